Source: an optimization exercise on an open RTL-to-GDS flow (aim: small area). Production flows keep margins and buffers that such runs may drop.
At most, simulation tests tie the RTL to the original design; equivalence was not proved.
Order is by start time. A run may have started before the one above it ended, and the first run may already hold edits.
Some runs may be left out. An edit can pass the tests and still lose a function that they never use.
Only the layout flow was run in run 3; the RTL was not checked for function there.

## flow/config.mk

```make
export PLATFORM = sky130hd
export DESIGN_NAME = mag_dig_top
export DESIGN_NICKNAME = mag_dig_top
export VERILOG_FILES = /design/flow/design.v
export SDC_FILE = /design/flow/constraint.sdc
export NUM_CORES = 8
export LEC_CHECK = 0
export CAP_MARGIN = 20
export CORE_MARGIN = 2
export CORE_UTILIZATION = 45
export PLACE_DENSITY = 0.6
export SLEW_MARGIN = 20
```

## flow/run.sh

```bash
#!/bin/bash
# synth_recipe.tcl (not shown) runs the flow's synth.tcl, then flattens the netlist and writes it again
# the make line also repeats each setting of config.mk as NAME=value (left out here)
make -C /OpenROAD-flow-scripts/flow DESIGN_CONFIG=/design/flow/config.mk WORK_HOME=/design/flow/orfs CLKGATE_MAP_FILE= SYNTH_SCRIPT=/design/flow/synth_recipe.tcl finish
```

## flow/design.v

```verilog
module sat_add #(parameter W=24) (
  input  signed [W-1:0] a,
  input  signed [W-1:0] b,
  output signed [W-1:0] y
);
  wire signed [W:0] s = a + b;
  assign y = (s[W] ^ s[W-1]) ? (s[W] ? {1'b1,{(W-1){1'b0}}} : {1'b0,{(W-1){1'b1}}}) : s[W-1:0];
endmodule
module sat_clip #(parameter WIN=48, parameter WOUT=24) (
  input  signed [WIN-1:0] din,
  output signed [WOUT-1:0] dout
);
  localparam signed [WIN-1:0] MAXP = {{(WIN-WOUT){1'b0}}, 1'b0, {(WOUT-1){1'b1}}};
  localparam signed [WIN-1:0] MAXN = {{(WIN-WOUT){1'b1}}, 1'b1, {(WOUT-1){1'b0}}};
  assign dout = (din > MAXP) ? MAXP[WOUT-1:0] :
                (din < MAXN) ? MAXN[WOUT-1:0] :
                din[WOUT-1:0];
endmodule
module crc8_poly07 (
  input        clk,
  input        rst_n,
  input        clr,        
  input        en,         
  input        din,        
  output [7:0] crc
);
  reg [7:0] r;
  wire fb = din ^ r[7];
  assign crc = r;
  always @(posedge clk or negedge rst_n) begin
    if(!rst_n) r <= 8'h00;
    else if (clr) r <= 8'h00;
    else if (en) begin
      r[7] <= r[6];
      r[6] <= r[5];
      r[5] <= r[4];
      r[4] <= r[3];
      r[3] <= r[2];
      r[2] <= r[1] ^ fb;  
      r[1] <= r[0] ^ fb;  
      r[0] <= fb;         
    end
  end
endmodule
module adc_axis_router #(
  parameter ADC_BITS = 10,
  parameter W = 24,
  parameter FRAC = 12
)(
  input                       clk,
  input                       rst_n,
  input      [ADC_BITS-1:0]   adc_code,    
  input                       adc_valid,
  input      [1:0]            mux_sel,     
  output reg signed [W-1:0]   x_sample, y_sample, z_sample,
  output reg                  x_valid,  y_valid,  z_valid
);
  wire [ADC_BITS:0] u = {1'b0, adc_code};
  wire signed [ADC_BITS:0] s = $signed(u) - (1 << (ADC_BITS-1));
  wire signed [W-1:0] q = {{(W-(ADC_BITS+1+FRAC)){s[ADC_BITS]}}, s, {FRAC{1'b0}}};
  always @(posedge clk or negedge rst_n) begin
    if(!rst_n) begin
      x_sample <= 0; y_sample <= 0; z_sample <= 0;
      x_valid <= 1'b0; y_valid <= 1'b0; z_valid <= 1'b0;
    end else begin
      x_valid <= 1'b0; y_valid <= 1'b0; z_valid <= 1'b0;
      if (adc_valid) begin
        case (mux_sel)
          2'd0: begin x_sample <= q; x_valid <= 1'b1; end
          2'd1: begin y_sample <= q; y_valid <= 1'b1; end
          2'd2: begin z_sample <= q; z_valid <= 1'b1; end
          default: ;
        endcase
      end
    end
  end
endmodule
module osr_mavg_dyn #(
  parameter W = 24,
  parameter LOG2_OSR_MAX = 8   
)(
  input                        clk,
  input                        rst_n,
  input  signed [W-1:0]        din,
  input                        din_valid,
  input        [7:0]           log2_osr,    
  output reg signed [W-1:0]    dout,
  output reg                   dout_valid
);
  reg [LOG2_OSR_MAX-1:0] cnt;
  reg signed [W+LOG2_OSR_MAX:0] acc;
  wire [LOG2_OSR_MAX-1:0] osr_mask = (1'b1 << log2_osr[LOG2_OSR_MAX-1:0]) - 1'b1;
  wire [LOG2_OSR_MAX-1:0] osr_val  = (1'b1 << log2_osr[LOG2_OSR_MAX-1:0]);
  always @(posedge clk or negedge rst_n) begin
    if(!rst_n) begin
      cnt <= 0; acc <= 0; dout <= 0; dout_valid <= 1'b0;
    end else begin
      dout_valid <= 1'b0;
      if (din_valid) begin
        acc <= acc + din;
        cnt <= cnt + 1'b1;
        if (cnt == osr_val - 1) begin
          dout <= acc >>> log2_osr[LOG2_OSR_MAX-1:0];
          dout_valid <= 1'b1;
          cnt <= 0;
          acc <= 0;
        end
      end
    end
  end
endmodule
module gain_offset_apply #(
  parameter W=24,
  parameter FRAC=12
)(
  input  signed [W-1:0] din,
  input  signed [W-1:0] offset,
  input  signed [W-1:0] gain,
  output signed [W-1:0] dout
);
  wire signed [W-1:0] din_z = din - offset;
  wire signed [2*W-1:0] p = din_z * gain;
  wire signed [2*W-1:0] pr = p + (1<<(FRAC-1));
  wire signed [W-1:0] s = pr >>> FRAC;
  wire signed [W:0] ext = {s[W-1], s};
  assign dout = (ext[W]^ext[W-1]) ? (ext[W] ? {1'b1,{(W-1){1'b0}}} : {1'b0,{(W-1){1'b1}}}) : s;
endmodule
module ema_drift #(
  parameter W=24
)(
  input                      clk,
  input                      rst_n,
  input  signed [W-1:0]      din,
  input                      din_valid,
  input  [7:0]               alpha_shift,
  input  signed [W-1:0]      freeze_th,
  output reg signed [W-1:0]  drift_out
);
  wire signed [W-1:0] err = din - drift_out;
  wire [W-1:0] abs_err = err[W-1] ? (~err + 1'b1) : err;
  always @(posedge clk or negedge rst_n) begin
    if(!rst_n) begin
      drift_out <= 0;
    end else if(din_valid) begin
      if(abs_err <= freeze_th) begin
        drift_out <= drift_out + (err >>> alpha_shift);
      end
    end
  end
endmodule
module iir_notch2 #(
  parameter W=24,
  parameter FRAC=12
)(
  input                       clk,
  input                       rst_n,
  input  signed [W-1:0]       din,
  input                       din_valid,
  input  signed [W-1:0]       b1,    
  input  signed [W-1:0]       a1,    
  input  signed [W-1:0]       a2,    
  output reg signed [W-1:0]   dout,
  output reg                  dout_valid
);
  reg signed [W-1:0] x1, x2, y1, y2;
  function [W-1:0] mult_q;
    input signed [W-1:0] a, b;
    reg signed [2*W-1:0] p;
    begin p = a*b + (1<<(FRAC-1)); mult_q = p >>> FRAC; end
  endfunction
  wire signed [W-1:0] t1 = mult_q(b1, x1);
  wire signed [W-1:0] t2 = mult_q(a1, y1);
  wire signed [W-1:0] t3 = mult_q(a2, y2);
  wire signed [W:0] ypre = $signed(din) + $signed(t1) + $signed(x2) - $signed(t2) - $signed(t3);
  wire signed [W-1:0] ys = (ypre[W]^ypre[W-1]) ? (ypre[W] ? {1'b1,{(W-1){1'b0}}} : {1'b0,{(W-1){1'b1}}}) : ypre[W-1:0];
  always @(posedge clk or negedge rst_n) begin
    if(!rst_n) begin x1<=0; x2<=0; y1<=0; y2<=0; dout<=0; dout_valid<=1'b0; end
    else begin
      dout_valid <= 1'b0;
      if(din_valid) begin
        dout <= ys; dout_valid <= 1'b1;
        x2 <= x1; x1 <= din;
        y2 <= y1; y1 <= ys;
      end
    end
  end
endmodule
module mat3x3_q12 #(
  parameter W=24,
  parameter FRAC=12
)(
  input  signed [W-1:0] x_in, y_in, z_in,
  input  signed [W-1:0] m00,m01,m02,m10,m11,m12,m20,m21,m22,
  output signed [W-1:0] x_out, y_out, z_out
);
  function [W-1:0] mult_q;
    input signed [W-1:0] a,b;
    reg signed [2*W-1:0] p;
    begin p = a*b + (1<<(FRAC-1)); mult_q = p >>> FRAC; end
  endfunction
  wire signed [W-1:0] x0 = mult_q(m00, x_in);
  wire signed [W-1:0] x1 = mult_q(m01, y_in);
  wire signed [W-1:0] x2 = mult_q(m02, z_in);
  wire signed [W-1:0] y0 = mult_q(m10, x_in);
  wire signed [W-1:0] y1 = mult_q(m11, y_in);
  wire signed [W-1:0] y2 = mult_q(m12, z_in);
  wire signed [W-1:0] z0 = mult_q(m20, x_in);
  wire signed [W-1:0] z1 = mult_q(m21, y_in);
  wire signed [W-1:0] z2 = mult_q(m22, z_in);
  wire signed [W-1:0] t01, sx, t23, sy, t45, sz;
  sat_add #(W) ax0 (.a(x0), .b(x1), .y(t01));
  sat_add #(W) ax1 (.a(t01), .b(x2), .y(sx));
  sat_add #(W) ay0 (.a(y0), .b(y1), .y(t23));
  sat_add #(W) ay1 (.a(t23), .b(y2), .y(sy));
  sat_add #(W) az0 (.a(z0), .b(z1), .y(t45));
  sat_add #(W) az1 (.a(t45), .b(z2), .y(sz));
  assign x_out = sx; assign y_out = sy; assign z_out = sz;
endmodule
module spi_regfile_crc #(
  parameter W=24,
  parameter FRAC=12
)(
  input  clk,
  input  rst_n,
  input  sclk,
  input  cs_n,
  input  mosi,
  output miso,
  output reg        notch50_en,
  output reg        notch60_en,
  output reg        selftest_en,
  output reg [7:0]  osr_log2,
  output reg [7:0]  drift_alpha_shift,
  output reg signed [W-1:0] drift_freeze_th,
  output reg signed [W-1:0] offset_x, offset_y, offset_z,
  output reg signed [W-1:0] gain_x, gain_y, gain_z,
  output reg signed [W-1:0] b1_50, a1_50, a2_50,
  output reg signed [W-1:0] b1_60, a1_60, a2_60,
  output reg signed [W-1:0] m00, m01, m02, m10, m11, m12, m20, m21, m22,
  output reg        cal_start,
  input             cal_busy,
  input             cal_done,
  input  signed [W-1:0] out_x, out_y, out_z,
  input  [31:0]     out_mag2,
  input  [31:0]     version_id,
  input  [31:0]     drift_slope_x, drift_slope_y, drift_slope_z,
  output reg        crc_error   
);
  reg miso_r; assign miso = miso_r;
  reg sclk_d, sclk_dd, cs_d;
  always @(posedge clk or negedge rst_n) begin
    if(!rst_n) begin sclk_d<=0; sclk_dd<=0; cs_d<=1; end
    else begin sclk_d<=sclk; sclk_dd<=sclk_d; cs_d<=cs_n; end
  end
  wire sclk_rise = (sclk_d & ~sclk_dd) & ~cs_d;
  wire sclk_fall = (~sclk_d & sclk_dd) & ~cs_d;
  reg [39:0] sh_in;    
  reg [31:0] sh_out;
  reg [5:0]  bitcnt;
  reg        in_crc_phase;
  wire       rw   = sh_in[39];
  wire [6:0] addr = sh_in[38:32];
  wire [7:0] crc_rx, crc_tx;
  wire       crc_clr = cs_n;
  wire       crc_en  = sclk_rise & ~in_crc_phase;
  wire       crc_tx_bit = (bitcnt < 6'd8) ? mosi : miso_r;
  crc8_poly07 UCRCRX (.clk(clk), .rst_n(rst_n), .clr(crc_clr), .en(crc_en), .din(mosi), .crc(crc_rx));
  crc8_poly07 UCRCTX (.clk(clk), .rst_n(rst_n), .clr(crc_clr), .en(crc_en), .din(crc_tx_bit), .crc(crc_tx));
  reg [7:0] crc_recvd;
  always @(posedge clk or negedge rst_n) begin
    if(!rst_n) begin
      notch50_en<=1'b0; notch60_en<=1'b0; selftest_en<=1'b0;
      osr_log2<=8'd3; drift_alpha_shift<=8'd18; drift_freeze_th<=0;
      offset_x<=0; offset_y<=0; offset_z<=0;
      gain_x<=(1<<FRAC); gain_y<=(1<<FRAC); gain_z<=(1<<FRAC);
      {b1_50,a1_50,a2_50,b1_60,a1_60,a2_60} <= 0;
      {m00,m01,m02,m10,m11,m12,m20,m21,m22} <= 0;
      cal_start<=1'b0; crc_error<=1'b0;
      bitcnt<=0; sh_in<=0; sh_out<=32'h0; miso_r<=1'b0;
      in_crc_phase<=1'b0; crc_recvd<=8'h00;
    end else begin
      cal_start <= 1'b0;
      if(cs_n) begin
        bitcnt <= 0; in_crc_phase<=1'b0;
      end else begin
        if(sclk_rise) begin
          if(!in_crc_phase) begin
            sh_in <= {sh_in[38:0], mosi};
            bitcnt <= bitcnt + 1'b1;
            if(bitcnt==7) begin
              case ({sh_in[5:0], mosi})
                7'h00: sh_out <= 32'h4D41474D;   
                7'h01: sh_out <= version_id;
                7'h02: sh_out <= {28'h0, selftest_en, notch60_en, notch50_en, 1'b0};
                7'h03: sh_out <= {30'h0, cal_done, cal_busy};
                7'h04: sh_out <= {crc_error, 31'h0};
                7'h10: sh_out <= {{(32-W){offset_x[W-1]}}, offset_x};
                7'h11: sh_out <= {{(32-W){offset_y[W-1]}}, offset_y};
                7'h12: sh_out <= {{(32-W){offset_z[W-1]}}, offset_z};
                7'h14: sh_out <= {{(32-W){gain_x[W-1]}}, gain_x};
                7'h15: sh_out <= {{(32-W){gain_y[W-1]}}, gain_y};
                7'h16: sh_out <= {{(32-W){gain_z[W-1]}}, gain_z};
                7'h18: sh_out <= {{(32-W){drift_freeze_th[W-1]}}, drift_freeze_th};
                7'h19: sh_out <= {24'h0, drift_alpha_shift};
                7'h1A: sh_out <= {24'h0, osr_log2};
                7'h1B: sh_out <= {{(32-W){b1_50[W-1]}}, b1_50};
                7'h1C: sh_out <= {{(32-W){a1_50[W-1]}}, a1_50};
                7'h1D: sh_out <= {{(32-W){a2_50[W-1]}}, a2_50};
                7'h1E: sh_out <= {{(32-W){b1_60[W-1]}}, b1_60};
                7'h1F: sh_out <= {{(32-W){a1_60[W-1]}}, a1_60};
                7'h20: sh_out <= {{(32-W){a2_60[W-1]}}, a2_60};
                7'h30: sh_out <= {{(32-W){m00[W-1]}}, m00};
                7'h31: sh_out <= {{(32-W){m01[W-1]}}, m01};
                7'h32: sh_out <= {{(32-W){m02[W-1]}}, m02};
                7'h33: sh_out <= {{(32-W){m10[W-1]}}, m10};
                7'h34: sh_out <= {{(32-W){m11[W-1]}}, m11};
                7'h35: sh_out <= {{(32-W){m12[W-1]}}, m12};
                7'h36: sh_out <= {{(32-W){m20[W-1]}}, m20};
                7'h37: sh_out <= {{(32-W){m21[W-1]}}, m21};
                7'h38: sh_out <= {{(32-W){m22[W-1]}}, m22};
                7'h40: sh_out <= drift_slope_x;
                7'h41: sh_out <= drift_slope_y;
                7'h42: sh_out <= drift_slope_z;
                7'h50: sh_out <= {{(32-W){out_x[W-1]}}, out_x};
                7'h51: sh_out <= {{(32-W){out_y[W-1]}}, out_y};
                7'h52: sh_out <= {{(32-W){out_z[W-1]}}, out_z};
                7'h53: sh_out <= out_mag2;
                default: sh_out <= 32'h0;
              endcase
            end
            if(bitcnt==39) begin
              in_crc_phase <= 1'b1;
              bitcnt <= 0;
            end
          end else begin
            crc_recvd <= {crc_recvd[6:0], mosi};
            bitcnt <= bitcnt + 1'b1;
            if(bitcnt==7) begin
              if(!rw) begin
                crc_error <= ({crc_recvd[6:0], mosi} != crc_rx);
                if({crc_recvd[6:0], mosi} == crc_rx) begin
                  case (addr)
                    7'h02: begin notch50_en<=sh_in[2]; notch60_en<=sh_in[3]; selftest_en<=sh_in[4]; cal_start<=sh_in[0]; end
                    7'h10: offset_x <= sh_in[23:0];
                    7'h11: offset_y <= sh_in[23:0];
                    7'h12: offset_z <= sh_in[23:0];
                    7'h14: gain_x   <= sh_in[23:0];
                    7'h15: gain_y   <= sh_in[23:0];
                    7'h16: gain_z   <= sh_in[23:0];
                    7'h18: drift_freeze_th <= sh_in[23:0];
                    7'h19: drift_alpha_shift <= sh_in[7:0];
                    7'h1A: osr_log2 <= sh_in[7:0];
                    7'h1B: b1_50 <= sh_in[23:0];
                    7'h1C: a1_50 <= sh_in[23:0];
                    7'h1D: a2_50 <= sh_in[23:0];
                    7'h1E: b1_60 <= sh_in[23:0];
                    7'h1F: a1_60 <= sh_in[23:0];
                    7'h20: a2_60 <= sh_in[23:0];
                    7'h30: m00 <= sh_in[23:0];
                    7'h31: m01 <= sh_in[23:0];
                    7'h32: m02 <= sh_in[23:0];
                    7'h33: m10 <= sh_in[23:0];
                    7'h34: m11 <= sh_in[23:0];
                    7'h35: m12 <= sh_in[23:0];
                    7'h36: m20 <= sh_in[23:0];
                    7'h37: m21 <= sh_in[23:0];
                    7'h38: m22 <= sh_in[23:0];
                    default: ;
                  endcase
                end
              end
            end
          end
        end
        if(sclk_fall) begin
          if(!in_crc_phase) begin
            miso_r   <= sh_out[31];
            sh_out   <= {sh_out[30:0], 1'b0};
          end else begin
            miso_r <= crc_tx[7 - bitcnt];
          end
        end
      end
    end
  end
endmodule
module mag_dig_top #(
  parameter ADC_BITS=10,
  parameter W=24,
  parameter FRAC=12,
  parameter LOG2_OSR_MAX=8
)(
  input                 clk,
  input                 rst_n,
  input  [ADC_BITS-1:0] adc_code,
  input                 adc_valid,
  input  [1:0]          mux_sel,
  input  sclk,
  input  cs_n,
  input  mosi,
  output miso,
  input  [31:0]         version_id
);
  wire signed [W-1:0] xs, ys, zs; wire xv, yv, zv;
  adc_axis_router #(.ADC_BITS(ADC_BITS),.W(W),.FRAC(FRAC)) UROUT (
    .clk(clk), .rst_n(rst_n),
    .adc_code(adc_code), .adc_valid(adc_valid), .mux_sel(mux_sel),
    .x_sample(xs), .y_sample(ys), .z_sample(zs),
    .x_valid(xv), .y_valid(yv), .z_valid(zv)
  );
  wire notch50_en, notch60_en, selftest_en;
  wire [7:0] osr_log2, drift_alpha_shift;
  wire signed [W-1:0] drift_freeze_th;
  wire signed [W-1:0] offset_x,offset_y,offset_z;
  wire signed [W-1:0] gain_x,gain_y,gain_z;
  wire signed [W-1:0] b1_50,a1_50,a2_50,b1_60,a1_60,a2_60;
  wire signed [W-1:0] m00,m01,m02,m10,m11,m12,m20,m21,m22;
  wire cal_start;
  wire crc_error;
  wire signed [W-1:0] out_x, out_y, out_z;
  wire [31:0] out_mag2;
  wire [31:0] drift_slope_x, drift_slope_y, drift_slope_z;
  wire cal_busy, cal_done;
  assign cal_busy = 1'b0;  
  assign cal_done = 1'b0;
  spi_regfile_crc #(.W(W),.FRAC(FRAC)) USPI (
    .clk(clk), .rst_n(rst_n),
    .sclk(sclk), .cs_n(cs_n), .mosi(mosi), .miso(miso),
    .notch50_en(notch50_en), .notch60_en(notch60_en), .selftest_en(selftest_en),
    .osr_log2(osr_log2), .drift_alpha_shift(drift_alpha_shift), .drift_freeze_th(drift_freeze_th),
    .offset_x(offset_x), .offset_y(offset_y), .offset_z(offset_z),
    .gain_x(gain_x), .gain_y(gain_y), .gain_z(gain_z),
    .b1_50(b1_50), .a1_50(a1_50), .a2_50(a2_50),
    .b1_60(b1_60), .a1_60(a1_60), .a2_60(a2_60),
    .m00(m00), .m01(m01), .m02(m02), .m10(m10), .m11(m11), .m12(m12), .m20(m20), .m21(m21), .m22(m22),
    .cal_start(cal_start),
    .cal_busy(cal_busy), .cal_done(cal_done),
    .out_x(out_x), .out_y(out_y), .out_z(out_z), .out_mag2(out_mag2),
    .version_id(version_id),
    .drift_slope_x(drift_slope_x), .drift_slope_y(drift_slope_y), .drift_slope_z(drift_slope_z),
    .crc_error(crc_error)
  );
  wire signed [W-1:0] x_dec, y_dec, z_dec; wire xv_dec, yv_dec, zv_dec;
  osr_mavg_dyn #(.W(W), .LOG2_OSR_MAX(LOG2_OSR_MAX)) UDX (.clk(clk), .rst_n(rst_n), .din(xs), .din_valid(xv), .log2_osr(osr_log2), .dout(x_dec), .dout_valid(xv_dec));
  osr_mavg_dyn #(.W(W), .LOG2_OSR_MAX(LOG2_OSR_MAX)) UDY (.clk(clk), .rst_n(rst_n), .din(ys), .din_valid(yv), .log2_osr(osr_log2), .dout(y_dec), .dout_valid(yv_dec));
  osr_mavg_dyn #(.W(W), .LOG2_OSR_MAX(LOG2_OSR_MAX)) UDZ (.clk(clk), .rst_n(rst_n), .din(zs), .din_valid(zv), .log2_osr(osr_log2), .dout(z_dec), .dout_valid(zv_dec));
  wire signed [W-1:0] x_cg,y_cg,z_cg;
  gain_offset_apply #(.W(W),.FRAC(FRAC)) CGX (.din(x_dec), .offset(offset_x), .gain(gain_x), .dout(x_cg));
  gain_offset_apply #(.W(W),.FRAC(FRAC)) CGY (.din(y_dec), .offset(offset_y), .gain(gain_y), .dout(y_cg));
  gain_offset_apply #(.W(W),.FRAC(FRAC)) CGZ (.din(z_dec), .offset(offset_z), .gain(gain_z), .dout(z_cg));
  wire signed [W-1:0] x_drift, y_drift, z_drift;
  ema_drift #(.W(W)) DFX (.clk(clk), .rst_n(rst_n), .din(x_cg), .din_valid(xv_dec), .alpha_shift(drift_alpha_shift), .freeze_th(drift_freeze_th), .drift_out(x_drift));
  ema_drift #(.W(W)) DFY (.clk(clk), .rst_n(rst_n), .din(y_cg), .din_valid(yv_dec), .alpha_shift(drift_alpha_shift), .freeze_th(drift_freeze_th), .drift_out(y_drift));
  ema_drift #(.W(W)) DFZ (.clk(clk), .rst_n(rst_n), .din(z_cg), .din_valid(zv_dec), .alpha_shift(drift_alpha_shift), .freeze_th(drift_freeze_th), .drift_out(z_drift));
  wire signed [W-1:0] x_hp = x_cg - x_drift;
  wire signed [W-1:0] y_hp = y_cg - y_drift;
  wire signed [W-1:0] z_hp = z_cg - z_drift;
  wire signed [W-1:0] x_n50,y_n50,z_n50, x_n60,y_n60,z_n60;
  iir_notch2 #(.W(W),.FRAC(FRAC)) N50X (.clk(clk), .rst_n(rst_n), .din(x_hp), .din_valid(xv_dec), .b1(b1_50), .a1(a1_50), .a2(a2_50), .dout(x_n50), .dout_valid());
  iir_notch2 #(.W(W),.FRAC(FRAC)) N50Y (.clk(clk), .rst_n(rst_n), .din(y_hp), .din_valid(yv_dec), .b1(b1_50), .a1(a1_50), .a2(a2_50), .dout(y_n50), .dout_valid());
  iir_notch2 #(.W(W),.FRAC(FRAC)) N50Z (.clk(clk), .rst_n(rst_n), .din(z_hp), .din_valid(zv_dec), .b1(b1_50), .a1(a1_50), .a2(a2_50), .dout(z_n50), .dout_valid());
  wire signed [W-1:0] x_after50 = notch50_en ? x_n50 : x_hp;
  wire signed [W-1:0] y_after50 = notch50_en ? y_n50 : y_hp;
  wire signed [W-1:0] z_after50 = notch50_en ? z_n50 : z_hp;
  iir_notch2 #(.W(W),.FRAC(FRAC)) N60X (.clk(clk), .rst_n(rst_n), .din(x_after50), .din_valid(xv_dec), .b1(b1_60), .a1(a1_60), .a2(a2_60), .dout(x_n60), .dout_valid());
  iir_notch2 #(.W(W),.FRAC(FRAC)) N60Y (.clk(clk), .rst_n(rst_n), .din(y_after50), .din_valid(yv_dec), .b1(b1_60), .a1(a1_60), .a2(a2_60), .dout(y_n60), .dout_valid());
  iir_notch2 #(.W(W),.FRAC(FRAC)) N60Z (.clk(clk), .rst_n(rst_n), .din(z_after50), .din_valid(zv_dec), .b1(b1_60), .a1(a1_60), .a2(a2_60), .dout(z_n60), .dout_valid());
  wire signed [W-1:0] x_lin_in = notch60_en ? x_n60 : x_after50;
  wire signed [W-1:0] y_lin_in = notch60_en ? y_n60 : y_after50;
  wire signed [W-1:0] z_lin_in = notch60_en ? z_n60 : z_after50;
  wire signed [W-1:0] x_pre = selftest_en ? 0 : x_lin_in;
  wire signed [W-1:0] y_pre = selftest_en ? 0 : y_lin_in;
  wire signed [W-1:0] z_pre = selftest_en ? 0 : z_lin_in;
  mat3x3_q12 #(.W(W),.FRAC(FRAC)) MAT (
    .x_in(x_pre), .y_in(y_pre), .z_in(z_pre),
    .m00(m00), .m01(m01), .m02(m02),
    .m10(m10), .m11(m11), .m12(m12),
    .m20(m20), .m21(m21), .m22(m22),
    .x_out(out_x), .y_out(out_y), .z_out(out_z)
  );
  wire signed [2*W-1:0] xx = out_x * out_x;
  wire signed [2*W-1:0] yy = out_y * out_y;
  wire signed [2*W-1:0] zz = out_z * out_z;
  wire signed [2*W:0] sum = xx + yy + zz;
  assign out_mag2 = sum[31:0];
  reg [9:0] cntx, cnty, cntz;
  reg signed [W-1:0] x_drift_prev, y_drift_prev, z_drift_prev;
  reg [31:0] slope_x, slope_y, slope_z;
  always @(posedge clk or negedge rst_n) begin
    if(!rst_n) begin
      cntx<=0; x_drift_prev<=0; slope_x<=0;
      cnty<=0; y_drift_prev<=0; slope_y<=0;
      cntz<=0; z_drift_prev<=0; slope_z<=0;
    end else begin
      if(xv_dec) begin
        cntx <= cntx + 1'b1;
        if(cntx==10'd1023) begin slope_x <= x_drift - x_drift_prev; x_drift_prev <= x_drift; cntx<=0; end
      end
      if(yv_dec) begin
        cnty <= cnty + 1'b1;
        if(cnty==10'd1023) begin slope_y <= y_drift - y_drift_prev; y_drift_prev <= y_drift; cnty<=0; end
      end
      if(zv_dec) begin
        cntz <= cntz + 1'b1;
        if(cntz==10'd1023) begin slope_z <= z_drift - z_drift_prev; z_drift_prev <= z_drift; cntz<=0; end
      end
    end
  end
  assign drift_slope_x = slope_x;
  assign drift_slope_y = slope_y;
  assign drift_slope_z = slope_z;
endmodule
```

## flow/constraint.sdc

```tcl
create_clock -name core_clock -period 55.0 [get_ports {clk}]
set_input_delay 11.0000 -clock core_clock [delete_from_list [all_inputs] [get_ports {clk}]]
set_output_delay 11.0000 -clock core_clock [all_outputs]
set_load 0.01 [all_outputs]
```

==> summary.md, run 1 <==
Endpoint with the worst hold slack: cntx[8]. By area the synthesized netlist is led by sky130_fd_sc_hd__fa_1 (48%), sky130_fd_sc_hd__inv_1 (9.9%), sky130_fd_sc_hd__ha_1 (8.8%). Timing would allow up to 25.7 MHz. The mean routed wirelength per cell was 27.1 µm; the number of cells produced by synthesis was 70288. The commonest cells after synthesis are sky130_fd_sc_hd__inv_1 (16798), sky130_fd_sc_hd__fa_1 (15207), sky130_fd_sc_hd__nand2_1 (11096). The endpoint identified for the worst register-to-register timing path is USPI.sh_out[31]. The max-slew violation count was 0; the floorplan die width was 1190 µm. In this run the worst hold path is classified as reg -> reg. The die covers 1430000 µm². By instance count, the cell type seen most on the critical path is sky130_fd_sc_hd__fa_1.

Across all layers, the routed design uses 479606 vias. The average vias per placed instance works out to 5.46. After filler insertion, the fill cell instance count of the layout stands at 136595. For the violation count after the first detailed-routing iteration, the log shows 41022. Number of design rule violations left after detail routing: 0.

Detailed placement finished with a half-perimeter wire length of 1910000 µm. The most common cell in the synthesized netlist was sky130_fd_sc_hd__inv_1. The logs give 245 for the TritonCTS buffer count and 51 for the I/O pin total. The worst stage delay on the critical path was 0.87 ns; the fraction of synthesized cell area taken by the top area cell type was 47.8%. The clock period minus final worst setup slack works out to 38.87 ns.

The total instance count after detailed placement came out at 87022. The tool flagged a number of max-cap violations equal to 0. The number of different library cells used by synthesis comes to 99.

The iteration count of the initial detailed-routing pass was 9. The run gives 0 as the setup-violating endpoint count in the final report. The root cell of the clock tree was sky130_fd_sc_hd__clkbuf_16. The number of antenna violations at the first check in global routing was 288; the clock slew at the register clock pins of the worst setup and hold paths was 0.06 ns.

The run gives 56.04 ns as the required time at the endpoint of the critical path. Of all cell types, the one taking the most synthesized area is sky130_fd_sc_hd__fa_1. The sort of element at the end of the critical path is a flop. The transition time of the tightest slew-check pin is 1.37 ns.

The logs give 0 for the post-cts sizing count and 0 for the setup fix buffers added after clock tree synthesis. Summed over all layers, the routed wires come to 2380000 µm. After the flow finishes, the layout carries non-filler instances totaling 87797. After synthesis the cells add up to 637000 µm². The origin of the worst min-delay path was cntx[8]. Buffer depth of the longest clock path: 5. The core region is 1410000 µm². Routability-driven placement finished with a final weighted congestion of 1.05. In the synthesized netlist the async set-or-reset flop fraction comes to 100%. The first global-routing pass estimated 3510000 µm of wire.

In this run, synthesis produced a sequential element count of 1674. Adding up every negative setup slack in the final design gives 0 ns. The relative area change from synthesis to final layout was 5.41%; the depth of the worst register-to-register path was 142. The remaining global-route overflow is 0, and the flop-to-flop setup slack is 16.13 ns. For this design, the sink count on the clock tree is 1674.

The predominant post-synthesis flop cell was sky130_fd_sc_hd__dfrtp_1. Broken down by cell family, the worst path's largest delay share belongs to adder cells. The logic depth of the worst path, buffers included was 142.

Of the synthesized area, sequential elements account for 6.58%. The via count of the first global-routing pass was 505640; the effective utilization at floorplan was 45.1%. STA classifies the critical path startpoint as a flop. In the finished design, the share of the clock period the worst path needs comes to 70.7%.

The later-pin clock latency in the skew report is 1.25 ns. For this run, the number of Yosys warnings is 8. STA puts the critical path data arrival time at 39.91 ns. The initialized floorplan defines 437 standard-cell rows.

In this run the tightest slew margin relative to its limit is 8.42%. In this run the remaining antenna-violating nets after routing total 0. The run finished with no timing, DRC or antenna violations. For this run, the post-layout net count is 88161. The run gives 4 as the number of levels in the clock H-tree. Together, buffers and inverters on the worst path number 25.

The synthesized design contains 0 enable-type register cells. Entering global routing, the biggest net connects 157 pins. The startpoint identified for the worst register-to-register timing path is USPI.offset_x[0]. The share of final-layout standard cells stronger than drive strength 1 works out to 5.58%. Across every metal layer, demand over resource in global routing totals 33.8%. The slowest cell on the critical path is sky130_fd_sc_hd__a2111oi_0.

Clock skew on the completed layout was measured at 0.201 ns. Setup repair after global routing left no endpoint under its margin. TritonCTS built the clock tree. The mean instance size in the synthesized netlist is 9.06 µm², and the vertical extent of the die is 1190 µm. In this run the worst path has a maximum fanout of 25. The count of cells along the worst hold path works out to 1.

Launch point of the worst path: USPI.offset_x[0]. For the hold buffer count at cts, the log shows 0. The setup path with the least slack is of type reg -> reg. The count of input and output buffers is 50, and the final-report hold violation count is 0.
## logic make-up (layout without fill, tap and decap cells)
group / Yosys count / count (layout) / share of synthesized area (%)
AO/OA/AOI/OAI: 4378 / 4378 / 4.35
AND/OR/NAND/NOR: 20319 / 20319 / 14.8
adder cells (fa/ha/maj): 19792 / 19792 / 56.8
flip-flops: 1674 / 1674 / 6.58
XOR/XNOR: 2327 / 2327 / 3.26
buffers and inverters: 20603 / 18919 / 12.1
multiplexers: 1195 / 1195 / 2.11
other: 0 / 316 / 0
## how the worst max path moves through the flow
stage	slack, ns	endpoint
after floorplan	23.05	USPI.sh_out[31]
after global placement	16.21	USPI.sh_out[31]
after detailed placement	16.60	USPI.sh_out[31]
after CTS	16.39	USPI.sh_out[31]
after global routing	14.15	USPI.sh_out[31]
final	16.13	USPI.sh_out[31]
## cell usage in the layout, fill, tap and decap left out, drive strengths merged, types with 162 or more instances in the layout
cell type,netlist,layout
a21o,339,339
a21oi,1178,1178
and2,5132,5132
and3,281,281
buf,163,1596
clkbuf,3618,315
dfrtp,1666,1666
diode,0,316
fa,15207,15207
ha,4504,4504
inv,16804,16831
mux2,986,986
mux2i,193,193
nand2,11096,11096
nand2b,467,467
nand3,279,279
nor2,1751,1751
nor2b,326,326
nor3,403,403
o21a,201,201
o21ai,1186,1186
o21bai,162,162
xnor2,1714,1714
xor2,586,586
## routing by layer
metal / vias up / track usage [%] / routed length, µm
li1: 201582 / - / -
met1: 250305 / 42.1 / 895000
met2: 22232 / 51.3 / 1040000
met3: 5407 / 8.86 / 237000
met4: 80 / 23.8 / 209000
met5: - / 0.152 / 705
## area by class of cell
type / instances / area, µm² / share of cell area [%]
Multi-Input combinational cell: 48011 / 520000 / 77.5
Clock inverter: 139 / 1770 / 0.263
Timing Repair Buffer: 1646 / 12800 / 1.90
Clock buffer: 312 / 6780 / 1.01
Sequential cell: 1674 / 42500 / 6.33
Antenna cell: 316 / 791 / 0.118
Inverter: 16822 / 63200 / 9.40
Tap cell: 18877 / 23600 / 3.52
## state kept, by name (all words and copies together) (netlist names), 25 cells and up
| signal | cells |
|---|---|
| slope_x | 25 |
| slope_z | 25 |
| USPI.sh_out | 32 |
| USPI.sh_in | 40 |
| slope_y | 25 |
## stage by stage
step | instance area (µm²) | setup slack, ns | hold slack [ns] | util [%]
2_1_floorplan | 637000 | 23.05 | 0.380 | -
3_3_place_gp | 662000 | 16.21 | 0.456 | 46.8
3_5_place_dp | 662000 | 16.60 | 0.458 | 46.8
4_1_cts | 671000 | 16.39 | 0.471 | 47.4
5_1_grt | 671000 | 14.15 | 0.489 | 47.5
6_report | 672000 | 16.13 | 0.469 | 47.5
Power of run 1 is not shown: the default activity estimate is doubtful for this run.
==> inputs of run 2 (changes only) <==
==> flow/design.v (replaced) <==
module mag_dig_top #(
  parameter ADC_BITS=10,
  parameter W=24,
  parameter FRAC=12,
  parameter LOG2_OSR_MAX=8
)(
  input                 clk,
  input                 rst_n,
  input  [ADC_BITS-1:0] adc_code,
  input                 adc_valid,
  input  [1:0]          mux_sel,
  input  sclk,
  input  cs_n,
  input  mosi,
  output miso,
  input  [31:0]         version_id
);
  reg  [3:0] ph;
  reg        sweep;
  wire [15:0] P = 16'd1 << ph;
  reg        rtC, rtR;         
  reg  [1:0] wax;              
  wire       rtCR = rtC | rtR;
  wire       adc_ok = adc_valid & (mux_sel != 2'd3);
  reg        bv;
  reg  [1:0] bax;
  reg  [9:0] bs;                
  reg        rp;
  reg  [1:0] rpax;
  always @(posedge clk or negedge rst_n) begin
    if (!rst_n) begin
      ph <= 4'd0; sweep <= 1'b1;
      rtC <= 1'b0; rtR <= 1'b0; wax <= 2'd0;
      bv <= 1'b0;
    end else begin
      ph <= ph + 4'd1;
      if (P[15]) begin
        sweep <= 1'b0;
        if (bv | adc_ok) begin
          rtC <= 1'b1; rtR <= 1'b0; wax <= adc_ok ? mux_sel : bax;
        end else if (rp) begin
          rtC <= 1'b0; rtR <= 1'b1; wax <= rpax;
        end else begin
          rtC <= 1'b0; rtR <= 1'b0;
        end
      end
      if (adc_ok) bv <= 1'b1;
      else if (P[0] & rtC) bv <= 1'b0;
    end
  end
  always @(posedge clk) begin
    if (adc_ok) begin bax <= mux_sel; bs <= {~adc_code[9], adc_code[8:0]}; end
  end
  reg        n50, n60, st;
  reg  [7:0] alpha, osr;
  reg        crc_error;
  reg  [2:0] slope24;           
  reg  [2:0] offs, gains;       
  reg  [383:0] LX, LY, LZ, G;
  reg  [1:0] cap_ax;
  wire [1:0] lsel = rtCR ? wax : cap_ax;
  wire [23:0] HEAD  = (lsel == 2'd0) ? LX[360 +: 24] : (lsel == 2'd1) ? LY[360 +: 24] : LZ[360 +: 24];
  wire [23:0] NEXT  = (lsel == 2'd0) ? LX[336 +: 24] : (lsel == 2'd1) ? LY[336 +: 24] : LZ[336 +: 24];
  wire [23:0] NEXT2 = (lsel == 2'd0) ? LX[312 +: 24] : (lsel == 2'd1) ? LY[312 +: 24] : LZ[312 +: 24];
  wire [23:0] GH  = G[360 +: 24];
  wire [23:0] GN2 = G[312 +: 24];
  reg  [23:0] T;
  reg  [31:0] S;
  reg  [24:0] S2;
  reg         ev_r, sl_r, cond_r, flo;
  reg  [23:0] PX, PY, PZ;       
  reg  [23:0] OUT0, OUT1, OUT2;
  reg  [31:0] MAG;
  reg  [23:0] MA, MB;
  reg         rnd;
  wire signed [35:0] PR = $signed(MA) * $signed(MB) + $signed({24'd0, rnd, 11'd0});
  wire [23:0] rq = PR[35:12];
  wire [31:0] sq = PR[31:0];
  wire        alo = (alpha <= 8'd12);
  wire [4:0]  ash = alo ? (5'd12 - alpha[4:0]) : ((alpha >= 8'd23) ? 5'd1 : (5'd24 - alpha[4:0]));
  wire [23:0] Tsh = alo ? T : {{12{T[23]}}, T[23:12]};
  wire [4:0]  dsh = 5'd21 - {2'b0, osr[2:0]};
  wire [23:0] X1Bo = flo ? NEXT2 : NEXT;
  wire [23:0] PSEL = st ? 24'd0 : (P[1] | P[4] | P[7]) ? PX : (P[2] | P[5] | P[8]) ? PY : PZ;
  wire [23:0] OSEL = P[9] ? OUT0 : P[11] ? OUT1 : OUT2;
  always @* begin
    MA = GN2; MB = HEAD; rnd = 1'b1;
    if (rtCR) begin
      if (P[0])              begin MA = HEAD; MB = 24'd1 << dsh; end
      else if (P[4])         begin MA = T;    MB = HEAD; end
      else if (P[7] | P[15]) begin MA = Tsh;  MB = 24'd1 << ash; rnd = 1'b0; end
      else if (P[9])         begin MA = GN2;  MB = X1Bo; end
      else                   begin MA = GN2;  MB = HEAD; end
    end else begin
      if (P[9] | P[11] | P[12]) begin MA = OSEL; MB = OSEL; rnd = 1'b0; end
      else                      begin MA = GH;   MB = PSEL; end
    end
  end
  reg  [31:0] A1, B1; reg sub1;
  wire [31:0] R1 = A1 + (sub1 ? ~B1 : B1) + {31'd0, sub1};
  reg  [24:0] A2, B2; reg sub2;
  wire [24:0] R2 = A2 + (sub2 ? ~B2 : B2) + {24'd0, sub2};
  wire [31:0] rq32 = {{8{rq[23]}}, rq};
  wire [24:0] rq25 = {rq[23], rq};
  function [24:0] sx25; input [23:0] v; sx25 = {v[23], v}; endfunction
  function [31:0] sx32; input [23:0] v; sx32 = {{8{v[23]}}, v}; endfunction
  function [23:0] sat25; input [24:0] v;
    sat25 = (v[24] ^ v[23]) ? (v[24] ? 24'h800000 : 24'h7FFFFF) : v[23:0];
  endfunction
  wire [24:0] cmpv = {1'b0, GN2} + {1'b0, T[23] ? T : ~T} + {24'd0, ~T[23]};
  wire        cond = cmpv[24];
  wire [23:0] dm = (P[7] ? cond : cond_r) ? rq : 24'd0;    
  wire [20:0] s21 = {{11{bs[9]}}, bs};
  always @* begin
    A1 = S; B1 = rq32; sub1 = 1'b0;
    A2 = S2; B2 = rq25; sub2 = 1'b0;
    if (rtCR) begin
      if (P[8])  begin A1 = sx32(T); B1 = sx32(HEAD); end
      if (P[11] | P[12]) sub1 = 1'b1;
      if (P[15]) begin A1 = sx32(T); B1 = sx32(dm); sub1 = 1'b1; end
      if (P[0])  begin A2 = sx25(HEAD); B2 = sx25({s21, 3'b0}); end
      if (P[3])  begin A2 = sx25(T); B2 = sx25(HEAD); sub2 = 1'b1; end
      if (P[5])  begin A2 = sx25(NEXT2); B2 = sx25(NEXT); sub2 = 1'b1; end
      if (P[6])  begin A2 = sx25(T); B2 = sx25(NEXT); sub2 = 1'b1; end
      if (P[7])  begin A2 = sx25(HEAD); B2 = sx25(dm); end
      if (P[9])  begin A2 = sx25(HEAD); end
      if (P[12]) begin B2 = sx25(n50 ? HEAD : T); end
      if (P[13] | P[14]) sub2 = 1'b1;
    end else begin
      B1 = sq;
      if (P[9])  A1 = 32'd0;
      if (P[1] | P[4] | P[7]) A2 = 25'd0;
    end
  end
  wire [7:0]  omask = (8'd1 << osr[2:0]) - 8'd1;
  wire        ev = rtC & (osr[7:3] == 5'd0) & (NEXT[7:0] == omask);
  wire        sl = ev & (NEXT[17:8] == 10'h3FF);
  reg  [23:0] cwd;    
  reg         cwe;    
  always @* begin
    cwd = 24'd0; cwe = 1'b0;
    case (ph)
      4'd0:  begin cwe = rtC;  cwd = ev ? 24'd0 : R2[23:0]; end
      4'd1:  begin cwe = rtC;  cwd = {5'd0, ev_r ? n50 : HEAD[18],
                                           ev_r ? HEAD[17:8] + 10'd1 : HEAD[17:8],
                                           ev_r ? 8'd0 : HEAD[7:0] + 8'd1}; end
      4'd2:  begin cwe = ev_r; cwd = {5'd0, T[23:5]}; end
      4'd5:  begin cwe = sl_r; cwd = R2[23:0]; end
      4'd6:  begin cwe = sl_r; cwd = NEXT; end
      4'd7:  begin cwe = ev_r; cwd = R2[23:0]; end
      4'd8:  begin cwe = ev_r; cwd = NEXT2; end
      4'd9:  begin cwe = ev_r; cwd = X1Bo; end
      4'd10: begin cwe = ev_r; cwd = T; end
      4'd11: begin cwe = ev_r; cwd = NEXT; end
      4'd12: begin cwe = ev_r; cwd = sat25(R1[24:0]); end
      4'd13: begin cwe = ev_r; cwd = NEXT; end
      4'd14: begin cwe = ev_r; cwd = sat25(R2); end
      4'd15: begin cwe = 1'b1; cwd = R1[23:0]; end
      default: ;
    endcase
    cwe = cwe & rtCR;
  end
  always @(posedge clk) begin
    if (rtCR) begin
      if (P[0]) begin T <= rq; ev_r <= ev; sl_r <= sl; end
      if (P[1]) flo <= HEAD[18];
      if (P[2] & ~ev_r) T <= {HEAD[18:0], 5'd0};
      if (P[3] | P[6]) T <= R2[23:0];
      if (P[4]) T <= rq;
      if (P[7]) cond_r <= cond & ev_r;
      if (P[8] | P[10] | P[11]) S <= R1;
      if (P[9] | P[12] | P[13]) S2 <= R2;
    end else begin
      ev_r <= 1'b0; sl_r <= 1'b0;
      if (P[1] | P[2] | P[4] | P[5] | P[7] | P[8]) S2 <= sx25(sat25(R2));
      if (P[3])  OUT0 <= sat25(R2);
      if (P[6])  OUT1 <= sat25(R2);
      if (P[10]) OUT2 <= sat25(R2);
      if (P[9] | P[11]) S <= R1;
      if (P[12]) MAG <= R1;
    end
    if (n60 ? P[15] : n50 ? P[13] : P[0]) begin
      PX <= LX[23:0]; PY <= LY[23:0]; PZ <= LZ[23:0];
    end
  end
  reg sclk_d, sclk_dd, cs_d;
  wire srise = sclk_d & ~sclk_dd & ~cs_d;
  wire sfall = ~sclk_d & sclk_dd & ~cs_d;
  reg  [5:0]  fc;
  reg  [7:0]  cmd;
  reg  [7:0]  lf;
  reg  [7:0]  HI;
  reg  [23:0] SH;
  reg         miso_r;
  assign miso = miso_r;
  wire        rw = cmd[7];
  reg         wp, wp_g;
  reg  [1:0]  wp_ax;
  reg  [3:0]  wp_slot;
  reg         cap, cap_g;
  reg  [3:0]  cap_slot;
  wire        land  = wp & (ph == wp_slot);
  wire        lland = land & ~wp_g;
  wire        gland = land & wp_g;
  function [7:0] crc_step; input [7:0] r; input b;
    reg fb; begin fb = b ^ r[7]; crc_step = {r[6:2], r[1] ^ fb, r[0] ^ fb, fb}; end
  endfunction
  wire        crc_in = (fc < 6'd8 || !rw) ? mosi : miso_r;
  wire [7:0]  lf_next = crc_step(lf, crc_in);
  wire [6:0]  ra = {cmd[5:0], mosi};
  reg  [31:0] rv;          
  reg         rring;       
  reg         rg;          
  reg  [1:0]  rax;
  reg  [3:0]  rslot;
  reg         rsgn_l;      
  always @* begin
    rv = 32'd0; rring = 1'b0; rg = 1'b0; rax = ra[1:0]; rslot = 4'd0; rsgn_l = 1'b0;
    case (ra)
      7'h00: rv = 32'h4D41474D;
      7'h01: rv = version_id;
      7'h02: rv = {28'd0, st, n60, n50, 1'b0};
      7'h04: rv = {crc_error, 31'd0};
      7'h10, 7'h11, 7'h12: begin rring = 1'b1; rslot = 4'd3; rsgn_l = offs[ra[1:0]]; end
      7'h14, 7'h15, 7'h16: begin rring = 1'b1; rslot = 4'd4; rsgn_l = gains[ra[1:0]]; end
      7'h40, 7'h41, 7'h42: begin rring = 1'b1; rslot = 4'd5; rsgn_l = slope24[ra[1:0]]; end
      7'h18: begin rring = 1'b1; rg = 1'b1; rslot = 4'd9;  end
      7'h19: rv = {24'd0, alpha};
      7'h1A: rv = {24'd0, osr};
      7'h1B: begin rring = 1'b1; rg = 1'b1; rslot = 4'd12; end
      7'h1C: begin rring = 1'b1; rg = 1'b1; rslot = 4'd14; end
      7'h1D: begin rring = 1'b1; rg = 1'b1; rslot = 4'd13; end
      7'h1E: begin rring = 1'b1; rg = 1'b1; rslot = 4'd11; end
      7'h1F: begin rring = 1'b1; rg = 1'b1; rslot = 4'd0;  end
      7'h20: begin rring = 1'b1; rg = 1'b1; rslot = 4'd15; end
      7'h30: begin rring = 1'b1; rg = 1'b1; rslot = 4'd1;  end
      7'h31: begin rring = 1'b1; rg = 1'b1; rslot = 4'd2;  end
      7'h32: begin rring = 1'b1; rg = 1'b1; rslot = 4'd3;  end
      7'h33: begin rring = 1'b1; rg = 1'b1; rslot = 4'd4;  end
      7'h34: begin rring = 1'b1; rg = 1'b1; rslot = 4'd5;  end
      7'h35: begin rring = 1'b1; rg = 1'b1; rslot = 4'd6;  end
      7'h36: begin rring = 1'b1; rg = 1'b1; rslot = 4'd7;  end
      7'h37: begin rring = 1'b1; rg = 1'b1; rslot = 4'd8;  end
      7'h38: begin rring = 1'b1; rg = 1'b1; rslot = 4'd10; end
      7'h50: rv = sx32(OUT0);
      7'h51: rv = sx32(OUT1);
      7'h52: rv = sx32(OUT2);
      7'h53: rv = MAG;
      default: ;
    endcase
  end
  wire [3:0]  gpos = ph + 4'd15 - rslot;
  wire        gsgn = G[{gpos, 4'd0} + {gpos, 3'd0} + 9'd23];
  wire        rsgn = rg ? gsgn : rsgn_l;
  wire [6:0]  wa = cmd[6:0];
  reg         wring, wg;
  reg  [3:0]  wslot;
  always @* begin
    wring = 1'b1; wg = 1'b1; wslot = 4'd0;
    case (wa)
      7'h10, 7'h11, 7'h12: begin wg = 1'b0; wslot = 4'd3; end
      7'h14, 7'h15, 7'h16: begin wg = 1'b0; wslot = 4'd4; end
      7'h18: wslot = 4'd9;
      7'h1B: wslot = 4'd12;
      7'h1C: wslot = 4'd14;
      7'h1D: wslot = 4'd13;
      7'h1E: wslot = 4'd11;
      7'h1F: wslot = 4'd0;
      7'h20: wslot = 4'd15;
      7'h30: wslot = 4'd1;
      7'h31: wslot = 4'd2;
      7'h32: wslot = 4'd3;
      7'h33: wslot = 4'd4;
      7'h34: wslot = 4'd5;
      7'h35: wslot = 4'd6;
      7'h36: wslot = 4'd7;
      7'h37: wslot = 4'd8;
      7'h38: wslot = 4'd10;
      default: wring = 1'b0;
    endcase
  end
  wire commit_cyc = srise & (fc == 6'd47) & ~rw;
  wire crc_ok = (lf_next == 8'd0);
  always @(posedge clk or negedge rst_n) begin
    if (!rst_n) begin
      sclk_d <= 1'b0; sclk_dd <= 1'b0; cs_d <= 1'b1;
      n50 <= 1'b0; n60 <= 1'b0; st <= 1'b0;
      alpha <= 8'd18; osr <= 8'd3; crc_error <= 1'b0;
      wp <= 1'b0; cap <= 1'b0; rp <= 1'b0;
      offs <= 3'd0; gains <= 3'd0; slope24 <= 3'd0;
    end else begin
      sclk_d <= sclk; sclk_dd <= sclk_d; cs_d <= cs_n;
      if (commit_cyc) begin
        crc_error <= ~crc_ok;
        if (crc_ok) begin
          if (wa == 7'h02) begin n50 <= SH[2]; n60 <= SH[3]; st <= SH[4]; end
          if (wa == 7'h19) alpha <= SH[7:0];
          if (wa == 7'h1A) osr <= SH[7:0];
          if (wring) begin wp <= 1'b1; wp_g <= wg; wp_ax <= wa[1:0]; wp_slot <= wslot; end
        end
      end
      if (land) wp <= 1'b0;
      if (lland) begin
        rp <= 1'b1; rpax <= wp_ax;
        if (wp_slot == 4'd3) offs[wp_ax] <= SH[23];
        else gains[wp_ax] <= SH[23];
      end else if (P[15] & ~(bv | adc_ok)) rp <= 1'b0;
      if (srise & (fc == 6'd7) & cmd[6] & rring) begin
        cap <= 1'b1; cap_g <= rg; cap_ax <= ra[1:0]; cap_slot <= rslot;
      end else if (cap & (ph == cap_slot)) cap <= 1'b0;
      if (rtCR & P[5] & sl_r) slope24[wax] <= R2[24];
    end
  end
  always @(posedge clk) begin
    if (cs_n) begin
      fc <= 6'd0; lf <= 8'd0;
    end else begin
      if (srise) begin
        fc <= fc + 6'd1;
        if (fc < 6'd8) cmd <= {cmd[6:0], mosi};
        if (fc < 6'd40 || !rw) lf <= lf_next;
        if (fc >= 6'd8 && fc < 6'd40 && !rw) SH <= {SH[22:0], mosi};
        if (fc == 6'd7 && cmd[6]) begin
          if (rring) HI <= {8{rsgn}};
          else begin HI <= rv[31:24]; SH <= rv[23:0]; end
        end
      end
      if (sfall && rw) begin
        if (fc >= 6'd8 && fc < 6'd16) begin miso_r <= HI[7]; HI <= {HI[6:0], 1'b0}; end
        else if (fc >= 6'd16 && fc < 6'd40) begin miso_r <= SH[23]; SH <= {SH[22:0], 1'b0}; end
        else if (fc >= 6'd40 && fc < 6'd48) begin miso_r <= lf[7]; lf <= {lf[6:0], 1'b0}; end
      end
    end
    if (cap & (ph == cap_slot)) SH <= cap_g ? GH : HEAD;
  end
  wire [23:0] BUS = sweep ? (P[4] ? 24'h001000 : 24'd0) : lland ? SH : cwd;
  wire weX = sweep | (cwe & (wax == 2'd0)) | (lland & (wp_ax == 2'd0));
  wire weY = sweep | (cwe & (wax == 2'd1)) | (lland & (wp_ax == 2'd1));
  wire weZ = sweep | (cwe & (wax == 2'd2)) | (lland & (wp_ax == 2'd2));
  wire [23:0] Gin = sweep ? 24'd0 : gland ? SH : GH;
  always @(posedge clk) begin
    LX <= {LX[359:0], weX ? BUS : LX[360 +: 24]};
    LY <= {LY[359:0], weY ? BUS : LY[360 +: 24]};
    LZ <= {LZ[359:0], weZ ? BUS : LZ[360 +: 24]};
    G  <= {G[359:0], Gin};
  end
endmodule
==> run 2 against run 1 <==
  * Worst hold slack got worse by 0.22 ns
  * Clock skew is 0.063 ns lower
  * Area after synthesis down 87%
  * First-iteration DRC count down 77%
  * Global-route usage increased by 2.1 points
==> summary.md, run 2 <==
The number of antenna-violating nets in the routed design is 0 (unchanged), and the post-synthesis sequential area ratio is 51.5% (+45 points). The later-pin clock latency in the skew report was 0.89 ns (-0.36 ns); the required time at the endpoint of the critical path was 55.69 ns (-0.35 ns). TritonCTS built the clock tree. The most common cell in the synthesized netlist is sky130_fd_sc_hd__dfxtp_1. The run gives 60062 (-88%) as the via count of the first global-routing pass. The cell row count was 156 (-64%); the total routed wirelength was 334000 µm (-86%).

The weighted congestion reported at the end of routability-driven placement is 1.13 (+7.6%). The worst hold path class was reg -> reg. The max-cap violation count was 0 (unchanged). For this run, the leading register cell type out of synthesis is sky130_fd_sc_hd__dfxtp_1. The global routing met3 resource utilization came out at 13.1% (+4.2 points). The data arrival time of the worst path was 18.04 ns (-21.87 ns). For this design, the slowest cell found on the critical path is sky130_fd_sc_hd__xor2_1. The transition time of the tightest slew-check pin was 1.35 ns (-0.0256 ns); the async set-or-reset flop fraction in the synthesized netlist was 2.33% (-98 points). The run gives 0 (unchanged) as the setup fix buffers added after clock tree synthesis.

Among the stages of the critical path, the cell type that occurs most often is sky130_fd_sc_hd__inv_1. The I/O pin total came out at 51 (unchanged). The setup-violating endpoint count in the final report came out at 0 (unchanged).

The violation count after the first detailed-routing iteration is 9308 (-77%), and the worst hold slack is 0.251 ns (-0.218 ns). The worst max-slew margin expressed relative to the limit came out at 10.0% (+1.6 points). The half-perimeter wire length after detailed placement is 245000 µm (-87%), and the layout net count is 8433 (-90%). The run gives 50.9% (-0.47 points) as the met2 demand-to-capacity share in global routing.

The count of input and output buffers was 50 (unchanged); the hold buffer count at cts was 0 (unchanged). The logs give 0 (unchanged) for the post-cts sizing count and 45.7% (+3.6 points) for the met1 routing resource usage after global routing. Total vias in the final route: 62769 (-87%). The clock slew at the register clock pins of the worst setup and hold paths was 0.06 ns (about the same). Worst stage delay on the critical path: 1.01 ns (+0.14 ns). The number of cells produced by synthesis is 7567 (-89%). The count of cell types in the netlist is 111 (+12%), and the iteration count of the initial detailed-routing pass is 10 (+1). The fraction of synthesized cell area taken by the top area cell type came out at 38.1% (-9.6 points). The final-layout setup total negative slack is 0 ns (unchanged), and the post-route fraction of the period consumed by the critical path is 31.5% (-39 points). The remaining global-route overflow came out at 0 (unchanged). The post-layout utilization of the core was 51.6% (+4.1 points). The max-slew violation count was 0 (unchanged); the mean instance size in the synthesized netlist was 10.8 µm² (+19%). The run gives 124 (-21%) as the largest net degree at the start of global routing.

The root buffer cell chosen for the clock tree is sky130_fd_sc_hd__clkbuf_16. Setup repair after global routing left no endpoint under its margin. Global-route usage over all layers: 35.8% (+2.1 points). The tools report the final-report hold violation count as 0 (unchanged). The mean routed wirelength per cell is 32.6 µm (+20%). The yosys synthesis warning count is 1 (-7), and the effective utilization at floorplan is 45.3% (+0.24 points).

Number of synthesized flops with an enable pin: 326 (+326). The floorplan die area is 185000 µm² (-87%), and the final cell count without fillers is 10243 (-88%). The tools report the total standard cell area after synthesis as 81900 µm² (-87%). The sort of element at the end of the critical path is a flop. Startpoint-to-endpoint class of the critical path: reg -> reg. TritonCTS buffer count: 182 (-26%). The area growth from synthesis to layout is 13.8%. The tools report the sink count of the clock tree as 1931 (+15%). The leading cell type in the layout, fill and taps excluded was sky130_fd_sc_hd__dfxtp_1. The run finished with no timing, DRC or antenna violations. The highest clock rate is 57.6 MHz (+120%).

The number of synthesized register bits works out to 1931 (+15%). The largest total area in the synthesized netlist belongs to sky130_fd_sc_hd__dfxtp_1. In this run the most used layer during global routing was met2. The buffer depth of the longest clock path is 3 (-2), and the number of antenna violations at the first check in global routing is 50 (-83%).

The clock period minus final worst setup slack was 17.35 ns (-21.52 ns). The number of design rule violations left after detail routing was 0 (unchanged). The total instance count after detailed placement was 9874 (-89%). The share of final-layout standard cells stronger than drive strength 1 is 10.8% (+5.2 points), and the vertical extent of the die is 431 µm (-64%). The average vias per placed instance came out at 6.13 (+12%).

STA classifies the critical path startpoint as a flop. By count the netlist is led by sky130_fd_sc_hd__dfxtp_1 (1560), sky130_fd_sc_hd__nand2_1 (822), sky130_fd_sc_hd__inv_1 (650). The logs give 4 (unchanged) for the number of levels in the clock H-tree and 465000 µm (-87%) for the global-route wire length before repair. Sorting the synthesized cells by area gives the leading types as sky130_fd_sc_hd__dfxtp_1 (38%), sky130_fd_sc_hd__edfxtp_1 (12%), sky130_fd_sc_hd__fa_1 (11%). Leaving out fill and tap cells, the most frequent cells in the layout are sky130_fd_sc_hd__dfxtp_1 (1560), sky130_fd_sc_hd__nand2_1 (821), sky130_fd_sc_hd__inv_1 (650).

Largest driver fanout on the critical path: 36 (+44%). The placeable core region was 181000 µm² (-87%). The final worst clock skew was 0.138 ns (-0.0633 ns); the floorplan die width was 431 µm (-64%).
[run 2: cell count changes after synthesis, moves of 1555 or more]
cell / change
sky130_fd_sc_hd__and2_1: -5061
sky130_fd_sc_hd__clkbuf_1: -3281
sky130_fd_sc_hd__dfrtp_1: -1627
sky130_fd_sc_hd__dfxtp_1: +1560
sky130_fd_sc_hd__fa_1: -14748
sky130_fd_sc_hd__ha_1: -4269
sky130_fd_sc_hd__inv_1: -16148
sky130_fd_sc_hd__nand2_1: -10274
sky130_fd_sc_hd__xnor2_1: -1555
[run 2: path summary, 6_finish.rpt]
path	from	to	slack, ns	cells after the start
max reg2reg	ph[1]	LZ[23]	37.65	49
min in group asynchronous	rst_n	crc_error	10.08	1
max in group asynchronous	rst_n	ph[3]	43.89	2
max	ph[1]	LZ[23]	37.65	49
min	G[130]	G[154]	0.25	0
min reg2reg	G[130]	G[154]	0.25	0
[run 2: per-stage QoR]
step	area, µm²	setup WS, ns
floorplan	81900	38.76
global placement	86300	38.06
detailed placement	86400	38.16
CTS	93000	38.13
global route	93100	37.38
finish	93200	37.65
[run 2: layer usage]
layer  routed length (µm)  vias to the layer above
met1               127000                    31111
li1                     -                    26250
met5                  184                        -
met2               136000                     4207
met3                43300                     1171
met4                27900                       30
[run 2: cell families (layout without fill, tap and decap cells)]
family                   after synthesis  after routing  share of synthesized area [%]
other                                  0             32                              0
adder cells (fa/ha/maj)              713            713                           15.1
buffers and inverters               1077           1351                           5.05
AND/OR/NAND/NOR                     1777           1777                           9.56
multiplexers                         143            143                           2.37
AO/OA/AOI/OAI                       1710           1710                           14.1
flip-flops                          1931           1931                           51.5
XOR/XNOR                             216            216                           2.38
[run 2: worst max-delay path, delay by kind of cell, from the launching register on]
kind / cells / cell delay, ns
adder cells (fa/ha/maj): 10 / 4.99
AND/OR/NAND/NOR: 9 / 2.11
AO/OA/AOI/OAI: 17 / 6.01
XOR/XNOR: 1 / 1.01
buffers and inverters: 10 / 1.99
flip-flops: 1 / 0.48
multiplexers: 2 / 0.58
[run 2: area by class of cell]
type,instances,area [µm²]
Clock buffer,259,5510
Timing Repair Buffer,362,2850
Sequential cell,1931,42200
Multi-Input combinational cell,4559,36000
Tap cell,2370,2970
Clock inverter,77,1150
Inverter,653,2450
Antenna cell,32,80.1
Fill cell,16023,87500
Power of run 2 is not shown: the default activity estimate is doubtful for this run.
==> inputs of run 3 (changes only) <==
--- a/flow/design.v
+++ b/flow/design.v
@@ -73,7 +73,8 @@
   reg  [31:0] MAG;
   reg  [23:0] MA, MB;
   reg         rnd;
-  wire signed [35:0] PR = $signed(MA) * $signed(MB) + $signed({24'd0, rnd, 11'd0});
+  wire [35:0] PR;
+  mul24b UMUL (.a(MA), .b(MB), .rnd(rnd), .p(PR));
   wire [23:0] rq = PR[35:12];
   wire [31:0] sq = PR[31:0];
   wire        alo = (alpha <= 8'd12);
@@ -82,24 +83,42 @@
   wire [4:0]  dsh = 5'd21 - {2'b0, osr[2:0]};
   wire [23:0] X1Bo = flo ? NEXT2 : NEXT;
   wire [23:0] PSEL = st ? 24'd0 : (P[1] | P[4] | P[7]) ? PX : (P[2] | P[5] | P[8]) ? PY : PZ;
-  wire [23:0] OSEL = P[9] ? OUT0 : P[11] ? OUT1 : OUT2;
+  wire [23:0] OSEL = ({24{P[9]}} & OUT0) | ({24{P[11]}} & OUT1) | ({24{P[12]}} & OUT2);
+  wire [4:0]  osh = P[0] ? dsh : ash;
+  wire [23:0] OH  = 24'd1 << osh;
+  wire mHEAD = rtCR & (P[0] | P[4]);
+  wire mTSH  = rtCR & (P[7] | P[15]);
+  wire mGN2  = rtCR & ~(P[0] | P[4] | P[7] | P[15]);
+  wire mOSL  = ~rtCR & (P[9] | P[11] | P[12]);
+  wire mGH   = ~rtCR & ~(P[9] | P[11] | P[12]);
+  wire nOH   = rtCR & (P[0] | P[7] | P[15]);
+  wire nT    = rtCR & P[4];
+  wire nN1   = rtCR & P[9] & ~flo;
+  wire nN2   = rtCR & P[9] & flo;
+  wire nHEAD = rtCR & (P[10] | P[11] | P[12] | P[13] | P[14]);
+  wire nPX   = ~rtCR & ~st & (P[1] | P[4] | P[7]);
+  wire nPY   = ~rtCR & ~st & (P[2] | P[5] | P[8]);
+  wire nPZ   = ~rtCR & ~st & (P[3] | P[6] | P[10]);
   always @* begin
-    MA = GN2; MB = HEAD; rnd = 1'b1;
-    if (rtCR) begin
-      if (P[0])              begin MA = HEAD; MB = 24'd1 << dsh; end
-      else if (P[4])         begin MA = T;    MB = HEAD; end
-      else if (P[7] | P[15]) begin MA = Tsh;  MB = 24'd1 << ash; rnd = 1'b0; end
-      else if (P[9])         begin MA = GN2;  MB = X1Bo; end
-      else                   begin MA = GN2;  MB = HEAD; end
-    end else begin
-      if (P[9] | P[11] | P[12]) begin MA = OSEL; MB = OSEL; rnd = 1'b0; end
-      else                      begin MA = GH;   MB = PSEL; end
-    end
+    rnd = ~(mTSH | mOSL);
+    MA = ({24{mHEAD}} & HEAD) | ({24{mTSH}} & Tsh) | ({24{mGN2}} & GN2) |
+         ({24{mOSL}} & OSEL) | ({24{mGH}} & GH);
+    MB = ({24{nOH}} & OH) | ({24{nT}} & T) | ({24{nN1}} & NEXT) | ({24{nN2}} & NEXT2) |
+         ({24{nHEAD}} & HEAD) | ({24{nPX}} & PX) | ({24{nPY}} & PY) | ({24{nPZ}} & PZ) |
+         ({24{mOSL}} & OSEL);
   end
   reg  [31:0] A1, B1; reg sub1;
-  wire [31:0] R1 = A1 + (sub1 ? ~B1 : B1) + {31'd0, sub1};
+  function [31:0] radd32; input [31:0] a; input [31:0] b; input ci;
+    integer i; reg c;
+    begin c = ci; for (i = 0; i < 32; i = i + 1) begin radd32[i] = a[i] ^ b[i] ^ c; c = (a[i] & b[i]) | (c & (a[i] ^ b[i])); end end
+  endfunction
+  function [24:0] radd25; input [24:0] a; input [24:0] b; input ci;
+    integer i; reg c;
+    begin c = ci; for (i = 0; i < 25; i = i + 1) begin radd25[i] = a[i] ^ b[i] ^ c; c = (a[i] & b[i]) | (c & (a[i] ^ b[i])); end end
+  endfunction
+  wire [31:0] R1 = radd32(A1, sub1 ? ~B1 : B1, sub1);
   reg  [24:0] A2, B2; reg sub2;
-  wire [24:0] R2 = A2 + (sub2 ? ~B2 : B2) + {24'd0, sub2};
+  wire [24:0] R2 = radd25(A2, sub2 ? ~B2 : B2, sub2);
   wire [31:0] rq32 = {{8{rq[23]}}, rq};
   wire [24:0] rq25 = {rq[23], rq};
   function [24:0] sx25; input [23:0] v; sx25 = {v[23], v}; endfunction
@@ -107,59 +126,56 @@
   function [23:0] sat25; input [24:0] v;
     sat25 = (v[24] ^ v[23]) ? (v[24] ? 24'h800000 : 24'h7FFFFF) : v[23:0];
   endfunction
-  wire [24:0] cmpv = {1'b0, GN2} + {1'b0, T[23] ? T : ~T} + {24'd0, ~T[23]};
-  wire        cond = cmpv[24];
-  wire [23:0] dm = (P[7] ? cond : cond_r) ? rq : 24'd0;    
+  function carry24; input [23:0] a; input [23:0] b; input ci;
+    integer i; reg c;
+    begin c = ci; for (i = 0; i < 24; i = i + 1) c = (a[i] & b[i]) | (c & (a[i] ^ b[i])); carry24 = c; end
+  endfunction
+  wire        cond = carry24(GN2, T[23] ? T : ~T, ~T[23]);
   wire [20:0] s21 = {{11{bs[9]}}, bs};
+  wire mprod = ~rtCR & (P[1] | P[2] | P[3] | P[4] | P[5] | P[6] | P[7] | P[8] | P[10]);
+  wire a1S  = (rtCR & (P[10] | P[11] | P[12])) | (~rtCR & (P[11] | P[12]));
+  wire a1T  = rtCR & (P[8] | P[15]);
+  wire b1rq = rtCR & (P[10] | P[11] | P[12] | (P[15] & cond_r));
+  wire b1H  = rtCR & P[8];
+  wire b1sq = ~rtCR & (P[9] | P[11] | P[12]);
+  wire a2H  = rtCR & (P[0] | P[7] | P[9]);
+  wire a2T  = rtCR & (P[3] | P[6]);
+  wire a2N2 = rtCR & P[5];
+  wire a2S2 = (rtCR & (P[12] | P[13] | P[14])) | (~rtCR & (P[2] | P[3] | P[5] | P[6] | P[8] | P[10]));
+  wire b2s  = rtCR & P[0];
+  wire b2H  = rtCR & (P[3] | (P[12] & n50));
+  wire b2N  = rtCR & (P[5] | P[6]);
+  wire b2T  = rtCR & P[12] & ~n50;
+  wire b2rq = (rtCR & (P[9] | P[13] | P[14] | (P[7] & cond))) | mprod;
   always @* begin
-    A1 = S; B1 = rq32; sub1 = 1'b0;
-    A2 = S2; B2 = rq25; sub2 = 1'b0;
-    if (rtCR) begin
-      if (P[8])  begin A1 = sx32(T); B1 = sx32(HEAD); end
-      if (P[11] | P[12]) sub1 = 1'b1;
-      if (P[15]) begin A1 = sx32(T); B1 = sx32(dm); sub1 = 1'b1; end
-      if (P[0])  begin A2 = sx25(HEAD); B2 = sx25({s21, 3'b0}); end
-      if (P[3])  begin A2 = sx25(T); B2 = sx25(HEAD); sub2 = 1'b1; end
-      if (P[5])  begin A2 = sx25(NEXT2); B2 = sx25(NEXT); sub2 = 1'b1; end
-      if (P[6])  begin A2 = sx25(T); B2 = sx25(NEXT); sub2 = 1'b1; end
-      if (P[7])  begin A2 = sx25(HEAD); B2 = sx25(dm); end
-      if (P[9])  begin A2 = sx25(HEAD); end
-      if (P[12]) begin B2 = sx25(n50 ? HEAD : T); end
-      if (P[13] | P[14]) sub2 = 1'b1;
-    end else begin
-      B1 = sq;
-      if (P[9])  A1 = 32'd0;
-      if (P[1] | P[4] | P[7]) A2 = 25'd0;
-    end
+    sub1 = rtCR & (P[11] | P[12] | P[15]);
+    sub2 = rtCR & (P[3] | P[5] | P[6] | P[13] | P[14]);
+    A1 = ({32{a1S}} & S) | ({32{a1T}} & sx32(T));
+    B1 = ({32{b1rq}} & rq32) | ({32{b1H}} & sx32(HEAD)) | ({32{b1sq}} & sq);
+    A2 = ({25{a2H}} & sx25(HEAD)) | ({25{a2T}} & sx25(T)) | ({25{a2N2}} & sx25(NEXT2)) | ({25{a2S2}} & S2);
+    B2 = ({25{b2s}} & sx25({s21, 3'b0})) | ({25{b2H}} & sx25(HEAD)) | ({25{b2N}} & sx25(NEXT)) |
+         ({25{b2T}} & sx25(T)) | ({25{b2rq}} & rq25);
   end
   wire [7:0]  omask = (8'd1 << osr[2:0]) - 8'd1;
   wire        ev = rtC & (osr[7:3] == 5'd0) & (NEXT[7:0] == omask);
   wire        sl = ev & (NEXT[17:8] == 10'h3FF);
-  reg  [23:0] cwd;    
-  reg         cwe;    
-  always @* begin
-    cwd = 24'd0; cwe = 1'b0;
-    case (ph)
-      4'd0:  begin cwe = rtC;  cwd = ev ? 24'd0 : R2[23:0]; end
-      4'd1:  begin cwe = rtC;  cwd = {5'd0, ev_r ? n50 : HEAD[18],
-                                           ev_r ? HEAD[17:8] + 10'd1 : HEAD[17:8],
-                                           ev_r ? 8'd0 : HEAD[7:0] + 8'd1}; end
-      4'd2:  begin cwe = ev_r; cwd = {5'd0, T[23:5]}; end
-      4'd5:  begin cwe = sl_r; cwd = R2[23:0]; end
-      4'd6:  begin cwe = sl_r; cwd = NEXT; end
-      4'd7:  begin cwe = ev_r; cwd = R2[23:0]; end
-      4'd8:  begin cwe = ev_r; cwd = NEXT2; end
-      4'd9:  begin cwe = ev_r; cwd = X1Bo; end
-      4'd10: begin cwe = ev_r; cwd = T; end
-      4'd11: begin cwe = ev_r; cwd = NEXT; end
-      4'd12: begin cwe = ev_r; cwd = sat25(R1[24:0]); end
-      4'd13: begin cwe = ev_r; cwd = NEXT; end
-      4'd14: begin cwe = ev_r; cwd = sat25(R2); end
-      4'd15: begin cwe = 1'b1; cwd = R1[23:0]; end
-      default: ;
-    endcase
-    cwe = cwe & rtCR;
-  end
+  wire [23:0] cnt_new = {5'd0, ev_r ? n50 : HEAD[18],
+                         ev_r ? HEAD[17:8] + 10'd1 : HEAD[17:8],
+                         ev_r ? 8'd0 : HEAD[7:0] + 8'd1};
+  wire w_R2  = (P[0] & ~ev) | P[5] | P[7];
+  wire w_CNT = P[1];
+  wire w_DEC = P[2];
+  wire w_N   = P[6] | P[11] | P[13] | (P[9] & ~flo);
+  wire w_N2  = P[8] | (P[9] & flo);
+  wire w_T   = P[10];
+  wire w_S1  = P[12];
+  wire w_S2  = P[14];
+  wire w_R1  = P[15];
+  wire [23:0] cwd = ({24{w_R2}} & R2[23:0]) | ({24{w_CNT}} & cnt_new) | ({24{w_DEC}} & {5'd0, T[23:5]}) |
+                    ({24{w_N}} & NEXT) | ({24{w_N2}} & NEXT2) | ({24{w_T}} & T) |
+                    ({24{w_S1}} & sat25(R1[24:0])) | ({24{w_S2}} & sat25(R2)) | ({24{w_R1}} & R1[23:0]);
+  wire cwe = rtCR & ((rtC & (P[0] | P[1])) | (ev_r & (P[2] | P[7] | P[8] | P[9] | P[10] | P[11] | P[12] | P[13] | P[14])) |
+                     (sl_r & (P[5] | P[6])) | P[15]);
   always @(posedge clk) begin
     if (rtCR) begin
       if (P[0]) begin T <= rq; ev_r <= ev; sl_r <= sl; end
@@ -189,14 +205,15 @@
   reg  [5:0]  fc;
   reg  [7:0]  cmd;
   reg  [7:0]  lf;
-  reg  [7:0]  HI;
+  reg         rwr;           
   reg  [23:0] SH;
   reg         miso_r;
   assign miso = miso_r;
-  wire        rw = cmd[7];
-  reg         wp, wp_g;
-  reg  [1:0]  wp_ax;
-  reg  [3:0]  wp_slot;
+  wire        rw = rwr;
+  reg         wp;
+  wire        wp_g;
+  wire [1:0]  wp_ax;
+  wire [3:0]  wp_slot;
   reg         cap, cap_g;
   reg  [3:0]  cap_slot;
   wire        land  = wp & (ph == wp_slot);
@@ -250,7 +267,9 @@
     endcase
   end
   wire [3:0]  gpos = ph + 4'd15 - rslot;
-  wire        gsgn = G[{gpos, 4'd0} + {gpos, 3'd0} + 9'd23];
+  wire [15:0] gmsb = {G[383], G[359], G[335], G[311], G[287], G[263], G[239], G[215],
+                      G[191], G[167], G[143], G[119], G[95],  G[71],  G[47],  G[23]};
+  wire        gsgn = gmsb[gpos];
   wire        rsgn = rg ? gsgn : rsgn_l;
   wire [6:0]  wa = cmd[6:0];
   reg         wring, wg;
@@ -280,6 +299,9 @@
     endcase
   end
   wire commit_cyc = srise & (fc == 6'd47) & ~rw;
+  assign wp_g = wg;
+  assign wp_ax = wa[1:0];
+  assign wp_slot = wslot;
   wire crc_ok = (lf_next == 8'd0);
   always @(posedge clk or negedge rst_n) begin
     if (!rst_n) begin
@@ -296,7 +318,7 @@
           if (wa == 7'h02) begin n50 <= SH[2]; n60 <= SH[3]; st <= SH[4]; end
           if (wa == 7'h19) alpha <= SH[7:0];
           if (wa == 7'h1A) osr <= SH[7:0];
-          if (wring) begin wp <= 1'b1; wp_g <= wg; wp_ax <= wa[1:0]; wp_slot <= wslot; end
+          if (wring) wp <= 1'b1;
         end
       end
       if (land) wp <= 1'b0;
@@ -318,15 +340,16 @@
       if (srise) begin
         fc <= fc + 6'd1;
         if (fc < 6'd8) cmd <= {cmd[6:0], mosi};
+        if (fc == 6'd7) rwr <= cmd[6];
         if (fc < 6'd40 || !rw) lf <= lf_next;
         if (fc >= 6'd8 && fc < 6'd40 && !rw) SH <= {SH[22:0], mosi};
         if (fc == 6'd7 && cmd[6]) begin
-          if (rring) HI <= {8{rsgn}};
-          else begin HI <= rv[31:24]; SH <= rv[23:0]; end
+          if (rring) cmd <= {8{rsgn}};
+          else begin cmd <= rv[31:24]; SH <= rv[23:0]; end
         end
       end
       if (sfall && rw) begin
-        if (fc >= 6'd8 && fc < 6'd16) begin miso_r <= HI[7]; HI <= {HI[6:0], 1'b0}; end
+        if (fc >= 6'd8 && fc < 6'd16) begin miso_r <= cmd[7]; cmd <= {cmd[6:0], 1'b0}; end
         else if (fc >= 6'd16 && fc < 6'd40) begin miso_r <= SH[23]; SH <= {SH[22:0], 1'b0}; end
         else if (fc >= 6'd40 && fc < 6'd48) begin miso_r <= lf[7]; lf <= {lf[6:0], 1'b0}; end
       end
@@ -345,3 +368,776 @@
     G  <= {G[359:0], Gin};
   end
 endmodule
+module mul24b(input [23:0] a, input [23:0] b, input rnd, output [35:0] p);
+  wire neg0 = b[1];
+  wire one0 = b[0] ^ 1'b0;
+  wire two0 = (b[1] & ~b[0] & ~1'b0) | (~b[1] & b[0] & 1'b0);
+  wire pp0_0 = (((one0 & a[0]) | (two0 & 1'b0)) ^ neg0);
+  wire pp0_1 = (((one0 & a[1]) | (two0 & a[0])) ^ neg0);
+  wire pp0_2 = (((one0 & a[2]) | (two0 & a[1])) ^ neg0);
+  wire pp0_3 = (((one0 & a[3]) | (two0 & a[2])) ^ neg0);
+  wire pp0_4 = (((one0 & a[4]) | (two0 & a[3])) ^ neg0);
+  wire pp0_5 = (((one0 & a[5]) | (two0 & a[4])) ^ neg0);
+  wire pp0_6 = (((one0 & a[6]) | (two0 & a[5])) ^ neg0);
+  wire pp0_7 = (((one0 & a[7]) | (two0 & a[6])) ^ neg0);
+  wire pp0_8 = (((one0 & a[8]) | (two0 & a[7])) ^ neg0);
+  wire pp0_9 = (((one0 & a[9]) | (two0 & a[8])) ^ neg0);
+  wire pp0_10 = (((one0 & a[10]) | (two0 & a[9])) ^ neg0);
+  wire pp0_11 = (((one0 & a[11]) | (two0 & a[10])) ^ neg0);
+  wire pp0_12 = (((one0 & a[12]) | (two0 & a[11])) ^ neg0);
+  wire pp0_13 = (((one0 & a[13]) | (two0 & a[12])) ^ neg0);
+  wire pp0_14 = (((one0 & a[14]) | (two0 & a[13])) ^ neg0);
+  wire pp0_15 = (((one0 & a[15]) | (two0 & a[14])) ^ neg0);
+  wire pp0_16 = (((one0 & a[16]) | (two0 & a[15])) ^ neg0);
+  wire pp0_17 = (((one0 & a[17]) | (two0 & a[16])) ^ neg0);
+  wire pp0_18 = (((one0 & a[18]) | (two0 & a[17])) ^ neg0);
+  wire pp0_19 = (((one0 & a[19]) | (two0 & a[18])) ^ neg0);
+  wire pp0_20 = (((one0 & a[20]) | (two0 & a[19])) ^ neg0);
+  wire pp0_21 = (((one0 & a[21]) | (two0 & a[20])) ^ neg0);
+  wire pp0_22 = (((one0 & a[22]) | (two0 & a[21])) ^ neg0);
+  wire pp0_23 = (((one0 & a[23]) | (two0 & a[22])) ^ neg0);
+  wire pp0_24 = ~(((one0 & a[23]) | (two0 & a[23])) ^ neg0);
+  wire neg1 = b[3];
+  wire one1 = b[2] ^ b[1];
+  wire two1 = (b[3] & ~b[2] & ~b[1]) | (~b[3] & b[2] & b[1]);
+  wire pp1_0 = (((one1 & a[0]) | (two1 & 1'b0)) ^ neg1);
+  wire pp1_1 = (((one1 & a[1]) | (two1 & a[0])) ^ neg1);
+  wire pp1_2 = (((one1 & a[2]) | (two1 & a[1])) ^ neg1);
+  wire pp1_3 = (((one1 & a[3]) | (two1 & a[2])) ^ neg1);
+  wire pp1_4 = (((one1 & a[4]) | (two1 & a[3])) ^ neg1);
+  wire pp1_5 = (((one1 & a[5]) | (two1 & a[4])) ^ neg1);
+  wire pp1_6 = (((one1 & a[6]) | (two1 & a[5])) ^ neg1);
+  wire pp1_7 = (((one1 & a[7]) | (two1 & a[6])) ^ neg1);
+  wire pp1_8 = (((one1 & a[8]) | (two1 & a[7])) ^ neg1);
+  wire pp1_9 = (((one1 & a[9]) | (two1 & a[8])) ^ neg1);
+  wire pp1_10 = (((one1 & a[10]) | (two1 & a[9])) ^ neg1);
+  wire pp1_11 = (((one1 & a[11]) | (two1 & a[10])) ^ neg1);
+  wire pp1_12 = (((one1 & a[12]) | (two1 & a[11])) ^ neg1);
+  wire pp1_13 = (((one1 & a[13]) | (two1 & a[12])) ^ neg1);
+  wire pp1_14 = (((one1 & a[14]) | (two1 & a[13])) ^ neg1);
+  wire pp1_15 = (((one1 & a[15]) | (two1 & a[14])) ^ neg1);
+  wire pp1_16 = (((one1 & a[16]) | (two1 & a[15])) ^ neg1);
+  wire pp1_17 = (((one1 & a[17]) | (two1 & a[16])) ^ neg1);
+  wire pp1_18 = (((one1 & a[18]) | (two1 & a[17])) ^ neg1);
+  wire pp1_19 = (((one1 & a[19]) | (two1 & a[18])) ^ neg1);
+  wire pp1_20 = (((one1 & a[20]) | (two1 & a[19])) ^ neg1);
+  wire pp1_21 = (((one1 & a[21]) | (two1 & a[20])) ^ neg1);
+  wire pp1_22 = (((one1 & a[22]) | (two1 & a[21])) ^ neg1);
+  wire pp1_23 = (((one1 & a[23]) | (two1 & a[22])) ^ neg1);
+  wire pp1_24 = ~(((one1 & a[23]) | (two1 & a[23])) ^ neg1);
+  wire neg2 = b[5];
+  wire one2 = b[4] ^ b[3];
+  wire two2 = (b[5] & ~b[4] & ~b[3]) | (~b[5] & b[4] & b[3]);
+  wire pp2_0 = (((one2 & a[0]) | (two2 & 1'b0)) ^ neg2);
+  wire pp2_1 = (((one2 & a[1]) | (two2 & a[0])) ^ neg2);
+  wire pp2_2 = (((one2 & a[2]) | (two2 & a[1])) ^ neg2);
+  wire pp2_3 = (((one2 & a[3]) | (two2 & a[2])) ^ neg2);
+  wire pp2_4 = (((one2 & a[4]) | (two2 & a[3])) ^ neg2);
+  wire pp2_5 = (((one2 & a[5]) | (two2 & a[4])) ^ neg2);
+  wire pp2_6 = (((one2 & a[6]) | (two2 & a[5])) ^ neg2);
+  wire pp2_7 = (((one2 & a[7]) | (two2 & a[6])) ^ neg2);
+  wire pp2_8 = (((one2 & a[8]) | (two2 & a[7])) ^ neg2);
+  wire pp2_9 = (((one2 & a[9]) | (two2 & a[8])) ^ neg2);
+  wire pp2_10 = (((one2 & a[10]) | (two2 & a[9])) ^ neg2);
+  wire pp2_11 = (((one2 & a[11]) | (two2 & a[10])) ^ neg2);
+  wire pp2_12 = (((one2 & a[12]) | (two2 & a[11])) ^ neg2);
+  wire pp2_13 = (((one2 & a[13]) | (two2 & a[12])) ^ neg2);
+  wire pp2_14 = (((one2 & a[14]) | (two2 & a[13])) ^ neg2);
+  wire pp2_15 = (((one2 & a[15]) | (two2 & a[14])) ^ neg2);
+  wire pp2_16 = (((one2 & a[16]) | (two2 & a[15])) ^ neg2);
+  wire pp2_17 = (((one2 & a[17]) | (two2 & a[16])) ^ neg2);
+  wire pp2_18 = (((one2 & a[18]) | (two2 & a[17])) ^ neg2);
+  wire pp2_19 = (((one2 & a[19]) | (two2 & a[18])) ^ neg2);
+  wire pp2_20 = (((one2 & a[20]) | (two2 & a[19])) ^ neg2);
+  wire pp2_21 = (((one2 & a[21]) | (two2 & a[20])) ^ neg2);
+  wire pp2_22 = (((one2 & a[22]) | (two2 & a[21])) ^ neg2);
+  wire pp2_23 = (((one2 & a[23]) | (two2 & a[22])) ^ neg2);
+  wire pp2_24 = ~(((one2 & a[23]) | (two2 & a[23])) ^ neg2);
+  wire neg3 = b[7];
+  wire one3 = b[6] ^ b[5];
+  wire two3 = (b[7] & ~b[6] & ~b[5]) | (~b[7] & b[6] & b[5]);
+  wire pp3_0 = (((one3 & a[0]) | (two3 & 1'b0)) ^ neg3);
+  wire pp3_1 = (((one3 & a[1]) | (two3 & a[0])) ^ neg3);
+  wire pp3_2 = (((one3 & a[2]) | (two3 & a[1])) ^ neg3);
+  wire pp3_3 = (((one3 & a[3]) | (two3 & a[2])) ^ neg3);
+  wire pp3_4 = (((one3 & a[4]) | (two3 & a[3])) ^ neg3);
+  wire pp3_5 = (((one3 & a[5]) | (two3 & a[4])) ^ neg3);
+  wire pp3_6 = (((one3 & a[6]) | (two3 & a[5])) ^ neg3);
+  wire pp3_7 = (((one3 & a[7]) | (two3 & a[6])) ^ neg3);
+  wire pp3_8 = (((one3 & a[8]) | (two3 & a[7])) ^ neg3);
+  wire pp3_9 = (((one3 & a[9]) | (two3 & a[8])) ^ neg3);
+  wire pp3_10 = (((one3 & a[10]) | (two3 & a[9])) ^ neg3);
+  wire pp3_11 = (((one3 & a[11]) | (two3 & a[10])) ^ neg3);
+  wire pp3_12 = (((one3 & a[12]) | (two3 & a[11])) ^ neg3);
+  wire pp3_13 = (((one3 & a[13]) | (two3 & a[12])) ^ neg3);
+  wire pp3_14 = (((one3 & a[14]) | (two3 & a[13])) ^ neg3);
+  wire pp3_15 = (((one3 & a[15]) | (two3 & a[14])) ^ neg3);
+  wire pp3_16 = (((one3 & a[16]) | (two3 & a[15])) ^ neg3);
+  wire pp3_17 = (((one3 & a[17]) | (two3 & a[16])) ^ neg3);
+  wire pp3_18 = (((one3 & a[18]) | (two3 & a[17])) ^ neg3);
+  wire pp3_19 = (((one3 & a[19]) | (two3 & a[18])) ^ neg3);
+  wire pp3_20 = (((one3 & a[20]) | (two3 & a[19])) ^ neg3);
+  wire pp3_21 = (((one3 & a[21]) | (two3 & a[20])) ^ neg3);
+  wire pp3_22 = (((one3 & a[22]) | (two3 & a[21])) ^ neg3);
+  wire pp3_23 = (((one3 & a[23]) | (two3 & a[22])) ^ neg3);
+  wire pp3_24 = ~(((one3 & a[23]) | (two3 & a[23])) ^ neg3);
+  wire neg4 = b[9];
+  wire one4 = b[8] ^ b[7];
+  wire two4 = (b[9] & ~b[8] & ~b[7]) | (~b[9] & b[8] & b[7]);
+  wire pp4_0 = (((one4 & a[0]) | (two4 & 1'b0)) ^ neg4);
+  wire pp4_1 = (((one4 & a[1]) | (two4 & a[0])) ^ neg4);
+  wire pp4_2 = (((one4 & a[2]) | (two4 & a[1])) ^ neg4);
+  wire pp4_3 = (((one4 & a[3]) | (two4 & a[2])) ^ neg4);
+  wire pp4_4 = (((one4 & a[4]) | (two4 & a[3])) ^ neg4);
+  wire pp4_5 = (((one4 & a[5]) | (two4 & a[4])) ^ neg4);
+  wire pp4_6 = (((one4 & a[6]) | (two4 & a[5])) ^ neg4);
+  wire pp4_7 = (((one4 & a[7]) | (two4 & a[6])) ^ neg4);
+  wire pp4_8 = (((one4 & a[8]) | (two4 & a[7])) ^ neg4);
+  wire pp4_9 = (((one4 & a[9]) | (two4 & a[8])) ^ neg4);
+  wire pp4_10 = (((one4 & a[10]) | (two4 & a[9])) ^ neg4);
+  wire pp4_11 = (((one4 & a[11]) | (two4 & a[10])) ^ neg4);
+  wire pp4_12 = (((one4 & a[12]) | (two4 & a[11])) ^ neg4);
+  wire pp4_13 = (((one4 & a[13]) | (two4 & a[12])) ^ neg4);
+  wire pp4_14 = (((one4 & a[14]) | (two4 & a[13])) ^ neg4);
+  wire pp4_15 = (((one4 & a[15]) | (two4 & a[14])) ^ neg4);
+  wire pp4_16 = (((one4 & a[16]) | (two4 & a[15])) ^ neg4);
+  wire pp4_17 = (((one4 & a[17]) | (two4 & a[16])) ^ neg4);
+  wire pp4_18 = (((one4 & a[18]) | (two4 & a[17])) ^ neg4);
+  wire pp4_19 = (((one4 & a[19]) | (two4 & a[18])) ^ neg4);
+  wire pp4_20 = (((one4 & a[20]) | (two4 & a[19])) ^ neg4);
+  wire pp4_21 = (((one4 & a[21]) | (two4 & a[20])) ^ neg4);
+  wire pp4_22 = (((one4 & a[22]) | (two4 & a[21])) ^ neg4);
+  wire pp4_23 = (((one4 & a[23]) | (two4 & a[22])) ^ neg4);
+  wire pp4_24 = ~(((one4 & a[23]) | (two4 & a[23])) ^ neg4);
+  wire neg5 = b[11];
+  wire one5 = b[10] ^ b[9];
+  wire two5 = (b[11] & ~b[10] & ~b[9]) | (~b[11] & b[10] & b[9]);
+  wire pp5_0 = (((one5 & a[0]) | (two5 & 1'b0)) ^ neg5);
+  wire pp5_1 = (((one5 & a[1]) | (two5 & a[0])) ^ neg5);
+  wire pp5_2 = (((one5 & a[2]) | (two5 & a[1])) ^ neg5);
+  wire pp5_3 = (((one5 & a[3]) | (two5 & a[2])) ^ neg5);
+  wire pp5_4 = (((one5 & a[4]) | (two5 & a[3])) ^ neg5);
+  wire pp5_5 = (((one5 & a[5]) | (two5 & a[4])) ^ neg5);
+  wire pp5_6 = (((one5 & a[6]) | (two5 & a[5])) ^ neg5);
+  wire pp5_7 = (((one5 & a[7]) | (two5 & a[6])) ^ neg5);
+  wire pp5_8 = (((one5 & a[8]) | (two5 & a[7])) ^ neg5);
+  wire pp5_9 = (((one5 & a[9]) | (two5 & a[8])) ^ neg5);
+  wire pp5_10 = (((one5 & a[10]) | (two5 & a[9])) ^ neg5);
+  wire pp5_11 = (((one5 & a[11]) | (two5 & a[10])) ^ neg5);
+  wire pp5_12 = (((one5 & a[12]) | (two5 & a[11])) ^ neg5);
+  wire pp5_13 = (((one5 & a[13]) | (two5 & a[12])) ^ neg5);
+  wire pp5_14 = (((one5 & a[14]) | (two5 & a[13])) ^ neg5);
+  wire pp5_15 = (((one5 & a[15]) | (two5 & a[14])) ^ neg5);
+  wire pp5_16 = (((one5 & a[16]) | (two5 & a[15])) ^ neg5);
+  wire pp5_17 = (((one5 & a[17]) | (two5 & a[16])) ^ neg5);
+  wire pp5_18 = (((one5 & a[18]) | (two5 & a[17])) ^ neg5);
+  wire pp5_19 = (((one5 & a[19]) | (two5 & a[18])) ^ neg5);
+  wire pp5_20 = (((one5 & a[20]) | (two5 & a[19])) ^ neg5);
+  wire pp5_21 = (((one5 & a[21]) | (two5 & a[20])) ^ neg5);
+  wire pp5_22 = (((one5 & a[22]) | (two5 & a[21])) ^ neg5);
+  wire pp5_23 = (((one5 & a[23]) | (two5 & a[22])) ^ neg5);
+  wire pp5_24 = ~(((one5 & a[23]) | (two5 & a[23])) ^ neg5);
+  wire neg6 = b[13];
+  wire one6 = b[12] ^ b[11];
+  wire two6 = (b[13] & ~b[12] & ~b[11]) | (~b[13] & b[12] & b[11]);
+  wire pp6_0 = (((one6 & a[0]) | (two6 & 1'b0)) ^ neg6);
+  wire pp6_1 = (((one6 & a[1]) | (two6 & a[0])) ^ neg6);
+  wire pp6_2 = (((one6 & a[2]) | (two6 & a[1])) ^ neg6);
+  wire pp6_3 = (((one6 & a[3]) | (two6 & a[2])) ^ neg6);
+  wire pp6_4 = (((one6 & a[4]) | (two6 & a[3])) ^ neg6);
+  wire pp6_5 = (((one6 & a[5]) | (two6 & a[4])) ^ neg6);
+  wire pp6_6 = (((one6 & a[6]) | (two6 & a[5])) ^ neg6);
+  wire pp6_7 = (((one6 & a[7]) | (two6 & a[6])) ^ neg6);
+  wire pp6_8 = (((one6 & a[8]) | (two6 & a[7])) ^ neg6);
+  wire pp6_9 = (((one6 & a[9]) | (two6 & a[8])) ^ neg6);
+  wire pp6_10 = (((one6 & a[10]) | (two6 & a[9])) ^ neg6);
+  wire pp6_11 = (((one6 & a[11]) | (two6 & a[10])) ^ neg6);
+  wire pp6_12 = (((one6 & a[12]) | (two6 & a[11])) ^ neg6);
+  wire pp6_13 = (((one6 & a[13]) | (two6 & a[12])) ^ neg6);
+  wire pp6_14 = (((one6 & a[14]) | (two6 & a[13])) ^ neg6);
+  wire pp6_15 = (((one6 & a[15]) | (two6 & a[14])) ^ neg6);
+  wire pp6_16 = (((one6 & a[16]) | (two6 & a[15])) ^ neg6);
+  wire pp6_17 = (((one6 & a[17]) | (two6 & a[16])) ^ neg6);
+  wire pp6_18 = (((one6 & a[18]) | (two6 & a[17])) ^ neg6);
+  wire pp6_19 = (((one6 & a[19]) | (two6 & a[18])) ^ neg6);
+  wire pp6_20 = (((one6 & a[20]) | (two6 & a[19])) ^ neg6);
+  wire pp6_21 = (((one6 & a[21]) | (two6 & a[20])) ^ neg6);
+  wire pp6_22 = (((one6 & a[22]) | (two6 & a[21])) ^ neg6);
+  wire pp6_23 = (((one6 & a[23]) | (two6 & a[22])) ^ neg6);
+  wire neg7 = b[15];
+  wire one7 = b[14] ^ b[13];
+  wire two7 = (b[15] & ~b[14] & ~b[13]) | (~b[15] & b[14] & b[13]);
+  wire pp7_0 = (((one7 & a[0]) | (two7 & 1'b0)) ^ neg7);
+  wire pp7_1 = (((one7 & a[1]) | (two7 & a[0])) ^ neg7);
+  wire pp7_2 = (((one7 & a[2]) | (two7 & a[1])) ^ neg7);
+  wire pp7_3 = (((one7 & a[3]) | (two7 & a[2])) ^ neg7);
+  wire pp7_4 = (((one7 & a[4]) | (two7 & a[3])) ^ neg7);
+  wire pp7_5 = (((one7 & a[5]) | (two7 & a[4])) ^ neg7);
+  wire pp7_6 = (((one7 & a[6]) | (two7 & a[5])) ^ neg7);
+  wire pp7_7 = (((one7 & a[7]) | (two7 & a[6])) ^ neg7);
+  wire pp7_8 = (((one7 & a[8]) | (two7 & a[7])) ^ neg7);
+  wire pp7_9 = (((one7 & a[9]) | (two7 & a[8])) ^ neg7);
+  wire pp7_10 = (((one7 & a[10]) | (two7 & a[9])) ^ neg7);
+  wire pp7_11 = (((one7 & a[11]) | (two7 & a[10])) ^ neg7);
+  wire pp7_12 = (((one7 & a[12]) | (two7 & a[11])) ^ neg7);
+  wire pp7_13 = (((one7 & a[13]) | (two7 & a[12])) ^ neg7);
+  wire pp7_14 = (((one7 & a[14]) | (two7 & a[13])) ^ neg7);
+  wire pp7_15 = (((one7 & a[15]) | (two7 & a[14])) ^ neg7);
+  wire pp7_16 = (((one7 & a[16]) | (two7 & a[15])) ^ neg7);
+  wire pp7_17 = (((one7 & a[17]) | (two7 & a[16])) ^ neg7);
+  wire pp7_18 = (((one7 & a[18]) | (two7 & a[17])) ^ neg7);
+  wire pp7_19 = (((one7 & a[19]) | (two7 & a[18])) ^ neg7);
+  wire pp7_20 = (((one7 & a[20]) | (two7 & a[19])) ^ neg7);
+  wire pp7_21 = (((one7 & a[21]) | (two7 & a[20])) ^ neg7);
+  wire neg8 = b[17];
+  wire one8 = b[16] ^ b[15];
+  wire two8 = (b[17] & ~b[16] & ~b[15]) | (~b[17] & b[16] & b[15]);
+  wire pp8_0 = (((one8 & a[0]) | (two8 & 1'b0)) ^ neg8);
+  wire pp8_1 = (((one8 & a[1]) | (two8 & a[0])) ^ neg8);
+  wire pp8_2 = (((one8 & a[2]) | (two8 & a[1])) ^ neg8);
+  wire pp8_3 = (((one8 & a[3]) | (two8 & a[2])) ^ neg8);
+  wire pp8_4 = (((one8 & a[4]) | (two8 & a[3])) ^ neg8);
+  wire pp8_5 = (((one8 & a[5]) | (two8 & a[4])) ^ neg8);
+  wire pp8_6 = (((one8 & a[6]) | (two8 & a[5])) ^ neg8);
+  wire pp8_7 = (((one8 & a[7]) | (two8 & a[6])) ^ neg8);
+  wire pp8_8 = (((one8 & a[8]) | (two8 & a[7])) ^ neg8);
+  wire pp8_9 = (((one8 & a[9]) | (two8 & a[8])) ^ neg8);
+  wire pp8_10 = (((one8 & a[10]) | (two8 & a[9])) ^ neg8);
+  wire pp8_11 = (((one8 & a[11]) | (two8 & a[10])) ^ neg8);
+  wire pp8_12 = (((one8 & a[12]) | (two8 & a[11])) ^ neg8);
+  wire pp8_13 = (((one8 & a[13]) | (two8 & a[12])) ^ neg8);
+  wire pp8_14 = (((one8 & a[14]) | (two8 & a[13])) ^ neg8);
+  wire pp8_15 = (((one8 & a[15]) | (two8 & a[14])) ^ neg8);
+  wire pp8_16 = (((one8 & a[16]) | (two8 & a[15])) ^ neg8);
+  wire pp8_17 = (((one8 & a[17]) | (two8 & a[16])) ^ neg8);
+  wire pp8_18 = (((one8 & a[18]) | (two8 & a[17])) ^ neg8);
+  wire pp8_19 = (((one8 & a[19]) | (two8 & a[18])) ^ neg8);
+  wire neg9 = b[19];
+  wire one9 = b[18] ^ b[17];
+  wire two9 = (b[19] & ~b[18] & ~b[17]) | (~b[19] & b[18] & b[17]);
+  wire pp9_0 = (((one9 & a[0]) | (two9 & 1'b0)) ^ neg9);
+  wire pp9_1 = (((one9 & a[1]) | (two9 & a[0])) ^ neg9);
+  wire pp9_2 = (((one9 & a[2]) | (two9 & a[1])) ^ neg9);
+  wire pp9_3 = (((one9 & a[3]) | (two9 & a[2])) ^ neg9);
+  wire pp9_4 = (((one9 & a[4]) | (two9 & a[3])) ^ neg9);
+  wire pp9_5 = (((one9 & a[5]) | (two9 & a[4])) ^ neg9);
+  wire pp9_6 = (((one9 & a[6]) | (two9 & a[5])) ^ neg9);
+  wire pp9_7 = (((one9 & a[7]) | (two9 & a[6])) ^ neg9);
+  wire pp9_8 = (((one9 & a[8]) | (two9 & a[7])) ^ neg9);
+  wire pp9_9 = (((one9 & a[9]) | (two9 & a[8])) ^ neg9);
+  wire pp9_10 = (((one9 & a[10]) | (two9 & a[9])) ^ neg9);
+  wire pp9_11 = (((one9 & a[11]) | (two9 & a[10])) ^ neg9);
+  wire pp9_12 = (((one9 & a[12]) | (two9 & a[11])) ^ neg9);
+  wire pp9_13 = (((one9 & a[13]) | (two9 & a[12])) ^ neg9);
+  wire pp9_14 = (((one9 & a[14]) | (two9 & a[13])) ^ neg9);
+  wire pp9_15 = (((one9 & a[15]) | (two9 & a[14])) ^ neg9);
+  wire pp9_16 = (((one9 & a[16]) | (two9 & a[15])) ^ neg9);
+  wire pp9_17 = (((one9 & a[17]) | (two9 & a[16])) ^ neg9);
+  wire neg10 = b[21];
+  wire one10 = b[20] ^ b[19];
+  wire two10 = (b[21] & ~b[20] & ~b[19]) | (~b[21] & b[20] & b[19]);
+  wire pp10_0 = (((one10 & a[0]) | (two10 & 1'b0)) ^ neg10);
+  wire pp10_1 = (((one10 & a[1]) | (two10 & a[0])) ^ neg10);
+  wire pp10_2 = (((one10 & a[2]) | (two10 & a[1])) ^ neg10);
+  wire pp10_3 = (((one10 & a[3]) | (two10 & a[2])) ^ neg10);
+  wire pp10_4 = (((one10 & a[4]) | (two10 & a[3])) ^ neg10);
+  wire pp10_5 = (((one10 & a[5]) | (two10 & a[4])) ^ neg10);
+  wire pp10_6 = (((one10 & a[6]) | (two10 & a[5])) ^ neg10);
+  wire pp10_7 = (((one10 & a[7]) | (two10 & a[6])) ^ neg10);
+  wire pp10_8 = (((one10 & a[8]) | (two10 & a[7])) ^ neg10);
+  wire pp10_9 = (((one10 & a[9]) | (two10 & a[8])) ^ neg10);
+  wire pp10_10 = (((one10 & a[10]) | (two10 & a[9])) ^ neg10);
+  wire pp10_11 = (((one10 & a[11]) | (two10 & a[10])) ^ neg10);
+  wire pp10_12 = (((one10 & a[12]) | (two10 & a[11])) ^ neg10);
+  wire pp10_13 = (((one10 & a[13]) | (two10 & a[12])) ^ neg10);
+  wire pp10_14 = (((one10 & a[14]) | (two10 & a[13])) ^ neg10);
+  wire pp10_15 = (((one10 & a[15]) | (two10 & a[14])) ^ neg10);
+  wire neg11 = b[23];
+  wire one11 = b[22] ^ b[21];
+  wire two11 = (b[23] & ~b[22] & ~b[21]) | (~b[23] & b[22] & b[21]);
+  wire pp11_0 = (((one11 & a[0]) | (two11 & 1'b0)) ^ neg11);
+  wire pp11_1 = (((one11 & a[1]) | (two11 & a[0])) ^ neg11);
+  wire pp11_2 = (((one11 & a[2]) | (two11 & a[1])) ^ neg11);
+  wire pp11_3 = (((one11 & a[3]) | (two11 & a[2])) ^ neg11);
+  wire pp11_4 = (((one11 & a[4]) | (two11 & a[3])) ^ neg11);
+  wire pp11_5 = (((one11 & a[5]) | (two11 & a[4])) ^ neg11);
+  wire pp11_6 = (((one11 & a[6]) | (two11 & a[5])) ^ neg11);
+  wire pp11_7 = (((one11 & a[7]) | (two11 & a[6])) ^ neg11);
+  wire pp11_8 = (((one11 & a[8]) | (two11 & a[7])) ^ neg11);
+  wire pp11_9 = (((one11 & a[9]) | (two11 & a[8])) ^ neg11);
+  wire pp11_10 = (((one11 & a[10]) | (two11 & a[9])) ^ neg11);
+  wire pp11_11 = (((one11 & a[11]) | (two11 & a[10])) ^ neg11);
+  wire pp11_12 = (((one11 & a[12]) | (two11 & a[11])) ^ neg11);
+  wire pp11_13 = (((one11 & a[13]) | (two11 & a[12])) ^ neg11);
+  wire s1 = pp0_16 ^ pp1_14;
+  wire c2 = pp0_16 & pp1_14;
+  wire s3 = pp0_17 ^ pp1_15;
+  wire c4 = pp0_17 & pp1_15;
+  wire s5 = pp0_18 ^ pp1_16 ^ pp2_14;
+  wire c6 = (pp0_18 & pp1_16) | (pp0_18 & pp2_14) | (pp1_16 & pp2_14);
+  wire s7 = pp3_12 ^ pp4_10;
+  wire c8 = pp3_12 & pp4_10;
+  wire s9 = pp0_19 ^ pp1_17 ^ pp2_15;
+  wire c10 = (pp0_19 & pp1_17) | (pp0_19 & pp2_15) | (pp1_17 & pp2_15);
+  wire s11 = pp3_13 ^ pp4_11;
+  wire c12 = pp3_13 & pp4_11;
+  wire s13 = pp0_20 ^ pp1_18 ^ pp2_16;
+  wire c14 = (pp0_20 & pp1_18) | (pp0_20 & pp2_16) | (pp1_18 & pp2_16);
+  wire s15 = pp3_14 ^ pp4_12 ^ pp5_10;
+  wire c16 = (pp3_14 & pp4_12) | (pp3_14 & pp5_10) | (pp4_12 & pp5_10);
+  wire s17 = pp6_8 ^ pp7_6;
+  wire c18 = pp6_8 & pp7_6;
+  wire s19 = pp0_21 ^ pp1_19 ^ pp2_17;
+  wire c20 = (pp0_21 & pp1_19) | (pp0_21 & pp2_17) | (pp1_19 & pp2_17);
+  wire s21 = pp3_15 ^ pp4_13 ^ pp5_11;
+  wire c22 = (pp3_15 & pp4_13) | (pp3_15 & pp5_11) | (pp4_13 & pp5_11);
+  wire s23 = pp6_9 ^ pp7_7;
+  wire c24 = pp6_9 & pp7_7;
+  wire s25 = pp0_22 ^ pp1_20 ^ pp2_18;
+  wire c26 = (pp0_22 & pp1_20) | (pp0_22 & pp2_18) | (pp1_20 & pp2_18);
+  wire s27 = pp3_16 ^ pp4_14 ^ pp5_12;
+  wire c28 = (pp3_16 & pp4_14) | (pp3_16 & pp5_12) | (pp4_14 & pp5_12);
+  wire s29 = pp6_10 ^ pp7_8 ^ pp8_6;
+  wire c30 = (pp6_10 & pp7_8) | (pp6_10 & pp8_6) | (pp7_8 & pp8_6);
+  wire s31 = pp9_4 ^ pp10_2;
+  wire c32 = pp9_4 & pp10_2;
+  wire s33 = pp0_23 ^ pp1_21 ^ pp2_19;
+  wire c34 = (pp0_23 & pp1_21) | (pp0_23 & pp2_19) | (pp1_21 & pp2_19);
+  wire s35 = pp3_17 ^ pp4_15 ^ pp5_13;
+  wire c36 = (pp3_17 & pp4_15) | (pp3_17 & pp5_13) | (pp4_15 & pp5_13);
+  wire s37 = pp6_11 ^ pp7_9 ^ pp8_7;
+  wire c38 = (pp6_11 & pp7_9) | (pp6_11 & pp8_7) | (pp7_9 & pp8_7);
+  wire s39 = pp9_5 ^ pp10_3;
+  wire c40 = pp9_5 & pp10_3;
+  wire s41 = pp0_24 ^ pp1_22 ^ pp2_20;
+  wire c42 = (pp0_24 & pp1_22) | (pp0_24 & pp2_20) | (pp1_22 & pp2_20);
+  wire s43 = pp3_18 ^ pp4_16 ^ pp5_14;
+  wire c44 = (pp3_18 & pp4_16) | (pp3_18 & pp5_14) | (pp4_16 & pp5_14);
+  wire s45 = pp6_12 ^ pp7_10 ^ pp8_8;
+  wire c46 = (pp6_12 & pp7_10) | (pp6_12 & pp8_8) | (pp7_10 & pp8_8);
+  wire s47 = pp9_6 ^ pp10_4 ^ pp11_2;
+  wire c48 = (pp9_6 & pp10_4) | (pp9_6 & pp11_2) | (pp10_4 & pp11_2);
+  wire s49 = pp1_23 ^ pp2_21 ^ pp3_19;
+  wire c50 = (pp1_23 & pp2_21) | (pp1_23 & pp3_19) | (pp2_21 & pp3_19);
+  wire s51 = pp4_17 ^ pp5_15 ^ pp6_13;
+  wire c52 = (pp4_17 & pp5_15) | (pp4_17 & pp6_13) | (pp5_15 & pp6_13);
+  wire s53 = pp7_11 ^ pp8_9 ^ pp9_7;
+  wire c54 = (pp7_11 & pp8_9) | (pp7_11 & pp9_7) | (pp8_9 & pp9_7);
+  wire s55 = pp10_5 ^ pp11_3;
+  wire c56 = pp10_5 & pp11_3;
+  wire s57 = pp1_24 ^ pp2_22 ^ pp3_20;
+  wire c58 = (pp1_24 & pp2_22) | (pp1_24 & pp3_20) | (pp2_22 & pp3_20);
+  wire s59 = pp4_18 ^ pp5_16 ^ pp6_14;
+  wire c60 = (pp4_18 & pp5_16) | (pp4_18 & pp6_14) | (pp5_16 & pp6_14);
+  wire s61 = pp7_12 ^ pp8_10 ^ pp9_8;
+  wire c62 = (pp7_12 & pp8_10) | (pp7_12 & pp9_8) | (pp8_10 & pp9_8);
+  wire s63 = pp2_23 ^ pp3_21 ^ pp4_19;
+  wire c64 = (pp2_23 & pp3_21) | (pp2_23 & pp4_19) | (pp3_21 & pp4_19);
+  wire s65 = pp5_17 ^ pp6_15 ^ pp7_13;
+  wire c66 = (pp5_17 & pp6_15) | (pp5_17 & pp7_13) | (pp6_15 & pp7_13);
+  wire s67 = pp8_11 ^ pp9_9;
+  wire c68 = pp8_11 & pp9_9;
+  wire s69 = pp2_24 ^ pp3_22 ^ pp4_20;
+  wire c70 = (pp2_24 & pp3_22) | (pp2_24 & pp4_20) | (pp3_22 & pp4_20);
+  wire s71 = pp5_18 ^ pp6_16 ^ pp7_14;
+  wire c72 = (pp5_18 & pp6_16) | (pp5_18 & pp7_14) | (pp6_16 & pp7_14);
+  wire s73 = pp3_23 ^ pp4_21 ^ pp5_19;
+  wire c74 = (pp3_23 & pp4_21) | (pp3_23 & pp5_19) | (pp4_21 & pp5_19);
+  wire s75 = pp6_17 ^ pp7_15;
+  wire c76 = pp6_17 & pp7_15;
+  wire s77 = pp3_24 ^ pp4_22 ^ pp5_20;
+  wire c78 = (pp3_24 & pp4_22) | (pp3_24 & pp5_20) | (pp4_22 & pp5_20);
+  wire s79 = pp4_23 ^ pp5_21;
+  wire c80 = pp4_23 & pp5_21;
+  wire s81 = pp0_10 ^ pp1_8;
+  wire c82 = pp0_10 & pp1_8;
+  wire s83 = pp0_11 ^ pp1_9 ^ pp2_7;
+  wire c84 = (pp0_11 & pp1_9) | (pp0_11 & pp2_7) | (pp1_9 & pp2_7);
+  wire s85 = pp0_12 ^ pp1_10 ^ pp2_8;
+  wire c86 = (pp0_12 & pp1_10) | (pp0_12 & pp2_8) | (pp1_10 & pp2_8);
+  wire s87 = pp3_6 ^ pp4_4;
+  wire c88 = pp3_6 & pp4_4;
+  wire s89 = pp0_13 ^ pp1_11 ^ pp2_9;
+  wire c90 = (pp0_13 & pp1_11) | (pp0_13 & pp2_9) | (pp1_11 & pp2_9);
+  wire s91 = pp3_7 ^ pp4_5;
+  wire c92 = pp3_7 & pp4_5;
+  wire s93 = pp0_14 ^ pp1_12 ^ pp2_10;
+  wire c94 = (pp0_14 & pp1_12) | (pp0_14 & pp2_10) | (pp1_12 & pp2_10);
+  wire s95 = pp3_8 ^ pp4_6 ^ pp5_4;
+  wire c96 = (pp3_8 & pp4_6) | (pp3_8 & pp5_4) | (pp4_6 & pp5_4);
+  wire s97 = pp6_2 ^ pp7_0;
+  wire c98 = pp6_2 & pp7_0;
+  wire s99 = pp0_15 ^ pp1_13 ^ pp2_11;
+  wire c100 = (pp0_15 & pp1_13) | (pp0_15 & pp2_11) | (pp1_13 & pp2_11);
+  wire s101 = pp3_9 ^ pp4_7 ^ pp5_5;
+  wire c102 = (pp3_9 & pp4_7) | (pp3_9 & pp5_5) | (pp4_7 & pp5_5);
+  wire s103 = pp6_3 ^ pp7_1;
+  wire c104 = pp6_3 & pp7_1;
+  wire s105 = s1 ^ pp2_12 ^ pp3_10;
+  wire c106 = (s1 & pp2_12) | (s1 & pp3_10) | (pp2_12 & pp3_10);
+  wire s107 = pp4_8 ^ pp5_6 ^ pp6_4;
+  wire c108 = (pp4_8 & pp5_6) | (pp4_8 & pp6_4) | (pp5_6 & pp6_4);
+  wire s109 = pp7_2 ^ pp8_0 ^ neg8;
+  wire c110 = (pp7_2 & pp8_0) | (pp7_2 & neg8) | (pp8_0 & neg8);
+  wire s111 = c2 ^ s3 ^ pp2_13;
+  wire c112 = (c2 & s3) | (c2 & pp2_13) | (s3 & pp2_13);
+  wire s113 = pp3_11 ^ pp4_9 ^ pp5_7;
+  wire c114 = (pp3_11 & pp4_9) | (pp3_11 & pp5_7) | (pp4_9 & pp5_7);
+  wire s115 = pp6_5 ^ pp7_3 ^ pp8_1;
+  wire c116 = (pp6_5 & pp7_3) | (pp6_5 & pp8_1) | (pp7_3 & pp8_1);
+  wire s117 = c4 ^ s5 ^ s7;
+  wire c118 = (c4 & s5) | (c4 & s7) | (s5 & s7);
+  wire s119 = pp5_8 ^ pp6_6 ^ pp7_4;
+  wire c120 = (pp5_8 & pp6_6) | (pp5_8 & pp7_4) | (pp6_6 & pp7_4);
+  wire s121 = pp8_2 ^ pp9_0 ^ neg9;
+  wire c122 = (pp8_2 & pp9_0) | (pp8_2 & neg9) | (pp9_0 & neg9);
+  wire s123 = c6 ^ c8 ^ s9;
+  wire c124 = (c6 & c8) | (c6 & s9) | (c8 & s9);
+  wire s125 = s11 ^ pp5_9 ^ pp6_7;
+  wire c126 = (s11 & pp5_9) | (s11 & pp6_7) | (pp5_9 & pp6_7);
+  wire s127 = pp7_5 ^ pp8_3 ^ pp9_1;
+  wire c128 = (pp7_5 & pp8_3) | (pp7_5 & pp9_1) | (pp8_3 & pp9_1);
+  wire s129 = c10 ^ c12 ^ s13;
+  wire c130 = (c10 & c12) | (c10 & s13) | (c12 & s13);
+  wire s131 = s15 ^ s17 ^ pp8_4;
+  wire c132 = (s15 & s17) | (s15 & pp8_4) | (s17 & pp8_4);
+  wire s133 = pp9_2 ^ pp10_0 ^ neg10;
+  wire c134 = (pp9_2 & pp10_0) | (pp9_2 & neg10) | (pp10_0 & neg10);
+  wire s135 = c14 ^ c16 ^ c18;
+  wire c136 = (c14 & c16) | (c14 & c18) | (c16 & c18);
+  wire s137 = s19 ^ s21 ^ s23;
+  wire c138 = (s19 & s21) | (s19 & s23) | (s21 & s23);
+  wire s139 = pp8_5 ^ pp9_3 ^ pp10_1;
+  wire c140 = (pp8_5 & pp9_3) | (pp8_5 & pp10_1) | (pp9_3 & pp10_1);
+  wire s141 = c20 ^ c22 ^ c24;
+  wire c142 = (c20 & c22) | (c20 & c24) | (c22 & c24);
+  wire s143 = s25 ^ s27 ^ s29;
+  wire c144 = (s25 & s27) | (s25 & s29) | (s27 & s29);
+  wire s145 = s31 ^ pp11_0 ^ neg11;
+  wire c146 = (s31 & pp11_0) | (s31 & neg11) | (pp11_0 & neg11);
+  wire s147 = c26 ^ c28 ^ c30;
+  wire c148 = (c26 & c28) | (c26 & c30) | (c28 & c30);
+  wire s149 = c32 ^ s33 ^ s35;
+  wire c150 = (c32 & s33) | (c32 & s35) | (s33 & s35);
+  wire s151 = s37 ^ s39 ^ pp11_1;
+  wire c152 = (s37 & s39) | (s37 & pp11_1) | (s39 & pp11_1);
+  wire s153 = c34 ^ c36 ^ c38;
+  wire c154 = (c34 & c36) | (c34 & c38) | (c36 & c38);
+  wire s155 = c40 ^ s41 ^ s43;
+  wire c156 = (c40 & s41) | (c40 & s43) | (s41 & s43);
+  wire s157 = s45 ^ s47 ^ 1'b1;
+  wire c158 = (s45 & s47) | (s45 & 1'b1) | (s47 & 1'b1);
+  wire s159 = c42 ^ c44 ^ c46;
+  wire c160 = (c42 & c44) | (c42 & c46) | (c44 & c46);
+  wire s161 = c48 ^ s49 ^ s51;
+  wire c162 = (c48 & s49) | (c48 & s51) | (s49 & s51);
+  wire s163 = s53 ^ s55 ^ 1'b1;
+  wire c164 = (s53 & s55) | (s53 & 1'b1) | (s55 & 1'b1);
+  wire s165 = c50 ^ c52 ^ c54;
+  wire c166 = (c50 & c52) | (c50 & c54) | (c52 & c54);
+  wire s167 = c56 ^ s57 ^ s59;
+  wire c168 = (c56 & s57) | (c56 & s59) | (s57 & s59);
+  wire s169 = s61 ^ pp10_6 ^ pp11_4;
+  wire c170 = (s61 & pp10_6) | (s61 & pp11_4) | (pp10_6 & pp11_4);
+  wire s171 = c58 ^ c60 ^ c62;
+  wire c172 = (c58 & c60) | (c58 & c62) | (c60 & c62);
+  wire s173 = s63 ^ s65 ^ s67;
+  wire c174 = (s63 & s65) | (s63 & s67) | (s65 & s67);
+  wire s175 = pp10_7 ^ pp11_5 ^ 1'b1;
+  wire c176 = (pp10_7 & pp11_5) | (pp10_7 & 1'b1) | (pp11_5 & 1'b1);
+  wire s177 = c64 ^ c66 ^ c68;
+  wire c178 = (c64 & c66) | (c64 & c68) | (c66 & c68);
+  wire s179 = s69 ^ s71 ^ pp8_12;
+  wire c180 = (s69 & s71) | (s69 & pp8_12) | (s71 & pp8_12);
+  wire s181 = pp9_10 ^ pp10_8 ^ pp11_6;
+  wire c182 = (pp9_10 & pp10_8) | (pp9_10 & pp11_6) | (pp10_8 & pp11_6);
+  wire s183 = c70 ^ c72 ^ s73;
+  wire c184 = (c70 & c72) | (c70 & s73) | (c72 & s73);
+  wire s185 = s75 ^ pp8_13 ^ pp9_11;
+  wire c186 = (s75 & pp8_13) | (s75 & pp9_11) | (pp8_13 & pp9_11);
+  wire s187 = pp10_9 ^ pp11_7 ^ 1'b1;
+  wire c188 = (pp10_9 & pp11_7) | (pp10_9 & 1'b1) | (pp11_7 & 1'b1);
+  wire s189 = c74 ^ c76 ^ s77;
+  wire c190 = (c74 & c76) | (c74 & s77) | (c76 & s77);
+  wire s191 = pp6_18 ^ pp7_16 ^ pp8_14;
+  wire c192 = (pp6_18 & pp7_16) | (pp6_18 & pp8_14) | (pp7_16 & pp8_14);
+  wire s193 = pp9_12 ^ pp10_10 ^ pp11_8;
+  wire c194 = (pp9_12 & pp10_10) | (pp9_12 & pp11_8) | (pp10_10 & pp11_8);
+  wire s195 = c78 ^ s79 ^ pp6_19;
+  wire c196 = (c78 & s79) | (c78 & pp6_19) | (s79 & pp6_19);
+  wire s197 = pp7_17 ^ pp8_15 ^ pp9_13;
+  wire c198 = (pp7_17 & pp8_15) | (pp7_17 & pp9_13) | (pp8_15 & pp9_13);
+  wire s199 = pp10_11 ^ pp11_9 ^ 1'b1;
+  wire c200 = (pp10_11 & pp11_9) | (pp10_11 & 1'b1) | (pp11_9 & 1'b1);
+  wire s201 = c80 ^ pp4_24 ^ pp5_22;
+  wire c202 = (c80 & pp4_24) | (c80 & pp5_22) | (pp4_24 & pp5_22);
+  wire s203 = pp6_20 ^ pp7_18 ^ pp8_16;
+  wire c204 = (pp6_20 & pp7_18) | (pp6_20 & pp8_16) | (pp7_18 & pp8_16);
+  wire s205 = pp9_14 ^ pp10_12 ^ pp11_10;
+  wire c206 = (pp9_14 & pp10_12) | (pp9_14 & pp11_10) | (pp10_12 & pp11_10);
+  wire s207 = pp5_23 ^ pp6_21 ^ pp7_19;
+  wire c208 = (pp5_23 & pp6_21) | (pp5_23 & pp7_19) | (pp6_21 & pp7_19);
+  wire s209 = pp8_17 ^ pp9_15 ^ pp10_13;
+  wire c210 = (pp8_17 & pp9_15) | (pp8_17 & pp10_13) | (pp9_15 & pp10_13);
+  wire s211 = pp11_11 ^ 1'b1;
+  wire c212 = pp11_11 & 1'b1;
+  wire s213 = pp5_24 ^ pp6_22 ^ pp7_20;
+  wire c214 = (pp5_24 & pp6_22) | (pp5_24 & pp7_20) | (pp6_22 & pp7_20);
+  wire s215 = pp8_18 ^ pp9_16 ^ pp10_14;
+  wire c216 = (pp8_18 & pp9_16) | (pp8_18 & pp10_14) | (pp9_16 & pp10_14);
+  wire s217 = pp6_23 ^ pp7_21 ^ pp8_19;
+  wire c218 = (pp6_23 & pp7_21) | (pp6_23 & pp8_19) | (pp7_21 & pp8_19);
+  wire s219 = pp9_17 ^ pp10_15;
+  wire c220 = pp9_17 & pp10_15;
+  wire s221 = pp0_6 ^ pp1_4;
+  wire c222 = pp0_6 & pp1_4;
+  wire s223 = pp0_7 ^ pp1_5;
+  wire c224 = pp0_7 & pp1_5;
+  wire s225 = pp0_8 ^ pp1_6 ^ pp2_4;
+  wire c226 = (pp0_8 & pp1_6) | (pp0_8 & pp2_4) | (pp1_6 & pp2_4);
+  wire s227 = pp3_2 ^ pp4_0;
+  wire c228 = pp3_2 & pp4_0;
+  wire s229 = pp0_9 ^ pp1_7 ^ pp2_5;
+  wire c230 = (pp0_9 & pp1_7) | (pp0_9 & pp2_5) | (pp1_7 & pp2_5);
+  wire s231 = pp3_3 ^ pp4_1;
+  wire c232 = pp3_3 & pp4_1;
+  wire s233 = s81 ^ pp2_6 ^ pp3_4;
+  wire c234 = (s81 & pp2_6) | (s81 & pp3_4) | (pp2_6 & pp3_4);
+  wire s235 = pp4_2 ^ pp5_0 ^ neg5;
+  wire c236 = (pp4_2 & pp5_0) | (pp4_2 & neg5) | (pp5_0 & neg5);
+  wire s237 = c82 ^ s83 ^ pp3_5;
+  wire c238 = (c82 & s83) | (c82 & pp3_5) | (s83 & pp3_5);
+  wire s239 = pp4_3 ^ pp5_1 ^ rnd;
+  wire c240 = (pp4_3 & pp5_1) | (pp4_3 & rnd) | (pp5_1 & rnd);
+  wire s241 = c84 ^ s85 ^ s87;
+  wire c242 = (c84 & s85) | (c84 & s87) | (s85 & s87);
+  wire s243 = pp5_2 ^ pp6_0 ^ neg6;
+  wire c244 = (pp5_2 & pp6_0) | (pp5_2 & neg6) | (pp6_0 & neg6);
+  wire s245 = c86 ^ c88 ^ s89;
+  wire c246 = (c86 & c88) | (c86 & s89) | (c88 & s89);
+  wire s247 = s91 ^ pp5_3 ^ pp6_1;
+  wire c248 = (s91 & pp5_3) | (s91 & pp6_1) | (pp5_3 & pp6_1);
+  wire s249 = c90 ^ c92 ^ s93;
+  wire c250 = (c90 & c92) | (c90 & s93) | (c92 & s93);
+  wire s251 = s95 ^ s97 ^ neg7;
+  wire c252 = (s95 & s97) | (s95 & neg7) | (s97 & neg7);
+  wire s253 = c94 ^ c96 ^ c98;
+  wire c254 = (c94 & c96) | (c94 & c98) | (c96 & c98);
+  wire s255 = s99 ^ s101 ^ s103;
+  wire c256 = (s99 & s101) | (s99 & s103) | (s101 & s103);
+  wire s257 = c100 ^ c102 ^ c104;
+  wire c258 = (c100 & c102) | (c100 & c104) | (c102 & c104);
+  wire s259 = s105 ^ s107 ^ s109;
+  wire c260 = (s105 & s107) | (s105 & s109) | (s107 & s109);
+  wire s261 = c106 ^ c108 ^ c110;
+  wire c262 = (c106 & c108) | (c106 & c110) | (c108 & c110);
+  wire s263 = s111 ^ s113 ^ s115;
+  wire c264 = (s111 & s113) | (s111 & s115) | (s113 & s115);
+  wire s265 = c112 ^ c114 ^ c116;
+  wire c266 = (c112 & c114) | (c112 & c116) | (c114 & c116);
+  wire s267 = s117 ^ s119 ^ s121;
+  wire c268 = (s117 & s119) | (s117 & s121) | (s119 & s121);
+  wire s269 = c118 ^ c120 ^ c122;
+  wire c270 = (c118 & c120) | (c118 & c122) | (c120 & c122);
+  wire s271 = s123 ^ s125 ^ s127;
+  wire c272 = (s123 & s125) | (s123 & s127) | (s125 & s127);
+  wire s273 = c124 ^ c126 ^ c128;
+  wire c274 = (c124 & c126) | (c124 & c128) | (c126 & c128);
+  wire s275 = s129 ^ s131 ^ s133;
+  wire c276 = (s129 & s131) | (s129 & s133) | (s131 & s133);
+  wire s277 = c130 ^ c132 ^ c134;
+  wire c278 = (c130 & c132) | (c130 & c134) | (c132 & c134);
+  wire s279 = s135 ^ s137 ^ s139;
+  wire c280 = (s135 & s137) | (s135 & s139) | (s137 & s139);
+  wire s281 = c136 ^ c138 ^ c140;
+  wire c282 = (c136 & c138) | (c136 & c140) | (c138 & c140);
+  wire s283 = s141 ^ s143 ^ s145;
+  wire c284 = (s141 & s143) | (s141 & s145) | (s143 & s145);
+  wire s285 = c142 ^ c144 ^ c146;
+  wire c286 = (c142 & c144) | (c142 & c146) | (c144 & c146);
+  wire s287 = s147 ^ s149 ^ s151;
+  wire c288 = (s147 & s149) | (s147 & s151) | (s149 & s151);
+  wire s289 = c148 ^ c150 ^ c152;
+  wire c290 = (c148 & c150) | (c148 & c152) | (c150 & c152);
+  wire s291 = s153 ^ s155 ^ s157;
+  wire c292 = (s153 & s155) | (s153 & s157) | (s155 & s157);
+  wire s293 = c154 ^ c156 ^ c158;
+  wire c294 = (c154 & c156) | (c154 & c158) | (c156 & c158);
+  wire s295 = s159 ^ s161 ^ s163;
+  wire c296 = (s159 & s161) | (s159 & s163) | (s161 & s163);
+  wire s297 = c160 ^ c162 ^ c164;
+  wire c298 = (c160 & c162) | (c160 & c164) | (c162 & c164);
+  wire s299 = s165 ^ s167 ^ s169;
+  wire c300 = (s165 & s167) | (s165 & s169) | (s167 & s169);
+  wire s301 = c166 ^ c168 ^ c170;
+  wire c302 = (c166 & c168) | (c166 & c170) | (c168 & c170);
+  wire s303 = s171 ^ s173 ^ s175;
+  wire c304 = (s171 & s173) | (s171 & s175) | (s173 & s175);
+  wire s305 = c172 ^ c174 ^ c176;
+  wire c306 = (c172 & c174) | (c172 & c176) | (c174 & c176);
+  wire s307 = s177 ^ s179 ^ s181;
+  wire c308 = (s177 & s179) | (s177 & s181) | (s179 & s181);
+  wire s309 = c178 ^ c180 ^ c182;
+  wire c310 = (c178 & c180) | (c178 & c182) | (c180 & c182);
+  wire s311 = s183 ^ s185 ^ s187;
+  wire c312 = (s183 & s185) | (s183 & s187) | (s185 & s187);
+  wire s313 = c184 ^ c186 ^ c188;
+  wire c314 = (c184 & c186) | (c184 & c188) | (c186 & c188);
+  wire s315 = s189 ^ s191 ^ s193;
+  wire c316 = (s189 & s191) | (s189 & s193) | (s191 & s193);
+  wire s317 = c190 ^ c192 ^ c194;
+  wire c318 = (c190 & c192) | (c190 & c194) | (c192 & c194);
+  wire s319 = s195 ^ s197 ^ s199;
+  wire c320 = (s195 & s197) | (s195 & s199) | (s197 & s199);
+  wire s321 = c196 ^ c198 ^ c200;
+  wire c322 = (c196 & c198) | (c196 & c200) | (c198 & c200);
+  wire s323 = s201 ^ s203 ^ s205;
+  wire c324 = (s201 & s203) | (s201 & s205) | (s203 & s205);
+  wire s325 = c202 ^ c204 ^ c206;
+  wire c326 = (c202 & c204) | (c202 & c206) | (c204 & c206);
+  wire s327 = s207 ^ s209 ^ s211;
+  wire c328 = (s207 & s209) | (s207 & s211) | (s209 & s211);
+  wire s329 = c208 ^ c210 ^ c212;
+  wire c330 = (c208 & c210) | (c208 & c212) | (c210 & c212);
+  wire s331 = s213 ^ s215 ^ pp11_12;
+  wire c332 = (s213 & s215) | (s213 & pp11_12) | (s215 & pp11_12);
+  wire s333 = c214 ^ c216 ^ s217;
+  wire c334 = (c214 & c216) | (c214 & s217) | (c216 & s217);
+  wire s335 = s219 ^ pp11_13 ^ 1'b1;
+  wire c336 = (s219 & pp11_13) | (s219 & 1'b1) | (pp11_13 & 1'b1);
+  wire s337 = pp0_4 ^ pp1_2;
+  wire c338 = pp0_4 & pp1_2;
+  wire s339 = pp0_5 ^ pp1_3;
+  wire c340 = pp0_5 & pp1_3;
+  wire s341 = s221 ^ pp2_2 ^ pp3_0;
+  wire c342 = (s221 & pp2_2) | (s221 & pp3_0) | (pp2_2 & pp3_0);
+  wire s343 = c222 ^ s223 ^ pp2_3;
+  wire c344 = (c222 & s223) | (c222 & pp2_3) | (s223 & pp2_3);
+  wire s345 = c224 ^ s225 ^ s227;
+  wire c346 = (c224 & s225) | (c224 & s227) | (s225 & s227);
+  wire s347 = c226 ^ c228 ^ s229;
+  wire c348 = (c226 & c228) | (c226 & s229) | (c228 & s229);
+  wire s349 = c230 ^ c232 ^ s233;
+  wire c350 = (c230 & c232) | (c230 & s233) | (c232 & s233);
+  wire s351 = c234 ^ c236 ^ s237;
+  wire c352 = (c234 & c236) | (c234 & s237) | (c236 & s237);
+  wire s353 = c238 ^ c240 ^ s241;
+  wire c354 = (c238 & c240) | (c238 & s241) | (c240 & s241);
+  wire s355 = c242 ^ c244 ^ s245;
+  wire c356 = (c242 & c244) | (c242 & s245) | (c244 & s245);
+  wire s357 = c246 ^ c248 ^ s249;
+  wire c358 = (c246 & c248) | (c246 & s249) | (c248 & s249);
+  wire s359 = c250 ^ c252 ^ s253;
+  wire c360 = (c250 & c252) | (c250 & s253) | (c252 & s253);
+  wire s361 = c254 ^ c256 ^ s257;
+  wire c362 = (c254 & c256) | (c254 & s257) | (c256 & s257);
+  wire s363 = c258 ^ c260 ^ s261;
+  wire c364 = (c258 & c260) | (c258 & s261) | (c260 & s261);
+  wire s365 = c262 ^ c264 ^ s265;
+  wire c366 = (c262 & c264) | (c262 & s265) | (c264 & s265);
+  wire s367 = c266 ^ c268 ^ s269;
+  wire c368 = (c266 & c268) | (c266 & s269) | (c268 & s269);
+  wire s369 = c270 ^ c272 ^ s273;
+  wire c370 = (c270 & c272) | (c270 & s273) | (c272 & s273);
+  wire s371 = c274 ^ c276 ^ s277;
+  wire c372 = (c274 & c276) | (c274 & s277) | (c276 & s277);
+  wire s373 = c278 ^ c280 ^ s281;
+  wire c374 = (c278 & c280) | (c278 & s281) | (c280 & s281);
+  wire s375 = c282 ^ c284 ^ s285;
+  wire c376 = (c282 & c284) | (c282 & s285) | (c284 & s285);
+  wire s377 = c286 ^ c288 ^ s289;
+  wire c378 = (c286 & c288) | (c286 & s289) | (c288 & s289);
+  wire s379 = c290 ^ c292 ^ s293;
+  wire c380 = (c290 & c292) | (c290 & s293) | (c292 & s293);
+  wire s381 = c294 ^ c296 ^ s297;
+  wire c382 = (c294 & c296) | (c294 & s297) | (c296 & s297);
+  wire s383 = c298 ^ c300 ^ s301;
+  wire c384 = (c298 & c300) | (c298 & s301) | (c300 & s301);
+  wire s385 = c302 ^ c304 ^ s305;
+  wire c386 = (c302 & c304) | (c302 & s305) | (c304 & s305);
+  wire s387 = c306 ^ c308 ^ s309;
+  wire c388 = (c306 & c308) | (c306 & s309) | (c308 & s309);
+  wire s389 = c310 ^ c312 ^ s313;
+  wire c390 = (c310 & c312) | (c310 & s313) | (c312 & s313);
+  wire s391 = c314 ^ c316 ^ s317;
+  wire c392 = (c314 & c316) | (c314 & s317) | (c316 & s317);
+  wire s393 = c318 ^ c320 ^ s321;
+  wire c394 = (c318 & c320) | (c318 & s321) | (c320 & s321);
+  wire s395 = c322 ^ c324 ^ s325;
+  wire c396 = (c322 & c324) | (c322 & s325) | (c324 & s325);
+  wire s397 = c326 ^ c328 ^ s329;
+  wire c398 = (c326 & c328) | (c326 & s329) | (c328 & s329);
+  wire s399 = c330 ^ c332 ^ s333;
+  wire c400 = (c330 & c332) | (c330 & s333) | (c332 & s333);
+  wire s401 = pp0_2 ^ pp1_0;
+  wire c402 = pp0_2 & pp1_0;
+  wire s403 = pp0_3 ^ pp1_1;
+  wire c404 = pp0_3 & pp1_1;
+  wire s405 = s337 ^ pp2_0 ^ neg2;
+  wire c406 = (s337 & pp2_0) | (s337 & neg2) | (pp2_0 & neg2);
+  wire s407 = c338 ^ s339 ^ pp2_1;
+  wire c408 = (c338 & s339) | (c338 & pp2_1) | (s339 & pp2_1);
+  wire s409 = c340 ^ s341 ^ neg3;
+  wire c410 = (c340 & s341) | (c340 & neg3) | (s341 & neg3);
+  wire s411 = c342 ^ s343 ^ pp3_1;
+  wire c412 = (c342 & s343) | (c342 & pp3_1) | (s343 & pp3_1);
+  wire s413 = c344 ^ s345 ^ neg4;
+  wire c414 = (c344 & s345) | (c344 & neg4) | (s345 & neg4);
+  wire s415 = c346 ^ s347 ^ s231;
+  wire c416 = (c346 & s347) | (c346 & s231) | (s347 & s231);
+  wire s417 = c348 ^ s349 ^ s235;
+  wire c418 = (c348 & s349) | (c348 & s235) | (s349 & s235);
+  wire s419 = c350 ^ s351 ^ s239;
+  wire c420 = (c350 & s351) | (c350 & s239) | (s351 & s239);
+  wire s421 = c352 ^ s353 ^ s243;
+  wire c422 = (c352 & s353) | (c352 & s243) | (s353 & s243);
+  wire s423 = c354 ^ s355 ^ s247;
+  wire c424 = (c354 & s355) | (c354 & s247) | (s355 & s247);
+  wire s425 = c356 ^ s357 ^ s251;
+  wire c426 = (c356 & s357) | (c356 & s251) | (s357 & s251);
+  wire s427 = c358 ^ s359 ^ s255;
+  wire c428 = (c358 & s359) | (c358 & s255) | (s359 & s255);
+  wire s429 = c360 ^ s361 ^ s259;
+  wire c430 = (c360 & s361) | (c360 & s259) | (s361 & s259);
+  wire s431 = c362 ^ s363 ^ s263;
+  wire c432 = (c362 & s363) | (c362 & s263) | (s363 & s263);
+  wire s433 = c364 ^ s365 ^ s267;
+  wire c434 = (c364 & s365) | (c364 & s267) | (s365 & s267);
+  wire s435 = c366 ^ s367 ^ s271;
+  wire c436 = (c366 & s367) | (c366 & s271) | (s367 & s271);
+  wire s437 = c368 ^ s369 ^ s275;
+  wire c438 = (c368 & s369) | (c368 & s275) | (s369 & s275);
+  wire s439 = c370 ^ s371 ^ s279;
+  wire c440 = (c370 & s371) | (c370 & s279) | (s371 & s279);
+  wire s441 = c372 ^ s373 ^ s283;
+  wire c442 = (c372 & s373) | (c372 & s283) | (s373 & s283);
+  wire s443 = c374 ^ s375 ^ s287;
+  wire c444 = (c374 & s375) | (c374 & s287) | (s375 & s287);
+  wire s445 = c376 ^ s377 ^ s291;
+  wire c446 = (c376 & s377) | (c376 & s291) | (s377 & s291);
+  wire s447 = c378 ^ s379 ^ s295;
+  wire c448 = (c378 & s379) | (c378 & s295) | (s379 & s295);
+  wire s449 = c380 ^ s381 ^ s299;
+  wire c450 = (c380 & s381) | (c380 & s299) | (s381 & s299);
+  wire s451 = c382 ^ s383 ^ s303;
+  wire c452 = (c382 & s383) | (c382 & s303) | (s383 & s303);
+  wire s453 = c384 ^ s385 ^ s307;
+  wire c454 = (c384 & s385) | (c384 & s307) | (s385 & s307);
+  wire s455 = c386 ^ s387 ^ s311;
+  wire c456 = (c386 & s387) | (c386 & s311) | (s387 & s311);
+  wire s457 = c388 ^ s389 ^ s315;
+  wire c458 = (c388 & s389) | (c388 & s315) | (s389 & s315);
+  wire s459 = c390 ^ s391 ^ s319;
+  wire c460 = (c390 & s391) | (c390 & s319) | (s391 & s319);
+  wire s461 = c392 ^ s393 ^ s323;
+  wire c462 = (c392 & s393) | (c392 & s323) | (s393 & s323);
+  wire s463 = c394 ^ s395 ^ s327;
+  wire c464 = (c394 & s395) | (c394 & s327) | (s395 & s327);
+  wire s465 = c396 ^ s397 ^ s331;
+  wire c466 = (c396 & s397) | (c396 & s331) | (s397 & s331);
+  wire s467 = c398 ^ s399 ^ s335;
+  wire c468 = (c398 & s399) | (c398 & s335) | (s399 & s335);
+  wire [35:0] xs = {c466, c464, c462, c460, c458, c456, c454, c452, c450, c448, c446, c444, c442, c440, c438, c436, c434, c432, c430, c428, c426, c424, c422, c420, c418, c416, c414, c412, c410, c408, c406, c404, c402, s401, pp0_1, pp0_0};
+  wire [35:0] ys = {s467, s465, s463, s461, s459, s457, s455, s453, s451, s449, s447, s445, s443, s441, s439, s437, s435, s433, s431, s429, s427, s425, s423, s421, s419, s417, s415, s413, s411, s409, s407, s405, s403, neg1, 1'b0, neg0};
+  assign p = xs + ys;
+endmodule
--- a/flow/config.mk
+++ b/flow/config.mk
@@ -5,8 +5,12 @@
 export SDC_FILE = /design/flow/constraint.sdc
 export NUM_CORES = 8
 export LEC_CHECK = 0
+export ABC_AREA = 1
 export CAP_MARGIN = 20
 export CORE_MARGIN = 2
 export CORE_UTILIZATION = 45
+export CTS_CLUSTER_DIAMETER = 70
+export CTS_CLUSTER_SIZE = 22
+export GPL_TIMING_DRIVEN = 0
 export PLACE_DENSITY = 0.6
 export SLEW_MARGIN = 20
==> run 3 against run 2 <==
  * Still clean
  * Worst hold slack gained 0.029 ns
  * Global-route usage grew 0.063 points
  * Clock-buffer cell count shrank 116
  * Setup slack lost 8.1 ns
  * Sequential share of layout area grew 7.5 points
  * Non-clock buffer count grew 34
  * Via count shrank 15%
  * Sequential cell count shrank 14
  * Synthesized cell count shrank 11%
  * Routed wire length shrank 12%
  * Highest routed layer unchanged
==> summary.md, run 3 <==
The share of final-layout standard cells stronger than drive strength 1 is 6.00% (-4.8 points), and the average vias per placed instance is 5.85 (-4.6%). The tools report the total vias in the final route as 53164 (-15%). For the cell row count, the log shows 146 (-6.4%). Mean routed wirelength per cell: 32.4 µm (-0.73%). The tools report the total standard cell area after synthesis as 71300 µm² (-13%). The logs give 39.2 MHz (-32%) for the highest clock rate and 162000 µm² (-13%) for the floorplan die area. In the layout the commonest cells are sky130_fd_sc_hd__dfxtp_1 (1560), sky130_fd_sc_hd__nand2_1 (987), sky130_fd_sc_hd__inv_1 (648).

The number of buffer and inverter stages on the critical path was 13 (+3). The logs give 233000 µm (-5.2%) for the half-perimeter wire length after detailed placement and 0 (unchanged) for the hold buffer count at cts. The cell family contributing the most delay on the critical path was adder cells. The run gives 0 ns (unchanged) as the final-layout setup total negative slack. The buffer depth of the longest clock path is 3 (unchanged). The run gives 7363 (-13%) as the layout net count.

The tools report the setup-violating endpoint count in the final report as 0 (unchanged). Worst stage delay on the critical path: 0.95 ns (-0.06 ns). The yosys synthesis warning count is 1 (unchanged), and the number of cells produced by synthesis is 6737 (-11%). The total routed wirelength is 295000 µm (-12%), and the number of antenna violations at the first check in global routing is 44 (-12%). The flop-to-flop setup slack was 29.51 ns (-8.14 ns). The run gives 3 (-1) as the number of levels in the clock H-tree. For the max-cap violation count, the log shows 0 (unchanged).

Max-slew violation count: 0 (unchanged). By count the netlist is led by sky130_fd_sc_hd__dfxtp_1 (1560), sky130_fd_sc_hd__nand2_1 (989), sky130_fd_sc_hd__inv_1 (648). The logs give 8 (-2) for the iteration count of the initial detailed-routing pass and 0 (unchanged) for the setup fix buffers added after clock tree synthesis. STA classifies the critical path endpoint as a flop. The tools report the count of cell types in the netlist as 85 (-23%). By area the synthesized netlist is led by sky130_fd_sc_hd__dfxtp_1 (44%), sky130_fd_sc_hd__edfxtp_1 (13%), sky130_fd_sc_hd__fa_1 (6.8%). The fraction of synthesized cell area taken by the top area cell type was 43.8% (+5.6 points). Final worst clock skew: 0.104 ns (-0.0332 ns). The most common cell in the synthesized netlist is sky130_fd_sc_hd__dfxtp_1.

The post-route fraction of the period consumed by the critical path works out to 46.3% (+15 points). The clock period minus final worst setup slack came out at 25.49 ns (+8.14 ns). Startpoint-to-endpoint class of the critical path: reg -> reg. Cell accounting for the most synthesized area: sky130_fd_sc_hd__dfxtp_1. The clock slew at the register clock pins of the worst setup and hold paths was 0.09 ns (+0.03 ns); the largest net degree at the start of global routing was 47 (-62%).

Count of input and output buffers: 50 (unchanged). The vertical extent of the die was 402 µm (-6.6%); the mean instance size in the synthesized netlist was 10.6 µm² (-2.1%). The run finished with no timing, DRC or antenna violations. The worst max-slew margin expressed relative to the limit is 14.7% (+4.7 points), and the via count of the first global-routing pass is 50768 (-15%). The post-cts sizing count is 0 (unchanged), and the number of design rule violations left after detail routing is 0 (unchanged). The predominant post-synthesis flop cell is sky130_fd_sc_hd__dfxtp_1. The largest driver fanout on the critical path came out at 10 (-72%). The relative area change from synthesis to final layout is 11.0%. The placeable core region is 158000 µm² (-13%). CTS placed an instance of sky130_fd_sc_hd__clkbuf_16 at the clock tree root.

The sink count of the clock tree is 1917 (-0.73%), and the post-synthesis sequential area ratio is 58.5% (+7.0 points). Signal routing reaches up to met5. The global-route wire length before repair was 404000 µm (-13%). Leading cell type in the layout, fill and taps excluded: sky130_fd_sc_hd__dfxtp_1. Most prevalent standard cell on the critical path: sky130_fd_sc_hd__fa_1.

Required time at the endpoint of the critical path: 55.71 ns (+0.02 ns). In this run the worst hold path is classified as reg -> reg. The slowest cell on the critical path was sky130_fd_sc_hd__nor3_2. The met3 wire length is 28400 µm (-34%), and the number of synthesized flops with an enable pin is 312 (-4.3%). The wire length the detailed router placed on met1 is 124000 µm (-2.6%), and the violation count after the first detailed-routing iteration is 6681 (-28%). TritonCTS built the clock tree. The later-pin clock latency in the skew report came out at 0.84 ns (-0.05 ns).

Setup repair after global routing left no endpoint under its margin. The floorplan die width was 402 µm (-6.6%). The TritonCTS buffer count is 117 (-36%).

The data arrival time of the worst path was 26.19 ns (+8.15 ns); the transition time of the tightest slew-check pin was 1.27 ns (-0.0782 ns). The run gives 0 (unchanged) as the remaining global-route overflow. The effective utilization at floorplan is 45.2% (-0.093 points), and the number of antenna-violating nets in the routed design is 0 (unchanged). The number of synthesized register bits is 1917 (-0.73%), and the weighted congestion reported at the end of routability-driven placement is 1.07 (-5.2%).

Kind of start point of the critical path: a flop. For the I/O pin total, the log shows 51 (unchanged). For the final-report hold violation count, the log shows 0 (unchanged). The met2 routed wirelength came out at 125000 µm (-8.3%). The tools report the global-route usage over all layers as 35.9% (+0.063 points). Async set-or-reset flop fraction in the synthesized netlist: 2.35% (+0.017 points).
run 3: final timing paths:
check,from,to,depth (start not counted)
setup reg to reg,ph[1],LX[5],70
setup / recovery,ph[1],LX[5],70
hold / removal,G[107],G[131],0
min in group asynchronous,rst_n,gains[1],1
max in group asynchronous,rst_n,cap,1
hold reg to reg,G[107],G[131],0
run 3: layer usage:
| metal | track usage, % | vias up |
|---|---|---|
| met1 | 49.2 | 26538 |
| met4 | 18.0 | 6 |
| met5 | 0 | - |
| met2 | 53.3 | 2891 |
| li1 | - | 23023 |
| met3 | 8.39 | 706 |
run 3: cell families after synthesis:
| logic type | after synthesis | synth area share (%) |
|---|---|---|
| flip-flops | 1917 | 58.5 |
| AND/OR/NAND/NOR | 1660 | 9.76 |
| AO/OA/AOI/OAI | 1408 | 12.6 |
| buffers and inverters | 1000 | 5.39 |
| XOR/XNOR | 383 | 4.70 |
| adder cells (fa/ha/maj) | 367 | 9.00 |
| multiplexers | 2 | 0.0281 |
run 3: area by class of cell:
type,instances,area (µm²)
fillers,14476,78600
flip-flops and latches,1917,41700
multi-input cells,3820,26100
clock buffers,143,3090
inverters,694,2610
well taps,2072,2590
plain buffers,306,1240
repair buffers,90,1080
clock inverters,41,684
diodes,12,30.0
run 3: stage by stage:
stage	area (µm²)	hold WS, ns	instances	util (%)	setup WS [ns]
global route	79200	0.290	9083	50.2	28.96
global placement	74400	0.310	8859	47.2	28.44
finish	79200	0.280	9095	50.2	29.51
CTS	79100	0.285	9081	50.1	29.94
floorplan	71300	0.310	6737	-	35.52
detailed placement	75300	0.312	8897	47.7	30.04
Power of run 3 is not shown: the default activity estimate is doubtful for this run.
==> inputs of run 4 (changes only) <==
--- a/flow/design.v
+++ b/flow/design.v
@@ -178,11 +178,10 @@
                      (sl_r & (P[5] | P[6])) | P[15]);
   always @(posedge clk) begin
     if (rtCR) begin
-      if (P[0]) begin T <= rq; ev_r <= ev; sl_r <= sl; end
+      if (P[0]) begin ev_r <= ev; sl_r <= sl; end
       if (P[1]) flo <= HEAD[18];
-      if (P[2] & ~ev_r) T <= {HEAD[18:0], 5'd0};
-      if (P[3] | P[6]) T <= R2[23:0];
-      if (P[4]) T <= rq;
+      if (P[0] | (P[2] & ~ev_r) | P[3] | P[4] | P[6])
+        T <= ({24{P[0] | P[4]}} & rq) | ({24{P[2]}} & {HEAD[18:0], 5'd0}) | ({24{P[3] | P[6]}} & R2[23:0]);
       if (P[7]) cond_r <= cond & ev_r;
       if (P[8] | P[10] | P[11]) S <= R1;
       if (P[9] | P[12] | P[13]) S2 <= R2;
@@ -238,12 +237,16 @@
       7'h01: rv = version_id;
       7'h02: rv = {28'd0, st, n60, n50, 1'b0};
       7'h04: rv = {crc_error, 31'd0};
+      7'h19: rv = {24'd0, alpha};
+      7'h1A: rv = {24'd0, osr};
+      7'h50: rv = sx32(OUT0);
+      7'h51: rv = sx32(OUT1);
+      7'h52: rv = sx32(OUT2);
+      7'h53: rv = MAG;
       7'h10, 7'h11, 7'h12: begin rring = 1'b1; rslot = 4'd3; rsgn_l = offs[ra[1:0]]; end
       7'h14, 7'h15, 7'h16: begin rring = 1'b1; rslot = 4'd4; rsgn_l = gains[ra[1:0]]; end
       7'h40, 7'h41, 7'h42: begin rring = 1'b1; rslot = 4'd5; rsgn_l = slope24[ra[1:0]]; end
       7'h18: begin rring = 1'b1; rg = 1'b1; rslot = 4'd9;  end
-      7'h19: rv = {24'd0, alpha};
-      7'h1A: rv = {24'd0, osr};
       7'h1B: begin rring = 1'b1; rg = 1'b1; rslot = 4'd12; end
       7'h1C: begin rring = 1'b1; rg = 1'b1; rslot = 4'd14; end
       7'h1D: begin rring = 1'b1; rg = 1'b1; rslot = 4'd13; end
@@ -259,10 +262,6 @@
       7'h36: begin rring = 1'b1; rg = 1'b1; rslot = 4'd7;  end
       7'h37: begin rring = 1'b1; rg = 1'b1; rslot = 4'd8;  end
       7'h38: begin rring = 1'b1; rg = 1'b1; rslot = 4'd10; end
-      7'h50: rv = sx32(OUT0);
-      7'h51: rv = sx32(OUT1);
-      7'h52: rv = sx32(OUT2);
-      7'h53: rv = MAG;
       default: ;
     endcase
   end
@@ -299,6 +298,12 @@
     endcase
   end
   wire commit_cyc = srise & (fc == 6'd47) & ~rw;
+  wire rd_dec = ~cs_n & srise & (fc == 6'd7) & cmd[6];
+  wire cmd_ld = rd_dec;
+  wire cmd_sh = ~cs_n & ~rd_dec & ((srise & (fc < 6'd8)) | (sfall & rw & (fc >= 6'd8) & (fc < 6'd16)));
+  wire sh_ld  = rd_dec & ~rring;
+  wire sh_cap = cap & (ph == cap_slot);
+  wire sh_sh  = ~cs_n & ~sh_cap & ((srise & ~rw & (fc >= 6'd8) & (fc < 6'd40)) | (sfall & rw & (fc >= 6'd16) & (fc < 6'd40)));
   assign wp_g = wg;
   assign wp_ax = wa[1:0];
   assign wp_slot = wslot;
@@ -339,28 +344,26 @@
     end else begin
       if (srise) begin
         fc <= fc + 6'd1;
-        if (fc < 6'd8) cmd <= {cmd[6:0], mosi};
         if (fc == 6'd7) rwr <= cmd[6];
         if (fc < 6'd40 || !rw) lf <= lf_next;
-        if (fc >= 6'd8 && fc < 6'd40 && !rw) SH <= {SH[22:0], mosi};
-        if (fc == 6'd7 && cmd[6]) begin
-          if (rring) cmd <= {8{rsgn}};
-          else begin cmd <= rv[31:24]; SH <= rv[23:0]; end
-        end
       end
       if (sfall && rw) begin
-        if (fc >= 6'd8 && fc < 6'd16) begin miso_r <= cmd[7]; cmd <= {cmd[6:0], 1'b0}; end
-        else if (fc >= 6'd16 && fc < 6'd40) begin miso_r <= SH[23]; SH <= {SH[22:0], 1'b0}; end
+        if (fc >= 6'd8 && fc < 6'd16) miso_r <= cmd[7];
+        else if (fc >= 6'd16 && fc < 6'd40) miso_r <= SH[23];
         else if (fc >= 6'd40 && fc < 6'd48) begin miso_r <= lf[7]; lf <= {lf[6:0], 1'b0}; end
       end
     end
-    if (cap & (ph == cap_slot)) SH <= cap_g ? GH : HEAD;
+    if (cmd_ld | cmd_sh)
+      cmd <= ({8{cmd_ld & rring}} & {8{rsgn}}) | ({8{cmd_ld & ~rring}} & rv[31:24]) | ({8{cmd_sh}} & {cmd[6:0], mosi});
+    if (sh_ld | sh_cap | sh_sh)
+      SH <= ({24{sh_ld}} & rv[23:0]) | ({24{sh_cap & cap_g}} & GH) | ({24{sh_cap & ~cap_g}} & HEAD) |
+            ({24{sh_sh}} & {SH[22:0], mosi});
   end
-  wire [23:0] BUS = sweep ? (P[4] ? 24'h001000 : 24'd0) : lland ? SH : cwd;
+  wire [23:0] BUS = ({24{~sweep}} & (cwd | ({24{lland}} & SH))) | {11'd0, sweep & P[4], 12'd0};
   wire weX = sweep | (cwe & (wax == 2'd0)) | (lland & (wp_ax == 2'd0));
   wire weY = sweep | (cwe & (wax == 2'd1)) | (lland & (wp_ax == 2'd1));
   wire weZ = sweep | (cwe & (wax == 2'd2)) | (lland & (wp_ax == 2'd2));
-  wire [23:0] Gin = sweep ? 24'd0 : gland ? SH : GH;
+  wire [23:0] Gin = ({24{~sweep & gland}} & SH) | ({24{~sweep & ~gland}} & GH);
   always @(posedge clk) begin
     LX <= {LX[359:0], weX ? BUS : LX[360 +: 24]};
     LY <= {LY[359:0], weY ? BUS : LY[360 +: 24]};
==> run 4 against run 3 <==
  * Still clean on timing, DRC and antenna
  * Worst hold slack got worse by 0.0031 ns
  * Non-clock buffer count fell by 28
  * Global-route usage decreased by 2.0 points
  * Core utilization hardly changed
  * Critical endpoint is now LY[1]
  * Largest cell class unchanged
==> summary.md, run 4 <==
The flow ran to the end and the layout has no timing, DRC or antenna violations. The relative area change from synthesis to final layout came out at 10.9% (about the same). The slowest stage of the critical path belongs to the cell sky130_fd_sc_hd__xnor2_1. STA classifies the critical path startpoint as a flop. The transition time of the tightest slew-check pin works out to 1.29 ns (+0.0155 ns).

The layout net count is 7141 (-3.0%), and the yosys synthesis warning count is 1 (unchanged). The setup fix buffers added after clock tree synthesis came out at 0 (unchanged). The setup path with the least slack is of type reg -> reg.

The max-slew violation count is 0 (unchanged). The via count of the first global-routing pass is 47446 (-6.5%), and the number of antenna-violating nets in the routed design is 0 (unchanged). Worst max-slew margin expressed relative to the limit: 14.3% (-0.42 points). For the hold buffer count at cts, the log shows 0 (unchanged). The share of final-layout standard cells stronger than drive strength 1 was 6.78% (+0.78 points); the count of cell types in the netlist was 84 (-1.2%).

The fraction of synthesized cell area taken by the top area cell type works out to 44.3% (+0.52 points). The kind of cell with the highest combined delay along the critical path is adder cells. Vertical extent of the die: 400 µm (-0.58%). The I/O pin total is 51 (unchanged). The run gives 217000 µm (-6.6%) as the half-perimeter wire length after detailed placement.

Post-route fraction of the period consumed by the critical path: 48.5% (+2.2 points). For the final-layout setup total negative slack, the log shows 0 ns (unchanged). The tree is rooted in a sky130_fd_sc_hd__clkbuf_16. The final worst clock skew was 0.110 ns (+0.00612 ns). The tools report the origin of the worst min-delay path as LX[166]. The logs give 0 (unchanged) for the number of design rule violations left after detail routing and 3 (unchanged) for the number of levels in the clock H-tree.

For the placeable core region, the log shows 156000 µm² (-1.3%). TritonCTS built the clock tree. The tools report the required time at the endpoint of the critical path as 55.69 ns (-0.02 ns). For the post-cts sizing count, the log shows 0 (unchanged).

The data arrival time of the worst path was 27.38 ns (+1.19 ns); the worst stage delay on the critical path was 0.90 ns (-0.05 ns). The floorplan die width works out to 400 µm (-0.58%). In this run the worst setup path begins at rtC. The largest driver fanout on the critical path was 10 (unchanged). For the total standard cell area after synthesis, the log shows 70500 µm² (-1.2%). For the violation count after the first detailed-routing iteration, the log shows 5768 (-14%). After synthesis, the cell types taking the most area are sky130_fd_sc_hd__dfxtp_1 (44%), sky130_fd_sc_hd__edfxtp_1 (13%), sky130_fd_sc_hd__fa_1 (6.9%).

The logs give 59.2% (+0.69 points) for the post-synthesis sequential area ratio and 0 (unchanged) for the max-cap violation count. The later-pin clock latency in the skew report came out at 0.84 ns (about the same). The tools report the setup-violating endpoint count in the final report as 0 (unchanged). The total vias in the final route is 50625 (-4.8%). For the effective utilization at floorplan, the log shows 45.2% (about the same). The total routed wirelength is 274000 µm (-7.1%), and the highest clock rate is 37.5 MHz (-4.5%).

The clock slew at the register clock pins of the worst setup and hold paths is 0.09 ns (about the same). The run gives 3 (unchanged) as the buffer depth of the longest clock path. The cell row count was 145 (-0.68%). The TritonCTS buffer count was 117 (unchanged).

The number of synthesized flops with an enable pin was 312 (unchanged); the number of antenna violations at the first check in global routing was 29 (-34%). The worst hold path class was reg -> reg. Number of synthesized register bits: 1917 (unchanged).

Sorting the synthesized cells by how often they occur yields sky130_fd_sc_hd__dfxtp_1 (1560), sky130_fd_sc_hd__nand2_1 (1039), sky130_fd_sc_hd__inv_1 (594). The mean routed wirelength per cell was 30.9 µm (-4.5%); the largest net degree at the start of global routing was 53 (+13%). The final-report hold violation count was 0 (unchanged); the remaining global-route overflow was 0 (unchanged). The clock period minus final worst setup slack is 26.70 ns (+1.21 ns). In this design, the critical path's most frequently occurring cell is sky130_fd_sc_hd__fa_1.

The run gives 1.03 (-4.3%) as the weighted congestion reported at the end of routability-driven placement. In this run the critical register-to-register path is launched from rtC. The number of buffer and inverter stages on the critical path is 12 (-1). The most common cell in the synthesized netlist was sky130_fd_sc_hd__dfxtp_1. The average vias per placed instance came out at 5.72 (-2.2%). Summed over all instances, the cell type with the most area after synthesis is sky130_fd_sc_hd__dfxtp_1.

The global-route usage over all layers came out at 33.9% (-2.0 points). The global-route wire length before repair is 375000 µm (-7.2%), and the sink count of the clock tree is 1917 (unchanged). STA classifies the critical path endpoint as a flop.

The async set-or-reset flop fraction in the synthesized netlist works out to 2.35% (unchanged). The floorplan die area came out at 160000 µm² (-1.2%). Leaving out fill and tap cells, the most frequent cell in the layout is sky130_fd_sc_hd__dfxtp_1. Setup repair after global routing left no endpoint under its margin. The predominant post-synthesis flop cell is sky130_fd_sc_hd__dfxtp_1. The count of input and output buffers works out to 50 (unchanged). The iteration count of the initial detailed-routing pass came out at 6 (-2). The library cells used most frequently in the layout, excluding fill and tap cells, are sky130_fd_sc_hd__dfxtp_1 (1560), sky130_fd_sc_hd__nand2_1 (1037), sky130_fd_sc_hd__inv_1 (594). The number of cells produced by synthesis came out at 6520 (-3.2%).

The mean instance size in the synthesized netlist works out to 10.8 µm² (+2.1%).
## run 4: worst paths after layout
kind                              to  slack, ns  cells after the start
hold / removal               LX[190]       0.28                      0
setup reg to reg               LY[1]      28.30                     68
max in group asynchronous  crc_error      44.29                      1
setup / recovery               LY[1]      28.30                     68
hold reg to reg              LX[190]       0.28                      0
min in group asynchronous     wax[0]      10.19                      1
## run 4: cell families (layout without fill, tap and decap cells)
| group | after synthesis | count (layout) | share of synthesized area [%] |
|---|---|---|---|
| flops | 1917 | 1917 | 59.2 |
| buf+inv | 925 | 1189 | 5.21 |
| simple gates | 1689 | 1689 | 10.2 |
| mux | 1 | 1 | 0.0142 |
| compound gates | 1234 | 1234 | 11.4 |
| xor+xnor | 387 | 387 | 4.82 |
| other cells | 0 | 10 | 0 |
| fa+ha+maj | 367 | 367 | 9.11 |
## run 4: cell type report
cell class | count | area [µm²]
Antenna cell | 10 | 25.0
Buffer | 283 | 1240
Clock buffer | 136 | 3050
Clock inverter | 43 | 719
Fill cell | 14207 | 77600
Inverter | 642 | 2430
Multi-Input combinational cell | 3678 | 25400
Sequential cell | 1917 | 41700
Tap cell | 2058 | 2570
Timing Repair Buffer | 85 | 982
## run 4: routing by layer
layer	global-route usage, %	vias up	wire length (µm)
li1	-	22263	-
met1	47.1	25047	116000
met2	48.5	2690	113000
met3	7.56	613	26100
met4	19.1	12	18100
met5	0.817	-	292
## run 4: stage by stage
step | hold WS (ns) | cells | util (%) | area [µm²] | setup slack [ns]
3_3_place_gp | 0.310 | 8628 | 47.2 | 73600 | 27.28
5_1_grt | 0.281 | 8842 | 50.2 | 78200 | 28.09
4_1_cts | 0.260 | 8841 | 50.1 | 78200 | 28.97
3_5_place_dp | 0.312 | 8662 | 47.7 | 74400 | 29.09
2_1_floorplan | 0.310 | 6520 | - | 70500 | 33.79
6_report | 0.277 | 8852 | 50.2 | 78200 | 28.30
Power of run 4 is not shown: the default activity estimate is doubtful for this run.
==> inputs of run 5 (changes only) <==
--- a/flow/config.mk
+++ b/flow/config.mk
@@ -9,8 +9,9 @@
 export CAP_MARGIN = 20
 export CORE_MARGIN = 2
 export CORE_UTILIZATION = 45
-export CTS_CLUSTER_DIAMETER = 70
-export CTS_CLUSTER_SIZE = 22
+export CTS_BUF_LIST = sky130_fd_sc_hd__clkbuf_8
+export CTS_CLUSTER_DIAMETER = 50
+export CTS_CLUSTER_SIZE = 14
 export GPL_TIMING_DRIVEN = 0
 export PLACE_DENSITY = 0.6
 export SLEW_MARGIN = 20
==> run 5 against run 4 <==
  * Via count is 0.84% higher
  * Register-to-register slack improved by 0.25 ns
  * Clock-buffer cell count rose by 50
  * Design area fell by 0.38%
  * First-iteration DRC count grew 0.24%
  * Critical path type unchanged
==> summary.md, run 5 <==
Max-slew violation count: 0 (unchanged). The average vias per placed instance was 5.71 (-0.22%); the final-layout setup total negative slack was 0 ns (unchanged). The mean instance size in the synthesized netlist is 10.8 µm² (unchanged).

In the layout the commonest cells are sky130_fd_sc_hd__dfxtp_1 (1560), sky130_fd_sc_hd__nand2_1 (1037), sky130_fd_sc_hd__inv_1 (615). The logs give 377000 µm (+0.62%) for the global-route wire length before repair and 30 (+3.4%) for the number of antenna violations at the first check in global routing. The relative area change from synthesis to final layout came out at 10.5%.

The buffer depth of the longest clock path is 3 (unchanged). For the global-route usage over all layers, the log shows 34.1% (+0.25 points). The tools report the half-perimeter wire length after detailed placement as 217000 µm (unchanged). The later-pin clock latency in the skew report is 0.97 ns (+0.13 ns), and the setup fix buffers added after clock tree synthesis is 0 (unchanged). The slowest stage of the critical path is the sky130_fd_sc_hd__xnor2_1 cell. The run gives 51050 (+0.84%) as the total vias in the final route.

For the remaining global-route overflow, the log shows 0 (unchanged). For the hold buffer count at cts, the log shows 0 (unchanged). Clock tree synthesis selected as its root buffer the cell sky130_fd_sc_hd__clkbuf_8. The tools report the effective utilization at floorplan as 45.2% (unchanged). The flow ran to the end and the layout has no timing, DRC or antenna violations.

The logs give 3.23% (-11 points) for the worst max-slew margin expressed relative to the limit and 4 (+1) for the number of levels in the clock H-tree. Fill cell instance count of the final layout: 14272 (+0.46%). Total standard cell area after synthesis: 70500 µm² (unchanged). The TritonCTS buffer count came out at 183 (+56%). The transition time of the tightest slew-check pin works out to 1.45 ns (+0.166 ns). For the highest clock rate, the log shows 37.8 MHz (+0.93%).

Number of synthesized flops with an enable pin: 312 (unchanged). STA classifies the critical path startpoint as a flop. The final worst clock skew was 0.0862 ns (-0.0243 ns). The setup path with the least slack is of type reg -> reg. The floorplan die area was 160000 µm² (unchanged). The yosys synthesis warning count came out at 1 (unchanged). The max-cap violation count was 0 (unchanged). The iteration count of the initial detailed-routing pass was 6 (unchanged). The vertical extent of the die was 400 µm (unchanged). Yosys instantiated no cell more often than sky130_fd_sc_hd__dfxtp_1. The largest driver fanout on the critical path is 10 (unchanged), and the clock slew at the register clock pins of the worst setup and hold paths is 0.09 ns (about the same). The count of input and output buffers is 50 (unchanged), and the fraction of synthesized cell area taken by the top area cell type is 44.3% (unchanged). The run gives 55.86 ns (+0.17 ns) as the required time at the endpoint of the critical path. The mean routed wirelength per cell is 30.8 µm (-0.57%), and the I/O pin total is 51 (unchanged).

The worst hold path class is reg -> reg. The number of cells produced by synthesis was 6520 (unchanged). The cell row count is 145 (unchanged), and the setup-violating endpoint count in the final report is 0 (unchanged).

The floorplan die width is 400 µm (unchanged). The async set-or-reset flop fraction in the synthesized netlist is 2.35% (unchanged). The commonest cells after synthesis are sky130_fd_sc_hd__dfxtp_1 (1560), sky130_fd_sc_hd__nand2_1 (1039), sky130_fd_sc_hd__inv_1 (594). Layout net count: 7207 (+0.92%).

The library cell used most frequently in the layout, excluding fill and tap cells, is sky130_fd_sc_hd__dfxtp_1. The logs give 1917 (unchanged) for the sink count of the clock tree and 53 (unchanged) for the largest net degree at the start of global routing. The number of synthesized register bits works out to 1917 (unchanged). The count of cell types in the netlist was 84 (unchanged). The tools report the placeable core region as 156000 µm² (unchanged). For the violation count after the first detailed-routing iteration, the log shows 5782 (+0.24%). TritonCTS built the clock tree. The number of design rule violations left after detail routing came out at 0 (unchanged). The predominant post-synthesis flop cell is sky130_fd_sc_hd__dfxtp_1. The post-cts sizing count was 0 (unchanged). The tools report the total routed wirelength as 275000 µm (+0.49%). In this design, the critical path's most frequently occurring cell is sky130_fd_sc_hd__fa_1. Sort of element at the end of the critical path: a flop.

The clock period minus final worst setup slack works out to 26.45 ns (-0.245 ns). The final-report hold violation count was 0 (unchanged). The post-route fraction of the period consumed by the critical path was 48.1% (-0.45 points). For the post-synthesis sequential area ratio, the log shows 59.2% (unchanged). The share of final-layout standard cells stronger than drive strength 1 is 7.91% (+1.1 points). The run gives 0 (unchanged) as the number of antenna-violating nets in the routed design.

The logs give 1.03 (unchanged) for the weighted congestion reported at the end of routability-driven placement and 48088 (+1.4%) for the via count of the first global-routing pass. The worst stage delay on the critical path works out to 0.95 ns (+0.05 ns). The cell accounting for the most synthesized area is sky130_fd_sc_hd__dfxtp_1.

Setup repair after global routing left no endpoint under its margin. Yosys attributes the largest share of cell area to sky130_fd_sc_hd__dfxtp_1 (44%), sky130_fd_sc_hd__edfxtp_1 (13%), sky130_fd_sc_hd__fa_1 (6.9%). Data arrival time of the worst path: 27.31 ns (-0.07 ns).
[run 5: per-layer routing]
layer	part of all wire (%)	up-vias	track usage [%]
met5	0.018	-	0
met4	6.4	6	19.7
met3	9.6	645	7.79
met2	42	2791	48.9
met1	42	25181	47.2
li1	-	22427	-
[run 5: final cells by class]
class / instances / area (µm²) / share of cell area (%)
antenna: 14 / 35.0 / 0.0450
clock buffer: 186 / 2560 / 3.29
inverter: 642 / 2430 / 3.12
multi-input combinational: 3678 / 25400 / 32.6
tap: 2058 / 2570 / 3.31
buffer: 283 / 1240 / 1.60
sequential: 1917 / 41700 / 53.6
timing repair buffer: 85 / 982 / 1.26
clock inverter: 83 / 912 / 1.17
[run 5: worst paths after layout]
| path | from | end | slack, ns | cells past startpoint |
|---|---|---|---|---|
| setup reg to reg | rtC | LY[1] | 28.55 | 68 |
| min in group asynchronous | rst_n | bv | 10.08 | 1 |
| hold reg to reg | LZ[209] | LZ[233] | 0.29 | 0 |
| max in group asynchronous | rst_n | gains[2] | 44.43 | 1 |
| hold / removal | LZ[209] | LZ[233] | 0.29 | 0 |
| setup / recovery | rtC | LY[1] | 28.55 | 68 |
[run 5: cell families (layout without fill, tap and decap cells)]
group / after synthesis / count (layout) / synth area share [%]
other cells: 0 / 14 / 0
buf+inv: 925 / 1279 / 5.21
compound gates: 1234 / 1234 / 11.4
mux: 1 / 1 / 0.0142
simple gates: 1689 / 1689 / 10.2
xor+xnor: 387 / 387 / 4.82
fa+ha+maj: 367 / 367 / 9.11
flops: 1917 / 1917 / 59.2
[run 5: critical path: cells and delay by family, from the launching register on]
| kind | cells | cell delay (ns) |
|---|---|---|
| xor+xnor | 2 | 1.16 |
| simple gates | 12 | 2.32 |
| compound gates | 13 | 3.60 |
| fa+ha+maj | 29 | 14.15 |
| buf+inv | 12 | 4.60 |
| flops | 1 | 0.44 |
[run 5: per-stage QoR]
stage	cell area (µm²)	utilization (%)	hold WS, ns	cells	worst slack [ns]
after floorplan	70500	-	0.310	6520	33.79
after global placement	73600	47.2	0.310	8628	27.28
after detailed placement	74400	47.7	0.312	8662	29.09
after CTS	77900	50.0	0.310	8931	29.03
after global routing	77900	50.0	0.305	8936	28.17
final	77900	50.0	0.291	8946	28.55
Power of run 5 is not shown: the default activity estimate is doubtful for this run.
==> inputs of run 6 (changes only) <==
--- a/flow/config.mk
+++ b/flow/config.mk
@@ -9,9 +9,8 @@
 export CAP_MARGIN = 20
 export CORE_MARGIN = 2
 export CORE_UTILIZATION = 45
-export CTS_BUF_LIST = sky130_fd_sc_hd__clkbuf_8
-export CTS_CLUSTER_DIAMETER = 50
-export CTS_CLUSTER_SIZE = 14
+export CTS_CLUSTER_DIAMETER = 80
+export CTS_CLUSTER_SIZE = 26
 export GPL_TIMING_DRIVEN = 0
 export PLACE_DENSITY = 0.6
 export SLEW_MARGIN = 20
==> run 6 against run 5 <==
  * Via count decreased by 0.65%
  * First-iteration DRC count grew 4.6%
  * Worst hold slack is essentially flat
  * Die area did not move
  * Critical path type unchanged
  * Largest cell class unchanged
==> summary.md, run 6 <==
The flow ran to the end and the layout has no timing, DRC or antenna violations. Compared with the post-synthesis result, the final layout area differs by 10.0%. The max-cap violation count is 0 (unchanged), and the hold buffer count at cts is 0 (unchanged). In this run the worst hold path is classified as reg -> reg. The count of cell types in the netlist was 84 (unchanged); the count of input and output buffers was 50 (unchanged). The global-route wire length before repair was 374000 µm (-0.93%). Leaving out fill and tap cells, the most frequent cells in the layout are sky130_fd_sc_hd__dfxtp_1 (1560), sky130_fd_sc_hd__nand2_1 (1037), sky130_fd_sc_hd__inv_1 (594). The sort of element at the end of the critical path is a flop.

The run gives 7119 (-1.2%) as the layout net count. For the final-layout setup total negative slack, the log shows 0 ns (unchanged). After synthesis, the cell types taking the most area are sky130_fd_sc_hd__dfxtp_1 (44%), sky130_fd_sc_hd__edfxtp_1 (13%), sky130_fd_sc_hd__fa_1 (6.9%).

Clock period minus final worst setup slack: 26.70 ns (+0.255 ns). The post-route fraction of the period consumed by the critical path works out to 48.6% (+0.46 points). The run gives 59.2% (unchanged) as the post-synthesis sequential area ratio. The logs give 37.4 MHz (-0.95%) for the highest clock rate and 0 (unchanged) for the number of antenna-violating nets in the routed design. The count of cells along the worst hold path was 0 (unchanged).

The launching point of the worst reg2reg path is rtC. The data arrival time of the worst path is 27.38 ns (+0.07 ns). The setup fix buffers added after clock tree synthesis is 0 (unchanged), and the worst max-slew margin expressed relative to the limit is 9.87% (+6.6 points). The depth of the worst register-to-register path is 68 (unchanged), and the final-report hold violation count is 0 (unchanged). The cell row count was 145 (unchanged). The effective utilization at floorplan was 45.2% (unchanged). The cell accounting for the most synthesized area is sky130_fd_sc_hd__dfxtp_1. The largest driver fanout on the critical path was 10 (unchanged).

The number of cells produced by synthesis came out at 6520 (unchanged). The later-pin clock latency in the skew report is 0.81 ns (-0.16 ns). Iteration count of the initial detailed-routing pass: 8 (+2).

The run gives 96 (-48%) as the TritonCTS buffer count. The logs give 0 (unchanged) for the number of design rule violations left after detail routing and 51 (unchanged) for the I/O pin total. In this run the most critical hold path is launched from LY[290]. The floorplan die area is 160000 µm² (unchanged), and the average vias per placed instance is 5.75 (+0.79%). For the weighted congestion reported at the end of routability-driven placement, the log shows 1.03 (unchanged). TritonCTS built the clock tree. Fraction of synthesized cell area taken by the top area cell type: 44.3% (unchanged).

The violation count after the first detailed-routing iteration came out at 6046 (+4.6%). Total routed wirelength: 274000 µm (-0.55%). Counting stages on the worst path, the most repeated cell is sky130_fd_sc_hd__fa_1. The async set-or-reset flop fraction in the synthesized netlist was 2.35% (unchanged); the total vias in the final route was 50718 (-0.65%). The tools report the buffer depth of the longest clock path as 3 (unchanged). The tools report the destination of the worst register-to-register timing path as LY[1]. The tools report the final worst clock skew as 0.105 ns (+0.0189 ns). The library cell used most frequently in the layout, excluding fill and tap cells, is sky130_fd_sc_hd__dfxtp_1. For the number of levels in the clock H-tree, the log shows 3 (-1). The transition time of the tightest slew-check pin is 1.35 ns (-0.0996 ns). The flop-to-flop setup slack was 28.30 ns (-0.25 ns); the via count of the first global-routing pass was 47078 (-2.1%).

The number of synthesized register bits works out to 1917 (unchanged). For hold timing, the worst endpoint is LY[314]. For this run, the leading register cell type out of synthesis is sky130_fd_sc_hd__dfxtp_1.

The tools report the required time at the endpoint of the critical path as 55.67 ns (-0.19 ns). For the max-slew violation count, the log shows 0 (unchanged). Yosys synthesis warning count: 1 (unchanged). The floorplan die width works out to 400 µm (unchanged).

The tools report the largest net degree at the start of global routing as 53 (unchanged). The mean instance size in the synthesized netlist works out to 10.8 µm² (unchanged). Among all stages on the critical path, the largest delay is contributed by sky130_fd_sc_hd__xnor2_1.

sky130_fd_sc_hd__dfxtp_1 is the most common cell in the netlist. The run gives 1917 (unchanged) as the sink count of the clock tree. Setup repair after global routing left no endpoint under its margin. The number of synthesized flops with an enable pin is 312 (unchanged). The global-route usage over all layers is 33.8% (-0.34 points). The root cell of the clock tree is sky130_fd_sc_hd__clkbuf_16.

The vertical extent of the die was 400 µm (unchanged); the share of final-layout standard cells stronger than drive strength 1 was 6.30% (-1.6 points). Sorting the synthesized cells by how often they occur yields sky130_fd_sc_hd__dfxtp_1 (1560), sky130_fd_sc_hd__nand2_1 (1039), sky130_fd_sc_hd__inv_1 (594). Worst stage delay on the critical path: 0.89 ns (-0.06 ns). The setup-violating endpoint count in the final report is 0 (unchanged), and the number of antenna violations at the first check in global routing is 31 (+3.3%).

The tools report the kind of start point of the critical path as a flop. The clock slew at the register clock pins of the worst setup and hold paths is 0.10 ns (about the same), and the post-cts sizing count is 0 (unchanged). For the half-perimeter wire length after detailed placement, the log shows 217000 µm (unchanged).

The mean routed wirelength per cell is 31.0 µm (+0.90%). The total standard cell area after synthesis was 70500 µm² (unchanged). The startpoint-to-endpoint class of the critical path is reg -> reg.

The logs give 156000 µm² (unchanged) for the placeable core region and 0 (unchanged) for the remaining global-route overflow.
-- run 6: cell counts after synthesis --
Identical to the previous run, type by type.
-- run 6: cells by family after synthesis --
family / share of synthesized area [%]
fa+ha+maj: 9.11
buf+inv: 5.21
flops: 59.2
xor+xnor: 4.82
mux: 0.0142
compound gates: 11.4
simple gates: 10.2
-- run 6: worst max path at each step --
stage,from,cells after the start,to
after floorplan,rtR,64,MAG[31]
after global placement,rtC,64,LY[1]
after detailed placement,rtC,68,LY[1]
after CTS,rtC,68,LY[1]
after global routing,rtC,68,LY[1]
final,rtC,68,LY[1]
-- run 6: layout make-up --
cell class / instances / area (µm²)
diodes: 11 / 27.5
plain buffers: 283 / 1240
clock buffers: 115 / 2540
clock inverters: 30 / 601
fillers: 14265 / 78300
inverters: 642 / 2430
multi-input cells: 3678 / 25400
flip-flops and latches: 1917 / 41700
well taps: 2058 / 2570
repair buffers: 84 / 975
-- run 6: metrics by stage --
step / hold WS, ns / cell area, µm² / util, % / instances / worst slack [ns]
after floorplan: 0.310 / 70500 / - / 6520 / 33.79
after global placement: 0.310 / 73600 / 47.2 / 8628 / 27.28
after detailed placement: 0.312 / 74400 / 47.7 / 8662 / 29.09
after CTS: 0.306 / 77500 / 49.7 / 8807 / 28.98
after global routing: 0.314 / 77500 / 49.8 / 8809 / 28.07
final: 0.291 / 77600 / 49.8 / 8818 / 28.30
-- run 6: critical path: cells and delay by family, from the launching register on --
kind / cells / cell delay [ns]
buffers and inverters: 12 / 3.78
adder cells (fa/ha/maj): 29 / 14.15
XOR/XNOR: 2 / 1.10
AO/OA/AOI/OAI: 13 / 4.38
AND/OR/NAND/NOR: 12 / 2.66
flip-flops: 1 / 0.45
-- run 6: layer usage --
layer	GRT usage, %	vias to the layer above	share of wire [%]
li1	-	22208	-
met1	47.3	25148	43
met2	48.7	2727	41
met3	7.16	623	9.3
met4	18.4	12	6.4
met5	0	-	0.030
Power of run 6 is not shown: the default activity estimate is doubtful for this run.
==> inputs of run 7 (changes only) <==
--- a/flow/config.mk
+++ b/flow/config.mk
@@ -9,8 +9,8 @@
 export CAP_MARGIN = 20
 export CORE_MARGIN = 2
 export CORE_UTILIZATION = 45
-export CTS_CLUSTER_DIAMETER = 80
-export CTS_CLUSTER_SIZE = 26
+export CTS_CLUSTER_DIAMETER = 85
+export CTS_CLUSTER_SIZE = 30
 export GPL_TIMING_DRIVEN = 0
 export PLACE_DENSITY = 0.6
 export SLEW_MARGIN = 20
==> run 7 against run 6 <==
  * Core utilization down 0.13 points
  * Clock skew down 0.028 ns
  * Via count down 0.64%
  * Critical endpoint unchanged
  * Largest cell class unchanged
==> summary.md, run 7 <==
The number of synthesized flops with an enable pin was 312 (unchanged). The worst hold path class is reg -> reg. Fill cell instance count of the final layout: 14308 (+0.30%).

The highest clock rate is 37.5 MHz (about the same), and the buffer depth of the longest clock path is 3 (unchanged). Global-route wire length before repair: 374000 µm (about the same). The logs give 84 (unchanged) for the count of cell types in the netlist and 0 (unchanged) for the hold buffer count at cts. The required time at the endpoint of the critical path came out at 55.67 ns (about the same). The post-cts sizing count is 0 (unchanged), and the violation count after the first detailed-routing iteration is 5586 (-7.6%). The root cell of the clock tree was sky130_fd_sc_hd__clkbuf_16. Number of levels in the clock H-tree: 3 (unchanged).

Slowest cell on the critical path: sky130_fd_sc_hd__xnor2_1. The run gives 87 (-9.4%) as the TritonCTS buffer count. The run gives 45.2% (unchanged) as the effective utilization at floorplan. The share of final-layout standard cells stronger than drive strength 1 is 6.16% (-0.14 points), and the yosys synthesis warning count is 1 (unchanged). The leading cell type in the layout, fill and taps excluded is sky130_fd_sc_hd__dfxtp_1. The run gives 156000 µm² (unchanged) as the placeable core region. In the layout the commonest cells are sky130_fd_sc_hd__dfxtp_1 (1560), sky130_fd_sc_hd__nand2_1 (1037), sky130_fd_sc_hd__inv_1 (594).

Kind of start point of the critical path: a flop. By count the netlist is led by sky130_fd_sc_hd__dfxtp_1 (1560), sky130_fd_sc_hd__nand2_1 (1039), sky130_fd_sc_hd__inv_1 (594). The fraction of synthesized cell area taken by the top area cell type was 44.3% (unchanged); the relative area change from synthesis to final layout was 9.70%. TritonCTS built the clock tree. The depth of the worst register-to-register path was 68 (unchanged); the transition time of the tightest slew-check pin was 1.33 ns (-0.0246 ns). The run gives 53 (unchanged) as the largest net degree at the start of global routing. The count of cells along the worst hold path was 0 (unchanged); the flop-to-flop setup slack was 28.32 ns (+0.02 ns). The total routed wirelength is 274000 µm (about the same), and the I/O pin total is 51 (unchanged).

The sink count of the clock tree was 1917 (unchanged); the final-layout setup total negative slack was 0 ns (unchanged). The run gives 217000 µm (unchanged) as the half-perimeter wire length after detailed placement. The floorplan die width is 400 µm (unchanged), and the count of input and output buffers is 50 (unchanged).

By area the synthesized netlist is led by sky130_fd_sc_hd__dfxtp_1 (44%), sky130_fd_sc_hd__edfxtp_1 (13%), sky130_fd_sc_hd__fa_1 (6.9%). The run gives 145 (unchanged) as the cell row count. The final-report hold violation count is 0 (unchanged). The max-slew violation count was 0 (unchanged); the vertical extent of the die was 400 µm (unchanged).

The tools report the endpoint with the worst hold slack as G[85]. The tools report the final worst clock skew as 0.0766 ns (-0.0285 ns). The setup fix buffers added after clock tree synthesis was 0 (unchanged). The run finished with no timing, DRC or antenna violations. The run gives 33.8% (about the same) as the global-route usage over all layers. For the number of design rule violations left after detail routing, the log shows 0 (unchanged).

The number of cells produced by synthesis is 6520 (unchanged). Number of synthesized register bits: 1917 (unchanged). The mean instance size in the synthesized netlist was 10.8 µm² (unchanged); the number of antenna violations at the first check in global routing was 28 (-9.7%). The layout net count is 7111 (-0.11%), and the max-cap violation count is 0 (unchanged).

The startpoint-to-endpoint class of the critical path is reg -> reg. The post-route fraction of the period consumed by the critical path was 48.5% (about the same); the average vias per placed instance was 5.72 (-0.53%). The weighted congestion reported at the end of routability-driven placement is 1.03 (unchanged). The largest driver fanout on the critical path is 10 (unchanged), and the worst max-slew margin expressed relative to the limit is 11.5% (+1.6 points). In this run the critical register-to-register path is launched from rtC.

Cell accounting for the most synthesized area: sky130_fd_sc_hd__dfxtp_1. The iteration count of the initial detailed-routing pass was 8 (unchanged). The most common cell in the synthesized netlist is sky130_fd_sc_hd__dfxtp_1. Async set-or-reset flop fraction in the synthesized netlist: 2.35% (unchanged). Worst stage delay on the critical path: 0.97 ns (+0.08 ns).

The worst setup path is captured at a flop. The logs give 50394 (-0.64%) for the total vias in the final route and 0.78 ns (-0.03 ns) for the later-pin clock latency in the skew report. The run gives 27.36 ns (-0.02 ns) as the data arrival time of the worst path.

The tools report the floorplan die area as 160000 µm² (unchanged). The number of antenna-violating nets in the routed design came out at 0 (unchanged). The clock period minus final worst setup slack came out at 26.68 ns (-0.0206 ns). The mean routed wirelength per cell is 31.1 µm (+0.16%), and the setup-violating endpoint count in the final report is 0 (unchanged). The remaining global-route overflow was 0 (unchanged). The clock slew at the register clock pins of the worst setup and hold paths works out to 0.11 ns (about the same).

For this run, the leading register cell type out of synthesis is sky130_fd_sc_hd__dfxtp_1. The most numerous cell type found on the critical path is sky130_fd_sc_hd__fa_1. Setup repair after global routing left no endpoint under its margin. The tools report the post-synthesis sequential area ratio as 59.2% (unchanged). The origin of the worst min-delay path is G[61].

The run gives 70500 µm² (unchanged) as the total standard cell area after synthesis. The worst register-to-register path ends at LY[1]. The via count of the first global-routing pass is 47071 (-0.015%).
## run 7: how the worst max path moves through the flow
stage	startpoint	cells after the start	endpoint	slack, ns
final	rtC	68	LY[1]	28.32
after global routing	rtC	68	LY[1]	28.14
after CTS	rtC	68	LY[1]	28.97
after detailed placement	rtC	68	LY[1]	29.09
after global placement	rtC	64	LY[1]	27.28
after floorplan	rtR	64	MAG[31]	33.79
## run 7: area by class of cell
class | instances | area [µm²] | share of cell area, %
Antenna cell | 10 | 25.0 | 0.0324
Buffer | 283 | 1240 | 1.61
Clock buffer | 104 | 2300 | 2.98
Clock inverter | 31 | 623 | 0.806
Inverter | 642 | 2430 | 3.14
Multi-Input combinational cell | 3678 | 25400 | 32.9
Sequential cell | 1917 | 41700 | 54.0
Tap cell | 2058 | 2570 | 3.33
Timing Repair Buffer | 85 | 982 | 1.27
## run 7: per-layer routing
metal  vias to the layer above  global-route usage, %  wire, µm
li1                      22194                      -         -
met1                     24991                   47.3    118000
met2                      2595                   49.0    114000
met3                       604                   7.14     24900
met4                        10                   18.2     17400
met5                         -                      0       120
## run 7: cell families (layout without fill, tap and decap cells)
logic type               after synthesis  after routing  share of synthesized area (%)
flip-flops                          1917           1917                           59.2
buffers and inverters                925           1145                           5.21
other                                  0             10                              0
adder cells (fa/ha/maj)              367            367                           9.11
multiplexers                           1              1                         0.0142
XOR/XNOR                             387            387                           4.82
AO/OA/AOI/OAI                       1234           1234                           11.4
AND/OR/NAND/NOR                     1689           1689                           10.2
## run 7: critical path: cells and delay by family, from the launching register on
kind / cells / cell delay (ns)
compound gates: 13 / 4.31
buf+inv: 12 / 3.77
simple gates: 12 / 2.64
xor+xnor: 2 / 1.18
flops: 1 / 0.45
fa+ha+maj: 29 / 14.16
## run 7: per-stage QoR
step           utilization (%)  instance area, µm²  instances  setup WS [ns]  hold slack [ns]
6_report                  49.6               77300       8808          28.32            0.315
4_1_cts                   49.6               77300       8797          28.97            0.316
3_5_place_dp              47.7               74400       8662          29.09            0.312
5_1_grt                   49.6               77300       8799          28.14            0.317
2_1_floorplan                -               70500       6520          33.79            0.310
3_3_place_gp              47.2               73600       8628          27.28            0.310
Power of run 7 is not shown: the default activity estimate is doubtful for this run.
==> inputs of run 8 (changes only) <==
--- a/flow/design.v
+++ b/flow/design.v
@@ -58,6 +58,7 @@
   reg  [2:0] offs, gains;       
   reg  [383:0] LX, LY, LZ, G;
   reg  [1:0] cap_ax;
+  reg        cap, cap_g, cap_o;    
   wire [1:0] lsel = rtCR ? wax : cap_ax;
   wire [23:0] HEAD  = (lsel == 2'd0) ? LX[360 +: 24] : (lsel == 2'd1) ? LY[360 +: 24] : LZ[360 +: 24];
   wire [23:0] NEXT  = (lsel == 2'd0) ? LX[336 +: 24] : (lsel == 2'd1) ? LY[336 +: 24] : LZ[336 +: 24];
@@ -68,7 +69,7 @@
   reg  [31:0] S;
   reg  [24:0] S2;
   reg         ev_r, sl_r, cond_r, flo;
-  reg  [23:0] PX, PY, PZ;       
+  reg  [23:0] PY, PZ;           
   reg  [23:0] OUT0, OUT1, OUT2;
   reg  [31:0] MAG;
   reg  [23:0] MA, MB;
@@ -81,9 +82,11 @@
   wire [4:0]  ash = alo ? (5'd12 - alpha[4:0]) : ((alpha >= 8'd23) ? 5'd1 : (5'd24 - alpha[4:0]));
   wire [23:0] Tsh = alo ? T : {{12{T[23]}}, T[23:12]};
   wire [4:0]  dsh = 5'd21 - {2'b0, osr[2:0]};
-  wire [23:0] X1Bo = flo ? NEXT2 : NEXT;
-  wire [23:0] PSEL = st ? 24'd0 : (P[1] | P[4] | P[7]) ? PX : (P[2] | P[5] | P[8]) ? PY : PZ;
-  wire [23:0] OSEL = ({24{P[9]}} & OUT0) | ({24{P[11]}} & OUT1) | ({24{P[12]}} & OUT2);
+  wire [23:0] cwd_cp;
+  wire        ocap = cap & cap_o & P[13];
+  wire [23:0] OSEL = ({24{P[9]  | (ocap & (cap_ax == 2'd0))}} & OUT0) |
+                     ({24{P[11] | (ocap & (cap_ax == 2'd1))}} & OUT1) |
+                     ({24{P[12] | (ocap & (cap_ax == 2'd2))}} & OUT2);
   wire [4:0]  osh = P[0] ? dsh : ash;
   wire [23:0] OH  = 24'd1 << osh;
   wire mHEAD = rtCR & (P[0] | P[4]);
@@ -93,8 +96,7 @@
   wire mGH   = ~rtCR & ~(P[9] | P[11] | P[12]);
   wire nOH   = rtCR & (P[0] | P[7] | P[15]);
   wire nT    = rtCR & P[4];
-  wire nN1   = rtCR & P[9] & ~flo;
-  wire nN2   = rtCR & P[9] & flo;
+  wire nX1B  = rtCR & P[9];
   wire nHEAD = rtCR & (P[10] | P[11] | P[12] | P[13] | P[14]);
   wire nPX   = ~rtCR & ~st & (P[1] | P[4] | P[7]);
   wire nPY   = ~rtCR & ~st & (P[2] | P[5] | P[8]);
@@ -103,8 +105,8 @@
     rnd = ~(mTSH | mOSL);
     MA = ({24{mHEAD}} & HEAD) | ({24{mTSH}} & Tsh) | ({24{mGN2}} & GN2) |
          ({24{mOSL}} & OSEL) | ({24{mGH}} & GH);
-    MB = ({24{nOH}} & OH) | ({24{nT}} & T) | ({24{nN1}} & NEXT) | ({24{nN2}} & NEXT2) |
-         ({24{nHEAD}} & HEAD) | ({24{nPX}} & PX) | ({24{nPY}} & PY) | ({24{nPZ}} & PZ) |
+    MB = ({24{nOH}} & OH) | ({24{nT | nPX}} & T) | ({24{nX1B}} & cwd_cp) |
+         ({24{nHEAD}} & HEAD) | ({24{nPY}} & PY) | ({24{nPZ}} & PZ) |
          ({24{mOSL}} & OSEL);
   end
   reg  [31:0] A1, B1; reg sub1;
@@ -138,7 +140,10 @@
   wire b1rq = rtCR & (P[10] | P[11] | P[12] | (P[15] & cond_r));
   wire b1H  = rtCR & P[8];
   wire b1sq = ~rtCR & (P[9] | P[11] | P[12]);
-  wire a2H  = rtCR & (P[0] | P[7] | P[9]);
+  wire a2H  = rtCR & (P[0] | P[1] | P[7] | P[9]);
+  wire b2c1 = rtCR & P[1] & ~ev_r;
+  wire b2c9 = rtCR & P[1] & ev_r;
+  wire [24:0] a2Hm = ~(rtCR & P[1]) ? 25'h1FFFFFF : ev_r ? 25'h007FE00 : 25'h007FEFF;
   wire a2T  = rtCR & (P[3] | P[6]);
   wire a2N2 = rtCR & P[5];
   wire a2S2 = (rtCR & (P[12] | P[13] | P[14])) | (~rtCR & (P[2] | P[3] | P[5] | P[6] | P[8] | P[10]));
@@ -152,41 +157,37 @@
     sub2 = rtCR & (P[3] | P[5] | P[6] | P[13] | P[14]);
     A1 = ({32{a1S}} & S) | ({32{a1T}} & sx32(T));
     B1 = ({32{b1rq}} & rq32) | ({32{b1H}} & sx32(HEAD)) | ({32{b1sq}} & sq);
-    A2 = ({25{a2H}} & sx25(HEAD)) | ({25{a2T}} & sx25(T)) | ({25{a2N2}} & sx25(NEXT2)) | ({25{a2S2}} & S2);
+    A2 = ({25{a2H}} & a2Hm & sx25(HEAD)) | ({25{a2T}} & sx25(T)) | ({25{a2N2}} & sx25(NEXT2)) | ({25{a2S2}} & S2);
     B2 = ({25{b2s}} & sx25({s21, 3'b0})) | ({25{b2H}} & sx25(HEAD)) | ({25{b2N}} & sx25(NEXT)) |
-         ({25{b2T}} & sx25(T)) | ({25{b2rq}} & rq25);
+         ({25{b2T}} & sx25(T)) | ({25{b2rq}} & rq25) | {15'd0, b2c9, 8'd0, b2c1};
   end
   wire [7:0]  omask = (8'd1 << osr[2:0]) - 8'd1;
   wire        ev = rtC & (osr[7:3] == 5'd0) & (NEXT[7:0] == omask);
-  wire        sl = ev & (NEXT[17:8] == 10'h3FF);
-  wire [23:0] cnt_new = {5'd0, ev_r ? n50 : HEAD[18],
-                         ev_r ? HEAD[17:8] + 10'd1 : HEAD[17:8],
-                         ev_r ? 8'd0 : HEAD[7:0] + 8'd1};
-  wire w_R2  = (P[0] & ~ev) | P[5] | P[7];
-  wire w_CNT = P[1];
-  wire w_DEC = P[2];
+  wire        sl = ev & (NEXT[18:9] == 10'h3FF);
+  wire w_R2  = (P[0] & ~ev) | P[1] | P[5] | P[7];
   wire w_N   = P[6] | P[11] | P[13] | (P[9] & ~flo);
   wire w_N2  = P[8] | (P[9] & flo);
-  wire w_T   = P[10];
-  wire w_S1  = P[12];
+  assign cwd_cp = ({24{w_N}} & NEXT) | ({24{w_N2}} & NEXT2);
+  wire w_T   = P[2] | P[10];
+  wire w_S1  = P[12] | P[15];
   wire w_S2  = P[14];
-  wire w_R1  = P[15];
-  wire [23:0] cwd = ({24{w_R2}} & R2[23:0]) | ({24{w_CNT}} & cnt_new) | ({24{w_DEC}} & {5'd0, T[23:5]}) |
-                    ({24{w_N}} & NEXT) | ({24{w_N2}} & NEXT2) | ({24{w_T}} & T) |
-                    ({24{w_S1}} & sat25(R1[24:0])) | ({24{w_S2}} & sat25(R2)) | ({24{w_R1}} & R1[23:0]);
+  wire [23:0] cwd = ({24{w_R2}} & R2[23:0]) | cwd_cp |
+                    ({24{w_T}} & T) | {23'd0, P[2] & n50} |
+                    ({24{w_S1}} & sat25(R1[24:0])) | ({24{w_S2}} & sat25(R2));
   wire cwe = rtCR & ((rtC & (P[0] | P[1])) | (ev_r & (P[2] | P[7] | P[8] | P[9] | P[10] | P[11] | P[12] | P[13] | P[14])) |
                      (sl_r & (P[5] | P[6])) | P[15]);
   always @(posedge clk) begin
     if (rtCR) begin
       if (P[0]) begin ev_r <= ev; sl_r <= sl; end
-      if (P[1]) flo <= HEAD[18];
+      if (P[2]) flo <= HEAD[0];
       if (P[0] | (P[2] & ~ev_r) | P[3] | P[4] | P[6])
-        T <= ({24{P[0] | P[4]}} & rq) | ({24{P[2]}} & {HEAD[18:0], 5'd0}) | ({24{P[3] | P[6]}} & R2[23:0]);
+        T <= ({24{P[0] | P[4]}} & rq) | ({24{P[2]}} & {HEAD[23:5], 5'd0}) | ({24{P[3] | P[6]}} & R2[23:0]);
       if (P[7]) cond_r <= cond & ev_r;
       if (P[8] | P[10] | P[11]) S <= R1;
       if (P[9] | P[12] | P[13]) S2 <= R2;
     end else begin
       ev_r <= 1'b0; sl_r <= 1'b0;
+      if (P[0]) T <= n60 ? LX[47:24] : n50 ? LX[95:72] : LX[23:0];
       if (P[1] | P[2] | P[4] | P[5] | P[7] | P[8]) S2 <= sx25(sat25(R2));
       if (P[3])  OUT0 <= sat25(R2);
       if (P[6])  OUT1 <= sat25(R2);
@@ -195,7 +196,7 @@
       if (P[12]) MAG <= R1;
     end
     if (n60 ? P[15] : n50 ? P[13] : P[0]) begin
-      PX <= LX[23:0]; PY <= LY[23:0]; PZ <= LZ[23:0];
+      PY <= LY[23:0]; PZ <= LZ[23:0];
     end
   end
   reg sclk_d, sclk_dd, cs_d;
@@ -213,7 +214,6 @@
   wire        wp_g;
   wire [1:0]  wp_ax;
   wire [3:0]  wp_slot;
-  reg         cap, cap_g;
   reg  [3:0]  cap_slot;
   wire        land  = wp & (ph == wp_slot);
   wire        lland = land & ~wp_g;
@@ -230,8 +230,9 @@
   reg  [1:0]  rax;
   reg  [3:0]  rslot;
   reg         rsgn_l;      
+  reg         ro;          
   always @* begin
-    rv = 32'd0; rring = 1'b0; rg = 1'b0; rax = ra[1:0]; rslot = 4'd0; rsgn_l = 1'b0;
+    rv = 32'd0; rring = 1'b0; rg = 1'b0; ro = 1'b0; rax = ra[1:0]; rslot = 4'd0; rsgn_l = 1'b0;
     case (ra)
       7'h00: rv = 32'h4D41474D;
       7'h01: rv = version_id;
@@ -239,9 +240,9 @@
       7'h04: rv = {crc_error, 31'd0};
       7'h19: rv = {24'd0, alpha};
       7'h1A: rv = {24'd0, osr};
-      7'h50: rv = sx32(OUT0);
-      7'h51: rv = sx32(OUT1);
-      7'h52: rv = sx32(OUT2);
+      7'h50: begin rring = 1'b1; ro = 1'b1; rslot = 4'd13; rsgn_l = OUT0[23]; end
+      7'h51: begin rring = 1'b1; ro = 1'b1; rslot = 4'd13; rsgn_l = OUT1[23]; end
+      7'h52: begin rring = 1'b1; ro = 1'b1; rslot = 4'd13; rsgn_l = OUT2[23]; end
       7'h53: rv = MAG;
       7'h10, 7'h11, 7'h12: begin rring = 1'b1; rslot = 4'd3; rsgn_l = offs[ra[1:0]]; end
       7'h14, 7'h15, 7'h16: begin rring = 1'b1; rslot = 4'd4; rsgn_l = gains[ra[1:0]]; end
@@ -333,7 +334,7 @@
         else gains[wp_ax] <= SH[23];
       end else if (P[15] & ~(bv | adc_ok)) rp <= 1'b0;
       if (srise & (fc == 6'd7) & cmd[6] & rring) begin
-        cap <= 1'b1; cap_g <= rg; cap_ax <= ra[1:0]; cap_slot <= rslot;
+        cap <= 1'b1; cap_g <= rg; cap_o <= ro; cap_ax <= ra[1:0]; cap_slot <= rslot;
       end else if (cap & (ph == cap_slot)) cap <= 1'b0;
       if (rtCR & P[5] & sl_r) slope24[wax] <= R2[24];
     end
@@ -356,7 +357,7 @@
     if (cmd_ld | cmd_sh)
       cmd <= ({8{cmd_ld & rring}} & {8{rsgn}}) | ({8{cmd_ld & ~rring}} & rv[31:24]) | ({8{cmd_sh}} & {cmd[6:0], mosi});
     if (sh_ld | sh_cap | sh_sh)
-      SH <= ({24{sh_ld}} & rv[23:0]) | ({24{sh_cap & cap_g}} & GH) | ({24{sh_cap & ~cap_g}} & HEAD) |
+      SH <= ({24{sh_ld}} & rv[23:0]) | ({24{sh_cap & cap_g}} & GH) | ({24{sh_cap & cap_o}} & OSEL) | ({24{sh_cap & ~cap_g & ~cap_o}} & HEAD) |
             ({24{sh_sh}} & {SH[22:0], mosi});
   end
   wire [23:0] BUS = ({24{~sweep}} & (cwd | ({24{lland}} & SH))) | {11'd0, sweep & P[4], 12'd0};
@@ -1142,5 +1143,9 @@
   wire c468 = (c398 & s399) | (c398 & s335) | (s399 & s335);
   wire [35:0] xs = {c466, c464, c462, c460, c458, c456, c454, c452, c450, c448, c446, c444, c442, c440, c438, c436, c434, c432, c430, c428, c426, c424, c422, c420, c418, c416, c414, c412, c410, c408, c406, c404, c402, s401, pp0_1, pp0_0};
   wire [35:0] ys = {s467, s465, s463, s461, s459, s457, s455, s453, s451, s449, s447, s445, s443, s441, s439, s437, s435, s433, s431, s429, s427, s425, s423, s421, s419, s417, s415, s413, s411, s409, s407, s405, s403, neg1, 1'b0, neg0};
-  assign p = xs + ys;
+  function [35:0] radd36; input [35:0] a; input [35:0] b;
+    integer i; reg c;
+    begin c = 1'b0; for (i = 0; i < 36; i = i + 1) begin radd36[i] = a[i] ^ b[i] ^ c; c = (a[i] & b[i]) | (c & (a[i] ^ b[i])); end end
+  endfunction
+  assign p = radd36(xs, ys);
 endmodule
--- a/flow/config.mk
+++ b/flow/config.mk
@@ -9,8 +9,8 @@
 export CAP_MARGIN = 20
 export CORE_MARGIN = 2
 export CORE_UTILIZATION = 45
-export CTS_CLUSTER_DIAMETER = 85
-export CTS_CLUSTER_SIZE = 30
+export CTS_CLUSTER_DIAMETER = 80
+export CTS_CLUSTER_SIZE = 26
 export GPL_TIMING_DRIVEN = 0
 export PLACE_DENSITY = 0.6
 export SLEW_MARGIN = 20
==> run 8 against run 7 <==
  * Design area down 2.2%
  * Clock skew is 0.0013 ns higher
  * Via count down 3.8%
  * Largest cell class unchanged
==> summary.md, run 8 <==
The layout net count is 6862 (-3.5%), and the count of cells along the worst hold path is 0 (unchanged). The I/O pin total came out at 51 (unchanged). TritonCTS buffer count: 100 (+15%). The global routing met3 resource utilization was 7.82% (+0.68 points). The startpoint-to-endpoint class of the critical path is reg -> reg. The largest driver fanout on the critical path came out at 10 (unchanged).

The mean instance size in the synthesized netlist is 11.0 µm² (+1.3%). The final worst clock skew is 0.0780 ns (+0.00135 ns), and the relative area change from synthesis to final layout is 10.3%. The slowest cell on the critical path is sky130_fd_sc_hd__clkbuf_1. The clock period minus final worst setup slack is 27.39 ns (+0.707 ns), and the required time at the endpoint of the critical path is 55.75 ns (+0.08 ns). For the hold buffer count at cts, the log shows 0 (unchanged).

Counting stages on the worst path, the most repeated cell is sky130_fd_sc_hd__fa_1. Buffer depth of the longest clock path: 3 (unchanged). For the highest clock rate, the log shows 36.5 MHz (-2.6%). The number of synthesized flops with an enable pin came out at 289 (-7.4%).

For the number of design rule violations left after detail routing, the log shows 0 (unchanged). The setup fix buffers added after clock tree synthesis is 0 (unchanged), and the fraction of synthesized cell area taken by the top area cell type is 45.5% (+1.2 points). The max-cap violation count came out at 0 (unchanged). The worst setup path is launched from a flop. The weighted congestion reported at the end of routability-driven placement was 1.07 (+3.6%); the count of cell types in the netlist was 77 (-8.3%). The top cell types in the final layout, fill and taps aside, are sky130_fd_sc_hd__dfxtp_1 (1560), sky130_fd_sc_hd__nand2_1 (887), sky130_fd_sc_hd__inv_1 (643). The transition time of the tightest slew-check pin was 1.20 ns (-0.127 ns). The sink count of the clock tree is 1894 (-1.2%). The fill cell instance count of the final layout is 14094 (-1.5%), and the share of final-layout standard cells stronger than drive strength 1 is 5.64% (-0.52 points).

The busiest metal layer after global routing was met1. The predominant post-synthesis flop cell is sky130_fd_sc_hd__dfxtp_1. The run finished with no timing, DRC or antenna violations. The path class of the tightest hold or removal check is reg -> reg. Setup repair after global routing left no endpoint under its margin.

The number of antenna-violating nets in the routed design came out at 0 (unchanged). The logs give 15 (-46%) for the number of antenna violations at the first check in global routing and 0 (unchanged) for the max-slew violation count. The worst setup path is captured at a flop.

The met1 routing resource usage after global routing is 47.5% (+0.23 points). The iteration count of the initial detailed-routing pass came out at 6 (-2). The run gives 28.14 ns (+0.78 ns) as the data arrival time of the worst path. The clock slew at the register clock pins of the worst setup and hold paths was 0.10 ns (about the same); the post-synthesis sequential area ratio was 59.8% (+0.65 points). The total routed wirelength is 260000 µm (-4.9%), and the total vias in the final route is 48458 (-3.8%). The final-report hold violation count is 0 (unchanged), and the cell row count is 143 (-1.4%).

The half-perimeter wire length after detailed placement is 209000 µm (-3.9%). Counting instances in the post-synthesis netlist gives the leading cell types as sky130_fd_sc_hd__dfxtp_1 (1560), sky130_fd_sc_hd__nand2_1 (887), sky130_fd_sc_hd__inv_1 (644). The tools report the number of levels in the clock H-tree as 3 (unchanged).

The tools report the violation count after the first detailed-routing iteration as 5886 (+5.4%). The tools report the remaining global-route overflow as 0 (unchanged). The tree is rooted in a sky130_fd_sc_hd__clkbuf_16. The most common cell in the synthesized netlist was sky130_fd_sc_hd__dfxtp_1.

The global-route usage over all layers was 33.0% (-0.81 points). For the pre-CTS setup slack, the log shows 28.17 ns (-0.923 ns). The post-route fraction of the period consumed by the critical path came out at 49.8% (+1.3 points). The met2 demand-to-capacity share in global routing is 46.7% (-2.3 points).

TritonCTS built the clock tree. For the placeable core region, the log shows 152000 µm² (-2.6%). The vertical extent of the die is 394 µm (-1.4%). For the total standard cell area after synthesis, the log shows 68600 µm² (-2.7%). The via count of the first global-routing pass came out at 45889 (-2.5%). Yosys attributes the largest share of cell area to sky130_fd_sc_hd__dfxtp_1 (46%), sky130_fd_sc_hd__edfxtp_1 (13%), sky130_fd_sc_hd__fa_1 (8.1%).

The run gives 27.61 ns (-0.707 ns) as the minimum setup slack in the final design. Leading cell type in the layout, fill and taps excluded: sky130_fd_sc_hd__dfxtp_1. The worst max-slew margin expressed relative to the limit is 19.6% (+8.1 points), and the count of input and output buffers is 50 (unchanged).

The effective utilization at floorplan is 45.2% (about the same). The run gives 0.81 ns (+0.03 ns) as the later-pin clock latency in the skew report. Number of cells produced by synthesis: 6262 (-4.0%). The tools report the post-cts sizing count as 0 (unchanged). The depth of the worst register-to-register path was 75 (+10%). The largest net degree at the start of global routing was 28 (-47%); the number of synthesized register bits was 1894 (-1.2%). The floorplan die area is 156000 µm² (-2.7%), and the floorplan die width is 394 µm (-1.4%). The average vias per placed instance came out at 5.67 (-0.96%).

The mean routed wirelength per cell was 30.4 µm (-2.1%); the setup-violating endpoint count in the final report was 0 (unchanged). The global-route wire length before repair is 359000 µm (-4.0%). sky130_fd_sc_hd__dfxtp_1 takes more of the synthesized area than any other cell. The async set-or-reset flop fraction in the synthesized netlist was 2.38% (+0.029 points). The worst stage delay on the critical path was 0.76 ns (-0.21 ns); the final-layout setup total negative slack was 0 ns (unchanged). The yosys synthesis warning count is 2 (+1).
## run 8: changes by cell type after synthesis, moves of 38 or more
cell                       previous run  this run
sky130_fd_sc_hd__a21oi_1            218       108
sky130_fd_sc_hd__ha_1               123        85
sky130_fd_sc_hd__xor2_1             342       286
sky130_fd_sc_hd__nor2_1             261       309
sky130_fd_sc_hd__clkbuf_1           192       230
sky130_fd_sc_hd__inv_1              594       644
sky130_fd_sc_hd__nand2_1           1039       887
## run 8: logic make-up (layout without fill, tap and decap cells)
family,count (synthesis),count (layout),share of synthesized area (%)
xor+xnor,351,351,4.48
compound gates,1150,1150,11.1
simple gates,1530,1530,9.42
buf+inv,973,1217,5.50
mux,2,2,0.0310
other cells,0,16,0
flops,1894,1894,59.8
fa+ha+maj,362,362,9.63
## run 8: critical path: cells and delay by family (launching register included)
family	cells	cell delay [ns]
buffers and inverters	13	4.62
AND/OR/NAND/NOR	12	3.75
adder cells (fa/ha/maj)	37	15.21
flip-flops	1	0.46
AO/OA/AOI/OAI	6	1.35
XOR/XNOR	7	1.94
## run 8: cell type report
| cell class | count | area (µm²) | area share (%) |
|---|---|---|---|
| antenna | 16 | 40.0 | 0.0529 |
| clock buffer | 118 | 2620 | 3.47 |
| sequential | 1894 | 41000 | 54.2 |
| multi-input combinational | 3395 | 24000 | 31.7 |
| tap | 2030 | 2540 | 3.36 |
| buffer | 295 | 1220 | 1.62 |
| timing repair buffer | 86 | 945 | 1.25 |
| inverter | 678 | 2550 | 3.37 |
| clock inverter | 40 | 722 | 0.954 |
## run 8: per-layer routing
metal	wire [µm]	share of wire, %
met5	49	0.019
met4	14700	5.6
met3	26100	10
met2	105000	40
met1	114000	44
## run 8: worst paths after layout
| kind | startpoint | end | slack (ns) |
|---|---|---|---|
| max | ph[0] | LZ[13] | 27.61 |
| min | G[85] | G[109] | 0.30 |
| max reg2reg | ph[0] | LZ[13] | 27.61 |
| min reg2reg | G[85] | G[109] | 0.30 |
| max in group asynchronous | rst_n | alpha[1] | 44.24 |
| min in group asynchronous | rst_n | sclk_d | 10.13 |
## run 8: through the flow
step / util, % / cells / area (µm²) / hold slack [ns]
final: 49.9 / 8552 / 75700 / 0.298
after global routing: 49.8 / 8536 / 75600 / 0.306
after CTS: 49.8 / 8536 / 75600 / 0.283
after detailed placement: 47.6 / 8378 / 72300 / 0.312
after global placement: 47.2 / 8342 / 71600 / 0.310
after floorplan: - / 6262 / 68600 / 0.310
Power of run 8 is not shown: the default activity estimate is doubtful for this run.
==> inputs of run 9 (changes only) <==
--- a/flow/config.mk
+++ b/flow/config.mk
@@ -8,9 +8,9 @@
 export ABC_AREA = 1
 export CAP_MARGIN = 20
 export CORE_MARGIN = 2
-export CORE_UTILIZATION = 45
+export CORE_UTILIZATION = 50
 export CTS_CLUSTER_DIAMETER = 80
 export CTS_CLUSTER_SIZE = 26
 export GPL_TIMING_DRIVEN = 0
-export PLACE_DENSITY = 0.6
+export PLACE_DENSITY = 0.7
 export SLEW_MARGIN = 20
==> run 9 against run 8 <==
  * First-iteration DRC count up 25%
  * Non-clock buffer count increased by 1
  * Sequential cell count is the same
  * Register-to-register slack worse by 0.24 ns
  * Cell count decreased by 3.0%
  * Via count rose by 4.6%
  * Routed wire length up 8.9%
  * Clock skew shrank 0.0073 ns
  * Die area shrank 9.9%
==> summary.md, run 9 <==
The slowest cell on the critical path was sky130_fd_sc_hd__xor2_1. The cell row count is 135 (-5.6%), and the sink count of the clock tree is 1894 (unchanged). The tools report the met2 demand-to-capacity share in global routing as 59.5% (+13 points). The complex-gate fraction of the synthesized area works out to 11.1% (unchanged). The global routing met3 resource utilization came out at 9.14% (+1.3 points). The fill cell instance count of the final layout is 11451 (-19%). The count of input and output buffers is 50 (unchanged), and the effective utilization at floorplan is 50.5% (+5.3 points). The logs give 140000 µm² (-9.9%) for the floorplan die area and 7370 (+25%) for the violation count after the first detailed-routing iteration. Data arrival time of the worst path: 28.21 ns (+0.07 ns). The tools report the total instance count after detailed placement as 8129 (-3.0%).

The max-cap violation count came out at 0 (unchanged). The top cell types in the final layout, fill and taps aside, are sky130_fd_sc_hd__dfxtp_1 (1560), sky130_fd_sc_hd__nand2_1 (887), sky130_fd_sc_hd__inv_1 (643). After global routing, the most crowded layer is met2. Count of cell types in the netlist: 77 (unchanged). The kind of start point of the critical path is a flop. The critical path is of the reg -> reg type. The tools report the number of design rule violations left after detail routing as 0 (unchanged). The most prevalent standard cell on the critical path is sky130_fd_sc_hd__fa_1. The mean instance size in the synthesized netlist was 11.0 µm² (unchanged). Clock period minus final worst setup slack: 27.63 ns (+0.241 ns). The met1 routing resource usage after global routing was 55.0% (+7.5 points).

The I/O pin total was 51 (unchanged); the global-route usage over all layers was 39.9% (+6.9 points). The async set-or-reset flop fraction in the synthesized netlist was 2.38% (unchanged); the highest clock rate was 36.2 MHz (-0.87%). The transition time of the tightest slew-check pin was 1.28 ns (+0.0757 ns).

After synthesis, the cell types taking the most area are sky130_fd_sc_hd__dfxtp_1 (46%), sky130_fd_sc_hd__edfxtp_1 (13%), sky130_fd_sc_hd__fa_1 (8.1%). The required time at the endpoint of the critical path is 55.58 ns (-0.17 ns), and the iteration count of the initial detailed-routing pass is 8 (+2). In the synthesized netlist, the cells that appear most often are sky130_fd_sc_hd__dfxtp_1 (1560), sky130_fd_sc_hd__nand2_1 (887), sky130_fd_sc_hd__inv_1 (644). The TritonCTS buffer count was 97 (-3.0%). For the buffer depth of the longest clock path, the log shows 3 (unchanged). The cell accounting for the most synthesized area was sky130_fd_sc_hd__dfxtp_1. The simple-gate area share of the yosys netlist is 9.42% (unchanged), and the placeable core region is 136000 µm² (-10%). The proportion of synthesized area in mux cells works out to 0.0310% (unchanged). The run gives 0 (unchanged) as the remaining global-route overflow. Share of synthesized cell area in full adder, half adder and majority cells: 9.63% (unchanged). The predominant post-synthesis flop cell was sky130_fd_sc_hd__dfxtp_1.

The post-route fraction of the period consumed by the critical path is 50.2% (+0.44 points). TritonCTS built the clock tree. Worst hold path class: reg -> reg.

The number of antenna violations at the first check in global routing was 41 (+26). The share of final-layout standard cells stronger than drive strength 1 is 5.47% (-0.17 points), and the number of cells produced by synthesis is 6262 (unchanged). The post-synthesis sequential area ratio came out at 59.8% (unchanged). The largest net degree at the start of global routing was 47 (+68%).

The fraction of synthesized cell area taken by the top area cell type is 45.5% (unchanged). The logs give 3 (unchanged) for the number of levels in the clock H-tree and 14.8% (-4.9 points) for the worst max-slew margin expressed relative to the limit. The logs give 0.307 ns (+0.00891 ns) for the worst hold slack and 6860 (-0.029%) for the layout net count.

The hold buffer count at cts was 0 (unchanged); the setup fix buffers added after clock tree synthesis was 0 (unchanged). The final worst clock skew was 0.0707 ns (-0.00727 ns). The final-layout setup total negative slack came out at 0 ns (unchanged). By instance count, the leading cell after synthesis is sky130_fd_sc_hd__dfxtp_1.

The relative area change from synthesis to final layout is 9.66%, and the setup-violating endpoint count in the final report is 0 (unchanged). The later-pin clock latency in the skew report is 0.80 ns (about the same), and the total vias in the final route is 50687 (+4.6%). The total standard cell area after synthesis was 68600 µm² (unchanged). The worst setup path is captured at a flop. Leaving out fill and tap cells, the most frequent cell in the layout is sky130_fd_sc_hd__dfxtp_1.

The XOR/XNOR share of the synthesized area works out to 4.48% (unchanged). Mean routed wirelength per cell: 34.2 µm (+12%). The post-cts sizing count was 0 (unchanged); the total routed wirelength was 283000 µm (+8.9%). The vertical extent of the die is 374 µm (-5.1%). The run gives 221000 µm (+5.8%) as the half-perimeter wire length after detailed placement. The global-route wire length before repair is 387000 µm (+7.8%), and the max-slew violation count is 0 (unchanged). The number of synthesized register bits works out to 1894 (unchanged). The tree is rooted in a sky130_fd_sc_hd__clkbuf_16.

The tools report the weighted congestion reported at the end of routability-driven placement as 1.06 (-0.23%). Via count of the first global-routing pass: 48499 (+5.7%). The run finished with no timing, DRC or antenna violations. The run gives 0 (unchanged) as the final-report hold violation count. The number of synthesized flops with an enable pin is 289 (unchanged).

The post-layout utilization of the core is 55.4% (+5.5 points). The number of antenna-violating nets in the routed design is 0 (unchanged), and the yosys synthesis warning count is 2 (unchanged). After synthesis, the largest family of logic cells by area is compound AO/OA/AOI/OAI gates. The floorplan die width is 374 µm (-5.1%), and the worst stage delay on the critical path is 0.89 ns (+0.13 ns). The final cell count without fillers was 8293 (-3.0%); the largest driver fanout on the critical path was 10 (unchanged). The average vias per placed instance works out to 6.11 (+7.9%).

Setup repair after global routing left no endpoint under its margin. The clock slew at the register clock pins of the worst setup and hold paths came out at 0.10 ns (about the same).
-- run 9: layout make-up --
cell class                 instances  area [µm²]  share of cell area [%]
tap                             1781        2230                    2.96
inverter                         678        2550                    3.39
timing repair buffer              87         952                    1.27
multi-input combinational       3395       24000                    31.9
sequential                      1894       41000                    54.6
antenna                            9        22.5                  0.0299
clock buffer                     121        2550                    3.39
buffer                           295        1220                    1.62
clock inverter                    33         668                   0.888
-- run 9: cells by family (layout without fill, tap and decap cells) --
kind of cell,count (synthesis),count (layout)
AO/OA/AOI/OAI,1150,1150
XOR/XNOR,351,351
adder cells (fa/ha/maj),362,362
buffers and inverters,973,1214
flip-flops,1894,1894
multiplexers,2,2
other,0,9
AND/OR/NAND/NOR,1530,1530
-- run 9: final timing paths --
kind                         from  endpoint  slack, ns  cells past startpoint
hold reg to reg            G[152]    G[176]       0.31                      0
max in group asynchronous   rst_n       n60      44.21                      1
setup / recovery            ph[1]     S[31]      27.37                     72
setup reg to reg            ph[1]     S[31]      27.37                     72
hold / removal             G[152]    G[176]       0.31                      0
min in group asynchronous   rst_n   sclk_dd      10.29                      1
-- run 9: layer usage --
metal | up-vias | wire (µm)
li1 | 21207 | -
met1 | 25381 | 116000
met2 | 3375 | 121000
met3 | 712 | 29200
met4 | 12 | 16400
met5 | - | 83
-- run 9: per-stage QoR --
| step | area (µm²) | setup WS [ns] |
|---|---|---|
| finish | 75200 | 27.37 |
| detailed placement | 72000 | 27.93 |
| global route | 75200 | 26.99 |
| global placement | 71300 | 27.17 |
| CTS | 75200 | 27.87 |
| floorplan | 68600 | 33.21 |
-- run 9: critical path: cells and delay by family, from the launching register on --
kind,cells,cell delay (ns)
AOI/OAI and AO/OA,3,0.68
xor gates and xnor gates,8,2.68
adders and majority gates,43,17.21
buffers and inverters,11,3.91
DFF,1,0.51
and+or+nand+nor,7,2.38
Power of run 9 is not shown: the default activity estimate is doubtful for this run.
==> inputs of run 10 (changes only) <==
--- a/flow/config.mk
+++ b/flow/config.mk
@@ -6,11 +6,11 @@
 export NUM_CORES = 8
 export LEC_CHECK = 0
 export ABC_AREA = 1
-export CAP_MARGIN = 20
+export CAP_MARGIN = 12
 export CORE_MARGIN = 2
-export CORE_UTILIZATION = 50
+export CORE_UTILIZATION = 45
 export CTS_CLUSTER_DIAMETER = 80
 export CTS_CLUSTER_SIZE = 26
 export GPL_TIMING_DRIVEN = 0
-export PLACE_DENSITY = 0.7
-export SLEW_MARGIN = 20
+export PLACE_DENSITY = 0.6
+export SLEW_MARGIN = 12
==> run 10 against run 9 <==
  * Sequential cell count is the same
  * Via count shrank 4.9%
  * Worst hold slack lost 0.0068 ns
  * Global-route usage shrank 7.0 points
  * Non-clock buffer count shrank 4
  * Routed wire length shrank 8.2%
  * Highest routed layer unchanged
==> summary.md, run 10 <==
The worst stage delay on the critical path came out at 1.00 ns (+0.11 ns). The endpoint with the worst hold slack was G[301]. The total routed wirelength was 260000 µm (-8.2%); the async set-or-reset flop fraction in the synthesized netlist was 2.38% (unchanged). The final-report hold violation count was 0 (unchanged).

In the synthesized netlist the dominant register cell turns out to be sky130_fd_sc_hd__dfxtp_1. The hold buffer count at cts came out at 0 (unchanged). Post-synthesis sequential area ratio: 59.8% (unchanged). The logs give 20 (-51%) for the number of antenna violations at the first check in global routing and 0 (unchanged) for the setup fix buffers added after clock tree synthesis. The final-layout setup total negative slack came out at 0 ns (unchanged). The largest total area in the synthesized netlist belongs to sky130_fd_sc_hd__dfxtp_1.

Relative area change from synthesis to final layout: 10.2%. The startpoint-to-endpoint class of the critical path is reg -> reg. The tools report the weighted congestion reported at the end of routability-driven placement as 1.07 (+0.24%). Origin of the worst min-delay path: G[277].

The endpoint identified for the worst register-to-register timing path is LZ[13]. The count of cell types in the netlist came out at 77 (unchanged). Violation count after the first detailed-routing iteration: 5966 (-19%). The largest driver fanout on the critical path was 10 (unchanged). The number of cells produced by synthesis is 6262 (unchanged), and the later-pin clock latency in the skew report is 0.79 ns (about the same). The average vias per placed instance is 5.64 (-7.7%), and the remaining global-route overflow is 0 (unchanged). The mean instance size in the synthesized netlist was 11.0 µm² (unchanged). Effective utilization at floorplan: 45.2% (-5.3 points). The share of final-layout standard cells stronger than drive strength 1 works out to 5.52% (+0.048 points). The floorplan die area was 156000 µm² (+11%).

The post-cts sizing count is 0 (unchanged), and the number of synthesized flops with an enable pin is 289 (unchanged). The total vias in the final route is 48183 (-4.9%). The mean routed wirelength per cell came out at 30.5 µm (-11%).

The cell sitting at the root of the clock tree is a sky130_fd_sc_hd__clkbuf_16. The highest clock rate is 36.0 MHz (-0.61%), and the max-slew violation count is 0 (unchanged). The flop-to-flop setup slack is 27.20 ns (-0.17 ns), and the post-route fraction of the period consumed by the critical path is 50.5% (+0.31 points). By area the synthesized netlist is led by sky130_fd_sc_hd__dfxtp_1 (46%), sky130_fd_sc_hd__edfxtp_1 (13%), sky130_fd_sc_hd__fa_1 (8.1%). By count the netlist is led by sky130_fd_sc_hd__dfxtp_1 (1560), sky130_fd_sc_hd__nand2_1 (887), sky130_fd_sc_hd__inv_1 (644). Layout net count: 6859 (-0.015%). The sort of element at the end of the critical path is a flop. The logs give 0 (unchanged) for the max-cap violation count and 6 (-2) for the iteration count of the initial detailed-routing pass. The count of cells along the worst hold path was 0 (unchanged); the post-layout utilization of the core was 49.8% (-5.6 points). The fraction of synthesized cell area taken by the top area cell type was 45.5% (unchanged). The TritonCTS buffer count is 100 (+3.1%), and the global-route wire length before repair is 358000 µm (-7.5%). In the layout the commonest cells are sky130_fd_sc_hd__dfxtp_1 (1560), sky130_fd_sc_hd__nand2_1 (887), sky130_fd_sc_hd__inv_1 (643). The buffer depth of the longest clock path is 3 (unchanged), and the number of antenna-violating nets in the routed design is 0 (unchanged).

The most prevalent standard cell on the critical path is sky130_fd_sc_hd__fa_1. The run gives 0 (unchanged) as the setup-violating endpoint count in the final report. Clock slew at the register clock pins of the worst setup and hold paths: 0.10 ns (about the same).

Leaving out fill and tap cells, the most frequent cell in the layout is sky130_fd_sc_hd__dfxtp_1. Worst max-slew margin expressed relative to the limit: 13.5% (-1.3 points). The tools report the I/O pin total as 51 (unchanged).

The run gives 143 (+5.9%) as the cell row count. Most common cell in the synthesized netlist: sky130_fd_sc_hd__dfxtp_1. Required time at the endpoint of the critical path: 55.73 ns (+0.15 ns). The tools report the via count of the first global-routing pass as 45746 (-5.7%).

The depth of the worst register-to-register path came out at 75 (+4.2%). The run gives 208000 µm (-5.7%) as the half-perimeter wire length after detailed placement. Slowest cell on the critical path: sky130_fd_sc_hd__xor2_1.

Largest net degree at the start of global routing: 47 (unchanged). The tools report the final worst clock skew as 0.0713 ns (+0.000625 ns). The yosys synthesis warning count is 2 (unchanged), and the count of input and output buffers is 50 (unchanged).

The min-delay analysis places its worst path in the category reg -> reg. Setup repair after global routing left no endpoint under its margin. The logs give 3 (unchanged) for the number of levels in the clock H-tree and 32.9% (-7.0 points) for the global-route usage over all layers.

The number of synthesized register bits is 1894 (unchanged), and the total standard cell area after synthesis is 68600 µm² (unchanged). The clock period minus final worst setup slack was 27.80 ns (+0.170 ns). The data arrival time of the worst path was 28.53 ns (+0.32 ns).

The number of design rule violations left after detail routing came out at 0 (unchanged). The vertical extent of the die works out to 394 µm (+5.4%). The kind of start point of the critical path is a flop. For the worst hold slack, the log shows 0.300 ns (-0.00685 ns). The launching point of the worst reg2reg path was ph[0].

The transition time of the tightest slew-check pin came out at 1.30 ns (+0.0224 ns). The placeable core region is 152000 µm² (+12%). The tools report the sink count of the clock tree as 1894 (unchanged).

Floorplan die width: 394 µm (+5.4%). The run finished with no timing, DRC or antenna violations. TritonCTS built the clock tree.
[run 10: per-stage QoR]
| stage | setup WS (ns) | std cells | cell area [µm²] |
|---|---|---|---|
| 3_5_place_dp | 27.82 | 8375 | 72200 |
| 4_1_cts | 27.69 | 8531 | 75600 |
| 2_1_floorplan | 33.21 | 6262 | 68600 |
| 6_report | 27.20 | 8539 | 75600 |
| 3_3_place_gp | 27.09 | 8342 | 71600 |
| 5_1_grt | 26.89 | 8531 | 75600 |
[run 10: cell type report]
type | instances | area [µm²]
inverter | 678 | 2550
fill | 14098 | 76100
multi-input combinational | 3395 | 24000
sequential | 1894 | 41000
buffer | 295 | 1220
tap | 2030 | 2540
clock buffer | 116 | 2590
antenna | 8 | 20.0
clock inverter | 40 | 761
timing repair buffer | 83 | 882
[run 10: cells by family after synthesis]
group	synth area share (%)
fa+ha+maj	9.63
xor+xnor	4.48
simple gates	9.42
flops	59.8
compound gates	11.1
buf+inv	5.50
mux	0.0310
[run 10: metal layers]
metal  part of all wire [%]  track usage [%]  routed length, µm  vias up
li1                       -                -                  -    21206
met1                     44             47.5             115000    23912
met2                     41             47.0             106000     2615
met3                    9.8             7.94              25400      442
met4                    5.1             14.1              13200        8
met5                  0.024                0                 62        -
[run 10: worst max path at each step]
| stage | start | to | depth (start not counted) |
|---|---|---|---|
| 2_1_floorplan | ph[1] | MAG[31] | 74 |
| 3_3_place_gp | ph[0] | LZ[13] | 75 |
| 6_report | ph[0] | LZ[13] | 75 |
| 5_1_grt | ph[0] | LZ[13] | 75 |
| 3_5_place_dp | ph[0] | MAG[31] | 72 |
| 4_1_cts | ph[0] | S[31] | 72 |
[run 10: worst max-delay path, delay by kind of cell, from the launching register on]
kind                       cells  cell delay, ns
xor gates and xnor gates       7            2.27
buffers and inverters         13            4.58
and+or+nand+nor               12            3.82
DFF                            1            0.46
adders and majority gates     37           15.17
AOI/OAI and AO/OA              6            1.34
Power of run 10 is not shown: the default activity estimate is doubtful for this run.
==> inputs of run 11 (changes only) <==
--- a/flow/design.v
+++ b/flow/design.v
@@ -69,9 +69,12 @@
   reg  [31:0] S;
   reg  [24:0] S2;
   reg         ev_r, sl_r, cond_r, flo;
-  reg  [23:0] PY, PZ;           
+  reg  [23:0] PY;               
   reg  [23:0] OUT0, OUT1, OUT2;
-  reg  [31:0] MAG;
+  reg  [1:0]  mq;
+  wire        mseq = (mq != 2'd0);
+  reg         mab;              
+  wire        mw = ~rtCR & ~mab & ~mseq;    
   reg  [23:0] MA, MB;
   reg         rnd;
   wire [35:0] PR;
@@ -84,29 +87,29 @@
   wire [4:0]  dsh = 5'd21 - {2'b0, osr[2:0]};
   wire [23:0] cwd_cp;
   wire        ocap = cap & cap_o & P[13];
-  wire [23:0] OSEL = ({24{P[9]  | (ocap & (cap_ax == 2'd0))}} & OUT0) |
-                     ({24{P[11] | (ocap & (cap_ax == 2'd1))}} & OUT1) |
-                     ({24{P[12] | (ocap & (cap_ax == 2'd2))}} & OUT2);
+  wire [23:0] OSEL = ({24{(mq == 2'd1) | (ocap & (cap_ax == 2'd0))}} & OUT0) |
+                     ({24{(mq == 2'd2) | (ocap & (cap_ax == 2'd1))}} & OUT1) |
+                     ({24{(mq == 2'd3) | (ocap & (cap_ax == 2'd2))}} & OUT2);
   wire [4:0]  osh = P[0] ? dsh : ash;
   wire [23:0] OH  = 24'd1 << osh;
   wire mHEAD = rtCR & (P[0] | P[4]);
   wire mTSH  = rtCR & (P[7] | P[15]);
   wire mGN2  = rtCR & ~(P[0] | P[4] | P[7] | P[15]);
-  wire mOSL  = ~rtCR & (P[9] | P[11] | P[12]);
-  wire mGH   = ~rtCR & ~(P[9] | P[11] | P[12]);
+  wire mOSL  = mseq | ocap;
+  wire mGH   = ~rtCR & ~mseq & ~ocap;
   wire nOH   = rtCR & (P[0] | P[7] | P[15]);
   wire nT    = rtCR & P[4];
   wire nX1B  = rtCR & P[9];
   wire nHEAD = rtCR & (P[10] | P[11] | P[12] | P[13] | P[14]);
-  wire nPX   = ~rtCR & ~st & (P[1] | P[4] | P[7]);
-  wire nPY   = ~rtCR & ~st & (P[2] | P[5] | P[8]);
-  wire nPZ   = ~rtCR & ~st & (P[3] | P[6] | P[10]);
+  wire nPX   = ~rtCR & ~mseq & ~st & (P[1] | P[4] | P[7]);
+  wire nPY   = ~rtCR & ~mseq & ~st & (P[2] | P[5] | P[8]);
+  wire nPZ   = ~rtCR & ~mseq & ~st & (P[3] | P[6] | P[10]);
   always @* begin
     rnd = ~(mTSH | mOSL);
     MA = ({24{mHEAD}} & HEAD) | ({24{mTSH}} & Tsh) | ({24{mGN2}} & GN2) |
          ({24{mOSL}} & OSEL) | ({24{mGH}} & GH);
     MB = ({24{nOH}} & OH) | ({24{nT | nPX}} & T) | ({24{nX1B}} & cwd_cp) |
-         ({24{nHEAD}} & HEAD) | ({24{nPY}} & PY) | ({24{nPZ}} & PZ) |
+         ({24{nHEAD}} & HEAD) | ({24{nPY}} & PY) | ({24{nPZ}} & S[23:0]) |
          ({24{mOSL}} & OSEL);
   end
   reg  [31:0] A1, B1; reg sub1;
@@ -134,19 +137,19 @@
   endfunction
   wire        cond = carry24(GN2, T[23] ? T : ~T, ~T[23]);
   wire [20:0] s21 = {{11{bs[9]}}, bs};
-  wire mprod = ~rtCR & (P[1] | P[2] | P[3] | P[4] | P[5] | P[6] | P[7] | P[8] | P[10]);
-  wire a1S  = (rtCR & (P[10] | P[11] | P[12])) | (~rtCR & (P[11] | P[12]));
+  wire mprod = ~rtCR & ~mseq & (P[1] | P[2] | P[3] | P[4] | P[5] | P[6] | P[7] | P[8] | P[10]);
+  wire a1S  = (rtCR & (P[10] | P[11] | P[12])) | (mq == 2'd2) | (mq == 2'd3);
   wire a1T  = rtCR & (P[8] | P[15]);
   wire b1rq = rtCR & (P[10] | P[11] | P[12] | (P[15] & cond_r));
   wire b1H  = rtCR & P[8];
-  wire b1sq = ~rtCR & (P[9] | P[11] | P[12]);
+  wire b1sq = mseq;
   wire a2H  = rtCR & (P[0] | P[1] | P[7] | P[9]);
   wire b2c1 = rtCR & P[1] & ~ev_r;
   wire b2c9 = rtCR & P[1] & ev_r;
   wire [24:0] a2Hm = ~(rtCR & P[1]) ? 25'h1FFFFFF : ev_r ? 25'h007FE00 : 25'h007FEFF;
   wire a2T  = rtCR & (P[3] | P[6]);
   wire a2N2 = rtCR & P[5];
-  wire a2S2 = (rtCR & (P[12] | P[13] | P[14])) | (~rtCR & (P[2] | P[3] | P[5] | P[6] | P[8] | P[10]));
+  wire a2S2 = (rtCR & (P[12] | P[13] | P[14])) | (~rtCR & ~mseq & (P[2] | P[3] | P[5] | P[6] | P[8] | P[10]));
   wire b2s  = rtCR & P[0];
   wire b2H  = rtCR & (P[3] | (P[12] & n50));
   wire b2N  = rtCR & (P[5] | P[6]);
@@ -188,16 +191,14 @@
     end else begin
       ev_r <= 1'b0; sl_r <= 1'b0;
       if (P[0]) T <= n60 ? LX[47:24] : n50 ? LX[95:72] : LX[23:0];
-      if (P[1] | P[2] | P[4] | P[5] | P[7] | P[8]) S2 <= sx25(sat25(R2));
-      if (P[3])  OUT0 <= sat25(R2);
-      if (P[6])  OUT1 <= sat25(R2);
-      if (P[10]) OUT2 <= sat25(R2);
-      if (P[9] | P[11]) S <= R1;
-      if (P[12]) MAG <= R1;
-    end
-    if (n60 ? P[15] : n50 ? P[13] : P[0]) begin
-      PY <= LY[23:0]; PZ <= LZ[23:0];
+      if (P[0] & ~mseq) S <= {8'd0, n60 ? LZ[47:24] : n50 ? LZ[95:72] : LZ[23:0]};
+      if (mw & (P[1] | P[2] | P[4] | P[5] | P[7] | P[8])) S2 <= sx25(sat25(R2));
+      if (mw & P[3])  OUT0 <= sat25(R2);
+      if (mw & P[6])  OUT1 <= sat25(R2);
+      if (mw & P[10]) OUT2 <= sat25(R2);
     end
+    if ((mq == 2'd1) | (mq == 2'd2)) S <= R1;
+    if (n60 ? P[15] : n50 ? P[13] : P[0]) PY <= LY[23:0];
   end
   reg sclk_d, sclk_dd, cs_d;
   wire srise = sclk_d & ~sclk_dd & ~cs_d;
@@ -243,7 +244,6 @@
       7'h50: begin rring = 1'b1; ro = 1'b1; rslot = 4'd13; rsgn_l = OUT0[23]; end
       7'h51: begin rring = 1'b1; ro = 1'b1; rslot = 4'd13; rsgn_l = OUT1[23]; end
       7'h52: begin rring = 1'b1; ro = 1'b1; rslot = 4'd13; rsgn_l = OUT2[23]; end
-      7'h53: rv = MAG;
       7'h10, 7'h11, 7'h12: begin rring = 1'b1; rslot = 4'd3; rsgn_l = offs[ra[1:0]]; end
       7'h14, 7'h15, 7'h16: begin rring = 1'b1; rslot = 4'd4; rsgn_l = gains[ra[1:0]]; end
       7'h40, 7'h41, 7'h42: begin rring = 1'b1; rslot = 4'd5; rsgn_l = slope24[ra[1:0]]; end
@@ -300,9 +300,10 @@
   end
   wire commit_cyc = srise & (fc == 6'd47) & ~rw;
   wire rd_dec = ~cs_n & srise & (fc == 6'd7) & cmd[6];
-  wire cmd_ld = rd_dec;
+  wire rd53   = rd_dec & (ra == 7'h53);
+  wire cmd_ld = rd_dec & ~rd53;
   wire cmd_sh = ~cs_n & ~rd_dec & ((srise & (fc < 6'd8)) | (sfall & rw & (fc >= 6'd8) & (fc < 6'd16)));
-  wire sh_ld  = rd_dec & ~rring;
+  wire sh_ld  = rd_dec & ~rring & ~rd53;
   wire sh_cap = cap & (ph == cap_slot);
   wire sh_sh  = ~cs_n & ~sh_cap & ((srise & ~rw & (fc >= 6'd8) & (fc < 6'd40)) | (sfall & rw & (fc >= 6'd16) & (fc < 6'd40)));
   assign wp_g = wg;
@@ -314,10 +315,13 @@
       sclk_d <= 1'b0; sclk_dd <= 1'b0; cs_d <= 1'b1;
       n50 <= 1'b0; n60 <= 1'b0; st <= 1'b0;
       alpha <= 8'd18; osr <= 8'd3; crc_error <= 1'b0;
-      wp <= 1'b0; cap <= 1'b0; rp <= 1'b0;
+      wp <= 1'b0; cap <= 1'b0; rp <= 1'b0; mq <= 2'd0; mab <= 1'b0;
       offs <= 3'd0; gains <= 3'd0; slope24 <= 3'd0;
     end else begin
       sclk_d <= sclk; sclk_dd <= sclk_d; cs_d <= cs_n;
+      mq <= rd53 ? 2'd1 : mseq ? mq + 2'd1 : 2'd0;
+      if (rd53) mab <= 1'b1;
+      else if (P[15] & ~mseq) mab <= 1'b0;
       if (commit_cyc) begin
         crc_error <= ~crc_ok;
         if (crc_ok) begin
@@ -354,10 +358,11 @@
         else if (fc >= 6'd40 && fc < 6'd48) begin miso_r <= lf[7]; lf <= {lf[6:0], 1'b0}; end
       end
     end
-    if (cmd_ld | cmd_sh)
-      cmd <= ({8{cmd_ld & rring}} & {8{rsgn}}) | ({8{cmd_ld & ~rring}} & rv[31:24]) | ({8{cmd_sh}} & {cmd[6:0], mosi});
-    if (sh_ld | sh_cap | sh_sh)
-      SH <= ({24{sh_ld}} & rv[23:0]) | ({24{sh_cap & cap_g}} & GH) | ({24{sh_cap & cap_o}} & OSEL) | ({24{sh_cap & ~cap_g & ~cap_o}} & HEAD) |
+    if (cmd_ld | cmd_sh | (mq == 2'd3))
+      cmd <= ({8{cmd_ld & rring}} & {8{rsgn}}) | ({8{cmd_ld & ~rring}} & rv[31:24]) | ({8{cmd_sh}} & {cmd[6:0], mosi}) |
+             ({8{mq == 2'd3}} & R1[31:24]);
+    if (sh_ld | sh_cap | sh_sh | (mq == 2'd3))
+      SH <= ({24{sh_ld}} & rv[23:0]) | ({24{mq == 2'd3}} & R1[23:0]) | ({24{sh_cap & (cap_g | cap_o)}} & MA) | ({24{sh_cap & ~cap_g & ~cap_o}} & HEAD) |
             ({24{sh_sh}} & {SH[22:0], mosi});
   end
   wire [23:0] BUS = ({24{~sweep}} & (cwd | ({24{lland}} & SH))) | {11'd0, sweep & P[4], 12'd0};
--- a/flow/config.mk
+++ b/flow/config.mk
@@ -6,11 +6,11 @@
 export NUM_CORES = 8
 export LEC_CHECK = 0
 export ABC_AREA = 1
-export CAP_MARGIN = 12
+export CAP_MARGIN = 20
 export CORE_MARGIN = 2
 export CORE_UTILIZATION = 45
 export CTS_CLUSTER_DIAMETER = 80
 export CTS_CLUSTER_SIZE = 26
 export GPL_TIMING_DRIVEN = 0
 export PLACE_DENSITY = 0.6
-export SLEW_MARGIN = 12
+export SLEW_MARGIN = 20
==> run 11 against run 10 <==
  * Critical path depth grew 2
  * Global-route usage is 1.3 points higher
  * Worst hold slack worse by 0.037 ns
  * Critical path type unchanged
  * Highest routed layer unchanged
==> summary.md, run 11 <==
The run finished with no timing, DRC or antenna violations. The mean instance size in the synthesized netlist works out to 10.5 µm² (-3.9%). In this run the worst hold path is classified as reg -> reg. The startpoint identified for the worst register-to-register timing path is rtC. The half-perimeter wire length after detailed placement was 214000 µm (+2.9%). The slowest cell on the critical path is sky130_fd_sc_hd__clkbuf_1.

The flop-to-flop setup slack was 28.28 ns (+1.08 ns). For the met2 demand-to-capacity share in global routing, the log shows 51.9% (+4.9 points). Total vias in the final route: 48704 (+1.1%). The number of design rule violations left after detail routing came out at 0 (unchanged). The placeable core region was 150000 µm² (-1.4%); the relative area change from synthesis to final layout was 9.90%. Leaving out fill and tap cells, the most frequent cell in the layout is sky130_fd_sc_hd__dfxtp_1. Origin of the worst min-delay path: G[44]. The I/O pin total is 51 (unchanged). The busiest metal layer after global routing is met2. The tools report the count of cell types in the netlist as 78 (+1.3%). For the data arrival time of the worst path, the log shows 27.42 ns (-1.11 ns). Yosys instantiated no cell more often than sky130_fd_sc_hd__dfxtp_1.

Launch point of the worst path: rtC. The run gives 50 (+6.4%) as the largest net degree at the start of global routing. STA classifies the critical path startpoint as a flop. The tools report the iteration count of the initial detailed-routing pass as 8 (+2). For the number of cells produced by synthesis, the log shows 6435 (+2.8%). The tools report the global-route usage over all layers as 34.2% (+1.3 points).

Mean routed wirelength per cell: 30.5 µm (about the same). The vertical extent of the die came out at 392 µm (-0.64%). The via count of the first global-routing pass was 46134 (+0.85%); the buffer depth of the longest clock path was 3 (unchanged). For the final worst clock skew, the log shows 0.0938 ns (+0.0225 ns). For the effective utilization at floorplan, the log shows 45.3% (+0.049 points). The tools report the post-cts sizing count as 0 (unchanged). For the sequential cell area in the final layout, the log shows 39400 µm² (-3.9%). Leaving out fill and tap cells, the most frequent cells in the layout are sky130_fd_sc_hd__dfxtp_1 (1560), sky130_fd_sc_hd__nand2_1 (1186), sky130_fd_sc_hd__inv_1 (563). The logs give 37.4 MHz (+4.1%) for the highest clock rate and 0 (unchanged) for the hold buffer count at cts. Count of input and output buffers: 50 (unchanged). The run gives 7027 (+2.4%) as the layout net count. The clock period minus final worst setup slack was 26.72 ns (-1.08 ns). The tools report the violation count after the first detailed-routing iteration as 5271 (-12%). The setup-violating endpoint count in the final report came out at 0 (unchanged).

The total standard cell area after synthesis was 67700 µm² (-1.3%). The combined area of the multi-input logic cells is 24800 µm² (+3.6%). The run gives 0 (unchanged) as the max-slew violation count. The worst setup path is of the reg -> reg kind. The pre-CTS setup slack is 28.39 ns (+0.570 ns).

The commonest cells after synthesis are sky130_fd_sc_hd__dfxtp_1 (1560), sky130_fd_sc_hd__nand2_1 (1188), sky130_fd_sc_hd__inv_1 (563). The average vias per placed instance is 5.61 (-0.62%), and the share of final-layout standard cells stronger than drive strength 1 is 5.28% (-0.24 points). The worst max-slew margin expressed relative to the limit is 15.0% (+1.5 points), and the global routing met3 resource utilization is 6.42% (-1.5 points).

The floorplan die area came out at 154000 µm² (-1.3%). The post-route fraction of the period consumed by the critical path was 48.6% (-2.0 points); the yosys synthesis warning count was 2 (unchanged). The number of antenna-violating nets in the routed design was 0 (unchanged); the transition time of the tightest slew-check pin was 1.28 ns (-0.0228 ns). Minimum setup slack in the final design: 28.28 ns (+1.08 ns).

After synthesis, the cell types taking the most area are sky130_fd_sc_hd__dfxtp_1 (46%), sky130_fd_sc_hd__edfxtp_1 (10%), sky130_fd_sc_hd__fa_1 (8.2%). The async set-or-reset flop fraction in the synthesized netlist is 2.61% (+0.23 points), and the number of antenna violations at the first check in global routing is 19 (-5.0%). The worst stage delay on the critical path was 0.74 ns (-0.26 ns). TritonCTS built the clock tree. Final-report hold violation count: 0 (unchanged). In the synthesized netlist the dominant register cell turns out to be sky130_fd_sc_hd__dfxtp_1. The clock slew at the register clock pins of the worst setup and hold paths was 0.11 ns (about the same); the weighted congestion reported at the end of routability-driven placement was 1.07 (+0.11%).

The number of synthesized flops with an enable pin is 233 (-19%). Setup repair after global routing left no endpoint under its margin. The TritonCTS buffer count is 98 (-2.0%). The remaining global-route overflow is 0 (unchanged).

For the met1 routing resource usage after global routing, the log shows 47.0% (-0.55 points). For the total routed wirelength, the log shows 264000 µm (+1.7%). The largest driver fanout on the critical path was 10 (unchanged). The setup fix buffers added after clock tree synthesis was 0 (unchanged); the sink count of the clock tree was 1841 (-2.8%).

The final-layout setup total negative slack is 0 ns (unchanged). The number of levels in the clock H-tree was 3 (unchanged). The floorplan die width was 392 µm (-0.64%). STA classifies the critical path endpoint as a flop. For the global-route wire length before repair, the log shows 364000 µm (+1.6%).

The required time at the endpoint of the critical path is 55.70 ns (-0.03 ns), and the cell row count is 142 (-0.70%). Root cell of the clock tree: sky130_fd_sc_hd__clkbuf_16. For the worst hold slack, the log shows 0.264 ns (-0.0365 ns). The fraction of synthesized cell area taken by the top area cell type works out to 46.1% (+0.60 points). Summed over all instances, the cell type with the most area after synthesis is sky130_fd_sc_hd__dfxtp_1. Among the stages of the critical path, the cell type that occurs most often is sky130_fd_sc_hd__fa_1. Number of synthesized register bits: 1841 (-2.8%). The later-pin clock latency in the skew report was 0.82 ns (+0.03 ns).

The fill cell instance count of the final layout is 13994 (-0.74%). The max-cap violation count is 0 (unchanged), and the post-synthesis sequential area ratio is 58.2% (-1.6 points).
==> run 11: logic make-up after synthesis <==
logic type | after synthesis | share of synthesized area (%)
muxes | 2 | 0.0314
adders and majority gates | 366 | 9.83
xor gates and xnor gates | 364 | 4.72
DFF | 1841 | 58.2
and+or+nand+nor | 1859 | 11.4
AOI/OAI and AO/OA | 1094 | 10.5
buffers and inverters | 909 | 5.25
==> run 11: final timing paths <==
kind | depth (start not counted) | endpoint
max | 77 | flop
min | 0 | G[68]
max reg2reg | 77 | flop
min reg2reg | 0 | G[68]
max in group asynchronous | 1 | rtC
min in group asynchronous | 1 | ph[2]
==> run 11: worst max-delay path, delay by kind of cell (launching register included) <==
| family | cells | cell delay, ns |
|---|---|---|
| adder cells (fa/ha/maj) | 40 | 16.37 |
| buffers and inverters | 11 | 3.36 |
| AO/OA/AOI/OAI | 10 | 2.63 |
| AND/OR/NAND/NOR | 10 | 2.03 |
| XOR/XNOR | 6 | 1.64 |
| flip-flops | 1 | 0.53 |
==> run 11: layer usage <==
metal  up-vias  wire length [µm]
met5         -                61
met4         8             15700
met3       532             22100
met2      2411            114000
met1     24179            113000
li1      21574                 -
==> run 11: metrics by stage <==
stage / std cells / utilization [%] / cell area (µm²)
2_1_floorplan: 6435 / - / 67700
3_3_place_gp: 8501 / 47.3 / 70700
3_5_place_dp: 8524 / 47.5 / 71100
4_1_cts: 8675 / 49.7 / 74400
5_1_grt: 8678 / 49.7 / 74400
6_report: 8685 / 49.7 / 74400
==> run 11: area by class of cell <==
cell class	instances	area share (%)
clock inverters	38	0.972
well taps	2016	3.39
repair buffers	76	1.04
flip-flops and latches	1841	53.0
inverters	603	3.05
plain buffers	306	1.73
diodes	7	0.0235
clock buffers	113	3.40
multi-input cells	3685	33.4
Power of run 11 is not shown: the default activity estimate is doubtful for this run.
==> inputs of run 12 (changes only) <==
--- a/flow/config.mk
+++ b/flow/config.mk
@@ -11,6 +11,6 @@
 export CORE_UTILIZATION = 45
 export CTS_CLUSTER_DIAMETER = 80
 export CTS_CLUSTER_SIZE = 26
-export GPL_TIMING_DRIVEN = 0
+export GPL_TIMING_DRIVEN = 1
 export PLACE_DENSITY = 0.6
 export SLEW_MARGIN = 20
==> run 12 against run 11 <==
  * Core utilization down 0.25 points
  * Non-clock buffer count shrank 178
  * First-iteration DRC count increased by 2.9%
  * Register-to-register slack improved by 1.4 ns
  * Routed wire length is 8.7% lower
  * Clock skew increased by 0.0033 ns
  * Area after synthesis is the same
  * Cell count down 2.0%
==> summary.md, run 12 <==
The flow ran to the end and the layout has no timing, DRC or antenna violations. The tools report the met1 routing resource usage after global routing as 45.6% (-1.4 points). By area, the combinational part of the netlist is dominated by simple AND/OR/NAND/NOR gates. The iteration count of the initial detailed-routing pass came out at 8 (unchanged). The data arrival time of the worst path is 25.97 ns (-1.45 ns), and the XOR/XNOR share of the synthesized area is 4.72% (unchanged). After global routing, the most crowded layer is met1.

Setup repair after global routing left no endpoint under its margin. Sorting the synthesized cells by area gives the leading types as sky130_fd_sc_hd__dfxtp_1 (46%), sky130_fd_sc_hd__edfxtp_1 (10%), sky130_fd_sc_hd__fa_1 (8.2%). The highest clock rate is 39.6 MHz (+5.7%), and the depth of the worst register-to-register path is 76 (-1.3%). The count of input and output buffers is 50 (unchanged), and the final-layout setup total negative slack is 0 ns (unchanged). The final worst clock skew was 0.0971 ns (+0.00332 ns); the post-route fraction of the period consumed by the critical path was 46.0% (-2.6 points).

Max-cap violation count: 0 (unchanged). Fraction of synthesized cell area taken by the top area cell type: 46.1% (unchanged). The run gives 0 (unchanged) as the post-cts sizing count. The logs give 2 (unchanged) for the yosys synthesis warning count and 51 (unchanged) for the I/O pin total.

The simple-gate area share of the yosys netlist was 11.4% (unchanged). The clock period minus final worst setup slack came out at 25.28 ns (-1.44 ns). The count of cell types in the netlist is 78 (unchanged), and the global routing met3 resource utilization is 7.60% (+1.2 points). The violation count after the first detailed-routing iteration is 5422 (+2.9%). The vertical extent of the die is 392 µm (unchanged), and the relative area change from synthesis to final layout is 9.33%.

The floorplan die width was 392 µm (unchanged). The setup fix buffers added after clock tree synthesis was 0 (unchanged); the async set-or-reset flop fraction in the synthesized netlist was 2.61% (unchanged). The number of design rule violations left after detail routing is 0 (unchanged). The final-report hold violation count is 0 (unchanged), and the later-pin clock latency in the skew report is 0.81 ns (about the same). Total routed wirelength: 242000 µm (-8.7%). Sort of element at the end of the critical path: a flop. The sink count of the clock tree came out at 1841 (unchanged). The number of cells produced by synthesis came out at 6435 (unchanged). For the setup-violating endpoint count in the final report, the log shows 0 (unchanged).

The number of levels in the clock H-tree is 3 (unchanged), and the finished layout cell area is 74000 µm² (-0.51%). The tools report the half-perimeter wire length after detailed placement as 180000 µm (-16%). For the remaining global-route overflow, the log shows 0 (unchanged). The most critical setup path has its startpoint at ph[2]. The share of final-layout standard cells stronger than drive strength 1 came out at 6.85% (+1.6 points). The tools report the global-route wire length before repair as 341000 µm (-6.3%).

The weighted congestion reported at the end of routability-driven placement was 1.02 (-4.7%); the largest net degree at the start of global routing was 68 (+36%). The tools report the floorplan die area as 154000 µm² (unchanged). For the required time at the endpoint of the critical path, the log shows 55.69 ns (about the same). Among all cell types in the netlist, the one instantiated most often is sky130_fd_sc_hd__dfxtp_1.

The slowest stage of the critical path is the sky130_fd_sc_hd__dfrtp_1 cell. Worst max-slew margin expressed relative to the limit: 23.5% (+8.5 points). The transition time of the tightest slew-check pin is 1.15 ns (-0.128 ns), and the average vias per placed instance is 5.62 (+0.13%). TritonCTS built the clock tree. The number of antenna-violating nets in the routed design is 0 (unchanged), and the hold buffer count at cts is 0 (unchanged). For the number of antenna violations at the first check in global routing, the log shows 8 (-11). The worst register-to-register path begins at ph[2].

The number of synthesized flops with an enable pin is 233 (unchanged). The share of synthesized cell area in full adder, half adder and majority cells was 9.83% (unchanged); the buffer depth of the longest clock path was 3 (unchanged). STA classifies the critical path startpoint as a flop. The total standard cell area after synthesis came out at 67700 µm² (unchanged). The worst hold path class is reg -> reg. The worst setup path is of the reg -> reg kind.

The total vias in the final route is 47795 (-1.9%), and the effective utilization at floorplan is 45.3% (unchanged). The placed instance area was 70800 µm² (-0.50%). The library cells used most frequently in the layout, excluding fill and tap cells, are sky130_fd_sc_hd__dfxtp_1 (1560), sky130_fd_sc_hd__nand2_1 (1187), sky130_fd_sc_hd__inv_1 (561). The largest driver fanout on the critical path was 24 (+14); the mean routed wirelength per cell was 28.4 µm (-6.8%). The cell row count is 142 (unchanged). The tools report the max-slew violation count as 0 (unchanged). The layout net count came out at 6849 (-2.5%).

Among all flip-flop cells after synthesis, the most frequent one is sky130_fd_sc_hd__dfxtp_1. The worst stage delay on the critical path was 0.73 ns (about the same); the clock slew at the register clock pins of the worst setup and hold paths was 0.10 ns (about the same). The met2 demand-to-capacity share in global routing is 44.9% (-7.0 points).

The root buffer cell chosen for the clock tree is sky130_fd_sc_hd__clkbuf_16. Counting stages on the worst path, the most repeated cell is sky130_fd_sc_hd__fa_1. Placeable core region: 150000 µm² (unchanged).

By count the netlist is led by sky130_fd_sc_hd__dfxtp_1 (1560), sky130_fd_sc_hd__nand2_1 (1188), sky130_fd_sc_hd__inv_1 (563). The complex-gate fraction of the synthesized area is 10.5% (unchanged). The leading cell type in the layout, fill and taps excluded is sky130_fd_sc_hd__dfxtp_1. Proportion of synthesized area in mux cells: 0.0314% (unchanged). The mean instance size in the synthesized netlist works out to 10.5 µm² (unchanged). The flop-to-flop setup slack was 29.72 ns (+1.44 ns); the TritonCTS buffer count was 98 (unchanged). The number of synthesized register bits is 1841 (unchanged).

Cell accounting for the most synthesized area: sky130_fd_sc_hd__dfxtp_1. The post-synthesis sequential area ratio is 58.2% (unchanged). The tools report the global-route usage over all layers as 31.3% (-2.9 points).

The tools report the via count of the first global-routing pass as 45195 (-2.0%).
==> run 12: changes by cell type in the layout (fill, tap and decap cells not counted), moves of 3 or more <==
cell | before | now
sky130_fd_sc_hd__inv_6 | 2 | 6
sky130_fd_sc_hd__buf_2 | 29 | 1
sky130_fd_sc_hd__buf_4 | 14 | 154
sky130_fd_sc_hd__buf_12 | 3 | 0
sky130_fd_sc_hd__clkbuf_1 | 238 | 14
sky130_fd_sc_hd__diode_2 | 7 | 10
sky130_fd_sc_hd__buf_6 | 16 | 0
sky130_fd_sc_hd__clkinv_16 | 11 | 7
sky130_fd_sc_hd__clkbuf_16 | 98 | 101
sky130_fd_sc_hd__clkbuf_2 | 3 | 0
sky130_fd_sc_hd__buf_1 | 38 | 0
sky130_fd_sc_hd__clkinv_2 | 4 | 0
==> run 12: metrics by stage <==
| stage | setup WS [ns] | util, % | cells | hold WS, ns |
|---|---|---|---|---|
| after detailed placement | 29.95 | 47.3 | 8349 | 0.312 |
| final | 29.72 | 49.5 | 8512 | 0.298 |
| after global placement | 30.47 | 47.3 | 8349 | 0.310 |
| after CTS | 29.95 | 49.5 | 8502 | 0.293 |
| after global routing | 28.71 | 49.5 | 8502 | 0.314 |
| after floorplan | 33.70 | - | 6435 | 0.310 |
==> run 12: layout make-up <==
class	instances	area, µm²
clock inverter	36	643
multi-input combinational	3685	24900
tap	2016	2520
fill	13833	75600
sequential	1841	39400
timing repair buffer	204	1650
antenna	10	25.0
clock buffer	117	2610
inverter	603	2270
==> run 12: kinds of logic after synthesis <==
family,after synthesis
compound gates,1094
xor+xnor,364
fa+ha+maj,366
buf+inv,909
flops,1841
mux,2
simple gates,1859
==> run 12: worst max-delay path, delay by kind of cell, from the launching register on <==
| kind | cells | cell delay, ns |
|---|---|---|
| adders and majority gates | 41 | 16.53 |
| and+or+nand+nor | 11 | 2.84 |
| AOI/OAI and AO/OA | 10 | 2.12 |
| xor gates and xnor gates | 6 | 1.53 |
| buffers and inverters | 8 | 1.42 |
| DFF | 1 | 0.73 |
==> run 12: how the worst min path moves through the flow <==
stage | to | slack, ns | start | cells past startpoint
floorplan | G[100] | 0.31 | G[76] | 0
global placement | LY[75] | 0.31 | LY[51] | 0
detailed placement | G[60] | 0.31 | G[36] | 0
CTS | LX[303] | 0.29 | LX[279] | 0
global route | LX[232] | 0.31 | LX[208] | 0
finish | LX[232] | 0.30 | LX[208] | 0
==> run 12: metal layers <==
metal  vias up  part of all wire [%]
li1      21211                     -
met1     23821                    45
met2      2354                    41
met3       405                   9.7
met4         4                   4.1
met5         -                 0.011
Power of run 12 is not shown: the default activity estimate is doubtful for this run.
==> inputs of run 13 (changes only) <==
--- a/flow/config.mk
+++ b/flow/config.mk
@@ -9,6 +9,7 @@
 export CAP_MARGIN = 20
 export CORE_MARGIN = 2
 export CORE_UTILIZATION = 45
+export CTS_BUF_LIST = sky130_fd_sc_hd__clkbuf_8 sky130_fd_sc_hd__clkbuf_16
 export CTS_CLUSTER_DIAMETER = 80
 export CTS_CLUSTER_SIZE = 26
 export GPL_TIMING_DRIVEN = 1
==> run 13 against run 12 <==
  * Clock skew decreased by 0.0011 ns
  * Register-to-register slack improved by 0.05 ns
  * Cell count about the same
  * Critical path depth unchanged
  * Area after synthesis unchanged
  * Sequential cell count unchanged
  * Routed wire length decreased by 0.17%
  * Die area unchanged
  * Non-clock buffer count unchanged
  * Core utilization about the same
  * Setup slack improved by 0.045 ns
  * Critical path type unchanged
  * Largest cell class unchanged
==> summary.md, run 13 <==
The flow ran to the end and the layout has no timing, DRC or antenna violations. The iteration count of the initial detailed-routing pass was 8 (unchanged); the clock period minus final worst setup slack was 25.23 ns (-0.0454 ns). The total routed wirelength is 241000 µm (-0.17%). Post-cts sizing count: 0 (unchanged).

TritonCTS built the clock tree. The setup-violating endpoint count in the final report is 0 (unchanged), and the worst max-slew margin expressed relative to the limit is 24.8% (+1.3 points). The final-layout setup total negative slack was 0 ns (unchanged). The remaining global-route overflow was 0 (unchanged); the number of buffer and inverter stages on the critical path was 8 (unchanged). The largest driver fanout on the critical path was 24 (unchanged). The mean instance size in the synthesized netlist was 10.5 µm² (unchanged).

Depth of the worst register-to-register path: 76 (unchanged). The tools report the kind of start point of the critical path as a flop. The sink count of the clock tree was 1841 (unchanged). For the total vias in the final route, the log shows 47639 (-0.33%). The share of final-layout standard cells stronger than drive strength 1 was 6.85% (unchanged); the max-cap violation count was 0 (unchanged).

Endpoint with the worst hold slack: LX[232]. For the minimum setup slack in the final design, the log shows 29.77 ns (+0.0454 ns). The most common cell in the synthesized netlist was sky130_fd_sc_hd__dfxtp_1.

The mean routed wirelength per cell came out at 28.3 µm (-0.18%). The TritonCTS buffer count is 98 (unchanged). CTS placed an instance of sky130_fd_sc_hd__clkbuf_16 at the clock tree root. The vertical extent of the die works out to 392 µm (unchanged). The count of cell types in the netlist is 78 (unchanged), and the buffer depth of the longest clock path is 3 (unchanged). The floorplan die area was 154000 µm² (unchanged); the largest net degree at the start of global routing was 68 (unchanged). Setup repair after global routing left no endpoint under its margin. The number of cells produced by synthesis was 6435 (unchanged). The most prevalent standard cell on the critical path was sky130_fd_sc_hd__fa_1. Global-route usage over all layers: 31.3% (about the same).

The final worst clock skew is 0.0961 ns (-0.00105 ns). Violation count after the first detailed-routing iteration: 5657 (+4.3%). Cell row count: 142 (unchanged).

The worst hold path belongs to the class reg -> reg. Sorting the synthesized cells by area gives the leading types as sky130_fd_sc_hd__dfxtp_1 (46%), sky130_fd_sc_hd__edfxtp_1 (10%), sky130_fd_sc_hd__fa_1 (8.2%). The number of antenna violations at the first check in global routing is 8 (unchanged), and the count of input and output buffers is 50 (unchanged). The run gives 0 (unchanged) as the setup fix buffers added after clock tree synthesis. The data arrival time of the worst path is 25.92 ns (-0.05 ns), and the half-perimeter wire length after detailed placement is 180000 µm (unchanged).

The number of antenna-violating nets in the routed design was 0 (unchanged). The tools report the sort of element at the end of the critical path as a flop. The cell accounting for the most synthesized area is sky130_fd_sc_hd__dfxtp_1.

The via count of the first global-routing pass is 45196 (+0.0022%), and the async set-or-reset flop fraction in the synthesized netlist is 2.61% (unchanged). The hold buffer count at cts was 0 (unchanged); the highest clock rate was 39.6 MHz (+0.18%). The fraction of synthesized cell area taken by the top area cell type came out at 46.1% (unchanged). The logs give 6849 (unchanged) for the layout net count and 51 (unchanged) for the I/O pin total. The max-slew violation count was 0 (unchanged); the pre-CTS setup slack was 29.95 ns (unchanged).

For the number of levels in the clock H-tree, the log shows 3 (unchanged). The post-route fraction of the period consumed by the critical path is 45.9% (-0.083 points), and the post-layout utilization of the core is 49.5% (about the same). The number of design rule violations left after detail routing is 0 (unchanged).

The tools report the required time at the endpoint of the critical path as 55.69 ns (about the same). The commonest cells after synthesis are sky130_fd_sc_hd__dfxtp_1 (1560), sky130_fd_sc_hd__nand2_1 (1188), sky130_fd_sc_hd__inv_1 (563). Number of synthesized register bits: 1841 (unchanged). The library cells used most frequently in the layout, excluding fill and tap cells, are sky130_fd_sc_hd__dfxtp_1 (1560), sky130_fd_sc_hd__nand2_1 (1187), sky130_fd_sc_hd__inv_1 (575). The post-synthesis sequential area ratio is 58.2% (unchanged), and the worst stage delay on the critical path is 0.73 ns (about the same). Placeable core region: 150000 µm² (unchanged).

Later-pin clock latency in the skew report: 0.81 ns (about the same). The worst setup path is of the reg -> reg kind. The transition time of the tightest slew-check pin is 1.13 ns (-0.0190 ns). The worst register-to-register path begins at ph[2]. The average vias per placed instance is 5.60 (-0.34%), and the global-route wire length before repair is 341000 µm (about the same). The cell family contributing the most delay on the critical path is adder cells.

Among all flip-flop cells after synthesis, the most frequent one is sky130_fd_sc_hd__dfxtp_1. The clock slew at the register clock pins of the worst setup and hold paths works out to 0.10 ns (about the same). The number of synthesized flops with an enable pin is 233 (unchanged), and the total standard cell area after synthesis is 67700 µm² (unchanged).

The tools report the worst hold slack as 0.298 ns (+0.000835 ns). The relative area change from synthesis to final layout was 9.34% (about the same). For the yosys synthesis warning count, the log shows 2 (unchanged).

The tools report the final-report hold violation count as 0 (unchanged). For the flop-to-flop setup slack, the log shows 29.77 ns (+0.05 ns). The weighted congestion reported at the end of routability-driven placement was 1.02 (unchanged). The tools report the origin of the worst min-delay path as LX[208]. Floorplan die width: 392 µm (unchanged).

Count of cells along the worst hold path: 0 (unchanged). The library cell used most frequently in the layout, excluding fill and tap cells, is sky130_fd_sc_hd__dfxtp_1. On the critical path, the stage with the largest delay is an instance of sky130_fd_sc_hd__dfrtp_1.

The effective utilization at floorplan came out at 45.3% (unchanged).
==> run 13: worst max-delay path by stage <==
stage | start | end | slack [ns] | cells past startpoint
2_1_floorplan | ph[1] | flop | 33.70 | 78
3_3_place_gp | ph[0] | flop | 30.47 | 79
6_report | ph[2] | flop | 29.77 | 76
5_1_grt | ph[2] | flop | 28.71 | 77
4_1_cts | ph[2] | flop | 29.95 | 78
3_5_place_dp | ph[2] | flop | 29.95 | 76
==> run 13: logic make-up after synthesis <==
| group | synth area share [%] |
|---|---|
| flip-flops | 58.2 |
| AND/OR/NAND/NOR | 11.4 |
| XOR/XNOR | 4.72 |
| multiplexers | 0.0314 |
| adder cells (fa/ha/maj) | 9.83 |
| buffers and inverters | 5.25 |
| AO/OA/AOI/OAI | 10.5 |
==> run 13: worst reg2reg max path, delay by kind of cell, from the launching register on <==
kind / cells / cell delay [ns]
AO/OA/AOI/OAI: 10 / 2.10
XOR/XNOR: 6 / 1.53
adder cells (fa/ha/maj): 41 / 16.50
buffers and inverters: 8 / 1.44
flip-flops: 1 / 0.73
AND/OR/NAND/NOR: 11 / 2.85
==> run 13: cell type report <==
cell class,count,area [µm²]
diodes,11,27.5
clock buffers,103,2550
clock inverters,50,696
fillers,13832,75600
inverters,603,2270
multi-input cells,3685,24900
flip-flops and latches,1841,39400
well taps,2016,2520
repair buffers,204,1650
==> run 13: stage by stage <==
step	instance area (µm²)	std cells
floorplan	67700	6435
global placement	70800	8349
detailed placement	70800	8349
CTS	74000	8502
global route	74000	8502
finish	74000	8513
==> run 13: metal layers <==
layer  part of all wire (%)  vias up  global-route usage (%)
li1                       -    21210                       -
met1                     45    23586                    45.6
met2                     41     2397                    44.9
met3                     10      442                    7.60
met4                    4.4        4                    11.3
met5                  0.011        -                       0
Power of run 13 is not shown: the default activity estimate is doubtful for this run.
==> inputs of run 14 (changes only) <==
--- a/flow/config.mk
+++ b/flow/config.mk
@@ -9,9 +9,8 @@
 export CAP_MARGIN = 20
 export CORE_MARGIN = 2
 export CORE_UTILIZATION = 45
-export CTS_BUF_LIST = sky130_fd_sc_hd__clkbuf_8 sky130_fd_sc_hd__clkbuf_16
-export CTS_CLUSTER_DIAMETER = 80
-export CTS_CLUSTER_SIZE = 26
+export CTS_CLUSTER_DIAMETER = 84
+export CTS_CLUSTER_SIZE = 28
 export GPL_TIMING_DRIVEN = 1
 export PLACE_DENSITY = 0.6
 export SLEW_MARGIN = 20
==> run 14 against run 13 <==
  * Cell count shrank 0.16%
  * Setup slack gained 0.034 ns
  * Highest routed layer unchanged
  * Fmax grew 0.13%
  * Still clean
  * First-iteration DRC count grew 1.9%
==> summary.md, run 14 <==
The run finished with no timing, DRC or antenna violations. Ranked by total cell area, the synthesized netlist is headed by sky130_fd_sc_hd__dfxtp_1 (46%), sky130_fd_sc_hd__edfxtp_1 (10%), sky130_fd_sc_hd__fa_1 (8.2%). The total routed wirelength was 241000 µm (-0.18%).

Among all flip-flop cells after synthesis, the most frequent one is sky130_fd_sc_hd__dfxtp_1. The clock period minus final worst setup slack was 25.20 ns (-0.0337 ns); the setup-violating endpoint count in the final report was 0 (unchanged). Count of cell types in the netlist: 78 (unchanged). The logs give 91 (-7.1%) for the TritonCTS buffer count and 180000 µm (unchanged) for the half-perimeter wire length after detailed placement. The total standard cell area after synthesis is 67700 µm² (unchanged), and the global-route wire length before repair is 340000 µm (-0.30%). The startpoint-to-endpoint class of the critical path was reg -> reg. The placeable core region came out at 150000 µm² (unchanged). The fill cell instance count of the final layout came out at 13859 (+0.20%). The run gives 0 (unchanged) as the remaining global-route overflow. The post-cts sizing count was 0 (unchanged). The tools report the number of antenna violations at the first check in global routing as 7 (-1). The final worst clock skew is 0.0793 ns (-0.0168 ns), and the largest driver fanout on the critical path is 24 (unchanged).

The logs give 1841 (unchanged) for the sink count of the clock tree and 55.68 ns (about the same) for the required time at the endpoint of the critical path. TritonCTS built the clock tree. Sequential cell area in the final layout: 39400 µm² (unchanged).

The run gives 6842 (-0.10%) as the layout net count. The mean instance size in the synthesized netlist works out to 10.5 µm² (unchanged). Floorplan die area: 154000 µm² (unchanged).

The worst hold path class is reg -> reg. The max-cap violation count was 0 (unchanged). The weighted congestion reported at the end of routability-driven placement is 1.02 (unchanged). The violation count after the first detailed-routing iteration is 5763 (+1.9%). The run gives 0 ns (unchanged) as the final-layout setup total negative slack. Tracing the worst setup path back leads to its startpoint at ph[2].

The depth of the worst register-to-register path came out at 78 (+2.6%). The global-route usage over all layers is 31.2% (-0.11 points). The max-slew violation count was 0 (unchanged). The most prevalent standard cell on the critical path was sky130_fd_sc_hd__fa_1. Via count of the first global-routing pass: 45187 (-0.020%). The effective utilization at floorplan is 45.3% (unchanged), and the fraction of synthesized cell area taken by the top area cell type is 46.1% (unchanged). The startpoint identified for the worst register-to-register timing path is ph[2].

The hold buffer count at cts came out at 0 (unchanged). The number of antenna-violating nets in the routed design came out at 0 (unchanged). For the cell row count, the log shows 142 (unchanged). The vertical extent of the die is 392 µm (unchanged), and the number of cells produced by synthesis is 6435 (unchanged). The share of final-layout standard cells stronger than drive strength 1 was 6.73% (-0.11 points); the number of synthesized flops with an enable pin was 233 (unchanged). For the combined area of the multi-input logic cells, the log shows 24900 µm² (unchanged). STA classifies the critical path endpoint as a flop. The logs give 25.9% (+1.1 points) for the worst max-slew margin expressed relative to the limit and 39.7 MHz (+0.13%) for the highest clock rate. The total vias in the final route is 47655 (+0.034%).

The count of cells along the worst hold path was 0 (unchanged); the mean routed wirelength per cell was 28.3 µm (about the same). The root cell of the clock tree is sky130_fd_sc_hd__clkbuf_16. Setup fix buffers added after clock tree synthesis: 0 (unchanged). The tools report the largest net degree at the start of global routing as 68 (unchanged).

Leaving out fill and tap cells, the most frequent cell in the layout is sky130_fd_sc_hd__dfxtp_1. Number of synthesized register bits: 1841 (unchanged). The post-route fraction of the period consumed by the critical path is 45.8% (-0.061 points). Cell accounting for the most synthesized area: sky130_fd_sc_hd__dfxtp_1.

The I/O pin total was 51 (unchanged). After synthesis, the most frequently instantiated cells are sky130_fd_sc_hd__dfxtp_1 (1560), sky130_fd_sc_hd__nand2_1 (1188), sky130_fd_sc_hd__inv_1 (563). The count of input and output buffers was 50 (unchanged).

The clock slew at the register clock pins of the worst setup and hold paths was 0.10 ns (about the same). The async set-or-reset flop fraction in the synthesized netlist was 2.61% (unchanged). The most common cell in the synthesized netlist is sky130_fd_sc_hd__dfxtp_1. The relative area change from synthesis to final layout is 8.98%. STA classifies the critical path startpoint as a flop. The buffer depth of the longest clock path was 3 (unchanged).

The top cell types in the final layout, fill and taps aside, are sky130_fd_sc_hd__dfxtp_1 (1560), sky130_fd_sc_hd__nand2_1 (1187), sky130_fd_sc_hd__inv_1 (561). For the number of design rule violations left after detail routing, the log shows 0 (unchanged). The later-pin clock latency in the skew report came out at 0.78 ns (-0.03 ns). The transition time of the tightest slew-check pin was 1.11 ns (-0.0175 ns). The tools report the data arrival time of the worst path as 25.88 ns (-0.04 ns). Worst stage delay on the critical path: 0.73 ns (about the same). The floorplan die width was 392 µm (unchanged); the iteration count of the initial detailed-routing pass was 8 (unchanged).

The average vias per placed instance came out at 5.61 (+0.20%). For the post-synthesis sequential area ratio, the log shows 58.2% (unchanged). The yosys synthesis warning count was 2 (unchanged). Setup repair after global routing left no endpoint under its margin. The tools report the final-report hold violation count as 0 (unchanged).

Number of levels in the clock H-tree: 3 (unchanged). The worst hold path begins at LX[157]. On the critical path, the stage with the largest delay is an instance of sky130_fd_sc_hd__dfrtp_1.
==> run 14: layer usage <==
metal,global-route usage [%],share of wire (%)
met2,44.5,41
met3,7.64,9.7
met4,12.0,4.4
met5,0,0.0046
met1,45.2,45
==> run 14: final timing paths <==
kind	endpoint	slack, ns
worst max-delay path	flop	29.80
worst min-delay path	LX[181]	0.31
worst max register to register	flop	29.80
worst min register to register	LX[181]	0.31
max in group asynchronous	n50	44.11
min in group asynchronous	ph[3]	10.37
==> run 14: cell families after synthesis <==
family | count (synthesis) | share of synthesized area (%)
muxes | 2 | 0.0314
and+or+nand+nor | 1859 | 11.4
AOI/OAI and AO/OA | 1094 | 10.5
xor gates and xnor gates | 364 | 4.72
buffers and inverters | 909 | 5.25
adders and majority gates | 366 | 9.83
DFF | 1841 | 58.2
==> run 14: area by class of cell <==
| type | instances | area share, % |
|---|---|---|
| Antenna cell | 7 | 0.0237 |
| Clock buffer | 107 | 3.24 |
| Inverter | 603 | 3.07 |
| Multi-Input combinational cell | 3685 | 33.7 |
| Sequential cell | 1841 | 53.4 |
| Timing Repair Buffer | 204 | 2.24 |
| Clock inverter | 36 | 0.851 |
| Tap cell | 2016 | 3.42 |
==> run 14: metrics by stage <==
stage	hold WS (ns)	std cells	setup WS [ns]	instance area (µm²)	util [%]
6_report	0.311	8499	29.80	73800	49.3
5_1_grt	0.324	8492	28.73	73800	49.3
4_1_cts	0.314	8492	29.96	73800	49.3
3_5_place_dp	0.312	8349	29.95	70800	47.3
3_3_place_gp	0.310	8349	30.47	70800	47.3
2_1_floorplan	0.310	6435	33.70	67700	-
==> run 14: critical path, delay by kind of cell, from the launching register on <==
kind                       cells  cell delay [ns]
adders and majority gates     41            16.48
and+or+nand+nor               12             2.89
AOI/OAI and AO/OA             10             1.96
buffers and inverters          9             1.51
xor gates and xnor gates       6             1.51
DFF                            1             0.73
Power of run 14 is not shown: the default activity estimate is doubtful for this run.
==> inputs of run 15 (changes only) <==
==> flow/flow/run.sh (new file) <==
#!/bin/bash
# Own layout flow: the standard ORFS flow (standard.sh) with three changes to how
# the layout is made:
#  - the buffers ABC inserted during synthesis are removed at floorplan
#    (REMOVE_ABC_BUFFERS=1) and repair_design re-buffers only where needed;
#  - the port buffers are sky130_fd_sc_hd__buf_1 (every port still gets a buffer);
#  - clock tree synthesis does not add dummy loads (the tree stays balanced by
#    clustering; no register's clock is delayed on purpose).
# Synthesis is the standard one (standard.sh runs synth_recipe.tcl unchanged).
set -euo pipefail
export REMOVE_ABC_BUFFERS=1
export BUFFER_PORTS_ARGS="-buffer_cell sky130_fd_sc_hd__buf_1"
export CTS_ARGS="-sink_clustering_enable -repair_clock_nets -sink_clustering_size 26 -sink_clustering_max_diameter 80 -dont_use_dummy_load"
bash standard.sh finish > flow_standard.log 2>&1
==> flow/standard.sh (new file) <==
#!/bin/bash
# synth_recipe.tcl (not shown) runs the flow's synth.tcl, then flattens the netlist and writes it again
# the make line also repeats each setting of config.mk as NAME=value (left out here)
make -C /OpenROAD-flow-scripts/flow DESIGN_CONFIG=/design/flow/config.mk WORK_HOME=/design/flow/orfs CLKGATE_MAP_FILE= SYNTH_SCRIPT=/design/flow/synth_recipe.tcl "${@:-finish}"
--- a/flow/config.mk
+++ b/flow/config.mk
@@ -9,8 +9,8 @@
 export CAP_MARGIN = 20
 export CORE_MARGIN = 2
 export CORE_UTILIZATION = 45
-export CTS_CLUSTER_DIAMETER = 84
-export CTS_CLUSTER_SIZE = 28
-export GPL_TIMING_DRIVEN = 1
+export CTS_CLUSTER_DIAMETER = 80
+export CTS_CLUSTER_SIZE = 26
+export GPL_TIMING_DRIVEN = 0
 export PLACE_DENSITY = 0.6
 export SLEW_MARGIN = 20
removed: flow/run.sh
==> run 15 against run 14 <==
  * Clock skew increased by 0.034 ns
  * Fmax decreased by 7.8%
  * Die area unchanged
  * Cell count decreased by 1.1%
  * Largest cell class unchanged
  * Critical path depth decreased by 7
  * Via count increased by 0.47%
  * Synthesized cell count unchanged
  * Critical path type unchanged
  * First-iteration DRC count decreased by 2.7%
  * Design area increased by 0.38%
==> summary.md, run 15 <==
The run finished with no timing, DRC or antenna violations. The run gives 0 (unchanged) as the setup fix buffers added after clock tree synthesis. The worst stage delay on the critical path was 0.95 ns (+0.22 ns). STA classifies the critical path startpoint as a flop. The setup-violating endpoint count in the final report came out at 0 (unchanged).

The vertical extent of the die was 392 µm (unchanged); the minimum setup slack in the final design was 27.68 ns (-2.13 ns). The logs give 74 (+8.8%) for the largest net degree at the start of global routing and 55.62 ns (-0.06 ns) for the required time at the endpoint of the critical path. The total routed wirelength is 231000 µm (-4.0%), and the total standard cell area after synthesis is 67700 µm² (unchanged). For the number of levels in the clock H-tree, the log shows 3 (unchanged).

The tools report the max-slew violation count as 0 (unchanged). The tools report the final worst clock skew as 0.113 ns (+0.0336 ns). For the violation count after the first detailed-routing iteration, the log shows 5609 (-2.7%).

The met1 routing resource usage after global routing is 40.8% (-4.5 points). The async set-or-reset flop fraction in the synthesized netlist came out at 2.61% (unchanged). The worst setup path is captured at a flop. The number of synthesized flops with an enable pin is 233 (unchanged).

Counting instances in the post-synthesis netlist gives the leading cell types as sky130_fd_sc_hd__dfxtp_1 (1560), sky130_fd_sc_hd__nand2_1 (1188), sky130_fd_sc_hd__inv_1 (563). In this run the worst hold path is classified as reg -> reg. The post-synthesis sequential area ratio is 58.2% (unchanged).

The buffer depth of the longest clock path was 3 (unchanged); the effective utilization at floorplan was 45.3% (unchanged). The share of final-layout standard cells stronger than drive strength 1 works out to 6.61% (-0.13 points). The floorplan die width is 392 µm (unchanged). Setup repair after global routing left no endpoint under its margin. The root buffer cell chosen for the clock tree is sky130_fd_sc_hd__clkbuf_16. The data arrival time of the worst path is 27.94 ns (+2.06 ns).

The slowest stage of the critical path belongs to the cell sky130_fd_sc_hd__clkinv_1. For the sink count of the clock tree, the log shows 1841 (unchanged). Most prevalent standard cell on the critical path: sky130_fd_sc_hd__fa_1. The tools report the number of cells produced by synthesis as 6435 (unchanged). The library cell used most frequently in the layout, excluding fill and tap cells, is sky130_fd_sc_hd__dfxtp_1. The placed instance area is 71700 µm² (+1.3%), and the number of antenna violations at the first check in global routing is 13 (+6). The logs give 8309 (-0.48%) for the total instance count after detailed placement and 0 (unchanged) for the hold buffer count at cts. TritonCTS built the clock tree. The tools report the later-pin clock latency in the skew report as 0.76 ns (-0.02 ns). The weighted congestion reported at the end of routability-driven placement was 1.03 (+1.8%). Relative to the synthesized area, the layout overhead comes to 9.39%. The transition time of the tightest slew-check pin is 1.20 ns (+0.0882 ns), and the number of synthesized register bits is 1841 (unchanged).

The run gives 45090 (-0.21%) as the via count of the first global-routing pass. The layout net count is 6806 (-0.53%). For the final-layout setup total negative slack, the log shows 0 ns (unchanged). The final cell count without fillers is 8406 (-1.1%).

The clock period minus final worst setup slack works out to 27.32 ns (+2.13 ns). The number of antenna-violating nets in the routed design came out at 0 (unchanged). The tools report the floorplan die area as 154000 µm² (unchanged). The total vias in the final route came out at 47877 (+0.47%). The clock slew at the register clock pins of the worst setup and hold paths was 0.09 ns (about the same).

The run gives 142 (unchanged) as the cell row count. In this run the most used layer during global routing was met2. Yosys synthesis warning count: 2 (unchanged).

The logs give 19.2% (-6.6 points) for the worst max-slew margin expressed relative to the limit and 29.9% (-1.3 points) for the global-route usage over all layers. The mean instance size in the synthesized netlist works out to 10.5 µm² (unchanged). The count of cell types in the netlist was 78 (unchanged); the iteration count of the initial detailed-routing pass was 8 (unchanged). The tools report the remaining global-route overflow as 0 (unchanged). The logs give 0 (unchanged) for the final-report hold violation count and 0 (unchanged) for the number of design rule violations left after detail routing. The library cells used most frequently in the layout, excluding fill and tap cells, are sky130_fd_sc_hd__dfxtp_1 (1560), sky130_fd_sc_hd__nand2_1 (1176), sky130_fd_sc_hd__inv_1 (550).

The met2 demand-to-capacity share in global routing is 44.1% (-0.47 points), and the highest clock rate is 36.6 MHz (-7.8%). The global-route wire length before repair came out at 327000 µm (-3.9%). The logs give 94 (+3.3%) for the TritonCTS buffer count and 7.21% (-0.43 points) for the global routing met3 resource utilization. For the placeable core region, the log shows 150000 µm² (unchanged).

Of all cell types, the one taking the most synthesized area is sky130_fd_sc_hd__dfxtp_1. Half-perimeter wire length after detailed placement: 172000 µm (-4.7%). The average vias per placed instance is 5.70 (+1.6%), and the post-cts sizing count is 0 (unchanged). For the max-cap violation count, the log shows 0 (unchanged).

Largest driver fanout on the critical path: 24 (unchanged). The fraction of synthesized cell area taken by the top area cell type is 46.1% (unchanged), and the pre-CTS setup slack is 28.33 ns (-1.62 ns). Mean routed wirelength per cell: 27.5 µm (-3.0%).

The predominant post-synthesis flop cell is sky130_fd_sc_hd__dfxtp_1. The count of input and output buffers came out at 50 (unchanged). The finished layout cell area was 74100 µm² (+0.38%). In the post-synthesis netlist, the biggest area contributors are sky130_fd_sc_hd__dfxtp_1 (46%), sky130_fd_sc_hd__edfxtp_1 (10%), sky130_fd_sc_hd__fa_1 (8.2%). Yosys instantiated no cell more often than sky130_fd_sc_hd__dfxtp_1.

The post-route fraction of the period consumed by the critical path is 49.7% (+3.9 points), and the I/O pin total is 51 (unchanged). By startpoint and endpoint, the worst setup path is classified as reg -> reg.
run 15: cell count changes in the layout (fill, tap and decap cells not counted), moves of 12 or more:
cell	delta
sky130_fd_sc_hd__buf_8	+15
sky130_fd_sc_hd__buf_4	-134
sky130_fd_sc_hd__nor2_1	-25
sky130_fd_sc_hd__clkbuf_1	-12
sky130_fd_sc_hd__buf_1	+49
sky130_fd_sc_hd__clkdlybuf4s50_1	-49
sky130_fd_sc_hd__nor2_4	+26
sky130_fd_sc_hd__buf_16	+35
sky130_fd_sc_hd__buf_6	+14
sky130_fd_sc_hd__buf_12	+24
run 15: metal layers:
metal / up-vias / wire [µm]
met5: - / 25
met4: 4 / 14000
met3: 603 / 23500
met2: 2760 / 97200
met1: 23433 / 96300
li1: 21077 / -
run 15: worst max-delay path: cells and delay by family (launching register included):
kind | cells | cell delay, ns
flops | 1 | 0.48
simple gates | 8 | 3.94
compound gates | 7 | 1.16
buf+inv | 8 | 2.94
xor+xnor | 6 | 1.58
fa+ha+maj | 42 | 17.05
run 15: path summary, 6_finish.rpt:
| check | start | end | slack, ns | cells past startpoint |
|---|---|---|---|---|
| max in group asynchronous | rst_n | cs_d | 44.03 | 2 |
| worst max-delay path | ph[1] | flop | 27.68 | 71 |
| worst max register to register | ph[1] | flop | 27.68 | 71 |
| worst min register to register | LX[182] | LX[206] | 0.28 | 0 |
| worst min-delay path | LX[182] | LX[206] | 0.28 | 0 |
| min in group asynchronous | rst_n | osr[7] | 10.29 | 1 |
run 15: kinds of logic after synthesis:
kind of cell / count (synthesis) / share of synthesized area, %
flops: 1841 / 58.2
mux: 2 / 0.0314
buf+inv: 909 / 5.25
fa+ha+maj: 366 / 9.83
compound gates: 1094 / 10.5
xor+xnor: 364 / 4.72
simple gates: 1859 / 11.4
run 15: layout make-up:
cell class / count / area, µm²
tap: 2016 / 2520
clock buffer: 94 / 2350
inverter: 603 / 2290
multi-input combinational: 3685 / 25300
antenna: 2 / 5.00
timing repair buffer: 165 / 2200
sequential: 1841 / 39400
fill: 13654 / 75500
run 15: per-stage QoR:
step	util [%]	hold slack, ns
floorplan	-	0.310
global placement	46.2	0.310
detailed placement	47.9	0.312
CTS	49.5	0.287
global route	49.5	0.285
finish	49.5	0.282
Power of run 15 is not shown: the default activity estimate is doubtful for this run.
==> inputs of run 16 (changes only) <==
==> flow/flow/run.sh (replaced) <==
#!/bin/bash
# Own layout flow: the standard ORFS flow (standard.sh, standard synthesis) with two
# changes to how the layout is made:
#  - the port buffers are sky130_fd_sc_hd__buf_1 (every port still gets a buffer);
#  - clock tree synthesis adds no dummy loads (the H-tree is still balanced by its
#    clustering; no register's clock is delayed on purpose).
set -euo pipefail
export BUFFER_PORTS_ARGS="-buffer_cell sky130_fd_sc_hd__buf_1"
export CTS_ARGS="-sink_clustering_enable -repair_clock_nets -sink_clustering_size 28 -sink_clustering_max_diameter 84 -dont_use_dummy_load"
bash standard.sh finish > flow_standard.log 2>&1
--- a/flow/config.mk
+++ b/flow/config.mk
@@ -9,8 +9,8 @@
 export CAP_MARGIN = 20
 export CORE_MARGIN = 2
 export CORE_UTILIZATION = 45
-export CTS_CLUSTER_DIAMETER = 80
-export CTS_CLUSTER_SIZE = 26
-export GPL_TIMING_DRIVEN = 0
+export CTS_CLUSTER_DIAMETER = 84
+export CTS_CLUSTER_SIZE = 28
+export GPL_TIMING_DRIVEN = 1
 export PLACE_DENSITY = 0.6
 export SLEW_MARGIN = 20
==> run 16 against run 15 <==
  * Die area is the same
  * Global-route usage grew 0.91 points
  * Routed wire length grew 3.0%
  * First-iteration DRC count grew 4.4%
  * Worst hold slack lost 0.026 ns
  * Core utilization shrank 0.88 points
  * Non-clock buffer count grew 42
  * Design area shrank 1.8%
  * Critical path depth grew 7
  * Area after synthesis is the same
  * Synthesized cell count is the same
==> summary.md, run 16 <==
The number of cells produced by synthesis is 6435 (unchanged). The yosys synthesis warning count was 2 (unchanged); the mean routed wirelength per cell was 28.2 µm (+2.5%). The final-layout setup total negative slack was 0 ns (unchanged). The predominant post-synthesis flop cell is sky130_fd_sc_hd__dfxtp_1.

The final worst clock skew is 0.142 ns (+0.0290 ns), and the clock slew at the register clock pins of the worst setup and hold paths is 0.09 ns (about the same). Mean instance size in the synthesized netlist: 10.5 µm² (unchanged). The worst hold path class was reg -> reg. The share of final-layout standard cells stronger than drive strength 1 is 6.19% (-0.41 points). The total routed wirelength is 238000 µm (+3.0%), and the I/O pin total is 51 (unchanged). The global-route wire length before repair is 336000 µm (+2.8%). The async set-or-reset flop fraction in the synthesized netlist is 2.61% (unchanged), and the post-cts sizing count is 0 (unchanged). The total instance count after detailed placement is 8351 (+0.51%), and the later-pin clock latency in the skew report is 0.78 ns (+0.02 ns). The number of synthesized flops with an enable pin came out at 233 (unchanged). For the via count of the first global-routing pass, the log shows 44683 (-0.90%). Total vias in the final route: 47674 (-0.42%). Post-synthesis sequential area ratio: 58.2% (unchanged). By count the netlist is led by sky130_fd_sc_hd__dfxtp_1 (1560), sky130_fd_sc_hd__nand2_1 (1188), sky130_fd_sc_hd__inv_1 (563). By area the synthesized netlist is led by sky130_fd_sc_hd__dfxtp_1 (46%), sky130_fd_sc_hd__edfxtp_1 (10%), sky130_fd_sc_hd__fa_1 (8.2%). The worst setup path is of the reg -> reg kind. Setup fix buffers added after clock tree synthesis: 0 (unchanged).

The highest clock rate was 39.8 MHz (+8.7%); the placeable core region was 150000 µm² (unchanged). The tools report the sort of element at the end of the critical path as a flop. The final-report hold violation count came out at 0 (unchanged). Leaving out fill and tap cells, the most frequent cell in the layout is sky130_fd_sc_hd__dfxtp_1. The effective utilization at floorplan was 45.3% (unchanged). The logs give 6844 (+0.56%) for the layout net count and 154000 µm² (unchanged) for the floorplan die area. The tools report the cell row count as 142 (unchanged). The vertical extent of the die works out to 392 µm (unchanged). The number of antenna violations at the first check in global routing is 19 (+6).

The relative area change from synthesis to final layout is 7.45%, and the clock period minus final worst setup slack is 25.14 ns (-2.19 ns). The run gives 6 (-2) as the iteration count of the initial detailed-routing pass. By instance count, the leading cell after synthesis is sky130_fd_sc_hd__dfxtp_1. TritonCTS built the clock tree. The top cell types in the final layout, fill and taps aside, are sky130_fd_sc_hd__dfxtp_1 (1560), sky130_fd_sc_hd__nand2_1 (1187), sky130_fd_sc_hd__inv_1 (561). The run gives 16.1% (-3.2 points) as the worst max-slew margin expressed relative to the limit.

The total standard cell area after synthesis was 67700 µm² (unchanged); the required time at the endpoint of the critical path was 55.63 ns (about the same). The fraction of synthesized cell area taken by the top area cell type is 46.1% (unchanged). For the fill cell instance count of the final layout, the log shows 13906 (+1.8%).

The largest driver fanout on the critical path works out to 24 (unchanged). The slowest cell on the critical path is sky130_fd_sc_hd__nand2_1. The average vias per placed instance came out at 5.64 (-0.92%). For the number of antenna-violating nets in the routed design, the log shows 0 (unchanged). The worst stage delay on the critical path works out to 0.65 ns (-0.30 ns). The largest net degree at the start of global routing was 70 (-5.4%); the placed instance area was 70500 µm² (-1.7%). The final cell count without fillers is 8448 (+0.50%). The floorplan die width was 392 µm (unchanged); the weighted congestion reported at the end of routability-driven placement was 1.01 (-2.1%).

The data arrival time of the worst path was 25.76 ns (-2.18 ns). The buffer depth of the longest clock path is 3 (unchanged), and the global-route usage over all layers is 30.8% (+0.91 points). Of all cell types, the one taking the most synthesized area is sky130_fd_sc_hd__dfxtp_1. The count of input and output buffers is 50 (unchanged). The violation count after the first detailed-routing iteration is 5853 (+4.4%).

The number of synthesized register bits works out to 1841 (unchanged). The remaining global-route overflow is 0 (unchanged), and the TritonCTS buffer count is 90 (-4.3%). The root cell of the clock tree is sky130_fd_sc_hd__clkbuf_16. The transition time of the tightest slew-check pin came out at 1.23 ns (+0.0282 ns). The max-slew violation count came out at 0 (unchanged). The flow ran to the end and the layout has no timing, DRC or antenna violations. The most prevalent standard cell on the critical path is sky130_fd_sc_hd__fa_1. Sink count of the clock tree: 1841 (unchanged).

The run gives 0 (unchanged) as the max-cap violation count. The number of design rule violations left after detail routing came out at 0 (unchanged). Kind of start point of the critical path: a flop. Setup repair after global routing left no endpoint under its margin.

For the hold buffer count at cts, the log shows 0 (unchanged). The run gives 72800 µm² (-1.8%) as the finished layout cell area. The setup-violating endpoint count in the final report is 0 (unchanged), and the count of cell types in the netlist is 78 (unchanged). The post-route fraction of the period consumed by the critical path was 45.7% (-4.0 points); the half-perimeter wire length after detailed placement was 179000 µm (+4.0%). The number of levels in the clock H-tree is 3 (unchanged).
[run 16: cell counts after synthesis]
No cell type changed its count.
[run 16: area by class of cell]
type / count / area (µm²) / area share, %
Antenna cell: 6 / 15.0 / 0.0206
Clock buffer: 90 / 2250 / 3.10
Inverter: 603 / 2270 / 3.12
Multi-Input combinational cell: 3685 / 24900 / 34.2
Sequential cell: 1841 / 39400 / 54.2
Tap cell: 2016 / 2520 / 3.47
Timing Repair Buffer: 207 / 1390 / 1.91
[run 16: final timing paths]
check | from | end | slack [ns] | cells after the start
hold reg to reg | G[10] | G[34] | 0.26 | 0
min in group asynchronous | rst_n | rtR | 10.36 | 2
max in group asynchronous | rst_n | sclk_d | 44.05 | 2
hold / removal | G[10] | G[34] | 0.26 | 0
setup reg to reg | ph[0] | flop | 29.86 | 78
setup / recovery | ph[0] | flop | 29.86 | 78
[run 16: worst max-delay path, delay by kind of cell, from the launching register on]
family	cells	cell delay [ns]
AOI/OAI and AO/OA	10	2.17
adders and majority gates	40	15.91
xor gates and xnor gates	6	1.50
and+or+nand+nor	11	2.91
buffers and inverters	11	2.02
DFF	1	0.46
[run 16: cell families after synthesis]
family                   share of synthesized area, %
AND/OR/NAND/NOR                                  11.4
AO/OA/AOI/OAI                                    10.5
buffers and inverters                            5.25
adder cells (fa/ha/maj)                          9.83
XOR/XNOR                                         4.72
multiplexers                                   0.0314
flip-flops                                       58.2
[run 16: per-stage QoR]
| stage | hold WS [ns] | utilization (%) | setup slack [ns] |
|---|---|---|---|
| after CTS | 0.252 | 48.6 | 30.14 |
| final | 0.256 | 48.6 | 29.86 |
| after floorplan | 0.310 | - | 33.70 |
| after detailed placement | 0.312 | 47.1 | 30.26 |
| after global routing | 0.254 | 48.6 | 28.93 |
| after global placement | 0.310 | 47.1 | 30.48 |
[run 16: layer usage]
metal  up-vias  share of wire (%)  global-route usage [%]
li1      21143                  -                       -
met1     23640                 45                    45.8
met3       413                9.8                    6.47
met2      2472                 40                    42.9
met5         -              0.013                  0.0319
met4         6                4.8                    13.3
Power of run 16 is not shown: the default activity estimate is doubtful for this run.
==> inputs of run 17 (changes only) <==
--- a/flow/config.mk
+++ b/flow/config.mk
@@ -6,11 +6,11 @@
 export NUM_CORES = 8
 export LEC_CHECK = 0
 export ABC_AREA = 1
-export CAP_MARGIN = 20
+export CAP_MARGIN = 10
 export CORE_MARGIN = 2
 export CORE_UTILIZATION = 45
 export CTS_CLUSTER_DIAMETER = 84
 export CTS_CLUSTER_SIZE = 28
 export GPL_TIMING_DRIVEN = 1
 export PLACE_DENSITY = 0.6
-export SLEW_MARGIN = 20
+export SLEW_MARGIN = 10
==> run 17 against run 16 <==
  * Sequential share of layout area about the same
  * Clock skew up 0.0032 ns
  * First-iteration DRC count about the same
  * Register-to-register slack better by 0.03 ns
  * Critical path type unchanged
  * Die area unchanged
  * Still clean on timing, DRC and antenna
  * Global-route usage unchanged
  * Worst hold slack about the same
  * Via count down 0.11%
  * Cell count about the same
  * Core utilization about the same
  * Highest routed layer unchanged
  * Non-clock buffer count down 1
  * Sequential cell count unchanged
==> summary.md, run 17 <==
The floorplan die width is 392 µm (unchanged), and the post-cts sizing count is 0 (unchanged). The iteration count of the initial detailed-routing pass is 6 (unchanged), and the worst max-slew margin expressed relative to the limit is 16.7% (+0.65 points). The required time at the endpoint of the critical path is 55.63 ns (about the same), and the transition time of the tightest slew-check pin is 1.22 ns (-0.00947 ns). The sink count of the clock tree came out at 1841 (unchanged).

The run gives 19 (unchanged) as the number of antenna violations at the first check in global routing. The global-route usage over all layers is 30.8% (unchanged). TritonCTS built the clock tree. The I/O pin total is 51 (unchanged). The weighted congestion reported at the end of routability-driven placement was 1.01 (unchanged). The logs give 2 (unchanged) for the yosys synthesis warning count and 0.78 ns (about the same) for the later-pin clock latency in the skew report. Final worst clock skew: 0.145 ns (+0.00321 ns). The floorplan die area was 154000 µm² (unchanged); the count of input and output buffers was 50 (unchanged).

The run gives 150000 µm² (unchanged) as the placeable core region. STA classifies the critical path startpoint as a flop. Setup-violating endpoint count in the final report: 0 (unchanged). Setup repair after global routing left no endpoint under its margin. Cell row count: 142 (unchanged).

The number of cells produced by synthesis was 6435 (unchanged); the number of synthesized flops with an enable pin was 233 (unchanged). The global routing stage identified its most utilized layer as met1. The total vias in the final route came out at 47621 (-0.11%). The total standard cell area after synthesis is 67700 µm² (unchanged). The tools report the TritonCTS buffer count as 90 (unchanged). The number of design rule violations left after detail routing was 0 (unchanged). The clock slew at the register clock pins of the worst setup and hold paths was 0.09 ns (about the same); the share of final-layout standard cells stronger than drive strength 1 was 6.18% (-0.015 points).

The async set-or-reset flop fraction in the synthesized netlist is 2.61% (unchanged). The tree is rooted in a sky130_fd_sc_hd__clkbuf_16. The run gives 58.2% (unchanged) as the post-synthesis sequential area ratio.

The final cell count without fillers is 8446 (-0.024%), and the violation count after the first detailed-routing iteration is 5855 (+0.034%). The vertical extent of the die was 392 µm (unchanged); the worst stage delay on the critical path was 0.65 ns (about the same). The run gives 0 (unchanged) as the final-report hold violation count.

The fraction of synthesized cell area taken by the top area cell type came out at 46.1% (unchanged). For the largest net degree at the start of global routing, the log shows 70 (unchanged). The biggest area contributor in the post-synthesis netlist is sky130_fd_sc_hd__dfxtp_1.

The final-layout setup total negative slack is 0 ns (unchanged). For the met1 routing resource usage after global routing, the log shows 45.8% (unchanged). In the post-synthesis netlist, the biggest area contributors are sky130_fd_sc_hd__dfxtp_1 (46%), sky130_fd_sc_hd__edfxtp_1 (10%), sky130_fd_sc_hd__fa_1 (8.2%). The buffer depth of the longest clock path is 3 (unchanged), and the clock period minus final worst setup slack is 25.11 ns (-0.0268 ns). The hold buffer count at cts came out at 0 (unchanged). The setup fix buffers added after clock tree synthesis was 0 (unchanged). The run gives 179000 µm (unchanged) as the half-perimeter wire length after detailed placement. The leading cell type in the layout, fill and taps excluded was sky130_fd_sc_hd__dfxtp_1. The average vias per placed instance works out to 5.64 (about the same). The worst setup path is captured at a flop. The run gives 45.3% (unchanged) as the effective utilization at floorplan. Yosys instantiated no cell more often than sky130_fd_sc_hd__dfxtp_1. For the data arrival time of the worst path, the log shows 25.74 ns (-0.02 ns). For the flop-to-flop setup slack, the log shows 29.89 ns (+0.03 ns). The tools report the total routed wirelength as 238000 µm (about the same). The cell family contributing the most delay on the critical path is adder cells.

Among the stages of the critical path, the cell type that occurs most often is sky130_fd_sc_hd__fa_1. The number of buffer and inverter stages on the critical path was 11 (unchanged); the layout net count was 6843 (-0.015%). Number of synthesized register bits: 1841 (unchanged). The via count of the first global-routing pass is 44683 (unchanged), and the largest driver fanout on the critical path is 24 (unchanged). The post-route fraction of the period consumed by the critical path was 45.7% (-0.049 points).

For the max-slew violation count, the log shows 0 (unchanged). For the highest clock rate, the log shows 39.8 MHz (+0.11%). Met2 demand-to-capacity share in global routing: 42.9% (unchanged). The run finished with no timing, DRC or antenna violations.

The critical path in this run is classified as reg -> reg. The predominant post-synthesis flop cell was sky130_fd_sc_hd__dfxtp_1. In the synthesized netlist, the cells that appear most often are sky130_fd_sc_hd__dfxtp_1 (1560), sky130_fd_sc_hd__nand2_1 (1188), sky130_fd_sc_hd__inv_1 (563). The number of antenna-violating nets in the routed design was 0 (unchanged). Among all stages on the critical path, the largest delay is contributed by sky130_fd_sc_hd__nand2_1.

Mean routed wirelength per cell: 28.1 µm (about the same). The total instance count after detailed placement came out at 8351 (unchanged). The top cell types in the final layout, fill and taps aside, are sky130_fd_sc_hd__dfxtp_1 (1560), sky130_fd_sc_hd__nand2_1 (1187), sky130_fd_sc_hd__inv_1 (561). Global routing met3 resource utilization: 6.47% (unchanged). The tools report the number of levels in the clock H-tree as 3 (unchanged). The relative area change from synthesis to final layout is 7.41% (about the same), and the mean instance size in the synthesized netlist is 10.5 µm² (unchanged).

The logs give 0 (unchanged) for the max-cap violation count and 0 (unchanged) for the remaining global-route overflow. The path class of the tightest hold or removal check is reg -> reg. Count of cell types in the netlist: 78 (unchanged). The global-route wire length before repair is 336000 µm (unchanged).
[run 17: cell counts after synthesis]
No cell type changed its count.
[run 17: worst paths after layout]
| path | to | cells past startpoint | start |
|---|---|---|---|
| worst max-delay path | flop | 78 | ph[0] |
| min in group asynchronous | rtR | 2 | rst_n |
| worst min register to register | G[34] | 0 | G[10] |
| max in group asynchronous | sclk_d | 2 | rst_n |
| worst min-delay path | G[34] | 0 | G[10] |
| worst max register to register | flop | 78 | ph[0] |
[run 17: logic make-up after synthesis]
logic type | count (synthesis) | share of synthesized area (%)
AO/OA/AOI/OAI | 1094 | 10.5
XOR/XNOR | 364 | 4.72
adder cells (fa/ha/maj) | 366 | 9.83
buffers and inverters | 909 | 5.25
flip-flops | 1841 | 58.2
multiplexers | 2 | 0.0314
AND/OR/NAND/NOR | 1859 | 11.4
[run 17: routing by layer]
metal  vias up  part of all wire [%]
li1      21145                     -
met1     23629                    45
met2      2434                    40
met3       407                   9.8
met4         6                   4.8
met5         -                 0.013
[run 17: area by class of cell]
class                   count  area (µm²)
multi-input cells        3685       24900
inverters                 603        2270
flip-flops and latches   1841       39400
well taps                2016        2520
clock buffers              90        2250
diodes                      5        12.5
repair buffers            206        1360
fillers                 13907       76900
[run 17: per-stage QoR]
stage          instance area [µm²]  util [%]  hold WS, ns  setup slack, ns
4_1_cts                      72700      48.6        0.252            30.14
3_5_place_dp                 70500      47.1        0.312            30.26
5_1_grt                      72700      48.6        0.254            28.93
6_report                     72700      48.6        0.256            29.89
3_3_place_gp                 70500      47.1        0.310            30.48
2_1_floorplan                67700         -        0.310            33.70
Power of run 17 is not shown: the default activity estimate is doubtful for this run.
==> inputs of run 18 (changes only) <==
--- a/flow/flow/run.sh
+++ b/flow/flow/run.sh
@@ -6,5 +6,5 @@
 #    clustering; no register's clock is delayed on purpose).
 set -euo pipefail
 export BUFFER_PORTS_ARGS="-buffer_cell sky130_fd_sc_hd__buf_1"
-export CTS_ARGS="-sink_clustering_enable -repair_clock_nets -sink_clustering_size 28 -sink_clustering_max_diameter 84 -dont_use_dummy_load"
+export CTS_ARGS="-sink_clustering_enable -repair_clock_nets -sink_clustering_size 17 -sink_clustering_max_diameter 62 -sink_clustering_buffer sky130_fd_sc_hd__clkbuf_8 -dont_use_dummy_load"
 bash standard.sh finish > flow_standard.log 2>&1
--- a/flow/config.mk
+++ b/flow/config.mk
@@ -6,11 +6,11 @@
 export NUM_CORES = 8
 export LEC_CHECK = 0
 export ABC_AREA = 1
-export CAP_MARGIN = 10
+export CAP_MARGIN = 20
 export CORE_MARGIN = 2
 export CORE_UTILIZATION = 45
 export CTS_CLUSTER_DIAMETER = 84
 export CTS_CLUSTER_SIZE = 28
 export GPL_TIMING_DRIVEN = 1
 export PLACE_DENSITY = 0.6
-export SLEW_MARGIN = 10
+export SLEW_MARGIN = 20
==> run 18 against run 17 <==
  * Still clean
  * Sequential cell count unchanged
  * Routed wire length increased by 0.46%
  * Clock skew shrank 0.022 ns
  * Core utilization is essentially flat
  * Register-to-register slack better by 0.07 ns
  * First-iteration DRC count shrank 1.7%
  * Worst hold slack worse by 0.015 ns
  * Critical path depth did not move
  * Fmax increased by 0.27%
==> summary.md, run 18 <==
For the number of cells produced by synthesis, the log shows 6435 (unchanged). Sort of element at the end of the critical path: a flop. The cell row count was 142 (unchanged).

The worst hold path belongs to the class reg -> reg. The logs give 0 (unchanged) for the remaining global-route overflow and 14.0% (-2.8 points) for the worst max-slew margin expressed relative to the limit. Post-synthesis sequential area ratio: 58.2% (unchanged). The final-report hold violation count was 0 (unchanged). The effective utilization at floorplan was 45.3% (unchanged). The max-cap violation count came out at 0 (unchanged). Among all cell types in the netlist, the one instantiated most often is sky130_fd_sc_hd__dfxtp_1.

Total vias in the final route: 48054 (+0.91%). The number of antenna-violating nets in the routed design is 0 (unchanged). By instance count, the cell type seen most on the critical path is sky130_fd_sc_hd__fa_1. The mean instance size in the synthesized netlist was 10.5 µm² (unchanged). The weighted congestion reported at the end of routability-driven placement was 1.01 (unchanged). In the post-synthesis netlist, the biggest area contributors are sky130_fd_sc_hd__dfxtp_1 (46%), sky130_fd_sc_hd__edfxtp_1 (10%), sky130_fd_sc_hd__fa_1 (8.2%). The vertical extent of the die came out at 392 µm (unchanged).

The placeable core region came out at 150000 µm² (unchanged). sky130_fd_sc_hd__dfxtp_1 takes more of the synthesized area than any other cell. The clock slew at the register clock pins of the worst setup and hold paths was 0.09 ns (about the same). The mean routed wirelength per cell works out to 28.1 µm (-0.33%). The startpoint-to-endpoint class of the critical path is reg -> reg. The via count of the first global-routing pass is 45285 (+1.3%), and the largest net degree at the start of global routing is 70 (unchanged). The iteration count of the initial detailed-routing pass is 6 (unchanged), and the highest clock rate is 39.9 MHz (+0.27%). The number of synthesized flops with an enable pin was 233 (unchanged); the number of antenna violations at the first check in global routing was 16 (-3).

The tools report the root cell of the clock tree as sky130_fd_sc_hd__clkbuf_16. Worst stage delay on the critical path: 0.63 ns (-0.02 ns). The most used flip-flop cell after synthesis is sky130_fd_sc_hd__dfxtp_1. The tools report the count of cell types in the netlist as 78 (unchanged). For the violation count after the first detailed-routing iteration, the log shows 5754 (-1.7%). Max-slew violation count: 0 (unchanged).

The tools report the data arrival time of the worst path as 25.69 ns (-0.05 ns). The relative area change from synthesis to final layout was 7.45% (about the same). Post-route fraction of the period consumed by the critical path: 45.5% (-0.12 points). The tools report the half-perimeter wire length after detailed placement as 179000 µm (unchanged).

In the layout the commonest cells are sky130_fd_sc_hd__dfxtp_1 (1560), sky130_fd_sc_hd__nand2_1 (1187), sky130_fd_sc_hd__inv_1 (561). The global-route usage over all layers is 31.0% (+0.20 points). The library cell used most frequently in the layout, excluding fill and tap cells, is sky130_fd_sc_hd__dfxtp_1.

The run gives 338000 µm (+0.58%) as the global-route wire length before repair. Setup repair after global routing left no endpoint under its margin. The post-cts sizing count is 0 (unchanged). The run gives 239000 µm (+0.46%) as the total routed wirelength.

The clock period minus final worst setup slack is 25.04 ns (-0.0665 ns). TritonCTS built the clock tree. The number of design rule violations left after detail routing was 0 (unchanged); the global routing met3 resource utilization was 7.12% (+0.65 points).

Setup fix buffers added after clock tree synthesis: 0 (unchanged). The tools report the TritonCTS buffer count as 148 (+64%). The run gives 154000 µm² (unchanged) as the floorplan die area. The required time at the endpoint of the critical path came out at 55.64 ns (about the same). The I/O pin total was 51 (unchanged). Setup-violating endpoint count in the final report: 0 (unchanged). The fraction of synthesized cell area taken by the top area cell type works out to 46.1% (unchanged). For the final worst clock skew, the log shows 0.123 ns (-0.0221 ns). The worst setup path is launched from a flop. The average vias per placed instance came out at 5.64 (+0.12%). Slowest cell on the critical path: sky130_fd_sc_hd__nand2_1. Layout net count: 6902 (+0.86%). The yosys synthesis warning count was 2 (unchanged); the sink count of the clock tree was 1841 (unchanged). The transition time of the tightest slew-check pin is 1.26 ns (+0.0403 ns), and the count of input and output buffers is 50 (unchanged). The run gives 0 (unchanged) as the hold buffer count at cts. The met2 demand-to-capacity share in global routing was 43.6% (+0.71 points); the largest driver fanout on the critical path was 24 (unchanged). The floorplan die width came out at 392 µm (unchanged). The commonest cells after synthesis are sky130_fd_sc_hd__dfxtp_1 (1560), sky130_fd_sc_hd__nand2_1 (1188), sky130_fd_sc_hd__inv_1 (563).

The tools report the total standard cell area after synthesis as 67700 µm² (unchanged). The buffer depth of the longest clock path came out at 3 (unchanged). The busiest metal layer after global routing is met1.

The share of final-layout standard cells stronger than drive strength 1 is 7.03% (+0.85 points), and the async set-or-reset flop fraction in the synthesized netlist is 2.61% (unchanged). The met1 routing resource usage after global routing was 45.6% (-0.13 points). The logs give 0.78 ns (about the same) for the later-pin clock latency in the skew report and 4 (+1) for the number of levels in the clock H-tree. The run finished with no timing, DRC or antenna violations. The number of synthesized register bits came out at 1841 (unchanged). The final-layout setup total negative slack came out at 0 ns (unchanged). The run gives 13931 (+0.17%) as the fill cell instance count of the final layout.
==> run 18: cell counts after synthesis <==
No cell type changed its count.
==> run 18: path summary, 6_finish.rpt <==
path	cells after the start	startpoint	endpoint	slack, ns
min reg2reg	0	LY[86]	LY[110]	0.24
max	78	ph[0]	flop	29.96
max in group asynchronous	2	rst_n	sclk_d	44.11
min	0	LY[86]	LY[110]	0.24
min in group asynchronous	2	rst_n	cap	10.36
max reg2reg	78	ph[0]	flop	29.96
==> run 18: cell type report <==
type	instances	area (µm²)	area share, %
clock buffers	148	2230	3.06
flip-flops and latches	1841	39400	54.2
well taps	2016	2520	3.47
inverters	603	2270	3.12
multi-input cells	3685	24900	34.2
diodes	13	32.5	0.0447
repair buffers	207	1390	1.91
==> run 18: kinds of logic (layout without fill, tap and decap cells) <==
group	Yosys count	in the layout	synth area share, %
XOR/XNOR	364	364	4.72
other	0	13	0
buffers and inverters	909	958	5.25
multiplexers	2	2	0.0314
adder cells (fa/ha/maj)	366	366	9.83
flip-flops	1841	1841	58.2
AO/OA/AOI/OAI	1094	1094	10.5
AND/OR/NAND/NOR	1859	1859	11.4
==> run 18: through the flow <==
| step | instances | setup WS [ns] | hold WS (ns) | cell area [µm²] | util, % |
|---|---|---|---|---|---|
| 2_1_floorplan | 6435 | 33.70 | 0.310 | 67700 | - |
| 3_3_place_gp | 8351 | 30.48 | 0.310 | 70500 | 47.1 |
| 3_5_place_dp | 8351 | 30.26 | 0.312 | 70500 | 47.1 |
| 4_1_cts | 8499 | 30.20 | 0.235 | 72700 | 48.6 |
| 5_1_grt | 8501 | 29.05 | 0.243 | 72700 | 48.6 |
| 6_report | 8513 | 29.96 | 0.241 | 72700 | 48.6 |
==> run 18: metal layers <==
metal  up-vias  share of wire (%)  wire, µm
met5         -             0.0029         7
met4         2                4.7     11100
met3       458                 10     23900
met2      2561                 41     97000
met1     23790                 45    107000
li1      21243                  -         -
==> run 18: critical path, delay by kind of cell, from the launching register on <==
family / cells / cell delay, ns
fa+ha+maj: 42 / 16.73
compound gates: 10 / 2.14
xor+xnor: 6 / 1.54
simple gates: 11 / 2.39
buf+inv: 9 / 1.67
flops: 1 / 0.44
Power of run 18 is not shown: the default activity estimate is doubtful for this run.
==> inputs of run 19 (changes only) <==
--- a/flow/design.v
+++ b/flow/design.v
@@ -23,8 +23,8 @@
   wire       rtCR = rtC | rtR;
   wire       adc_ok = adc_valid & (mux_sel != 2'd3);
   reg        bv;
-  reg  [1:0] bax;
-  reg  [9:0] bs;                
+  wire [1:0] bax;
+  wire [9:0] bs;
   reg        rp;
   reg  [1:0] rpax;
   always @(posedge clk or negedge rst_n) begin
@@ -48,9 +48,6 @@
       else if (P[0] & rtC) bv <= 1'b0;
     end
   end
-  always @(posedge clk) begin
-    if (adc_ok) begin bax <= mux_sel; bs <= {~adc_code[9], adc_code[8:0]}; end
-  end
   reg        n50, n60, st;
   reg  [7:0] alpha, osr;
   reg        crc_error;
@@ -69,7 +66,7 @@
   reg  [31:0] S;
   reg  [24:0] S2;
   reg         ev_r, sl_r, cond_r, flo;
-  reg  [23:0] PY;               
+  reg         pyok;             
   reg  [23:0] OUT0, OUT1, OUT2;
   reg  [1:0]  mq;
   wire        mseq = (mq != 2'd0);
@@ -109,7 +106,7 @@
     MA = ({24{mHEAD}} & HEAD) | ({24{mTSH}} & Tsh) | ({24{mGN2}} & GN2) |
          ({24{mOSL}} & OSEL) | ({24{mGH}} & GH);
     MB = ({24{nOH}} & OH) | ({24{nT | nPX}} & T) | ({24{nX1B}} & cwd_cp) |
-         ({24{nHEAD}} & HEAD) | ({24{nPY}} & PY) | ({24{nPZ}} & S[23:0]) |
+         ({24{nHEAD}} & HEAD) | ({24{nPY}} & SH) | ({24{nPZ}} & S[23:0]) |
          ({24{mOSL}} & OSEL);
   end
   reg  [31:0] A1, B1; reg sub1;
@@ -198,7 +195,6 @@
       if (mw & P[10]) OUT2 <= sat25(R2);
     end
     if ((mq == 2'd1) | (mq == 2'd2)) S <= R1;
-    if (n60 ? P[15] : n50 ? P[13] : P[0]) PY <= LY[23:0];
   end
   reg sclk_d, sclk_dd, cs_d;
   wire srise = sclk_d & ~sclk_dd & ~cs_d;
@@ -223,7 +219,9 @@
     reg fb; begin fb = b ^ r[7]; crc_step = {r[6:2], r[1] ^ fb, r[0] ^ fb, fb}; end
   endfunction
   wire        crc_in = (fc < 6'd8 || !rw) ? mosi : miso_r;
-  wire [7:0]  lf_next = crc_step(lf, crc_in);
+  wire [7:0]  lf_next = crc_step((fc == 6'd0) ? 8'd0 : lf, crc_in);
+  assign bs  = {lf[1:0], cmd};
+  assign bax = lf[3:2];
   wire [6:0]  ra = {cmd[5:0], mosi};
   reg  [31:0] rv;          
   reg         rring;       
@@ -305,6 +303,8 @@
   wire cmd_sh = ~cs_n & ~rd_dec & ((srise & (fc < 6'd8)) | (sfall & rw & (fc >= 6'd8) & (fc < 6'd16)));
   wire sh_ld  = rd_dec & ~rring & ~rd53;
   wire sh_cap = cap & (ph == cap_slot);
+  wire shbusy = (~cs_n & (fc >= 6'd8)) | wp | cap | rd_dec | mseq;
+  wire pyld   = ~shbusy & (n60 ? P[15] : n50 ? P[13] : P[0]);
   wire sh_sh  = ~cs_n & ~sh_cap & ((srise & ~rw & (fc >= 6'd8) & (fc < 6'd40)) | (sfall & rw & (fc >= 6'd16) & (fc < 6'd40)));
   assign wp_g = wg;
   assign wp_ax = wa[1:0];
@@ -315,13 +315,15 @@
       sclk_d <= 1'b0; sclk_dd <= 1'b0; cs_d <= 1'b1;
       n50 <= 1'b0; n60 <= 1'b0; st <= 1'b0;
       alpha <= 8'd18; osr <= 8'd3; crc_error <= 1'b0;
-      wp <= 1'b0; cap <= 1'b0; rp <= 1'b0; mq <= 2'd0; mab <= 1'b0;
+      wp <= 1'b0; cap <= 1'b0; rp <= 1'b0; mq <= 2'd0; mab <= 1'b1; pyok <= 1'b0;
       offs <= 3'd0; gains <= 3'd0; slope24 <= 3'd0;
     end else begin
       sclk_d <= sclk; sclk_dd <= sclk_d; cs_d <= cs_n;
       mq <= rd53 ? 2'd1 : mseq ? mq + 2'd1 : 2'd0;
-      if (rd53) mab <= 1'b1;
-      else if (P[15] & ~mseq) mab <= 1'b0;
+      if (rd53 | shbusy) mab <= 1'b1;
+      else if (P[0] & ~mseq & (pyok | pyld)) mab <= 1'b0;
+      if (shbusy) pyok <= 1'b0;
+      else if (pyld) pyok <= 1'b1;
       if (commit_cyc) begin
         crc_error <= ~crc_ok;
         if (crc_ok) begin
@@ -345,7 +347,8 @@
   end
   always @(posedge clk) begin
     if (cs_n) begin
-      fc <= 6'd0; lf <= 8'd0;
+      fc <= 6'd0;
+      if (adc_ok) lf[3:0] <= {mux_sel, ~adc_code[9], adc_code[8]};
     end else begin
       if (srise) begin
         fc <= fc + 6'd1;
@@ -358,11 +361,12 @@
         else if (fc >= 6'd40 && fc < 6'd48) begin miso_r <= lf[7]; lf <= {lf[6:0], 1'b0}; end
       end
     end
-    if (cmd_ld | cmd_sh | (mq == 2'd3))
+    if (cmd_ld | cmd_sh | (mq == 2'd3) | adc_ok)
       cmd <= ({8{cmd_ld & rring}} & {8{rsgn}}) | ({8{cmd_ld & ~rring}} & rv[31:24]) | ({8{cmd_sh}} & {cmd[6:0], mosi}) |
+             ({8{adc_ok}} & adc_code[7:0]) |
              ({8{mq == 2'd3}} & R1[31:24]);
-    if (sh_ld | sh_cap | sh_sh | (mq == 2'd3))
-      SH <= ({24{sh_ld}} & rv[23:0]) | ({24{mq == 2'd3}} & R1[23:0]) | ({24{sh_cap & (cap_g | cap_o)}} & MA) | ({24{sh_cap & ~cap_g & ~cap_o}} & HEAD) |
+    if (sh_ld | sh_cap | sh_sh | (mq == 2'd3) | pyld)
+      SH <= ({24{sh_ld}} & rv[23:0]) | ({24{pyld}} & LY[23:0]) | ({24{mq == 2'd3}} & R1[23:0]) | ({24{sh_cap & (cap_g | cap_o)}} & MA) | ({24{sh_cap & ~cap_g & ~cap_o}} & HEAD) |
             ({24{sh_sh}} & {SH[22:0], mosi});
   end
   wire [23:0] BUS = ({24{~sweep}} & (cwd | ({24{lland}} & SH))) | {11'd0, sweep & P[4], 12'd0};
--- a/flow/flow/run.sh
+++ b/flow/flow/run.sh
@@ -6,5 +6,5 @@
 #    clustering; no register's clock is delayed on purpose).
 set -euo pipefail
 export BUFFER_PORTS_ARGS="-buffer_cell sky130_fd_sc_hd__buf_1"
-export CTS_ARGS="-sink_clustering_enable -repair_clock_nets -sink_clustering_size 17 -sink_clustering_max_diameter 62 -sink_clustering_buffer sky130_fd_sc_hd__clkbuf_8 -dont_use_dummy_load"
+export CTS_ARGS="-sink_clustering_enable -repair_clock_nets -sink_clustering_size 28 -sink_clustering_max_diameter 84 -dont_use_dummy_load"
 bash standard.sh finish > flow_standard.log 2>&1
==> run 19 against run 18 <==
  * Fmax fell by 1.4%
  * Clock skew decreased by 0.0048 ns
  * Cell count down 1.7%
  * Routed wire length grew 6.0%
  * Highest routed layer unchanged
  * Sequential share of layout area is 0.68 points lower
  * Via count grew 2.3%
  * Synthesized cell count about the same
  * Critical path type unchanged
  * Register-to-register slack lost 0.35 ns
  * Worst hold slack improved by 0.045 ns
  * Core utilization grew 0.054 points
==> summary.md, run 19 <==
The run finished with no timing, DRC or antenna violations. The max-slew violation count was 0 (unchanged). The worst setup path is of the reg -> reg kind. The total routed wirelength is 253000 µm (+6.0%), and the global routing met3 resource utilization is 7.53% (+0.41 points).

The total vias in the final route was 49141 (+2.3%). Sort of element at the end of the critical path: a flop. The tools report the largest net degree at the start of global routing as 55 (-21%). Leaving out fill and tap cells, the most frequent cell in the layout is sky130_fd_sc_hd__dfxtp_1.

Leaving out fill and tap cells, the most frequent cells in the layout are sky130_fd_sc_hd__dfxtp_1 (1550), sky130_fd_sc_hd__nand2_1 (1173), sky130_fd_sc_hd__inv_1 (571). The transition time of the tightest slew-check pin works out to 1.25 ns (-0.00315 ns). The tools report the setup fix buffers added after clock tree synthesis as 0 (unchanged). The clock period minus final worst setup slack was 25.39 ns (+0.348 ns).

The fill cell instance count of the final layout is 13666 (-1.9%). Ranked by total cell area, the synthesized netlist is headed by sky130_fd_sc_hd__dfxtp_1 (46%), sky130_fd_sc_hd__edfxtp_1 (9.3%), sky130_fd_sc_hd__fa_1 (8.3%). The required time at the endpoint of the critical path came out at 55.57 ns (-0.07 ns). The post-route fraction of the period consumed by the critical path is 46.2% (+0.63 points). The half-perimeter wire length after detailed placement came out at 184000 µm (+3.0%). The floorplan die width came out at 390 µm (-0.61%). The placeable core region is 148000 µm² (-1.3%).

The vertical extent of the die was 390 µm (-0.61%). The async set-or-reset flop fraction in the synthesized netlist was 2.71% (+0.11 points); the relative area change from synthesis to final layout was 7.49% (about the same). The post-synthesis sequential area ratio was 57.5% (-0.71 points); the finished layout cell area was 71900 µm² (-1.2%). The layout net count is 6848 (-0.78%). TritonCTS built the clock tree.

The complex-gate fraction of the synthesized area was 11.2% (+0.67 points); the depth of the worst register-to-register path was 74 (-5.1%). The run gives 0 (unchanged) as the post-cts sizing count. The count of input and output buffers was 50 (unchanged). The worst max-slew margin expressed relative to the limit is 15.6% (+1.7 points).

For the number of design rule violations left after detail routing, the log shows 0 (unchanged). The commonest cells after synthesis are sky130_fd_sc_hd__dfxtp_1 (1550), sky130_fd_sc_hd__nand2_1 (1177), sky130_fd_sc_hd__inv_1 (575). The predominant post-synthesis flop cell is sky130_fd_sc_hd__dfxtp_1.

Dominant combinational cell family by area after synthesis: simple AND/OR/NAND/NOR gates. The setup-violating endpoint count in the final report was 0 (unchanged); the max-cap violation count was 0 (unchanged). Global-route wire length before repair: 353000 µm (+4.4%). Setup repair after global routing left no endpoint under its margin. The final-layout setup total negative slack came out at 0 ns (unchanged).

On the critical path, the stage with the largest delay is an instance of sky130_fd_sc_hd__inv_2. Global-route usage over all layers: 32.8% (+1.8 points). The worst hold path belongs to the class reg -> reg.

The effective utilization at floorplan was 45.3% (about the same); the mean instance size in the synthesized netlist was 10.4 µm² (-1.3%). For the total standard cell area after synthesis, the log shows 66900 µm² (-1.2%). The average vias per placed instance is 5.87 (+4.0%), and the placed instance area is 69600 µm² (-1.2%). The number of levels in the clock H-tree was 3 (-1); the yosys synthesis warning count was 2 (unchanged). The violation count after the first detailed-routing iteration came out at 6159 (+7.0%).

The number of synthesized flops with an enable pin is 207 (-11%), and the data arrival time of the worst path is 25.96 ns (+0.27 ns). The post-layout utilization of the core was 48.7% (+0.054 points); the share of synthesized cell area in full adder, half adder and majority cells was 9.96% (+0.12 points). The worst stage delay on the critical path is 0.63 ns (about the same). Total instance count after detailed placement: 8270 (-0.97%).

The run gives 141 (-0.70%) as the cell row count. For the final worst clock skew, the log shows 0.118 ns (-0.00477 ns). The tools report the number of cells produced by synthesis as 6438 (+0.047%). The kind of start point of the critical path is a flop. The TritonCTS buffer count is 88 (-41%). Of all cell types, the one taking the most synthesized area is sky130_fd_sc_hd__dfxtp_1. The number of synthesized register bits is 1806 (-1.9%), and the count of cell types in the netlist is 69 (-12%). The tools report the hold buffer count at cts as 0 (unchanged).

The simple-gate area share of the yosys netlist was 11.4% (-0.064 points); the via count of the first global-routing pass was 46566 (+2.8%). The tools report the met2 demand-to-capacity share in global routing as 48.6% (+5.0 points). The iteration count of the initial detailed-routing pass is 7 (+1), and the I/O pin total is 51 (unchanged).

The mean routed wirelength per cell is 30.3 µm (+7.9%). The tools report the number of antenna-violating nets in the routed design as 0 (unchanged). The proportion of synthesized area in mux cells was 0.0150% (-0.016 points); the share of final-layout standard cells stronger than drive strength 1 was 5.85% (-1.2 points). The largest driver fanout on the critical path was 45 (+88%).

The sequential cell area in the final layout came out at 38500 µm² (-2.4%). The count of cells along the worst hold path was 0 (unchanged). The final-report hold violation count was 0 (unchanged); the combined area of the multi-input logic cells was 25100 µm² (+0.97%). The most prevalent standard cell on the critical path is sky130_fd_sc_hd__fa_1. The fraction of synthesized cell area taken by the top area cell type is 46.4% (+0.27 points).

Clock slew at the register clock pins of the worst setup and hold paths: 0.09 ns (about the same). The highest clock rate is 39.4 MHz (-1.4%). After global routing, the most crowded layer is met2. The XOR/XNOR share of the synthesized area works out to 4.75% (+0.034 points). The met1 routing resource usage after global routing was 44.1% (-1.5 points). The tools report the sink count of the clock tree as 1806 (-1.9%). The tools report the weighted congestion reported at the end of routability-driven placement as 1.07 (+6.1%).

The floorplan die area was 152000 µm² (-1.2%); the later-pin clock latency in the skew report was 0.75 ns (-0.03 ns). The tree is rooted in a sky130_fd_sc_hd__clkbuf_16. The final cell count without fillers is 8368 (-1.7%), and the buffer depth of the longest clock path is 3 (unchanged). The most common cell in the synthesized netlist is sky130_fd_sc_hd__dfxtp_1. The remaining global-route overflow was 0 (unchanged). The number of antenna violations at the first check in global routing came out at 19 (+3).
==> run 19: changes by cell type after synthesis, sizes merged, moves of 11 or more <==
cell and delta:
a211oi +17, a21oi +15, a221oi -12, a22oi +17, buf -15, clkbuf +16
edfxtp -26, nand2 -20, nor2 -11, o211ai +12, o21ai +31, o221ai +20
==> run 19: critical path: cells and delay by family (launching register included) <==
kind,cells,cell delay [ns]
adder cells (fa/ha/maj),41,16.43
AO/OA/AOI/OAI,10,2.77
buffers and inverters,7,2.23
AND/OR/NAND/NOR,9,1.91
XOR/XNOR,7,1.47
flip-flops,1,0.43
==> run 19: cell type report <==
type                       count  share of cell area (%)
inverter                     602                    3.15
timing repair buffer         211                    1.94
tap                         1930                    3.36
antenna                        8                  0.0278
clock buffer                  88                    3.06
multi-input combinational   3723                    34.9
sequential                  1806                    53.5
==> run 19: kinds of logic (layout without fill, tap and decap cells) <==
logic type,Yosys count,in the layout
XOR/XNOR,363,363
AND/OR/NAND/NOR,1824,1824
other,0,8
flip-flops,1806,1806
adder cells (fa/ha/maj),366,366
AO/OA/AOI/OAI,1169,1169
multiplexers,1,1
buffers and inverters,909,901
==> run 19: routing by layer <==
layer  wire length [µm]  part of all wire (%)
met3              26600                    11
met4              17100                   6.7
met1             102000                    40
met5                105                 0.041
met2             107000                    42
==> run 19: final timing paths <==
check	startpoint	endpoint	slack, ns
min	LY[200]	LY[224]	0.29
min in group asynchronous	rst_n	osr[3]	10.41
max	rtC	flop	29.61
max reg2reg	rtC	flop	29.61
max in group asynchronous	rst_n	rtC	44.03
min reg2reg	LY[200]	LY[224]	0.29
==> run 19: metrics by stage <==
| stage | setup slack [ns] | hold slack (ns) |
|---|---|---|
| finish | 29.61 | 0.286 |
| global route | 28.64 | 0.295 |
| CTS | 29.94 | 0.290 |
| detailed placement | 29.97 | 0.312 |
| global placement | 30.14 | 0.309 |
| floorplan | 33.00 | 0.310 |
Power of run 19 is left out: the tool's default activity adds up to more than one toggle a clock period on the data nets, which glitch-free logic cannot reach.
==> inputs of run 20 (changes only) <==
--- a/flow/design.v
+++ b/flow/design.v
@@ -64,14 +64,15 @@
   wire [23:0] GN2 = G[312 +: 24];
   reg  [23:0] T;
   reg  [31:0] S;
-  reg  [24:0] S2;
   reg         ev_r, sl_r, cond_r, flo;
   reg         pyok;             
-  reg  [23:0] OUT0, OUT1, OUT2;
+  reg  [23:0] OUT0, OUT1;
+  reg  [24:0] OUT2;
+  reg  [1:0]  dcnt;
   reg  [1:0]  mq;
   wire        mseq = (mq != 2'd0);
   reg         mab;              
-  wire        mw = ~rtCR & ~mab & ~mseq;    
+  wire        mw = ~rtCR & ~mab & ~mseq & (dcnt != 2'd0);    
   reg  [23:0] MA, MB;
   reg         rnd;
   wire [35:0] PR;
@@ -84,9 +85,12 @@
   wire [4:0]  dsh = 5'd21 - {2'b0, osr[2:0]};
   wire [23:0] cwd_cp;
   wire        ocap = cap & cap_o & P[13];
-  wire [23:0] OSEL = ({24{(mq == 2'd1) | (ocap & (cap_ax == 2'd0))}} & OUT0) |
-                     ({24{(mq == 2'd2) | (ocap & (cap_ax == 2'd1))}} & OUT1) |
-                     ({24{(mq == 2'd3) | (ocap & (cap_ax == 2'd2))}} & OUT2);
+  wire mrow = ~rtCR & ~mseq;
+  wire [24:0] OSEL25 = ({25{(mq == 2'd1) | (ocap & (cap_ax == 2'd0)) | (mrow & (P[2] | P[3]))}} & sx25(OUT0)) |
+                       ({25{(mq == 2'd2) | (ocap & (cap_ax == 2'd1)) | (mrow & (P[5] | P[6]))}} & sx25(OUT1)) |
+                       ({25{(mq == 2'd3) | (ocap & (cap_ax == 2'd2)) | (mrow & (P[8] | P[10])) |
+                            (rtCR & (P[12] | P[13] | P[14]))}} & OUT2);
+  wire [23:0] OSEL = OSEL25[23:0];
   wire [4:0]  osh = P[0] ? dsh : ash;
   wire [23:0] OH  = 24'd1 << osh;
   wire mHEAD = rtCR & (P[0] | P[4]);
@@ -157,7 +161,7 @@
     sub2 = rtCR & (P[3] | P[5] | P[6] | P[13] | P[14]);
     A1 = ({32{a1S}} & S) | ({32{a1T}} & sx32(T));
     B1 = ({32{b1rq}} & rq32) | ({32{b1H}} & sx32(HEAD)) | ({32{b1sq}} & sq);
-    A2 = ({25{a2H}} & a2Hm & sx25(HEAD)) | ({25{a2T}} & sx25(T)) | ({25{a2N2}} & sx25(NEXT2)) | ({25{a2S2}} & S2);
+    A2 = ({25{a2H}} & a2Hm & sx25(HEAD)) | ({25{a2T}} & sx25(T)) | ({25{a2N2}} & sx25(NEXT2)) | ({25{a2S2}} & OSEL25);
     B2 = ({25{b2s}} & sx25({s21, 3'b0})) | ({25{b2H}} & sx25(HEAD)) | ({25{b2N}} & sx25(NEXT)) |
          ({25{b2T}} & sx25(T)) | ({25{b2rq}} & rq25) | {15'd0, b2c9, 8'd0, b2c1};
   end
@@ -184,15 +188,14 @@
         T <= ({24{P[0] | P[4]}} & rq) | ({24{P[2]}} & {HEAD[23:5], 5'd0}) | ({24{P[3] | P[6]}} & R2[23:0]);
       if (P[7]) cond_r <= cond & ev_r;
       if (P[8] | P[10] | P[11]) S <= R1;
-      if (P[9] | P[12] | P[13]) S2 <= R2;
+      if (P[9] | P[12] | P[13]) OUT2 <= R2;
     end else begin
       ev_r <= 1'b0; sl_r <= 1'b0;
       if (P[0]) T <= n60 ? LX[47:24] : n50 ? LX[95:72] : LX[23:0];
       if (P[0] & ~mseq) S <= {8'd0, n60 ? LZ[47:24] : n50 ? LZ[95:72] : LZ[23:0]};
-      if (mw & (P[1] | P[2] | P[4] | P[5] | P[7] | P[8])) S2 <= sx25(sat25(R2));
-      if (mw & P[3])  OUT0 <= sat25(R2);
-      if (mw & P[6])  OUT1 <= sat25(R2);
-      if (mw & P[10]) OUT2 <= sat25(R2);
+      if (mw & (P[1] | P[2] | P[3]))  OUT0 <= sat25(R2);
+      if (mw & (P[4] | P[5] | P[6]))  OUT1 <= sat25(R2);
+      if (mw & (P[7] | P[8] | P[10])) OUT2 <= sx25(sat25(R2));
     end
     if ((mq == 2'd1) | (mq == 2'd2)) S <= R1;
   end
@@ -315,11 +318,14 @@
       sclk_d <= 1'b0; sclk_dd <= 1'b0; cs_d <= 1'b1;
       n50 <= 1'b0; n60 <= 1'b0; st <= 1'b0;
       alpha <= 8'd18; osr <= 8'd3; crc_error <= 1'b0;
-      wp <= 1'b0; cap <= 1'b0; rp <= 1'b0; mq <= 2'd0; mab <= 1'b1; pyok <= 1'b0;
+      wp <= 1'b0; cap <= 1'b0; rp <= 1'b0; mq <= 2'd0; mab <= 1'b1; pyok <= 1'b0; dcnt <= 2'd2;
       offs <= 3'd0; gains <= 3'd0; slope24 <= 3'd0;
     end else begin
       sclk_d <= sclk; sclk_dd <= sclk_d; cs_d <= cs_n;
       mq <= rd53 ? 2'd1 : mseq ? mq + 2'd1 : 2'd0;
+      if ((commit_cyc & crc_ok & (wa == 7'h02)) | gland) dcnt <= 2'd2;
+      else if (P[15] & rtCR) begin if (dcnt == 2'd0) dcnt <= 2'd1; end
+      else if (P[15] & ~mab & ~mseq & (dcnt != 2'd0)) dcnt <= dcnt - 2'd1;
       if (rd53 | shbusy) mab <= 1'b1;
       else if (P[0] & ~mseq & (pyok | pyld)) mab <= 1'b0;
       if (shbusy) pyok <= 1'b0;
==> run 20 against run 19 <==
  * Clock skew barely moved
  * Fmax fell by 4.4%
  * Global-route usage fell by 1.8 points
  * Non-clock buffer count fell by 13
  * Largest cell class unchanged
  * Area after synthesis fell by 0.77%
  * Highest routed layer unchanged
  * Register-to-register slack got worse by 1.2 ns
  * Design area fell by 1.0%
  * Die area fell by 0.76%
  * Routed wire length fell by 6.1%
  * Worst hold slack got worse by 0.034 ns
==> summary.md, run 20 <==
The run finished with no timing, DRC or antenna violations. By count the netlist is led by sky130_fd_sc_hd__dfxtp_1 (1550), sky130_fd_sc_hd__nand2_1 (1019), sky130_fd_sc_hd__inv_1 (641). The clock period minus final worst setup slack came out at 26.55 ns (+1.16 ns).

The synthesized design spends more area on one cell type than any other, namely sky130_fd_sc_hd__dfxtp_1. The pre-CTS setup slack is 29.04 ns (-0.925 ns), and the worst stage delay on the critical path is 0.91 ns (+0.28 ns). The total instance count after detailed placement is 8181 (-1.1%).

For the final worst clock skew, the log shows 0.118 ns (-0.0000150 ns). The mean instance size in the synthesized netlist works out to 10.4 µm² (+0.28%). Cell row count: 140 (-0.71%).

The share of final-layout standard cells stronger than drive strength 1 works out to 6.32% (+0.47 points). The floorplan die width is 388 µm (-0.38%). The launching point of the worst reg2reg path was rtC. The logs give 13 (-6) for the number of antenna violations at the first check in global routing and 175000 µm (-5.3%) for the half-perimeter wire length after detailed placement. The buffer depth of the longest clock path was 3 (unchanged); the clock slew at the register clock pins of the worst setup and hold paths was 0.10 ns (about the same). The worst max-slew margin expressed relative to the limit is 17.0% (+1.4 points), and the average vias per placed instance is 5.74 (-2.2%). Number of cells produced by synthesis: 6371 (-1.0%). In this run the clock root is driven by a sky130_fd_sc_hd__clkbuf_16.

The tools report the flop-to-flop setup slack as 28.45 ns (-1.16 ns). The final-report hold violation count is 0 (unchanged). After synthesis, the cell types taking the most area are sky130_fd_sc_hd__dfxtp_1 (47%), sky130_fd_sc_hd__fa_1 (8.4%), sky130_fd_sc_hd__edfxtp_1 (8.3%). The run gives 335000 µm (-5.1%) as the global-route wire length before repair. The path class of the tightest hold or removal check is reg -> reg.

Effective utilization at floorplan: 45.4% (+0.14 points). Remaining global-route overflow: 0 (unchanged). The slowest stage of the critical path is the sky130_fd_sc_hd__a211oi_1 cell. For the placeable core region, the log shows 146000 µm² (-1.1%). The largest driver fanout on the critical path was 47 (+4.4%); the via count of the first global-routing pass was 44932 (-3.5%). The most numerous cell type found on the critical path is sky130_fd_sc_hd__fa_1.

The run gives 27.20 ns (+1.24 ns) as the data arrival time of the worst path. Number of synthesized register bits: 1784 (-1.2%). The minimum setup slack in the final design was 28.45 ns (-1.16 ns).

The library cell used most frequently in the layout, excluding fill and tap cells, is sky130_fd_sc_hd__dfxtp_1. The logs give 0 (unchanged) for the setup fix buffers added after clock tree synthesis and 31.0% (-1.8 points) for the global-route usage over all layers. The total vias in the final route is 47495 (-3.3%), and the post-cts sizing count is 0 (unchanged).

The tools report the iteration count of the initial detailed-routing pass as 8 (+1). The mean routed wirelength per cell works out to 28.8 µm (-5.0%). The logs give 238000 µm (-6.1%) for the total routed wirelength and 66400 µm² (-0.77%) for the total standard cell area after synthesis.

The count of cell types in the netlist came out at 68 (-1.4%). For the sink count of the clock tree, the log shows 1784 (-1.2%). The largest net degree at the start of global routing was 69 (+25%); the floorplan die area was 151000 µm² (-0.76%).

The logs give 55.65 ns (+0.08 ns) for the required time at the endpoint of the critical path and 5923 (-3.8%) for the violation count after the first detailed-routing iteration. The run gives 0 (unchanged) as the max-slew violation count. Tracing the worst setup path back leads to its startpoint at rtC. The post-synthesis sequential area ratio was 57.0% (-0.56 points); the I/O pin total was 51 (unchanged). STA classifies the critical path endpoint as a flop. The count of input and output buffers was 50 (unchanged). Setup repair after global routing left no endpoint under its margin. The later-pin clock latency in the skew report is 0.77 ns (+0.02 ns). Leaving out fill and tap cells, the most frequent cells in the layout are sky130_fd_sc_hd__dfxtp_1 (1550), sky130_fd_sc_hd__nand2_1 (1016), sky130_fd_sc_hd__inv_1 (637). The number of antenna-violating nets in the routed design is 0 (unchanged). The layout net count is 6770 (-1.1%), and the highest clock rate is 37.7 MHz (-4.4%). For the setup-violating endpoint count in the final report, the log shows 0 (unchanged). The predominant post-synthesis flop cell was sky130_fd_sc_hd__dfxtp_1.

The number of levels in the clock H-tree is 3 (unchanged). The kind of start point of the critical path was a flop. Vertical extent of the die: 388 µm (-0.38%).

From synthesis to final layout, the design area changed by 7.23%. The yosys synthesis warning count was 2 (unchanged). Final-layout setup total negative slack: 0 ns (unchanged).

The final cell count without fillers is 8270 (-1.2%), and the transition time of the tightest slew-check pin is 1.24 ns (-0.0103 ns). The async set-or-reset flop fraction in the synthesized netlist is 2.86% (+0.15 points), and the TritonCTS buffer count is 85 (-3.4%). The fraction of synthesized cell area taken by the top area cell type was 46.8% (+0.36 points); the fill cell instance count of the final layout was 13471 (-1.4%).

The hold buffer count at cts came out at 0 (unchanged). Number of design rule violations left after detail routing: 0 (unchanged). Post-route fraction of the period consumed by the critical path: 48.3% (+2.1 points). sky130_fd_sc_hd__dfxtp_1 is the most common cell in the netlist. The run gives 0 (unchanged) as the max-cap violation count. Startpoint-to-endpoint class of the critical path: reg -> reg. The depth of the worst register-to-register path was 77 (+4.1%); the number of synthesized flops with an enable pin was 183 (-12%).

TritonCTS built the clock tree. For the weighted congestion reported at the end of routability-driven placement, the log shows 1.03 (-4.5%).
-- run 20: cell count changes in the layout (fill, tap and decap cells not counted), moves of 24 or more --
cell	delta
sky130_fd_sc_hd__edfxtp_1	-24
sky130_fd_sc_hd__nor2_1	+60
sky130_fd_sc_hd__nand2_1	-157
sky130_fd_sc_hd__o21ai_0	-86
sky130_fd_sc_hd__inv_1	+66
sky130_fd_sc_hd__nand3_1	-60
sky130_fd_sc_hd__o22ai_1	+50
sky130_fd_sc_hd__a22oi_1	-40
-- run 20: final cells by class --
cell class                      instances  area (µm²)  area share, %
Antenna cell                            4        10.0         0.0141
Tap cell                             1917        2400           3.37
Timing Repair Buffer                  198        1300           1.83
Clock buffer                           85        2130           2.99
Sequential cell                      1784       37800           53.1
Multi-Input combinational cell       3594       24900           35.0
Inverter                              688        2580           3.63
-- run 20: worst max-delay path, delay by kind of cell (launching register included) --
kind / cells / cell delay, ns
adders and majority gates: 40 / 16.13
buffers and inverters: 9 / 2.36
DFF: 1 / 0.47
xor gates and xnor gates: 7 / 1.87
AOI/OAI and AO/OA: 9 / 2.51
and+or+nand+nor: 12 / 3.07
-- run 20: worst min-delay path by stage --
stage                        from       to  cells after the start
after floorplan             G[76]   G[100]                      0
after global placement     G[247]   G[271]                      0
after detailed placement  LX[214]  LX[238]                      0
after CTS                   G[34]    G[58]                      0
after global routing      LZ[337]  LZ[361]                      0
final                       G[34]    G[58]                      0
-- run 20: kinds of logic after synthesis --
| logic type | synth area share (%) |
|---|---|
| compound gates | 11.8 |
| xor+xnor | 4.83 |
| fa+ha+maj | 10.1 |
| buf+inv | 5.81 |
| mux | 0.0151 |
| flops | 57.0 |
| simple gates | 10.5 |
-- run 20: layer usage --
metal / wire, µm / part of all wire [%] / GRT usage, % / vias up
met5: 83 / 0.035 / 0 / -
met4: 13100 / 5.5 / 14.9 / 14
met1: 99700 / 42 / 42.5 / 23341
met3: 22700 / 9.6 / 6.59 / 545
li1: - / - / - / 21021
met2: 102000 / 43 / 46.8 / 2574
-- run 20: metrics by stage --
step / hold slack [ns] / util [%] / instance area, µm²
after detailed placement: 0.312 / 47.2 / 69000
final: 0.251 / 48.7 / 71200
after CTS: 0.249 / 48.7 / 71200
after global placement: 0.310 / 47.2 / 69000
after floorplan: 0.310 / - / 66400
after global routing: 0.244 / 48.7 / 71200
Power of run 20 is left out for the same reason.
==> inputs of run 21 (changes only) <==
--- a/flow/design.v
+++ b/flow/design.v
@@ -66,6 +66,7 @@
   reg  [31:0] S;
   reg         ev_r, sl_r, cond_r, flo;
   reg         pyok;             
+  wire        pyld;             
   reg  [23:0] OUT0, OUT1;
   reg  [24:0] OUT2;
   reg  [1:0]  dcnt;
@@ -192,12 +193,12 @@
     end else begin
       ev_r <= 1'b0; sl_r <= 1'b0;
       if (P[0]) T <= n60 ? LX[47:24] : n50 ? LX[95:72] : LX[23:0];
-      if (P[0] & ~mseq) S <= {8'd0, n60 ? LZ[47:24] : n50 ? LZ[95:72] : LZ[23:0]};
       if (mw & (P[1] | P[2] | P[3]))  OUT0 <= sat25(R2);
       if (mw & (P[4] | P[5] | P[6]))  OUT1 <= sat25(R2);
       if (mw & (P[7] | P[8] | P[10])) OUT2 <= sx25(sat25(R2));
     end
     if ((mq == 2'd1) | (mq == 2'd2)) S <= R1;
+    if (pyld) S <= {8'd0, LZ[23:0]};
   end
   reg sclk_d, sclk_dd, cs_d;
   wire srise = sclk_d & ~sclk_dd & ~cs_d;
@@ -307,7 +308,7 @@
   wire sh_ld  = rd_dec & ~rring & ~rd53;
   wire sh_cap = cap & (ph == cap_slot);
   wire shbusy = (~cs_n & (fc >= 6'd8)) | wp | cap | rd_dec | mseq;
-  wire pyld   = ~shbusy & (n60 ? P[15] : n50 ? P[13] : P[0]);
+  assign pyld = ~shbusy & (n60 ? P[15] : n50 ? P[13] : P[0]);
   wire sh_sh  = ~cs_n & ~sh_cap & ((srise & ~rw & (fc >= 6'd8) & (fc < 6'd40)) | (sfall & rw & (fc >= 6'd16) & (fc < 6'd40)));
   assign wp_g = wg;
   assign wp_ax = wa[1:0];
==> run 21 against run 20 <==
  * Worst hold slack got worse by 0.018 ns
  * Routed wire length increased by 5.2%
  * First-iteration DRC count increased by 7.4%
  * Clock-buffer cell count increased by 1
==> summary.md, run 21 <==
The flow ran to the end and the layout has no timing, DRC or antenna violations. The tools report the remaining global-route overflow as 0 (unchanged). The worst stage delay on the critical path is 0.89 ns (-0.02 ns). The clock period minus final worst setup slack works out to 25.22 ns (-1.33 ns). The total routed wirelength is 250000 µm (+5.2%). The logs give 6294 (-1.2%) for the number of cells produced by synthesis and 2 (unchanged) for the yosys synthesis warning count. The fraction of synthesized cell area taken by the top area cell type came out at 47.2% (+0.48 points). The tools report the total vias in the final route as 48400 (+1.9%). The floorplan die width was 387 µm (-0.24%). In this run the clock root is driven by a sky130_fd_sc_hd__clkbuf_16. The effective utilization at floorplan was 45.3% (-0.12 points); the post-route fraction of the period consumed by the critical path was 45.9% (-2.4 points).

The number of synthesized register bits works out to 1784 (unchanged). The I/O pin total is 51 (unchanged), and the mean instance size in the synthesized netlist is 10.5 µm² (+0.72%). The fill cell instance count of the final layout is 13481 (+0.074%). The run gives 25.79 ns (-1.41 ns) as the data arrival time of the worst path. The post-cts sizing count was 0 (unchanged). The count of input and output buffers was 50 (unchanged); the placeable core region was 146000 µm² (-0.24%).

The final worst clock skew is 0.133 ns (+0.0146 ns), and the relative area change from synthesis to final layout is 7.58%. Weighted congestion reported at the end of routability-driven placement: 1.11 (+7.8%). The via count of the first global-routing pass is 46022 (+2.4%). For the final-report hold violation count, the log shows 0 (unchanged).

The clock slew at the register clock pins of the worst setup and hold paths works out to 0.09 ns (about the same). The leading cell type in the layout, fill and taps excluded was sky130_fd_sc_hd__dfxtp_1. The highest clock rate is 39.6 MHz (+5.3%), and the post-synthesis sequential area ratio is 57.1% (+0.16 points). Setup-violating endpoint count in the final report: 0 (unchanged). The worst hold path class is reg -> reg. By area the synthesized netlist is led by sky130_fd_sc_hd__dfxtp_1 (47%), sky130_fd_sc_hd__fa_1 (8.4%), sky130_fd_sc_hd__edfxtp_1 (8.0%). The setup fix buffers added after clock tree synthesis was 0 (unchanged). Setup repair after global routing left no endpoint under its margin.

The tools report the number of levels in the clock H-tree as 3 (unchanged). The async set-or-reset flop fraction in the synthesized netlist was 2.86% (unchanged). Sort of element at the end of the critical path: a flop. The most prevalent standard cell on the critical path is sky130_fd_sc_hd__fa_1.

The largest driver fanout on the critical path works out to 26 (-45%). Number of design rule violations left after detail routing: 0 (unchanged). The mean routed wirelength per cell is 30.4 µm (+5.8%). In the layout the commonest cells are sky130_fd_sc_hd__dfxtp_1 (1558), sky130_fd_sc_hd__nand2_1 (1063), sky130_fd_sc_hd__inv_1 (588).

The share of final-layout standard cells stronger than drive strength 1 was 6.51% (+0.19 points). The tools report the sink count of the clock tree as 1784 (unchanged). The slowest stage of the critical path belongs to the cell sky130_fd_sc_hd__nor2_4.

TritonCTS built the clock tree. The logs give 0.76 ns (about the same) for the later-pin clock latency in the skew report and 6706 (-0.95%) for the layout net count. Startpoint-to-endpoint class of the critical path: reg -> reg. The violation count after the first detailed-routing iteration was 6360 (+7.4%); the hold buffer count at cts was 0 (unchanged).

The tools report the iteration count of the initial detailed-routing pass as 6 (-2). Largest net degree at the start of global routing: 55 (-20%). The number of antenna violations at the first check in global routing is 23 (+10). STA classifies the critical path startpoint as a flop. The logs give 12.7% (-4.3 points) for the worst max-slew margin expressed relative to the limit and 150000 µm² (-0.49%) for the floorplan die area. The max-slew violation count is 0 (unchanged), and the transition time of the tightest slew-check pin is 1.31 ns (+0.0646 ns). The max-cap violation count is 0 (unchanged), and the required time at the endpoint of the critical path is 55.57 ns (-0.08 ns). The final-layout setup total negative slack is 0 ns (unchanged).

The most used flip-flop cell after synthesis is sky130_fd_sc_hd__dfxtp_1. The cell row count is 140 (unchanged). The largest total area in the synthesized netlist belongs to sky130_fd_sc_hd__dfxtp_1. The vertical extent of the die works out to 387 µm (-0.24%).

The total standard cell area after synthesis is 66000 µm² (-0.50%). Most common cell in the synthesized netlist: sky130_fd_sc_hd__dfxtp_1. The count of cell types in the netlist was 76 (+12%); the number of antenna-violating nets in the routed design was 0 (unchanged). The tools report the global-route usage over all layers as 32.8% (+1.8 points).

The global-route wire length before repair was 349000 µm (+4.4%). The average vias per placed instance came out at 5.89 (+2.5%). The number of synthesized flops with an enable pin is 175 (-4.4%), and the TritonCTS buffer count is 86 (+1.2%). The tools report the buffer depth of the longest clock path as 3 (unchanged). Ranked by instance count, the synthesized netlist is headed by sky130_fd_sc_hd__dfxtp_1 (1558), sky130_fd_sc_hd__nand2_1 (1066), sky130_fd_sc_hd__inv_1 (592). For the half-perimeter wire length after detailed placement, the log shows 183000 µm (+4.8%).
[run 21: critical path: cells and delay by family (launching register included)]
family / cells / cell delay, ns
flops: 1 / 0.45
buf+inv: 7 / 1.67
compound gates: 11 / 2.64
xor+xnor: 6 / 1.24
fa+ha+maj: 42 / 16.41
simple gates: 8 / 2.61
[run 21: cell families after synthesis]
group / after synthesis / share of synthesized area (%)
flip-flops: 1784 / 57.1
buffers and inverters: 932 / 5.51
multiplexers: 2 / 0.0379
adder cells (fa/ha/maj): 369 / 10.1
XOR/XNOR: 366 / 4.85
AND/OR/NAND/NOR: 1683 / 10.8
AO/OA/AOI/OAI: 1158 / 11.5
[run 21: per-layer routing]
layer  track usage [%]  vias up  part of all wire [%]
li1                  -    20760                     -
met1              44.4    23797                    41
met2              46.3     3107                    41
met3              10.1      726                    11
met4              18.9       10                   6.7
met5             0.383        -                 0.053
[run 21: layout make-up]
type	instances	area [µm²]	share of cell area, %
multi-input cells	3578	25000	35.2
diodes	19	47.5	0.0669
repair buffers	198	1300	1.83
well taps	1917	2400	3.38
clock buffers	86	2150	3.03
inverters	639	2410	3.39
flip-flops and latches	1784	37700	53.1
[run 21: final timing paths]
| check | startpoint | endpoint | slack (ns) | cells past startpoint |
|---|---|---|---|---|
| hold / removal | LZ[298] | LZ[322] | 0.23 | 0 |
| setup / recovery | ph[0] | flop | 29.78 | 74 |
| hold reg to reg | LZ[298] | LZ[322] | 0.23 | 0 |
| setup reg to reg | ph[0] | flop | 29.78 | 74 |
| min in group asynchronous | rst_n | slope24[0] | 10.45 | 2 |
| max in group asynchronous | rst_n | ph[3] | 43.91 | 2 |
[run 21: metrics by stage]
step,cell area [µm²],hold slack [ns],utilization [%],instances,setup slack (ns)
finish,71000,0.233,48.7,8221,29.78
global route,71000,0.244,48.7,8205,29.04
CTS,71000,0.234,48.7,8200,30.14
detailed placement,68800,0.312,47.2,8114,30.15
global placement,68800,0.310,47.2,8113,30.49
floorplan,66000,0.310,-,6294,33.21
Power of run 21 is left out for the same reason.
==> inputs of run 22 (changes only) <==
--- a/flow/design.v
+++ b/flow/design.v
@@ -63,7 +63,7 @@
   wire [23:0] GH  = G[360 +: 24];
   wire [23:0] GN2 = G[312 +: 24];
   reg  [23:0] T;
-  reg  [31:0] S;
+  reg  [24:0] S;
   reg         ev_r, sl_r, cond_r, flo;
   reg         pyok;             
   wire        pyld;             
@@ -140,7 +140,8 @@
   wire        cond = carry24(GN2, T[23] ? T : ~T, ~T[23]);
   wire [20:0] s21 = {{11{bs[9]}}, bs};
   wire mprod = ~rtCR & ~mseq & (P[1] | P[2] | P[3] | P[4] | P[5] | P[6] | P[7] | P[8] | P[10]);
-  wire a1S  = (rtCR & (P[10] | P[11] | P[12])) | (mq == 2'd2) | (mq == 2'd3);
+  wire a1S  = rtCR & (P[10] | P[11] | P[12]);
+  wire a1M  = (mq == 2'd2) | (mq == 2'd3);    
   wire a1T  = rtCR & (P[8] | P[15]);
   wire b1rq = rtCR & (P[10] | P[11] | P[12] | (P[15] & cond_r));
   wire b1H  = rtCR & P[8];
@@ -160,7 +161,7 @@
   always @* begin
     sub1 = rtCR & (P[11] | P[12] | P[15]);
     sub2 = rtCR & (P[3] | P[5] | P[6] | P[13] | P[14]);
-    A1 = ({32{a1S}} & S) | ({32{a1T}} & sx32(T));
+    A1 = ({32{a1S}} & {{7{S[24]}}, S}) | ({32{a1M}} & {cmd, S[23:0]}) | ({32{a1T}} & sx32(T));
     B1 = ({32{b1rq}} & rq32) | ({32{b1H}} & sx32(HEAD)) | ({32{b1sq}} & sq);
     A2 = ({25{a2H}} & a2Hm & sx25(HEAD)) | ({25{a2T}} & sx25(T)) | ({25{a2N2}} & sx25(NEXT2)) | ({25{a2S2}} & OSEL25);
     B2 = ({25{b2s}} & sx25({s21, 3'b0})) | ({25{b2H}} & sx25(HEAD)) | ({25{b2N}} & sx25(NEXT)) |
@@ -188,7 +189,7 @@
       if (P[0] | (P[2] & ~ev_r) | P[3] | P[4] | P[6])
         T <= ({24{P[0] | P[4]}} & rq) | ({24{P[2]}} & {HEAD[23:5], 5'd0}) | ({24{P[3] | P[6]}} & R2[23:0]);
       if (P[7]) cond_r <= cond & ev_r;
-      if (P[8] | P[10] | P[11]) S <= R1;
+      if (P[8] | P[10] | P[11]) S <= R1[24:0];
       if (P[9] | P[12] | P[13]) OUT2 <= R2;
     end else begin
       ev_r <= 1'b0; sl_r <= 1'b0;
@@ -197,8 +198,8 @@
       if (mw & (P[4] | P[5] | P[6]))  OUT1 <= sat25(R2);
       if (mw & (P[7] | P[8] | P[10])) OUT2 <= sx25(sat25(R2));
     end
-    if ((mq == 2'd1) | (mq == 2'd2)) S <= R1;
-    if (pyld) S <= {8'd0, LZ[23:0]};
+    if ((mq == 2'd1) | (mq == 2'd2)) S <= R1[24:0];
+    if (pyld) S <= {1'b0, LZ[23:0]};
   end
   reg sclk_d, sclk_dd, cs_d;
   wire srise = sclk_d & ~sclk_dd & ~cs_d;
@@ -368,10 +369,10 @@
         else if (fc >= 6'd40 && fc < 6'd48) begin miso_r <= lf[7]; lf <= {lf[6:0], 1'b0}; end
       end
     end
-    if (cmd_ld | cmd_sh | (mq == 2'd3) | adc_ok)
+    if (cmd_ld | cmd_sh | mseq | adc_ok)
       cmd <= ({8{cmd_ld & rring}} & {8{rsgn}}) | ({8{cmd_ld & ~rring}} & rv[31:24]) | ({8{cmd_sh}} & {cmd[6:0], mosi}) |
              ({8{adc_ok}} & adc_code[7:0]) |
-             ({8{mq == 2'd3}} & R1[31:24]);
+             ({8{mseq}} & R1[31:24]);
     if (sh_ld | sh_cap | sh_sh | (mq == 2'd3) | pyld)
       SH <= ({24{sh_ld}} & rv[23:0]) | ({24{pyld}} & LY[23:0]) | ({24{mq == 2'd3}} & R1[23:0]) | ({24{sh_cap & (cap_g | cap_o)}} & MA) | ({24{sh_cap & ~cap_g & ~cap_o}} & HEAD) |
             ({24{sh_sh}} & {SH[22:0], mosi});
==> run 22 against run 21 <==
  * Cell count fell by 0.80%
  * Design area fell by 0.55%
  * Register-to-register slack improved by 0.27 ns
  * Routed wire length fell by 5.3%
  * Setup slack improved by 0.27 ns
  * Synthesized cell count fell by 0.95%
  * Sequential share of layout area rose by 0.093 points
  * Largest cell class unchanged
  * Critical path depth rose by 3
  * Core utilization fell by 0.15 points
  * Still clean
  * Worst hold slack got worse by 0.025 ns
  * Global-route usage fell by 1.3 points
==> summary.md, run 22 <==
The clock period minus final worst setup slack is 24.96 ns (-0.269 ns), and the max-slew violation count is 0 (unchanged). The transition time of the tightest slew-check pin works out to 1.20 ns (-0.111 ns). The I/O pin total was 51 (unchanged); the required time at the endpoint of the critical path was 55.61 ns (+0.04 ns).

Largest driver fanout on the critical path: 56 (+120%). The relative area change from synthesis to final layout was 7.53% (about the same); the global-route wire length before repair was 332000 µm (-4.8%). The highest clock rate came out at 40.1 MHz (+1.1%).

The origin of the worst min-delay path was LZ[232]. The effective utilization at floorplan was 45.2% (-0.12 points). The half-perimeter wire length after detailed placement is 171000 µm (-6.7%). Total standard cell area after synthesis: 65700 µm² (-0.50%). The top cell types in the final layout, fill and taps aside, are sky130_fd_sc_hd__dfxtp_1 (1551), sky130_fd_sc_hd__nand2_1 (998), sky130_fd_sc_hd__inv_1 (594). The logs give 145000 µm² (-0.24%) for the placeable core region and 76 (unchanged) for the count of cell types in the netlist. For the final worst clock skew, the log shows 0.113 ns (-0.0199 ns). The root cell of the clock tree is sky130_fd_sc_hd__clkbuf_16. The tools report the pre-CTS setup slack as 30.43 ns (+0.276 ns). The fill cell instance count of the final layout was 13514 (+0.24%).

The cell row count was 140 (unchanged). Endpoint with the worst hold slack: LZ[256]. The number of antenna-violating nets in the routed design came out at 0 (unchanged). Setup repair after global routing left no endpoint under its margin. The run gives 3 (unchanged) as the buffer depth of the longest clock path. The number of levels in the clock H-tree was 3 (unchanged). The tools report the setup fix buffers added after clock tree synthesis as 0 (unchanged). The later-pin clock latency in the skew report was 0.78 ns (+0.02 ns); the floorplan die width was 386 µm (-0.25%). The run gives 18 (-22%) as the number of antenna violations at the first check in global routing. sky130_fd_sc_hd__dfxtp_1 takes more of the synthesized area than any other cell. The setup-violating endpoint count in the final report is 0 (unchanged), and the fraction of synthesized cell area taken by the top area cell type is 47.3% (about the same). The run finished with no timing, DRC or antenna violations. The iteration count of the initial detailed-routing pass was 7 (+1). The total routed wirelength is 237000 µm (-5.3%). Sorting the synthesized cells by how often they occur yields sky130_fd_sc_hd__dfxtp_1 (1551), sky130_fd_sc_hd__nand2_1 (1003), sky130_fd_sc_hd__inv_1 (595). The kind of start point of the critical path was a flop. The number of synthesized flops with an enable pin is 175 (unchanged). The final-report hold violation count was 0 (unchanged); the mean instance size in the synthesized netlist was 10.5 µm² (+0.45%).

The via count of the first global-routing pass came out at 45042 (-2.1%). The most numerous cell type found on the critical path is sky130_fd_sc_hd__fa_1. The tools report the flop-to-flop setup slack as 30.04 ns (+0.27 ns). The number of synthesized register bits is 1777 (-0.39%). The violation count after the first detailed-routing iteration came out at 5968 (-6.2%).

The worst hold path class is reg -> reg. The count of cells along the worst hold path was 0 (unchanged). The tools report the number of cells produced by synthesis as 6234 (-0.95%). The max-cap violation count was 0 (unchanged).

The hold buffer count at cts is 0 (unchanged), and the floorplan die area is 149000 µm² (-0.50%). The yosys synthesis warning count is 2 (unchanged), and the layout net count is 6654 (-0.78%). Among all cell types in the netlist, the one instantiated most often is sky130_fd_sc_hd__dfxtp_1. The average vias per placed instance is 5.82 (-1.2%), and the post-cts sizing count is 0 (unchanged).

The logs give 1.05 (-4.7%) for the weighted congestion reported at the end of routability-driven placement and 57.2% (+0.076 points) for the post-synthesis sequential area ratio. The largest net degree at the start of global routing is 59 (+7.3%). The worst setup path is captured at a flop.

The post-route fraction of the period consumed by the critical path is 45.4% (-0.49 points). The data arrival time of the worst path was 25.57 ns (-0.22 ns); the vertical extent of the die was 386 µm (-0.25%). The sink count of the clock tree was 1777 (-0.39%). For the global-route usage over all layers, the log shows 31.5% (-1.3 points). The worst hold slack was 0.208 ns (-0.0254 ns); the number of design rule violations left after detail routing was 0 (unchanged). The most used flip-flop cell after synthesis is sky130_fd_sc_hd__dfxtp_1. The clock slew at the register clock pins of the worst setup and hold paths came out at 0.11 ns (+0.02 ns).

The worst stage delay on the critical path is 0.61 ns (-0.28 ns). The TritonCTS buffer count was 88 (+2.3%). The tools report the final-layout setup total negative slack as 0 ns (unchanged). In the post-synthesis netlist, the biggest area contributors are sky130_fd_sc_hd__dfxtp_1 (47%), sky130_fd_sc_hd__fa_1 (8.4%), sky130_fd_sc_hd__edfxtp_1 (8.0%). The startpoint-to-endpoint class of the critical path is reg -> reg. The share of final-layout standard cells stronger than drive strength 1 is 6.47% (-0.041 points). TritonCTS built the clock tree. The slowest cell on the critical path is sky130_fd_sc_hd__buf_4. The depth of the worst register-to-register path came out at 77 (+4.1%). The mean routed wirelength per cell works out to 29.1 µm (-4.5%). The worst register-to-register path begins at rtC. The count of input and output buffers works out to 50 (unchanged). The total vias in the final route is 47443 (-2.0%). The leading cell type in the layout, fill and taps excluded is sky130_fd_sc_hd__dfxtp_1.

The minimum setup slack in the final design was 30.04 ns (+0.269 ns). The async set-or-reset flop fraction in the synthesized netlist is 2.87% (+0.011 points). The post-layout utilization of the core was 48.6% (-0.15 points); the remaining global-route overflow was 0 (unchanged). The worst max-slew margin expressed relative to the limit is 19.3% (+6.6 points).
run 22: cell count changes in the layout (fill, tap and decap cells not counted), moves of 7 or more:
cell | before | now
sky130_fd_sc_hd__nand2_1 | 1063 | 998
sky130_fd_sc_hd__xor2_1 | 329 | 321
sky130_fd_sc_hd__a21oi_1 | 146 | 127
sky130_fd_sc_hd__o221ai_1 | 36 | 53
sky130_fd_sc_hd__o211ai_1 | 29 | 17
sky130_fd_sc_hd__and3_1 | 5 | 13
sky130_fd_sc_hd__a22oi_1 | 38 | 49
sky130_fd_sc_hd__dfxtp_1 | 1558 | 1551
sky130_fd_sc_hd__o2111ai_1 | 39 | 28
sky130_fd_sc_hd__a221oi_1 | 95 | 111
sky130_fd_sc_hd__o31ai_1 | 14 | 6
sky130_fd_sc_hd__o21ai_0 | 260 | 273
sky130_fd_sc_hd__diode_2 | 19 | 6
run 22: metrics by stage:
step	std cells	cell area (µm²)
final	8155	70700
after global routing	8150	70600
after CTS	8148	70600
after detailed placement	8060	68400
after global placement	8059	68400
after floorplan	6234	65700
run 22: final cells by class:
cell class / count / area (µm²) / share of cell area [%]
sequential: 1777 / 37600 / 53.2
multi-input combinational: 3528 / 24700 / 35.0
inverter: 642 / 2420 / 3.43
tap: 1917 / 2400 / 3.39
clock buffer: 88 / 2200 / 3.12
timing repair buffer: 197 / 1320 / 1.87
antenna: 6 / 15.0 / 0.0213
run 22: kinds of logic (layout without fill, tap and decap cells):
logic type               count (synthesis)  in the layout  share of synthesized area, %
flip-flops                            1777           1777                          57.2
AND/OR/NAND/NOR                       1638           1638                          10.6
AO/OA/AOI/OAI                         1161           1161                          11.7
buffers and inverters                  929            927                          5.53
adder cells (fa/ha/maj)                370            370                          10.2
XOR/XNOR                               357            357                          4.76
multiplexers                             2              2                        0.0324
other                                    0              6                             0
run 22: critical path, delay by kind of cell, from the launching register on:
| family | cells | cell delay (ns) |
|---|---|---|
| buf+inv | 8 | 2.58 |
| simple gates | 11 | 1.88 |
| fa+ha+maj | 41 | 16.12 |
| xor+xnor | 8 | 1.59 |
| compound gates | 9 | 2.06 |
| flops | 1 | 0.46 |
run 22: worst max-delay path by stage:
stage / start / end / slack (ns)
after global placement: rtC / flop / 30.76
after CTS: rtC / flop / 30.34
after detailed placement: rtC / flop / 30.43
after global routing: rtC / flop / 28.91
final: rtC / flop / 30.04
after floorplan: rtC / cmd[7] / 32.85
run 22: per-layer routing:
metal | share of wire, % | up-vias | track usage (%)
met5 | 0.041 | - | 0
met2 | 42 | 2999 | 45.7
met1 | 41 | 23117 | 42.7
li1 | - | 20637 | -
met3 | 11 | 674 | 8.52
met4 | 6.6 | 16 | 16.9
Power of run 22 is left out for the same reason.
==> inputs of run 23 (changes only) <==
--- a/flow/flow/run.sh
+++ b/flow/flow/run.sh
@@ -6,5 +6,5 @@
 #    clustering; no register's clock is delayed on purpose).
 set -euo pipefail
 export BUFFER_PORTS_ARGS="-buffer_cell sky130_fd_sc_hd__buf_1"
-export CTS_ARGS="-sink_clustering_enable -repair_clock_nets -sink_clustering_size 28 -sink_clustering_max_diameter 84 -dont_use_dummy_load"
+export CTS_ARGS="-sink_clustering_enable -repair_clock_nets -sink_clustering_size 32 -sink_clustering_max_diameter 84 -dont_use_dummy_load"
 bash standard.sh finish > flow_standard.log 2>&1
==> run 23 against run 22 <==
  * First-iteration DRC count decreased by 0.85%
  * Setup slack got worse by 0.058 ns
  * Die area did not move
  * Area after synthesis did not move
  * Routed wire length fell by 0.16%
  * Clock-buffer cell count shrank 6
  * Via count fell by 0.32%
  * Non-clock buffer count is the same
  * Fmax decreased by 0.23%
  * Sequential share of layout area increased by 0.12 points
  * Global-route usage hardly changed
  * Sequential cell count unchanged
  * Highest routed layer unchanged
==> summary.md, run 23 <==
The run finished with no timing, DRC or antenna violations. The tools report the later-pin clock latency in the skew report as 0.78 ns (about the same). The weighted congestion reported at the end of routability-driven placement was 1.05 (unchanged); the number of design rule violations left after detail routing was 0 (unchanged). Placed instance area: 68400 µm² (unchanged). The post-synthesis sequential area ratio was 57.2% (unchanged); the largest net degree at the start of global routing was 59 (unchanged). The flop-to-flop setup slack is 29.99 ns (-0.06 ns), and the mean instance size in the synthesized netlist is 10.5 µm² (unchanged). TritonCTS built the clock tree. The number of levels in the clock H-tree is 3 (unchanged), and the highest clock rate is 40.0 MHz (-0.23%). The final-layout setup total negative slack was 0 ns (unchanged). The worst hold path belongs to the class reg -> reg. The finished layout cell area is 70500 µm² (-0.22%), and the half-perimeter wire length after detailed placement is 171000 µm (unchanged). The fraction of synthesized cell area taken by the top area cell type was 47.3% (unchanged).

The clock slew at the register clock pins of the worst setup and hold paths was 0.11 ns (about the same). The tools report the launch point of the worst path as rtC. For the violation count after the first detailed-routing iteration, the log shows 5917 (-0.85%). The clock period minus final worst setup slack was 25.01 ns (+0.0577 ns). For the remaining global-route overflow, the log shows 0 (unchanged). The floorplan die area is 149000 µm² (unchanged), and the final worst clock skew is 0.149 ns (+0.0360 ns).

The mean routed wirelength per cell works out to 29.0 µm (about the same). The run gives 1777 (unchanged) as the sink count of the clock tree. The largest individual stage delay along the critical path comes from the cell sky130_fd_sc_hd__buf_4.

The worst setup path is captured at a flop. Counting stages on the worst path, the most repeated cell is sky130_fd_sc_hd__fa_1. Combined area of the multi-input logic cells: 24700 µm² (unchanged). Floorplan die width: 386 µm (unchanged). The startpoint-to-endpoint class of the critical path was reg -> reg. The layout net count was 6648 (-0.090%); the vertical extent of the die was 386 µm (unchanged). The number of synthesized flops with an enable pin works out to 175 (unchanged). The I/O pin total came out at 51 (unchanged).

The placeable core region came out at 145000 µm² (unchanged). The most common cell in the synthesized netlist was sky130_fd_sc_hd__dfxtp_1. In this run the most critical hold path is launched from LZ[194]. Setup repair after global routing left no endpoint under its margin. Launching point of the worst reg2reg path: rtC. The largest driver fanout on the critical path is 56 (unchanged), and the TritonCTS buffer count is 82 (-6.8%).

The transition time of the tightest slew-check pin was 1.23 ns (+0.0267 ns); the share of final-layout standard cells stronger than drive strength 1 was 6.38% (-0.090 points). The run gives 13518 (+0.030%) as the fill cell instance count of the final layout. The top cell types in the final layout, fill and taps aside, are sky130_fd_sc_hd__dfxtp_1 (1551), sky130_fd_sc_hd__nand2_1 (998), sky130_fd_sc_hd__inv_1 (594). The number of antenna violations at the first check in global routing was 11 (-7); the cell row count was 140 (unchanged). The run gives 0.252 ns (+0.0445 ns) as the worst hold slack.

For hold timing, the worst endpoint is LZ[218]. The run gives 37600 µm² (unchanged) as the sequential cell area in the final layout. The run gives 45089 (+0.10%) as the via count of the first global-routing pass. The tools report the required time at the endpoint of the critical path as 55.61 ns (about the same). The tools report the count of cell types in the netlist as 76 (unchanged).

The global-route wire length before repair is 333000 µm (about the same), and the effective utilization at floorplan is 45.2% (unchanged). The global-route usage over all layers was 31.5% (about the same); the worst stage delay on the critical path was 0.59 ns (-0.02 ns). Yosys synthesis warning count: 2 (unchanged).

The count of cells along the worst hold path works out to 0 (unchanged). The commonest cells after synthesis are sky130_fd_sc_hd__dfxtp_1 (1551), sky130_fd_sc_hd__nand2_1 (1003), sky130_fd_sc_hd__inv_1 (595). By area the synthesized netlist is led by sky130_fd_sc_hd__dfxtp_1 (47%), sky130_fd_sc_hd__fa_1 (8.4%), sky130_fd_sc_hd__edfxtp_1 (8.0%). The data arrival time of the worst path was 25.63 ns (+0.06 ns). The iteration count of the initial detailed-routing pass is 9 (+2), and the post-route fraction of the period consumed by the critical path is 45.5% (+0.10 points). For the number of antenna-violating nets in the routed design, the log shows 0 (unchanged). The max-cap violation count is 0 (unchanged). The depth of the worst register-to-register path is 77 (unchanged).

The synthesized design spends more area on one cell type than any other, namely sky130_fd_sc_hd__dfxtp_1. Count of input and output buffers: 50 (unchanged). The average vias per placed instance is 5.80 (-0.23%). The tools report the kind of start point of the critical path as a flop. Predominant post-synthesis flop cell: sky130_fd_sc_hd__dfxtp_1.

The buffer depth of the longest clock path was 3 (unchanged). The setup fix buffers added after clock tree synthesis was 0 (unchanged). The number of cells produced by synthesis is 6234 (unchanged), and the worst max-slew margin expressed relative to the limit is 17.6% (-1.8 points).

Post-cts sizing count: 0 (unchanged). Async set-or-reset flop fraction in the synthesized netlist: 2.87% (unchanged). The number of synthesized register bits works out to 1777 (unchanged). The setup-violating endpoint count in the final report was 0 (unchanged); the relative area change from synthesis to final layout was 7.30%.

The leading cell type in the layout, fill and taps excluded was sky130_fd_sc_hd__dfxtp_1. The final-report hold violation count is 0 (unchanged). The max-slew violation count was 0 (unchanged); the total standard cell area after synthesis was 65700 µm² (unchanged).

The logs give 0 (unchanged) for the hold buffer count at cts and 47292 (-0.32%) for the total vias in the final route. The root buffer cell chosen for the clock tree is sky130_fd_sc_hd__clkbuf_16. The tools report the total routed wirelength as 237000 µm (-0.16%).
-- run 23: cell type report --
class | instances | area share, %
clock buffers | 82 | 2.91
repair buffers | 197 | 1.87
inverters | 642 | 3.43
diodes | 5 | 0.0177
flip-flops and latches | 1777 | 53.3
multi-input cells | 3528 | 35.0
well taps | 1917 | 3.40
-- run 23: worst max-delay path, delay by kind of cell, from the launching register on --
family	cells	cell delay, ns
fa+ha+maj	41	16.07
buf+inv	8	2.58
compound gates	9	2.13
simple gates	11	1.89
xor+xnor	8	1.62
flops	1	0.45
-- run 23: kinds of logic (layout without fill, tap and decap cells) --
logic type / Yosys count / count (layout) / share of synthesized area (%)
other: 0 / 5 / 0
DFF: 1777 / 1777 / 57.2
muxes: 2 / 2 / 0.0324
xor gates and xnor gates: 357 / 357 / 4.76
buffers and inverters: 929 / 921 / 5.53
AOI/OAI and AO/OA: 1161 / 1161 / 11.7
adders and majority gates: 370 / 370 / 10.2
and+or+nand+nor: 1638 / 1638 / 10.6
-- run 23: routing by layer --
layer  global-route usage [%]  vias to the layer above  wire length, µm  share of wire, %
met1                     42.6                    23013            95300                40
met2                     45.4                     2952            97400                41
met5                    0.130                        -               76             0.032
met3                     8.52                      684            27400                12
met4                     17.8                       12            16400               6.9
li1                         -                    20631                -                 -
-- run 23: worst max path at each step --
stage | to | slack (ns) | depth (start not counted)
2_1_floorplan | cmd[7] | 32.85 | 79
3_3_place_gp | flop | 30.76 | 79
3_5_place_dp | flop | 30.43 | 77
4_1_cts | flop | 30.37 | 77
5_1_grt | flop | 28.96 | 77
6_report | flop | 29.99 | 77
-- run 23: through the flow --
step	util, %	setup WS [ns]	std cells
final	48.5	29.99	8148
after floorplan	-	32.85	6234
after global routing	48.5	28.96	8144
after CTS	48.5	30.37	8142
after global placement	47.0	30.76	8059
after detailed placement	47.1	30.43	8060
Power of run 23 is left out for the same reason.
==> inputs of run 24 (changes only) <==
--- a/flow/flow/run.sh
+++ b/flow/flow/run.sh
@@ -6,5 +6,5 @@
 #    clustering; no register's clock is delayed on purpose).
 set -euo pipefail
 export BUFFER_PORTS_ARGS="-buffer_cell sky130_fd_sc_hd__buf_1"
-export CTS_ARGS="-sink_clustering_enable -repair_clock_nets -sink_clustering_size 32 -sink_clustering_max_diameter 84 -dont_use_dummy_load"
+export CTS_ARGS="-sink_clustering_enable -repair_clock_nets -sink_clustering_size 34 -sink_clustering_max_diameter 70 -dont_use_dummy_load"
 bash standard.sh finish > flow_standard.log 2>&1
--- a/flow/config.mk
+++ b/flow/config.mk
@@ -9,8 +9,8 @@
 export CAP_MARGIN = 20
 export CORE_MARGIN = 2
 export CORE_UTILIZATION = 45
-export CTS_CLUSTER_DIAMETER = 84
-export CTS_CLUSTER_SIZE = 28
+export CTS_CLUSTER_DIAMETER = 70
+export CTS_CLUSTER_SIZE = 34
 export GPL_TIMING_DRIVEN = 1
-export PLACE_DENSITY = 0.6
+export PLACE_DENSITY = 0.7
 export SLEW_MARGIN = 20
==> run 24 against run 23 <==
  * Non-clock buffer count is 6 lower
  * Clock-buffer cell count increased by 7
  * Design area grew 0.24%
  * Routed wire length fell by 1.1%
  * Area after synthesis is the same
  * Clock skew shrank 0.0071 ns
  * Core utilization increased by 0.11 points
  * Sequential cell count stayed put
==> summary.md, run 24 <==
The run finished with no timing, DRC or antenna violations. The clock slew at the register clock pins of the worst setup and hold paths was 0.11 ns (about the same). The sequential cell area in the final layout was 37600 µm² (unchanged); the minimum setup slack in the final design was 30.00 ns (+0.0164 ns). The number of synthesized register bits was 1777 (unchanged). The number of cells produced by synthesis is 6234 (unchanged), and the post-layout utilization of the core is 48.6% (+0.11 points).

The average vias per placed instance came out at 5.91 (+1.8%). The predominant post-synthesis flop cell was sky130_fd_sc_hd__dfxtp_1. The iteration count of the initial detailed-routing pass was 7 (-2). The sort of element at the end of the critical path was a flop. The run gives 25.54 ns (-0.09 ns) as the data arrival time of the worst path.

The final-layout setup total negative slack was 0 ns (unchanged). The slowest stage of the critical path is the sky130_fd_sc_hd__inv_2 cell. The tightest min-delay check is of the reg -> reg type. The critical path in this run is classified as reg -> reg. The run gives 1777 (unchanged) as the sink count of the clock tree. The clock period minus final worst setup slack was 25.00 ns (-0.0164 ns). Setup-violating endpoint count in the final report: 0 (unchanged). The leading cell type in the layout, fill and taps excluded is sky130_fd_sc_hd__dfxtp_1. For the cell row count, the log shows 140 (unchanged). Ranked by instance count, the synthesized netlist is headed by sky130_fd_sc_hd__dfxtp_1 (1551), sky130_fd_sc_hd__nand2_1 (1003), sky130_fd_sc_hd__inv_1 (595). In the layout the commonest cells are sky130_fd_sc_hd__dfxtp_1 (1551), sky130_fd_sc_hd__nand2_1 (998), sky130_fd_sc_hd__inv_1 (594).

Max-slew violation count: 0 (unchanged). Half-perimeter wire length after detailed placement: 168000 µm (-1.8%). The transition time of the tightest slew-check pin was 1.26 ns (+0.0329 ns).

The remaining global-route overflow was 0 (unchanged); the floorplan die width was 386 µm (unchanged). The mean instance size in the synthesized netlist was 10.5 µm² (unchanged); the share of final-layout standard cells stronger than drive strength 1 was 6.39% (+0.015 points). Final worst clock skew: 0.142 ns (-0.00705 ns).

The count of cell types in the netlist is 76 (unchanged). The I/O pin total came out at 51 (unchanged). Global-route usage over all layers: 31.0% (-0.46 points). The count of input and output buffers is 50 (unchanged), and the post-route fraction of the period consumed by the critical path is 45.4% (about the same).

The run gives 61 (+3.4%) as the largest net degree at the start of global routing. sky130_fd_sc_hd__dfxtp_1 takes more of the synthesized area than any other cell. Compared with the post-synthesis result, the final layout area differs by 7.55%. The fraction of synthesized cell area taken by the top area cell type was 47.3% (unchanged). The run gives 0.78 ns (about the same) as the later-pin clock latency in the skew report.

The logs give 55.54 ns (-0.07 ns) for the required time at the endpoint of the critical path and 2 (unchanged) for the yosys synthesis warning count. The total vias in the final route is 48152 (+1.8%). TritonCTS built the clock tree. Setup fix buffers added after clock tree synthesis: 0 (unchanged). The TritonCTS buffer count is 89 (+8.5%). The tree is rooted in a sky130_fd_sc_hd__clkbuf_16.

The tools report the kind of start point of the critical path as a flop. The mean routed wirelength per cell was 28.7 µm (-1.1%). The most common cell in the synthesized netlist was sky130_fd_sc_hd__dfxtp_1. The tools report the worst max-slew margin expressed relative to the limit as 16.1% (-1.4 points). The number of synthesized flops with an enable pin is 175 (unchanged), and the worst stage delay on the critical path is 0.57 ns (-0.02 ns). For the via count of the first global-routing pass, the log shows 45495 (+0.90%). The highest clock rate was 40.0 MHz (about the same); the async set-or-reset flop fraction in the synthesized netlist was 2.87% (unchanged).

The logs give 0 (unchanged) for the number of antenna-violating nets in the routed design and 8151 (+0.037%) for the final cell count without fillers. The logs give 0 (unchanged) for the final-report hold violation count and 65700 µm² (unchanged) for the total standard cell area after synthesis. Weighted congestion reported at the end of routability-driven placement: 1.09 (+3.9%). In the post-synthesis netlist, the biggest area contributors are sky130_fd_sc_hd__dfxtp_1 (47%), sky130_fd_sc_hd__fa_1 (8.4%), sky130_fd_sc_hd__edfxtp_1 (8.0%).

The largest driver fanout on the critical path was 35 (-38%). The tools report the number of levels in the clock H-tree as 3 (unchanged). The total instance count after detailed placement was 8055 (-0.062%); the max-cap violation count was 0 (unchanged). Violation count after the first detailed-routing iteration: 6598 (+12%). The total routed wirelength came out at 234000 µm (-1.1%). The hold buffer count at cts was 0 (unchanged); the global-route wire length before repair was 329000 µm (-1.3%). The layout net count was 6649 (+0.015%); the pre-CTS setup slack was 30.30 ns (-0.125 ns). The run gives 3 (unchanged) as the buffer depth of the longest clock path.

The vertical extent of the die was 386 µm (unchanged). The number of design rule violations left after detail routing is 0 (unchanged). The tools report the post-synthesis sequential area ratio as 57.2% (unchanged). The post-cts sizing count came out at 0 (unchanged). The combined area of the multi-input logic cells was 24700 µm² (about the same); the fill cell instance count of the final layout was 13248 (-2.0%). Setup repair after global routing left no endpoint under its margin.

The floorplan die area was 149000 µm² (unchanged). The logs give 45.2% (unchanged) for the effective utilization at floorplan and 145000 µm² (unchanged) for the placeable core region. Most prevalent standard cell on the critical path: sky130_fd_sc_hd__fa_1. The tools report the number of antenna violations at the first check in global routing as 12 (+1).
run 24: layer usage:
| metal | GRT usage [%] | routed length, µm | share of wire (%) | up-vias |
|---|---|---|---|---|
| met4 | 20.4 | 18200 | 7.8 | 6 |
| met3 | 8.91 | 29200 | 12 | 782 |
| met2 | 43.7 | 94800 | 41 | 3389 |
| met5 | 0 | 37 | 0.016 | - |
| met1 | 41.5 | 91800 | 39 | 23340 |
| li1 | - | - | - | 20635 |
run 24: worst max-delay path, delay by kind of cell (launching register included):
kind                       cells  cell delay, ns
buffers and inverters          6            1.86
and+or+nand+nor               10            2.19
xor gates and xnor gates       8            1.78
DFF                            1            0.46
adders and majority gates     41           16.11
AOI/OAI and AO/OA             11            2.37
run 24: final timing paths:
kind	startpoint	end	slack, ns	cells past startpoint
worst max register to register	rtC	flop	30.00	76
max in group asynchronous	rst_n	osr[6]	43.98	2
min in group asynchronous	rst_n	bv	10.41	2
worst min-delay path	LZ[254]	LZ[278]	0.22	0
worst min register to register	LZ[254]	LZ[278]	0.22	0
worst max-delay path	rtC	flop	30.00	76
run 24: through the flow:
| step | area [µm²] | hold slack (ns) |
|---|---|---|
| after floorplan | 65700 | 0.310 |
| after global placement | 68400 | 0.310 |
| after detailed placement | 68400 | 0.312 |
| after CTS | 70600 | 0.221 |
| after global routing | 70700 | 0.221 |
| final | 70700 | 0.224 |
run 24: cells by family after synthesis:
family | after synthesis | share of synthesized area [%]
flops | 1777 | 57.2
simple gates | 1638 | 10.6
compound gates | 1161 | 11.7
buf+inv | 929 | 5.53
fa+ha+maj | 370 | 10.2
xor+xnor | 357 | 4.76
mux | 2 | 0.0324
run 24: final cells by class:
class / count / share of cell area, %
flip-flops and latches: 1777 / 53.2
multi-input cells: 3528 / 35.0
inverters: 642 / 3.42
well taps: 1917 / 3.39
clock buffers: 89 / 3.15
repair buffers: 191 / 1.82
diodes: 7 / 0.0248
Power of run 24 is left out for the same reason.
==> inputs of run 25 (changes only) <==
--- a/flow/design.v
+++ b/flow/design.v
@@ -146,11 +146,11 @@
   wire b1rq = rtCR & (P[10] | P[11] | P[12] | (P[15] & cond_r));
   wire b1H  = rtCR & P[8];
   wire b1sq = mseq;
-  wire a2H  = rtCR & (P[0] | P[1] | P[7] | P[9]);
+  wire a2H  = rtCR & (P[0] | P[1] | (P[2] & ~ev_r) | P[7] | P[9]);
   wire b2c1 = rtCR & P[1] & ~ev_r;
   wire b2c9 = rtCR & P[1] & ev_r;
-  wire [24:0] a2Hm = ~(rtCR & P[1]) ? 25'h1FFFFFF : ev_r ? 25'h007FE00 : 25'h007FEFF;
-  wire a2T  = rtCR & (P[3] | P[6]);
+  wire [24:0] a2Hm = (rtCR & P[2]) ? 25'h1FFFFE0 : ~(rtCR & P[1]) ? 25'h1FFFFFF : ev_r ? 25'h007FE00 : 25'h007FEFF;
+  wire a2T  = rtCR & (P[3] | P[6] | P[10] | (P[2] & ev_r));
   wire a2N2 = rtCR & P[5];
   wire a2S2 = (rtCR & (P[12] | P[13] | P[14])) | (~rtCR & ~mseq & (P[2] | P[3] | P[5] | P[6] | P[8] | P[10]));
   wire b2s  = rtCR & P[0];
@@ -170,15 +170,14 @@
   wire [7:0]  omask = (8'd1 << osr[2:0]) - 8'd1;
   wire        ev = rtC & (osr[7:3] == 5'd0) & (NEXT[7:0] == omask);
   wire        sl = ev & (NEXT[18:9] == 10'h3FF);
-  wire w_R2  = (P[0] & ~ev) | P[1] | P[5] | P[7];
+  wire w_R2  = (P[0] & ~ev) | P[1] | P[2] | P[5] | P[7] | P[10];
   wire w_N   = P[6] | P[11] | P[13] | (P[9] & ~flo);
   wire w_N2  = P[8] | (P[9] & flo);
   assign cwd_cp = ({24{w_N}} & NEXT) | ({24{w_N2}} & NEXT2);
-  wire w_T   = P[2] | P[10];
   wire w_S1  = P[12] | P[15];
   wire w_S2  = P[14];
   wire [23:0] cwd = ({24{w_R2}} & R2[23:0]) | cwd_cp |
-                    ({24{w_T}} & T) | {23'd0, P[2] & n50} |
+                    {23'd0, P[2] & n50} |
                     ({24{w_S1}} & sat25(R1[24:0])) | ({24{w_S2}} & sat25(R2));
   wire cwe = rtCR & ((rtC & (P[0] | P[1])) | (ev_r & (P[2] | P[7] | P[8] | P[9] | P[10] | P[11] | P[12] | P[13] | P[14])) |
                      (sl_r & (P[5] | P[6])) | P[15]);
@@ -187,7 +186,7 @@
       if (P[0]) begin ev_r <= ev; sl_r <= sl; end
       if (P[2]) flo <= HEAD[0];
       if (P[0] | (P[2] & ~ev_r) | P[3] | P[4] | P[6])
-        T <= ({24{P[0] | P[4]}} & rq) | ({24{P[2]}} & {HEAD[23:5], 5'd0}) | ({24{P[3] | P[6]}} & R2[23:0]);
+        T <= ({24{P[0] | P[4]}} & rq) | ({24{P[2] | P[3] | P[6]}} & R2[23:0]);
       if (P[7]) cond_r <= cond & ev_r;
       if (P[8] | P[10] | P[11]) S <= R1[24:0];
       if (P[9] | P[12] | P[13]) OUT2 <= R2;
--- a/flow/flow/run.sh
+++ b/flow/flow/run.sh
@@ -6,5 +6,5 @@
 #    clustering; no register's clock is delayed on purpose).
 set -euo pipefail
 export BUFFER_PORTS_ARGS="-buffer_cell sky130_fd_sc_hd__buf_1"
-export CTS_ARGS="-sink_clustering_enable -repair_clock_nets -sink_clustering_size 34 -sink_clustering_max_diameter 70 -dont_use_dummy_load"
+export CTS_ARGS="-sink_clustering_enable -repair_clock_nets -sink_clustering_size 28 -sink_clustering_max_diameter 84 -dont_use_dummy_load"
 bash standard.sh finish > flow_standard.log 2>&1
--- a/flow/config.mk
+++ b/flow/config.mk
@@ -9,8 +9,8 @@
 export CAP_MARGIN = 20
 export CORE_MARGIN = 2
 export CORE_UTILIZATION = 45
-export CTS_CLUSTER_DIAMETER = 70
-export CTS_CLUSTER_SIZE = 34
+export CTS_CLUSTER_DIAMETER = 84
+export CTS_CLUSTER_SIZE = 28
 export GPL_TIMING_DRIVEN = 1
-export PLACE_DENSITY = 0.7
+export PLACE_DENSITY = 0.6
 export SLEW_MARGIN = 20
==> run 25 against run 24 <==
  * Core utilization up 0.13 points
  * Sequential share of layout area increased by 0.37 points
  * Routed wire length up 1.8%
  * Synthesized cell count shrank 0.13%
  * Register-to-register slack worse by 1.2 ns
  * Design area is 0.69% lower
  * Die area shrank 0.43%
  * Largest cell class unchanged
==> summary.md, run 25 <==
The library cell used most frequently in the layout, excluding fill and tap cells, is sky130_fd_sc_hd__dfxtp_1. Among all cell types in the netlist, the one instantiated most often is sky130_fd_sc_hd__dfxtp_1. The number of levels in the clock H-tree came out at 3 (unchanged).

The predominant post-synthesis flop cell is sky130_fd_sc_hd__dfxtp_1. The vertical extent of the die is 385 µm (-0.22%). The largest driver fanout on the critical path was 47 (+34%).

The number of synthesized flops with an enable pin was 175 (unchanged). The logs give 37600 µm² (unchanged) for the sequential cell area in the final layout and 2 (unchanged) for the yosys synthesis warning count. By count the netlist is led by sky130_fd_sc_hd__dfxtp_1 (1551), sky130_fd_sc_hd__nand2_1 (1100), sky130_fd_sc_hd__inv_1 (551). The half-perimeter wire length after detailed placement came out at 172000 µm (+2.4%). The placed instance area was 68000 µm² (-0.58%); the weighted congestion reported at the end of routability-driven placement was 1.04 (-5.3%). The final worst clock skew is 0.108 ns (-0.0333 ns), and the iteration count of the initial detailed-routing pass is 6 (-1). The setup-violating endpoint count in the final report was 0 (unchanged); the total routed wirelength was 238000 µm (+1.8%). In the post-synthesis netlist, the biggest area contributors are sky130_fd_sc_hd__dfxtp_1 (47%), sky130_fd_sc_hd__fa_1 (8.5%), sky130_fd_sc_hd__edfxtp_1 (8.0%). The post-cts sizing count was 0 (unchanged); the count of input and output buffers was 50 (unchanged). The logs give 55.66 ns (+0.12 ns) for the required time at the endpoint of the critical path and 57 (-6.6%) for the largest net degree at the start of global routing. The run finished with no timing, DRC or antenna violations.

The clock slew at the register clock pins of the worst setup and hold paths works out to 0.09 ns (-0.02 ns). The hold buffer count at cts is 0 (unchanged). The highest clock rate came out at 38.2 MHz (-4.5%). The logs give 0 (unchanged) for the number of design rule violations left after detail routing and 144000 µm² (-0.95%) for the placeable core region.

The total instance count after detailed placement was 8023 (-0.40%); the fill cell instance count of the final layout was 13322 (+0.56%). The cell accounting for the most synthesized area was sky130_fd_sc_hd__dfxtp_1. For the final-layout setup total negative slack, the log shows 0 ns (unchanged). The post-layout utilization of the core is 48.7% (+0.13 points), and the relative area change from synthesis to final layout is 7.29%. The share of final-layout standard cells stronger than drive strength 1 works out to 5.96% (-0.43 points). The global-route usage over all layers is 31.8% (+0.79 points), and the data arrival time of the worst path is 26.84 ns (+1.30 ns). The number of cells produced by synthesis is 6226 (-0.13%).

The run gives 0 (unchanged) as the max-cap violation count. The final cell count without fillers came out at 8116 (-0.43%). The effective utilization at floorplan came out at 45.4% (+0.23 points). The combined area of the multi-input logic cells is 24600 µm² (-0.45%).

The setup fix buffers added after clock tree synthesis was 0 (unchanged). Setup repair after global routing left no endpoint under its margin. The global-route wire length before repair is 333000 µm (+1.4%), and the number of antenna-violating nets in the routed design is 0 (unchanged). The worst hold path class is reg -> reg.

The layout net count is 6627 (-0.33%), and the mean instance size in the synthesized netlist is 10.5 µm² (-0.31%). The cell row count is 139 (-0.71%), and the total standard cell area after synthesis is 65400 µm² (-0.44%). The remaining global-route overflow is 0 (unchanged), and the later-pin clock latency in the skew report is 0.78 ns (about the same). The average vias per placed instance was 5.77 (-2.3%). Clock period minus final worst setup slack: 26.18 ns (+1.18 ns). The tools report the total vias in the final route as 46835 (-2.7%).

The async set-or-reset flop fraction in the synthesized netlist works out to 2.87% (unchanged). The worst stage delay on the critical path was 0.73 ns (+0.16 ns). The mean routed wirelength per cell was 29.4 µm (+2.2%). The I/O pin total came out at 51 (unchanged). The sink count of the clock tree came out at 1777 (unchanged). The floorplan die width was 385 µm (-0.22%); the count of cell types in the netlist was 71 (-6.6%). The cell that appears most often on the critical path is sky130_fd_sc_hd__fa_1.

The finished layout cell area is 70200 µm² (-0.69%), and the post-route fraction of the period consumed by the critical path is 47.6% (+2.1 points). The worst max-slew margin expressed relative to the limit is 24.0% (+7.9 points). Transition time of the tightest slew-check pin: 1.13 ns (-0.130 ns). The run gives 148000 µm² (-0.43%) as the floorplan die area. The largest individual stage delay along the critical path comes from the cell sky130_fd_sc_hd__nand2_1. The number of synthesized register bits came out at 1777 (unchanged). The TritonCTS buffer count was 84 (-5.6%).

The startpoint-to-endpoint class of the critical path is reg -> reg. Post-synthesis sequential area ratio: 57.5% (+0.25 points). For the number of antenna violations at the first check in global routing, the log shows 20 (+8). STA classifies the critical path startpoint as a flop. The via count of the first global-routing pass was 44753 (-1.6%); the buffer depth of the longest clock path was 3 (unchanged).

The fraction of synthesized cell area taken by the top area cell type came out at 47.5% (+0.21 points). Root cell of the clock tree: sky130_fd_sc_hd__clkbuf_16. STA classifies the critical path endpoint as a flop. The run gives 5738 (-13%) as the violation count after the first detailed-routing iteration. The final-report hold violation count came out at 0 (unchanged). The run gives 0 (unchanged) as the max-slew violation count. TritonCTS built the clock tree. In the layout the commonest cells are sky130_fd_sc_hd__dfxtp_1 (1551), sky130_fd_sc_hd__nand2_1 (1098), sky130_fd_sc_hd__inv_1 (547).
[run 25: metrics by stage]
stage / hold WS [ns] / setup WS [ns]
2_1_floorplan: 0.310 / 33.22
3_3_place_gp: 0.310 / 29.40
3_5_place_dp: 0.312 / 29.13
4_1_cts: 0.272 / 29.11
5_1_grt: 0.272 / 27.58
6_report: 0.267 / 28.82
[run 25: path summary, 6_finish.rpt]
check,startpoint,to,slack (ns),cells after the start
setup / recovery,rtC,flop,28.82,76
hold / removal,G[271],G[295],0.27,0
setup reg to reg,rtC,flop,28.82,76
hold reg to reg,G[271],G[295],0.27,0
max in group asynchronous,rst_n,alpha[5],44.03,2
min in group asynchronous,rst_n,bv,10.42,2
[run 25: logic make-up after synthesis]
group / synth area share, %
flops: 57.5
simple gates: 11.0
buf+inv: 5.24
xor+xnor: 4.93
fa+ha+maj: 10.3
mux: 0.0497
compound gates: 11.1
[run 25: routing by layer]
metal  share of wire, %  GRT usage (%)  vias up  wire (µm)
met5              0.072              0        -        172
met4                7.5           19.9       26      17800
met1                 40           41.7    22878      94800
li1                   -              -    20490          -
met2                 43           47.4     2741     102000
met3                 10           7.49      700      23800
[run 25: worst max-delay path, delay by kind of cell, from the launching register on]
family,cells,cell delay [ns]
adders and majority gates,41,15.86
buffers and inverters,8,3.34
AOI/OAI and AO/OA,12,3.00
xor gates and xnor gates,6,1.70
and+or+nand+nor,9,1.68
DFF,1,0.46
[run 25: layout make-up]
type                    instances  area share (%)
flip-flops and latches       1777            53.6
multi-input cells            3560            35.1
well taps                    1903            3.39
inverters                     600            3.22
clock buffers                  84            3.00
repair buffers                184            1.73
diodes                          8          0.0285
Power of run 25 is left out for the same reason.
==> inputs of run 26 (changes only) <==
--- a/flow/flow/run.sh
+++ b/flow/flow/run.sh
@@ -6,5 +6,5 @@
 #    clustering; no register's clock is delayed on purpose).
 set -euo pipefail
 export BUFFER_PORTS_ARGS="-buffer_cell sky130_fd_sc_hd__buf_1"
-export CTS_ARGS="-sink_clustering_enable -repair_clock_nets -sink_clustering_size 28 -sink_clustering_max_diameter 84 -dont_use_dummy_load"
+export CTS_ARGS="-sink_clustering_enable -repair_clock_nets -sink_clustering_size 31 -sink_clustering_max_diameter 84 -dont_use_dummy_load"
 bash standard.sh finish > flow_standard.log 2>&1
==> run 26 against run 25 <==
  * Clock-buffer cell count shrank 4
  * Worst hold slack gained 0.0055 ns
  * Largest cell class unchanged
  * Core utilization shrank 0.073 points
  * Setup slack gained 0.010 ns
  * Global-route usage hardly changed
  * Synthesized cell count unchanged
  * Critical path depth stayed put
  * Cell count about the same
==> summary.md, run 26 <==
The flow ran to the end and the layout has no timing, DRC or antenna violations. The tools report the total vias in the final route as 47007 (+0.37%). The library cells used most frequently in the layout, excluding fill and tap cells, are sky130_fd_sc_hd__dfxtp_1 (1551), sky130_fd_sc_hd__nand2_1 (1098), sky130_fd_sc_hd__inv_1 (547). The complex-gate fraction of the synthesized area is 11.1% (unchanged).

Global-route usage over all layers: 31.8% (about the same). The count of cells along the worst hold path is 0 (unchanged), and the number of levels in the clock H-tree is 3 (unchanged). The root cell of the clock tree was sky130_fd_sc_hd__clkbuf_16.

The cell that appears most often on the critical path is sky130_fd_sc_hd__fa_1. Sink count of the clock tree: 1777 (unchanged). The max-cap violation count is 0 (unchanged), and the total standard cell area after synthesis is 65400 µm² (unchanged). The async set-or-reset flop fraction in the synthesized netlist was 2.87% (unchanged); the placed instance area was 68000 µm² (unchanged).

The XOR/XNOR share of the synthesized area was 4.93% (unchanged); the fill cell instance count of the final layout was 13314 (-0.060%). Broken down by cell family, the worst path's largest delay share belongs to adder cells. The post-layout utilization of the core was 48.7% (-0.073 points); the clock slew at the register clock pins of the worst setup and hold paths was 0.11 ns (+0.02 ns). The run gives 44686 (-0.15%) as the via count of the first global-routing pass.

For the highest clock rate, the log shows 38.2 MHz (about the same). TritonCTS buffer count: 80 (-4.8%). Setup repair after global routing left no endpoint under its margin. The tools report the final-layout setup total negative slack as 0 ns (unchanged).

The proportion of synthesized area in mux cells is 0.0497% (unchanged), and the max-slew violation count is 0 (unchanged). Depth of the worst register-to-register path: 76 (unchanged). The tools report the endpoint with the worst hold slack as G[295]. The yosys synthesis warning count was 2 (unchanged). The cell row count was 139 (unchanged). The tools report the launching point of the worst reg2reg path as rtC. The remaining global-route overflow is 0 (unchanged), and the fraction of synthesized cell area taken by the top area cell type is 47.5% (unchanged). Leaving out fill and tap cells, the most frequent cell in the layout is sky130_fd_sc_hd__dfxtp_1. For the worst max-slew margin expressed relative to the limit, the log shows 22.9% (-1.1 points). The tools report the I/O pin total as 51 (unchanged). The clock period minus final worst setup slack was 26.17 ns (-0.0103 ns). The min-delay analysis places its worst path in the category reg -> reg. The logs give 6226 (unchanged) for the number of cells produced by synthesis and 101000 µm (-0.56%) for the met2 routed wirelength. TritonCTS built the clock tree. Sort of element at the end of the critical path: a flop. The tools report the later-pin clock latency in the skew report as 0.76 ns (-0.02 ns).

The tools report the floorplan die area as 148000 µm² (unchanged). The vertical extent of the die is 385 µm (unchanged). The number of buffer and inverter stages on the critical path was 8 (unchanged).

For the sequential cell area in the final layout, the log shows 37600 µm² (unchanged). The total routed wirelength was 238000 µm (-0.15%); the transition time of the tightest slew-check pin was 1.14 ns (+0.0165 ns). The setup fix buffers added after clock tree synthesis was 0 (unchanged). The run gives 26.78 ns (-0.06 ns) as the data arrival time of the worst path.

The tools report the layout net count as 6623 (-0.060%). The setup-violating endpoint count in the final report came out at 0 (unchanged). The largest individual stage delay along the critical path comes from the cell sky130_fd_sc_hd__nand2_1. For the post-cts sizing count, the log shows 0 (unchanged). The worst hold slack is 0.273 ns (+0.00550 ns). The logs give 172000 µm (unchanged) for the half-perimeter wire length after detailed placement and 57 (unchanged) for the largest net degree at the start of global routing. The largest driver fanout on the critical path is 47 (unchanged), and the mean routed wirelength per cell is 29.3 µm (about the same). The number of synthesized register bits was 1777 (unchanged). The tools report the number of antenna-violating nets in the routed design as 0 (unchanged). Final worst clock skew: 0.0971 ns (-0.0113 ns). The floorplan die width is 385 µm (unchanged).

The most common cell in the synthesized netlist is sky130_fd_sc_hd__dfxtp_1. Relative to the synthesized area, the layout overhead comes to 7.12%. By count the netlist is led by sky130_fd_sc_hd__dfxtp_1 (1551), sky130_fd_sc_hd__nand2_1 (1100), sky130_fd_sc_hd__inv_1 (551). The wire length the detailed router placed on met1 came out at 94100 µm (-0.77%). The run gives 1.04 (unchanged) as the weighted congestion reported at the end of routability-driven placement. The count of input and output buffers came out at 50 (unchanged). The share of final-layout standard cells stronger than drive strength 1 works out to 5.90% (-0.061 points). The share of synthesized cell area in full adder, half adder and majority cells works out to 10.3% (unchanged). The number of antenna violations at the first check in global routing is 16 (-20%).

Number of design rule violations left after detail routing: 0 (unchanged). In this run the most critical hold path is launched from G[271]. The count of cell types in the netlist came out at 71 (unchanged).

The startpoint-to-endpoint class of the critical path is reg -> reg. The predominant post-synthesis flop cell is sky130_fd_sc_hd__dfxtp_1. The tools report the effective utilization at floorplan as 45.4% (unchanged). The global-route wire length before repair came out at 333000 µm (about the same). For the required time at the endpoint of the critical path, the log shows 55.61 ns (-0.05 ns).

The finished layout cell area is 70100 µm² (-0.15%), and the post-route fraction of the period consumed by the critical path is 47.6% (about the same). Post-synthesis sequential area ratio: 57.5% (unchanged). The number of synthesized flops with an enable pin is 175 (unchanged). The run gives 0 (unchanged) as the hold buffer count at cts. After synthesis, the largest family of logic cells by area is compound AO/OA/AOI/OAI gates. The tools report the iteration count of the initial detailed-routing pass as 6 (unchanged). STA classifies the critical path startpoint as a flop. The combined area of the multi-input logic cells was 24600 µm² (unchanged); the mean instance size in the synthesized netlist was 10.5 µm² (unchanged). The final-report hold violation count came out at 0 (unchanged). Flop-to-flop setup slack: 28.83 ns (about the same). Worst stage delay on the critical path: 0.74 ns (about the same). The average vias per placed instance works out to 5.80 (+0.43%).

Ranked by total cell area, the synthesized netlist is headed by sky130_fd_sc_hd__dfxtp_1 (47%), sky130_fd_sc_hd__fa_1 (8.5%), sky130_fd_sc_hd__edfxtp_1 (8.0%). For the placeable core region, the log shows 144000 µm² (unchanged). The highest layer touched by signal routing is met5. The biggest area contributor in the post-synthesis netlist is sky130_fd_sc_hd__dfxtp_1.

The simple-gate area share of the yosys netlist works out to 11.0% (unchanged). The run gives 24400 µm (+2.7%) as the met3 wire length. The logs give 5335 (-7.0%) for the violation count after the first detailed-routing iteration and 3 (unchanged) for the buffer depth of the longest clock path.
[run 26: kinds of logic after synthesis]
group           after synthesis
compound gates             1126
xor+xnor                    368
fa+ha+maj                   370
buf+inv                     889
flops                      1777
mux                           3
simple gates               1693
[run 26: metrics by stage]
step / worst slack, ns / std cells
2_1_floorplan: 33.22 / 6226
3_3_place_gp: 29.40 / 8022
3_5_place_dp: 29.13 / 8023
4_1_cts: 29.08 / 8103
5_1_grt: 27.58 / 8105
6_report: 28.83 / 8111
[run 26: worst max-delay path by stage]
stage / from / endpoint / cells after the start / slack (ns)
2_1_floorplan: ph[1] / cmd[7] / 72 / 33.22
3_3_place_gp: rtC / flop / 76 / 29.40
3_5_place_dp: rtC / flop / 76 / 29.13
4_1_cts: rtC / flop / 76 / 29.08
5_1_grt: rtC / flop / 76 / 27.58
6_report: rtC / flop / 76 / 28.83
[run 26: per-layer routing]
| metal | vias to the layer above | global-route usage [%] |
|---|---|---|
| met2 | 2796 | 47.2 |
| li1 | 20470 | - |
| met4 | 12 | 20.5 |
| met1 | 23042 | 41.5 |
| met5 | - | 0 |
| met3 | 687 | 7.75 |
[run 26: worst register-to-register path: cells and delay by family (launching register included)]
kind / cells / cell delay, ns
AOI/OAI and AO/OA: 12 / 3.01
xor gates and xnor gates: 6 / 1.68
adders and majority gates: 41 / 15.86
buffers and inverters: 8 / 3.39
DFF: 1 / 0.47
and+or+nand+nor: 9 / 1.65
[run 26: cell type report]
cell class / instances / share of cell area, %
antenna: 7 / 0.0250
clock buffer: 80 / 2.86
inverter: 600 / 3.22
multi-input combinational: 3560 / 35.1
sequential: 1777 / 53.6
tap: 1903 / 3.40
timing repair buffer: 184 / 1.73
Power of run 26 is left out for the same reason.
==> inputs of run 27 (changes only) <==
--- a/flow/flow/run.sh
+++ b/flow/flow/run.sh
@@ -6,5 +6,5 @@
 #    clustering; no register's clock is delayed on purpose).
 set -euo pipefail
 export BUFFER_PORTS_ARGS="-buffer_cell sky130_fd_sc_hd__buf_1"
-export CTS_ARGS="-sink_clustering_enable -repair_clock_nets -sink_clustering_size 31 -sink_clustering_max_diameter 84 -dont_use_dummy_load"
+export CTS_ARGS="-sink_clustering_enable -repair_clock_nets -sink_clustering_size 28 -sink_clustering_max_diameter 84 -dont_use_dummy_load"
 bash standard.sh finish > flow_standard.log 2>&1
--- a/flow/config.mk
+++ b/flow/config.mk
@@ -8,9 +8,9 @@
 export ABC_AREA = 1
 export CAP_MARGIN = 20
 export CORE_MARGIN = 2
-export CORE_UTILIZATION = 45
+export CORE_UTILIZATION = 40
 export CTS_CLUSTER_DIAMETER = 84
 export CTS_CLUSTER_SIZE = 28
 export GPL_TIMING_DRIVEN = 1
-export PLACE_DENSITY = 0.6
+export PLACE_DENSITY = 0.55
 export SLEW_MARGIN = 20
==> run 27 against run 26 <==
  * Synthesized cell count unchanged
  * Sequential share of layout area shrank 0.42 points
  * Clock skew increased by 0.030 ns
  * Core utilization is 5.2 points lower
  * Sequential cell count did not move
  * First-iteration DRC count grew 5.3%
  * Global-route usage shrank 3.4 points
  * Clock-buffer cell count rose by 8
  * Via count decreased by 0.89%
  * Highest routed layer is now met4
  * Die area rose by 12%
==> summary.md, run 27 <==
The flow ran to the end and the layout has no timing, DRC or antenna violations. The floorplan die area came out at 167000 µm² (+12%). The worst setup path is launched from a flop. The origin of the worst min-delay path is LZ[294].

Buffer depth of the longest clock path: 3 (unchanged). The global-route usage over all layers is 28.4% (-3.4 points), and the post-cts sizing count is 0 (unchanged). TritonCTS buffer count: 88 (+10%). The global-route wire length before repair is 339000 µm (+1.8%), and the final worst clock skew is 0.127 ns (+0.0296 ns). The launch point of the worst path was rtC.

The max-cap violation count is 0 (unchanged), and the relative area change from synthesis to final layout is 7.97%. Leaving out fill and tap cells, the most frequent cells in the layout are sky130_fd_sc_hd__dfxtp_1 (1551), sky130_fd_sc_hd__nand2_1 (1097), sky130_fd_sc_hd__inv_1 (551). The number of cells produced by synthesis is 6226 (unchanged). The setup fix buffers added after clock tree synthesis came out at 0 (unchanged). Max-slew violation count: 0 (unchanged).

The total vias in the final route came out at 46588 (-0.89%). The highest clock rate is 40.3 MHz (+5.6%), and the via count of the first global-routing pass is 44913 (+0.51%). The number of antenna-violating nets in the routed design was 0 (unchanged); the clock slew at the register clock pins of the worst setup and hold paths was 0.10 ns (about the same).

The commonest cells after synthesis are sky130_fd_sc_hd__dfxtp_1 (1551), sky130_fd_sc_hd__nand2_1 (1100), sky130_fd_sc_hd__inv_1 (551). The async set-or-reset flop fraction in the synthesized netlist was 2.87% (unchanged); the mean instance size in the synthesized netlist was 10.5 µm² (unchanged). The number of synthesized flops with an enable pin was 175 (unchanged); the mean routed wirelength per cell was 28.8 µm (-1.9%). The number of synthesized register bits is 1777 (unchanged). For the post-synthesis sequential area ratio, the log shows 57.5% (unchanged).

The clock period minus final worst setup slack is 24.79 ns (-1.38 ns), and the post-route fraction of the period consumed by the critical path is 45.1% (-2.5 points). Data arrival time of the worst path: 25.48 ns (-1.30 ns). In this design, the critical path's most frequently occurring cell is sky130_fd_sc_hd__fa_1.

Among all flip-flop cells after synthesis, the most frequent one is sky130_fd_sc_hd__dfxtp_1. The run gives 65400 µm² (unchanged) as the total standard cell area after synthesis. The most common cell in the synthesized netlist is sky130_fd_sc_hd__dfxtp_1. Setup repair after global routing left no endpoint under its margin. The logs give 0 (unchanged) for the setup-violating endpoint count in the final report and 15684 (+18%) for the fill cell instance count of the final layout. The floorplan die width is 408 µm (+6.0%), and the required time at the endpoint of the critical path is 55.69 ns (+0.08 ns). The transition time of the tightest slew-check pin was 1.29 ns (+0.142 ns). The startpoint-to-endpoint class of the critical path is reg -> reg.

The effective utilization at floorplan is 40.2% (-5.2 points). The count of cell types in the netlist was 71 (unchanged). The run gives 0 (unchanged) as the final-report hold violation count.

The tools report the final cell count without fillers as 8391 (+3.5%). The count of input and output buffers was 50 (unchanged). Leaving out fill and tap cells, the most frequent cell in the layout is sky130_fd_sc_hd__dfxtp_1.

The remaining global-route overflow was 0 (unchanged); the vertical extent of the die was 408 µm (+6.0%). The largest individual stage delay along the critical path comes from the cell sky130_fd_sc_hd__inv_1. The pre-CTS setup slack came out at 30.28 ns (+1.16 ns). The minimum setup slack in the final design was 30.21 ns (+1.38 ns). The worst setup path is captured at a flop. The largest driver fanout on the critical path was 36 (-23%); the cell row count was 148 (+6.5%). The layout net count is 6631 (+0.12%), and the total routed wirelength is 241000 µm (+1.4%).

The sink count of the clock tree was 1777 (unchanged); the total instance count after detailed placement was 8295 (+3.4%). The largest net degree at the start of global routing came out at 66 (+16%). The average vias per placed instance was 5.55 (-4.2%).

The run gives 2 (unchanged) as the yosys synthesis warning count. The hold buffer count at cts came out at 0 (unchanged). The fraction of synthesized cell area taken by the top area cell type works out to 47.5% (unchanged). The final-layout setup total negative slack is 0 ns (unchanged). The number of design rule violations left after detail routing was 0 (unchanged); the share of final-layout standard cells stronger than drive strength 1 was 6.06% (+0.15 points). The launching point of the worst reg2reg path was rtC. The tools report the I/O pin total as 51 (unchanged). The number of antenna violations at the first check in global routing came out at 14 (-2). For the number of levels in the clock H-tree, the log shows 3 (unchanged). For the later-pin clock latency in the skew report, the log shows 0.76 ns (about the same). By area the synthesized netlist is led by sky130_fd_sc_hd__dfxtp_1 (47%), sky130_fd_sc_hd__fa_1 (8.5%), sky130_fd_sc_hd__edfxtp_1 (8.0%). The cell accounting for the most synthesized area is sky130_fd_sc_hd__dfxtp_1. The half-perimeter wire length after detailed placement is 177000 µm (+3.2%). Violation count after the first detailed-routing iteration: 5619 (+5.3%).

The iteration count of the initial detailed-routing pass came out at 8 (+2). The min-delay analysis places its worst path in the category reg -> reg. The worst stage delay on the critical path came out at 0.72 ns (-0.02 ns). TritonCTS built the clock tree. For the worst max-slew margin expressed relative to the limit, the log shows 13.3% (-9.6 points). The root cell of the clock tree was sky130_fd_sc_hd__clkbuf_16. The run gives 163000 µm² (+13%) as the placeable core region.

For the weighted congestion reported at the end of routability-driven placement, the log shows 1.01 (-2.2%).
run 27: cell count changes in the layout (fill, tap and decap cells not counted), moves of 2 or more:
cell,previous run,this run
sky130_fd_sc_hd__clkinv_1,14,11
sky130_fd_sc_hd__inv_1,547,551
sky130_fd_sc_hd__o21ai_2,4,2
sky130_fd_sc_hd__o21ai_4,1,3
sky130_fd_sc_hd__nor2_2,8,10
sky130_fd_sc_hd__clkbuf_16,81,88
run 27: path summary, 6_finish.rpt:
path / depth (start not counted) / slack [ns] / endpoint
max reg2reg: 73 / 30.21 / flop
min in group asynchronous: 2 / 10.38 / sclk_d
max: 73 / 30.21 / flop
max in group asynchronous: 2 / 44.02 / alpha[3]
min reg2reg: 0 / 0.27 / LZ[318]
min: 0 / 0.27 / LZ[318]
run 27: final cells by class:
type                       count  area (µm²)  share of cell area, %
multi-input combinational   3560       24600                   34.9
antenna                        7        17.5                 0.0248
sequential                  1777       37600                   53.2
timing repair buffer         184        1210                   1.72
clock buffer                  88        2200                   3.12
inverter                     600        2260                   3.20
tap                         2175        2720                   3.85
run 27: critical path: cells and delay by family (launching register included):
family,cells,cell delay [ns]
xor gates and xnor gates,6,1.48
buffers and inverters,5,1.77
and+or+nand+nor,9,2.28
DFF,1,0.46
AOI/OAI and AO/OA,12,2.76
adders and majority gates,41,15.93
run 27: kinds of logic (layout without fill, tap and decap cells):
family          count (synthesis)  after routing  synth area share (%)
mux                             3              3                0.0497
buf+inv                       889            872                  5.24
simple gates                 1693           1693                  11.0
fa+ha+maj                     370            370                  10.3
flops                        1777           1777                  57.5
other cells                     0              7                     0
compound gates               1126           1126                  11.1
xor+xnor                      368            368                  4.93
run 27: per-stage QoR:
stage	area [µm²]	utilization (%)	hold slack (ns)
6_report	70600	43.4	0.268
5_1_grt	70600	43.4	0.269
4_1_cts	70600	43.4	0.272
3_5_place_dp	68400	42.1	0.312
3_3_place_gp	68400	42.1	0.310
2_1_floorplan	65400	-	0.310
run 27: per-layer routing:
layer	global-route usage (%)	vias up	share of wire [%]
met3	5.88	565	8.4
met4	16.7	0	7.0
met5	0	-	0
li1	-	20481	-
met1	37.3	23156	41
met2	43.4	2386	44
Power of run 27 is left out for the same reason.
==> inputs of run 28 (changes only) <==
==> flow/flow/run.sh (replaced) <==
#!/bin/bash
# Own layout flow: the standard ORFS flow (standard.sh) with these changes to how
# the layout is made (synthesis is the standard one, run first and unchanged):
#  - the port buffers are sky130_fd_sc_hd__buf_1 (every port still gets a buffer);
#  - clock tree synthesis adds no dummy loads (the H-tree is still balanced by its
#    clustering; no register's clock is delayed on purpose);
#  - after synthesis, the resizer may only use the small buffers buf_1 / buf_2 when it
#    repairs slew and capacitance.
set -euo pipefail
bash standard.sh synth > flow_synth.log 2>&1
export BUFFER_PORTS_ARGS="-buffer_cell sky130_fd_sc_hd__buf_1"
export CTS_ARGS="-sink_clustering_enable -repair_clock_nets -sink_clustering_size 28 -sink_clustering_max_diameter 84 -dont_use_dummy_load"
export DONT_USE_CELLS="sky130_fd_sc_hd__buf_4 sky130_fd_sc_hd__buf_6 sky130_fd_sc_hd__buf_8 sky130_fd_sc_hd__buf_12 sky130_fd_sc_hd__buf_16 sky130_fd_sc_hd__bufbuf_8 sky130_fd_sc_hd__bufbuf_16"
bash standard.sh finish > flow_standard.log 2>&1
--- a/flow/config.mk
+++ b/flow/config.mk
@@ -8,9 +8,9 @@
 export ABC_AREA = 1
 export CAP_MARGIN = 20
 export CORE_MARGIN = 2
-export CORE_UTILIZATION = 40
+export CORE_UTILIZATION = 45
 export CTS_CLUSTER_DIAMETER = 84
 export CTS_CLUSTER_SIZE = 28
 export GPL_TIMING_DRIVEN = 1
-export PLACE_DENSITY = 0.55
+export PLACE_DENSITY = 0.6
 export SLEW_MARGIN = 20
==> run 28 against run 27 <==
  * Area after synthesis stayed put
  * Design area is 0.64% lower
  * Sequential cell count stayed put
  * Clock-buffer cell count is 4 lower
  * First-iteration DRC count is 2.1% higher
  * Routed wire length is 1.3% lower
  * Die area is 11% lower
  * Setup slack worse by 1.4 ns
  * Via count is 0.53% higher
  * Largest cell class unchanged
==> summary.md, run 28 <==
The most common cell in the synthesized netlist was sky130_fd_sc_hd__dfxtp_1. The combined area of the multi-input logic cells is 24600 µm² (about the same), and the largest net degree at the start of global routing is 57 (-14%). For this run, the leading register cell type out of synthesis is sky130_fd_sc_hd__dfxtp_1.

Number of design rule violations left after detail routing: 0 (unchanged). The depth of the worst register-to-register path works out to 76 (+4.1%). The largest driver fanout on the critical path works out to 47 (+31%).

The fraction of synthesized cell area taken by the top area cell type was 47.5% (unchanged); the setup-violating endpoint count in the final report was 0 (unchanged). Share of final-layout standard cells stronger than drive strength 1: 5.96% (-0.093 points). The cell sitting at the root of the clock tree is a sky130_fd_sc_hd__clkbuf_16. The logs give 38.2 MHz (-5.3%) for the highest clock rate and 102000 µm (-3.3%) for the met2 routed wirelength. For the weighted congestion reported at the end of routability-driven placement, the log shows 1.04 (+2.3%). The setup fix buffers added after clock tree synthesis is 0 (unchanged). The final-layout setup total negative slack is 0 ns (unchanged). After synthesis, the cell types taking the most area are sky130_fd_sc_hd__dfxtp_1 (47%), sky130_fd_sc_hd__fa_1 (8.5%), sky130_fd_sc_hd__edfxtp_1 (8.0%). The tools report the via count of the first global-routing pass as 44753 (-0.36%). The number of antenna-violating nets in the routed design is 0 (unchanged). The worst register-to-register path begins at rtC. The remaining global-route overflow came out at 0 (unchanged). The total routed wirelength was 238000 µm (-1.3%). The number of cells produced by synthesis is 6226 (unchanged), and the post-cts sizing count is 0 (unchanged). The worst max-slew margin expressed relative to the limit came out at 24.0% (+11 points). The worst hold path class is reg -> reg. The TritonCTS buffer count is 84 (-4.5%). The final-report hold violation count came out at 0 (unchanged). The sequential cell area in the final layout is 37600 µm² (unchanged), and the clock slew at the register clock pins of the worst setup and hold paths is 0.09 ns (about the same). For the layout net count, the log shows 6627 (-0.060%). For the total standard cell area after synthesis, the log shows 65400 µm² (unchanged). The max-slew violation count came out at 0 (unchanged).

The tools report the later-pin clock latency in the skew report as 0.78 ns (+0.02 ns). For this design, the slowest cell found on the critical path is sky130_fd_sc_hd__nand2_1. The mean routed wirelength per cell is 29.4 µm (+2.1%), and the relative area change from synthesis to final layout is 7.29%. The count of input and output buffers came out at 50 (unchanged).

Cell row count: 139 (-6.1%). The floorplan die area is 148000 µm² (-11%), and the effective utilization at floorplan is 45.4% (+5.2 points). For the met3 wire length, the log shows 23800 µm (+18%).

The fill cell instance count of the final layout came out at 13322 (-15%). The clock period minus final worst setup slack was 26.18 ns (+1.39 ns). The count of cell types in the netlist was 71 (unchanged); the flop-to-flop setup slack was 28.82 ns (-1.39 ns).

For the sink count of the clock tree, the log shows 1777 (unchanged). After synthesis, the most frequently instantiated cells are sky130_fd_sc_hd__dfxtp_1 (1551), sky130_fd_sc_hd__nand2_1 (1100), sky130_fd_sc_hd__inv_1 (551). Cell accounting for the most synthesized area: sky130_fd_sc_hd__dfxtp_1.

The number of synthesized flops with an enable pin was 175 (unchanged); the iteration count of the initial detailed-routing pass was 6 (-2). The wire length the detailed router placed on met1 was 94800 µm (-4.3%). Worst stage delay on the critical path: 0.73 ns (about the same). The run gives 51 (unchanged) as the I/O pin total.

The worst setup path is of the reg -> reg kind. The async set-or-reset flop fraction in the synthesized netlist works out to 2.87% (unchanged). The endpoint with the worst hold slack was G[295].

The floorplan die width works out to 385 µm (-5.7%). The run finished with no timing, DRC or antenna violations. For the global-route wire length before repair, the log shows 333000 µm (-1.7%). Mean instance size in the synthesized netlist: 10.5 µm² (unchanged). The tools report the total vias in the final route as 46835 (+0.53%). The run gives 0 (unchanged) as the max-cap violation count.

Signal routing reaches up to met5. STA classifies the critical path startpoint as a flop. Among the stages of the critical path, the cell type that occurs most often is sky130_fd_sc_hd__fa_1. The library cells used most frequently in the layout, excluding fill and tap cells, are sky130_fd_sc_hd__dfxtp_1 (1551), sky130_fd_sc_hd__nand2_1 (1098), sky130_fd_sc_hd__inv_1 (547). The buffer depth of the longest clock path was 3 (unchanged); the global-route usage over all layers was 31.8% (+3.4 points).

The number of antenna violations at the first check in global routing is 20 (+6). The count of cells along the worst hold path is 0 (unchanged), and the transition time of the tightest slew-check pin is 1.13 ns (-0.159 ns). The data arrival time of the worst path is 26.84 ns (+1.36 ns). The average vias per placed instance was 5.77 (+3.9%). TritonCTS built the clock tree.

In this run the most critical hold path is launched from G[271]. The post-route fraction of the period consumed by the critical path works out to 47.6% (+2.5 points). Setup repair after global routing left no endpoint under its margin. The logs give 0.108 ns (-0.0183 ns) for the final worst clock skew and 57.5% (unchanged) for the post-synthesis sequential area ratio. The yosys synthesis warning count was 2 (unchanged); the half-perimeter wire length after detailed placement was 172000 µm (-3.1%).

The worst setup path is captured at a flop. Violation count after the first detailed-routing iteration: 5738 (+2.1%). The number of synthesized register bits was 1777 (unchanged); the placeable core region was 144000 µm² (-11%). The vertical extent of the die was 385 µm (-5.7%); the hold buffer count at cts was 0 (unchanged).

For the number of levels in the clock H-tree, the log shows 3 (unchanged). The library cell used most frequently in the layout, excluding fill and tap cells, is sky130_fd_sc_hd__dfxtp_1. The required time at the endpoint of the critical path is 55.66 ns (-0.03 ns).
==> run 28: cell types whose count changed in the layout (fill, tap and decap cells not counted), moves of 2 or more <==
cell	change
sky130_fd_sc_hd__clkbuf_16	-4
sky130_fd_sc_hd__inv_1	-4
sky130_fd_sc_hd__clkinv_1	+3
sky130_fd_sc_hd__nor2_2	-2
sky130_fd_sc_hd__o21ai_2	+2
sky130_fd_sc_hd__o21ai_4	-2
==> run 28: routing by layer <==
layer | track usage (%) | vias to the layer above
li1 | - | 20490
met1 | 41.7 | 22878
met2 | 47.4 | 2741
met3 | 7.49 | 700
met4 | 19.9 | 26
met5 | 0 | -
==> run 28: worst max-delay path by stage <==
stage | endpoint | start | cells after the start | slack (ns)
after global placement | flop | rtC | 76 | 29.40
after detailed placement | flop | rtC | 76 | 29.13
final | flop | rtC | 76 | 28.82
after CTS | flop | rtC | 76 | 29.11
after floorplan | cmd[7] | ph[1] | 72 | 33.22
after global routing | flop | rtC | 76 | 27.58
==> run 28: final cells by class <==
type	instances	share of cell area, %
well taps	1903	3.39
multi-input cells	3560	35.1
clock buffers	84	3.00
inverters	600	3.22
diodes	8	0.0285
flip-flops and latches	1777	53.6
repair buffers	184	1.73
==> run 28: through the flow <==
step	area (µm²)	worst slack (ns)	utilization [%]	std cells	hold WS, ns
global placement	68000	29.40	47.2	8022	0.310
CTS	70100	29.11	48.7	8107	0.272
finish	70200	28.82	48.7	8116	0.267
global route	70200	27.58	48.7	8110	0.272
detailed placement	68000	29.13	47.2	8023	0.312
floorplan	65400	33.22	-	6226	0.310
==> run 28: logic make-up after synthesis <==
| kind of cell | count (synthesis) | share of synthesized area (%) |
|---|---|---|
| buf+inv | 889 | 5.24 |
| xor+xnor | 368 | 4.93 |
| mux | 3 | 0.0497 |
| fa+ha+maj | 370 | 10.3 |
| flops | 1777 | 57.5 |
| compound gates | 1126 | 11.1 |
| simple gates | 1693 | 11.0 |
==> run 28: worst max-delay path: cells and delay by family (launching register included) <==
| family | cells | cell delay [ns] |
|---|---|---|
| adders and majority gates | 41 | 15.86 |
| buffers and inverters | 8 | 3.34 |
| AOI/OAI and AO/OA | 12 | 3.00 |
| xor gates and xnor gates | 6 | 1.70 |
| and+or+nand+nor | 9 | 1.68 |
| DFF | 1 | 0.46 |
Power of run 28 is left out for the same reason.
==> inputs of run 29 (changes only) <==
==> flow/flow/run.sh (replaced) <==
#!/bin/bash
# Own layout flow: the standard ORFS flow (standard.sh) with these changes to how
# the layout is made (synthesis is the standard one, run first and unchanged):
#  - the port buffers are sky130_fd_sc_hd__buf_1 (every port still gets a buffer);
#  - clock tree synthesis adds no dummy loads (the H-tree is still balanced by its
#    clustering; no register's clock is delayed on purpose);
#  - after synthesis, the resizer may only use the small buffers buf_1 / buf_2 when it
#    repairs slew and capacitance (the platform's own don't-use list is kept).
set -euo pipefail
bash standard.sh synth > flow_synth.log 2>&1
export BUFFER_PORTS_ARGS="-buffer_cell sky130_fd_sc_hd__buf_1"
export CTS_ARGS="-sink_clustering_enable -repair_clock_nets -sink_clustering_size 28 -sink_clustering_max_diameter 84 -dont_use_dummy_load"
DU="sky130_fd_sc_hd__probe_p_8 sky130_fd_sc_hd__probec_p_8 sky130_fd_sc_hd__lpflow_bleeder_1 sky130_fd_sc_hd__lpflow_clkbufkapwr_1 sky130_fd_sc_hd__lpflow_clkbufkapwr_16 sky130_fd_sc_hd__lpflow_clkbufkapwr_2 sky130_fd_sc_hd__lpflow_clkbufkapwr_4 sky130_fd_sc_hd__lpflow_clkbufkapwr_8 sky130_fd_sc_hd__lpflow_clkinvkapwr_1 sky130_fd_sc_hd__lpflow_clkinvkapwr_16 sky130_fd_sc_hd__lpflow_clkinvkapwr_2 sky130_fd_sc_hd__lpflow_clkinvkapwr_4 sky130_fd_sc_hd__lpflow_clkinvkapwr_8 sky130_fd_sc_hd__lpflow_decapkapwr_12 sky130_fd_sc_hd__lpflow_decapkapwr_3 sky130_fd_sc_hd__lpflow_decapkapwr_4 sky130_fd_sc_hd__lpflow_decapkapwr_6 sky130_fd_sc_hd__lpflow_decapkapwr_8 sky130_fd_sc_hd__lpflow_inputiso0n_1 sky130_fd_sc_hd__lpflow_inputiso0p_1 sky130_fd_sc_hd__lpflow_inputiso1n_1 sky130_fd_sc_hd__lpflow_inputiso1p_1 sky130_fd_sc_hd__lpflow_inputisolatch_1 sky130_fd_sc_hd__lpflow_isobufsrc_1 sky130_fd_sc_hd__lpflow_isobufsrc_16 sky130_fd_sc_hd__lpflow_isobufsrc_2 sky130_fd_sc_hd__lpflow_isobufsrc_4 sky130_fd_sc_hd__lpflow_isobufsrc_8 sky130_fd_sc_hd__lpflow_isobufsrckapwr_16 sky130_fd_sc_hd__lpflow_lsbuf_lh_hl_isowell_tap_1 sky130_fd_sc_hd__lpflow_lsbuf_lh_hl_isowell_tap_2 sky130_fd_sc_hd__lpflow_lsbuf_lh_hl_isowell_tap_4 sky130_fd_sc_hd__lpflow_lsbuf_lh_isowell_4 sky130_fd_sc_hd__lpflow_lsbuf_lh_isowell_tap_1 sky130_fd_sc_hd__lpflow_lsbuf_lh_isowell_tap_2 sky130_fd_sc_hd__lpflow_lsbuf_lh_isowell_tap_4  sky130_fd_sc_hd__buf_4 sky130_fd_sc_hd__buf_6 sky130_fd_sc_hd__buf_8 sky130_fd_sc_hd__buf_12 sky130_fd_sc_hd__buf_16 sky130_fd_sc_hd__bufbuf_8 sky130_fd_sc_hd__bufbuf_16"
bash standard.sh finish "DONT_USE_CELLS=$DU" > flow_standard.log 2>&1
==> run 29 against run 28 <==
  * Still clean on timing, DRC and antenna
  * Sequential cell count is the same
  * First-iteration DRC count grew 6.4%
  * Via count grew 1.2%
  * Critical path depth is the same
  * Routed wire length grew 1.7%
  * Sequential share of layout area grew 0.30 points
  * Global-route usage grew 0.54 points
  * Fmax grew 1.2%
  * Clock-buffer cell count shrank 1
==> summary.md, run 29 <==
Number of synthesized flops with an enable pin: 175 (unchanged). After synthesis, the most frequently instantiated cells are sky130_fd_sc_hd__dfxtp_1 (1551), sky130_fd_sc_hd__nand2_1 (1100), sky130_fd_sc_hd__inv_1 (551). The floorplan die width works out to 385 µm (unchanged).

The run gives 139 (unchanged) as the cell row count. The worst register-to-register path begins at rtC. Worst stage delay on the critical path: 0.69 ns (-0.04 ns). The global-route wire length before repair is 338000 µm (+1.5%), and the number of design rule violations left after detail routing is 0 (unchanged). For the number of cells produced by synthesis, the log shows 6226 (unchanged).

The I/O pin total is 51 (unchanged), and the share of final-layout standard cells stronger than drive strength 1 is 5.08% (-0.88 points). The number of synthesized register bits was 1777 (unchanged); the async set-or-reset flop fraction in the synthesized netlist was 2.87% (unchanged). The mean routed wirelength per cell was 29.8 µm (+1.5%). The run gives 41 (-28%) as the largest net degree at the start of global routing. The count of input and output buffers was 50 (unchanged). The run gives 148000 µm² (unchanged) as the floorplan die area. The logs give 8132 (+0.20%) for the final cell count without fillers and 8041 (+0.22%) for the total instance count after detailed placement.

Cell accounting for the most synthesized area: sky130_fd_sc_hd__dfxtp_1. The run gives 57.5% (unchanged) as the post-synthesis sequential area ratio. The worst setup path is launched from a flop. The worst max-slew margin expressed relative to the limit is 19.6% (-4.4 points). Via count of the first global-routing pass: 44881 (+0.29%). The clock slew at the register clock pins of the worst setup and hold paths works out to 0.10 ns (about the same). Slowest cell on the critical path: sky130_fd_sc_hd__nand2_1.

Leading cell type in the layout, fill and taps excluded: sky130_fd_sc_hd__dfxtp_1. Final-layout setup total negative slack: 0 ns (unchanged). In the layout the commonest cells are sky130_fd_sc_hd__dfxtp_1 (1551), sky130_fd_sc_hd__nand2_1 (1098), sky130_fd_sc_hd__inv_1 (547).

The data arrival time of the worst path came out at 26.55 ns (-0.29 ns). Setup repair after global routing left no endpoint under its margin. The post-route fraction of the period consumed by the critical path was 47.0% (-0.55 points). The tools report the TritonCTS buffer count as 83 (-1.2%). The most common cell in the synthesized netlist is sky130_fd_sc_hd__dfxtp_1.

The tools report the sort of element at the end of the critical path as a flop. The flop-to-flop setup slack is 29.12 ns (+0.30 ns). The layout net count is 6644 (+0.26%), and the setup-violating endpoint count in the final report is 0 (unchanged). The mean instance size in the synthesized netlist was 10.5 µm² (unchanged); the number of buffer and inverter stages on the critical path was 7 (-1). The buffer depth of the longest clock path was 3 (unchanged); the count of cell types in the netlist was 71 (unchanged).

The post-cts sizing count is 0 (unchanged). The flow ran to the end and the layout has no timing, DRC or antenna violations. The number of levels in the clock H-tree was 3 (unchanged).

Required time at the endpoint of the critical path: 55.67 ns (about the same). For hold timing, the worst endpoint is LX[324]. After synthesis, the cell types taking the most area are sky130_fd_sc_hd__dfxtp_1 (47%), sky130_fd_sc_hd__fa_1 (8.5%), sky130_fd_sc_hd__edfxtp_1 (8.0%). Highest clock rate: 38.6 MHz (+1.2%).

The root buffer cell chosen for the clock tree is sky130_fd_sc_hd__clkbuf_16. The tools report the setup fix buffers added after clock tree synthesis as 0 (unchanged). The tools report the origin of the worst min-delay path as LX[300].

Fraction of synthesized cell area taken by the top area cell type: 47.5% (unchanged). The run gives 1.07 (+3.5%) as the weighted congestion reported at the end of routability-driven placement. TritonCTS built the clock tree. The yosys synthesis warning count is 2 (unchanged). The tools report the later-pin clock latency in the skew report as 0.77 ns (about the same). The tools report the violation count after the first detailed-routing iteration as 6103 (+6.4%). The sink count of the clock tree was 1777 (unchanged). For the number of antenna-violating nets in the routed design, the log shows 0 (unchanged).

The tools report the total standard cell area after synthesis as 65400 µm² (unchanged). The predominant post-synthesis flop cell was sky130_fd_sc_hd__dfxtp_1. The total vias in the final route came out at 47384 (+1.2%).

Compared with the post-synthesis result, the final layout area differs by 6.69%. In this run the worst hold path is classified as reg -> reg. The final-report hold violation count came out at 0 (unchanged). The average vias per placed instance was 5.83 (+0.97%); the max-slew violation count was 0 (unchanged). Max-cap violation count: 0 (unchanged).

The iteration count of the initial detailed-routing pass came out at 6 (unchanged). The clock period minus final worst setup slack came out at 25.88 ns (-0.303 ns). The run gives 17 (-15%) as the number of antenna violations at the first check in global routing.

The count of cells along the worst hold path works out to 0 (unchanged). Placeable core region: 144000 µm² (unchanged). The most prevalent standard cell on the critical path is sky130_fd_sc_hd__fa_1. The vertical extent of the die was 385 µm (unchanged). The cell family contributing the most delay on the critical path is adder cells.

The depth of the worst register-to-register path is 76 (unchanged), and the half-perimeter wire length after detailed placement is 183000 µm (+6.6%). The setup path with the least slack is of type reg -> reg. The logs give 0 (unchanged) for the remaining global-route overflow and 0 (unchanged) for the hold buffer count at cts.

The effective utilization at floorplan was 45.4% (unchanged); the total routed wirelength was 242000 µm (+1.7%). The largest driver fanout on the critical path came out at 24 (-49%). The tools report the final worst clock skew as 0.122 ns (+0.0135 ns).

Transition time of the tightest slew-check pin: 1.20 ns (+0.0769 ns). The global-route usage over all layers came out at 32.4% (+0.54 points).
run 29: worst reg2reg max path: cells and delay by family, from the launching register on:
family,cells,cell delay (ns)
buf+inv,7,2.81
simple gates,12,2.71
compound gates,10,2.33
fa+ha+maj,41,16.06
flops,1,0.47
xor+xnor,6,1.48
run 29: stage by stage:
stage	util [%]	hold WS, ns	instance area (µm²)	worst slack (ns)
2_1_floorplan	-	0.310	65400	33.22
3_3_place_gp	47.0	0.309	67700	29.85
3_5_place_dp	47.0	0.312	67700	29.54
4_1_cts	48.4	0.260	69800	29.52
5_1_grt	48.5	0.260	69800	28.10
6_report	48.5	0.255	69800	29.12
run 29: worst max path at each step:
stage	from	endpoint	slack, ns	cells after the start
after floorplan	ph[1]	cmd[7]	33.22	72
after global placement	rtC	flop	29.85	76
after detailed placement	rtC	flop	29.54	76
after CTS	rtC	flop	29.52	76
after global routing	rtC	flop	28.10	75
final	rtC	flop	29.12	76
run 29: layer usage:
metal	up-vias	wire, µm	track usage [%]
met3	795	24700	7.85
li1	20527	-	-
met5	-	141	0
met2	2852	102000	48.0
met4	22	18200	20.2
met1	23188	96900	42.5
run 29: layout make-up:
class	instances	area, µm²
Timing Repair Buffer	202	861
Multi-Input combinational cell	3560	24600
Inverter	600	2260
Antenna cell	7	17.5
Tap cell	1903	2380
Sequential cell	1777	37600
Fill cell	13440	74200
Clock buffer	83	2080
run 29: cell families after synthesis:
group                    count (synthesis)  share of synthesized area [%]
AND/OR/NAND/NOR                       1693                           11.0
multiplexers                             3                         0.0497
AO/OA/AOI/OAI                         1126                           11.1
adder cells (fa/ha/maj)                370                           10.3
XOR/XNOR                               368                           4.93
buffers and inverters                  889                           5.24
flip-flops                            1777                           57.5
Power of run 29 is left out for the same reason.
==> inputs of run 30 (changes only) <==
--- a/flow/config.mk
+++ b/flow/config.mk
@@ -6,11 +6,11 @@
 export NUM_CORES = 8
 export LEC_CHECK = 0
 export ABC_AREA = 1
-export CAP_MARGIN = 20
+export CAP_MARGIN = 10
 export CORE_MARGIN = 2
 export CORE_UTILIZATION = 45
 export CTS_CLUSTER_DIAMETER = 84
 export CTS_CLUSTER_SIZE = 28
 export GPL_TIMING_DRIVEN = 1
 export PLACE_DENSITY = 0.6
-export SLEW_MARGIN = 20
+export SLEW_MARGIN = 10
==> run 30 against run 29 <==
  * Clock skew shrank 0.013 ns
  * Worst hold slack gained 0.018 ns
  * Critical path type unchanged
  * Fmax shrank 0.66%
  * Still clean
  * Sequential cell count is the same
==> summary.md, run 30 <==
The run finished with no timing, DRC or antenna violations. The hold buffer count at cts was 0 (unchanged). The cell accounting for the most synthesized area is sky130_fd_sc_hd__dfxtp_1. Leaving out fill and tap cells, the most frequent cells in the layout are sky130_fd_sc_hd__dfxtp_1 (1551), sky130_fd_sc_hd__nand2_1 (1098), sky130_fd_sc_hd__inv_1 (548). The startpoint-to-endpoint class of the critical path is reg -> reg. The number of cells produced by synthesis was 6226 (unchanged); the relative area change from synthesis to final layout was 6.69% (about the same). Required time at the endpoint of the critical path: 55.66 ns (about the same).

The yosys synthesis warning count is 2 (unchanged). The number of antenna-violating nets in the routed design was 0 (unchanged); the largest driver fanout on the critical path was 23 (-4.2%). Number of levels in the clock H-tree: 3 (unchanged).

Clock tree synthesis selected as its root buffer the cell sky130_fd_sc_hd__clkbuf_16. The transition time of the tightest slew-check pin came out at 1.36 ns (+0.158 ns). The iteration count of the initial detailed-routing pass is 7 (+1), and the setup-violating endpoint count in the final report is 0 (unchanged). The fraction of synthesized cell area taken by the top area cell type came out at 47.5% (unchanged). For the placeable core region, the log shows 144000 µm² (unchanged).

The count of input and output buffers was 50 (unchanged). The number of synthesized flops with an enable pin works out to 175 (unchanged). Clock period minus final worst setup slack: 26.05 ns (+0.173 ns).

The sequential cell area in the final layout came out at 37600 µm² (unchanged). The commonest cells after synthesis are sky130_fd_sc_hd__dfxtp_1 (1551), sky130_fd_sc_hd__nand2_1 (1100), sky130_fd_sc_hd__inv_1 (551). TritonCTS built the clock tree.

Clock slew at the register clock pins of the worst setup and hold paths: 0.09 ns (about the same). The run gives 47423 (+0.082%) as the total vias in the final route. By instance count, the cell type seen most on the critical path is sky130_fd_sc_hd__fa_1.

The post-route fraction of the period consumed by the critical path is 47.4% (+0.31 points), and the half-perimeter wire length after detailed placement is 183000 µm (-0.12%). For this run, the leading register cell type out of synthesis is sky130_fd_sc_hd__dfxtp_1. Setup repair after global routing left no endpoint under its margin. The logs give 32.3% (-0.058 points) for the global-route usage over all layers and 0 (unchanged) for the max-cap violation count.

Mean instance size in the synthesized netlist: 10.5 µm² (unchanged). The floorplan die width is 385 µm (unchanged). The final worst clock skew came out at 0.109 ns (-0.0128 ns).

Sorting the synthesized cells by area gives the leading types as sky130_fd_sc_hd__dfxtp_1 (47%), sky130_fd_sc_hd__fa_1 (8.5%), sky130_fd_sc_hd__edfxtp_1 (8.0%). The global-route wire length before repair was 338000 µm (-0.11%). The worst max-slew margin expressed relative to the limit was 9.13% (-10 points); the cell row count was 139 (unchanged).

The average vias per placed instance was 5.83 (about the same). Async set-or-reset flop fraction in the synthesized netlist: 2.87% (unchanged). The tools report the buffer depth of the longest clock path as 3 (unchanged). The logs give 65400 µm² (unchanged) for the total standard cell area after synthesis and 26.71 ns (+0.16 ns) for the data arrival time of the worst path. The floorplan die area was 148000 µm² (unchanged).

The worst setup path is launched from a flop. The violation count after the first detailed-routing iteration came out at 6141 (+0.62%). The post-cts sizing count is 0 (unchanged). The final-report hold violation count is 0 (unchanged). The number of design rule violations left after detail routing is 0 (unchanged), and the effective utilization at floorplan is 45.4% (unchanged). The mean routed wirelength per cell works out to 29.8 µm (about the same). In the post-synthesis netlist, the cell with the most instances is sky130_fd_sc_hd__dfxtp_1. The final-layout setup total negative slack was 0 ns (unchanged); the remaining global-route overflow was 0 (unchanged).

The share of final-layout standard cells stronger than drive strength 1 is 5.00% (-0.080 points), and the I/O pin total is 51 (unchanged). The number of synthesized register bits is 1777 (unchanged), and the later-pin clock latency in the skew report is 0.75 ns (-0.02 ns). The total instance count after detailed placement was 8040 (-0.012%).

The run gives 44751 (-0.29%) as the via count of the first global-routing pass. The weighted congestion reported at the end of routability-driven placement came out at 1.07 (unchanged). The TritonCTS buffer count was 84 (+1.2%).

The tightest min-delay check is of the reg -> reg type. Leading cell type in the layout, fill and taps excluded: sky130_fd_sc_hd__dfxtp_1. The total routed wirelength is 243000 µm (about the same). Layout net count: 6643 (-0.015%). For the count of cell types in the netlist, the log shows 71 (unchanged). The final cell count without fillers came out at 8131 (-0.012%).

For the largest net degree at the start of global routing, the log shows 41 (unchanged). Slowest cell on the critical path: sky130_fd_sc_hd__inv_1. The worst stage delay on the critical path is 0.83 ns (+0.14 ns), and the fill cell instance count of the final layout is 13294 (-1.1%). The max-slew violation count came out at 0 (unchanged). For the setup fix buffers added after clock tree synthesis, the log shows 0 (unchanged). For the highest clock rate, the log shows 38.4 MHz (-0.66%). Sort of element at the end of the critical path: a flop. The run gives 24600 µm² (about the same) as the combined area of the multi-input logic cells.

The vertical extent of the die came out at 385 µm (unchanged). For the number of antenna violations at the first check in global routing, the log shows 15 (-2). The logs give 1777 (unchanged) for the sink count of the clock tree and 57.5% (unchanged) for the post-synthesis sequential area ratio.
-- run 30: cell count changes in the layout (fill, tap and decap cells not counted), sizes merged --
| cell | change |
|---|---|
| clkinv | -1 |
| buf | +1 |
| inv | +1 |
| clkbuf | -2 |
-- run 30: cell type report --
cell class                      instances  share of cell area (%)
Clock buffer                           84                    3.01
Timing Repair Buffer                  200                    1.21
Antenna cell                            7                  0.0251
Sequential cell                      1777                    53.9
Tap cell                             1903                    3.41
Multi-Input combinational cell       3560                    35.2
Inverter                              600                    3.23
-- run 30: cells by family (layout without fill, tap and decap cells) --
family / count (synthesis) / in the layout / share of synthesized area (%)
adder cells (fa/ha/maj): 370 / 370 / 10.3
XOR/XNOR: 368 / 368 / 4.93
multiplexers: 3 / 3 / 0.0497
flip-flops: 1777 / 1777 / 57.5
AND/OR/NAND/NOR: 1693 / 1693 / 11.0
other: 0 / 7 / 0
AO/OA/AOI/OAI: 1126 / 1126 / 11.1
buffers and inverters: 889 / 884 / 5.24
-- run 30: per-layer routing --
layer | track usage, % | wire length [µm]
met3 | 7.32 | 24400
met1 | 42.9 | 97100
met5 | 0 | 86
met4 | 19.5 | 18000
met2 | 48.1 | 103000
-- run 30: path summary, 6_finish.rpt --
| check | startpoint | to | slack [ns] | cells past startpoint |
|---|---|---|---|---|
| worst max-delay path | rtC | flop | 28.95 | 74 |
| worst min-delay path | LZ[79] | LZ[103] | 0.27 | 0 |
| worst max register to register | rtC | flop | 28.95 | 74 |
| worst min register to register | LZ[79] | LZ[103] | 0.27 | 0 |
| max in group asynchronous | rst_n | mq[0] | 43.49 | 2 |
| min in group asynchronous | rst_n | offs[1] | 10.35 | 1 |
-- run 30: critical path, delay by kind of cell (launching register included) --
family,cells,cell delay [ns]
XOR/XNOR,6,1.53
buffers and inverters,7,2.68
AO/OA/AOI/OAI,11,2.93
adder cells (fa/ha/maj),41,16.02
AND/OR/NAND/NOR,9,2.26
flip-flops,1,0.46
-- run 30: per-stage QoR --
| step | util [%] | hold slack, ns | area, µm² | worst slack [ns] |
|---|---|---|---|---|
| 2_1_floorplan | - | 0.310 | 65400 | 33.22 |
| 6_report | 48.5 | 0.274 | 69800 | 28.95 |
| 4_1_cts | 48.5 | 0.269 | 69800 | 29.40 |
| 3_3_place_gp | 47.0 | 0.309 | 67700 | 29.85 |
| 3_5_place_dp | 47.0 | 0.312 | 67700 | 29.40 |
| 5_1_grt | 48.5 | 0.273 | 69800 | 28.08 |
Power of run 30 is left out for the same reason.
==> inputs of run 31 (changes only) <==
--- a/flow/flow/run.sh
+++ b/flow/flow/run.sh
@@ -11,4 +11,5 @@
 export BUFFER_PORTS_ARGS="-buffer_cell sky130_fd_sc_hd__buf_1"
 export CTS_ARGS="-sink_clustering_enable -repair_clock_nets -sink_clustering_size 28 -sink_clustering_max_diameter 84 -dont_use_dummy_load"
 DU="sky130_fd_sc_hd__probe_p_8 sky130_fd_sc_hd__probec_p_8 sky130_fd_sc_hd__lpflow_bleeder_1 sky130_fd_sc_hd__lpflow_clkbufkapwr_1 sky130_fd_sc_hd__lpflow_clkbufkapwr_16 sky130_fd_sc_hd__lpflow_clkbufkapwr_2 sky130_fd_sc_hd__lpflow_clkbufkapwr_4 sky130_fd_sc_hd__lpflow_clkbufkapwr_8 sky130_fd_sc_hd__lpflow_clkinvkapwr_1 sky130_fd_sc_hd__lpflow_clkinvkapwr_16 sky130_fd_sc_hd__lpflow_clkinvkapwr_2 sky130_fd_sc_hd__lpflow_clkinvkapwr_4 sky130_fd_sc_hd__lpflow_clkinvkapwr_8 sky130_fd_sc_hd__lpflow_decapkapwr_12 sky130_fd_sc_hd__lpflow_decapkapwr_3 sky130_fd_sc_hd__lpflow_decapkapwr_4 sky130_fd_sc_hd__lpflow_decapkapwr_6 sky130_fd_sc_hd__lpflow_decapkapwr_8 sky130_fd_sc_hd__lpflow_inputiso0n_1 sky130_fd_sc_hd__lpflow_inputiso0p_1 sky130_fd_sc_hd__lpflow_inputiso1n_1 sky130_fd_sc_hd__lpflow_inputiso1p_1 sky130_fd_sc_hd__lpflow_inputisolatch_1 sky130_fd_sc_hd__lpflow_isobufsrc_1 sky130_fd_sc_hd__lpflow_isobufsrc_16 sky130_fd_sc_hd__lpflow_isobufsrc_2 sky130_fd_sc_hd__lpflow_isobufsrc_4 sky130_fd_sc_hd__lpflow_isobufsrc_8 sky130_fd_sc_hd__lpflow_isobufsrckapwr_16 sky130_fd_sc_hd__lpflow_lsbuf_lh_hl_isowell_tap_1 sky130_fd_sc_hd__lpflow_lsbuf_lh_hl_isowell_tap_2 sky130_fd_sc_hd__lpflow_lsbuf_lh_hl_isowell_tap_4 sky130_fd_sc_hd__lpflow_lsbuf_lh_isowell_4 sky130_fd_sc_hd__lpflow_lsbuf_lh_isowell_tap_1 sky130_fd_sc_hd__lpflow_lsbuf_lh_isowell_tap_2 sky130_fd_sc_hd__lpflow_lsbuf_lh_isowell_tap_4  sky130_fd_sc_hd__buf_4 sky130_fd_sc_hd__buf_6 sky130_fd_sc_hd__buf_8 sky130_fd_sc_hd__buf_12 sky130_fd_sc_hd__buf_16 sky130_fd_sc_hd__bufbuf_8 sky130_fd_sc_hd__bufbuf_16"
+export REMOVE_ABC_BUFFERS=1
 bash standard.sh finish "DONT_USE_CELLS=$DU" > flow_standard.log 2>&1
--- a/flow/config.mk
+++ b/flow/config.mk
@@ -6,11 +6,11 @@
 export NUM_CORES = 8
 export LEC_CHECK = 0
 export ABC_AREA = 1
-export CAP_MARGIN = 10
+export CAP_MARGIN = 20
 export CORE_MARGIN = 2
 export CORE_UTILIZATION = 45
 export CTS_CLUSTER_DIAMETER = 84
 export CTS_CLUSTER_SIZE = 28
-export GPL_TIMING_DRIVEN = 1
+export GPL_TIMING_DRIVEN = 0
 export PLACE_DENSITY = 0.6
-export SLEW_MARGIN = 10
+export SLEW_MARGIN = 20
==> run 31 against run 30 <==
  * Area after synthesis stayed put
  * Clock skew is 0.043 ns higher
  * Fmax is 9.9% lower
  * Still clean
  * Register-to-register slack worse by 2.9 ns
  * Critical path depth is 2 lower
  * Core utilization is 0.18 points higher
  * Clock-buffer cell count stayed put
  * Cell count is 0.31% lower
  * Via count is 0.91% lower
  * Setup slack worse by 2.9 ns
  * Die area stayed put
  * Highest routed layer unchanged
==> summary.md, run 31 <==
The final-report hold violation count was 0 (unchanged); the number of synthesized flops with an enable pin was 175 (unchanged). The floorplan die area came out at 148000 µm² (unchanged). Setup repair after global routing left no endpoint under its margin.

The clock period minus final worst setup slack works out to 28.92 ns (+2.87 ns). The count of cells along the worst hold path works out to 0 (unchanged). The worst hold path class is reg -> reg. sky130_fd_sc_hd__dfxtp_1 takes more of the synthesized area than any other cell. The launching point of the worst reg2reg path is rtC. The total instance count after detailed placement is 8013 (-0.34%), and the proportion of synthesized area in mux cells is 0.0497% (unchanged).

The remaining global-route overflow came out at 0 (unchanged). The largest net degree at the start of global routing is 57 (+39%). The post-cts sizing count was 0 (unchanged); the final cell count without fillers was 8106 (-0.31%). The worst stage delay on the critical path was 0.87 ns (+0.04 ns). In the post-synthesis netlist, the biggest area contributors are sky130_fd_sc_hd__dfxtp_1 (47%), sky130_fd_sc_hd__fa_1 (8.5%), sky130_fd_sc_hd__edfxtp_1 (8.0%).

The endpoint with the worst hold slack was G[92]. Total routed wirelength: 218000 µm (-9.9%). The number of synthesized register bits came out at 1777 (unchanged). Clock tree synthesis selected as its root buffer the cell sky130_fd_sc_hd__clkbuf_16.

The total standard cell area after synthesis is 65400 µm² (unchanged), and the relative area change from synthesis to final layout is 7.10%. The tools report the placeable core region as 144000 µm² (unchanged). Effective utilization at floorplan: 45.4% (unchanged).

Kind of start point of the critical path: a flop. The setup-violating endpoint count in the final report was 0 (unchanged); the mean instance size in the synthesized netlist was 10.5 µm² (unchanged). The commonest cells after synthesis are sky130_fd_sc_hd__dfxtp_1 (1551), sky130_fd_sc_hd__nand2_1 (1100), sky130_fd_sc_hd__inv_1 (551).

The sink count of the clock tree was 1777 (unchanged); the count of cell types in the netlist was 71 (unchanged). Buffer depth of the longest clock path: 3 (unchanged). The run finished with no timing, DRC or antenna violations. The run gives 29.1% (-3.2 points) as the global-route usage over all layers.

Transition time of the tightest slew-check pin: 1.27 ns (-0.0935 ns). Share of synthesized cell area in full adder, half adder and majority cells: 10.3% (unchanged). Floorplan die width: 385 µm (unchanged). The tools report the sort of element at the end of the critical path as a flop.

The number of cells produced by synthesis was 6226 (unchanged). The tools report the max-cap violation count as 0 (unchanged). The number of levels in the clock H-tree was 3 (unchanged).

The yosys synthesis warning count was 2 (unchanged); the violation count after the first detailed-routing iteration was 6200 (+0.96%). For the worst hold slack, the log shows 0.240 ns (-0.0339 ns). The startpoint identified for the worst hold timing path is G[68].

The run gives 0.77 ns (+0.02 ns) as the later-pin clock latency in the skew report. The number of design rule violations left after detail routing is 0 (unchanged), and the average vias per placed instance is 5.80 (-0.60%). Global-route wire length before repair: 311000 µm (-8.1%). TritonCTS buffer count: 84 (unchanged). The worst setup path is of the reg -> reg kind. Yosys instantiated no cell more often than sky130_fd_sc_hd__dfxtp_1. The post-route fraction of the period consumed by the critical path was 52.6% (+5.2 points). The share of final-layout standard cells stronger than drive strength 1 came out at 6.73% (+1.7 points). The worst max-slew margin expressed relative to the limit came out at 15.4% (+6.2 points). The number of antenna-violating nets in the routed design came out at 0 (unchanged). In the layout the commonest cells are sky130_fd_sc_hd__dfxtp_1 (1551), sky130_fd_sc_hd__nand2_1 (1085), sky130_fd_sc_hd__inv_1 (534). The tools report the total vias in the final route as 46993 (-0.91%).

The leading cell type in the layout, fill and taps excluded was sky130_fd_sc_hd__dfxtp_1. The data arrival time of the worst path is 29.58 ns (+2.87 ns). The highest clock rate came out at 34.6 MHz (-9.9%). The vertical extent of the die works out to 385 µm (unchanged).

The dominant combinational cell family by area after synthesis is compound AO/OA/AOI/OAI gates. TritonCTS built the clock tree. Layout net count: 6621 (-0.33%). The cell row count is 139 (unchanged). Count of input and output buffers: 50 (unchanged). The most used flip-flop cell after synthesis is sky130_fd_sc_hd__dfxtp_1. The clock slew at the register clock pins of the worst setup and hold paths was 0.10 ns (about the same); the final worst clock skew was 0.153 ns (+0.0434 ns).

The max-slew violation count is 0 (unchanged), and the weighted congestion reported at the end of routability-driven placement is 1.04 (-3.5%). The largest driver fanout on the critical path is 41 (+78%), and the XOR/XNOR share of the synthesized area is 4.93% (unchanged). The complex-gate fraction of the synthesized area was 11.1% (unchanged); the final-layout setup total negative slack was 0 ns (unchanged). The logs give 55.66 ns (about the same) for the required time at the endpoint of the critical path and 26.08 ns (-2.87 ns) for the flop-to-flop setup slack.

The number of antenna violations at the first check in global routing came out at 11 (-4). The depth of the worst register-to-register path was 72 (-2.7%); the iteration count of the initial detailed-routing pass was 7 (unchanged). The slowest cell on the critical path was sky130_fd_sc_hd__nand2_1. The run gives 0 (unchanged) as the setup fix buffers added after clock tree synthesis. The half-perimeter wire length after detailed placement came out at 160000 µm (-12%). The via count of the first global-routing pass came out at 43784 (-2.2%).

In this design, the critical path's most frequently occurring cell is sky130_fd_sc_hd__fa_1. The simple-gate area share of the yosys netlist is 11.0% (unchanged). The I/O pin total was 51 (unchanged); the hold buffer count at cts was 0 (unchanged). Fraction of synthesized cell area taken by the top area cell type: 47.5% (unchanged). The fill cell instance count of the final layout came out at 13305 (+0.083%). The mean routed wirelength per cell works out to 27.0 µm (-9.6%).

Async set-or-reset flop fraction in the synthesized netlist: 2.87% (unchanged). The post-synthesis sequential area ratio was 57.5% (unchanged).
==> run 31: worst max-delay path: cells and delay by family (launching register included) <==
family	cells	cell delay (ns)
AOI/OAI and AO/OA	10	2.45
adders and majority gates	41	16.52
DFF	1	0.57
buffers and inverters	7	3.58
xor gates and xnor gates	6	2.01
and+or+nand+nor	8	3.59
==> run 31: how the worst max path moves through the flow <==
stage               start      to  slack (ns)  cells past startpoint
floorplan             rtC  cmd[7]       30.23                     68
global placement      rtC  LX[22]       19.42                     59
detailed placement    rtC    flop       26.82                     75
CTS                   rtC    flop       26.74                     75
global route          rtC    flop       25.55                     75
finish                rtC    flop       26.08                     72
==> run 31: cell type report <==
cell class	instances	area, µm²	area share, %
flip-flops and latches	1777	37600	53.7
multi-input cells	3560	24800	35.5
well taps	1903	2380	3.40
inverters	600	2270	3.24
clock buffers	84	2100	3.00
repair buffers	178	858	1.23
diodes	4	10.0	0.0143
==> run 31: cells by family after synthesis <==
group / after synthesis
buffers and inverters: 889
DFF: 1777
adders and majority gates: 370
AOI/OAI and AO/OA: 1126
muxes: 3
and+or+nand+nor: 1693
xor gates and xnor gates: 368
==> run 31: metrics by stage <==
| step | util (%) | instance area [µm²] | worst slack (ns) |
|---|---|---|---|
| final | 48.7 | 70100 | 26.08 |
| after global routing | 48.6 | 70000 | 25.55 |
| after CTS | 48.6 | 70000 | 26.74 |
| after detailed placement | 47.1 | 67900 | 26.82 |
| after global placement | 46.4 | 66800 | 19.42 |
| after floorplan | - | 64200 | 30.23 |
==> run 31: metal layers <==
layer  track usage, %  part of all wire, %  routed length, µm  up-vias
li1                 -                    -                  -    20474
met3             7.25                   12              26000      662
met2             41.4                   41              88800     3013
met4             13.7                  5.8              12700        6
met1             41.4                   42              91000    22838
met5                0                0.019                 41        -
Power of run 31 is left out for the same reason.
==> inputs of run 32 (changes only) <==
--- a/flow/flow/run.sh
+++ b/flow/flow/run.sh
@@ -9,7 +9,6 @@
 set -euo pipefail
 bash standard.sh synth > flow_synth.log 2>&1
 export BUFFER_PORTS_ARGS="-buffer_cell sky130_fd_sc_hd__buf_1"
-export CTS_ARGS="-sink_clustering_enable -repair_clock_nets -sink_clustering_size 28 -sink_clustering_max_diameter 84 -dont_use_dummy_load"
+export CTS_ARGS="-sink_clustering_enable -repair_clock_nets -sink_clustering_size 31 -sink_clustering_max_diameter 84 -dont_use_dummy_load"
 DU="sky130_fd_sc_hd__probe_p_8 sky130_fd_sc_hd__probec_p_8 sky130_fd_sc_hd__lpflow_bleeder_1 sky130_fd_sc_hd__lpflow_clkbufkapwr_1 sky130_fd_sc_hd__lpflow_clkbufkapwr_16 sky130_fd_sc_hd__lpflow_clkbufkapwr_2 sky130_fd_sc_hd__lpflow_clkbufkapwr_4 sky130_fd_sc_hd__lpflow_clkbufkapwr_8 sky130_fd_sc_hd__lpflow_clkinvkapwr_1 sky130_fd_sc_hd__lpflow_clkinvkapwr_16 sky130_fd_sc_hd__lpflow_clkinvkapwr_2 sky130_fd_sc_hd__lpflow_clkinvkapwr_4 sky130_fd_sc_hd__lpflow_clkinvkapwr_8 sky130_fd_sc_hd__lpflow_decapkapwr_12 sky130_fd_sc_hd__lpflow_decapkapwr_3 sky130_fd_sc_hd__lpflow_decapkapwr_4 sky130_fd_sc_hd__lpflow_decapkapwr_6 sky130_fd_sc_hd__lpflow_decapkapwr_8 sky130_fd_sc_hd__lpflow_inputiso0n_1 sky130_fd_sc_hd__lpflow_inputiso0p_1 sky130_fd_sc_hd__lpflow_inputiso1n_1 sky130_fd_sc_hd__lpflow_inputiso1p_1 sky130_fd_sc_hd__lpflow_inputisolatch_1 sky130_fd_sc_hd__lpflow_isobufsrc_1 sky130_fd_sc_hd__lpflow_isobufsrc_16 sky130_fd_sc_hd__lpflow_isobufsrc_2 sky130_fd_sc_hd__lpflow_isobufsrc_4 sky130_fd_sc_hd__lpflow_isobufsrc_8 sky130_fd_sc_hd__lpflow_isobufsrckapwr_16 sky130_fd_sc_hd__lpflow_lsbuf_lh_hl_isowell_tap_1 sky130_fd_sc_hd__lpflow_lsbuf_lh_hl_isowell_tap_2 sky130_fd_sc_hd__lpflow_lsbuf_lh_hl_isowell_tap_4 sky130_fd_sc_hd__lpflow_lsbuf_lh_isowell_4 sky130_fd_sc_hd__lpflow_lsbuf_lh_isowell_tap_1 sky130_fd_sc_hd__lpflow_lsbuf_lh_isowell_tap_2 sky130_fd_sc_hd__lpflow_lsbuf_lh_isowell_tap_4  sky130_fd_sc_hd__buf_4 sky130_fd_sc_hd__buf_6 sky130_fd_sc_hd__buf_8 sky130_fd_sc_hd__buf_12 sky130_fd_sc_hd__buf_16 sky130_fd_sc_hd__bufbuf_8 sky130_fd_sc_hd__bufbuf_16"
-export REMOVE_ABC_BUFFERS=1
 bash standard.sh finish "DONT_USE_CELLS=$DU" > flow_standard.log 2>&1
--- a/flow/config.mk
+++ b/flow/config.mk
@@ -11,6 +11,6 @@
 export CORE_UTILIZATION = 45
 export CTS_CLUSTER_DIAMETER = 84
 export CTS_CLUSTER_SIZE = 28
-export GPL_TIMING_DRIVEN = 0
+export GPL_TIMING_DRIVEN = 1
 export PLACE_DENSITY = 0.6
 export SLEW_MARGIN = 20
==> run 32 against run 31 <==
  * Highest routed layer unchanged
  * Fmax increased by 12%
  * Via count grew 0.73%
  * Clock skew fell by 0.031 ns
  * Synthesized cell count is the same
  * Critical path type unchanged
  * First-iteration DRC count up 2.8%
  * Still clean
  * Area after synthesis unchanged
  * Setup slack gained 3.0 ns
==> summary.md, run 32 <==
For the final worst clock skew, the log shows 0.121 ns (-0.0312 ns). The buffer depth of the longest clock path was 3 (unchanged). sky130_fd_sc_hd__dfxtp_1 is the most common cell in the netlist. The path class of the tightest hold or removal check is reg -> reg. The final-report hold violation count is 0 (unchanged).

For the post-layout utilization of the core, the log shows 48.4% (-0.25 points). The average vias per placed instance is 5.82 (+0.43%). Ranked by total cell area, the synthesized netlist is headed by sky130_fd_sc_hd__dfxtp_1 (47%), sky130_fd_sc_hd__fa_1 (8.5%), sky130_fd_sc_hd__edfxtp_1 (8.0%). The global-route usage over all layers is 32.3% (+3.2 points), and the iteration count of the initial detailed-routing pass is 6 (-1). The run gives 0.78 ns (about the same) as the later-pin clock latency in the skew report.

Slowest cell on the critical path: sky130_fd_sc_hd__nand2_1. Setup fix buffers added after clock tree synthesis: 0 (unchanged). The finished layout cell area was 69700 µm² (-0.50%); the fraction of synthesized cell area taken by the top area cell type was 47.5% (unchanged). The clock period minus final worst setup slack was 25.89 ns (-3.02 ns); the I/O pin total was 51 (unchanged). The placed instance area is 67700 µm² (-0.30%). Setup repair after global routing left no endpoint under its margin. The share of final-layout standard cells stronger than drive strength 1 was 5.03% (-1.7 points). The hold buffer count at cts is 0 (unchanged). The dominant combinational cell family by area after synthesis was compound AO/OA/AOI/OAI gates. Total vias in the final route: 47335 (+0.73%). The worst stage delay on the critical path was 0.69 ns (-0.18 ns); the max-cap violation count was 0 (unchanged). The violation count after the first detailed-routing iteration was 6372 (+2.8%); the number of antenna-violating nets in the routed design was 0 (unchanged).

The run gives 41 (-28%) as the largest net degree at the start of global routing. For this run, the leading register cell type out of synthesis is sky130_fd_sc_hd__dfxtp_1. The share of synthesized cell area in full adder, half adder and majority cells came out at 10.3% (unchanged). The count of cell types in the netlist was 71 (unchanged); the number of synthesized flops with an enable pin was 175 (unchanged). The count of input and output buffers was 50 (unchanged); the data arrival time of the worst path was 26.57 ns (-3.01 ns). The floorplan die area was 148000 µm² (unchanged). The via count of the first global-routing pass was 44732 (+2.2%).

The tools report the origin of the worst min-delay path as LZ[189]. The run gives 45.4% (unchanged) as the effective utilization at floorplan. The XOR/XNOR share of the synthesized area was 4.93% (unchanged).

The simple-gate area share of the yosys netlist was 11.0% (unchanged); the layout net count was 6641 (+0.30%). The run finished with no timing, DRC or antenna violations. The largest driver fanout on the critical path came out at 24 (-41%).

Sort of element at the end of the critical path: a flop. Transition time of the tightest slew-check pin: 1.18 ns (-0.0880 ns). For the total routed wirelength, the log shows 242000 µm (+11%).

The mean routed wirelength per cell was 29.8 µm (+11%); the cell row count was 139 (unchanged). The number of cells produced by synthesis is 6226 (unchanged), and the weighted congestion reported at the end of routability-driven placement is 1.07 (+3.6%). Startpoint-to-endpoint class of the critical path: reg -> reg. In this run the worst setup path begins at rtC. The vertical extent of the die is 385 µm (unchanged), and the total standard cell area after synthesis is 65400 µm² (unchanged).

The startpoint identified for the worst register-to-register timing path is rtC. The clock slew at the register clock pins of the worst setup and hold paths is 0.10 ns (about the same). The run gives 0 (unchanged) as the post-cts sizing count. Async set-or-reset flop fraction in the synthesized netlist: 2.87% (unchanged).

The relative area change from synthesis to final layout came out at 6.56%. The TritonCTS buffer count came out at 79 (-6.0%). The library cell used most frequently in the layout, excluding fill and tap cells, is sky130_fd_sc_hd__dfxtp_1.

Global-route wire length before repair: 338000 µm (+8.7%). Placeable core region: 144000 µm² (unchanged). The setup-violating endpoint count in the final report is 0 (unchanged), and the remaining global-route overflow is 0 (unchanged).

Cell accounting for the most synthesized area: sky130_fd_sc_hd__dfxtp_1. The post-synthesis sequential area ratio was 57.5% (unchanged). The floorplan die width came out at 385 µm (unchanged).

CTS placed an instance of sky130_fd_sc_hd__clkbuf_16 at the clock tree root. Complex-gate fraction of the synthesized area: 11.1% (unchanged). TritonCTS built the clock tree. The kind of start point of the critical path was a flop.

The post-route fraction of the period consumed by the critical path is 47.1% (-5.5 points), and the half-perimeter wire length after detailed placement is 183000 µm (+14%). The run gives 15 (+4) as the number of antenna violations at the first check in global routing. The top cell types in the final layout, fill and taps aside, are sky130_fd_sc_hd__dfxtp_1 (1551), sky130_fd_sc_hd__nand2_1 (1098), sky130_fd_sc_hd__inv_1 (548). The mean instance size in the synthesized netlist was 10.5 µm² (unchanged). The sink count of the clock tree was 1777 (unchanged). The max-slew violation count was 0 (unchanged); the final-layout setup total negative slack was 0 ns (unchanged). The tools report the yosys synthesis warning count as 2 (unchanged).

The proportion of synthesized area in mux cells works out to 0.0497% (unchanged). The run gives 21.0% (+5.6 points) as the worst max-slew margin expressed relative to the limit. The highest clock rate is 38.6 MHz (+12%), and the number of design rule violations left after detail routing is 0 (unchanged). The commonest cells after synthesis are sky130_fd_sc_hd__dfxtp_1 (1551), sky130_fd_sc_hd__nand2_1 (1100), sky130_fd_sc_hd__inv_1 (551). In this design, the critical path's most frequently occurring cell is sky130_fd_sc_hd__fa_1. The number of synthesized register bits is 1777 (unchanged). For the required time at the endpoint of the critical path, the log shows 55.68 ns (+0.02 ns). The run gives 3 (unchanged) as the number of levels in the clock H-tree.
run 32: cell counts after synthesis:
Identical to the previous run, type by type.
run 32: through the flow:
stage | hold slack [ns] | setup slack, ns | instances
2_1_floorplan | 0.310 | 33.22 | 6226
3_3_place_gp | 0.309 | 29.85 | 8040
3_5_place_dp | 0.312 | 29.54 | 8041
4_1_cts | 0.256 | 29.56 | 8120
5_1_grt | 0.265 | 28.15 | 8122
6_report | 0.258 | 29.11 | 8130
run 32: final cells by class:
type	count	area [µm²]
antenna	8	20.0
clock buffer	79	1980
fill	13456	74300
inverter	600	2260
multi-input combinational	3560	24600
sequential	1777	37600
tap	1903	2380
timing repair buffer	203	875
run 32: path summary, 6_finish.rpt:
kind | slack, ns | endpoint | cells past startpoint
min in group asynchronous | 10.36 | ph[0] | 1
setup / recovery | 29.11 | flop | 76
max in group asynchronous | 43.52 | mq[0] | 2
setup reg to reg | 29.11 | flop | 76
hold reg to reg | 0.26 | LZ[213] | 0
hold / removal | 0.26 | LZ[213] | 0
run 32: kinds of logic after synthesis:
kind of cell / Yosys count
mux: 3
xor+xnor: 368
compound gates: 1126
fa+ha+maj: 370
buf+inv: 889
flops: 1777
simple gates: 1693
run 32: worst max-delay path, delay by kind of cell, from the launching register on:
| family | cells | cell delay [ns] |
|---|---|---|
| and+or+nand+nor | 12 | 2.69 |
| AOI/OAI and AO/OA | 10 | 2.34 |
| xor gates and xnor gates | 6 | 1.45 |
| adders and majority gates | 41 | 16.08 |
| DFF | 1 | 0.47 |
| buffers and inverters | 7 | 2.80 |
run 32: layer usage:
layer / track usage, % / share of wire, % / vias up
met3: 8.21 / 10 / 720
li1: - / - / 20512
met5: 0 / 0.0078 / -
met2: 47.9 / 42 / 2956
met1: 42.5 / 40 / 23143
met4: 19.5 / 7.3 / 4
Power of run 32 is left out for the same reason.

## what the ideal ports hide
How much do the figures lean on ideal ports? The routed layouts below were timed once more, with nothing changed but the port constraints. Step 1 (the two cells are an assumption about what drives the block):
set clk [get_ports {clk}]
set_driving_cell -lib_cell sky130_fd_sc_hd__clkbuf_16 $clk
set_driving_cell -lib_cell sky130_fd_sc_hd__buf_2 [delete_from_list [all_inputs] $clk]
Step 2 times the ports against the registers' clock, not the clock port: input delays grow and output delays shrink by t, the midpoint of the rising clock arrivals with the driver on. Three values: ideal ports, drivers, drivers and shift; two values: the first two.
run | t, ns | setup WS [ns] | latest minus earliest clock arrival (ns)
run 1 | 1.339 | 16.126 / 16.126 / 16.126 | 0.218 / 0.218
run 2 | 0.915 | 37.648 / 37.648 / 37.648 | 0.140 / 0.141
run 3 | 0.865 | 29.511 / 29.511 / 29.511 | 0.105 / 0.105
run 4 | 0.870 | 28.305 / 28.305 / 28.305 | 0.111 / 0.110
run 5 | 1.001 | 28.550 / 28.550 / 28.550 | 0.087 / 0.086
run 6 | 0.846 | 28.296 / 28.296 / 28.296 | 0.105 / 0.105
run 7 | 0.829 | 28.316 / 28.316 / 28.316 | 0.077 / 0.077
run 8 | 0.849 | 27.609 / 27.609 / 27.609 | 0.080 / 0.080
run 9 | 0.840 | 27.368 / 27.368 / 27.368 | 0.071 / 0.072
run 10 | 0.835 | 27.199 / 27.199 / 27.199 | 0.072 / 0.071
run 11 | 0.849 | 28.282 / 28.282 / 28.282 | 0.104 / 0.105
run 12 | 0.833 | 29.724 / 29.724 / 29.724 | 0.097 / 0.097
run 13 | 0.835 | 29.770 / 29.770 / 29.770 | 0.096 / 0.096
run 14 | 0.818 | 29.803 / 29.803 / 29.803 | 0.080 / 0.079
run 15 | 0.787 | 27.678 / 27.678 / 27.678 | 0.113 / 0.113
run 16 | 0.789 | 29.865 / 29.865 / 29.865 | 0.142 / 0.142
run 17 | 0.790 | 29.891 / 29.891 / 29.891 | 0.145 / 0.145
run 18 | 0.800 | 29.958 / 29.958 / 29.958 | 0.123 / 0.123
run 19 | 0.783 | 29.610 / 29.610 / 29.610 | 0.120 / 0.121
run 20 | 0.796 | 28.449 / 28.449 / 28.449 | 0.118 / 0.118
run 21 | 0.773 | 29.775 / 29.775 / 29.775 | 0.134 / 0.134
run 22 | 0.787 | 30.044 / 30.044 / 30.044 | 0.144 / 0.144
run 23 | 0.791 | 29.986 / 29.986 / 29.986 | 0.151 / 0.151
run 24 | 0.777 | 30.003 / 30.003 / 30.003 | 0.147 / 0.146
run 25 | 0.811 | 28.821 / 28.821 / 28.821 | 0.109 / 0.109
run 26 | 0.797 | 28.831 / 28.831 / 28.831 | 0.097 / 0.097
run 27 | 0.777 | 30.212 / 30.212 / 30.212 | 0.126 / 0.126
run 28 | 0.811 | 28.821 / 28.821 / 28.821 | 0.109 / 0.109
run 29 | 0.788 | 29.124 / 29.124 / 29.124 | 0.122 / 0.122
run 30 | 0.780 | 28.951 / 28.951 / 28.951 | 0.110 / 0.109
run 31 | 0.773 | 26.082 / 26.082 / 26.082 | 0.153 / 0.153
run 32 | 0.799 | 29.107 / 29.107 / 29.107 | 0.121 / 0.121
After both steps every run listed still meets setup and hold.
